What follows belongs to an exercise in optimizing a design on an open flow for small area, a short achievable clock period and few clock cycles per item; a production flow would make more cautious choices. Where RTL was checked, it was by simulation tests only, not by an equivalence proof against the original. The runs stand in the order in which they began. Some may have run side by side, so a run need not build on the results above it, and the first need not be the original design. Not every run is shown, and edits may drop behaviour that the tests do not exercise. Only the layout flow was run in runs 26, 27, 30, 31 and 36; the RTL was not checked for function there. Power figures rest on the tool's default switching activity, not on a simulated workload.

$ cat flow/config.mk
export PLATFORM = sky130hd
export DESIGN_NAME = upsample_csc
export DESIGN_NICKNAME = upsample_csc
export VERILOG_FILES = /design/flow/design.v
export SDC_FILE = /design/flow/constraint.sdc
export NUM_CORES = 4
export LEC_CHECK = 0
export CAP_MARGIN = 20
export CORE_MARGIN = 2
export CORE_UTILIZATION = 40
export PLACE_DENSITY = 0.6
export SLEW_MARGIN = 20
$ cat flow/constraint.sdc
create_clock -name core_clock -period 11.0 [get_ports {clk}]
set_input_delay 2.2000 -clock core_clock [delete_from_list [all_inputs] [get_ports {clk}]]
set_output_delay 2.2000 -clock core_clock [all_outputs]
set_load 0.01 [all_outputs]
$ cat flow/design.v
typedef enum logic [2:0] {
	S_IDLE,
	S_ENABLE_UART_RX,
	S_WAIT_UART_RX,
	S_M1,
	S_M2,
	S_M3
}top_state_type;
typedef enum logic [5:0] {
	S_M1_IDLE,
	S_M1_Lead_in_0,
	S_M1_Lead_in_1,
	S_M1_Lead_in_2,
	S_M1_Lead_in_3,
	S_M1_Lead_in_4,
	S_M1_Lead_in_5,
	S_M1_Lead_in_6,
	S_M1_Lead_in_7,
	S_M1_Lead_in_8,
	S_M1_Loop_0,
	S_M1_Loop_1,
	S_M1_Loop_2,
	S_M1_Loop_3,
	S_M1_Loop_4,
	S_M1_Loop_5,
	S_M1_Loop_6,
	S_M1_Loop_7,
	S_M1_Loop_8,
	S_M1_Loop_9,
	S_M1_Loop_10,
	S_M1_Loop_11,
	S_M1_Loop_12,
	S_M1_Loop_13,
	S_M1_Loop_14,
	S_M1_Loop_15,
	S_M1_Lead_out_0,
	S_M1_Lead_out_1,
	S_M1_Lead_out_2,
	S_M1_Lead_out_3,
	S_M1_Lead_out_4,
	S_M1_Lead_out_5,
	S_M1_Lead_out_6,
	S_M1_Lead_out_7,
	S_M1_Lead_out_8,
	S_M1_Lead_out_9,
	S_M1_Lead_out_10,
	S_M1_Lead_out_11,
	S_M1_Lead_out_12,
	S_M1_Lead_out_13,
	S_M1_Lead_out_14,
	S_M1_Lead_out_15,
	S_M1_Lead_out_16,
	S_M1_Lead_out_17,
	S_M1_Lead_out_18,
	S_M1_Lead_out_19,
	S_M1_Lead_out_20,
	S_M1_Lead_out_21,
	S_M1_Lead_out_22,
	S_M1_Lead_out_23,
	S_M1_Lead_out_24,
	S_M1_Lead_out_25,
	S_M1_Lead_out_26,
	S_M1_Lead_out_27,
	S_M1_Lead_out_28,
	S_M1_Lead_out_29,
	S_M1_1,
	S_M1_DONE
}M1_state_type;
typedef enum logic [2:0] {
	S_M2_IDLE,
	S_M2_1,
	S_M2_DONE
}M2_state_type;
typedef enum logic [2:0] {
	S_M3_IDLE,
	S_M3_1,
	S_M3_DONE
}M3_state_type;
typedef enum logic [1:0] {
	S_RXC_IDLE,
	S_RXC_SYNC,
	S_RXC_ASSEMBLE_DATA,
	S_RXC_STOP_BIT
} RX_Controller_state_type;
typedef enum logic [2:0] {
	S_US_IDLE,
	S_US_STRIP_FILE_HEADER_1,
	S_US_STRIP_FILE_HEADER_2,
	S_US_START_FIRST_BYTE_RECEIVE,
	S_US_WRITE_FIRST_BYTE,
	S_US_START_SECOND_BYTE_RECEIVE,
	S_US_WRITE_SECOND_BYTE
} UART_SRAM_state_type;
typedef enum logic [3:0] {
	S_VS_WAIT_NEW_PIXEL_ROW,
	S_VS_NEW_PIXEL_ROW_DELAY_1,
	S_VS_NEW_PIXEL_ROW_DELAY_2,
	S_VS_NEW_PIXEL_ROW_DELAY_3,
	S_VS_NEW_PIXEL_ROW_DELAY_4,
	S_VS_NEW_PIXEL_ROW_DELAY_5,
	S_VS_FETCH_PIXEL_DATA_0,
	S_VS_FETCH_PIXEL_DATA_1,
	S_VS_FETCH_PIXEL_DATA_2,
	S_VS_FETCH_PIXEL_DATA_3
} VGA_SRAM_state_type;
`timescale 1ns/100ps
`default_nettype none
module M1 (
    input logic CLOCK_50_I,                    
    input logic resetn,                        
    input logic M1_start,
    output logic M1_done,
    input logic [15:0] M1_SRAM_read_data,
    output logic [15:0] M1_SRAM_write_data,
    output logic [17:0] M1_SRAM_address,
    output logic M1_SRAM_we_n,
    output logic [31:0] M1_mult_1_in1,
    output logic [31:0] M1_mult_1_in2,
    output logic [31:0] M1_mult_2_in1,
    output logic [31:0] M1_mult_2_in2,
    output logic [31:0] M1_mult_3_in1,
    output logic [31:0] M1_mult_3_in2,
    input logic [63:0] M1_mult_res_1,
    input logic [63:0] M1_mult_res_2,
    input logic [63:0] M1_mult_res_3
);
M1_state_type top_state;
parameter Y_base_address = 18'd0,
            U_base_address = 18'd38400,
             V_base_address = 18'd57600,
             RGB_base_address = 18'd146944,
        R_rem = 32'd14608704,
        G_rem = 32'd8879296,
        B_rem = 32'd18148672,
        Y_coe = 18'd76284,
        R_U_coe = 18'd0,
        R_V_coe = 18'd104595,
        G_U_coe = 18'd25624,
        G_V_coe = 18'd53281,
        B_U_coe = 18'd132251,
        B_V_coe = 18'd0,
        UV_5_coe = 18'd21,
        UV_3_coe = 18'd52,
        UV_1_coe = 18'd159,
        UV_rem = 18'd128;
logic [31:0] mult_op_1, mult_op_2, mult_op_3, mult_op_4, mult_op_5, mult_op_6;
logic [63:0] mult_res_1, mult_res_2, mult_res_3;
assign M1_mult_1_in1 = mult_op_1;
assign M1_mult_1_in2 = mult_op_2;
assign M1_mult_2_in1 = mult_op_3;
assign M1_mult_2_in2 = mult_op_4;
assign M1_mult_3_in1 = mult_op_5;
assign M1_mult_3_in2 = mult_op_6;
assign mult_res_1 = M1_mult_res_1;
assign mult_res_2 = M1_mult_res_2;
assign mult_res_3 = M1_mult_res_3;
logic [17:0] Y_counter;
logic [17:0] U_V_counter;
logic [17:0] RGB_counter;
logic [7:0] line_counter;
logic [15:0] Y_data;  
logic [7:0] U_prime_data;  
logic [7:0] U_buffer;  
logic [7:0] U_jplus5_data;
logic [7:0] U_jplus3_data;
logic [7:0] U_jplus1_data;
logic [7:0] U_jminus1_data;
logic [7:0] U_jminus3_data;
logic [7:0] U_jminus5_data;
logic [7:0] V_prime_data;  
logic [7:0] V_buffer;  
logic [7:0] V_jplus5_data;
logic [7:0] V_jplus3_data;
logic [7:0] V_jplus1_data;
logic [7:0] V_jminus1_data;
logic [7:0] V_jminus3_data;
logic [7:0] V_jminus5_data;
logic [63:0] R_data;  
logic [63:0] G_data;  
logic [63:0] B_data;  
logic start_buf;
always @(posedge CLOCK_50_I or negedge resetn) begin
    if (~resetn) begin
        top_state <= S_M1_IDLE;
        start_buf <= 1'b0;
        M1_done <= 1'b0;
        mult_op_1 <= 32'd0;
        mult_op_2 <= 32'd0;
        mult_op_3 <= 32'd0;
        mult_op_4 <= 32'd0;
        mult_op_5 <= 32'd0;
        mult_op_6 <= 32'd0;
        Y_counter <= 18'd0;
        U_V_counter <= 18'd0;
        RGB_counter <= 18'd0;
        Y_data <= 16'd0;
        U_prime_data <= 8'd0;
        U_buffer <= 8'd0;
        U_jplus5_data <= 8'd0;
        U_jplus3_data <= 8'd0;
        U_jplus1_data <= 8'd0;
        U_jminus1_data <= 8'd0;
        U_jminus3_data <= 8'd0;
        U_jminus5_data <= 8'd0;
        V_prime_data <= 8'd0;
        V_buffer <= 8'd0;
        V_jplus5_data <= 8'd0;
        V_jplus3_data <= 8'd0;
        V_jplus1_data <= 8'd0;
        V_jminus1_data <= 8'd0;
        V_jminus3_data <= 8'd0;
        V_jminus5_data <= 8'd0;
        R_data <= 8'd0;
        G_data <= 8'd0;
        B_data <= 8'd0;
        M1_SRAM_address <= 18'd0;
        M1_SRAM_write_data <= 16'd0;
        M1_SRAM_we_n <= 1'b1;
    end else begin
			start_buf <= M1_start;
        case (top_state)
        S_M1_IDLE: begin
            if(M1_start && ~start_buf) begin
              M1_SRAM_address <= Y_base_address + Y_counter;
                top_state <= S_M1_Lead_in_0;
            end
        end
        S_M1_Lead_in_0: begin
            M1_SRAM_address <= U_base_address + U_V_counter;
            M1_SRAM_we_n <= 1'b1;
            top_state <= S_M1_Lead_in_1;
        end
        S_M1_Lead_in_1: begin
            M1_SRAM_address <= V_base_address + U_V_counter;
            U_V_counter <= U_V_counter + 18'd1;
            top_state <= S_M1_Lead_in_2;
        end
        S_M1_Lead_in_2: begin
            M1_SRAM_address <= U_base_address + U_V_counter;
            Y_data <= M1_SRAM_read_data;  
            top_state <= S_M1_Lead_in_3;
        end
        S_M1_Lead_in_3: begin
            M1_SRAM_address <= V_base_address + U_V_counter;
            U_prime_data <= M1_SRAM_read_data[15:8];  
            U_jplus1_data <= M1_SRAM_read_data[7:0];  
            U_jminus1_data <= M1_SRAM_read_data[15:8];  
            U_jminus3_data <= M1_SRAM_read_data[15:8];  
            U_jminus5_data <= M1_SRAM_read_data[15:8];  
            top_state <= S_M1_Lead_in_4;
        end
        S_M1_Lead_in_4: begin
            V_prime_data <= M1_SRAM_read_data[15:8];  
            V_jplus1_data <= M1_SRAM_read_data[7:0];  
            V_jminus1_data <= M1_SRAM_read_data[15:8];  
            V_jminus3_data <= M1_SRAM_read_data[15:8];  
            V_jminus5_data <= M1_SRAM_read_data[15:8];  
            mult_op_1 <= Y_coe;
            mult_op_2 <= Y_data[15:8];
            mult_op_3 <= R_U_coe;
            mult_op_4 <= U_prime_data;
            mult_op_5 <= R_V_coe;
            mult_op_6 <= M1_SRAM_read_data[15:8];
            top_state <= S_M1_Lead_in_5;
        end
        S_M1_Lead_in_5: begin
            U_jplus5_data <= M1_SRAM_read_data[7:0];  
            U_jplus3_data <= M1_SRAM_read_data[15:8];  
            R_data <= (mult_res_1 + mult_res_3 - R_rem);
            mult_op_3 <= G_U_coe;
            mult_op_5 <= G_V_coe;
            top_state <= S_M1_Lead_in_6;
        end
        S_M1_Lead_in_6: begin
            V_jplus5_data <= M1_SRAM_read_data[7:0];  
            V_jplus3_data <= M1_SRAM_read_data[15:8];  
            G_data <= (mult_res_1 - mult_res_2 - mult_res_3 + G_rem);
            mult_op_3 <= B_U_coe;
            mult_op_5 <= B_V_coe;
        if (RGB_counter != 18'd0) RGB_counter <= RGB_counter + 18'd1;
            top_state <= S_M1_Lead_in_7;
        end
        S_M1_Lead_in_7: begin
            M1_SRAM_address <= RGB_base_address + RGB_counter;
            M1_SRAM_we_n <= 1'b0;
            M1_SRAM_write_data[15:8] <= (R_data[31] == 1'b1)?8'b0:((|R_data[30:24])?8'd255:R_data[23:16]);
            M1_SRAM_write_data[7:0] <= (G_data[31] == 1'b1)?8'b0:((|G_data[30:24])?8'd255:G_data[23:16]);;
            B_data <= (mult_res_1 + mult_res_2 - B_rem);
            mult_op_1 <= UV_5_coe;
            mult_op_2 <= U_jplus5_data + U_jminus5_data;
            mult_op_3 <= UV_3_coe;
            mult_op_4 <= U_jplus3_data + U_jminus3_data;
            mult_op_5 <= UV_1_coe;
            mult_op_6 <= U_jplus1_data + U_jminus1_data;
            Y_counter <= Y_counter + 18'd1;
            top_state <= S_M1_Lead_in_8;
        end
        S_M1_Lead_in_8: begin
            M1_SRAM_address <= Y_base_address + Y_counter;
            M1_SRAM_we_n <= 1'b1;
            U_prime_data <= (mult_res_1 - mult_res_2 + mult_res_3 + UV_rem) >> 8;
            mult_op_1 <= UV_5_coe;
            mult_op_2 <= V_jplus5_data + V_jminus5_data;
            mult_op_3 <= UV_3_coe;
            mult_op_4 <= V_jplus3_data + V_jminus3_data;
            mult_op_5 <= UV_1_coe;
            mult_op_6 <= V_jplus1_data + V_jminus1_data;
            U_V_counter <= U_V_counter + 18'd1;
            top_state <= S_M1_Loop_0;
        end
        S_M1_Loop_0: begin
            M1_SRAM_address <= U_base_address + U_V_counter;
            V_prime_data <= (mult_res_1 - mult_res_2 + mult_res_3 + UV_rem) >> 8;
            mult_op_1 <= Y_coe;
            mult_op_2 <= Y_data[7:0];
            mult_op_3 <= R_U_coe;
            mult_op_4 <= U_prime_data;
            mult_op_5 <= R_V_coe;
            mult_op_6 <= (mult_res_1 - mult_res_2 + mult_res_3 + UV_rem) >> 8;
            top_state <= S_M1_Loop_1;
        end
        S_M1_Loop_1: begin
            M1_SRAM_address <= V_base_address + U_V_counter;
            R_data <= (mult_res_1 + mult_res_3 - R_rem);
            mult_op_3 <= G_U_coe;
            mult_op_5 <= G_V_coe;
            RGB_counter <= RGB_counter + 18'd1;
            top_state <= S_M1_Loop_2;
        end
        S_M1_Loop_2: begin
            M1_SRAM_address <= RGB_base_address + RGB_counter;
            Y_data <= M1_SRAM_read_data;  
            M1_SRAM_we_n <= 1'b0;
            M1_SRAM_write_data[15:8] <= (B_data[31] == 1'b1)?8'b0:((|B_data[30:24])?8'd255:B_data[23:16]);;
            M1_SRAM_write_data[7:0] <= (R_data[31] == 1'b1)?8'b0:((|R_data[30:24])?8'd255:R_data[23:16]);;
            U_prime_data <= U_jplus1_data;
            G_data <= (mult_res_1 - mult_res_2 - mult_res_3 + G_rem);
            mult_op_3 <= B_U_coe;
            mult_op_5 <= B_V_coe;
            top_state <= S_M1_Loop_3;
        end
        S_M1_Loop_3: begin
            M1_SRAM_we_n <= 1'b1;
            U_buffer <= M1_SRAM_read_data[7:0];  
            U_jplus5_data <= M1_SRAM_read_data[15:8];  
            U_jplus3_data <= U_jplus5_data;  
            U_jplus1_data <= U_jplus3_data;  
            U_jminus1_data <= U_jplus1_data;  
            U_jminus3_data <= U_jminus1_data;
            U_jminus5_data <= U_jminus3_data;
            V_prime_data <= V_jplus1_data;
            B_data <= (mult_res_1 + mult_res_2 - B_rem);
            mult_op_1 <= Y_coe;
            mult_op_2 <= Y_data[15:8];
            mult_op_3 <= R_U_coe;
            mult_op_4 <= U_prime_data;
            mult_op_5 <= R_V_coe;
            mult_op_6 <= V_jplus1_data;
            RGB_counter <= RGB_counter + 18'd1;
            top_state <= S_M1_Loop_4;
        end
        S_M1_Loop_4: begin
            M1_SRAM_address <= RGB_base_address + RGB_counter;
            M1_SRAM_we_n <= 1'b0;
            M1_SRAM_write_data[15:8] <= (G_data[31] == 1'b1)?8'b0:((|G_data[30:24])?8'd255:G_data[23:16]);;
            M1_SRAM_write_data[7:0] <= (B_data[31] == 1'b1)?8'b0:((|B_data[30:24])?8'd255:B_data[23:16]);;
            V_buffer <= M1_SRAM_read_data[7:0];  
            V_jplus5_data <= M1_SRAM_read_data[15:8];  
            V_jplus3_data <= V_jplus5_data;  
            V_jplus1_data <= V_jplus3_data;  
            V_jminus1_data <= V_jplus1_data;  
            V_jminus3_data <= V_jminus1_data;
            V_jminus5_data <= V_jminus3_data;
            R_data <= (mult_res_1 + mult_res_3 - R_rem);
            mult_op_3 <= G_U_coe;
            mult_op_5 <= G_V_coe;
            top_state <= S_M1_Loop_5;
        end
        S_M1_Loop_5: begin
            M1_SRAM_we_n <= 1'b1;
            G_data <= (mult_res_1 - mult_res_2 - mult_res_3 + G_rem);
            mult_op_3 <= B_U_coe;
            mult_op_5 <= B_V_coe;
            RGB_counter <= RGB_counter + 18'd1;
            top_state <= S_M1_Loop_6;
        end
        S_M1_Loop_6: begin
            M1_SRAM_address <= RGB_base_address + RGB_counter;
            M1_SRAM_we_n <= 1'b0;
            M1_SRAM_write_data[15:8] <= (R_data[31] == 1'b1)?8'b0:((|R_data[30:24])?8'd255:R_data[23:16]);;
            M1_SRAM_write_data[7:0] <= (G_data[31] == 1'b1)?8'b0:((|G_data[30:24])?8'd255:G_data[23:16]);;
            B_data <= (mult_res_1 + mult_res_2 - B_rem);
            mult_op_1 <= UV_5_coe;
            mult_op_2 <= U_jplus5_data + U_jminus5_data;
            mult_op_3 <= UV_3_coe;
            mult_op_4 <= U_jplus3_data + U_jminus3_data;
            mult_op_5 <= UV_1_coe;
            mult_op_6 <= U_jplus1_data + U_jminus1_data;
            Y_counter <= Y_counter + 18'd1;
            top_state <= S_M1_Loop_7;
        end
        S_M1_Loop_7: begin
            M1_SRAM_address <= Y_base_address + Y_counter;
            M1_SRAM_we_n <= 1'b1;
            U_prime_data <= (mult_res_1 - mult_res_2 + mult_res_3 + UV_rem) >> 8;
            mult_op_2 <= V_jplus5_data + V_jminus5_data;
            mult_op_4 <= V_jplus3_data + V_jminus3_data;
            mult_op_6 <= V_jplus1_data + V_jminus1_data;
            top_state <= S_M1_Loop_8;
        end
        S_M1_Loop_8: begin
            V_prime_data <= (mult_res_1 - mult_res_2 + mult_res_3 + UV_rem) >> 8;
            mult_op_1 <= Y_coe;
            mult_op_2 <= Y_data[7:0];
            mult_op_3 <= R_U_coe;
            mult_op_4 <= U_prime_data;
            mult_op_5 <= R_V_coe;
            mult_op_6 <= (mult_res_1 - mult_res_2 + mult_res_3 + UV_rem) >> 8;
            top_state <= S_M1_Loop_9;
        end
        S_M1_Loop_9: begin
            R_data <= (mult_res_1 + mult_res_3 - R_rem);
            mult_op_3 <= G_U_coe;
            mult_op_5 <= G_V_coe;
            RGB_counter <= RGB_counter + 18'd1;
            top_state <= S_M1_Loop_10;
        end
        S_M1_Loop_10: begin
            M1_SRAM_address <= RGB_base_address + RGB_counter;
            Y_data <= M1_SRAM_read_data;  
            M1_SRAM_we_n <= 1'b0;
            M1_SRAM_write_data[15:8] <= (B_data[31] == 1'b1)?8'b0:((|B_data[30:24])?8'd255:B_data[23:16]);;
            M1_SRAM_write_data[7:0] <= (R_data[31] == 1'b1)?8'b0:((|R_data[30:24])?8'd255:R_data[23:16]);;
            U_prime_data <= U_jplus1_data;
            G_data <= (mult_res_1 - mult_res_2 - mult_res_3 + G_rem);
            mult_op_3 <= B_U_coe;
            mult_op_5 <= B_V_coe;
            top_state <= S_M1_Loop_11;
        end
        S_M1_Loop_11: begin
            M1_SRAM_we_n <= 1'b1;
            U_jplus5_data <= U_buffer;
            U_jplus3_data <= U_jplus5_data;  
            U_jplus1_data <= U_jplus3_data;  
            U_jminus1_data <= U_jplus1_data;  
            U_jminus3_data <= U_jminus1_data;
            U_jminus5_data <= U_jminus3_data;
            V_prime_data <= V_jplus1_data;
            B_data <= (mult_res_1 + mult_res_2 - B_rem);
            mult_op_1 <= Y_coe;
            mult_op_2 <= Y_data[15:8];
            mult_op_3 <= R_U_coe;
            mult_op_4 <= U_prime_data;
            mult_op_5 <= R_V_coe;
            mult_op_6 <= V_jplus1_data;
            RGB_counter <= RGB_counter + 18'd1;
            top_state <= S_M1_Loop_12;
        end
        S_M1_Loop_12: begin
            M1_SRAM_address <= RGB_base_address + RGB_counter;
            M1_SRAM_we_n <= 1'b0;
            M1_SRAM_write_data[15:8] <= (G_data[31] == 1'b1)?8'b0:((|G_data[30:24])?8'd255:G_data[23:16]);;
            M1_SRAM_write_data[7:0] <= (B_data[31] == 1'b1)?8'b0:((|B_data[30:24])?8'd255:B_data[23:16]);;
            V_jplus5_data <= V_buffer;
            V_jplus3_data <= V_jplus5_data;
            V_jplus1_data <= V_jplus3_data;
            V_jminus1_data <= V_jplus1_data;
            V_jminus3_data <= V_jminus1_data;
            V_jminus5_data <= V_jminus3_data;
            R_data <= (mult_res_1 + mult_res_3 - R_rem);
            mult_op_3 <= G_U_coe;
            mult_op_5 <= G_V_coe;
            top_state <= S_M1_Loop_13;
        end
        S_M1_Loop_13: begin
            M1_SRAM_we_n <= 1'b1;
            G_data <= (mult_res_1 - mult_res_2 - mult_res_3 + G_rem);
            mult_op_3 <= B_U_coe;
            mult_op_5 <= B_V_coe;
            RGB_counter <= RGB_counter + 18'd1;
            top_state <= S_M1_Loop_14;
        end
        S_M1_Loop_14: begin
            M1_SRAM_address <= RGB_base_address + RGB_counter;
            M1_SRAM_we_n <= 1'b0;
            M1_SRAM_write_data[15:8] <= (R_data[31] == 1'b1)?8'b0:((|R_data[30:24])?8'd255:R_data[23:16]);;
            M1_SRAM_write_data[7:0] <= (G_data[31] == 1'b1)?8'b0:((|G_data[30:24])?8'd255:G_data[23:16]);;
            B_data <= (mult_res_1 + mult_res_2 - B_rem);
            mult_op_1 <= UV_5_coe;
            mult_op_2 <= U_jplus5_data + U_jminus5_data;
            mult_op_3 <= UV_3_coe;
            mult_op_4 <= U_jplus3_data + U_jminus3_data;
            mult_op_5 <= UV_1_coe;
            mult_op_6 <= U_jplus1_data + U_jminus1_data;
            Y_counter <= Y_counter + 18'd1;
            top_state <= S_M1_Loop_15;
        end
        S_M1_Loop_15: begin
            M1_SRAM_address <= Y_base_address + Y_counter;
            M1_SRAM_we_n <= 1'b1;
            U_prime_data <= (mult_res_1 - mult_res_2 + mult_res_3 + UV_rem) >> 8;
            mult_op_2 <= V_jplus5_data + V_jminus5_data;
            mult_op_4 <= V_jplus3_data + V_jminus3_data;
            mult_op_6 <= V_jplus1_data + V_jminus1_data;
            if (U_V_counter % 18'd80 == 18'd79) begin
                top_state <= S_M1_Lead_out_0;
            end else begin
                U_V_counter <= U_V_counter + 18'd1;
                top_state <= S_M1_Loop_0;
        end
        end
        S_M1_Lead_out_0: begin
                        V_prime_data <= (mult_res_1 - mult_res_2 + mult_res_3 + UV_rem) >> 8;
                        mult_op_1 <= Y_coe;
                        mult_op_2 <= Y_data[7:0];
                        mult_op_3 <= R_U_coe;
                        mult_op_4 <= U_prime_data;
                        mult_op_5 <= R_V_coe;
                        mult_op_6 <= ((mult_res_1 - mult_res_2 + mult_res_3 + UV_rem) >> 8);
            top_state <= S_M1_Lead_out_1;
        end
        S_M1_Lead_out_1: begin
                        R_data <= (mult_res_1 + mult_res_3 - R_rem);
                        mult_op_3 <= G_U_coe;
                        mult_op_5 <= G_V_coe;
                        RGB_counter <= RGB_counter + 18'd1;
            top_state <= S_M1_Lead_out_2;
        end
        S_M1_Lead_out_2: begin
                        M1_SRAM_address <= RGB_base_address + RGB_counter;
                        Y_data <= M1_SRAM_read_data;
                        M1_SRAM_we_n <= 1'b0;
                        M1_SRAM_write_data[15:8] <= (B_data[31] == 1'b1)?8'b0:((|B_data[30:24])?8'd255:B_data[23:16]);;
                        M1_SRAM_write_data[7:0] <= (R_data[31] == 1'b1)?8'b0:((|R_data[30:24])?8'd255:R_data[23:16]);;
                        U_prime_data <= U_jplus1_data;
                        G_data <= (mult_res_1 - mult_res_2 - mult_res_3 + G_rem);
                        mult_op_3 <= B_U_coe;
                        mult_op_5 <= B_V_coe;
            top_state <= S_M1_Lead_out_3;
        end
        S_M1_Lead_out_3: begin
                        M1_SRAM_we_n <= 1'b1;
                        U_jplus3_data <= U_jplus5_data;
                        U_jplus1_data <= U_jplus3_data;
                        U_jminus1_data <= U_jplus1_data;
                        U_jminus3_data <= U_jminus1_data;
                        U_jminus5_data <= U_jminus3_data;
                        V_prime_data <= V_jplus1_data;
                        B_data <= (mult_res_1 + mult_res_2 - B_rem);
                        mult_op_1 <= Y_coe;
                        mult_op_2 <= Y_data[15:8];
                        mult_op_3 <= R_U_coe;
                        mult_op_4 <= U_prime_data;
                        mult_op_5 <= R_V_coe;
                        mult_op_6 <= V_jplus1_data;
                        RGB_counter <= RGB_counter + 18'd1;
            top_state <= S_M1_Lead_out_4;
        end
        S_M1_Lead_out_4: begin
                        M1_SRAM_address <= RGB_base_address + RGB_counter;
                        M1_SRAM_we_n <= 1'b0;
                        M1_SRAM_write_data[15:8] <= (G_data[31] == 1'b1)?8'b0:((|G_data[30:24])?8'd255:G_data[23:16]);;
                        M1_SRAM_write_data[7:0] <= (B_data[31] == 1'b1)?8'b0:((|B_data[30:24])?8'd255:B_data[23:16]);;
                        V_jplus3_data <= V_jplus5_data;
                        V_jplus1_data <= V_jplus3_data;
                        V_jminus1_data <= V_jplus1_data;
                        V_jminus3_data <= V_jminus1_data;
                        V_jminus5_data <= V_jminus3_data;
                        R_data <= (mult_res_1 + mult_res_3 - R_rem);
                        mult_op_3 <= G_U_coe;
                        mult_op_5 <= G_V_coe;
            top_state <= S_M1_Lead_out_5;
        end
        S_M1_Lead_out_5: begin
                        M1_SRAM_we_n <= 1'b1;
                        G_data <= (mult_res_1 - mult_res_2 - mult_res_3 + G_rem);
                        mult_op_3 <= B_U_coe;
                        mult_op_5 <= B_V_coe;
                        RGB_counter <= RGB_counter + 18'd1;
            top_state <= S_M1_Lead_out_6;
        end
        S_M1_Lead_out_6: begin
                        M1_SRAM_address <= RGB_base_address + RGB_counter;
                        M1_SRAM_we_n <= 1'b0;
                        M1_SRAM_write_data[15:8] <= (R_data[31] == 1'b1)?8'b0:((|R_data[30:24])?8'd255:R_data[23:16]);;
                        M1_SRAM_write_data[7:0] <= (G_data[31] == 1'b1)?8'b0:((|G_data[30:24])?8'd255:G_data[23:16]);;
                        B_data <= (mult_res_1 + mult_res_2 - B_rem);
                        mult_op_1 <= UV_5_coe;
                        mult_op_2 <= U_jplus5_data + U_jminus5_data;
                        mult_op_3 <= UV_3_coe;
                        mult_op_4 <= U_jplus3_data + U_jminus3_data;
                        mult_op_5 <= UV_1_coe;
                        mult_op_6 <= U_jplus1_data + U_jminus1_data;
                        Y_counter <= Y_counter + 18'd1;
            top_state <= S_M1_Lead_out_7;
        end
        S_M1_Lead_out_7: begin
                        M1_SRAM_address <= Y_base_address + Y_counter;
                        M1_SRAM_we_n <= 1'b1;
                        U_prime_data <= (mult_res_1 - mult_res_2 + mult_res_3 + UV_rem) >> 8;
                        mult_op_2 <= V_jplus5_data + V_jminus5_data;
                        mult_op_4 <= V_jplus3_data + V_jminus3_data;
                        mult_op_6 <= V_jplus1_data + V_jminus1_data;
            top_state <= S_M1_Lead_out_8;
        end
        S_M1_Lead_out_8: begin
                        V_prime_data <= (mult_res_1 - mult_res_2 + mult_res_3 + UV_rem) >> 8;
                        mult_op_1 <= Y_coe;
                        mult_op_2 <= Y_data[7:0];
                        mult_op_3 <= R_U_coe;
                        mult_op_4 <= U_prime_data;
                        mult_op_5 <= R_V_coe;
                        mult_op_6 <= ((mult_res_1 - mult_res_2 + mult_res_3 + UV_rem) >> 8);
            top_state <= S_M1_Lead_out_9;
        end
        S_M1_Lead_out_9: begin
                        R_data <= (mult_res_1 + mult_res_3 - R_rem);
                        mult_op_3 <= G_U_coe;
                        mult_op_5 <= G_V_coe;
                        RGB_counter <= RGB_counter + 18'd1;
            top_state <= S_M1_Lead_out_10;
        end
        S_M1_Lead_out_10: begin
                        M1_SRAM_address <= RGB_base_address + RGB_counter;
                        Y_data <= M1_SRAM_read_data;
                        M1_SRAM_we_n <= 1'b0;
                        M1_SRAM_write_data[15:8] <= (B_data[31] == 1'b1)?8'b0:((|B_data[30:24])?8'd255:B_data[23:16]);;
                        M1_SRAM_write_data[7:0] <= (R_data[31] == 1'b1)?8'b0:((|R_data[30:24])?8'd255:R_data[23:16]);;
                        U_prime_data <= U_jplus1_data;
                        G_data <= (mult_res_1 - mult_res_2 - mult_res_3 + G_rem);
                        mult_op_3 <= B_U_coe;
                        mult_op_5 <= B_V_coe;
            top_state <= S_M1_Lead_out_11;
        end
        S_M1_Lead_out_11: begin
                        M1_SRAM_we_n <= 1'b1;
                        U_jplus1_data <= U_jplus3_data;
                        U_jminus1_data <= U_jplus1_data;
                        U_jminus3_data <= U_jminus1_data;
                        U_jminus5_data <= U_jminus3_data;
                        V_prime_data <= V_jplus1_data;
                        B_data <= (mult_res_1 + mult_res_2 - B_rem);
                        mult_op_1 <= Y_coe;
                        mult_op_2 <= Y_data[15:8];
                        mult_op_3 <= R_U_coe;
                        mult_op_4 <= U_prime_data;
                        mult_op_5 <= R_V_coe;
                        mult_op_6 <= V_jplus1_data;
                        RGB_counter <= RGB_counter + 18'd1;
            top_state <= S_M1_Lead_out_12;
        end
        S_M1_Lead_out_12: begin
                        M1_SRAM_address <= RGB_base_address + RGB_counter;
                        M1_SRAM_we_n <= 1'b0;
                        M1_SRAM_write_data[15:8] <= (G_data[31] == 1'b1)?8'b0:((|G_data[30:24])?8'd255:G_data[23:16]);;
                        M1_SRAM_write_data[7:0] <= (B_data[31] == 1'b1)?8'b0:((|B_data[30:24])?8'd255:B_data[23:16]);;
                        V_jplus1_data <= V_jplus3_data;
                        V_jminus1_data <= V_jplus1_data;
                        V_jminus3_data <= V_jminus1_data;
                        V_jminus5_data <= V_jminus3_data;
                        R_data <= (mult_res_1 + mult_res_3 - R_rem);
                        mult_op_3 <= G_U_coe;
                        mult_op_5 <= G_V_coe;
            top_state <= S_M1_Lead_out_13;
        end
        S_M1_Lead_out_13: begin
                        M1_SRAM_we_n <= 1'b1;
                        G_data <= (mult_res_1 - mult_res_2 - mult_res_3 + G_rem);
                        mult_op_3 <= B_U_coe;
                        mult_op_5 <= B_V_coe;
                        RGB_counter <= RGB_counter + 18'd1;
            top_state <= S_M1_Lead_out_14;
        end
        S_M1_Lead_out_14: begin
                        M1_SRAM_address <= RGB_base_address + RGB_counter;
                        M1_SRAM_we_n <= 1'b0;
                        M1_SRAM_write_data[15:8] <= (R_data[31] == 1'b1)?8'b0:((|R_data[30:24])?8'd255:R_data[23:16]);;
                        M1_SRAM_write_data[7:0] <= (G_data[31] == 1'b1)?8'b0:((|G_data[30:24])?8'd255:G_data[23:16]);;
                        B_data <= (mult_res_1 + mult_res_2 - B_rem);
                        mult_op_1 <= UV_5_coe;
                        mult_op_2 <= U_jplus5_data + U_jminus5_data;
                        mult_op_3 <= UV_3_coe;
                        mult_op_4 <= U_jplus3_data + U_jminus3_data;
                        mult_op_5 <= UV_1_coe;
                        mult_op_6 <= U_jplus1_data + U_jminus1_data;
                        Y_counter <= Y_counter + 18'd1;
            top_state <= S_M1_Lead_out_15;
        end
        S_M1_Lead_out_15: begin
                        M1_SRAM_address <= Y_base_address + Y_counter;
                        M1_SRAM_we_n <= 1'b1;
                        U_prime_data <= (mult_res_1 - mult_res_2 + mult_res_3 + UV_rem) >> 8;
                        mult_op_2 <= V_jplus5_data + V_jminus5_data;
                        mult_op_4 <= V_jplus3_data + V_jminus3_data;
                        mult_op_6 <= V_jplus1_data + V_jminus1_data;
            top_state <= S_M1_Lead_out_16;
        end
        S_M1_Lead_out_16: begin
                        V_prime_data <= (mult_res_1 - mult_res_2 + mult_res_3 + UV_rem) >> 8;
                        mult_op_1 <= Y_coe;
                        mult_op_2 <= Y_data[7:0];
                        mult_op_3 <= R_U_coe;
                        mult_op_4 <= U_prime_data;
                        mult_op_5 <= R_V_coe;
                        mult_op_6 <= ((mult_res_1 - mult_res_2 + mult_res_3 + UV_rem) >> 8);
            top_state <= S_M1_Lead_out_17;
        end
        S_M1_Lead_out_17: begin
                        R_data <= (mult_res_1 + mult_res_3 - R_rem);
                        mult_op_3 <= G_U_coe;
                        mult_op_5 <= G_V_coe;
                        RGB_counter <= RGB_counter + 18'd1;
            top_state <= S_M1_Lead_out_18;
        end
        S_M1_Lead_out_18: begin
                        M1_SRAM_address <= RGB_base_address + RGB_counter;
                        Y_data <= M1_SRAM_read_data;
                        M1_SRAM_we_n <= 1'b0;
                        M1_SRAM_write_data[15:8] <= (B_data[31] == 1'b1)?8'b0:((|B_data[30:24])?8'd255:B_data[23:16]);;
                        M1_SRAM_write_data[7:0] <= (R_data[31] == 1'b1)?8'b0:((|R_data[30:24])?8'd255:R_data[23:16]);;
                        U_prime_data <= U_jplus1_data;
                        G_data <= (mult_res_1 - mult_res_2 - mult_res_3 + G_rem);
                        mult_op_3 <= B_U_coe;
                        mult_op_5 <= B_V_coe;
            top_state <= S_M1_Lead_out_19;
        end
        S_M1_Lead_out_19: begin
                        M1_SRAM_we_n <= 1'b1;
                        U_jminus1_data <= U_jplus1_data;
                        U_jminus3_data <= U_jminus1_data;
                        U_jminus5_data <= U_jminus3_data;
                        V_prime_data <= V_jplus1_data;
                        B_data <= (mult_res_1 + mult_res_2 - B_rem);
                        mult_op_1 <= Y_coe;
                        mult_op_2 <= Y_data[15:8];
                        mult_op_3 <= R_U_coe;
                        mult_op_4 <= U_prime_data;
                        mult_op_5 <= R_V_coe;
                        mult_op_6 <= V_jplus1_data;
                        RGB_counter <= RGB_counter + 18'd1;
            top_state <= S_M1_Lead_out_20;
        end
        S_M1_Lead_out_20: begin
                        M1_SRAM_address <= RGB_base_address + RGB_counter;
                        M1_SRAM_we_n <= 1'b0;
                        M1_SRAM_write_data[15:8] <= (G_data[31] == 1'b1)?8'b0:((|G_data[30:24])?8'd255:G_data[23:16]);;
                        M1_SRAM_write_data[7:0] <= (B_data[31] == 1'b1)?8'b0:((|B_data[30:24])?8'd255:B_data[23:16]);;
                        V_jminus1_data <= V_jplus1_data;
                        V_jminus3_data <= V_jminus1_data;
                        V_jminus5_data <= V_jminus3_data;
                        R_data <= (mult_res_1 + mult_res_3 - R_rem);
                        mult_op_3 <= G_U_coe;
                        mult_op_5 <= G_V_coe;
            top_state <= S_M1_Lead_out_21;
        end
        S_M1_Lead_out_21: begin
                        M1_SRAM_we_n <= 1'b1;
                        G_data <= (mult_res_1 - mult_res_2 - mult_res_3 + G_rem);
                        mult_op_3 <= B_U_coe;
                        mult_op_5 <= B_V_coe;
                        RGB_counter <= RGB_counter + 18'd1;
            top_state <= S_M1_Lead_out_22;
        end
        S_M1_Lead_out_22: begin
                        M1_SRAM_address <= RGB_base_address + RGB_counter;
                        M1_SRAM_we_n <= 1'b0;
                        M1_SRAM_write_data[15:8] <= (R_data[31] == 1'b1)?8'b0:((|R_data[30:24])?8'd255:R_data[23:16]);;
                        M1_SRAM_write_data[7:0] <= (G_data[31] == 1'b1)?8'b0:((|G_data[30:24])?8'd255:G_data[23:16]);;
                        B_data <= (mult_res_1 + mult_res_2 - B_rem);
                        mult_op_1 <= UV_5_coe;
                        mult_op_2 <= U_jplus5_data + U_jminus5_data;
                        mult_op_3 <= UV_3_coe;
                        mult_op_4 <= U_jplus3_data + U_jminus3_data;
                        mult_op_5 <= UV_1_coe;
                        mult_op_6 <= U_jplus1_data + U_jminus1_data;
            top_state <= S_M1_Lead_out_23;
        end
        S_M1_Lead_out_23: begin
                        M1_SRAM_we_n <= 1'b1;
                        U_prime_data <= (mult_res_1 - mult_res_2 + mult_res_3 + UV_rem) >> 8;
                        mult_op_2 <= V_jplus5_data + V_jminus5_data;
                        mult_op_4 <= V_jplus3_data + V_jminus3_data;
                        mult_op_6 <= V_jplus1_data + V_jminus1_data;
            top_state <= S_M1_Lead_out_24;
        end
        S_M1_Lead_out_24: begin
                        V_prime_data <= (mult_res_1 - mult_res_2 + mult_res_3 + UV_rem) >> 8;
                        mult_op_1 <= Y_coe;
                        mult_op_2 <= Y_data[7:0];
                        mult_op_3 <= R_U_coe;
                        mult_op_4 <= U_prime_data;
                        mult_op_5 <= R_V_coe;
                        mult_op_6 <= ((mult_res_1 - mult_res_2 + mult_res_3 + UV_rem) >> 8);
            top_state <= S_M1_Lead_out_25;
        end
        S_M1_Lead_out_25: begin
                        R_data <= (mult_res_1 + mult_res_3 - R_rem);
                        mult_op_3 <= G_U_coe;
                        mult_op_5 <= G_V_coe;
                        RGB_counter <= RGB_counter + 18'd1;
            top_state <= S_M1_Lead_out_26;
        end
        S_M1_Lead_out_26: begin
                        M1_SRAM_address <= RGB_base_address + RGB_counter;
                        M1_SRAM_we_n <= 1'b0;
                        M1_SRAM_write_data[15:8] <= (B_data[31] == 1'b1)?8'b0:((|B_data[30:24])?8'd255:B_data[23:16]);;
                        M1_SRAM_write_data[7:0] <= (R_data[31] == 1'b1)?8'b0:((|R_data[30:24])?8'd255:R_data[23:16]);;
                        G_data <= (mult_res_1 - mult_res_2 - mult_res_3 + G_rem);
                        mult_op_3 <= B_U_coe;
                        mult_op_5 <= B_V_coe;
            top_state <= S_M1_Lead_out_27;
        end
        S_M1_Lead_out_27: begin
                        M1_SRAM_we_n <= 1'b1;
                        B_data <= (mult_res_1 + M1_mult_res_2 - B_rem);
                        RGB_counter <= RGB_counter + 18'd1;
            top_state <= S_M1_Lead_out_28;
        end
        S_M1_Lead_out_28: begin
                        M1_SRAM_address <= RGB_base_address + RGB_counter;
                        M1_SRAM_we_n <= 1'b0;
                        M1_SRAM_write_data[15:8] <= (G_data[31] == 1'b1)?8'b0:((|G_data[30:24])?8'd255:G_data[23:16]);;
                        M1_SRAM_write_data[7:0] <= (B_data[31] == 1'b1)?8'b0:((|B_data[30:24])?8'd255:B_data[23:16]);;
            Y_counter <= Y_counter + 18'd1;
            top_state <= S_M1_Lead_out_29;
        end
        S_M1_Lead_out_29: begin
            M1_SRAM_we_n <= 1'b1;
            M1_SRAM_address <= Y_base_address + Y_counter;
            if (Y_counter >= 18'd38399) begin
                top_state <= S_M1_1;
            end else begin
                U_V_counter <= U_V_counter + 18'd1;
                top_state <= S_M1_Lead_in_0;
            end
        end
        S_M1_1: begin
            top_state <= S_M1_DONE;
        end
        S_M1_DONE: begin
            M1_done <= 1'b1;
        end
        default: top_state <= S_M1_IDLE;
        endcase
    end
end
endmodule
`timescale 1ns/100ps
`default_nettype none
module upsample_csc (
    input  logic        clk,
    input  logic        resetn,
    input  logic        start,
    output logic        done,
    input  logic [15:0] sram_read_data,
    output logic [15:0] sram_write_data,
    output logic [17:0] sram_address,
    output logic        sram_we_n
);
logic [31:0] mult_1_in1, mult_1_in2;
logic [31:0] mult_2_in1, mult_2_in2;
logic [31:0] mult_3_in1, mult_3_in2;
logic [63:0] mult_1_res, mult_2_res, mult_3_res;
assign mult_1_res = mult_1_in1 * mult_1_in2;
assign mult_2_res = mult_2_in1 * mult_2_in2;
assign mult_3_res = mult_3_in1 * mult_3_in2;
M1 M1_unit (
    .CLOCK_50_I(clk),
    .resetn(resetn),
    .M1_start(start),
    .M1_done(done),
    .M1_SRAM_read_data(sram_read_data),
    .M1_SRAM_write_data(sram_write_data),
    .M1_SRAM_address(sram_address),
    .M1_SRAM_we_n(sram_we_n),
    .M1_mult_1_in1(mult_1_in1),
    .M1_mult_1_in2(mult_1_in2),
    .M1_mult_2_in1(mult_2_in1),
    .M1_mult_2_in2(mult_2_in2),
    .M1_mult_3_in1(mult_3_in1),
    .M1_mult_3_in2(mult_3_in2),
    .M1_mult_res_1(mult_1_res),
    .M1_mult_res_2(mult_2_res),
    .M1_mult_res_3(mult_3_res)
);
endmodule
$ cat flow/run.sh
#!/bin/bash
# synth_recipe.tcl (not shown) runs the flow's synth.tcl, then flattens the netlist and writes it again
# the make line also repeats each setting of config.mk as NAME=value (left out here)
make -C /OpenROAD-flow-scripts/flow DESIGN_CONFIG=/design/flow/config.mk WORK_HOME=/design/flow/orfs CLKGATE_MAP_FILE= SYNTH_SCRIPT=/design/flow/synth_recipe.tcl finish
==> results of run 1 <==
layer usage:
metal	wire length (um)	part of all wire [%]	GRT usage (%)
met5	0	0	0
met4	4020	3.2	6.49
met3	5160	4.1	2.01
met2	59100	47	35.3
met1	56500	45	28.6
final cells by class:
class	instances	share of cell area [%]
Clock buffer	62	2.45
Inverter	918	6.70
Timing Repair Buffer	199	3.24
Clock inverter	13	0.377
Multi-Input combinational cell	3761	66.8
Tap cell	1524	3.71
Sequential cell	343	16.7
registers in the layout, summed over array words and instances, names as in the netlist, 9 cells and up:
register and cells:
M1_unit.RGB_counter 18, M1_unit.Y_data 16, M1_unit.M1_SRAM_address 18, M1_unit.R_data 16
M1_unit.mult_op_4 9, M1_unit.B_data 16, M1_unit.mult_op_2 9, M1_unit.M1_SRAM_write_data 16
M1_unit.U_V_counter 18, M1_unit.G_data 16, M1_unit.Y_counter 18, M1_unit.mult_op_6 32
through the flow:
stage / instance area, um^2 / cells
6_report: 51400 / 6820
3_5_place_dp: 49600 / 6732
5_1_grt: 51400 / 6820
4_1_cts: 51000 / 6808
3_3_place_gp: 49600 / 6732
2_1_floorplan: 46700 / 5174
cells in the final DEF (no fill, tap or decap), types with 27 or more instances in the layout:
cell	n
nand4_1	30
clkbuf_16	45
mux2_2	35
nand3_1	66
nand2_1	326
o221a_2	45
ha_1	871
clkdlybuf4s50_1	53
a22oi_1	55
a31oi_1	28
o21ai_0	208
and2_1	210
xor2_1	83
nor2b_1	44
o21a_1	27
nand2b_1	36
dfrtp_1	336
inv_1	910
nor3_1	49
fa_1	371
buf_4	143
o21bai_1	33
nor2_1	267
xnor2_1	193
a221oi_1	27
a21o_1	83
a21oi_1	258
worst max path at each step:
stage	end	startpoint	slack, ns	cells past startpoint
after floorplan	M1_unit.mult_op_6[31]$_DFFE_PN0P_	M1_unit.mult_op_1[13]$_DFFE_PN0P_	0.02	49
after global placement	M1_unit.mult_op_6[31]$_DFFE_PN0P_	M1_unit.mult_op_1[13]$_DFFE_PN0P_	-0.14	48
after detailed placement	M1_unit.mult_op_6[31]$_DFFE_PN0P_	M1_unit.mult_op_1[13]$_DFFE_PN0P_	-0.36	47
after CTS	M1_unit.mult_op_6[31]$_DFFE_PN0P_	M1_unit.mult_op_1[13]$_DFFE_PN0P_	0.003	48
after global routing	M1_unit.mult_op_6[31]$_DFFE_PN0P_	M1_unit.mult_op_1[4]$_DFFE_PN0P_	-0.09	52
final	M1_unit.mult_op_6[31]$_DFFE_PN0P_	M1_unit.mult_op_1[4]$_DFFE_PN0P_	0.53	52
cell families after synthesis:
group           count (synthesis)
fa+ha+maj                    1249
simple gates                 1177
buf+inv                      1070
compound gates               1010
flops                         343
xor+xnor                      281
mux                            44
synthesized netlist by cell type, types with 10 or more instances:
cell type	number	area share, %
inv_1	913	7.3
ha_1	876	23
fa_1	373	16
dfrtp_1	342	18
nand2_1	327	2.6
nor2_1	270	2.2
a21oi_1	265	2.8
o21ai_0	222	2.4
and2_1	211	2.8
xnor2_1	197	3.7
clkbuf_1	130	1.0
a21o_1	83	1.3
xor2_1	83	1.6
nand3_1	66	0.71
a22oi_1	55	0.88
nor3_1	54	0.58
nor2b_1	46	0.62
o221a_2	45	1.1
nand2b_1	36	0.48
mux2_2	35	0.84
o21bai_1	33	0.53
nand4_1	30	0.40
a31oi_1	28	0.38
a221oi_1	27	0.51
o21a_1	27	0.43
a22o_1	26	0.49
and3_1	26	0.35
or3_1	24	0.32
nor4_1	22	0.29
o211ai_1	18	0.29
a222oi_1	16	0.34
o31ai_1	16	0.26
a211oi_1	14	0.23
buf_1	13	0.10
o22ai_1	13	0.17
or2_2	13	0.17
a211o_1	12	0.23
a311oi_1	12	0.23
a21boi_0	10	0.16
critical path: cells and delay by family (launching register included):
family	cells	cell delay [ns]
adder cells (fa/ha/maj)	12	4.14
buffers and inverters	9	0.87
AND/OR/NAND/NOR	6	0.66
AO/OA/AOI/OAI	22	3.65
XOR/XNOR	3	0.60
flip-flops	1	0.42
timing repair:
item | 4_1_cts | 5_1_grt
buffers inserted | 1 | 11
pin swaps | 0 | 31
endpoints found under the setup margin | 2 | 10
gates resized for setup | 10 | 65
hold endpoints to repair | 0 | 0
==> impl_results.md, run 1 <==
* Multi-input gate area at 34400 um^2
* CTS root buf: clkbuf_16
* Synth Area in XOR/XNOR at 5.30%
* Cells after Synth at 5174
* Antenna-violating nets left at 0
* Vias in the first global route at 37200
* Number of flops mapped to enable cells by yosys at 0
* Share of cells above drive strength 1 at 7.46%
* Initial DRC count at 2378
* Worst R2R End: M1_unit.mult_op_6[31]$_DFFE_PN0P_
* Hold_buf cts at 0
* Worst-skew pair later-pin latency at 0.60 ns
* Startpoint Class: flop
* Sum Neg Setup Slack at 0 ns
* Worst Setup End Kind: flop
* Hold crit path type: reg2reg
* Fillers at 11400
* Synth Area in Compound Gates at 14.5%
* Core Footprint at 116000 um^2
* CP max FO at 4
* Final Hold Fails at 0
* Initial antenna violation count at 0
* Synth unique cells at 92
* Combinational family with the most area after synthesis: adder cells
* Final WL at 125000 um
* Worst R2R Start: M1_unit.mult_op_1[4]$_DFFE_PN0P_
* H-tree levels at 2
* Slew Limit Headroom at 26.6%
* Critical Path Most Common Cell: ha_1
* ANT cells at 0
* Post-layout minimum cycle time at 10.47 ns
* Mux contribution to synthesized area at 1.05%
* Crit path DAT at 10.95 ns
* Via count at 36200
* IO buf count at 54
* Cts bufs inserted at 44
* Simple-gate portion of the synthesized area at 12.6%
* First-pass iteration count of the detailed router at 7
* R2R depth at 52
* CTS tree: yes
* TritonCTS sink count at 343
* Final worst clock skew at 0.0198 ns
* R2R Setup Slk at 0.53 ns
* Seq cells post-synth at 343
* Crit path kind: reg2reg
* Hold_ws at 0.471 ns
* Final #Nets at 6535
* Status: no timing/DRC/antenna violations
* Largest net degree at the start of global routing at 134
* Post-synth top flop: dfrtp_1
* CTS max path bufs at 3
* Slew Viols, Final at 0
* Slew at the pin with the worst max-slew slack at 1.09 ns
* Fin crit share at 95.2%
* Width of the die at 346 um
* HP Start: M1_unit.G_data[28]$_DFFE_PN0P_
* Hold Path End: M1_unit.G_data[28]$_DFFE_PN0P_
* Global-route wire length before repair at 203000 um
* Max incr delay on CP at 0.53 ns
* Vias per cell at 5.31
* GR Util All Layers at 21.0%
* Worst Path Required at 11.48 ns
* Gpl congestion at 0.929
* Seq/Total Area, Yosys at 18.4%
* Die area at 119000 um^2
* Ys Warns at 1
* Reg area at 8590 um^2
* Ys async rst share at 100%
* WL/cell at 18.3 um
* Die Span Y at 346 um
* Grt total ovfl at 0
* Residual DRC count at 0
* Syn Std Cell Area at 46700 um^2
* Post-Syn Area per Cell at 9.02 um^2
* Clock transition at path regs at 0.06 ns
* Initial core utilization at 40.3%
* WHS Path Cells at 2
* Crit-path slowest cell: fa_1
* Post-synth net total at 6442
* Final worst slack at 0.529 ns
* Dpl hpwl at 102000 um
* DP Worst Slack at -0.364 ns
* P&R area growth vs syn at 10.2%
* I/O Pins at 55
* Synth Area in Adders at 39.5%
* Setup violators final at 0
* Max Clk Rate at 95.5 MHz
* # Max-Cap Violations at 0
* Post-layout util at 44.4%
* # rows at 125
Testbench counts, summed over its fixed seeds: cycles 1,544,415, pixels 384,000.
Power of run 1 is left out: the tool's default activity adds up to more than one toggle a clock period on the data nets, which glitch-free logic cannot reach.
## Run 2: large edit since run 1, in outline
flow/design.v: 886 -> 1461 lines; modules unchanged: 0
  filt_core: new, 250 lines, not shown
  csc_pix: new, 1076 lines, shown in part
  upsample_csc: edited, 37 -> 129 lines, not shown
  removed: M1
  code outside the modules changed too, not shown
==> module csc_pix as of run 2, first 40 of 1076 lines <==
module csc_pix(input wire [7:0] y, input wire [7:0] u, input wire [9:0] v, output wire [7:0] r, output wire [7:0] gg, output wire [7:0] b);
  wire q_0 = y[4] ^ y[2] ^ y[0];
  wire q_1 = (y[4] & y[2]) | (y[4] & y[0]) | (y[2] & y[0]);
  wire q_2 = y[5] ^ y[3] ^ y[1];
  wire q_3 = (y[5] & y[3]) | (y[5] & y[1]) | (y[3] & y[1]);
  wire q_4 = y[6] ^ y[4] ^ y[2];
  wire q_5 = (y[6] & y[4]) | (y[6] & y[2]) | (y[4] & y[2]);
  wire q_6 = y[7] ^ y[5] ^ y[3];
  wire q_7 = (y[7] & y[5]) | (y[7] & y[3]) | (y[5] & y[3]);
  wire q_8 = y[0] ^ ~v[9];
  wire q_9 = y[0] & ~v[9];
  wire q_10 = y[6] ^ y[4] ^ y[1];
  wire q_11 = (y[6] & y[4]) | (y[6] & y[1]) | (y[4] & y[1]);
  wire q_12 = ~v[6] ^ v[4];
  wire q_13 = ~v[6] & v[4];
  wire q_14 = y[7] ^ y[5] ^ y[2];
  wire q_15 = (y[7] & y[5]) | (y[7] & y[2]) | (y[5] & y[2]);
  wire q_16 = ~v[7] ^ v[5];
  wire q_17 = ~v[7] & v[5];
  wire q_18 = y[6] ^ y[3] ^ ~v[8];
  wire q_19 = (y[6] & y[3]) | (y[6] & ~v[8]) | (y[3] & ~v[8]);
  wire q_20 = y[7] ^ y[4] ^ v[9];
  wire q_21 = (y[7] & y[4]) | (y[7] & v[9]) | (y[4] & v[9]);
  wire q_22 = ~y[4] ^ ~v[6];
  wire q_23 = ~y[4] & ~v[6];
  wire q_24 = ~y[5] ^ ~v[7] ^ v[5];
  wire q_25 = (~y[5] & ~v[7]) | (~y[5] & v[5]) | (~v[7] & v[5]);
  wire q_26 = v[3] ^ v[0];
  wire q_27 = v[3] & v[0];
  wire q_28 = ~y[6] ^ ~v[8] ^ v[6];
  wire q_29 = (~y[6] & ~v[8]) | (~y[6] & v[6]) | (~v[8] & v[6]);
  wire q_30 = v[4] ^ v[1];
  wire q_31 = v[4] & v[1];
  wire q_32 = ~y[7] ^ y[0] ^ v[9];
  wire q_33 = (~y[7] & y[0]) | (~y[7] & v[9]) | (y[0] & v[9]);
  wire q_34 = v[7] ^ v[5] ^ v[2];
  wire q_35 = (v[7] & v[5]) | (v[7] & v[2]) | (v[5] & v[2]);
  wire q_36 = y[1] ^ v[8] ^ v[6];
  wire q_37 = (y[1] & v[8]) | (y[1] & v[6]) | (v[8] & v[6]);
  wire q_38 = y[2] ^ y[0] ^ ~v[9];
==> run 2 against run 1 <==
  * Largest cell class unchanged
  * Cell area shrank 53%
  * Worst setup slack gained 4.6 ns
  * Register-to-register slack gained 4.6 ns
  * Still clean
  * First-iteration DRC count shrank 61%
  * Routed wire length shrank 57%
  * Flip-flop and latch count shrank 37
  * Die area shrank 52%
==> impl_results.md, run 2 <==
* Gpl congestion at 0.933
* Most common cell after layout, fill and taps aside: inv_1
* Worst Path Required at 11.42 ns
* Max incr delay on CP at 0.66 ns
* Fillers at 4979
* Fin cells at 2877
* GR Util All Layers at 19.5%
* Ys Warns at 1
* Final #Nets at 2627
* M1 GR Usage at 26.5%
* Global-route wire length before repair at 86600 um
* Die Span Y at 238 um
* TritonCTS sink count at 306
* Post-layout minimum cycle time at 5.87 ns
* Grt total ovfl at 0
* WHS Path Cells at 0
* Postcts setup bufs at 0
* Initial antenna violation count at 0
* Ys async rst share at 3.27%
* RSZ-0062 raised after global routing: false
* Gr busiest metal: met2
* Number of flops mapped to enable cells by yosys at 120
* Final worst clock skew at 0.0158 ns
* Die area at 56800 um^2
* Width of the die at 238 um
* Core Footprint at 54000 um^2
* Share of cells above drive strength 1 at 4.54%
* Initial DRC count at 936
* Final WL at 53500 um
* ANT cells at 0
* Max FFs per register at 96
* Worst R2R End: sram_write_data[13]$_DFF_P_
* WP buf/inv at 4
* P&R area growth vs syn at 10.9%
* Yosys top cell by area: fa_1
* Antenna-violating nets left at 0
* H-tree levels at 1
* Cts repair resizes at 0
* # rows at 85
* Slew Viols, Final at 0
* Post-synth net total at 2575
* Residual DRC count at 0
* First-pass iteration count of the detailed router at 7
* Crit path DAT at 6.29 ns
* Dpl cells at 2820
* Slew Limit Headroom at 37.3%
* Post-layout util at 45.1%
* Vias per cell at 5.12
* CP max FO at 8
* Final Hold Fails at 0
* Status: no timing/DRC/antenna violations
* HP Start: ch[59]$_DFFE_PP_
* R2R Setup Slk at 5.13 ns
* Worst Setup End Kind: flop
* Post-synth top flop: dfxtp_1
* I/O Pins at 55
* Crit path kind: reg2reg
* Final worst slack at 5.13 ns
* Slew at the pin with the worst max-slew slack at 0.937 ns
* R2R depth at 17
* IO buf count at 54
* Commonest non-fill, non-tap cells in the layout: 378 x inv_1, 236 x fa_1, 215 x ha_1, 184 x nand2_1, 176 x dfxtp_1
* Crit-path slowest cell: dfxtp_1
* Cts bufs inserted at 31
* Largest net degree at the start of global routing at 90
* Syn Std Cell Area at 22000 um^2
* Seq cells post-synth at 306
* Biggest regs: ch: 96 flops, ra: 18 flops, sram_address: 18 flops
* Hold_buf cts at 0
* Setup violators final at 0
* Critical path launch point: py[1]$_DFF_P_
* Vias in the first global route at 15500
* DP Worst Slack at 5.17 ns
* Grt met2 use at 32.8%
* Worst R2R Start: py[1]$_DFF_P_
* Hold Path End: ch[51]$_DFFE_PP_
* GR Util met3 at 2.41%
* Hold crit path type: reg2reg
* Synth unique cells at 68
* Crit path cell chain: inv_1 -> fa_1 -> inv_1 -> fa_1 -> fa_1 -> inv_1 -> fa_1 -> inv_1 -> ha_1 -> nand4_1 -> a211oi_1 -> o211ai_1 -> nand3_1 -> o2111ai_1 -> a31oi_1 -> mux2i_1 -> o21ai_0
* WL/cell at 18.6 um
* Sum Neg Setup Slack at 0 ns
* Most frequent cell after synthesis: inv_1
* CTS tree: yes
* Commonest cells post-synth: 378 x inv_1, 236 x fa_1, 215 x ha_1
* Max Clk Rate at 170 MHz
* Via count at 14700
* Largest reg by FF count: ch
* Seq/Total Area, Yosys at 33.6%
* Post-Syn Area per Cell at 10.4 um^2
* Startpoint Class: flop
* CTS root buf: clkbuf_16
* Initial core utilization at 40.7%
* Worst-skew pair later-pin latency at 0.57 ns
* Crit path max-delay family: adder cells
* Dpl hpwl at 42400 um
* Post-synth top area share at 21.5%
* Clock transition at path regs at 0.07 ns
* Synth area leaders: fa_1 22%, edfxtp_1 16%, dfxtp_1 16%
* CTS max path bufs at 3
* Fin crit share at 53.3%
* # Max-Cap Violations at 0
* Cells after Synth at 2105
## run 2: worst max-delay path by stage
stage | end | cells past startpoint | slack (ns)
final | sram_write_data[13]$_DFF_P_ | 17 | 5.13
after global routing | sram_write_data[13]$_DFF_P_ | 17 | 4.71
after CTS | sram_write_data[13]$_DFF_P_ | 17 | 5.09
after detailed placement | sram_write_data[13]$_DFF_P_ | 17 | 5.17
after global placement | sram_write_data[13]$_DFF_P_ | 17 | 5.42
after floorplan | ch[88]$_DFFE_PP_ | 5 | 2.88
## run 2: area by class of cell
cell class	instances	area, um^2	share of cell area, %
inverter	379	1420	5.84
clock buffer	45	903	3.71
clock inverter	12	155	0.637
multi-input combinational	1375	13000	53.4
timing repair buffer	64	619	2.54
tap	696	871	3.58
sequential	306	7380	30.3
## run 2: worst reg2reg max path, cell delays in order, from the launching register on
cell	delay, ns
dfxtp_1	0.66
inv_1	0.31
fa_1	0.56
inv_1	0.20
fa_1	0.48
fa_1	0.55
inv_1	0.05
fa_1	0.49
inv_1	0.04
ha_1	0.28
nand4_1	0.15
a211oi_1	0.29
o211ai_1	0.18
nand3_1	0.23
o2111ai_1	0.19
a31oi_1	0.31
mux2i_1	0.52
o21ai_0	0.20
## run 2: layer usage
metal,wire [um],up-vias
met5,0,-
met4,1350,0
met3,2240,83
met2,25500,321
met1,24400,7276
li1,-,7049
## run 2: logic make-up after synthesis
kind of cell	count (synthesis)	synth area share (%)
xor+xnor	102	4.07
simple gates	442	9.35
fa+ha+maj	451	33.8
compound gates	334	9.75
mux	46	2.23
flops	306	33.6
buf+inv	424	7.26
## run 2: through the flow
stage,instance area (um^2),hold WS (ns)
floorplan,22000,0.392
global placement,23300,0.399
detailed placement,23300,0.405
CTS,24400,0.414
global route,24400,0.418
finish,24400,0.413
Testbench counts for the RTL of run 2, summed over its fixed seeds: cycles 960,155, pixels 384,000.
Power of run 2 is left out for the same reason.
==> run 3: changes to the inputs <==
--- a/flow/config.mk
+++ b/flow/config.mk
@@ -7,6 +7,6 @@
 export LEC_CHECK = 0
 export CAP_MARGIN = 20
 export CORE_MARGIN = 2
-export CORE_UTILIZATION = 40
-export PLACE_DENSITY = 0.6
+export CORE_UTILIZATION = 60
+export PLACE_DENSITY = 0.75
 export SLEW_MARGIN = 20
==> run 3 against run 2 <==
  * Largest cell class unchanged
  * Utilization rose by 21 points
  * Via count up 1.3%
  * Synthesized cell count unchanged
  * Highest routed layer unchanged
  * Maximum frequency grew 0.43%
  * Final cell count decreased by 8.0%
  * Flip-flop and latch count unchanged
  * Global-route usage is 8.2 points higher
  * Non-clock buffer count fell by 2
  * Sequential share of layout area up 0.51 points
==> impl_results.md, run 3 <==
* Status: no timing/DRC/antenna violations
* Crit path cell chain: inv_1 -> fa_1 -> inv_1 -> fa_1 -> fa_1 -> inv_1 -> fa_1 -> inv_1 -> ha_1 -> nand4_1 -> a211oi_1 -> o211ai_1 -> nand3_1 -> o2111ai_1 -> a31oi_1 -> mux2i_1 -> o21ai_0
* Postcts setup bufs at 0
* Sum Neg Setup Slack at 0 ns
* Most common cell after layout, fill and taps aside: inv_1
* Slew Limit Headroom at 27.8%
* I/O Pins at 55
* Max Clk Rate at 171 MHz
* Critical path launch point: py[1]$_DFF_P_
* R2R depth at 17
* CTS max path bufs at 3
* Seq/Total Area, Yosys at 33.6%
* Post-layout minimum cycle time at 5.84 ns
* RSZ-0062 raised after global routing: false
* Gpl congestion at 0.993
* Multi-input gate area at 13000 um^2
* Width of the die at 195 um
* Cts repair resizes at 0
* WL/cell at 19.0 um
* TritonCTS sink count at 306
* Initial antenna violation count at 1
* # Max-Cap Violations at 0
* Slew at the pin with the worst max-slew slack at 1.08 ns
* H-tree levels at 1
* Final #Nets at 2624
* Seq cells post-synth at 306
* Cts bufs inserted at 30
* Post-synth net total at 2575
* Grt total ovfl at 0
* IO buf count at 54
* Largest reg by FF count: ch
* Hold_buf cts at 0
* Slew Viols, Final at 0
* Post-layout util at 65.9%
* Most frequent cell after synthesis: inv_1
* GR Util All Layers at 27.7%
* Synth area leaders: fa_1 22%, edfxtp_1 16%, dfxtp_1 16%
* CTS root buf: clkbuf_16
* Worst-skew pair later-pin latency at 0.60 ns
* Number of flops mapped to enable cells by yosys at 120
* Final Hold Fails at 0
* Initial core utilization at 60.4%
* Residual DRC count at 0
* CP max FO at 8
* Vias in the first global route at 15900
* Clock transition at path regs at 0.07 ns
* Worst R2R Start: py[1]$_DFF_P_
* Global-route wire length before repair at 83400 um
* Synth unique cells at 68
* Biggest regs: ch: 96 flops, ra: 18 flops, sram_address: 18 flops
* Largest net degree at the start of global routing at 90
* Crit path DAT at 6.24 ns
* Dpl hpwl at 39700 um
* Vias per cell at 5.64
* P&R area growth vs syn at 9.03%
* Final WL at 50300 um
* Core Footprint at 36300 um^2
* Final worst clock skew at 0.0583 ns
* R2R Setup Slk at 5.16 ns
* Share of cells above drive strength 1 at 4.32%
* Commonest cells post-synth: 378 x inv_1, 236 x fa_1, 215 x ha_1
* Post-synth top flop: dfxtp_1
* # rows at 70
* Worst Setup End Kind: flop
* Antenna-violating nets left at 0
* Ys async rst share at 3.27%
* Post-Syn Area per Cell at 10.4 um^2
* Startpoint Class: flop
* First-pass iteration count of the detailed router at 5
* Commonest non-fill, non-tap cells in the layout: 378 x inv_1, 236 x fa_1, 215 x ha_1, 184 x nand2_1, 176 x dfxtp_1
* Die Span Y at 195 um
* Max FFs per register at 96
* Die area at 38200 um^2
* Post-synth top area share at 21.5%
* Fillers at 2686
* Hold crit path type: reg2reg
* Initial DRC count at 933
* Worst R2R End: sram_write_data[13]$_DFF_P_
* Cells after Synth at 2105
* Crit path kind: reg2reg
* Fin crit share at 53.1%
* CTS tree: yes
* Max incr delay on CP at 0.64 ns
* Via count at 14900
* Yosys top cell by area: fa_1
* Worst Path Required at 11.40 ns
* Hold_ws at 0.412 ns
* CP endpoint: sram_write_data[13]$_DFF_P_
* Ys Warns at 1
* Reg area at 7380 um^2
* Setup violators final at 0
* Syn Std Cell Area at 22000 um^2
* Crit-path slowest cell: dfxtp_1
run 3: cell types whose count changed in the layout (fill, tap and decap cells not counted), sizes merged:
cell and delta:
clkinvlp +4, clkinv +7, bufinv -2, diode +1, clkbuf -11, buf -2
run 3: logic make-up (layout without fill, tap and decap cells):
group	Yosys count	after routing	share of synthesized area (%)
adders and majority gates	451	451	33.8
and+or+nand+nor	442	442	9.35
buffers and inverters	424	496	7.26
AOI/OAI and AO/OA	334	334	9.75
DFF	306	306	33.6
xor gates and xnor gates	102	102	4.07
muxes	46	46	2.23
other	0	1	0
run 3: how the worst min path moves through the flow:
stage | from | endpoint | cells past startpoint
2_1_floorplan | fru[0]$_DFF_P_ | pu[0]$_DFF_P_ | 2
3_3_place_gp | ch[11]$_DFFE_PP_ | ch[3]$_DFFE_PP_ | 0
3_5_place_dp | fru[6]$_DFF_P_ | pu[6]$_DFF_P_ | 2
4_1_cts | fru[6]$_DFF_P_ | pu[6]$_DFF_P_ | 2
5_1_grt | ch[15]$_DFFE_PP_ | ch[7]$_DFFE_PP_ | 0
6_report | fru[6]$_DFF_P_ | pu[6]$_DFF_P_ | 2
run 3: metal layers:
metal	GRT usage [%]	vias up	routed length, um
li1	-	7041	-
met1	38.2	7372	22100
met2	46.6	416	24100
met3	2.61	86	2640
met4	8.93	0	1440
met5	0	-	0
run 3: layout make-up:
class	instances	share of cell area (%)
clock inverter	21	0.742
inverter	379	5.94
sequential	306	30.8
multi-input combinational	1375	54.3
clock buffer	34	3.24
timing repair buffer	62	2.52
antenna	1	0.0104
tap	468	2.44
run 3: critical path: cells and delay by family, from the launching register on:
family / cells / cell delay (ns)
simple gates: 2 / 0.38
buf+inv: 4 / 0.62
flops: 1 / 0.64
fa+ha+maj: 5 / 2.38
compound gates: 5 / 1.13
mux: 1 / 0.48
run 3: per-stage QoR:
step / setup WS (ns) / instances / cell area, um^2
2_1_floorplan: 2.88 / 2105 / 22000
3_3_place_gp: 5.44 / 2590 / 23000
3_5_place_dp: 5.25 / 2590 / 23000
4_1_cts: 5.17 / 2645 / 23900
5_1_grt: 4.59 / 2645 / 24000
6_report: 5.16 / 2646 / 24000
Power of run 3 is left out for the same reason.
==> run 4: changes to the inputs <==
--- a/flow/config.mk
+++ b/flow/config.mk
@@ -5,8 +5,9 @@
 export SDC_FILE = /design/flow/constraint.sdc
 export NUM_CORES = 4
 export LEC_CHECK = 0
+export ABC_AREA = 1
 export CAP_MARGIN = 20
 export CORE_MARGIN = 2
-export CORE_UTILIZATION = 60
-export PLACE_DENSITY = 0.75
+export CORE_UTILIZATION = 40
+export PLACE_DENSITY = 0.6
 export SLEW_MARGIN = 20
==> run 4 against run 3 <==
  * Final cell count up 28%
  * Global-route usage down 8.3 points
  * Flip-flop and latch count unchanged
  * Utilization fell by 21 points
  * Highest routed layer unchanged
  * Still clean
  * Clock skew down 0.037 ns
==> impl_results.md, run 4 <==
* HP Start: ch[43]$_DFFE_PP_
* Initial antenna violation count at 1
* Crit path cell chain: inv_1 -> fa_1 -> inv_1 -> fa_1 -> fa_1 -> inv_1 -> fa_1 -> inv_1 -> ha_1 -> nand2_1 -> nor2_1 -> nand2_1 -> nor2_1 -> nand2_1 -> nand2_2 -> nand2_1 -> nand2_1 -> nand2_1 -> nand2_1 -> nand3_1 -> nand3_1 -> nand3_1
* Worst-skew pair later-pin latency at 0.58 ns
* Number of flops mapped to enable cells by yosys at 120
* Width of the die at 243 um
* Syn Std Cell Area at 22800 um^2
* Startpoint Class: flop
* I/O Pins at 55
* Post-Syn Area per Cell at 8.99 um^2
* Initial DRC count at 1022
* Cells after Synth at 2539
* Fin crit share at 47.9%
* Final worst clock skew at 0.0213 ns
* Vias in the first global route at 17400
* Hold crit path type: reg2reg
* Fillers at 5444
* Hold_buf cts at 0
* Grt total ovfl at 0
* Post-synth top area share at 20.7%
* Final #Nets at 3069
* Multi-input gate area at 13200 um^2
* # Max-Cap Violations at 0
* Via count at 16600
* Most common cell after layout, fill and taps aside: inv_1
* ANT cells at 0
* Residual DRC count at 0
* Initial core utilization at 40.5%
* Sum Neg Setup Slack at 0 ns
* Worst Path Required at 11.46 ns
* Seq cells post-synth at 306
* Antenna-violating nets left at 0
* Ys Warns at 1
* CTS max path bufs at 3
* CP max FO at 9
* Max incr delay on CP at 0.67 ns
* Final Hold Fails at 0
* Die Span Y at 243 um
* Crit path DAT at 5.72 ns
* Critical path launch point: py[1]$_DFF_P_
* P&R area growth vs syn at 11.2%
* RSZ-0062 raised after global routing: false
* Slew Viols, Final at 0
* GR Util All Layers at 19.4%
* Die area at 59000 um^2
* Crit path kind: reg2reg
* Share of cells above drive strength 1 at 4.23%
* Max FFs per register at 96
* Yosys top cell by area: fa_1
* Worst Setup End Kind: flop
* Final worst slack at 5.73 ns
* Crit-path slowest cell: dfxtp_1
* IO buf count at 54
* Slew Limit Headroom at 31.9%
* First-pass iteration count of the detailed router at 5
* Seq/Total Area, Yosys at 32.3%
* Global-route wire length before repair at 91200 um
* Core Footprint at 56400 um^2
* Clock transition at path regs at 0.07 ns
* Synth unique cells at 56
* H-tree levels at 1
* Setup violators final at 0
* Cts bufs inserted at 31
* Biggest regs: ch: 96 flops, ra: 18 flops, sram_address: 18 flops
* Ys async rst share at 3.27%
* CTS root buf: clkbuf_16
* Reg area at 7380 um^2
* Critical Path Most Common Cell: nand2_1
* Post-synth net total at 3009
* Status: no timing/DRC/antenna violations
* Largest reg by FF count: ch
* Postcts setup bufs at 0
* Commonest non-fill, non-tap cells in the layout: 548 x inv_1, 495 x nand2_1, 236 x fa_1, 215 x ha_1, 176 x dfxtp_1
* Final WL at 55900 um
* Commonest cells post-synth: 548 x inv_1, 496 x nand2_1, 236 x fa_1
* Most frequent cell after synthesis: inv_1
* Worst R2R Start: py[1]$_DFF_P_
* Gpl congestion at 0.947
* CTS tree: yes
* Cts repair resizes at 0
* Post-synth top flop: dfxtp_1
* DP Worst Slack at 5.75 ns
* TritonCTS sink count at 306
* Slew at the pin with the worst max-slew slack at 1.02 ns
* Dpl hpwl at 44400 um
* Vias per cell at 4.92
* Max Clk Rate at 190 MHz
* WL/cell at 16.6 um
* # rows at 87
* Largest net degree at the start of global routing at 89
* Post-layout minimum cycle time at 5.27 ns
* Synth area leaders: fa_1 21%, edfxtp_1 16%, dfxtp_1 15%
run 4: routing by layer:
metal,up-vias,wire [um],GRT usage [%]
met2,351,27200,33.9
met1,8074,25200,25.4
met3,72,2360,2.40
li1,8115,-,-
met5,-,0,0
met4,0,1200,4.85
run 4: area by class of cell:
class / count / share of cell area [%]
Tap cell: 756 / 3.73
Clock inverter: 20 / 1.19
Timing Repair Buffer: 63 / 2.41
Inverter: 556 / 8.23
Multi-Input combinational cell: 1641 / 52.1
Clock buffer: 37 / 3.26
Sequential cell: 306 / 29.1
run 4: path summary, 6_finish.rpt:
kind                                                to  slack (ns)  cells past startpoint
max                        sram_write_data[10]$_DFF_P_        5.73                     22
min                                   ch[35]$_DFFE_PP_        0.41                      0
max reg2reg                sram_write_data[10]$_DFF_P_        5.73                     22
min reg2reg                           ch[35]$_DFFE_PP_        0.41                      0
max in group asynchronous          sram_we_n$_DFF_PN1_        8.69                      1
min in group asynchronous             k[1]$_DFFE_PN0P_        1.95                      1
run 4: critical path, delay by kind of cell, from the launching register on:
kind                       cells  cell delay [ns]
adders and majority gates      5             2.41
and+or+nand+nor               13             1.51
DFF                            1             0.67
buffers and inverters          4             0.53
run 4: kinds of logic after synthesis:
logic type	synth area share, %
simple gates	16.9
buf+inv	9.81
fa+ha+maj	32.5
flops	32.3
compound gates	6.84
xor+xnor	1.61
mux	0.0439
run 4: metrics by stage:
step	cell area, um^2	cells	hold WS (ns)	util, %
global route	25400	3379	0.422	45.0
detailed placement	24200	3322	0.405	43.0
finish	25400	3379	0.414	45.0
global placement	24200	3322	0.401	43.0
floorplan	22800	2539	0.400	-
CTS	25400	3379	0.418	45.0
Power of run 4 is not shown: the default activity estimate is doubtful for this run.
==> run 5: changes to the inputs <==
==> flow/flow/run.sh (new file) <==
#!/bin/bash
# Own layout flow: the standard synthesis unchanged, then the standard ORFS steps with
# stronger timing repair (a larger setup margin, all endpoints) and faster port buffers.
# Each step's full output goes to a log file in the work folder.
set -euo pipefail
bash standard.sh synth > synth.log 2>&1
bash standard.sh SETUP_SLACK_MARGIN=${MARGIN:-7} TNS_END_PERCENT=100 \
     BUFFER_PORTS_ARGS="-buffer_cell sky130_fd_sc_hd__buf_4" finish > layout.log 2>&1
==> flow/standard.sh (new file) <==
#!/bin/bash
# synth_recipe.tcl (not shown) runs the flow's synth.tcl, then flattens the netlist and writes it again
# the make line also repeats each setting of config.mk as NAME=value (left out here)
make -C /OpenROAD-flow-scripts/flow DESIGN_CONFIG=/design/flow/config.mk WORK_HOME=/design/flow/orfs CLKGATE_MAP_FILE= SYNTH_SCRIPT=/design/flow/synth_recipe.tcl "${@:-finish}"
removed: flow/run.sh
==> run 5 against run 4 <==
  * Sequential share of layout area shrank 1.5 points
  * Synthesized area stayed put
  * Global-route usage increased by 0.62 points
  * Die area did not move
  * Critical path type unchanged
  * Final cell count is 2.4% higher
  * Synthesized cell count did not move
  * Routed wire length up 5.2%
  * Utilization grew 3.0 points
  * First-iteration DRC count down 3.7%
  * Critical endpoint is now sram_write_data[8]$_DFF_P_
==> impl_results.md, run 5 <==
* Slew Limit Headroom at 29.6%
* Synth Area in Adders at 32.5%
* Post-synth net total at 3009
* Synth Area in Compound Gates at 6.84%
* Global-route wire length before repair at 94500 um
* Initial antenna violation count at 1
* ANT cells at 0
* IO buf count at 54
* Grt total ovfl at 0
* Synth area leaders: fa_1 21%, edfxtp_1 16%, dfxtp_1 15%
* Post-Syn Area per Cell at 8.99 um^2
* Most frequent cell after synthesis: inv_1
* CTS root buf: clkbuf_16
* Fin cells at 3460
* Post-layout minimum cycle time at 4.56 ns
* Final #Nets at 3150
* Combinational family with the most area after synthesis: adder cells
* GR Util All Layers at 20.0%
* Ys async rst share at 3.27%
* I/O Pins at 55
* Hold crit path type: reg2reg
* Commonest non-fill, non-tap cells in the layout: 509 x inv_1, 438 x nand2_1, 222 x fa_1, 190 x ha_1, 142 x dfxtp_1
* Slew Viols, Final at 0
* Max FFs per register at 96
* Worst Setup End Kind: flop
* Via count at 17100
* Post-layout util at 48.0%
* WHS Path Cells at 0
* Largest net degree at the start of global routing at 89
* Reg area at 7490 um^2
* Width of the die at 243 um
* WP buf/inv at 3
* Biggest regs: ch: 96 flops, ra: 18 flops, sram_address: 18 flops
* Synth Area in XOR/XNOR at 1.61%
* Crit path DAT at 5.01 ns
* Multi-input gate area at 14400 um^2
* Gpl congestion at 0.917
* Share of cells above drive strength 1 at 18.7%
* Mux contribution to synthesized area at 0.0439%
* Crit path kind: reg2reg
* Worst-skew pair later-pin latency at 0.58 ns
* Commonest cells post-synth: 548 x inv_1, 496 x nand2_1, 236 x fa_1
* Residual DRC count at 0
* Ys Warns at 1
* Clock transition at path regs at 0.07 ns
* Initial DRC count at 984
* TritonCTS sink count at 306
* HP Start: ch[76]$_DFFE_PP_
* Crit path cell chain: fa_2 -> fa_1 -> inv_1 -> fa_1 -> inv_1 -> fa_1 -> ha_4 -> nand2_1 -> nor2_4 -> nand2_1 -> nor2_1 -> nand2_1 -> nand2_4 -> fa_2 -> inv_2 -> nand3_2 -> nand3_2 -> nand3_2
* Cts bufs inserted at 30
* CP max FO at 6
* CTS max path bufs at 3
* Syn Std Cell Area at 22800 um^2
* Post-DP Area at 24200 um^2
* Cells after Synth at 2539
* Simple-gate portion of the synthesized area at 16.9%
* Worst R2R End: sram_write_data[8]$_DFF_P_
* Final worst clock skew at 0.0206 ns
* Max incr delay on CP at 0.58 ns
* P&R area growth vs syn at 18.7%
* Dpl cells at 3319
* WL/cell at 17.0 um
* Vias in the first global route at 17600
* Design area at 27100 um^2
* Worst R2R Start: py[4]$_DFF_P_
* Most common cell after layout, fill and taps aside: inv_1
* RSZ-0062 raised after global routing: true
* R2R depth at 18
* Vias per cell at 4.95
* Final Hold Fails at 0
* CTS tree: yes
* Yosys top cell by area: fa_1
* Initial core utilization at 40.5%
* Seq/Total Area, Yosys at 32.3%
* # rows at 87
* Dpl hpwl at 43900 um
* Post-synth top flop: dfxtp_1
* H-tree levels at 1
* Worst Path Required at 11.45 ns
* Largest reg by FF count: ch
* Status: no timing/DRC/antenna violations
* Synth unique cells at 56
* Die Span Y at 243 um
* R2R Setup Slk at 6.44 ns
* First-pass iteration count of the detailed router at 6
* Hold Path End: ch[68]$_DFFE_PP_
* Sum Neg Setup Slack at 0 ns
* Fillers at 5334
* Max Clk Rate at 219 MHz
* Seq cells post-synth at 306
* Setup violators final at 0
* Crit-path slowest cell: fa_1
* Die area at 59000 um^2
* Startpoint Class: flop
* # Max-Cap Violations at 0
* Slew at the pin with the worst max-slew slack at 1.05 ns
* Number of flops mapped to enable cells by yosys at 120
* Antenna-violating nets left at 0
* Final WL at 58800 um
* Crit path max-delay family: adder cells
* Post-synth top area share at 20.7%
* Core Footprint at 56400 um^2
* Fin crit share at 41.4%
[run 5: cell count changes in the layout (fill, tap and decap cells not counted), moves of 34 or more]
cell / change
buf_4: +115
nand2_1: -57
nand2_2: +37
dfxtp_1: -34
inv_1: -39
nand3_1: -40
clkdlybuf4s50_1: -54
nand3_2: +38
[run 5: per-stage QoR]
step | hold WS [ns] | setup slack (ns)
after floorplan | 0.400 | 6.66
after global placement | 0.400 | 6.00
after detailed placement | 0.405 | 6.01
after CTS | 0.411 | 6.55
after global routing | 0.411 | 6.34
final | 0.410 | 6.44
[run 5: worst max path at each step]
stage,cells past startpoint,start,end
after floorplan,20,py[1]$_DFF_P_,sram_write_data[8]$_DFF_P_
after global placement,18,pu[1]$_DFF_P_,sram_write_data[0]$_DFF_P_
after detailed placement,18,pu[1]$_DFF_P_,sram_write_data[0]$_DFF_P_
after CTS,20,py[1]$_DFF_P_,sram_write_data[0]$_DFF_P_
after global routing,20,pu[5]$_DFF_P_,sram_write_data[0]$_DFF_P_
final,18,py[4]$_DFF_P_,sram_write_data[8]$_DFF_P_
[run 5: final cells by class]
class / count / share of cell area [%]
clock buffers: 43 / 3.26
flip-flops and latches: 306 / 27.6
clock inverters: 13 / 0.342
inverters: 556 / 8.01
multi-input cells: 1643 / 53.0
well taps: 756 / 3.49
repair buffers: 143 / 4.24
[run 5: per-layer routing]
metal  share of wire, %  GRT usage, %  routed length (um)
met1                 44          27.1               26000
met2                 49          34.6               28700
met3                5.2          2.23                3060
met4                1.8          3.93                1050
met5                  0             0                   0
[run 5: cell families after synthesis]
family / count (synthesis)
AO/OA/AOI/OAI: 272
XOR/XNOR: 42
adder cells (fa/ha/maj): 451
buffers and inverters: 592
flip-flops: 306
multiplexers: 1
AND/OR/NAND/NOR: 875
[run 5: worst reg2reg max path, stage by stage (launching register included)]
cell and delay (ns):
dfxtp_4 0.46, fa_2 0.55, fa_1 0.58, inv_1 0.07, fa_1 0.50, inv_1 0.05
fa_1 0.51, ha_4 0.30, nand2_1 0.08, nor2_4 0.12, nand2_1 0.07, nor2_1 0.08
nand2_1 0.09, nand2_4 0.16, fa_2 0.45, inv_2 0.07, nand3_2 0.10, nand3_2 0.09
nand3_2 0.08
[run 5: timing repair]
item	CTS	global route
setup buffers	63	19
hold buffers	0	0
pin swaps	90	92
cloned	2	1
resized for setup	190	117
endpoints found under the setup margin	50	54
Power of run 5 is not shown: the default activity estimate is doubtful for this run.
==> run 6: changes to the inputs <==
--- a/flow/design.v
+++ b/flow/design.v
@@ -1376,7 +1376,7 @@
     end
 end
 always_ff @(posedge clk) begin
-    if (go) begin
+    if (~run) begin                          
         sram_address <= 18'd65530;           
         yc  <= 16'd65531;
         ua  <= 16'd38400;                    
--- a/flow/flow/run.sh
+++ b/flow/flow/run.sh
@@ -4,5 +4,5 @@
 # Each step's full output goes to a log file in the work folder.
 set -euo pipefail
 bash standard.sh synth > synth.log 2>&1
-bash standard.sh SETUP_SLACK_MARGIN=${MARGIN:-7} TNS_END_PERCENT=100 \
+bash standard.sh SETUP_SLACK_MARGIN=9 TNS_END_PERCENT=100 \
      BUFFER_PORTS_ARGS="-buffer_cell sky130_fd_sc_hd__buf_4" finish > layout.log 2>&1
==> run 6 against run 5 <==
  * Cell area rose by 11%
  * Register-to-register slack improved by 0.09 ns
  * Sequential share of layout area fell by 2.6 points
  * Die area fell by 0.42%
  * Synthesized area fell by 0.43%
  * Non-clock buffer count rose by 158
  * Maximum frequency rose by 2.0%
  * Hold slack improved by 0.0050 ns
  * First-iteration DRC count rose by 26%
==> impl_results.md, run 6 <==
* Synth Area in Compound Gates at 7.40%
* Reg area at 7550 um^2
* Seq/Total Area, Yosys at 32.5%
* Initial antenna violation count at 0
* H-tree levels at 1
* Worst R2R End: sram_write_data[9]$_DFF_P_
* Commonest cells post-synth: 552 x inv_1, 452 x nand2_1, 236 x fa_1
* Width of the die at 242 um
* Worst Path Required at 11.46 ns
* Synth area leaders: fa_1 21%, edfxtp_1 16%, dfxtp_1 16%
* Max incr delay on CP at 0.55 ns
* Gpl congestion at 0.911
* Simple-gate portion of the synthesized area at 15.9%
* Antenna-violating nets left at 0
* Mux contribution to synthesized area at 0%
* ANT cells at 0
* Status: no timing/DRC/antenna violations
* Crit-path slowest cell: fa_2
* Int Pwr at 2.36 mW
* Commonest non-fill, non-tap cells in the layout: 495 x inv_1, 362 x nand2_1, 217 x fa_1, 174 x ha_1, 154 x buf_4
* # rows at 87
* Max Clk Rate at 224 MHz
* CTS max path bufs at 3
* Hold crit path type: reg2reg
* Combinational family with the most area after synthesis: adder cells
* Initial DRC count at 1238
* Worst Setup End Kind: flop
* CTS tree: yes
* Design area at 30200 um^2
* Comb pwr share at 34.7%
* Fin crit share at 40.6%
* Cts bufs inserted at 29
* # Max-Cap Violations at 0
* Max FFs per register at 96
* WP buf/inv at 4
* Number of flops mapped to enable cells by yosys at 120
* Switching Share at 33.5%
* I/O Pins at 55
* Vias per cell at 5.05
* Final WL at 64800 um
* Grt total ovfl at 0
* Slew Viols, Final at 0
* Biggest regs: ch: 96 flops, ra: 18 flops, sram_address: 18 flops
* Yosys top cell by area: fa_1
* Critical path launch point: py[4]$_DFF_P_
* Post-DP Area at 24500 um^2
* Fillers at 4746
* Largest reg by FF count: ch
* TritonCTS sink count at 306
* Post-layout minimum cycle time at 4.47 ns
* CP max FO at 6
* P_leak at 13.9 nW
* RSZ-0062 raised after global routing: true
* CP endpoint: sram_write_data[9]$_DFF_P_
* Crit path max-delay family: adder cells
* Worst R2R Start: py[4]$_DFF_P_
* Final Hold Fails at 0
* Final #Nets at 3280
* Crit path kind: reg2reg
* Dpl hpwl at 43700 um
* Most frequent cell after synthesis: inv_1
* Initial core utilization at 40.4%
* Flop pwr share at 35.0%
* Power per cell area at 117 nW/um^2
* Synth Area in Adders at 32.6%
* Crit. path cell count at 18
* Sum Neg Setup Slack at 0 ns
* Syn Std Cell Area at 22700 um^2
* Crit path DAT at 4.93 ns
* Final worst clock skew at 0.0143 ns
* Slew Limit Headroom at 28.0%
* Post-synth top flop: dfxtp_1
* Slew at the pin with the worst max-slew slack at 1.08 ns
* Post-synth top area share at 20.8%
* GR Util All Layers at 21.0%
* First-pass iteration count of the detailed router at 5
* Startpoint Class: flop
* R2R depth at 18
* Hold_buf cts at 0
* Ys Warns at 1
* CTS root buf: clkbuf_16
* R2R Setup Slk at 6.53 ns
* Post-synth net total at 2977
* Synth Area in XOR/XNOR at 1.70%
* Vias in the first global route at 18500
* Crit path cell chain: fa_2 -> buf_6 -> fa_1 -> inv_2 -> fa_1 -> inv_2 -> fa_2 -> ha_4 -> nand2_2 -> nor2_4 -> buf_4 -> a21oi_4 -> nand2_4 -> fa_2 -> xnor2_2 -> nand3_1 -> nand3_1 -> nand3_1
* Most common cell after layout, fill and taps aside: inv_1
* Cells after Synth at 2507
* Clk pwr share at 30.3%
* Setup violators final at 0
* Seq cells post-synth at 306
* Clock transition at path regs at 0.07 ns
* Synth unique cells at 56
* Largest net degree at the start of global routing at 64
* Peak VDD IR at 137 uV
* Multi-input gate area at 15400 um^2
* Die area at 58700 um^2
* Die Span Y at 242 um
* Post-Syn Area per Cell at 9.06 um^2
* Share of cells above drive strength 1 at 30.9%
* Global-route wire length before repair at 98300 um
* P&R area growth vs syn at 32.8%
* Residual DRC count at 0
* Via count at 18100
* Core Footprint at 56300 um^2
* Switch Pwr at 1.19 mW
* Ys async rst share at 3.27%
* Worst-skew pair later-pin latency at 0.58 ns
* IO buf count at 54
* WL/cell at 18.1 um
## run 6: cell types whose count changed after synthesis, moves of 5 or more
cell / previous run / this run
o21ai_0: 84 / 106
nand3b_1: 10 / 15
nand2_1: 496 / 452
o22ai_1: 12 / 20
nor2_1: 135 / 118
## run 6: kinds of logic after synthesis
kind of cell               count (synthesis)
adders and majority gates                451
AOI/OAI and AO/OA                        296
DFF                                      306
buffers and inverters                    595
and+or+nand+nor                          815
xor gates and xnor gates                  44
## run 6: metal layers
layer | vias up | GRT usage, % | part of all wire [%]
met4 | 2 | 6.05 | 2.9
li1 | 8529 | - | -
met3 | 121 | 3.06 | 5.0
met2 | 495 | 37.1 | 50
met5 | - | 0.735 | 0.088
met1 | 8977 | 26.6 | 42
## run 6: repair_timing
item	CTS	global route
endpoints found under the setup margin	285	293
resized for setup	453	215
setup buffers	160	77
cloned	6	5
endpoints found under the hold margin	0	0
pin swaps	180	145
## run 6: worst min-delay path by stage
stage | start | end | cells after the start
floorplan | ylo[1]$_DFF_P_ | py[1]$_DFF_P_ | 2
global placement | ch[44]$_DFFE_PP_ | ch[36]$_DFFE_PP_ | 0
detailed placement | ch[11]$_DFFE_PP_ | ch[3]$_DFFE_PP_ | 0
CTS | ch[42]$_DFFE_PP_ | ch[34]$_DFFE_PP_ | 0
global route | ch[44]$_DFFE_PP_ | ch[36]$_DFFE_PP_ | 0
finish | ch[42]$_DFFE_PP_ | ch[34]$_DFFE_PP_ | 0
## run 6: stage by stage
step	hold slack [ns]	total power [mW]	utilization (%)	instances	setup slack, ns
floorplan	0.395	1.92	-	2507	6.62
global placement	0.401	2.17	43.4	3287	6.03
detailed placement	0.405	2.19	43.4	3287	5.99
CTS	0.417	3.48	50.7	3507	6.59
global route	0.420	3.74	53.6	3589	6.38
finish	0.415	3.54	53.6	3589	6.53
## run 6: power by group through the flow
stage / sequential [mW] / clock, mW / combinational [mW]
6_report: 1.24 / 1.07 / 1.23
5_1_grt: 1.24 / 1.13 / 1.37
4_1_cts: 1.24 / 1.09 / 1.15
3_5_place_dp: 1.27 / 0 / 0.923
3_3_place_gp: 1.27 / 0 / 0.902
2_1_floorplan: 1.27 / 0 / 0.649
## run 6: worst register-to-register path: cells and delay by family, from the launching register on
| family | cells | cell delay, ns |
|---|---|---|
| adder cells (fa/ha/maj) | 6 | 2.71 |
| AND/OR/NAND/NOR | 6 | 0.50 |
| flip-flops | 1 | 0.45 |
| buffers and inverters | 4 | 0.36 |
| XOR/XNOR | 1 | 0.17 |
| AO/OA/AOI/OAI | 1 | 0.16 |
## run 6: final cells by class
cell class                      instances  area share [%]
Sequential cell                       306            25.0
Clock buffer                           40            2.83
Tap cell                              756            3.13
Inverter                              561            7.44
Timing Repair Buffer                  301            9.98
Clock inverter                         14           0.560
Timing Repair inverter                  1          0.0249
Multi-Input combinational cell       1610            51.0
Testbench counts for the RTL of run 6, summed over its fixed seeds: cycles 960,155, pixels 384,000.
==> run 7: changes to the inputs <==
--- a/flow/flow/run.sh
+++ b/flow/flow/run.sh
@@ -4,5 +4,5 @@
 # Each step's full output goes to a log file in the work folder.
 set -euo pipefail
 bash standard.sh synth > synth.log 2>&1
-bash standard.sh SETUP_SLACK_MARGIN=9 TNS_END_PERCENT=100 \
+bash standard.sh SETUP_SLACK_MARGIN=8 TNS_END_PERCENT=100 \
      BUFFER_PORTS_ARGS="-buffer_cell sky130_fd_sc_hd__buf_4" finish > layout.log 2>&1
==> run 7 against run 6 <==
  * Global-route usage down 0.86 points
  * Critical endpoint is now sram_write_data[0]$_DFF_P_
  * Clock-buffer cell count decreased by 2
  * Hold slack better by 0.0014 ns
  * Worst setup slack worse by 0.065 ns
  * Highest routed layer is now met4
  * Combinational power is essentially flat
  * Clock power is essentially flat
  * Critical path type unchanged
  * Flip-flop and latch count unchanged
  * Final cell count fell by 3.5%
  * First-iteration DRC count decreased by 8.1%
==> impl_results.md, run 7 <==
* GR Util All Layers at 20.1%
* Synth area leaders: fa_1 21%, edfxtp_1 16%, dfxtp_1 16%
* Slew Limit Headroom at 27.4%
* Dpl hpwl at 44100 um
* Cells after Synth at 2507
* Final worst clock skew at 0.0349 ns
* Flop pwr share at 34.5%
* Die Span Y at 242 um
* Clk pwr share at 30.5%
* Max Clk Rate at 220 MHz
* Final #Nets at 3154
* Worst-skew pair later-pin latency at 0.59 ns
* Gpl congestion at 0.905
* Setup violators final at 0
* H-tree levels at 1
* Initial core utilization at 40.4%
* IO buf count at 54
* Largest reg by FF count: ch
* Clock transition at path regs at 0.07 ns
* CTS root buf: clkbuf_16
* Syn Std Cell Area at 22700 um^2
* Peak VDD IR at 135 uV
* WL/cell at 17.3 um
* Seq/Total Area, Yosys at 32.5%
* Max FFs per register at 96
* Vias in the first global route at 17500
* I/O Pins at 55
* Most common cell after layout, fill and taps aside: inv_1
* CTS max path bufs at 3
* Most frequent cell after synthesis: inv_1
* Crit path DAT at 5.03 ns
* Design area at 28000 um^2
* Fin crit share at 41.2%
* Width of the die at 242 um
* Slew Viols, Final at 0
* TritonCTS sink count at 306
* CTS tree: yes
* Ys Warns at 1
* Global-route wire length before repair at 94600 um
* Slew at the pin with the worst max-slew slack at 1.09 ns
* Residual DRC count at 0
* Via count at 17200
* Initial antenna violation count at 0
* Hold crit path type: reg2reg
* Worst Setup End Kind: flop
* Commonest non-fill, non-tap cells in the layout: 505 x inv_1, 391 x nand2_1, 217 x fa_1, 181 x ha_1, 121 x buf_4
* Switching Share at 33.6%
* Die area at 58700 um^2
* Final WL at 59900 um
* ANT cells at 0
* Share of cells above drive strength 1 at 23.3%
* Final Hold Fails at 0
* Synth unique cells at 56
* # Max-Cap Violations at 0
* Switch Pwr at 1.21 mW
* Yosys top cell by area: fa_1
* Dpl cells at 3289
* DP Worst Slack at 6.01 ns
* Ys async rst share at 3.27%
* Core Footprint at 56300 um^2
* RSZ-0062 raised after global routing: true
* Worst Path Required at 11.50 ns
* Antenna-violating nets left at 0
* Post-synth top flop: dfxtp_1
* P_leak at 12.9 nW
* P&R area growth vs syn at 23.0%
* Int Pwr at 2.38 mW
* First-pass iteration count of the detailed router at 5
* Final worst slack at 6.46 ns
* Commonest cells post-synth: 552 x inv_1, 452 x nand2_1, 236 x fa_1
* Cts bufs inserted at 30
* Initial DRC count at 1138
* Sum Neg Setup Slack at 0 ns
* Post-layout minimum cycle time at 4.54 ns
* Startpoint Class: flop
* Largest net degree at the start of global routing at 89
* Number of flops mapped to enable cells by yosys at 120
* Power per cell area at 128 nW/um^2
* Crit path kind: reg2reg
* Post-DP Area at 24200 um^2
* Post-synth top area share at 20.8%
* Grt total ovfl at 0
* # rows at 87
* Vias per cell at 4.96
* Post-synth net total at 2977
* Seq cells post-synth at 306
* CP max FO at 8
* Status: no timing/DRC/antenna violations
* Post-Syn Area per Cell at 9.06 um^2
* Fin cells at 3464
* Comb pwr share at 35.0%
* Biggest regs: ch: 96 flops, ra: 18 flops, sram_address: 18 flops
==> run 7: cell counts after synthesis <==
No cell type changed its count.
==> run 7: power groups by stage <==
stage	clock network [mW]	logic, mW	registers (mW)
floorplan	0	0.647	1.26
global placement	0	0.908	1.26
detailed placement	0	0.931	1.26
CTS	1.11	1.15	1.24
global route	1.15	1.40	1.24
finish	1.09	1.26	1.24
==> run 7: cells by family after synthesis <==
| group | Yosys count | synth area share, % |
|---|---|---|
| buffers and inverters | 595 | 9.87 |
| DFF | 306 | 32.5 |
| xor gates and xnor gates | 44 | 1.70 |
| AOI/OAI and AO/OA | 296 | 7.40 |
| and+or+nand+nor | 815 | 15.9 |
| adders and majority gates | 451 | 32.6 |
==> run 7: final timing paths <==
path,start,end,slack [ns],cells past startpoint
worst max-delay path,py[1]$_DFF_P_,sram_write_data[0]$_DFF_P_,6.46,22
worst min-delay path,ch[72]$_DFFE_PP_,ch[64]$_DFFE_PP_,0.42,0
worst max register to register,py[1]$_DFF_P_,sram_write_data[0]$_DFF_P_,6.46,22
worst min register to register,ch[72]$_DFFE_PP_,ch[64]$_DFFE_PP_,0.42,0
max in group asynchronous,resetn,lead[0]$_DFFE_PN1P_,9.36,1
min in group asynchronous,resetn,k[2]$_DFFE_PN0P_,1.42,1
==> run 7: cell type report <==
| class | instances | area, um^2 |
|---|---|---|
| Inverter | 561 | 2180 |
| Sequential cell | 306 | 7540 |
| Clock buffer | 38 | 801 |
| Multi-Input combinational cell | 1608 | 14700 |
| Fill cell | 5120 | 28300 |
| Tap cell | 756 | 946 |
| Clock inverter | 18 | 253 |
| Timing Repair Buffer | 177 | 1560 |
==> run 7: stage by stage <==
step | total power [mW] | hold WS (ns) | utilization, %
2_1_floorplan | 1.91 | 0.400 | -
3_3_place_gp | 2.17 | 0.400 | 42.9
3_5_place_dp | 2.19 | 0.405 | 42.9
4_1_cts | 3.51 | 0.414 | 47.7
5_1_grt | 3.80 | 0.420 | 49.7
6_report | 3.59 | 0.417 | 49.7
==> run 7: what timing repair did <==
action,in CTS,in global routing
setup endpoints to repair,106,95
buffers inserted,78,39
gates cloned,2,0
pin swaps,99,95
resized for setup,291,173
hold buffers,0,0
==> run 7: routing by layer <==
| metal | vias to the layer above | GRT usage [%] | share of wire, % |
|---|---|---|---|
| met1 | 8414 | 27.4 | 45 |
| met4 | 0 | 5.03 | 2.7 |
| met5 | - | 0 | 0 |
| met3 | 94 | 1.91 | 4.5 |
| met2 | 410 | 34.6 | 48 |
| li1 | 8274 | - | - |
==> run 7: worst max-delay path: stages (launching register included) <==
cell        delay (ns)
dfxtp_4           0.39
clkinvlp_4        0.12
fa_2              0.60
inv_2             0.06
fa_1              0.50
fa_1              0.51
inv_2             0.05
fa_1              0.49
inv_2             0.05
ha_4              0.26
nand2_4           0.06
nor2_4            0.12
nand2_1           0.06
nor2_1            0.08
nand2_1           0.09
nand2_4           0.15
buf_6             0.13
nand4_1           0.15
nand2_1           0.11
nand2_2           0.10
nand2_4           0.16
nand3_1           0.10
nand3_1           0.09
==> run 8: changes to the inputs <==
--- a/flow/flow/run.sh
+++ b/flow/flow/run.sh
@@ -4,5 +4,5 @@
 # Each step's full output goes to a log file in the work folder.
 set -euo pipefail
 bash standard.sh synth > synth.log 2>&1
-bash standard.sh SETUP_SLACK_MARGIN=8 TNS_END_PERCENT=100 \
+bash standard.sh SETUP_SLACK_MARGIN=7 TNS_END_PERCENT=100 \
      BUFFER_PORTS_ARGS="-buffer_cell sky130_fd_sc_hd__buf_4" finish > layout.log 2>&1
==> run 8 against run 7 <==
  * Critical endpoint unchanged
  * Still clean on timing, DRC and antenna
  * Synthesized cell count stayed put
  * Largest power group unchanged
  * Die area unchanged
  * Synthesized area unchanged
  * Maximum frequency is 1.2% higher
  * Register-to-register slack better by 0.05 ns
  * Combinational power is essentially flat
  * Clock skew grew 0.018 ns
  * Critical path depth shrank 1
==> impl_results.md, run 8 <==
* CP max FO at 8
* Synth unique cells at 56
* Cells after Synth at 2507
* CTS max path bufs at 3
* Slew Viols, Final at 0
* Most frequent cell after synthesis: inv_1
* Slew Limit Headroom at 18.1%
* Initial DRC count at 1021
* Initial core utilization at 40.4%
* # Max-Cap Violations at 0
* Post-synth net total at 2977
* Clk pwr share at 29.8%
* Post-DP Area at 24100 um^2
* Seq/Total Area, Yosys at 32.5%
* Comb pwr share at 35.2%
* Commonest cells post-synth: 552 x inv_1, 452 x nand2_1, 236 x fa_1
* Final WL at 59100 um
* Biggest regs: ch: 96 flops, ra: 18 flops, sram_address: 18 flops
* Final #Nets at 3155
* Status: no timing/DRC/antenna violations
* Crit path kind: reg2reg
* Dpl hpwl at 43900 um
* CTS root buf: clkbuf_16
* I/O Pins at 55
* RSZ-0062 raised after global routing: true
* Sum Neg Setup Slack at 0 ns
* Seq cells post-synth at 306
* Share of cells above drive strength 1 at 20.0%
* Post-synth top area share at 20.8%
* Vias per cell at 4.94
* TritonCTS sink count at 306
* Die area at 58700 um^2
* Vias in the first global route at 17500
* P&R area growth vs syn at 20.7%
* Cts bufs inserted at 30
* Hold_ws at 0.417 ns
* WL/cell at 17.1 um
* Antenna-violating nets left at 0
* Design area at 27400 um^2
* GR Util All Layers at 20.0%
* Switch Pwr at 1.17 mW
* Gpl congestion at 0.892
* Final worst clock skew at 0.0529 ns
* R2R Setup Slk at 6.52 ns
* Ys async rst share at 3.27%
* Fillers at 5269
* Commonest non-fill, non-tap cells in the layout: 502 x inv_1, 402 x nand2_1, 217 x fa_1, 190 x ha_1, 155 x buf_4
* Slew at the pin with the worst max-slew slack at 1.23 ns
* Syn Std Cell Area at 22700 um^2
* Grt total ovfl at 0
* Hold crit path type: reg2reg
* CP endpoint: sram_write_data[0]$_DFF_P_
* Clock transition at path regs at 0.06 ns
* Global-route wire length before repair at 94000 um
* Yosys top cell by area: fa_1
* Flop pwr share at 35.0%
* Worst Setup End Kind: flop
* Via count at 17100
* Die Span Y at 242 um
* H-tree levels at 1
* Fin crit share at 40.8%
* Largest reg by FF count: ch
* Power per cell area at 128 nW/um^2
* ANT cells at 0
* Number of flops mapped to enable cells by yosys at 120
* Final Hold Fails at 0
* R2R depth at 21
* Most common cell after layout, fill and taps aside: inv_1
* IO buf count at 54
* Core Footprint at 56300 um^2
* Worst R2R End: sram_write_data[0]$_DFF_P_
* P_leak at 12.8 nW
* Switching Share at 33.4%
* # rows at 87
* Peak VDD IR at 116 uV
* Post-layout minimum cycle time at 4.48 ns
* Largest net degree at the start of global routing at 89
* Hold_buf cts at 0
* Width of the die at 242 um
* Startpoint Class: flop
* Post-Syn Area per Cell at 9.06 um^2
* Ys Warns at 1
* Setup violators final at 0
* CTS tree: yes
* Post-synth top flop: dfxtp_1
* Max Clk Rate at 223 MHz
* Residual DRC count at 0
* Critical path launch point: py[4]$_DFF_P_
* Int Pwr at 2.35 mW
* First-pass iteration count of the detailed router at 5
* Max FFs per register at 96
* Crit path DAT at 4.93 ns
* Synth area leaders: fa_1 21%, edfxtp_1 16%, dfxtp_1 16%
* Worst-skew pair later-pin latency at 0.61 ns
* Worst R2R Start: py[4]$_DFF_P_
* Worst Path Required at 11.45 ns
* Initial antenna violation count at 0
-- run 8: cell counts after synthesis --
No cell type changed its count.
-- run 8: metal layers --
| metal | vias up | part of all wire [%] | track usage, % |
|---|---|---|---|
| met2 | 388 | 49 | 34.7 |
| met3 | 69 | 4.5 | 2.12 |
| met4 | 0 | 2.0 | 4.27 |
| met1 | 8404 | 45 | 27.0 |
| met5 | - | 0 | 0 |
| li1 | 8269 | - | - |
-- run 8: worst min path at each step --
stage / startpoint / slack (ns) / cells past startpoint / endpoint
after global routing: ch[73]$_DFFE_PP_ / 0.42 / 0 / ch[65]$_DFFE_PP_
after CTS: ch[56]$_DFFE_PP_ / 0.42 / 0 / ch[48]$_DFFE_PP_
final: ch[56]$_DFFE_PP_ / 0.42 / 0 / ch[48]$_DFFE_PP_
after floorplan: ch[8]$_DFFE_PP_ / 0.40 / 0 / ch[0]$_DFFE_PP_
after detailed placement: ch[56]$_DFFE_PP_ / 0.40 / 0 / ch[48]$_DFFE_PP_
after global placement: ch[44]$_DFFE_PP_ / 0.40 / 0 / ch[36]$_DFFE_PP_
-- run 8: metrics by stage --
step,instances,power (mW),worst slack (ns),utilization [%]
finish,3465,3.52,6.52,48.7
detailed placement,3289,2.16,5.96,42.9
global placement,3289,2.15,6.01,42.9
floorplan,2507,1.91,6.62,-
global route,3465,3.73,6.32,48.7
CTS,3431,3.38,6.52,47.2
-- run 8: worst max-delay path: stages (launching register included) --
cell and delay [ns]:
dfxtp_4 0.38, buf_6 0.13, ha_4 0.22, fa_1 0.46, fa_1 0.57, inv_2 0.04, fa_1 0.52, inv_1 0.05
fa_1 0.48, ha_4 0.28, nand2_2 0.07, nand2_2 0.06, nand2_2 0.09, nand2_4 0.06, nand2_2 0.09, nand2_4 0.07
a21oi_4 0.15, nand3b_1 0.14, nand2_4 0.17, nand3b_1 0.15, nand3_1 0.10, nand3_1 0.07
-- run 8: cell type report --
type / count / area [um^2] / area share [%]
multi-input cells: 1608 / 14300 / 52.3
clock buffers: 45 / 906 / 3.30
repair buffers: 178 / 1450 / 5.30
flip-flops and latches: 306 / 7480 / 27.3
well taps: 756 / 946 / 3.45
inverters: 561 / 2190 / 7.99
clock inverters: 11 / 110 / 0.401
-- run 8: logic make-up (layout without fill, tap and decap cells) --
group                      after synthesis  in the layout  share of synthesized area [%]
AOI/OAI and AO/OA                      296            296                           7.40
buffers and inverters                  595            795                           9.87
adders and majority gates              451            451                           32.6
DFF                                    306            306                           32.5
and+or+nand+nor                        815            817                           15.9
xor gates and xnor gates                44             44                           1.70
-- run 8: repair_timing --
| item | CTS | global route |
|---|---|---|
| hold endpoints to repair | 0 | 0 |
| pin swaps | 91 | 78 |
| resized for setup | 193 | 130 |
| buffers inserted | 85 | 33 |
| setup endpoints to repair | 50 | 51 |
| cloned | 1 | 1 |
-- run 8: power groups by stage --
stage	clock network, mW	registers (mW)	logic (mW)
final	1.05	1.23	1.24
after global routing	1.12	1.24	1.38
after global placement	0	1.26	0.883
after floorplan	0	1.26	0.642
after detailed placement	0	1.26	0.892
after CTS	1.07	1.23	1.08
==> run 9: changes to the inputs <==
--- a/flow/flow/run.sh
+++ b/flow/flow/run.sh
@@ -4,5 +4,5 @@
 # Each step's full output goes to a log file in the work folder.
 set -euo pipefail
 bash standard.sh synth > synth.log 2>&1
-bash standard.sh SETUP_SLACK_MARGIN=7 TNS_END_PERCENT=100 \
+bash standard.sh SETUP_SLACK_MARGIN=6.4 TNS_END_PERCENT=100 \
      BUFFER_PORTS_ARGS="-buffer_cell sky130_fd_sc_hd__buf_4" finish > layout.log 2>&1
==> run 9 against run 8 <==
  * Still clean
  * Die area stayed put
  * Power fell by 5.3%
  * First-iteration DRC count up 9.3%
  * Sequential share of layout area is 1.4 points higher
  * Combinational power decreased by 19%
  * Cell area is 5.1% lower
  * Clock-buffer cell count down 2
  * Sequential power is essentially flat
  * Synthesized cell count unchanged
  * Critical path depth unchanged
  * Critical endpoint is now sram_write_data[10]$_DFF_P_
  * Largest power group is now sequential cells
  * Highest routed layer unchanged
==> impl_results.md, run 9 <==
* Status: no timing/DRC/antenna violations
* Final #Nets at 3087
* ANT cells at 0
* Hold_ws at 0.415 ns
* Yosys top cell by area: fa_1
* CP max FO at 8
* Crit path kind: reg2reg
* Reg area at 7460 um^2
* Dpl hpwl at 44500 um
* Routed wl met2 at 27600 um
* Width of the die at 242 um
* Slew Limit Headroom at 26.5%
* Final Hold Fails at 0
* Crit path cell chain: clkinvlp_4 -> fa_2 -> inv_4 -> fa_1 -> fa_1 -> inv_1 -> fa_1 -> inv_2 -> ha_4 -> nand2_4 -> nor2_4 -> nand2_1 -> nor2_1 -> nand2_1 -> nand2_4 -> buf_4 -> nand4_1 -> nand3_2 -> nand2_4 -> nand3_1 -> nand3_1
* Die Span Y at 242 um
* CTS max path bufs at 3
* Power per cell area at 128 nW/um^2
* Seq cells post-synth at 306
* Largest reg by FF count: ch
* Final worst slack at 6.45 ns
* TritonCTS sink count at 306
* P&R area growth vs syn at 14.5%
* Ys Warns at 1
* Max Clk Rate at 220 MHz
* Dpl cells at 3290
* Grt total ovfl at 0
* Slew at the pin with the worst max-slew slack at 1.10 ns
* Gpl congestion at 0.944
* Critical path launch point: py[5]$_DFF_P_
* Cts bufs inserted at 30
* Max incr delay on CP at 0.62 ns
* Final WL at 57100 um
* Clock transition at path regs at 0.07 ns
* Vias per cell at 4.89
* Post-layout minimum cycle time at 4.55 ns
* # Max-Cap Violations at 0
* RSZ-0062 raised after global routing: true
* Power Total at 3.33 mW
* Setup violators final at 0
* Vias in the first global route at 16500
* Post-synth top area share at 20.8%
* Post-Syn Area per Cell at 9.06 um^2
* Synth area leaders: fa_1 21%, edfxtp_1 16%, dfxtp_1 16%
* Number of flops mapped to enable cells by yosys at 120
* DR WL met3 at 2740 um
* Slew Viols, Final at 0
* Ys async rst share at 3.27%
* DP Worst Slack at 5.52 ns
* CTS root buf: clkbuf_16
* WL/cell at 16.8 um
* Crit-path slowest cell: fa_2
* Most common cell after layout, fill and taps aside: inv_1
* I/O Pins at 55
* Synth unique cells at 56
* Worst R2R Start: py[5]$_DFF_P_
* Core Footprint at 56300 um^2
* Share of cells above drive strength 1 at 12.7%
* Residual DRC count at 0
* Peak VDD IR at 145 uV
* Via count at 16600
* Fin cells at 3396
* Global-route wire length before repair at 90000 um
* Sum Neg Setup Slack at 0 ns
* Crit path DAT at 5.01 ns
* Commonest non-fill, non-tap cells in the layout: 533 x inv_1, 431 x nand2_1, 229 x fa_1, 205 x ha_1, 146 x dfxtp_1
* Fin crit share at 41.3%
* Hold_buf cts at 0
* Design area at 26000 um^2
* Worst-skew pair later-pin latency at 0.59 ns
* Commonest cells post-synth: 552 x inv_1, 452 x nand2_1, 236 x fa_1
* Initial antenna violation count at 0
* Biggest regs: ch: 96 flops, ra: 18 flops, sram_address: 18 flops
* Post-layout util at 46.2%
* Post-DP Area at 24000 um^2
* Worst Path Required at 11.46 ns
* CTS tree: yes
* Initial DRC count at 1116
* H-tree levels at 1
* Seq/Total Area, Yosys at 32.5%
* Syn Std Cell Area at 22700 um^2
* Startpoint Class: flop
* Highest metal used: met4
* Antenna-violating nets left at 0
* Cells after Synth at 2507
* Largest net degree at the start of global routing at 89
* Met1 Wirelength at 25600 um
* Fillers at 5323
* Most frequent cell after synthesis: inv_1
* Die area at 58700 um^2
* Hold crit path type: reg2reg
* Multi-input gate area at 13500 um^2
* P_leak at 12.4 nW
* Worst Setup End Kind: flop
* # rows at 87
* GR Util All Layers at 19.3%
* Post-synth top flop: dfxtp_1
* IO buf count at 54
* Final worst clock skew at 0.0142 ns
* Post-synth net total at 2977
* First-pass iteration count of the detailed router at 5
* Max FFs per register at 96
* Initial core utilization at 40.4%
* HP Start: ch[15]$_DFFE_PP_
==> run 9: routing by layer <==
layer | up-vias | global-route usage [%]
li1 | 8128 | -
met1 | 8010 | 26.5
met2 | 387 | 33.1
met3 | 70 | 2.03
met4 | 0 | 3.81
met5 | - | 0
==> run 9: path summary, 6_finish.rpt <==
path,to,slack (ns),cells after the start
worst max-delay path,sram_write_data[10]$_DFF_P_,6.45,21
worst min-delay path,ch[7]$_DFFE_PP_,0.41,0
worst max register to register,sram_write_data[10]$_DFF_P_,6.45,21
worst min register to register,ch[7]$_DFFE_PP_,0.41,0
max in group asynchronous,lead[1]$_DFFE_PN1P_,9.36,1
min in group asynchronous,start_d$_DFF_PN0_,1.42,1
==> run 9: area by class of cell <==
type                            count  share of cell area, %
Sequential cell                   306                   28.7
Tap cell                          756                   3.64
Timing Repair Buffer              111                   3.23
Multi-Input combinational cell   1607                   52.1
Clock inverter                     12                  0.418
Clock buffer                       43                   3.67
Inverter                          561                   8.31
==> run 9: kinds of logic after synthesis <==
logic type,synth area share (%)
flops,32.5
compound gates,7.40
fa+ha+maj,32.6
buf+inv,9.87
simple gates,15.9
xor+xnor,1.70
==> run 9: worst max-delay path, delay by kind of cell (launching register included) <==
kind	cells	cell delay (ns)
adders and majority gates	5	2.37
and+or+nand+nor	11	1.18
buffers and inverters	5	0.45
DFF	1	0.41
==> run 9: repair_timing <==
action	CTS	global route
pin swaps	6	36
gates cloned	0	1
setup endpoints to repair	42	37
resized for setup	76	80
hold endpoints to repair	0	0
setup buffers	28	22
==> run 9: where the power goes <==
part	switching, mW	internal (mW)
clock network	0.469	0.613
logic	0.608	0.407
registers	0.0230	1.21
total	1.10	2.23
## Run 10: large edit since run 9, in outline
flow/design.v: 1461 -> 1428 lines; modules unchanged: 0
  csa_fa: new, 4 lines
  csa_ha: new, 4 lines
  filt_s1: new, 181 lines, not shown
  filt_s2: new, 64 lines, not shown
  pix_s1: new, 653 lines, shown in part
  pix_s2: new, 368 lines, not shown
  upsample_csc: edited, 129 -> 148 lines, not shown
  removed: filt_core, csc_pix
==> module csa_fa as of run 10 <==
module csa_fa(input wire a, input wire b, input wire c, output wire s, output wire co);
  assign s = a ^ b ^ c;
  assign co = (a & b) | (a & c) | (b & c);
endmodule
==> module csa_ha as of run 10 <==
module csa_ha(input wire a, input wire b, output wire s, output wire co);
  assign s = a ^ b;
  assign co = a & b;
endmodule
==> module pix_s1 as of run 10, first 39 of 653 lines <==
module pix_s1(input wire [7:0] y, input wire [7:0] u, input wire [9:0] v, output wire [34:0] mr, output wire [34:0] mgg, output wire [34:0] mb);
  wire vn9 = ~v[9];
  wire p1_0, p1_1;
  csa_fa p1_i0 (.a(y[4]), .b(y[2]), .c(y[0]), .s(p1_0), .co(p1_1));
  wire p1_2, p1_3;
  csa_fa p1_i2 (.a(y[5]), .b(y[3]), .c(y[1]), .s(p1_2), .co(p1_3));
  wire p1_4, p1_5;
  csa_fa p1_i4 (.a(y[6]), .b(y[4]), .c(y[2]), .s(p1_4), .co(p1_5));
  wire p1_6, p1_7;
  csa_fa p1_i6 (.a(y[7]), .b(y[5]), .c(y[3]), .s(p1_6), .co(p1_7));
  wire p1_8, p1_9;
  csa_ha p1_i8 (.a(y[0]), .b(vn9), .s(p1_8), .co(p1_9));
  wire p1_10, p1_11;
  csa_fa p1_i10 (.a(y[6]), .b(y[4]), .c(y[1]), .s(p1_10), .co(p1_11));
  wire p1_12, p1_13;
  csa_ha p1_i12 (.a(~v[6]), .b(v[4]), .s(p1_12), .co(p1_13));
  wire p1_14, p1_15;
  csa_fa p1_i14 (.a(y[7]), .b(y[5]), .c(y[2]), .s(p1_14), .co(p1_15));
  wire p1_16, p1_17;
  csa_ha p1_i16 (.a(~v[7]), .b(v[5]), .s(p1_16), .co(p1_17));
  wire p1_18, p1_19;
  csa_fa p1_i18 (.a(y[6]), .b(y[3]), .c(~v[8]), .s(p1_18), .co(p1_19));
  wire p1_20, p1_21;
  csa_fa p1_i20 (.a(y[7]), .b(y[4]), .c(~vn9), .s(p1_20), .co(p1_21));
  wire p1_22, p1_23;
  csa_ha p1_i22 (.a(~y[4]), .b(~v[6]), .s(p1_22), .co(p1_23));
  wire p1_24, p1_25;
  csa_fa p1_i24 (.a(~y[5]), .b(~v[7]), .c(v[5]), .s(p1_24), .co(p1_25));
  wire p1_26, p1_27;
  csa_ha p1_i26 (.a(v[3]), .b(v[0]), .s(p1_26), .co(p1_27));
  wire p1_28, p1_29;
  csa_fa p1_i28 (.a(~y[6]), .b(~v[8]), .c(v[6]), .s(p1_28), .co(p1_29));
  wire p1_30, p1_31;
  csa_ha p1_i30 (.a(v[4]), .b(v[1]), .s(p1_30), .co(p1_31));
  wire p1_32, p1_33;
  csa_fa p1_i32 (.a(~y[7]), .b(y[0]), .c(~vn9), .s(p1_32), .co(p1_33));
  wire p1_34, p1_35;
  csa_fa p1_i34 (.a(v[7]), .b(v[5]), .c(v[2]), .s(p1_34), .co(p1_35));
  wire p1_36, p1_37;
--- a/flow/flow/run.sh
+++ b/flow/flow/run.sh
@@ -4,5 +4,5 @@
 # Each step's full output goes to a log file in the work folder.
 set -euo pipefail
 bash standard.sh synth > synth.log 2>&1
-bash standard.sh SETUP_SLACK_MARGIN=6.4 TNS_END_PERCENT=100 \
+bash standard.sh SETUP_SLACK_MARGIN=7.5 TNS_END_PERCENT=100 \
      BUFFER_PORTS_ARGS="-buffer_cell sky130_fd_sc_hd__buf_4" finish > layout.log 2>&1
==> run 10 against run 9 <==
  * Clock skew increased by 0.0012 ns
  * Maximum frequency increased by 32%
  * Worst setup slack improved by 1.1 ns
  * Highest routed layer unchanged
  * Global-route usage decreased by 0.89 points
==> impl_results.md, run 10 <==
* Status: no timing/DRC/antenna violations
* Final worst slack at 7.56 ns
* Reg area at 10400 um^2
* Post-synth top flop: dfxtp_1
* Vias in the first global route at 17200
* Synth area leaders: dfxtp_1 25%, fa_1 19%, edfxtp_1 15%
* Biggest regs: ch: 96 flops, mr: 35 flops, mg: 34 flops
* CTS tree: yes
* Antenna-violating nets left at 0
* Design area at 28500 um^2
* Post-layout minimum cycle time at 3.44 ns
* Largest net degree at the start of global routing at 90
* RSZ-0062 raised after global routing: true
* Cells after Synth at 2495
* Most frequent cell after synthesis: inv_1
* Post-Syn Area per Cell at 10.1 um^2
* Crit path kind: reg2reg
* Core Footprint at 62700 um^2
* GR Util All Layers at 18.4%
* Most common cell after layout, fill and taps aside: inv_1
* R2R Setup Slk at 7.56 ns
* Initial DRC count at 905
* Seq cells post-synth at 451
* R2R depth at 10
* Worst R2R End: fm[20]$_DFF_P_
* Commonest cells post-synth: 500 x inv_1, 385 x nand2_1, 312 x dfxtp_1
* Crit path DAT at 3.95 ns
* Commonest non-fill, non-tap cells in the layout: 499 x inv_1, 384 x nand2_1, 297 x dfxtp_1, 243 x fa_1, 216 x ha_1
* Worst Path Required at 11.51 ns
* IO buf count at 54
* Die Span Y at 255 um
* Final worst clock skew at 0.0153 ns
* Seq/Total Area, Yosys at 41.1%
* Multi-input gate area at 12800 um^2
* Max FFs per register at 96
* WHS Path Cells at 0
* Share of cells above drive strength 1 at 8.87%
* Setup violators final at 0
* Final #Nets at 3053
* CTS max path bufs at 3
* DP Worst Slack at 7.30 ns
* ANT cells at 0
* Vias per cell at 4.76
* TritonCTS sink count at 451
* Dpl hpwl at 44800 um
* Syn Std Cell Area at 25200 um^2
* Post-synth net total at 2974
* Initial antenna violation count at 0
* First-pass iteration count of the detailed router at 5
* Worst-skew pair later-pin latency at 0.60 ns
* H-tree levels at 2
* Final Hold Fails at 0
* WL/cell at 16.7 um
* Width of the die at 255 um
* Max Clk Rate at 290 MHz
* CTS root buf: clkbuf_16
* CP max FO at 3
* Number of flops mapped to enable cells by yosys at 128
* # rows at 92
* Initial core utilization at 40.2%
* # Max-Cap Violations at 0
* Post-synth top area share at 24.7%
* Worst Setup End Kind: flop
* Die area at 65100 um^2
* Hold Path End: yrl[5]$_DFF_P_
* Yosys top cell by area: dfxtp_1
* I/O Pins at 55
* Sum Neg Setup Slack at 0 ns
* Startpoint Class: flop
* P&R area growth vs syn at 12.9%
* Slew Viols, Final at 0
* Largest reg by FF count: ch
* Ys async rst share at 2.44%
* Fillers at 5843
* Cts bufs inserted at 50
* HP Start: yr[5]$_DFF_P_
* Via count at 16500
* Synth unique cells at 63
* Hold crit path type: reg2reg
* Post-DP Area at 26600 um^2
* Final WL at 57800 um
* Ys Warns at 1
* Fin crit share at 31.3%
* Slew Limit Headroom at 25.0%
* Worst R2R Start: fa[5]$_DFF_P_
* Clock transition at path regs at 0.05 ns
* Slew at the pin with the worst max-slew slack at 1.12 ns
* Gpl congestion at 0.943
* Residual DRC count at 0
* Global-route wire length before repair at 92700 um
* Hold_buf cts at 0
* Grt total ovfl at 0
==> run 10: cell count changes in the layout (fill, tap and decap cells not counted), sizes merged, moves of 10 or more <==
cell and change:
o21bai +10, nand3 -30, dfxtp +136, nor2 -20, clkinv +10, clkinvlp -10
inv -28, nand2 -72, o22ai -12, clkbuf +23, buf -46
==> run 10: worst max path at each step <==
stage / endpoint / start / slack, ns / cells after the start
after floorplan: fm[20]$_DFF_P_ / fa[7]$_DFF_P_ / 7.57 / 10
after global placement: mg[34]$_DFF_P_ / py[7]$_DFF_P_ / 7.34 / 10
after detailed placement: fb[8]$_DFF_P_ / jc[4]$_SDFFE_PN1P_ / 7.30 / 16
after CTS: mg[34]$_DFF_P_ / pu[1]$_DFF_P_ / 7.47 / 11
after global routing: fa[7]$_DFF_P_ / jc[5]$_SDFFE_PN0P_ / 7.39 / 15
final: fm[20]$_DFF_P_ / fa[5]$_DFF_P_ / 7.56 / 10
==> run 10: cell families after synthesis <==
family / share of synthesized area [%]
AOI/OAI and AO/OA: 6.83
xor gates and xnor gates: 1.91
adders and majority gates: 30.0
buffers and inverters: 8.51
DFF: 41.1
muxes: 0.0446
and+or+nand+nor: 11.6
==> run 10: area by class of cell <==
class                           count  area share, %
Clock buffer                       66           4.74
Clock inverter                     27           1.39
Inverter                          526           6.94
Multi-Input combinational cell   1480           45.0
Sequential cell                   451           36.4
Tap cell                          846           3.71
Timing Repair Buffer               65           1.72
==> run 10: per-stage QoR <==
stage               instances  utilization [%]  hold WS [ns]
CTS                      3456             45.3         0.325
global placement         3363             42.4         0.315
detailed placement       3363             42.4         0.312
floorplan                2495                -         0.310
finish                   3461             45.4         0.325
global route             3461             45.4         0.335
==> run 10: what timing repair did <==
action	4_1_cts	5_1_grt
gates cloned	0	1
endpoints found under the setup margin	8	19
resized for setup	6	23
pin swaps	4	2
endpoints found under the hold margin	0	0
buffers inserted	0	4
==> run 10: critical path: stages, from the launching register on <==
cell	delay, ns
dfxtp_1	0.34
ha_1	0.33
fa_1	0.54
inv_1	0.05
fa_1	0.47
fa_1	0.55
inv_1	0.05
fa_1	0.47
ha_4	0.30
nand4_1	0.09
o221ai_2	0.18
==> run 10: per-layer routing <==
layer  vias to the layer above  part of all wire [%]  global-route usage [%]
li1                       8041                     -                       -
met1                      7955                    44                    23.5
met2                       353                    47                    31.0
met3                       120                   4.6                    3.22
met4                         0                   4.1                    7.28
met5                         -                     0                       0
Testbench counts for the RTL of run 10, summed over its fixed seeds: cycles 960,175, pixels 384,000.
Power of run 10 is not shown: the default activity estimate is doubtful for this run.
==> run 11: changes to the inputs <==
--- a/flow/config.mk
+++ b/flow/config.mk
@@ -5,7 +5,7 @@
 export SDC_FILE = /design/flow/constraint.sdc
 export NUM_CORES = 4
 export LEC_CHECK = 0
-export ABC_AREA = 1
+export ABC_AREA = 0
 export CAP_MARGIN = 20
 export CORE_MARGIN = 2
 export CORE_UTILIZATION = 40
==> run 11 against run 10 <==
  * Still clean
  * Sequential share of layout area increased by 0.54 points
  * Clock skew up 0.024 ns
  * Final cell count decreased by 9.7%
  * Global-route usage shrank 0.64 points
  * Clock-buffer cell count fell by 1
  * Synthesized cell count decreased by 12%
  * Flip-flop and latch count unchanged
  * Hold slack better by 0.0034 ns
  * Utilization increased by 0.28 points
  * Die area fell by 1.8%
  * Synthesized area is 1.8% lower
  * Largest cell class unchanged
==> impl_results.md, run 11 <==
* Post-layout minimum cycle time at 3.44 ns
* Antenna-violating nets left at 0
* Largest reg by FF count: ch
* Cells after Synth at 2198
* Hold_buf cts at 0
* Worst Setup End Kind: output pin
* WP buf/inv at 1
* Seq cells post-synth at 451
* Final worst slack at 7.56 ns
* Final #Nets at 2776
* Design area at 28100 um^2
* Post-DP Area at 26100 um^2
* Post-synth top flop: dfxtp_1
* Global-route wire length before repair at 87700 um
* Worst R2R Start: pv[4]$_DFF_P_
* H-tree levels at 2
* CTS tree: yes
* Share of cells above drive strength 1 at 10.7%
* Setup violators final at 0
* Fin crit share at 31.3%
* GR Util All Layers at 17.8%
* CP endpoint: sram_we_n
* Fillers at 5631
* TritonCTS sink count at 451
* Initial antenna violation count at 1
* # rows at 91
* Status: no timing/DRC/antenna violations
* Initial core utilization at 40.3%
* Commonest cells post-synth: 364 x inv_1, 312 x dfxtp_1, 245 x nand2_1
* CP max FO at 2
* Vias per cell at 4.89
* Via count at 15300
* CTS max path bufs at 3
* Final Hold Fails at 0
* Final WL at 54600 um
* Ys async rst share at 2.44%
* Largest net degree at the start of global routing at 88
* Crit path DAT at 1.24 ns
* Width of the die at 253 um
* Syn Std Cell Area at 24800 um^2
* Core Footprint at 61500 um^2
* Crit path kind: reg2out
* Ys Warns at 1
* Die area at 64000 um^2
* ANT cells at 0
* Slew at the pin with the worst max-slew slack at 0.933 ns
* Most common cell after layout, fill and taps aside: inv_1
* Clock transition at path regs at 0.06 ns
* Commonest non-fill, non-tap cells in the layout: 357 x inv_1, 294 x dfxtp_1, 243 x nand2_1, 243 x fa_1, 215 x ha_1
* Multi-input gate area at 12900 um^2
* Max FFs per register at 96
* Crit. path cell count at 1
* Vias in the first global route at 16200
* IO buf count at 54
* Post-layout util at 45.7%
* Seq/Total Area, Yosys at 41.8%
* Yosys top cell by area: dfxtp_1
* Slew Limit Headroom at 37.6%
* Final worst clock skew at 0.0388 ns
* Dpl hpwl at 41900 um
* Residual DRC count at 0
* # Max-Cap Violations at 0
* P&R area growth vs syn at 13.5%
* Crit path max-delay family: flip-flops
* CTS root buf: clkbuf_16
* I/O Pins at 55
* Max incr delay on CP at 0.53 ns
* Gpl congestion at 0.904
* Die Span Y at 253 um
* Synth unique cells at 71
* Most frequent cell after synthesis: inv_1
* Synth area leaders: dfxtp_1 25%, fa_1 20%, edfxtp_1 16%
* Sum Neg Setup Slack at 0 ns
* Biggest regs: ch: 96 flops, mr: 35 flops, mg: 34 flops
* Grt total ovfl at 0
* Hold crit path type: reg2reg
* Critical path launch point: sram_we_n$_DFF_PN1_
* Worst R2R End: mr[34]$_DFF_P_
* Crit path cell chain: buf_4
* WL/cell at 17.5 um
* Worst-skew pair later-pin latency at 0.61 ns
* Startpoint Class: flop
* RSZ-0062 raised after global routing: true
* Slew Viols, Final at 0
* DP Worst Slack at 6.90 ns
* Post-Syn Area per Cell at 11.3 um^2
* Crit-path slowest cell: dfstp_2
* R2R depth at 11
* Post-synth top area share at 25.2%
* First-pass iteration count of the detailed router at 5
* Initial DRC count at 737
* Reg area at 10400 um^2
* Max Clk Rate at 291 MHz
* R2R Setup Slk at 7.60 ns
* Post-synth net total at 2677
* Number of flops mapped to enable cells by yosys at 128
* Cts bufs inserted at 48
* Worst Path Required at 8.80 ns
-- run 11: routing by layer --
layer  share of wire (%)  global-route usage (%)  routed length, um  vias up
li1                    -                       -                  -     7352
met1                  44                    22.7              23800     7552
met2                  48                    29.9              26400      293
met3                 5.1                    3.80               2770       85
met4                 2.9                    6.09               1600        0
met5                   0                       0                  0        -
-- run 11: cells by family after synthesis --
family,synth area share (%)
fa+ha+maj,30.6
compound gates,6.91
xor+xnor,3.68
mux,1.70
simple gates,9.03
buf+inv,6.25
flops,41.8
-- run 11: through the flow --
stage	hold WS [ns]	cells
floorplan	0.310	2198
global route	0.330	3127
global placement	0.314	3009
detailed placement	0.312	3009
CTS	0.328	3110
finish	0.328	3127
-- run 11: worst min path at each step --
stage	startpoint	to	slack (ns)	depth (start not counted)
after floorplan	yr[0]$_DFF_P_	yrl[0]$_DFF_P_	0.31	0
after global placement	yr[6]$_DFF_P_	yrl[6]$_DFF_P_	0.31	0
after detailed placement	yr[6]$_DFF_P_	yrl[6]$_DFF_P_	0.31	0
after CTS	yr[2]$_DFF_P_	yrl[2]$_DFF_P_	0.33	0
after global routing	yr[2]$_DFF_P_	yrl[2]$_DFF_P_	0.33	0
final	yr[2]$_DFF_P_	yrl[2]$_DFF_P_	0.33	0
-- run 11: layout make-up --
cell class              instances  share of cell area, %
multi-input cells            1340                   46.0
flip-flops and latches        451                   37.0
clock buffers                  65                   4.97
inverters                     364                   4.95
well taps                     790                   3.52
repair buffers                 92                   2.48
clock inverters                25                   1.05
-- run 11: timing repair --
action                     4_1_cts  5_1_grt
cloned                           0        2
pin swaps                        1        4
setup endpoints to repair       23       15
hold endpoints to repair         0        0
gates resized for setup         18       24
setup buffers                   11       14
Power of run 11 is left out: the tool's default activity adds up to more than one toggle a clock period on the data nets, which glitch-free logic cannot reach.
==> run 12: changes to the inputs <==
--- a/flow/flow/run.sh
+++ b/flow/flow/run.sh
@@ -4,5 +4,5 @@
 # Each step's full output goes to a log file in the work folder.
 set -euo pipefail
 bash standard.sh synth > synth.log 2>&1
-bash standard.sh SETUP_SLACK_MARGIN=7.5 TNS_END_PERCENT=100 \
+bash standard.sh SETUP_SLACK_MARGIN=8.0 TNS_END_PERCENT=100 \
      BUFFER_PORTS_ARGS="-buffer_cell sky130_fd_sc_hd__buf_4" finish > layout.log 2>&1
==> run 12 against run 11 <==
  * Final cell count grew 2.8%
  * Routed wire length is 4.8% higher
  * Non-clock buffer count grew 83
  * Register-to-register slack improved by 0.21 ns
  * Die area did not move
  * Flip-flop and latch count stayed put
  * Utilization is 2.2 points higher
  * Sequential share of layout area decreased by 1.3 points
==> impl_results.md, run 12 <==
* Dpl cells at 3011
* Yosys top cell by area: dfxtp_1
* CTS max path bufs at 3
* Status: no timing/DRC/antenna violations
* Largest reg by FF count: ch
* Number of flops mapped to enable cells by yosys at 128
* Initial antenna violation count at 0
* CTS tree: yes
* Fin crit share at 31.2%
* Slew at the pin with the worst max-slew slack at 1.01 ns
* Residual DRC count at 0
* Width of the die at 253 um
* Crit path kind: reg2out
* Biggest regs: ch: 96 flops, mr: 35 flops, mg: 34 flops
* GR Util All Layers at 18.6%
* Ys Warns at 1
* Seq cells post-synth at 451
* Max Clk Rate at 291 MHz
* Final worst clock skew at 0.0413 ns
* Post-synth top area share at 25.2%
* Largest net degree at the start of global routing at 86
* Initial core utilization at 40.3%
* Hold crit path type: reg2reg
* Worst Path Required at 8.80 ns
* Grt total ovfl at 0
* First-pass iteration count of the detailed router at 4
* Core Footprint at 61500 um^2
* Ys async rst share at 2.44%
* Syn Std Cell Area at 24800 um^2
* # rows at 91
* Setup violators final at 0
* Commonest cells post-synth: 364 x inv_1, 312 x dfxtp_1, 245 x nand2_1
* Max FFs per register at 96
* Post-Syn Area per Cell at 11.3 um^2
* Slew Viols, Final at 0
* Initial DRC count at 983
* CP max FO at 2
* Crit path max-delay family: flip-flops
* Antenna-violating nets left at 0
* Via count at 15700
* Clock transition at path regs at 0.06 ns
* Final #Nets at 2862
* I/O Pins at 55
* Cells after Synth at 2198
* Die area at 64000 um^2
* Max incr delay on CP at 0.54 ns
* # Max-Cap Violations at 0
* Crit path DAT at 1.24 ns
* Seq/Total Area, Yosys at 41.8%
* IO buf count at 54
* Slew Limit Headroom at 32.3%
* Most frequent cell after synthesis: inv_1
* Synth unique cells at 71
* Cts bufs inserted at 51
* Vias in the first global route at 16700
* Fillers at 5436
* Gpl congestion at 0.897
* P&R area growth vs syn at 18.8%
* Synth area leaders: dfxtp_1 25%, fa_1 20%, edfxtp_1 16%
* WL/cell at 17.8 um
* Post-synth net total at 2677
* Die Span Y at 253 um
* Post-layout minimum cycle time at 3.44 ns
* Worst Setup End Kind: output pin
* Design area at 29400 um^2
* TritonCTS sink count at 451
* Share of cells above drive strength 1 at 18.8%
* Startpoint Class: flop
* Crit path cell chain: buf_6
* Final Hold Fails at 0
* Hold_buf cts at 0
* Worst-skew pair later-pin latency at 0.61 ns
* Fin cells at 3215
* WP buf/inv at 1
* Post-synth top flop: dfxtp_1
* CTS root buf: clkbuf_16
* RSZ-0062 raised after global routing: true
* Post-DP Area at 26100 um^2
* Sum Neg Setup Slack at 0 ns
* Global-route wire length before repair at 91400 um
* Final WL at 57200 um
* Most common cell after layout, fill and taps aside: inv_1
* Crit-path slowest cell: dfstp_2
* Post-layout util at 47.9%
* Vias per cell at 4.89
* Commonest non-fill, non-tap cells in the layout: 326 x inv_1, 248 x dfxtp_1, 239 x nand2_1, 231 x fa_1, 204 x ha_1
* Dpl hpwl at 42000 um
* ANT cells at 0
* H-tree levels at 2
run 12: logic make-up after synthesis:
family	count (synthesis)	synth area share (%)
AO/OA/AOI/OAI	249	6.91
buffers and inverters	409	6.25
AND/OR/NAND/NOR	494	9.03
flip-flops	451	41.8
XOR/XNOR	104	3.68
multiplexers	31	1.70
adder cells (fa/ha/maj)	460	30.6
run 12: final cells by class:
cell class	instances	area [um^2]	share of cell area, %
multi-input cells	1340	13200	44.8
flip-flops and latches	451	10500	35.7
repair buffers	175	1570	5.33
inverters	364	1470	4.98
clock buffers	61	1350	4.57
well taps	790	988	3.36
clock inverters	34	367	1.24
run 12: through the flow:
stage               hold slack, ns  worst slack (ns)
finish                       0.323              7.56
global placement             0.314              6.98
CTS                          0.323              7.52
floorplan                    0.310              7.95
global route                 0.325              7.51
detailed placement           0.312              6.92
run 12: worst register-to-register path, delay by kind of cell, from the launching register on:
kind	cells	cell delay, ns
fa+ha+maj	6	2.39
flops	1	0.36
compound gates	2	0.21
buf+inv	2	0.10
run 12: final timing paths:
| path | cells after the start | slack [ns] | end | start |
|---|---|---|---|---|
| max | 1 | 7.56 | sram_we_n | sram_we_n$_DFF_PN1_ |
| min | 0 | 0.32 | yrl[4]$_DFF_P_ | yr[4]$_DFF_P_ |
| max reg2reg | 10 | 7.81 | fm[20]$_DFF_P_ | fa[5]$_DFF_P_ |
| min reg2reg | 0 | 0.32 | yrl[4]$_DFF_P_ | yr[4]$_DFF_P_ |
| max in group asynchronous | 1 | 9.36 | lead[2]$_DFFE_PN1P_ | resetn |
| min in group asynchronous | 1 | 1.41 | k[2]$_DFFE_PN0P_ | resetn |
run 12: layer usage:
layer,up-vias,share of wire [%],track usage (%)
met5,-,0,0
met4,0,2.8,5.66
met3,112,5.3,3.94
met2,343,48,31.7
met1,7736,43,23.6
li1,7523,-,-
run 12: repair_timing:
item,4_1_cts,5_1_grt
gates cloned,1,1
setup endpoints to repair,172,96
resized for setup,149,98
setup buffers,63,44
pin swaps,12,52
Power of run 12 is left out for the same reason.
==> run 13: changes to the inputs <==
--- a/flow/flow/run.sh
+++ b/flow/flow/run.sh
@@ -4,5 +4,5 @@
 # Each step's full output goes to a log file in the work folder.
 set -euo pipefail
 bash standard.sh synth > synth.log 2>&1
-bash standard.sh SETUP_SLACK_MARGIN=8.0 TNS_END_PERCENT=100 \
+bash standard.sh SETUP_SLACK_MARGIN=7.5 TNS_END_PERCENT=100 \
      BUFFER_PORTS_ARGS="-buffer_cell sky130_fd_sc_hd__buf_4" finish > layout.log 2>&1
--- a/flow/config.mk
+++ b/flow/config.mk
@@ -9,5 +9,6 @@
 export CAP_MARGIN = 20
 export CORE_MARGIN = 2
 export CORE_UTILIZATION = 40
+export CTS_BUF_LIST = sky130_fd_sc_hd__clkbuf_4 sky130_fd_sc_hd__clkbuf_8
 export PLACE_DENSITY = 0.6
 export SLEW_MARGIN = 20
==> run 13 against run 12 <==
  * Critical path type unchanged
  * Non-clock buffer count decreased by 82
  * Sequential share of layout area grew 1.2 points
  * Critical path depth stayed put
  * Maximum frequency decreased by 1.0%
  * Global-route usage shrank 0.62 points
  * Worst setup slack got worse by 0.035 ns
==> impl_results.md, run 13 <==
* Initial core utilization at 40.3%
* Simple-gate portion of the synthesized area at 9.03%
* WP buf/inv at 1
* Global-route wire length before repair at 88600 um
* Clock transition at path regs at 0.06 ns
* RSZ-0062 raised after global routing: true
* Final WL at 54900 um
* Worst Setup End Kind: output pin
* Combinational family with the most area after synthesis: adder cells
* Most frequent cell after synthesis: inv_1
* Initial DRC count at 708
* Width of the die at 253 um
* Final #Nets at 2805
* Vias per cell at 4.86
* Residual DRC count at 0
* Yosys top cell by area: dfxtp_1
* Ys Warns at 1
* IO buf count at 54
* CTS max path bufs at 3
* Crit path kind: reg2out
* Crit path max-delay family: flip-flops
* Final Hold Fails at 0
* Post-layout minimum cycle time at 3.47 ns
* R2R Setup Slk at 7.62 ns
* Antenna-violating nets left at 0
* CTS tree: yes
* Share of cells above drive strength 1 at 12.8%
* Ys async rst share at 2.44%
* GR Util All Layers at 17.9%
* Dpl hpwl at 41900 um
* Crit-path slowest cell: dfstp_2
* Post-synth top area share at 25.2%
* Vias in the first global route at 16400
* Number of flops mapped to enable cells by yosys at 128
* Seq cells post-synth at 451
* Max incr delay on CP at 0.54 ns
* First-pass iteration count of the detailed router at 6
* Commonest non-fill, non-tap cells in the layout: 357 x inv_1, 295 x dfxtp_1, 243 x nand2_1, 243 x fa_1, 216 x ha_1
* Worst R2R Start: pv[4]$_DFF_P_
* Post-synth top flop: dfxtp_1
* Startpoint Class: flop
* Largest net degree at the start of global routing at 88
* # Max-Cap Violations at 0
* Fillers at 5658
* CP max FO at 2
* Initial antenna violation count at 2
* Worst Path Required at 8.80 ns
* P&R area growth vs syn at 13.8%
* Sum Neg Setup Slack at 0 ns
* Status: no timing/DRC/antenna violations
* Worst-skew pair later-pin latency at 0.67 ns
* Hold_buf cts at 0
* # rows at 91
* Synth Area in XOR/XNOR at 3.68%
* Final worst clock skew at 0.0630 ns
* Crit path cell chain: buf_6
* Mux contribution to synthesized area at 1.70%
* Synth Area in Compound Gates at 6.91%
* Fin crit share at 31.6%
* Biggest regs: ch: 96 flops, mr: 35 flops, mg: 34 flops
* Critical path launch point: sram_we_n$_DFF_PN1_
* WL/cell at 17.3 um
* Syn Std Cell Area at 24800 um^2
* R2R depth at 8
* Synth area leaders: dfxtp_1 25%, fa_1 20%, edfxtp_1 16%
* Max Clk Rate at 288 MHz
* Post-Syn Area per Cell at 11.3 um^2
* Slew Limit Headroom at 39.8%
* H-tree levels at 3
* Largest reg by FF count: ch
* Grt total ovfl at 0
* Seq/Total Area, Yosys at 41.8%
* Via count at 15500
* Max FFs per register at 96
* Gpl congestion at 0.904
* Crit path DAT at 1.27 ns
* TritonCTS sink count at 451
* Synth unique cells at 71
* I/O Pins at 55
* Die area at 64000 um^2
* Synth Area in Adders at 30.6%
* Core Footprint at 61500 um^2
* Final worst slack at 7.53 ns
* Cts bufs inserted at 77
* Design area at 28200 um^2
* Setup violators final at 0
* CTS root buf: clkbuf_8
* Cells after Synth at 2198
* Post-DP Area at 26100 um^2
* Crit. path cell count at 1
* Slew at the pin with the worst max-slew slack at 0.891 ns
* Die Span Y at 253 um
* CP endpoint: sram_we_n
* DP Worst Slack at 6.90 ns
* Worst R2R End: mg[6]$_DFF_P_
* Hold crit path type: reg2reg
* Most common cell after layout, fill and taps aside: inv_1
* Slew Viols, Final at 0
* Commonest cells post-synth: 364 x inv_1, 312 x dfxtp_1, 245 x nand2_1
* Post-synth net total at 2677
## run 13: per-layer routing
layer	track usage (%)	vias up	wire length (um)
met1	23.0	7639	24300
met3	4.04	100	2710
li1	-	7418	-
met4	5.22	0	1350
met2	30.3	300	26500
met5	0	-	0
## run 13: through the flow
step	hold WS, ns	std cells	utilization [%]
floorplan	0.310	2198	-
global placement	0.314	3009	42.4
detailed placement	0.312	3009	42.4
CTS	0.294	3164	45.5
global route	0.311	3181	45.9
finish	0.304	3181	45.9
## run 13: layout make-up
| type | count | area [um^2] | area share, % |
|---|---|---|---|
| diodes | 1 | 2.50 | 0.00887 |
| well taps | 790 | 988 | 3.50 |
| repair buffers | 93 | 722 | 2.56 |
| clock buffers | 121 | 1480 | 5.26 |
| inverters | 364 | 1390 | 4.94 |
| multi-input cells | 1339 | 12900 | 45.9 |
| flip-flops and latches | 451 | 10400 | 36.9 |
| clock inverters | 22 | 278 | 0.985 |
## run 13: kinds of logic (layout without fill, tap and decap cells)
family                   after synthesis  after routing
AO/OA/AOI/OAI                        249            249
XOR/XNOR                             104            104
adder cells (fa/ha/maj)              460            460
buffers and inverters                409            600
flip-flops                           451            451
multiplexers                          31             31
other                                  0              1
AND/OR/NAND/NOR                      494            495
## run 13: worst min path at each step
stage / from / depth (start not counted) / end
final: yr[6]$_DFF_P_ / 0 / yrl[6]$_DFF_P_
after global routing: yr[6]$_DFF_P_ / 0 / yrl[6]$_DFF_P_
after CTS: yr[6]$_DFF_P_ / 0 / yrl[6]$_DFF_P_
after detailed placement: yr[6]$_DFF_P_ / 0 / yrl[6]$_DFF_P_
after global placement: yr[6]$_DFF_P_ / 0 / yrl[6]$_DFF_P_
after floorplan: yr[0]$_DFF_P_ / 0 / yrl[0]$_DFF_P_
## run 13: timing repair
action	CTS	global route
cloned	0	1
setup endpoints to repair	23	18
setup buffers	12	14
resized for setup	18	24
pin swaps	1	3
Power of run 13 is left out for the same reason.
==> run 14: too many edits to list; what changed since run 13 <==
flow/design.v: 1428 -> 1405 lines; modules unchanged: 1
  upsample_csc: edited, 148 -> 1395 lines, shown in part
  removed: csa_ha, filt_s1, filt_s2, pix_s1, pix_s2
==> module upsample_csc, changes in run 14, first 52 of 1329 lines <==
@@ -14,8 +14,7 @@
 logic        fpar;        
 logic [2:0]  lead;        
 logic [7:0]  jc;          
-logic [15:0] yc;          
-logic [15:0] ua;          
+logic [16:0] yc;          
 logic [17:0] ra;          
 wire go   = ~run & ~done & start & ~start_d;
 wire k4   = (k == 3'd4);
@@ -50,27 +49,21 @@
         sram_we_n <= ~(run & ~last & (lead == 3'd0) & (k <= 3'd2));
     end
 end
+wire [18:0] uv_addr = {{2{yc[16]}}, yc} + (fpar ? 19'd115205 : 19'd76805);
 always_ff @(posedge clk) begin
     if (~run) begin                          
         sram_address <= 18'd65530;           
-        yc  <= 16'd65531;
-        ua  <= 16'd38400;                    
+        yc  <= -17'sd5;                      
         ra  <= 18'd146923;                   
         jc  <= 8'd154;                       
     end else begin
         case (k)
             3'd4: begin                      
-                sram_address <= {2'b00, yc};
-                yc <= yc + 16'd1;
-            end
-            3'd3: begin                      
-                if (fpar) begin
-                    sram_address <= {2'b00, ua} + 18'd19200;
-                    ua <= ua + 16'd1;
-                end else begin
-                    sram_address <= {2'b00, ua};
-                end
+                sram_address <= {2'b00, yc[15:0]};
+                yc <= yc + 17'd1;
             end
+            3'd3:                            
+                sram_address <= uv_addr[18:1];
             default: begin                   
                 sram_address <= ra;
                 ra <= ra + 18'd1;
@@ -109,10 +102,249 @@
 end
 wire [20:0] fm_d;
 logic [20:0] fm;
-filt_s1 u_f1 (.a(fa), .b(fb), .c(fc), .m(fm_d));
+  wire f1_0 = fa[7] ^ fa[5];
+  wire f1_1 = fa[7] & fa[5];
+  wire f1_2 = fa[8] ^ fa[6];
--- a/flow/config.mk
+++ b/flow/config.mk
@@ -9,6 +9,7 @@
 export CAP_MARGIN = 20
 export CORE_MARGIN = 2
 export CORE_UTILIZATION = 40
-export CTS_BUF_LIST = sky130_fd_sc_hd__clkbuf_4 sky130_fd_sc_hd__clkbuf_8
 export PLACE_DENSITY = 0.6
 export SLEW_MARGIN = 20
+export SYNTH_HIERARCHICAL = 1
+export SYNTH_MINIMUM_KEEP_SIZE = 0
==> run 14 against run 13 <==
  * Worst setup slack improved by 0.018 ns
  * Critical path type unchanged
  * Final cell count fell by 9.8%
  * Largest cell class unchanged
  * Cell area fell by 4.5%
  * Still clean on timing, DRC and antenna
  * Non-clock buffer count fell by 14
==> impl_results.md, run 14 <==
* Slew Viols, Final at 0
* Crit path cell chain: buf_6
* Syn Std Cell Area at 23700 um^2
* GR Util All Layers at 17.3%
* Slew Limit Headroom at 39.0%
* Status: no timing/DRC/antenna violations
* GR Util met3 at 2.45%
* Number of flops mapped to enable cells by yosys at 128
* Cts bufs inserted at 47
* Crit path kind: reg2out
* Crit path max-delay family: flip-flops
* Initial core utilization at 40.3%
* I/O Pins at 55
* # Max-Cap Violations at 0
* Worst Path Required at 8.80 ns
* Final WL at 50900 um
* ANT cells at 0
* R2R Setup Slk at 7.60 ns
* Dpl cells at 2769
* Design area at 26900 um^2
* Post-layout minimum cycle time at 3.45 ns
* Setup violators final at 0
* HP Start: yr[4]$_DFF_P_
* Max FFs per register at 96
* P&R area growth vs syn at 13.6%
* Biggest regs: ch: 96 flops, mr: 35 flops, mg: 34 flops
* Largest net degree at the start of global routing at 75
* WHS Path Cells at 0
* Reg area at 10100 um^2
* Final worst slack at 7.55 ns
* CTS max path bufs at 3
* H-tree levels at 2
* Vias in the first global route at 15000
* Global-route wire length before repair at 82000 um
* R2R depth at 10
* Most common cell after layout, fill and taps aside: dfxtp_1
* CTS root buf: clkbuf_16
* Initial DRC count at 858
* Width of the die at 247 um
* Yosys top cell by area: dfxtp_1
* Hold crit path type: reg2reg
* Grt met2 use at 30.0%
* Cells after Synth at 1971
* Worst Setup End Kind: output pin
* CP max FO at 2
* Worst R2R End: mr[34]$_DFF_P_
* Crit path DAT at 1.25 ns
* Fin crit share at 31.4%
* Post-synth top flop: dfxtp_1
* Largest reg by FF count: ch
* Final Hold Fails at 0
* Share of cells above drive strength 1 at 10.4%
* Max incr delay on CP at 0.55 ns
* Hold_buf cts at 0
* Residual DRC count at 0
* Gpl congestion at 0.881
* Post-synth top area share at 25.1%
* WP buf/inv at 1
* Post-synth net total at 2451
* Max Clk Rate at 290 MHz
* Fin cells at 2870
* Dpl hpwl at 38400 um
* TritonCTS sink count at 436
* Most frequent cell after synthesis: dfxtp_1
* Antenna-violating nets left at 0
* Fillers at 5375
* Post-Syn Area per Cell at 12.0 um^2
* DP Worst Slack at 6.76 ns
* Vias per cell at 5.01
* Seq/Total Area, Yosys at 42.5%
* Seq cells post-synth at 436
* Gr busiest metal: met2
* Synth area leaders: dfxtp_1 25%, fa_1 21%, edfxtp_1 16%
* Slew at the pin with the worst max-slew slack at 0.890 ns
* RSZ-0062 raised after global routing: false
* Crit-path slowest cell: dfstp_2
* Core Footprint at 58800 um^2
* Post-DP Area at 25000 um^2
* IO buf count at 54
* Worst R2R Start: pv[4]$_DFF_P_
* M1 GR Usage at 22.8%
* Hold Path End: yrl[4]$_DFF_P_
* First-pass iteration count of the detailed router at 5
* Ys async rst share at 2.52%
* Clock transition at path regs at 0.06 ns
* Die area at 61200 um^2
* Startpoint Class: flop
* Multi-input gate area at 12800 um^2
* Worst-skew pair later-pin latency at 0.60 ns
* Grt total ovfl at 0
* Final #Nets at 2538
* Via count at 14400
* Sum Neg Setup Slack at 0 ns
* Ys Warns at 7
* WL/cell at 17.7 um
* Die Span Y at 247 um
* Final worst clock skew at 0.0232 ns
* Initial antenna violation count at 0
* Commonest non-fill, non-tap cells in the layout: 287 x dfxtp_1, 252 x fa_1, 216 x nand2_1, 208 x ha_1, 186 x inv_1
* Synth unique cells at 77
* # rows at 89
* CTS tree: yes
* Commonest cells post-synth: 297 x dfxtp_1, 252 x fa_1, 219 x nand2_1
-- run 14: worst max path at each step --
stage | from | end | slack [ns] | cells past startpoint
3_5_place_dp | jc[5]$_SDFFE_PN0P_ | fa[8]$_DFF_P_ | 6.76 | 16
6_report | sram_we_n$_DFF_PN1_ | sram_we_n | 7.55 | 1
4_1_cts | jc[5]$_SDFFE_PN0P_ | fa[8]$_DFF_P_ | 7.51 | 16
2_1_floorplan | py[6]$_DFF_P_ | mb[34]$_DFF_P_ | 7.61 | 8
3_3_place_gp | jc[5]$_SDFFE_PN0P_ | fa[8]$_DFF_P_ | 6.95 | 16
5_1_grt | pv[4]$_DFF_P_ | mr[34]$_DFF_P_ | 7.50 | 10
-- run 14: modules after synthesis, one instance, submodules excluded --
module | area [um^2] | copies in the design | flip-flops and latches | cells inside
csa_fa | 20.0 | 242 | 0 | 1
upsample_csc | 18900 | 1 | 436 | 1729
-- run 14: cell type report --
cell class | instances | share of cell area (%)
clock buffer | 60 | 4.87
clock inverter | 28 | 1.46
inverter | 189 | 2.68
multi-input combinational | 1305 | 47.6
sequential | 436 | 37.5
tap | 773 | 3.59
timing repair buffer | 79 | 2.30
-- run 14: what timing repair did --
item,CTS,global route
setup endpoints to repair,25,14
cloned,0,1
pin swaps,0,2
resized for setup,11,22
setup buffers,0,12
-- run 14: cell families (layout without fill, tap and decap cells) --
group,after synthesis,in the layout,share of synthesized area (%)
fa+ha+maj,461,461,32.3
mux,26,26,1.53
flops,436,436,42.5
xor+xnor,89,89,3.29
simple gates,451,452,8.90
buf+inv,231,356,3.70
compound gates,277,277,7.81
-- run 14: metal layers --
layer  part of all wire, %  vias to the layer above
met5                     0                        -
met4                   1.9                        0
met3                   4.1                       64
met2                    50                      276
met1                    44                     7195
li1                      -                     6847
-- run 14: stage by stage --
step                      utilization [%]  hold WS (ns)
after floorplan                         -         0.310
after global placement               42.6         0.314
after detailed placement             42.6         0.315
after CTS                            45.5         0.327
after global routing                 45.8         0.330
final                                45.8         0.326
Testbench counts for the RTL of run 14, summed over its fixed seeds: cycles 960,175, pixels 384,000.
Power of run 14 is left out for the same reason.
==> run 15: changes to the inputs <==
--- a/flow/config.mk
+++ b/flow/config.mk
@@ -8,8 +8,8 @@
 export ABC_AREA = 0
 export CAP_MARGIN = 20
 export CORE_MARGIN = 2
-export CORE_UTILIZATION = 40
-export PLACE_DENSITY = 0.6
+export CORE_UTILIZATION = 55
+export PLACE_DENSITY = 0.7
 export SLEW_MARGIN = 20
 export SYNTH_HIERARCHICAL = 1
 export SYNTH_MINIMUM_KEEP_SIZE = 0
==> run 15 against run 14 <==
  * Routed wire length decreased by 0.89%
  * Non-clock buffer count increased by 2
  * Hold slack improved by 0.0015 ns
  * Critical path depth unchanged
  * Final cell count decreased by 8.0%
  * Still clean on timing, DRC and antenna
  * Cell area decreased by 1.7%
==> impl_results.md, run 15 <==
* Hold_buf cts at 0
* Post-layout minimum cycle time at 3.44 ns
* Slew Limit Headroom at 33.6%
* Initial DRC count at 867
* Initial antenna violation count at 0
* Post-layout util at 61.8%
* CTS tree: yes
* TritonCTS sink count at 436
* Core Footprint at 42800 um^2
* Final worst clock skew at 0.0359 ns
* Fillers at 3350
* Final Hold Fails at 0
* CTS root buf: clkbuf_16
* Slew at the pin with the worst max-slew slack at 0.996 ns
* Vias per cell at 5.52
* Final WL at 50400 um
* Synth unique cells at 77
* Worst Setup End Kind: output pin
* ANT cells at 0
* Post-synth top area share at 25.1%
* WP buf/inv at 1
* Worst R2R End: mg[9]$_DFF_P_
* RSZ-0062 raised after global routing: true
* First-pass iteration count of the detailed router at 5
* WL/cell at 19.1 um
* Sum Neg Setup Slack at 0 ns
* Yosys top cell by area: dfxtp_1
* Largest reg by FF count: ch
* Die Span Y at 212 um
* Setup violators final at 0
* Commonest non-fill, non-tap cells in the layout: 285 x dfxtp_1, 252 x fa_1, 216 x nand2_1, 208 x ha_1, 187 x inv_1
* Status: no timing/DRC/antenna violations
* Biggest regs: ch: 96 flops, mr: 35 flops, mg: 34 flops
* Width of the die at 212 um
* Clock transition at path regs at 0.06 ns
* Die area at 44800 um^2
* Cells after Synth at 1971
* Largest net degree at the start of global routing at 82
* Crit path max-delay family: flip-flops
* Global-route wire length before repair at 82100 um
* Most frequent cell after synthesis: dfxtp_1
* Residual DRC count at 0
* Gpl congestion at 0.903
* Syn Std Cell Area at 23700 um^2
* # Max-Cap Violations at 0
* Commonest cells post-synth: 297 x dfxtp_1, 252 x fa_1, 219 x nand2_1
* Max incr delay on CP at 0.53 ns
* Worst-skew pair later-pin latency at 0.60 ns
* Number of flops mapped to enable cells by yosys at 128
* Ys async rst share at 2.52%
* # rows at 76
* Crit path kind: reg2out
* Seq cells post-synth at 436
* P&R area growth vs syn at 11.6%
* Via count at 14600
* Post-synth net total at 2451
* HP Start: yr[6]$_DFF_P_
* Seq/Total Area, Yosys at 42.5%
* Crit path DAT at 1.24 ns
* Post-Syn Area per Cell at 12.0 um^2
* Max Clk Rate at 290 MHz
* Final #Nets at 2538
* Cts bufs inserted at 45
* Antenna-violating nets left at 0
* Hold crit path type: reg2reg
* R2R Setup Slk at 7.68 ns
* Worst R2R Start: pv[7]$_DFF_P_
* Startpoint Class: flop
* CP max FO at 2
* Vias in the first global route at 15500
* Synth area leaders: dfxtp_1 25%, fa_1 21%, edfxtp_1 16%
* Slew Viols, Final at 0
* CTS max path bufs at 3
* I/O Pins at 55
* Hold Path End: yrl[6]$_DFF_P_
* IO buf count at 54
* Share of cells above drive strength 1 at 10.5%
* Most common cell after layout, fill and taps aside: dfxtp_1
* GR Util All Layers at 23.9%
* Worst Path Required at 8.80 ns
* Post-synth top flop: dfxtp_1
* Max FFs per register at 96
* Dpl hpwl at 37500 um
* Ys Warns at 7
* Crit path cell chain: buf_4
* Grt total ovfl at 0
* H-tree levels at 2
* Crit-path slowest cell: dfstp_2
* WHS Path Cells at 0
* Fin crit share at 31.3%
* Initial core utilization at 55.4%
* R2R depth at 6
## run 15: cell count changes in the layout (fill, tap and decap cells not counted), sizes merged, moves of 2 or more
cell and delta:
bufinv -5, clkinvlp -4, clkbuf +3, inv +3, buf +2
## run 15: worst max-delay path by stage
stage,slack (ns),from,depth (start not counted),to
after floorplan,7.61,py[6]$_DFF_P_,8,mb[34]$_DFF_P_
after global placement,6.91,jc[5]$_SDFFE_PN0P_,16,fa[8]$_DFF_P_
after detailed placement,6.78,jc[5]$_SDFFE_PN0P_,16,fa[8]$_DFF_P_
after CTS,7.50,pu[7]$_DFF_P_,8,mb[34]$_DFF_P_
after global routing,7.49,jc[5]$_SDFFE_PN0P_,16,fb[8]$_DFF_P_
final,7.56,sram_we_n$_DFF_PN1_,1,sram_we_n
## run 15: area by class of cell
cell class                 count  area (um^2)  share of cell area (%)
clock buffer                  63         1290                    4.89
clock inverter                21          245                   0.927
inverter                     189          717                    2.71
multi-input combinational   1305        12800                    48.5
sequential                   436        10100                    38.1
tap                          546          683                    2.58
timing repair buffer          81          612                    2.31
## run 15: routing by layer
layer / global-route usage, % / vias to the layer above / routed length (um)
met2: 40.1 / 342 / 24600
met5: 0 / - / 0
met4: 9.35 / 0 / 1800
li1: - / 6836 / -
met3: 3.06 / 101 / 2340
met1: 31.7 / 7301 / 21700
## run 15: cells by family (layout without fill, tap and decap cells)
family / count (synthesis) / after routing / share of synthesized area, %
fa+ha+maj: 461 / 461 / 32.3
simple gates: 451 / 452 / 8.90
flops: 436 / 436 / 42.5
compound gates: 277 / 277 / 7.81
buf+inv: 231 / 354 / 3.70
xor+xnor: 89 / 89 / 3.29
mux: 26 / 26 / 1.53
## run 15: metrics by stage
step | cell area, um^2 | hold slack [ns] | std cells | setup slack [ns]
floorplan | 23700 | 0.310 | 1971 | 7.61
global placement | 24800 | 0.312 | 2544 | 6.91
detailed placement | 24800 | 0.313 | 2544 | 6.78
CTS | 26300 | 0.328 | 2629 | 7.50
global route | 26500 | 0.332 | 2641 | 7.49
finish | 26500 | 0.327 | 2641 | 7.56
## run 15: what timing repair did
| action | in CTS | in global routing |
|---|---|---|
| endpoints found under the setup margin | 21 | 16 |
| resized for setup | 9 | 21 |
| setup buffers | 1 | 11 |
| pin swaps | 0 | 1 |
| cloned | 0 | 1 |
## run 15: per-module statistics from Yosys, one instance, submodules excluded
module,flip-flops and latches,cells,cell area (um^2),times used
upsample_csc,436,1729,18900,1
csa_fa,0,1,20.0,242
Power of run 15 is left out for the same reason.
==> run 16: changes to the inputs <==
--- a/flow/config.mk
+++ b/flow/config.mk
@@ -9,6 +9,8 @@
 export CAP_MARGIN = 20
 export CORE_MARGIN = 2
 export CORE_UTILIZATION = 55
+export CTS_CLUSTER_DIAMETER = 100
+export CTS_CLUSTER_SIZE = 28
 export PLACE_DENSITY = 0.7
 export SLEW_MARGIN = 20
 export SYNTH_HIERARCHICAL = 1
==> run 16 against run 15 <==
  * Via count fell by 1.5%
  * Cell area down 3.1%
  * Critical path type unchanged
  * Largest cell class unchanged
  * Die area stayed put
  * Critical path depth unchanged
  * Routed wire length decreased by 2.8%
  * Still clean
==> impl_results.md, run 16 <==
* Setup violators final at 0
* CP endpoint: sram_we_n
* CTS tree: yes
* Sum Neg Setup Slack at 0 ns
* Highest metal used: met4
* Worst R2R End: fm[20]$_DFF_P_
* Post-synth top area share at 25.1%
* TritonCTS sink count at 436
* Slew Viols, Final at 0
* R2R Setup Slk at 7.70 ns
* Commonest non-fill, non-tap cells in the layout: 285 x dfxtp_1, 252 x fa_1, 216 x nand2_1, 208 x ha_1, 187 x inv_1
* Fin crit share at 31.2%
* Slew Limit Headroom at 34.1%
* Vias in the first global route at 15200
* Via count at 14400
* Crit path cell chain: buf_4
* Die Span Y at 212 um
* Most frequent cell after synthesis: dfxtp_1
* Commonest cells post-synth: 297 x dfxtp_1, 252 x fa_1, 219 x nand2_1
* Final #Nets at 2515
* Syn Std Cell Area at 23700 um^2
* Initial DRC count at 921
* Yosys top cell by area: dfxtp_1
* Worst Setup End Kind: output pin
* Residual DRC count at 0
* Crit path max-delay family: flip-flops
* Met1 Wirelength at 21500 um
* Max incr delay on CP at 0.55 ns
* Slew at the pin with the worst max-slew slack at 0.989 ns
* ANT cells at 0
* GR Util All Layers at 23.0%
* CP max FO at 2
* Post-synth top flop: dfxtp_1
* Max Clk Rate at 291 MHz
* IO buf count at 54
* # Max-Cap Violations at 0
* Fin cells at 2595
* Worst-skew pair later-pin latency at 0.57 ns
* Share of cells above drive strength 1 at 8.49%
* Number of flops mapped to enable cells by yosys at 128
* WL/cell at 18.9 um
* Clock transition at path regs at 0.11 ns
* Initial core utilization at 55.4%
* Biggest regs: ch: 96 flops, mr: 35 flops, mg: 34 flops
* Largest net degree at the start of global routing at 82
* R2R depth at 8
* Crit path kind: reg2out
* Seq cells post-synth at 436
* Max FFs per register at 96
* Crit. path cell count at 1
* Initial antenna violation count at 0
* DR WL met3 at 2010 um
* Cells after Synth at 1971
* Worst R2R Start: fa[5]$_DFF_P_
* Dpl hpwl at 37500 um
* Startpoint Class: flop
* Largest reg by FF count: ch
* Global-route wire length before repair at 80200 um
* Crit-path slowest cell: dfstp_2
* Post-layout minimum cycle time at 3.43 ns
* Gpl congestion at 0.903
* Grt total ovfl at 0
* Vias per cell at 5.54
* Hold_ws at 0.335 ns
* Ys async rst share at 2.52%
* Status: no timing/DRC/antenna violations
* CTS max path bufs at 3
* Cts bufs inserted at 20
* Antenna-violating nets left at 0
* Final WL at 49000 um
* Hold crit path type: reg2reg
* Worst Path Required at 8.80 ns
* Synth area leaders: dfxtp_1 25%, fa_1 21%, edfxtp_1 16%
* Ys Warns at 7
* Final Hold Fails at 0
* Routed wl met2 at 24300 um
* Final worst clock skew at 0.0356 ns
* RSZ-0062 raised after global routing: true
* Post-Syn Area per Cell at 12.0 um^2
* Post-synth net total at 2451
* Synth unique cells at 77
* # rows at 76
* Width of the die at 212 um
* Most common cell after layout, fill and taps aside: dfxtp_1
* H-tree levels at 1
* Seq/Total Area, Yosys at 42.5%
* Die area at 44800 um^2
* Critical path launch point: sram_we_n$_DFF_PN1_
* WP buf/inv at 1
* I/O Pins at 55
* P&R area growth vs syn at 8.07%
* Core Footprint at 42800 um^2
* First-pass iteration count of the detailed router at 5
* Crit path DAT at 1.23 ns
* CTS root buf: clkbuf_16
* Dpl cells at 2544
run 16: cell counts after synthesis:
No cell type changed its count.
run 16: cell families after synthesis:
| group | share of synthesized area (%) |
|---|---|
| flip-flops | 42.5 |
| multiplexers | 1.53 |
| buffers and inverters | 3.70 |
| AO/OA/AOI/OAI | 7.81 |
| adder cells (fa/ha/maj) | 32.3 |
| AND/OR/NAND/NOR | 8.90 |
| XOR/XNOR | 3.29 |
run 16: cell type report:
class / instances / area (um^2)
Tap cell: 546 / 683
Clock inverter: 6 / 129
Inverter: 189 / 717
Multi-Input combinational cell: 1305 / 12800
Sequential cell: 436 / 10100
Clock buffer: 30 / 548
Timing Repair Buffer: 83 / 627
Fill cell: 3444 / 17200
run 16: Yosys stat by module, one instance, submodules excluded:
module	times used	area, um^2	flip-flops and latches
upsample_csc	1	18900	436
csa_fa	242	20.0	0
run 16: layer usage:
metal / vias to the layer above / GRT usage (%)
met5: - / 0
met4: 0 / 5.51
met3: 69 / 3.14
met2: 293 / 40.1
met1: 7235 / 30.7
li1: 6770 / -
run 16: stage by stage:
stage                     setup WS [ns]  util, %  instance area (um^2)
after CTS                          7.49     59.5                 25500
after global routing               7.48     59.9                 25600
after detailed placement           6.78     57.8                 24800
after floorplan                    7.61        -                 23700
after global placement             6.91     57.8                 24800
final                              7.57     59.9                 25600
run 16: timing repair:
action | CTS | global route
gates resized for setup | 10 | 24
buffers inserted | 1 | 13
pin swaps | 0 | 1
hold buffers | 0 | 0
gates cloned | 0 | 1
endpoints found under the setup margin | 22 | 18
run 16: worst reg2reg max path, stage by stage (launching register included):
cell and delay [ns]:
dfxtp_2 0.37, ha_1 0.33, fa_1 0.52, fa_1 0.52, fa_1 0.52, fa_1 0.56, ha_1 0.22, o21ai_0 0.07
nand2b_1 0.07
run 16: worst min path at each step:
stage | from | to | slack (ns) | depth (start not counted)
final | yr[5]$_DFF_P_ | yrl[5]$_DFF_P_ | 0.34 | 0
after global routing | yr[1]$_DFF_P_ | yrl[1]$_DFF_P_ | 0.34 | 0
after CTS | yr[1]$_DFF_P_ | yrl[1]$_DFF_P_ | 0.34 | 0
after detailed placement | yr[1]$_DFF_P_ | yrl[1]$_DFF_P_ | 0.31 | 0
after global placement | yr[4]$_DFF_P_ | yrl[4]$_DFF_P_ | 0.31 | 0
after floorplan | yr[0]$_DFF_P_ | yrl[0]$_DFF_P_ | 0.31 | 0
Power of run 16 is left out for the same reason.
==> run 17: changes to the inputs <==
--- a/flow/config.mk
+++ b/flow/config.mk
@@ -10,7 +10,7 @@
 export CORE_MARGIN = 2
 export CORE_UTILIZATION = 55
 export CTS_CLUSTER_DIAMETER = 100
-export CTS_CLUSTER_SIZE = 28
+export CTS_CLUSTER_SIZE = 33
 export PLACE_DENSITY = 0.7
 export SLEW_MARGIN = 20
 export SYNTH_HIERARCHICAL = 1
==> run 17 against run 16 <==
  * Synthesized area unchanged
  * Utilization down 0.25 points
  * Synthesized cell count unchanged
  * Clock skew about the same
  * Hold slack better by 0.0045 ns
  * Highest routed layer unchanged
==> impl_results.md, run 17 <==
* Commonest non-fill, non-tap cells in the layout: 285 x dfxtp_1, 252 x fa_1, 217 x nand2_1, 208 x ha_1, 187 x inv_1
* Via count at 14400
* Clock transition at path regs at 0.12 ns
* Synth Area in Adders at 32.3%
* Setup violators final at 0
* Seq/Total Area, Yosys at 42.5%
* Crit path kind: reg2out
* WP buf/inv at 1
* Fin crit share at 31.2%
* Global-route wire length before repair at 80200 um
* CTS root buf: clkbuf_16
* Vias per cell at 5.55
* Final Hold Fails at 0
* Post-layout minimum cycle time at 3.43 ns
* Max FFs per register at 96
* H-tree levels at 1
* # rows at 76
* Yosys top cell by area: dfxtp_1
* Final WL at 49200 um
* WL/cell at 19.0 um
* RSZ-0062 raised after global routing: true
* Combinational family with the most area after synthesis: adder cells
* Status: no timing/DRC/antenna violations
* Biggest regs: ch: 96 flops, mr: 35 flops, mg: 34 flops
* Width of the die at 212 um
* Crit-path slowest cell: dfstp_2
* IO buf count at 54
* Slew Limit Headroom at 33.1%
* Syn Std Cell Area at 23700 um^2
* TritonCTS sink count at 436
* Final worst clock skew at 0.0357 ns
* Sum Neg Setup Slack at 0 ns
* Crit path DAT at 1.23 ns
* Crit path max-delay family: flip-flops
* Hold crit path type: reg2reg
* GR Util All Layers at 23.1%
* P&R area growth vs syn at 7.63%
* Synth area leaders: dfxtp_1 25%, fa_1 21%, edfxtp_1 16%
* Simple-gate portion of the synthesized area at 8.90%
* Dpl hpwl at 37500 um
* Mux contribution to synthesized area at 1.53%
* Worst-skew pair later-pin latency at 0.57 ns
* Hold_buf cts at 0
* Seq cells post-synth at 436
* Max Clk Rate at 292 MHz
* CTS max path bufs at 3
* Largest net degree at the start of global routing at 82
* Worst Path Required at 8.80 ns
* Final #Nets at 2513
* Post-synth net total at 2451
* Ys async rst share at 2.52%
* ANT cells at 0
* # Max-Cap Violations at 0
* Most frequent cell after synthesis: dfxtp_1
* First-pass iteration count of the detailed router at 5
* CTS tree: yes
* Post-synth top area share at 25.1%
* Share of cells above drive strength 1 at 8.36%
* Worst Setup End Kind: output pin
* Cells after Synth at 1971
* Initial DRC count at 908
* Number of flops mapped to enable cells by yosys at 128
* Max incr delay on CP at 0.55 ns
* Synth Area in Compound Gates at 7.81%
* Synth Area in XOR/XNOR at 3.29%
* Slew at the pin with the worst max-slew slack at 1.00 ns
* Ys Warns at 7
* Slew Viols, Final at 0
* Vias in the first global route at 15100
* Initial core utilization at 55.4%
* I/O Pins at 55
* Initial antenna violation count at 0
* Largest reg by FF count: ch
* Antenna-violating nets left at 0
* Commonest cells post-synth: 297 x dfxtp_1, 252 x fa_1, 219 x nand2_1
* Post-Syn Area per Cell at 12.0 um^2
* Gpl congestion at 0.903
* Most common cell after layout, fill and taps aside: dfxtp_1
* Crit path cell chain: buf_4
* Cts bufs inserted at 18
* Die Span Y at 212 um
* Die area at 44800 um^2
* Synth unique cells at 77
* Core Footprint at 42800 um^2
* Grt total ovfl at 0
* Post-synth top flop: dfxtp_1
* Startpoint Class: flop
* Residual DRC count at 0
* CP max FO at 2
-- run 17: cell counts after synthesis --
No cell type changed its count.
-- run 17: path summary, 6_finish.rpt --
check / startpoint / endpoint / slack [ns] / cells after the start
setup / recovery: sram_we_n$_DFF_PN1_ / sram_we_n / 7.57 / 1
hold / removal: yr[1]$_DFF_P_ / yrl[1]$_DFF_P_ / 0.34 / 0
setup reg to reg: jc[5]$_SDFFE_PN0P_ / fa[8]$_DFF_P_ / 7.66 / 18
hold reg to reg: yr[1]$_DFF_P_ / yrl[1]$_DFF_P_ / 0.34 / 0
max in group asynchronous: resetn / lead[2]$_DFFE_PN1P_ / 9.33 / 1
min in group asynchronous: resetn / fpar$_DFFE_PN0P_ / 1.44 / 1
-- run 17: cells by family (layout without fill, tap and decap cells) --
kind of cell	count (synthesis)	count (layout)
XOR/XNOR	89	89
adder cells (fa/ha/maj)	461	461
buffers and inverters	231	304
flip-flops	436	436
AND/OR/NAND/NOR	451	452
multiplexers	26	26
AO/OA/AOI/OAI	277	277
-- run 17: layout make-up --
class / count / area (um^2)
fill: 3453 / 17300
clock buffer: 25 / 477
multi-input combinational: 1305 / 12800
timing repair buffer: 83 / 639
sequential: 436 / 10100
tap: 546 / 683
clock inverter: 7 / 85.1
inverter: 189 / 717
-- run 17: per-module statistics from Yosys (local to each module, per instance) --
| module | copies in the design | area [um^2] |
|---|---|---|
| csa_fa | 242 | 20.0 |
| upsample_csc | 1 | 18900 |
-- run 17: timing repair --
item                                    CTS  global route
setup buffers                             1            13
cloned                                    0             1
pin swaps                                 0             1
endpoints found under the setup margin   23            20
hold endpoints to repair                  0             0
gates resized for setup                  10            22
-- run 17: through the flow --
step,instances,instance area [um^2],setup WS (ns),hold slack [ns],utilization [%]
final,2591,25500,7.57,0.339,59.6
after floorplan,1971,23700,7.61,0.310,-
after detailed placement,2544,24800,6.78,0.313,57.8
after CTS,2577,25300,7.46,0.339,59.2
after global routing,2591,25500,7.44,0.344,59.6
after global placement,2544,24800,6.91,0.312,57.8
-- run 17: routing by layer --
metal  routed length, um  share of wire (%)  GRT usage [%]  up-vias
li1                    -                  -              -     6767
met1               21600                 44           31.1     7233
met2               24300                 49           39.9      302
met3                2030                4.1           2.71       80
met4                1310                2.7           5.83        0
met5                   0                  0              0        -
Power of run 17 is left out for the same reason.
==> run 18: changes to the inputs <==
--- a/flow/config.mk
+++ b/flow/config.mk
@@ -6,11 +6,10 @@
 export NUM_CORES = 4
 export LEC_CHECK = 0
 export ABC_AREA = 0
+export ABC_CLOCK_PERIOD_IN_PS = 3500
 export CAP_MARGIN = 20
 export CORE_MARGIN = 2
 export CORE_UTILIZATION = 55
-export CTS_CLUSTER_DIAMETER = 100
-export CTS_CLUSTER_SIZE = 33
 export PLACE_DENSITY = 0.7
 export SLEW_MARGIN = 20
 export SYNTH_HIERARCHICAL = 1
==> run 18 against run 17 <==
  * Synthesized cell count did not move
  * Die area unchanged
  * Global-route usage increased by 0.79 points
  * Utilization rose by 2.2 points
  * Cell area grew 3.7%
  * Sequential share of layout area fell by 1.4 points
  * Maximum frequency fell by 0.39%
  * Clock skew barely moved
  * Hold slack lost 0.012 ns
  * Flip-flop and latch count did not move
  * Worst setup slack worse by 0.013 ns
  * Non-clock buffer count down 2
==> impl_results.md, run 18 <==
* Commonest cells post-synth: 297 x dfxtp_1, 252 x fa_1, 219 x nand2_1
* Synth unique cells at 77
* Final #Nets at 2538
* CTS max path bufs at 3
* Die Span Y at 212 um
* R2R Setup Slk at 7.68 ns
* Setup violators final at 0
* Fin crit share at 31.3%
* CP max FO at 2
* Reg area at 10100 um^2
* RSZ-0062 raised after global routing: true
* Hold_ws at 0.327 ns
* Cts bufs inserted at 45
* Final Hold Fails at 0
* Initial DRC count at 867
* Slew at the pin with the worst max-slew slack at 0.996 ns
* I/O Pins at 55
* Die area at 44800 um^2
* Number of flops mapped to enable cells by yosys at 128
* Gpl congestion at 0.903
* WHS Path Cells at 0
* Post-synth top flop: dfxtp_1
* Final WL at 50400 um
* Max FFs per register at 96
* Worst R2R End: mg[9]$_DFF_P_
* P&R area growth vs syn at 11.6%
* Yosys top cell by area: dfxtp_1
* Global-route wire length before repair at 82100 um
* Most frequent cell after synthesis: dfxtp_1
* TritonCTS sink count at 436
* Ys async rst share at 2.52%
* Sum Neg Setup Slack at 0 ns
* Post-synth net total at 2451
* Residual DRC count at 0
* Max Clk Rate at 290 MHz
* Worst Path Required at 8.80 ns
* Dpl hpwl at 37500 um
* Core Footprint at 42800 um^2
* Fillers at 3350
* Crit. path cell count at 1
* Commonest non-fill, non-tap cells in the layout: 285 x dfxtp_1, 252 x fa_1, 216 x nand2_1, 208 x ha_1, 187 x inv_1
* WP buf/inv at 1
* Hold_buf cts at 0
* GR Util All Layers at 23.9%
* Slew Viols, Final at 0
* Largest net degree at the start of global routing at 82
* Post-synth top area share at 25.1%
* Final worst clock skew at 0.0359 ns
* Biggest regs: ch: 96 flops, mr: 35 flops, mg: 34 flops
* Worst-skew pair later-pin latency at 0.60 ns
* Crit path max-delay family: flip-flops
* Vias in the first global route at 15500
* HP Start: yr[6]$_DFF_P_
* First-pass iteration count of the detailed router at 5
* IO buf count at 54
* Post-Syn Area per Cell at 12.0 um^2
* Hold Path End: yrl[6]$_DFF_P_
* Status: no timing/DRC/antenna violations
* # rows at 76
* Syn Std Cell Area at 23700 um^2
* Crit path kind: reg2out
* Antenna-violating nets left at 0
* WL/cell at 19.1 um
* # Max-Cap Violations at 0
* Initial antenna violation count at 0
* Crit-path slowest cell: dfstp_2
* Most common cell after layout, fill and taps aside: dfxtp_1
* Crit path cell chain: buf_4
* Via count at 14600
* R2R depth at 6
* H-tree levels at 2
* Cells after Synth at 1971
* Max incr delay on CP at 0.53 ns
* Crit path DAT at 1.24 ns
* Width of the die at 212 um
* Clock transition at path regs at 0.06 ns
* Synth area leaders: dfxtp_1 25%, fa_1 21%, edfxtp_1 16%
* Ys Warns at 7
* Share of cells above drive strength 1 at 10.5%
* Initial core utilization at 55.4%
* Largest reg by FF count: ch
* Seq/Total Area, Yosys at 42.5%
* Slew Limit Headroom at 33.6%
* Vias per cell at 5.52
* Worst R2R Start: pv[7]$_DFF_P_
* Post-layout util at 61.8%
* ANT cells at 0
* Hold crit path type: reg2reg
* Worst Setup End Kind: output pin
* Post-layout minimum cycle time at 3.44 ns
* Seq cells post-synth at 436
* Startpoint Class: flop
* Grt total ovfl at 0
* CTS tree: yes
* Multi-input gate area at 12800 um^2
* CTS root buf: clkbuf_16
## run 18: changes by cell type in the layout (fill, tap and decap cells not counted), sizes merged
| cell | previous run | this run |
|---|---|---|
| clkbuf | 25 | 63 |
| buf | 83 | 81 |
| inv | 192 | 190 |
| bufinv | 0 | 3 |
| clkinvlp | 2 | 3 |
| clkinv | 2 | 14 |
## run 18: timing repair
action	CTS	global route
pin swaps	0	1
cloned	0	1
gates resized for setup	9	21
endpoints found under the setup margin	21	16
buffers inserted	1	11
## run 18: Yosys stat by module (local to each module, per instance)
module | cells inside | area [um^2] | flops+latches | copies in the design
csa_fa | 1 | 20.0 | 0 | 242
upsample_csc | 1729 | 18900 | 436 | 1
## run 18: layout make-up
type	count	share of cell area, %
sequential	436	38.1
timing repair buffer	81	2.31
inverter	189	2.71
clock inverter	21	0.927
multi-input combinational	1305	48.5
tap	546	2.58
clock buffer	63	4.89
## run 18: kinds of logic after synthesis
group                      Yosys count  share of synthesized area (%)
buffers and inverters              231                           3.70
adders and majority gates          461                           32.3
DFF                                436                           42.5
AOI/OAI and AO/OA                  277                           7.81
muxes                               26                           1.53
xor gates and xnor gates            89                           3.29
and+or+nand+nor                    451                           8.90
## run 18: through the flow
stage / instance area, um^2 / setup slack (ns) / std cells
after floorplan: 23700 / 7.61 / 1971
after global placement: 24800 / 6.91 / 2544
after detailed placement: 24800 / 6.78 / 2544
after CTS: 26300 / 7.50 / 2629
after global routing: 26500 / 7.49 / 2641
final: 26500 / 7.56 / 2641
## run 18: metal layers
metal,wire length [um],part of all wire [%],global-route usage (%),up-vias
li1,-,-,-,6836
met1,21700,43,31.7,7301
met2,24600,49,40.1,342
met3,2340,4.6,3.06,101
met4,1800,3.6,9.35,0
met5,0,0,0,-
## run 18: worst max-delay path by stage
stage | slack [ns] | start | endpoint
floorplan | 7.61 | py[6]$_DFF_P_ | mb[34]$_DFF_P_
finish | 7.56 | sram_we_n$_DFF_PN1_ | sram_we_n
global route | 7.49 | jc[5]$_SDFFE_PN0P_ | fb[8]$_DFF_P_
global placement | 6.91 | jc[5]$_SDFFE_PN0P_ | fa[8]$_DFF_P_
CTS | 7.50 | pu[7]$_DFF_P_ | mb[34]$_DFF_P_
detailed placement | 6.78 | jc[5]$_SDFFE_PN0P_ | fa[8]$_DFF_P_
Power of run 18 is left out for the same reason.
==> run 19: changes to the inputs <==
--- a/flow/flow/run.sh
+++ b/flow/flow/run.sh
@@ -4,5 +4,5 @@
 # Each step's full output goes to a log file in the work folder.
 set -euo pipefail
 bash standard.sh synth > synth.log 2>&1
-bash standard.sh SETUP_SLACK_MARGIN=7.5 TNS_END_PERCENT=100 \
+bash standard.sh SETUP_SLACK_MARGIN=7.2 TNS_END_PERCENT=100 \
      BUFFER_PORTS_ARGS="-buffer_cell sky130_fd_sc_hd__buf_4" finish > layout.log 2>&1
--- a/flow/config.mk
+++ b/flow/config.mk
@@ -6,10 +6,11 @@
 export NUM_CORES = 4
 export LEC_CHECK = 0
 export ABC_AREA = 0
-export ABC_CLOCK_PERIOD_IN_PS = 3500
 export CAP_MARGIN = 20
 export CORE_MARGIN = 2
 export CORE_UTILIZATION = 55
+export CTS_CLUSTER_DIAMETER = 100
+export CTS_CLUSTER_SIZE = 28
 export PLACE_DENSITY = 0.7
 export SLEW_MARGIN = 20
 export SYNTH_HIERARCHICAL = 1
==> run 19 against run 18 <==
  * Still clean on timing, DRC and antenna
  * First-iteration DRC count grew 3.3%
  * Critical path depth grew 7
  * Cell area shrank 3.8%
  * Synthesized cell count is the same
  * Flip-flop and latch count is the same
  * Non-clock buffer count shrank 12
  * Global-route usage shrank 0.84 points
  * Die area is the same
  * Hold slack gained 0.0071 ns
  * Critical path type is now reg2reg
==> impl_results.md, run 19 <==
* Postcts setup bufs at 0
* HP Start: yr[5]$_DFF_P_
* Ys async rst share at 2.52%
* Post-synth net total at 2451
* Seq cells post-synth at 436
* Worst-skew pair later-pin latency at 0.57 ns
* Residual DRC count at 0
* Final Hold Fails at 0
* Via count at 14300
* Largest reg by FF count: ch
* Cells after Synth at 1971
* Cts repair resizes at 3
* Slew Viols, Final at 0
* Design area at 25400 um^2
* Clock transition at path regs at 0.11 ns
* Core Footprint at 42800 um^2
* CTS root buf: clkbuf_16
* ANT cells at 0
* Max Clk Rate at 279 MHz
* First-pass iteration count of the detailed router at 5
* Most frequent cell after synthesis: dfxtp_1
* Final #Nets at 2500
* CP max FO at 6
* Startpoint Class: flop
* Cts bufs inserted at 20
* Die Span Y at 212 um
* Share of cells above drive strength 1 at 6.83%
* Hold Path End: yrl[5]$_DFF_P_
* Dpl hpwl at 37500 um
* Seq/Total Area, Yosys at 42.5%
* Final WL at 48700 um
* TritonCTS sink count at 436
* Ys Warns at 7
* Final worst clock skew at 0.0319 ns
* Worst Setup End Kind: flop
* Most common cell after layout, fill and taps aside: dfxtp_1
* Vias per cell at 5.53
* Commonest cells post-synth: 297 x dfxtp_1, 252 x fa_1, 219 x nand2_1
* Post-Syn Area per Cell at 12.0 um^2
* RSZ-0062 raised after global routing: false
* I/O Pins at 55
* Global-route wire length before repair at 80100 um
* Biggest regs: ch: 96 flops, mr: 35 flops, mg: 34 flops
* # Max-Cap Violations at 0
* Die area at 44800 um^2
* Critical Path Most Common Cell: fa_1
* WHS Path Cells at 0
* Sum Neg Setup Slack at 0 ns
* # rows at 76
* Worst R2R End: mb[34]$_DFF_P_
* Critical path launch point: pu[7]$_DFF_P_
* Worst R2R Start: pu[7]$_DFF_P_
* Crit-path slowest cell: dfxtp_1
* Post-layout minimum cycle time at 3.58 ns
* Grt total ovfl at 0
* Initial antenna violation count at 0
* Max FFs per register at 96
* CTS tree: yes
* Gpl congestion at 0.903
* Post-synth top flop: dfxtp_1
* Synth unique cells at 77
* Crit path kind: reg2reg
* P&R area growth vs syn at 7.35%
* Post-synth top area share at 25.1%
* WP buf/inv at 1
* WL/cell at 18.9 um
* Post-DP Area at 24800 um^2
* Yosys top cell by area: dfxtp_1
* Crit path DAT at 4.03 ns
* Commonest non-fill, non-tap cells in the layout: 296 x dfxtp_1, 252 x fa_1, 217 x nand2_1, 209 x ha_1, 189 x inv_1
* Antenna-violating nets left at 0
* Hold crit path type: reg2reg
* Vias in the first global route at 15200
* Fin crit share at 32.5%
* Width of the die at 212 um
* H-tree levels at 1
* Initial core utilization at 55.4%
* Status: no timing/DRC/antenna violations
* Hold_buf cts at 0
* IO buf count at 54
* GR Util All Layers at 23.0%
* R2R depth at 8
* Crit path max-delay family: adder cells
* R2R Setup Slk at 7.42 ns
* Syn Std Cell Area at 23700 um^2
* Setup violators final at 0
* Synth area leaders: dfxtp_1 25%, fa_1 21%, edfxtp_1 16%
* Slew at the pin with the worst max-slew slack at 0.983 ns
* Max incr delay on CP at 0.76 ns
* Crit path cell chain: inv_1 -> fa_1 -> fa_1 -> fa_1 -> ha_1 -> or3_1 -> o21ai_0 -> a21oi_1
* Slew Limit Headroom at 32.6%
* CTS max path bufs at 3
* Initial DRC count at 896
* Worst Path Required at 11.45 ns
* Largest net degree at the start of global routing at 82
* Number of flops mapped to enable cells by yosys at 128
[run 19: how the worst max path moves through the flow]
stage	slack (ns)	depth (start not counted)	endpoint
after floorplan	7.61	8	mb[34]$_DFF_P_
final	7.42	8	mb[34]$_DFF_P_
after global placement	6.91	16	fa[8]$_DFF_P_
after detailed placement	6.78	16	fa[8]$_DFF_P_
after CTS	7.26	15	fa[8]$_DFF_P_
after global routing	7.24	8	mb[34]$_DFF_P_
[run 19: modules after synthesis (local to each module, per instance)]
| module | cell area [um^2] | cells inside |
|---|---|---|
| csa_fa | 20.0 | 1 |
| upsample_csc | 18900 | 1729 |
[run 19: per-stage QoR]
| step | setup slack (ns) | utilization (%) | instances | hold slack (ns) |
|---|---|---|---|---|
| 4_1_cts | 7.26 | 59.4 | 2580 | 0.336 |
| 6_report | 7.42 | 59.5 | 2580 | 0.334 |
| 3_5_place_dp | 6.78 | 57.8 | 2544 | 0.313 |
| 2_1_floorplan | 7.61 | - | 1971 | 0.310 |
| 3_3_place_gp | 6.91 | 57.8 | 2544 | 0.312 |
| 5_1_grt | 7.24 | 59.5 | 2580 | 0.340 |
[run 19: per-layer routing]
layer / track usage, % / vias up / part of all wire (%)
li1: - / 6736 / -
met2: 40.1 / 274 / 50
met1: 30.7 / 7180 / 44
met5: 0 / - / 0
met3: 3.07 / 74 / 3.9
met4: 5.39 / 0 / 2.5
[run 19: kinds of logic (layout without fill, tap and decap cells)]
| family | after synthesis | count (layout) | share of synthesized area (%) |
|---|---|---|---|
| simple gates | 451 | 451 | 8.90 |
| mux | 26 | 26 | 1.53 |
| fa+ha+maj | 461 | 461 | 32.3 |
| compound gates | 277 | 277 | 7.81 |
| xor+xnor | 89 | 89 | 3.29 |
| flops | 436 | 436 | 42.5 |
| buf+inv | 231 | 294 | 3.70 |
[run 19: area by class of cell]
| class | instances | area, um^2 |
|---|---|---|
| flip-flops and latches | 436 | 10100 |
| well taps | 546 | 683 |
| fillers | 3454 | 17300 |
| clock buffers | 30 | 548 |
| repair buffers | 69 | 518 |
| inverters | 189 | 709 |
| clock inverters | 6 | 129 |
| multi-input cells | 1304 | 12800 |
[run 19: worst register-to-register path, cell delays in order (launching register included)]
cell and delay (ns):
dfxtp_1 0.76, inv_1 0.42, fa_1 0.52, fa_1 0.48, fa_1 0.57, ha_1 0.23
or3_1 0.36, o21ai_0 0.08, a21oi_1 0.06
Power of run 19 is left out for the same reason.
==> run 20: changes to the inputs <==
--- a/flow/flow/run.sh
+++ b/flow/flow/run.sh
@@ -4,5 +4,5 @@
 # Each step's full output goes to a log file in the work folder.
 set -euo pipefail
 bash standard.sh synth > synth.log 2>&1
-bash standard.sh SETUP_SLACK_MARGIN=7.2 TNS_END_PERCENT=100 \
+bash standard.sh SETUP_SLACK_MARGIN=7.7 TNS_END_PERCENT=100 \
      BUFFER_PORTS_ARGS="-buffer_cell sky130_fd_sc_hd__buf_4" finish > layout.log 2>&1
==> run 20 against run 19 <==
  * Clock skew grew 0.0056 ns
  * Hold slack lost 0.0067 ns
  * First-iteration DRC count grew 2.1%
  * Synthesized cell count is the same
  * Critical path depth shrank 7
  * Largest cell class unchanged
  * Die area is the same
  * Cell area grew 1.8%
  * Critical path type is now reg2out
  * Synthesized area is the same
  * Global-route usage shrank 0.24 points
  * Still clean
==> impl_results.md, run 20 <==
* Vias in the first global route at 15000
* Hold crit path type: reg2reg
* Yosys top cell by area: dfxtp_1
* I/O Pins at 55
* Design area at 25900 um^2
* Vias per cell at 5.52
* Final Hold Fails at 0
* Slew Limit Headroom at 32.0%
* Setup violators final at 0
* Clock transition at path regs at 0.11 ns
* Cells after Synth at 1971
* Slew at the pin with the worst max-slew slack at 1.02 ns
* WP buf/inv at 1
* Post-synth net total at 2451
* WL/cell at 18.8 um
* Most common cell after layout, fill and taps aside: dfxtp_1
* Final WL at 49200 um
* Biggest regs: ch: 96 flops, mr: 35 flops, mg: 34 flops
* Largest reg by FF count: ch
* RSZ-0062 raised after global routing: true
* Width of the die at 212 um
* CP max FO at 2
* Synth area leaders: dfxtp_1 25%, fa_1 21%, edfxtp_1 16%
* CTS tree: yes
* Crit path DAT at 1.25 ns
* Global-route wire length before repair at 78800 um
* Via count at 14500
* Gpl congestion at 0.912
* Residual DRC count at 0
* Dpl hpwl at 37000 um
* Final #Nets at 2538
* Commonest non-fill, non-tap cells in the layout: 261 x dfxtp_1, 252 x fa_1, 215 x nand2_1, 207 x ha_1, 181 x inv_1
* Seq/Total Area, Yosys at 42.5%
* Final worst clock skew at 0.0374 ns
* Crit path cell chain: buf_6
* Cts bufs inserted at 20
* Worst Path Required at 8.80 ns
* Startpoint Class: flop
* Post-synth top flop: dfxtp_1
* CTS max path bufs at 3
* Fin crit share at 31.3%
* Slew Viols, Final at 0
* Post-Syn Area per Cell at 12.0 um^2
* Max FFs per register at 96
* Hold_buf cts at 0
* Post-layout minimum cycle time at 3.45 ns
* R2R Setup Slk at 7.76 ns
* Synth unique cells at 77
* H-tree levels at 1
* Initial DRC count at 915
* Status: no timing/DRC/antenna violations
* Grt total ovfl at 0
* Core Footprint at 42800 um^2
* Seq cells post-synth at 436
* GR Util All Layers at 22.8%
* Ys Warns at 7
* # Max-Cap Violations at 0
* Syn Std Cell Area at 23700 um^2
* Number of flops mapped to enable cells by yosys at 128
* Initial core utilization at 55.4%
* Initial antenna violation count at 0
* Antenna-violating nets left at 0
* Share of cells above drive strength 1 at 11.2%
* Worst-skew pair later-pin latency at 0.58 ns
* P&R area growth vs syn at 9.31%
* First-pass iteration count of the detailed router at 5
* Crit path max-delay family: flip-flops
* Max Clk Rate at 290 MHz
* Worst Setup End Kind: output pin
* Post-layout util at 60.6%
* Sum Neg Setup Slack at 0 ns
* Die Span Y at 212 um
* # rows at 76
* Die area at 44800 um^2
* Post-DP Area at 24700 um^2
* Most frequent cell after synthesis: dfxtp_1
* ANT cells at 0
* TritonCTS sink count at 436
* Crit-path slowest cell: dfstp_2
* Post-synth top area share at 25.1%
* Crit path kind: reg2out
* CTS root buf: clkbuf_16
* Commonest cells post-synth: 297 x dfxtp_1, 252 x fa_1, 219 x nand2_1
* Max incr delay on CP at 0.56 ns
* Largest net degree at the start of global routing at 83
* Ys async rst share at 2.52%
* IO buf count at 54
[run 20: changes by cell type in the layout (fill, tap and decap cells not counted), moves of 5 or more]
cell,delta
inv_1,-8
buf_6,+5
dfxtp_1,-35
buf_4,+29
dfxtp_2,+30
dfxtp_4,+5
clkinvlp_4,+8
[run 20: kinds of logic (layout without fill, tap and decap cells)]
kind of cell | count (synthesis) | count (layout) | share of synthesized area, %
AOI/OAI and AO/OA | 277 | 277 | 7.81
muxes | 26 | 26 | 1.53
adders and majority gates | 461 | 461 | 32.3
and+or+nand+nor | 451 | 452 | 8.90
xor gates and xnor gates | 89 | 89 | 3.29
DFF | 436 | 436 | 42.5
buffers and inverters | 231 | 330 | 3.70
[run 20: timing repair]
action / CTS / global route
endpoints found under the setup margin: 55 / 33
setup buffers: 10 / 30
cloned: 0 / 1
pin swaps: 3 / 6
resized for setup: 39 / 49
[run 20: per-module statistics from Yosys, one instance, submodules excluded]
module | flip-flops and latches | cell area, um^2
csa_fa | 0 | 20.0
upsample_csc | 436 | 18900
[run 20: worst paths after layout]
check | startpoint | to | cells past startpoint
max in group asynchronous | resetn | lead[1]$_DFFE_PN1P_ | 1
setup / recovery | sram_we_n$_DFF_PN1_ | sram_we_n | 1
hold reg to reg | yr[4]$_DFF_P_ | yrl[4]$_DFF_P_ | 0
setup reg to reg | pv[8]$_SDFF_PN0_ | mr[9]$_DFF_P_ | 6
hold / removal | yr[4]$_DFF_P_ | yrl[4]$_DFF_P_ | 0
min in group asynchronous | resetn | run$_DFFE_PN0P_ | 1
[run 20: per-stage QoR]
stage               worst slack [ns]  instances  hold slack [ns]
floorplan                       7.72       1971            0.310
global placement                6.95       2541            0.315
detailed placement              6.83       2541            0.312
CTS                             7.53       2586            0.333
global route                    7.51       2617            0.342
finish                          7.55       2617            0.328
[run 20: per-layer routing]
metal	routed length [um]	GRT usage, %	vias up	share of wire, %
met2	23800	38.8	326	48
met5	0	0	-	0
met1	21600	31.1	7235	44
met4	1280	5.59	0	2.6
li1	-	-	6818	-
met3	2480	3.12	77	5.0
[run 20: layout make-up]
cell class                 instances  area [um^2]
tap                              546          683
clock buffer                      29          534
fill                            3384        16900
sequential                       436        10100
clock inverter                     6          101
timing repair buffer             106          847
multi-input combinational       1305        12900
inverter                         189          739
Power of run 20 is left out for the same reason.
==> run 21: changes to the inputs <==
--- a/flow/design.v
+++ b/flow/design.v
@@ -19,6 +19,7 @@
 );
 logic        run;
 logic        start_d;
+logic        we;          
 logic [2:0]  k;           
 logic        fpar;        
 logic [2:0]  lead;        
@@ -27,13 +28,14 @@
 logic [17:0] ra;          
 wire go   = ~run & ~done & start & ~start_d;
 wire k4   = (k == 3'd4);
-wire last = ~sram_we_n & (&sram_address);    
+wire last = we & (&sram_address);             
+assign sram_we_n = ~we;
 always_ff @(posedge clk or negedge resetn) begin
     if (~resetn) begin
         run       <= 1'b0;
         start_d   <= 1'b0;
         done      <= 1'b0;
-        sram_we_n <= 1'b1;
+        we        <= 1'b0;
         k         <= 3'd0;
         fpar      <= 1'b0;
         lead      <= 3'd7;
@@ -55,7 +57,7 @@
             done <= 1'b1;
             run  <= 1'b0;
         end
-        sram_we_n <= ~(run & ~last & (lead == 3'd0) & (k <= 3'd2));
+        we <= run & ~last & (lead == 3'd0) & (k <= 3'd2);
     end
 end
 wire [18:0] uv_addr = {{2{yc[16]}}, yc} + (fpar ? 19'd115205 : 19'd76805);
@@ -92,11 +94,14 @@
     if (k == 3'd1 &&  fpar) uw <= sram_read_data;
     if (k == 3'd1 && ~fpar) vw <= sram_read_data;
 end
-wire j0   = (jc == 8'd0);
-wire j1   = (jc == 8'd1);
-wire j157 = (jc == 8'd157);
-wire j158 = (jc == 8'd158);
-wire j159 = (jc == 8'd159);
+logic j0, j1, j157, j158, j159;
+always_ff @(posedge clk) begin
+    j0   <= (jc == 8'd0);
+    j1   <= (jc == 8'd1);
+    j157 <= (jc == 8'd157);
+    j158 <= (jc == 8'd158);
+    j159 <= (jc == 8'd159);
+end
 wire [7:0] t0 = ch[7:0], t1 = ch[23:16], t2 = ch[39:32], t3 = ch[55:48], t4 = ch[71:64], t5 = ch[87:80];
 wire [7:0] la  = j0 ? t2 : j1 ? t1 : t0;
 wire [7:0] lb  = j0 ? t2 : t1;
--- a/flow/flow/run.sh
+++ b/flow/flow/run.sh
@@ -4,5 +4,5 @@
 # Each step's full output goes to a log file in the work folder.
 set -euo pipefail
 bash standard.sh synth > synth.log 2>&1
-bash standard.sh SETUP_SLACK_MARGIN=7.7 TNS_END_PERCENT=100 \
+bash standard.sh SETUP_SLACK_MARGIN=7.5 TNS_END_PERCENT=100 \
      BUFFER_PORTS_ARGS="-buffer_cell sky130_fd_sc_hd__buf_4" finish > layout.log 2>&1
==> run 21 against run 20 <==
  * Still clean on timing, DRC and antenna
  * Worst setup slack better by 0.030 ns
  * Synthesized area is 0.68% higher
  * Synthesized cell count is 0.56% higher
  * Clock skew is 0.010 ns lower
  * Register-to-register slack worse by 0.18 ns
  * Global-route usage is 0.58 points lower
  * First-iteration DRC count is 6.3% lower
  * Die area is 0.67% higher
  * Clock-buffer cell count is 2 lower
  * Non-clock buffer count is 43 lower
  * Highest routed layer unchanged
==> impl_results.md, run 21 <==
* CTS tree: yes
* Share of cells above drive strength 1 at 6.49%
* Most common cell after layout, fill and taps aside: dfxtp_1
* Final WL at 48100 um
* Slew Limit Headroom at 38.0%
* ANT cells at 0
* Post-layout minimum cycle time at 3.42 ns
* Crit path kind: reg2reg
* Combinational family with the most area after synthesis: adder cells
* Final Hold Fails at 0
* Setup violators final at 0
* Hold crit path type: reg2reg
* Cts bufs inserted at 20
* Postcts setup bufs at 0
* Gr busiest metal: met2
* Ys Warns at 7
* CP max FO at 8
* Dpl hpwl at 36500 um
* IO buf count at 54
* Commonest cells post-synth: 302 x dfxtp_1, 252 x fa_1, 216 x inv_1
* Startpoint Class: flop
* Initial antenna violation count at 0
* Vias per cell at 5.40
* Via count at 14100
* Worst Setup End Kind: flop
* Cells after Synth at 1982
* Crit-path slowest cell: dfxtp_1
* Max FFs per register at 96
* Initial DRC count at 857
* Synth Area in XOR/XNOR at 2.97%
* Post-synth top area share at 25.3%
* # rows at 76
* Initial core utilization at 55.5%
* Crit path max-delay family: adder cells
* Hold_ws at 0.336 ns
* Residual DRC count at 0
* Number of flops mapped to enable cells by yosys at 128
* Post-synth net total at 2462
* CTS max path bufs at 3
* Die Span Y at 212 um
* Fillers at 3534
* Max Clk Rate at 293 MHz
* Synth area leaders: dfxtp_1 25%, fa_1 21%, edfxtp_1 16%
* GR Util met3 at 3.09%
* # Max-Cap Violations at 0
* Core Footprint at 43000 um^2
* Post-Syn Area per Cell at 12.0 um^2
* Vias in the first global route at 14600
* Max incr delay on CP at 0.73 ns
* Sum Neg Setup Slack at 0 ns
* CTS root buf: clkbuf_16
* Simple-gate portion of the synthesized area at 7.52%
* Fin cells at 2618
* Synth unique cells at 68
* Biggest regs: ch: 96 flops, mr: 35 flops, mg: 34 flops
* Global-route wire length before repair at 77800 um
* Slew Viols, Final at 0
* Worst Path Required at 11.51 ns
* RSZ-0062 raised after global routing: false
* Largest net degree at the start of global routing at 94
* GR Util All Layers at 22.2%
* Worst-skew pair later-pin latency at 0.57 ns
* Width of the die at 212 um
* Synth Area in Adders at 32.1%
* Status: no timing/DRC/antenna violations
* Die area at 45100 um^2
* Dpl cells at 2586
* Slew at the pin with the worst max-slew slack at 0.928 ns
* Synth Area in Compound Gates at 8.71%
* Syn Std Cell Area at 23900 um^2
* Crit path cell chain: inv_1 -> fa_1 -> fa_1 -> fa_1 -> fa_1
* Seq/Total Area, Yosys at 42.6%
* M1 GR Usage at 31.0%
* Seq cells post-synth at 441
* Grt met2 use at 36.7%
* Final worst slack at 7.58 ns
* P&R area growth vs syn at 7.04%
* Crit path DAT at 3.93 ns
* TritonCTS sink count at 441
* Post-synth top flop: dfxtp_1
* WL/cell at 18.4 um
* Clock transition at path regs at 0.11 ns
* Gpl congestion at 0.863
* DP Worst Slack at 7.14 ns
* Mux contribution to synthesized area at 2.00%
* First-pass iteration count of the detailed router at 5
* Final worst clock skew at 0.0271 ns
* Final #Nets at 2504
* Commonest non-fill, non-tap cells in the layout: 291 x dfxtp_1, 252 x fa_1, 216 x inv_1, 209 x ha_1, 173 x nand2_1
* Grt total ovfl at 0
* Yosys top cell by area: dfxtp_1
* Largest reg by FF count: ch
* Critical Path Most Common Cell: fa_1
* Most frequent cell after synthesis: dfxtp_1
* Ys async rst share at 2.49%
* Fin crit share at 31.1%
* H-tree levels at 1
* Antenna-violating nets left at 0
* WP buf/inv at 1
* I/O Pins at 55
[run 21: layout make-up]
type | instances | area, um^2 | area share, %
multi-input combinational | 1282 | 12800 | 49.9
sequential | 441 | 10200 | 39.9
inverter | 216 | 811 | 3.17
tap | 585 | 732 | 2.86
clock buffer | 27 | 527 | 2.06
timing repair buffer | 63 | 477 | 1.87
clock inverter | 4 | 58.8 | 0.230
[run 21: what timing repair did]
item | in CTS | in global routing
gates cloned | 0 | 1
resized for setup | 7 | 7
pin swaps | 0 | 0
endpoints found under the setup margin | 13 | 6
hold buffers | 0 | 0
[run 21: per-stage QoR]
step | instance area (um^2) | util, %
floorplan | 23900 | -
global placement | 24900 | 58.0
detailed placement | 24900 | 58.0
CTS | 25500 | 59.4
global route | 25500 | 59.4
finish | 25500 | 59.4
[run 21: worst paths after layout]
check                               from  slack [ns]             endpoint  depth (start not counted)
setup / recovery           pv[7]$_DFF_P_        7.58        mg[9]$_DFF_P_                          5
hold / removal             yr[4]$_DFF_P_        0.34       yrl[4]$_DFF_P_                          0
min in group asynchronous         resetn        1.45     done$_DFFE_PN0P_                          1
max in group asynchronous         resetn        9.32  lead[2]$_DFFE_PN1P_                          1
hold reg to reg            yr[4]$_DFF_P_        0.34       yrl[4]$_DFF_P_                          0
setup reg to reg           pv[7]$_DFF_P_        7.58        mg[9]$_DFF_P_                          5
[run 21: cells by family after synthesis]
group / after synthesis
compound gates: 316
buf+inv: 260
mux: 37
xor+xnor: 81
flops: 441
simple gates: 386
fa+ha+maj: 461
[run 21: per-module statistics from Yosys, one instance, submodules excluded]
module | cell area, um^2 | copies in the design
upsample_csc | 19000 | 1
csa_fa | 20.0 | 242
[run 21: routing by layer]
| metal | wire, um | share of wire (%) | vias to the layer above |
|---|---|---|---|
| met3 | 2150 | 4.5 | 67 |
| met4 | 1140 | 2.4 | 0 |
| met5 | 0 | 0 | - |
| met2 | 22900 | 48 | 287 |
| met1 | 21900 | 46 | 7011 |
| li1 | - | - | 6762 |
Testbench counts for the RTL of run 21, summed over its fixed seeds: cycles 960,175, pixels 384,000.
Power of run 21 is left out for the same reason.
==> run 22: changes to the inputs <==
--- a/flow/flow/run.sh
+++ b/flow/flow/run.sh
@@ -4,5 +4,5 @@
 # Each step's full output goes to a log file in the work folder.
 set -euo pipefail
 bash standard.sh synth > synth.log 2>&1
-bash standard.sh SETUP_SLACK_MARGIN=7.5 TNS_END_PERCENT=100 \
+bash standard.sh SETUP_SLACK_MARGIN=7.8 TNS_END_PERCENT=100 \
      BUFFER_PORTS_ARGS="-buffer_cell sky130_fd_sc_hd__buf_4" finish > layout.log 2>&1
==> run 22 against run 21 <==
  * Routed wire length grew 2.3%
  * Utilization rose by 1.1 points
  * Non-clock buffer count increased by 25
  * Global-route usage up 0.23 points
  * Hold slack gained 0.0020 ns
  * Die area unchanged
  * Highest routed layer is now met5
==> impl_results.md, run 22 <==
* Status: no timing/DRC/antenna violations
* Biggest regs: ch: 96 flops, mr: 35 flops, mg: 34 flops
* Seq cells post-synth at 441
* Synth Area in XOR/XNOR at 2.97%
* # rows at 76
* Cells after Synth at 1982
* Die area at 45100 um^2
* CP max FO at 2
* Worst Setup End Kind: output pin
* Setup violators final at 0
* Worst-skew pair later-pin latency at 0.56 ns
* Yosys top cell by area: dfxtp_1
* Most frequent cell after synthesis: dfxtp_1
* Post-layout minimum cycle time at 3.34 ns
* Post-synth top area share at 25.3%
* Vias per cell at 5.40
* Post-synth top flop: dfxtp_1
* Sum Neg Setup Slack at 0 ns
* Slew Limit Headroom at 36.3%
* CTS root buf: clkbuf_16
* Initial antenna violation count at 1
* Hold_buf cts at 0
* Startpoint Class: flop
* I/O Pins at 55
* Residual DRC count at 0
* Final WL at 49200 um
* Max FFs per register at 96
* Syn Std Cell Area at 23900 um^2
* H-tree levels at 1
* Slew at the pin with the worst max-slew slack at 0.955 ns
* WL/cell at 18.6 um
* Vias in the first global route at 14700
* Slew Viols, Final at 0
* Core Footprint at 43000 um^2
* Synth unique cells at 68
* Gpl congestion at 0.899
* Seq/Total Area, Yosys at 42.6%
* R2R Setup Slk at 7.80 ns
* Clock transition at path regs at 0.11 ns
* CTS tree: yes
* Via count at 14300
* Combinational family with the most area after synthesis: adder cells
* Antenna-violating nets left at 0
* Initial core utilization at 55.5%
* # Max-Cap Violations at 0
* Cts bufs inserted at 20
* Largest net degree at the start of global routing at 77
* GR Util All Layers at 22.4%
* Max Clk Rate at 299 MHz
* Commonest cells post-synth: 302 x dfxtp_1, 252 x fa_1, 216 x inv_1
* Fillers at 3443
* Crit path kind: reg2out
* Reg area at 10300 um^2
* ANT cells at 0
* Ys async rst share at 2.49%
* Synth Area in Adders at 32.1%
* Multi-input gate area at 12800 um^2
* Most common cell after layout, fill and taps aside: fa_1
* TritonCTS sink count at 441
* Number of flops mapped to enable cells by yosys at 128
* Fin crit share at 30.4%
* Synth Area in Compound Gates at 8.71%
* First-pass iteration count of the detailed router at 5
* Die Span Y at 212 um
* Largest reg by FF count: ch
* Share of cells above drive strength 1 at 10.5%
* Simple-gate portion of the synthesized area at 7.52%
* P&R area growth vs syn at 9.05%
* Initial DRC count at 1031
* Width of the die at 212 um
* Grt total ovfl at 0
* CTS max path bufs at 3
* Mux contribution to synthesized area at 2.00%
* Final Hold Fails at 0
* Post-Syn Area per Cell at 12.0 um^2
* Final worst clock skew at 0.0250 ns
* IO buf count at 54
* Crit path DAT at 1.14 ns
* Worst Path Required at 8.80 ns
* Synth area leaders: dfxtp_1 25%, fa_1 21%, edfxtp_1 16%
* Final #Nets at 2529
* Global-route wire length before repair at 78300 um
* Hold crit path type: reg2reg
* Ys Warns at 7
* Commonest non-fill, non-tap cells in the layout: 252 x fa_1, 243 x dfxtp_1, 210 x inv_1, 207 x ha_1, 173 x nand2_1
* RSZ-0062 raised after global routing: true
* Post-synth net total at 2462
* Dpl hpwl at 37500 um
## run 22: cell counts after synthesis
Identical to the previous run, type by type.
## run 22: final timing paths
check | start | end | cells past startpoint
setup / recovery | we$_DFF_PN0_ | sram_we_n | 2
hold / removal | yr[6]$_DFF_P_ | yrl[6]$_DFF_P_ | 0
setup reg to reg | fa[5]$_DFF_P_ | fm[20]$_DFF_P_ | 8
hold reg to reg | yr[6]$_DFF_P_ | yrl[6]$_DFF_P_ | 0
max in group asynchronous | resetn | lead[2]$_DFFE_PN1P_ | 1
min in group asynchronous | resetn | k[1]$_DFFE_PN0P_ | 1
## run 22: stage by stage
| step | setup WS (ns) | util (%) | cell area [um^2] | instances | hold slack [ns] |
|---|---|---|---|---|---|
| 4_1_cts | 7.64 | 60.2 | 25900 | 2633 | 0.338 |
| 3_5_place_dp | 7.52 | 58.0 | 24900 | 2586 | 0.314 |
| 3_3_place_gp | 7.58 | 58.0 | 24900 | 2586 | 0.311 |
| 5_1_grt | 7.61 | 60.6 | 26000 | 2646 | 0.341 |
| 6_report | 7.66 | 60.6 | 26000 | 2646 | 0.338 |
| 2_1_floorplan | 7.82 | - | 23900 | 1982 | 0.310 |
## run 22: layout make-up
type | count | area share (%)
Clock buffer | 30 | 2.11
Clock inverter | 4 | 0.288
Inverter | 216 | 3.19
Multi-Input combinational cell | 1282 | 49.1
Sequential cell | 441 | 39.4
Tap cell | 585 | 2.81
Timing Repair Buffer | 88 | 3.06
## run 22: kinds of logic after synthesis
kind of cell	after synthesis
adder cells (fa/ha/maj)	461
flip-flops	441
AND/OR/NAND/NOR	386
AO/OA/AOI/OAI	316
buffers and inverters	260
XOR/XNOR	81
multiplexers	37
## run 22: per-layer routing
layer	up-vias	share of wire (%)	GRT usage (%)
met2	308	47	37.0
met4	2	2.6	5.98
met1	7059	45	31.4
li1	6828	-	-
met3	79	4.9	3.09
met5	-	0.026	0
## run 22: modules after synthesis (local to each module, per instance)
module,area [um^2],cells inside,flip-flops and latches,times used
upsample_csc,19000,1740,441,1
csa_fa,20.0,1,0,242
## run 22: timing repair
item	4_1_cts	5_1_grt
gates resized for setup	86	24
gates cloned	0	1
buffers inserted	13	12
pin swaps	2	6
setup endpoints to repair	65	55
## run 22: worst max-delay path: stages (launching register included)
cell and delay [ns]:
dfrtp_1 0.42, inv_2 0.07, buf_6 0.10
Power of run 22 is left out for the same reason.
--- run 23: outline of the changes from run 22 ---
flow/design.v: 1410 -> 1192 lines; modules unchanged: 1
  upsample_csc: edited, 1400 -> 1182 lines, shown in part
==> module upsample_csc, changes in run 23, first 50 of 1950 lines <==
@@ -23,13 +23,13 @@
 assign sram_we_n = ~we;
 always_ff @(posedge clk or negedge resetn) begin
     if (~resetn) begin
-        run       <= 1'b0;
-        start_d   <= 1'b0;
-        done      <= 1'b0;
-        we        <= 1'b0;
-        k         <= 3'd0;
-        fpar      <= 1'b0;
-        lead      <= 3'd7;
+        run     <= 1'b0;
+        start_d <= 1'b0;
+        done    <= 1'b0;
+        we      <= 1'b0;
+        k       <= 3'd0;
+        fpar    <= 1'b0;
+        lead    <= 3'd7;
     end else begin
         start_d <= start;
         if (go) begin
@@ -48,25 +48,24 @@
             done <= 1'b1;
             run  <= 1'b0;
         end
-        we <= run & ~last & (lead == 3'd0) & (k <= 3'd2);
+        we <= run & ~last & (lead == 3'd0) & (k >= 3'd1) & (k <= 3'd3);
     end
 end
-wire [18:0] uv_addr = {{2{yc[16]}}, yc} + (fpar ? 19'd115205 : 19'd76805);
+wire [18:0] uv_addr = {{2{yc[16]}}, yc} + (yc[0] ? 19'd76804 : 19'd115204);
 always_ff @(posedge clk) begin
     if (~run) begin                          
-        sram_address <= 18'd65530;           
-        yc  <= -17'sd5;                      
+        sram_address <= 18'd0;               
+        yc  <= -17'sd6;                      
         ra  <= 18'd146923;                   
         jc  <= 8'd154;                       
     end else begin
         case (k)
-            3'd4: begin                      
+            3'd4: sram_address <= uv_addr[18:1];    
+            3'd0: begin                             
                 sram_address <= {2'b00, yc[15:0]};
                 yc <= yc + 17'd1;
             end
-            3'd3:                            
-                sram_address <= uv_addr[18:1];
-            default: begin                   
==> run 23 against run 22 <==
  * Still clean on timing, DRC and antenna
  * Non-clock buffer count up 25
  * Routed wire length down 2.8%
  * Sequential share of layout area up 0.42 points
  * Flip-flop and latch count down 43
  * Final cell count down 6.5%
  * Synthesized area down 7.1%
  * Cell area down 6.2%
  * Worst setup slack better by 0.012 ns
  * Critical path type unchanged
==> impl_results.md, run 23 <==
* Status: no timing/DRC/antenna violations
* WP buf/inv at 2
* Seq cells post-synth at 398
* Residual DRC count at 0
* Cts bufs inserted at 19
* # Max-Cap Violations at 0
* Synth unique cells at 64
* Commonest cells post-synth: 235 x fa_1, 222 x dfxtp_1, 211 x inv_1
* Hold crit path type: reg2reg
* Yosys top cell by area: edfxtp_1
* GR Util All Layers at 23.6%
* CTS max path bufs at 3
* Design area at 24400 um^2
* Max Clk Rate at 301 MHz
* Initial DRC count at 970
* Post-synth net total at 2266
* Post-synth top flop: dfxtp_1
* I/O Pins at 55
* Startpoint Class: flop
* ANT cells at 0
* RSZ-0062 raised after global routing: true
* Fin crit share at 30.3%
* Crit-path slowest cell: dfrtp_1
* Share of cells above drive strength 1 at 11.3%
* Seq/Total Area, Yosys at 43.6%
* Largest reg by FF count: ch
* Ys async rst share at 2.76%
* Width of the die at 205 um
* # rows at 73
* Slew at the pin with the worst max-slew slack at 0.834 ns
* Die Span Y at 205 um
* Vias per cell at 5.45
* Slew Viols, Final at 0
* Core Footprint at 39700 um^2
* TritonCTS sink count at 398
* Global-route wire length before repair at 76000 um
* Crit path DAT at 1.13 ns
* Final worst clock skew at 0.0284 ns
* Clock transition at path regs at 0.11 ns
* Worst Path Required at 8.80 ns
* Post-DP Area at 23200 um^2
* Initial antenna violation count at 1
* Crit path kind: reg2out
* IO buf count at 54
* Vias in the first global route at 14000
* Most frequent cell after synthesis: fa_1
* P&R area growth vs syn at 10.1%
* Dpl hpwl at 37300 um
* Crit path cell chain: inv_2 -> buf_6
* Final WL at 47800 um
* Antenna-violating nets left at 0
* Syn Std Cell Area at 22200 um^2
* Initial core utilization at 55.8%
* Worst-skew pair later-pin latency at 0.55 ns
* WL/cell at 19.3 um
* CTS tree: yes
* Grt total ovfl at 0
* Final Hold Fails at 0
* Max incr delay on CP at 0.43 ns
* CP max FO at 2
* Post-layout minimum cycle time at 3.33 ns
* Number of flops mapped to enable cells by yosys at 165
* Via count at 13500
* Max FFs per register at 96
* Commonest non-fill, non-tap cells in the layout: 235 x fa_1, 205 x inv_1, 181 x dfxtp_1, 165 x edfxtp_1, 160 x ha_1
* Setup violators final at 0
* Ys Warns at 7
* CTS root buf: clkbuf_16
* Post-Syn Area per Cell at 12.0 um^2
* Gpl congestion at 0.909
* Die area at 41900 um^2
* Largest net degree at the start of global routing at 89
* H-tree levels at 1
* Crit path max-delay family: flip-flops
* Worst Setup End Kind: output pin
* Most common cell after layout, fill and taps aside: fa_1
* Cells after Synth at 1849
* Slew Limit Headroom at 44.3%
* Sum Neg Setup Slack at 0 ns
* Post-synth top area share at 22.3%
* Synth area leaders: edfxtp_1 22%, fa_1 21%, dfxtp_1 20%
* Biggest regs: ch: 96 flops, mrb: 35 flops, mg: 34 flops
* Final #Nets at 2353
* Fillers at 3107
* First-pass iteration count of the detailed router at 7
-- run 23: layer usage --
layer	vias to the layer above	global-route usage, %	routed length [um]	part of all wire (%)
met4	2	6.21	1240	2.6
met1	6706	33.0	21300	45
li1	6388	-	-	-
met5	-	0	13	0.027
met3	72	2.62	2280	4.8
met2	320	39.5	23000	48
-- run 23: cells by family (layout without fill, tap and decap cells) --
group                      Yosys count  count (layout)  synth area share (%)
AOI/OAI and AO/OA                  284             284                  7.79
buffers and inverters              260             360                  4.40
DFF                                398             398                  43.6
xor gates and xnor gates            71              71                  2.80
and+or+nand+nor                    381             381                  8.33
muxes                               57              57                  2.62
adders and majority gates          398             398                  30.4
-- run 23: area by class of cell --
| cell class | count | area (um^2) | area share [%] |
|---|---|---|---|
| multi-input combinational | 1191 | 11600 | 47.5 |
| clock buffer | 29 | 513 | 2.10 |
| sequential | 398 | 9740 | 39.9 |
| clock inverter | 5 | 73.8 | 0.302 |
| tap | 525 | 657 | 2.69 |
| inverter | 213 | 803 | 3.29 |
| timing repair buffer | 113 | 1040 | 4.27 |
-- run 23: final timing paths --
path                                 startpoint                  end  slack (ns)  depth (start not counted)
min in group asynchronous                resetn         we$_DFF_PN0_        1.47                          1
worst min register to register  ylo1[3]$_DFF_P_      ylo2[3]$_DFF_P_        0.34                          0
worst max register to register  py[7]$_DFFE_PP_      mrb[34]$_DFF_P_        7.83                          9
max in group asynchronous                resetn  lead[0]$_DFFE_PN1P_        9.27                          1
worst max-delay path               we$_DFF_PN0_            sram_we_n        7.67                          2
worst min-delay path            ylo1[3]$_DFF_P_      ylo2[3]$_DFF_P_        0.34                          0
-- run 23: Yosys stat by module, one instance, submodules excluded --
module | flops+latches | times used | area, um^2 | cells inside
upsample_csc | 398 | 1 | 17700 | 1623
csa_fa | 0 | 226 | 20.0 | 1
-- run 23: timing repair --
item / CTS / global route
buffers inserted: 20 / 27
hold endpoints to repair: 0 / 0
pin swaps: 2 / 9
hold buffers: 0 / 0
resized for setup: 62 / 26
setup endpoints to repair: 53 / 65
-- run 23: per-stage QoR --
stage | setup WS, ns | utilization [%] | std cells | hold WS (ns)
2_1_floorplan | 7.77 | - | 1849 | 0.310
3_3_place_gp | 7.62 | 58.4 | 2393 | 0.312
3_5_place_dp | 7.51 | 58.4 | 2393 | 0.312
4_1_cts | 7.65 | 60.8 | 2447 | 0.336
5_1_grt | 7.64 | 61.5 | 2474 | 0.341
6_report | 7.67 | 61.5 | 2474 | 0.335
Testbench counts for the RTL of run 23, summed over its fixed seeds: cycles 960,180, pixels 384,000.
Power of run 23 is left out for the same reason.
==> run 24: changes to the inputs <==
--- a/flow/flow/run.sh
+++ b/flow/flow/run.sh
@@ -4,5 +4,5 @@
 # Each step's full output goes to a log file in the work folder.
 set -euo pipefail
 bash standard.sh synth > synth.log 2>&1
-bash standard.sh SETUP_SLACK_MARGIN=7.8 TNS_END_PERCENT=100 \
+bash standard.sh SETUP_SLACK_MARGIN=7.5 TNS_END_PERCENT=100 \
      BUFFER_PORTS_ARGS="-buffer_cell sky130_fd_sc_hd__buf_4" finish > layout.log 2>&1
==> run 24 against run 23 <==
  * Via count is 1.2% lower
  * Synthesized cell count stayed put
  * Critical path depth is 8 higher
  * Clock-buffer cell count is 1 lower
  * Still clean on timing, DRC and antenna
  * Register-to-register slack worse by 0.17 ns
  * Critical endpoint is now mrb[34]$_DFF_P_
==> impl_results.md, run 24 <==
* Status: no timing/DRC/antenna violations
* Final worst clock skew at 0.0340 ns
* WL/cell at 19.2 um
* Biggest regs: ch: 96 flops, mrb: 35 flops, mg: 34 flops
* Antenna-violating nets left at 0
* Die area at 41900 um^2
* Largest net degree at the start of global routing at 90
* Most frequent cell after synthesis: fa_1
* Commonest non-fill, non-tap cells in the layout: 235 x fa_1, 222 x dfxtp_1, 209 x inv_1, 165 x edfxtp_1, 162 x ha_1
* Clock transition at path regs at 0.11 ns
* H-tree levels at 1
* Final WL at 46900 um
* Cts bufs inserted at 18
* Seq/Total Area, Yosys at 43.6%
* Post-layout minimum cycle time at 3.34 ns
* First-pass iteration count of the detailed router at 5
* Hold crit path type: reg2reg
* Post-synth top flop: dfxtp_1
* Syn Std Cell Area at 22200 um^2
* P&R area growth vs syn at 8.00%
* Cells after Synth at 1849
* TritonCTS sink count at 398
* Share of cells above drive strength 1 at 7.59%
* Slew Limit Headroom at 36.7%
* Initial antenna violation count at 0
* ANT cells at 0
* Slew at the pin with the worst max-slew slack at 0.949 ns
* Worst-skew pair later-pin latency at 0.56 ns
* I/O Pins at 55
* Worst Setup End Kind: flop
* Initial DRC count at 1032
* Seq cells post-synth at 398
* RSZ-0062 raised after global routing: false
* Final #Nets at 2328
* Yosys top cell by area: edfxtp_1
* Width of the die at 205 um
* CTS max path bufs at 3
* Final Hold Fails at 0
* Commonest cells post-synth: 235 x fa_1, 222 x dfxtp_1, 211 x inv_1
* Ys Warns at 7
* Gpl congestion at 0.938
* # Max-Cap Violations at 0
* CTS tree: yes
* Core Footprint at 39700 um^2
* Grt total ovfl at 0
* Worst Path Required at 11.44 ns
* Crit path DAT at 3.78 ns
* Dpl hpwl at 36800 um
* Post-Syn Area per Cell at 12.0 um^2
* Setup violators final at 0
* Post-synth top area share at 22.3%
* # rows at 73
* Number of flops mapped to enable cells by yosys at 165
* Startpoint Class: flop
* Max FFs per register at 96
* Vias in the first global route at 13900
* CP max FO at 8
* Vias per cell at 5.44
* Largest reg by FF count: ch
* Slew Viols, Final at 0
* Hold_buf cts at 0
* Initial core utilization at 55.8%
* Synth unique cells at 64
* GR Util All Layers at 23.3%
* Post-synth net total at 2266
* Most common cell after layout, fill and taps aside: fa_1
* Die Span Y at 205 um
* Sum Neg Setup Slack at 0 ns
* Global-route wire length before repair at 75500 um
* Ys async rst share at 2.76%
* Max Clk Rate at 300 MHz
* Crit path kind: reg2reg
* Residual DRC count at 0
* Via count at 13300
* IO buf count at 54
* Fin crit share at 30.3%
* CTS root buf: clkbuf_16
* Synth area leaders: edfxtp_1 22%, fa_1 21%, dfxtp_1 20%
-- run 24: changes by cell type in the layout (fill, tap and decap cells not counted), moves of 4 or more --
cell | previous run | this run
buf_4 | 70 | 86
buf_6 | 37 | 0
dfxtp_1 | 181 | 222
dfxtp_2 | 39 | 0
inv_1 | 205 | 209
inv_2 | 6 | 1
-- run 24: kinds of logic after synthesis --
family / Yosys count / synth area share [%]
adders and majority gates: 398 / 30.4
DFF: 398 / 43.6
and+or+nand+nor: 381 / 8.33
AOI/OAI and AO/OA: 284 / 7.79
buffers and inverters: 260 / 4.40
xor gates and xnor gates: 71 / 2.80
muxes: 57 / 2.62
-- run 24: path summary, 6_finish.rpt --
check	depth (start not counted)	startpoint	endpoint	slack, ns
setup reg to reg	10	py[5]$_DFFE_PP_	mrb[34]$_DFF_P_	7.66
max in group asynchronous	1	resetn	lead[1]$_DFFE_PN1P_	9.30
hold / removal	0	ylo1[5]$_DFF_P_	ylo2[5]$_DFF_P_	0.34
hold reg to reg	0	ylo1[5]$_DFF_P_	ylo2[5]$_DFF_P_	0.34
setup / recovery	10	py[5]$_DFFE_PP_	mrb[34]$_DFF_P_	7.66
min in group asynchronous	1	resetn	run$_DFFE_PN0P_	1.45
-- run 24: worst max-delay path, stage by stage (launching register included) --
cell and delay (ns):
edfxtp_1 0.38, buf_12 0.16, clkinvlp_4 0.15, ha_4 0.27
fa_1 0.57, fa_1 0.46, fa_1 0.46, ha_1 0.29
or2_2 0.30, a21oi_1 0.14, a21oi_1 0.05
-- run 24: repair_timing --
action,4_1_cts,5_1_grt
pin swaps,0,2
endpoints found under the hold margin,0,0
setup endpoints to repair,10,4
gates resized for setup,2,10
setup buffers,3,19
-- run 24: layout make-up --
cell class,instances,area (um^2)
clock buffer,28,488
clock inverter,4,47.5
fill,3190,15800
inverter,213,807
multi-input combinational,1191,11600
sequential,398,9680
tap,525,657
timing repair buffer,89,713
-- run 24: metal layers --
layer  GRT usage [%]  wire length, um  vias to the layer above
li1                -                -                     6352
met1            32.7            21200                     6636
met2            40.2            22900                      307
met3            2.74             2300                       33
met4            3.26              486                        0
met5               0                0                        -
-- run 24: per-module statistics from Yosys, one instance, submodules excluded --
module	cells	times used	flops+latches
upsample_csc	1623	1	398
csa_fa	1	226	0
-- run 24: metrics by stage --
step | utilization [%] | hold slack [ns] | instances | cell area (um^2) | setup WS, ns
6_report | 60.3 | 0.337 | 2448 | 23900 | 7.66
5_1_grt | 60.3 | 0.344 | 2448 | 23900 | 7.51
4_1_cts | 59.7 | 0.338 | 2428 | 23700 | 7.51
3_5_place_dp | 58.3 | 0.313 | 2393 | 23200 | 7.28
3_3_place_gp | 58.3 | 0.310 | 2393 | 23200 | 7.41
2_1_floorplan | - | 0.310 | 1849 | 22200 | 7.54
Power of run 24 is left out for the same reason.
==> run 25: changes to the inputs <==
--- a/flow/design.v
+++ b/flow/design.v
@@ -368,31 +368,14 @@
 always_ff @(posedge clk) begin
     ylo1 <= sram_read_data[7:0];
     ylo2 <= ylo1;
-    case (k)
-        3'd3: begin
-            py <= sram_read_data[15:8];
-            pw <= {2'b00, ch[47:40]};       
-            sr <= 1'b0;
-        end
-        3'd4: begin
-            pw <= {2'b00, ch[31:24]};       
-            sr <= 1'b1;
-            pu <= ch[39:32];                
-            pv <= {2'b00, ch[31:24]};       
-        end
-        3'd0: begin
-            py <= ylo2;
-            pw <= fq;                       
-            sr <= 1'b1;
-        end
-        3'd1: begin
-            pw <= {2'b00, fq[7:0]};         
-            sr <= 1'b0;
-            pu <= fq[7:0];
-            pv <= fvr;
-        end
-        default: ;
-    endcase
+    if (k == 3'd3) py <= sram_read_data[15:8];
+    if (k == 3'd0) py <= ylo2;
+    sr <= (k == 3'd4) || (k == 3'd0);
+    pw <= (k == 3'd3) ? {2'b00, ch[47:40]} :                   
+          (k == 3'd4) ? {2'b00, ch[31:24]} :                   
+                        {fq[9:8] & {2{k == 3'd0}}, fq[7:0]};   
+    pu <= (k == 3'd4) ? ch[39:32] : fq[7:0];                   
+    pv <= (k == 3'd4) ? {2'b00, ch[31:24]} : fvr;              
 end
 wire [34:0] mrb_d, mg_d;
 logic [34:0] mrb, mg;
--- a/flow/config.mk
+++ b/flow/config.mk
@@ -8,10 +8,10 @@
 export ABC_AREA = 0
 export CAP_MARGIN = 20
 export CORE_MARGIN = 2
-export CORE_UTILIZATION = 55
+export CORE_UTILIZATION = 65
 export CTS_CLUSTER_DIAMETER = 100
 export CTS_CLUSTER_SIZE = 28
-export PLACE_DENSITY = 0.7
+export PLACE_DENSITY = 0.8
 export SLEW_MARGIN = 20
 export SYNTH_HIERARCHICAL = 1
 export SYNTH_MINIMUM_KEEP_SIZE = 0
==> run 25 against run 24 <==
  * Final cell count down 3.2%
  * Worst setup slack worse by 0.063 ns
  * Routed wire length down 2.8%
  * Synthesized area down 1.5%
  * Critical endpoint unchanged
  * First-iteration DRC count down 8.1%
  * Utilization up 10 points
  * Clock-buffer cell count down 1
==> impl_results.md, run 25 <==
* Post-layout minimum cycle time at 3.40 ns
* # Max-Cap Violations at 0
* Post-synth top flop: dfxtp_1
* Worst R2R Start: py[7]$_DFFE_PP_
* Initial core utilization at 65.7%
* Gr busiest metal: met2
* Cells after Synth at 1863
* Reg area at 9390 um^2
* Global-route wire length before repair at 74800 um
* Worst Setup End Kind: flop
* Ys Warns at 7
* Most frequent cell after synthesis: dfxtp_1
* WL/cell at 19.2 um
* Most common cell after layout, fill and taps aside: dfxtp_1
* Vias in the first global route at 14300
* Final worst clock skew at 0.0430 ns
* Multi-input gate area at 11500 um^2
* Max Clk Rate at 294 MHz
* Crit path cell chain: inv_2 -> fa_1 -> fa_1 -> fa_1 -> fa_1 -> ha_1 -> or3_1 -> o21ai_0 -> a21oi_1
* Initial antenna violation count at 1
* Width of the die at 187 um
* Clock transition at path regs at 0.11 ns
* M1 GR Usage at 36.9%
* Hold crit path type: reg2reg
* CP max FO at 3
* WHS Path Cells at 0
* CTS root buf: clkbuf_16
* Startpoint Class: flop
* HP Start: ylo1[2]$_DFF_P_
* CTS max path bufs at 3
* Seq cells post-synth at 398
* Slew Limit Headroom at 31.9%
* Worst R2R End: mrb[34]$_DFF_P_
* Commonest non-fill, non-tap cells in the layout: 248 x dfxtp_1, 235 x fa_1, 198 x inv_1, 174 x nand2_1, 162 x ha_1
* Max incr delay on CP at 0.56 ns
* Slew Viols, Final at 0
* Post-DP Area at 22700 um^2
* CTS tree: yes
* Hold_buf cts at 0
* Max FFs per register at 96
* Grt met2 use at 46.2%
* Initial DRC count at 948
* Worst Path Required at 11.42 ns
* Yosys top cell by area: dfxtp_1
* Vias per cell at 5.74
* Final #Nets at 2326
* R2R depth at 9
* Fin crit share at 30.9%
* Hold_ws at 0.335 ns
* Crit path DAT at 3.82 ns
* IO buf count at 54
* Post-layout util at 70.3%
* Post-synth net total at 2280
* Core Footprint at 33300 um^2
* RSZ-0062 raised after global routing: false
* Final WL at 45600 um
* Synth area leaders: dfxtp_1 23%, fa_1 22%, edfxtp_1 19%
* Ys async rst share at 2.76%
* # rows at 67
* Antenna-violating nets left at 0
* Via count at 13600
* GR Util met3 at 4.02%
* Setup violators final at 0
* Largest reg by FF count: ch
* Syn Std Cell Area at 21900 um^2
* Sum Neg Setup Slack at 0 ns
* Residual DRC count at 0
* Design area at 23400 um^2
* R2R Setup Slk at 7.60 ns
* Gpl congestion at 0.941
* Final Hold Fails at 0
* Dpl hpwl at 35700 um
* H-tree levels at 1
* GR Util All Layers at 27.2%
* Grt total ovfl at 0
* Die Span Y at 187 um
* Share of cells above drive strength 1 at 6.72%
* Crit path kind: reg2reg
* Cts bufs inserted at 18
* Commonest cells post-synth: 251 x dfxtp_1, 235 x fa_1, 201 x inv_1
* Biggest regs: ch: 96 flops, mrb: 35 flops, mg: 34 flops
* ANT cells at 0
* Fillers at 2319
* Post-Syn Area per Cell at 11.7 um^2
* Die area at 35100 um^2
* Critical Path Most Common Cell: fa_1
* Number of flops mapped to enable cells by yosys at 136
* Seq/Total Area, Yosys at 43.0%
* Crit-path slowest cell: fa_1
* Largest net degree at the start of global routing at 51
* First-pass iteration count of the detailed router at 7
* TritonCTS sink count at 398
* Hold Path End: ylo2[2]$_DFF_P_
* P&R area growth vs syn at 7.01%
* Slew at the pin with the worst max-slew slack at 1.02 ns
* I/O Pins at 55
* Status: no timing/DRC/antenna violations
* Post-synth top area share at 23.0%
* Synth unique cells at 65
* Worst-skew pair later-pin latency at 0.56 ns
## run 25: kinds of logic (layout without fill, tap and decap cells)
group / Yosys count / in the layout / share of synthesized area [%]
xor gates and xnor gates: 71 / 71 / 2.88
adders and majority gates: 398 / 398 / 30.9
DFF: 398 / 398 / 43.0
and+or+nand+nor: 409 / 409 / 8.74
muxes: 44 / 44 / 2.02
buffers and inverters: 254 / 312 / 4.43
AOI/OAI and AO/OA: 289 / 289 / 8.11
## run 25: per-module statistics from Yosys, one instance, submodules excluded
module        cell area, um^2  copies in the design  flip-flops and latches
upsample_csc            17300                     1                     398
csa_fa                   20.0                   226                       0
## run 25: stage by stage
stage	cells	setup slack, ns
finish	2369	7.60
global route	2369	7.51
CTS	2357	7.53
detailed placement	2320	7.10
global placement	2320	7.27
floorplan	1863	7.52
## run 25: how the worst max path moves through the flow
stage,slack [ns],to,from
final,7.60,mrb[34]$_DFF_P_,py[7]$_DFFE_PP_
after global routing,7.51,mrb[34]$_DFF_P_,py[7]$_DFFE_PP_
after CTS,7.53,yc[14]$_SDFFE_PN1P_,k[1]$_DFFE_PN0P_
after detailed placement,7.10,yc[14]$_SDFFE_PN1P_,k[0]$_DFFE_PN0P_
after global placement,7.27,mrb[34]$_DFF_P_,py[7]$_DFFE_PP_
after floorplan,7.52,mrb[34]$_DFF_P_,py[7]$_DFFE_PP_
## run 25: per-layer routing
metal / vias to the layer above / wire length, um
met5: - / 9
met3: 81 / 2760
met1: 6757 / 19400
li1: 6307 / -
met2: 452 / 22100
met4: 2 / 1240
## run 25: area by class of cell
type,instances,area share (%)
inverters,201,3.24
multi-input cells,1211,49.2
well taps,448,2.40
repair buffers,79,2.61
clock buffers,27,2.11
flip-flops and latches,398,40.2
clock inverters,5,0.251
## run 25: what timing repair did
item	4_1_cts	5_1_grt
buffers inserted	5	12
resized for setup	2	5
setup endpoints to repair	15	15
pin swaps	0	2
## run 25: critical path, delay by kind of cell, from the launching register on
| family | cells | cell delay (ns) |
|---|---|---|
| flip-flops | 1 | 0.44 |
| AND/OR/NAND/NOR | 1 | 0.36 |
| buffers and inverters | 1 | 0.08 |
| AO/OA/AOI/OAI | 2 | 0.14 |
| adder cells (fa/ha/maj) | 5 | 2.25 |
Testbench counts for the RTL of run 25, summed over its fixed seeds: cycles 960,180, pixels 384,000.
Power of run 25 is left out for the same reason.
==> run 26: changes to the inputs <==
--- a/flow/design.v
+++ b/flow/design.v
@@ -4,6 +4,10 @@
   assign s = a ^ b ^ c;
   assign co = (a & b) | (a & c) | (b & c);
 endmodule
+module csa_ha(input wire a, input wire b, output wire s, output wire co);
+  assign s = a ^ b;
+  assign co = a & b;
+endmodule
 `default_nettype wire
 `timescale 1ns/100ps
 `default_nettype none
@@ -117,12 +121,12 @@
 end
 wire [20:0] fm_d;
 logic [20:0] fm;
-  wire f1_0 = fa[7] ^ fa[5];
-  wire f1_1 = fa[7] & fa[5];
-  wire f1_2 = fa[8] ^ fa[6];
-  wire f1_3 = fa[8] & fa[6];
-  wire f1_4 = fa[5] ^ fa[3];
-  wire f1_5 = fa[5] & fa[3];
+  wire f1_0, f1_1;
+  csa_ha f1_i0 (.a(fa[7]), .b(fa[5]), .s(f1_0), .co(f1_1));
+  wire f1_2, f1_3;
+  csa_ha f1_i2 (.a(fa[8]), .b(fa[6]), .s(f1_2), .co(f1_3));
+  wire f1_4, f1_5;
+  csa_ha f1_i4 (.a(fa[5]), .b(fa[3]), .s(f1_4), .co(f1_5));
   wire f1_6, f1_7;
   csa_fa f1_i6 (.a(fa[6]), .b(fa[4]), .c(fa[2]), .s(f1_6), .co(f1_7));
   wire f1_8, f1_9;
@@ -131,8 +135,8 @@
   csa_fa f1_i10 (.a(f1_0), .b(fa[3]), .c(~fb[5]), .s(f1_10), .co(f1_11));
   wire f1_12, f1_13;
   csa_fa f1_i12 (.a(fb[3]), .b(~fb[1]), .c(~fc[7]), .s(f1_12), .co(f1_13));
-  wire f1_14 = fc[2] ^ fc[0];
-  wire f1_15 = fc[2] & fc[0];
+  wire f1_14, f1_15;
+  csa_ha f1_i14 (.a(fc[2]), .b(fc[0]), .s(f1_14), .co(f1_15));
   wire f1_16, f1_17;
   csa_fa f1_i16 (.a(f1_2), .b(fa[4]), .c(~fb[6]), .s(f1_16), .co(f1_17));
   wire f1_18, f1_19;
@@ -152,16 +156,16 @@
   wire f1_32 = ~fc[3];
   wire f1_33, f1_34;
   csa_fa f1_i33 (.a(fa[7]), .b(fb[7]), .c(~fb[5]), .s(f1_33), .co(f1_34));
-  wire f1_35 = fa[8] ^ fb[8];
-  wire f1_36 = fa[8] & fb[8];
-  wire f1_37 = fa[2] ^ fa[0];
-  wire f1_38 = fa[2] & fa[0];
-  wire f1_39 = fa[3] ^ fa[1];
-  wire f1_40 = fa[3] & fa[1];
+  wire f1_35, f1_36;
+  csa_ha f1_i35 (.a(fa[8]), .b(fb[8]), .s(f1_35), .co(f1_36));
+  wire f1_37, f1_38;
+  csa_ha f1_i37 (.a(fa[2]), .b(fa[0]), .s(f1_37), .co(f1_38));
+  wire f1_39, f1_40;
+  csa_ha f1_i39 (.a(fa[3]), .b(fa[1]), .s(f1_39), .co(f1_40));
   wire f1_41, f1_42;
   csa_fa f1_i41 (.a(fa[4]), .b(fa[2]), .c(fa[0]), .s(f1_41), .co(f1_42));
-  wire f1_43 = ~fb[2] ^ fb[0];
-  wire f1_44 = ~fb[2] & fb[0];
+  wire f1_43, f1_44;
+  csa_ha f1_i43 (.a(~fb[2]), .b(fb[0]), .s(f1_43), .co(f1_44));
   wire f1_45, f1_46;
   csa_fa f1_i45 (.a(f1_4), .b(fa[1]), .c(~fb[3]), .s(f1_45), .co(f1_46));
   wire f1_47, f1_48;
@@ -197,10 +201,10 @@
   wire f1_77, f1_78;
   csa_fa f1_i77 (.a(~fb[7]), .b(fc[8]), .c(fc[6]), .s(f1_77), .co(f1_78));
   wire f1_79 = ~f1_36;
-  wire f1_80 = ~fb[8] ^ fc[7];
-  wire f1_81 = ~fb[8] & fc[7];
-  wire f1_82 = f1_37 ^ ~fb[0];
-  wire f1_83 = f1_37 & ~fb[0];
+  wire f1_80, f1_81;
+  csa_ha f1_i80 (.a(~fb[8]), .b(fc[7]), .s(f1_80), .co(f1_81));
+  wire f1_82, f1_83;
+  csa_ha f1_i82 (.a(f1_37), .b(~fb[0]), .s(f1_82), .co(f1_83));
   wire f1_84, f1_85;
   csa_fa f1_i84 (.a(f1_39), .b(~fb[1]), .c(~fc[3]), .s(f1_84), .co(f1_85));
   wire f1_86, f1_87;
@@ -225,10 +229,10 @@
   csa_fa f1_i104 (.a(f1_77), .b(f1_79), .c(f1_74), .s(f1_104), .co(f1_105));
   wire f1_106 = ~(f1_80 ^ f1_78);
   wire f1_107 = f1_80 | f1_78;
-  wire f1_108 = fa[0] ^ ~fc[0];
-  wire f1_109 = fa[0] & ~fc[0];
-  wire f1_110 = fa[1] ^ ~fc[1];
-  wire f1_111 = fa[1] & ~fc[1];
+  wire f1_108, f1_109;
+  csa_ha f1_i108 (.a(fa[0]), .b(~fc[0]), .s(f1_108), .co(f1_109));
+  wire f1_110, f1_111;
+  csa_ha f1_i110 (.a(fa[1]), .b(~fc[1]), .s(f1_110), .co(f1_111));
   wire f1_112 = ~(f1_82 ^ ~fc[2]);
   wire f1_113 = f1_82 | ~fc[2];
   wire f1_114, f1_115;
@@ -391,22 +395,22 @@
   wire wr7 = pw[7] & sr;
   wire wr8 = pw[8] & sr;
   wire wr9 = wn9 & sr;
-  wire rb1_0 = ~py[5] ^ ~pw[7];
-  wire rb1_1 = ~py[5] & ~pw[7];
-  wire rb1_2 = ~py[6] ^ ~pw[8];
-  wire rb1_3 = ~py[6] & ~pw[8];
+  wire rb1_0, rb1_1;
+  csa_ha rb1_i0 (.a(~py[5]), .b(~pw[7]), .s(rb1_0), .co(rb1_1));
+  wire rb1_2, rb1_3;
+  csa_ha rb1_i2 (.a(~py[6]), .b(~pw[8]), .s(rb1_2), .co(rb1_3));
   wire rb1_4, rb1_5;
   csa_fa rb1_i4 (.a(~py[7]), .b(py[0]), .c(~wn9), .s(rb1_4), .co(rb1_5));
   wire rb1_6, rb1_7;
   csa_fa rb1_i6 (.a(py[1]), .b(~pw[8]), .c(pw[5]), .s(rb1_6), .co(rb1_7));
-  wire rb1_8 = pw[3] ^ pw[0];
-  wire rb1_9 = pw[3] & pw[0];
+  wire rb1_8, rb1_9;
+  csa_ha rb1_i8 (.a(pw[3]), .b(pw[0]), .s(rb1_8), .co(rb1_9));
   wire rb1_10, rb1_11;
   csa_fa rb1_i10 (.a(py[2]), .b(py[0]), .c(~wn9), .s(rb1_10), .co(rb1_11));
   wire rb1_12, rb1_13;
   csa_fa rb1_i12 (.a(pw[6]), .b(pw[4]), .c(pw[1]), .s(rb1_12), .co(rb1_13));
-  wire rb1_14 = ~wr8 ^ wr1;
-  wire rb1_15 = ~wr8 & wr1;
+  wire rb1_14, rb1_15;
+  csa_ha rb1_i14 (.a(~wr8), .b(wr1), .s(rb1_14), .co(rb1_15));
   wire rb1_16, rb1_17;
   csa_fa rb1_i16 (.a(py[3]), .b(py[1]), .c(pw[7]), .s(rb1_16), .co(rb1_17));
   wire rb1_18, rb1_19;
@@ -423,14 +427,14 @@
   csa_fa rb1_i28 (.a(py[5]), .b(py[3]), .c(py[1]), .s(rb1_28), .co(rb1_29));
   wire rb1_30, rb1_31;
   csa_fa rb1_i30 (.a(wn9), .b(pw[7]), .c(pw[4]), .s(rb1_30), .co(rb1_31));
-  wire rb1_32 = wr4 ^ wr2;
-  wire rb1_33 = wr4 & wr2;
+  wire rb1_32, rb1_33;
+  csa_ha rb1_i32 (.a(wr4), .b(wr2), .s(rb1_32), .co(rb1_33));
   wire rb1_34, rb1_35;
   csa_fa rb1_i34 (.a(py[6]), .b(py[4]), .c(py[2]), .s(rb1_34), .co(rb1_35));
   wire rb1_36, rb1_37;
   csa_fa rb1_i36 (.a(pw[8]), .b(pw[5]), .c(wr5), .s(rb1_36), .co(rb1_37));
-  wire rb1_38 = wr3 ^ ~wr0;
-  wire rb1_39 = wr3 & ~wr0;
+  wire rb1_38, rb1_39;
+  csa_ha rb1_i38 (.a(wr3), .b(~wr0), .s(rb1_38), .co(rb1_39));
   wire rb1_40, rb1_41;
   csa_fa rb1_i40 (.a(py[7]), .b(py[5]), .c(py[3]), .s(rb1_40), .co(rb1_41));
   wire rb1_42, rb1_43;
@@ -447,22 +451,22 @@
   csa_fa rb1_i52 (.a(py[7]), .b(py[5]), .c(py[2]), .s(rb1_52), .co(rb1_53));
   wire rb1_54, rb1_55;
   csa_fa rb1_i54 (.a(pw[8]), .b(pw[1]), .c(wr8), .s(rb1_54), .co(rb1_55));
-  wire rb1_56 = wr6 ^ ~wr3;
-  wire rb1_57 = wr6 & ~wr3;
+  wire rb1_56, rb1_57;
+  csa_ha rb1_i56 (.a(wr6), .b(~wr3), .s(rb1_56), .co(rb1_57));
   wire rb1_58, rb1_59;
   csa_fa rb1_i58 (.a(py[6]), .b(py[3]), .c(wn9), .s(rb1_58), .co(rb1_59));
   wire rb1_60, rb1_61;
   csa_fa rb1_i60 (.a(pw[2]), .b(wr9), .c(wr7), .s(rb1_60), .co(rb1_61));
   wire rb1_62, rb1_63;
   csa_fa rb1_i62 (.a(py[7]), .b(py[4]), .c(pw[3]), .s(rb1_62), .co(rb1_63));
-  wire rb1_64 = ~py[2] ^ ~pw[4];
-  wire rb1_65 = ~py[2] & ~pw[4];
+  wire rb1_64, rb1_65;
+  csa_ha rb1_i64 (.a(~py[2]), .b(~pw[4]), .s(rb1_64), .co(rb1_65));
   wire rb1_66, rb1_67;
   csa_fa rb1_i66 (.a(~py[3]), .b(~pw[5]), .c(~pw[3]), .s(rb1_66), .co(rb1_67));
   wire rb1_68, rb1_69;
   csa_fa rb1_i68 (.a(~py[4]), .b(~pw[6]), .c(~pw[4]), .s(rb1_68), .co(rb1_69));
-  wire rb1_70 = pw[1] ^ ~wr3;
-  wire rb1_71 = pw[1] & ~wr3;
+  wire rb1_70, rb1_71;
+  csa_ha rb1_i70 (.a(pw[1]), .b(~wr3), .s(rb1_70), .co(rb1_71));
   wire rb1_72, rb1_73;
   csa_fa rb1_i72 (.a(rb1_0), .b(~pw[5]), .c(pw[2]), .s(rb1_72), .co(rb1_73));
   wire rb1_74 = ~(pw[0] ^ ~wr4);
@@ -525,10 +529,10 @@
   wire rb1_131 = ~wr6 | rb1_63;
   wire rb1_132, rb1_133;
   csa_fa rb1_i132 (.a(py[6]), .b(pw[5]), .c(~wr7), .s(rb1_132), .co(rb1_133));
-  wire rb1_134 = py[7] ^ pw[6];
-  wire rb1_135 = py[7] & pw[6];
-  wire rb1_136 = ~py[1] ^ ~pw[3];
-  wire rb1_137 = ~py[1] & ~pw[3];
+  wire rb1_134, rb1_135;
+  csa_ha rb1_i134 (.a(py[7]), .b(pw[6]), .s(rb1_134), .co(rb1_135));
+  wire rb1_136, rb1_137;
+  csa_ha rb1_i136 (.a(~py[1]), .b(~pw[3]), .s(rb1_136), .co(rb1_137));
   wire rb1_138, rb1_139;
   csa_fa rb1_i138 (.a(rb1_64), .b(~pw[2]), .c(~wr1), .s(rb1_138), .co(rb1_139));
   wire rb1_140, rb1_141;
@@ -571,8 +575,8 @@
   wire rb1_177 = rb1_134 | ~wr8;
   wire rb1_178, rb1_179;
   csa_fa rb1_i178 (.a(pw[7]), .b(~wr9), .c(sr), .s(rb1_178), .co(rb1_179));
-  wire rb1_180 = ~py[0] ^ ~pw[2];
-  wire rb1_181 = ~py[0] & ~pw[2];
+  wire rb1_180, rb1_181;
+  csa_ha rb1_i180 (.a(~py[0]), .b(~pw[2]), .s(rb1_180), .co(rb1_181));
   wire rb1_182, rb1_183;
   csa_fa rb1_i182 (.a(rb1_136), .b(~pw[1]), .c(~wr0), .s(rb1_182), .co(rb1_183));
   wire rb1_184 = ~(rb1_138 ^ rb1_137);
@@ -617,8 +621,8 @@
   csa_fa rb1_i222 (.a(rb1_176), .b(rb1_133), .c(rb1_175), .s(rb1_222), .co(rb1_223));
   wire rb1_224, rb1_225;
   csa_fa rb1_i224 (.a(rb1_178), .b(rb1_135), .c(rb1_177), .s(rb1_224), .co(rb1_225));
-  wire rb1_226 = pw[8] ^ rb1_179;
-  wire rb1_227 = pw[8] & rb1_179;
+  wire rb1_226, rb1_227;
+  csa_ha rb1_i226 (.a(pw[8]), .b(rb1_179), .s(rb1_226), .co(rb1_227));
   wire rb1_228 = rb1_180 ^ ~pw[0];
   wire rb1_229 = rb1_180 & ~pw[0];
   wire rb1_230 = rb1_182 ^ rb1_181;
@@ -666,26 +670,26 @@
   wire rb1_272 = rb1_252 & rb1_268;
   assign mrb_d = {rb1_271, rb1_227, rb1_225, rb1_223, rb1_221, rb1_219, rb1_217, rb1_215, rb1_213, rb1_211, rb1_209, rb1_207, rb1_205, rb1_203, rb1_201, rb1_199, rb1_197, rb1_195, wn9, rb1_226, rb1_224, rb1_222, rb1_220, rb1_218, rb1_216, rb1_214, rb1_212, rb1_210, rb1_208, rb1_206, rb1_204, rb1_202, rb1_200, rb1_198, rb1_196};
   wire vn9 = ~pv[9];
-  wire g1_0 = py[7] ^ py[5];
-  wire g1_1 = py[7] & py[5];
-  wire g1_2 = py[6] ^ py[4];
-  wire g1_3 = py[6] & py[4];
-  wire g1_4 = py[7] ^ py[5];
-  wire g1_5 = py[7] & py[5];
-  wire g1_6 = ~py[7] ^ py[0];
-  wire g1_7 = ~py[7] & py[0];
+  wire g1_0, g1_1;
+  csa_ha g1_i0 (.a(py[7]), .b(py[5]), .s(g1_0), .co(g1_1));
+  wire g1_2, g1_3;
+  csa_ha g1_i2 (.a(py[6]), .b(py[4]), .s(g1_2), .co(g1_3));
+  wire g1_4, g1_5;
+  csa_ha g1_i4 (.a(py[7]), .b(py[5]), .s(g1_4), .co(g1_5));
+  wire g1_6, g1_7;
+  csa_ha g1_i6 (.a(~py[7]), .b(py[0]), .s(g1_6), .co(g1_7));
   wire g1_8, g1_9;
   csa_fa g1_i8 (.a(py[4]), .b(py[2]), .c(py[0]), .s(g1_8), .co(g1_9));
   wire g1_10, g1_11;
   csa_fa g1_i10 (.a(py[5]), .b(py[3]), .c(py[1]), .s(g1_10), .co(g1_11));
-  wire g1_12 = ~pu[4] ^ pu[1];
-  wire g1_13 = ~pu[4] & pu[1];
+  wire g1_12, g1_13;
+  csa_ha g1_i12 (.a(~pu[4]), .b(pu[1]), .s(g1_12), .co(g1_13));
   wire g1_14, g1_15;
   csa_fa g1_i14 (.a(py[6]), .b(py[4]), .c(py[2]), .s(g1_14), .co(g1_15));
   wire g1_16, g1_17;
   csa_fa g1_i16 (.a(~pu[5]), .b(pu[2]), .c(~pu[0]), .s(g1_16), .co(g1_17));
-  wire g1_18 = ~pv[3] ^ pv[1];
-  wire g1_19 = ~pv[3] & pv[1];
+  wire g1_18, g1_19;
+  csa_ha g1_i18 (.a(~pv[3]), .b(pv[1]), .s(g1_18), .co(g1_19));
   wire g1_20, g1_21;
   csa_fa g1_i20 (.a(g1_0), .b(py[3]), .c(py[0]), .s(g1_20), .co(g1_21));
   wire g1_22, g1_23;
@@ -708,24 +712,24 @@
   csa_fa g1_i38 (.a(py[6]), .b(py[3]), .c(pu[6]), .s(g1_38), .co(g1_39));
   wire g1_40, g1_41;
   csa_fa g1_i40 (.a(~pu[4]), .b(~pv[7]), .c(pv[5]), .s(g1_40), .co(g1_41));
-  wire g1_42 = ~pv[3] ^ g1_5;
-  wire g1_43 = ~pv[3] & g1_5;
+  wire g1_42, g1_43;
+  csa_ha g1_i42 (.a(~pv[3]), .b(g1_5), .s(g1_42), .co(g1_43));
   wire g1_44, g1_45;
   csa_fa g1_i44 (.a(py[7]), .b(py[4]), .c(pu[7]), .s(g1_44), .co(g1_45));
   wire g1_46, g1_47;
   csa_fa g1_i46 (.a(~pu[5]), .b(~pv[8]), .c(pv[6]), .s(g1_46), .co(g1_47));
   wire g1_48, g1_49;
   csa_fa g1_i48 (.a(py[5]), .b(~pu[6]), .c(~vn9), .s(g1_48), .co(g1_49));
-  wire g1_50 = ~py[3] ^ pu[2];
-  wire g1_51 = ~py[3] & pu[2];
+  wire g1_50, g1_51;
+  csa_ha g1_i50 (.a(~py[3]), .b(pu[2]), .s(g1_50), .co(g1_51));
   wire g1_52, g1_53;
   csa_fa g1_i52 (.a(~py[4]), .b(pu[3]), .c(~pu[1]), .s(g1_52), .co(g1_53));
   wire g1_54, g1_55;
   csa_fa g1_i54 (.a(~py[5]), .b(pu[4]), .c(~pu[2]), .s(g1_54), .co(g1_55));
   wire g1_56, g1_57;
   csa_fa g1_i56 (.a(~py[6]), .b(pu[5]), .c(~pu[3]), .s(g1_56), .co(g1_57));
-  wire g1_58 = ~pv[8] ^ ~pv[3];
-  wire g1_59 = ~pv[8] & ~pv[3];
+  wire g1_58, g1_59;
+  csa_ha g1_i58 (.a(~pv[8]), .b(~pv[3]), .s(g1_58), .co(g1_59));
   wire g1_60, g1_61;
   csa_fa g1_i60 (.a(g1_6), .b(pu[6]), .c(~pu[4]), .s(g1_60), .co(g1_61));
   wire g1_62 = ~(~vn9 ^ ~pv[4]);
@@ -782,10 +786,10 @@
   csa_fa g1_i112 (.a(py[6]), .b(~pu[7]), .c(pv[8]), .s(g1_112), .co(g1_113));
   wire g1_114 = ~(~pv[6] ^ g1_49);
   wire g1_115 = ~pv[6] | g1_49;
-  wire g1_116 = py[7] ^ vn9;
-  wire g1_117 = py[7] & vn9;
-  wire g1_118 = g1_50 ^ ~pu[0];
-  wire g1_119 = g1_50 & ~pu[0];
+  wire g1_116, g1_117;
+  csa_ha g1_i116 (.a(py[7]), .b(vn9), .s(g1_116), .co(g1_117));
+  wire g1_118, g1_119;
+  csa_ha g1_i118 (.a(g1_50), .b(~pu[0]), .s(g1_118), .co(g1_119));
   wire g1_120, g1_121;
   csa_fa g1_i120 (.a(g1_52), .b(~pv[6]), .c(~pv[1]), .s(g1_120), .co(g1_121));
   wire g1_122, g1_123;
@@ -822,8 +826,8 @@
   csa_fa g1_i152 (.a(g1_112), .b(g1_114), .c(g1_109), .s(g1_152), .co(g1_153));
   wire g1_154, g1_155;
   csa_fa g1_i154 (.a(g1_116), .b(~pv[7]), .c(g1_113), .s(g1_154), .co(g1_155));
-  wire g1_156 = ~py[0] ^ ~pv[2];
-  wire g1_157 = ~py[0] & ~pv[2];
+  wire g1_156, g1_157;
+  csa_ha g1_i156 (.a(~py[0]), .b(~pv[2]), .s(g1_156), .co(g1_157));
   wire g1_158, g1_159;
   csa_fa g1_i158 (.a(~py[1]), .b(pu[0]), .c(~pv[3]), .s(g1_158), .co(g1_159));
   wire g1_160, g1_161;
@@ -868,8 +872,8 @@
   csa_fa g1_i198 (.a(g1_154), .b(g1_115), .c(g1_153), .s(g1_198), .co(g1_199));
   wire g1_200, g1_201;
   csa_fa g1_i200 (.a(pv[8]), .b(g1_117), .c(g1_155), .s(g1_200), .co(g1_201));
-  wire g1_202 = ~vn9 ^ ~pv[8];
-  wire g1_203 = ~vn9 & ~pv[8];
+  wire g1_202, g1_203;
+  csa_ha g1_i202 (.a(~vn9), .b(~pv[8]), .s(g1_202), .co(g1_203));
   wire g1_204 = ~g1_156;
   wire g1_205 = g1_158 ^ g1_157;
   wire g1_206 = g1_158 & g1_157;
--- a/flow/config.mk
+++ b/flow/config.mk
@@ -8,10 +8,10 @@
 export ABC_AREA = 0
 export CAP_MARGIN = 20
 export CORE_MARGIN = 2
-export CORE_UTILIZATION = 65
+export CORE_UTILIZATION = 55
 export CTS_CLUSTER_DIAMETER = 100
 export CTS_CLUSTER_SIZE = 28
-export PLACE_DENSITY = 0.8
+export PLACE_DENSITY = 0.7
 export SLEW_MARGIN = 20
 export SYNTH_HIERARCHICAL = 1
 export SYNTH_MINIMUM_KEEP_SIZE = 0
==> run 26 against run 25 <==
  * Synthesized cell count decreased by 0.97%
  * Cell area increased by 1.0%
  * Clock-buffer cell count unchanged
  * Critical path depth decreased by 2
  * Synthesized area increased by 0.21%
  * Via count decreased by 3.5%
  * First-iteration DRC count decreased by 11%
  * Flip-flop and latch count unchanged
  * Global-route usage decreased by 4.1 points
==> impl_results.md, run 26 <==
* Initial DRC count at 845
* Crit path kind: reg2reg
* Hold_buf cts at 0
* Die area at 41400 um^2
* P&R area growth vs syn at 7.86%
* CTS max path bufs at 3
* Synth unique cells at 68
* Synth Area in Compound Gates at 8.11%
* Setup violators final at 0
* IO buf count at 54
* Final #Nets at 2321
* Max FFs per register at 96
* Syn Std Cell Area at 21900 um^2
* Vias per cell at 5.38
* Largest net degree at the start of global routing at 72
* Number of flops mapped to enable cells by yosys at 136
* WL/cell at 18.6 um
* Post-synth top area share at 22.9%
* Hold crit path type: reg2reg
* Dpl hpwl at 36000 um
* CTS root buf: clkbuf_16
* Most common cell after layout, fill and taps aside: dfxtp_1
* Antenna-violating nets left at 0
* Final worst clock skew at 0.0191 ns
* ANT cells at 0
* Worst Setup End Kind: flop
* Cells after Synth at 1845
* First-pass iteration count of the detailed router at 5
* Post-layout minimum cycle time at 3.44 ns
* Gpl congestion at 0.892
* Crit path DAT at 3.88 ns
* Worst-skew pair later-pin latency at 0.55 ns
* Post-synth net total at 2263
* Global-route wire length before repair at 73700 um
* Initial antenna violation count at 1
* Cts bufs inserted at 19
* Seq cells post-synth at 398
* Die Span Y at 204 um
* Slew Viols, Final at 0
* Post-Syn Area per Cell at 11.9 um^2
* Ys Warns at 7
* Biggest regs: ch: 96 flops, mrb: 35 flops, mg: 34 flops
* Fin crit share at 31.3%
* Max Clk Rate at 291 MHz
* Seq/Total Area, Yosys at 42.9%
* RSZ-0062 raised after global routing: true
* Synth Area in XOR/XNOR at 2.95%
* Commonest cells post-synth: 251 x dfxtp_1, 235 x fa_1, 195 x inv_1
* Largest reg by FF count: ch
* GR Util All Layers at 23.0%
* Final WL at 45400 um
* I/O Pins at 55
* Yosys top cell by area: dfxtp_1
* Share of cells above drive strength 1 at 7.94%
* # rows at 73
* Residual DRC count at 0
* Slew Limit Headroom at 37.6%
* TritonCTS sink count at 398
* Slew at the pin with the worst max-slew slack at 0.935 ns
* Commonest non-fill, non-tap cells in the layout: 248 x dfxtp_1, 235 x fa_1, 195 x inv_1, 178 x nand2_1, 164 x ha_1
* Width of the die at 204 um
* H-tree levels at 1
* Mux contribution to synthesized area at 2.07%
* Synth Area in Adders at 30.9%
* Most frequent cell after synthesis: dfxtp_1
* CTS tree: yes
* Sum Neg Setup Slack at 0 ns
* Worst Path Required at 11.44 ns
* Startpoint Class: flop
* Post-synth top flop: dfxtp_1
* CP max FO at 9
* Core Footprint at 39500 um^2
* Status: no timing/DRC/antenna violations
* Synth area leaders: dfxtp_1 23%, fa_1 21%, edfxtp_1 19%
* # Max-Cap Violations at 0
* Grt total ovfl at 0
* Clock transition at path regs at 0.10 ns
* Simple-gate portion of the synthesized area at 8.92%
* Vias in the first global route at 13800
* Combinational family with the most area after synthesis: adder cells
* Ys async rst share at 2.76%
* Via count at 13100
* Initial core utilization at 55.4%
* Final Hold Fails at 0
## run 26: cell count changes after synthesis, sizes merged, moves of 5 or more
cell	delta
a31oi	+5
and2	+12
and3	+7
inv	-6
nand3b	-6
nor2	-31
nor2b	+8
nor3	-9
o2111ai	-6
o221ai	+7
o22ai	+8
o32ai	-9
or3	-6
## run 26: logic make-up (layout without fill, tap and decap cells)
kind of cell | count (synthesis) | in the layout
and+or+nand+nor | 399 | 399
adders and majority gates | 399 | 399
buffers and inverters | 243 | 313
DFF | 398 | 398
muxes | 45 | 45
xor gates and xnor gates | 73 | 73
AOI/OAI and AO/OA | 288 | 288
## run 26: per-module statistics from Yosys, one instance, submodules excluded
module | times used | cells inside | cell area (um^2)
csa_ha | 38 | 1 | 12.5
upsample_csc | 1 | 1581 | 16900
csa_fa | 226 | 1 | 20.0
## run 26: per-layer routing
metal | vias to the layer above | global-route usage, % | wire length (um)
met1 | 6433 | 32.6 | 20500
met5 | - | 0 | 13
met4 | 2 | 6.52 | 1330
met2 | 322 | 37.2 | 20900
met3 | 79 | 3.52 | 2690
li1 | 6281 | - | -
## run 26: repair_timing
action | CTS | global route
buffers inserted | 2 | 20
endpoints found under the setup margin | 16 | 4
resized for setup | 3 | 4
## run 26: worst paths after layout
path	from	to	slack [ns]	depth (start not counted)
min	ylo1[1]$_DFF_P_	ylo2[1]$_DFF_P_	0.34	0
min reg2reg	ylo1[1]$_DFF_P_	ylo2[1]$_DFF_P_	0.34	0
max	py[0]$_DFFE_PP_	mrb[34]$_DFF_P_	7.56	7
min in group asynchronous	resetn	done$_DFFE_PN0P_	1.47	1
max reg2reg	py[0]$_DFFE_PP_	mrb[34]$_DFF_P_	7.56	7
max in group asynchronous	resetn	lead[2]$_DFFE_PN1P_	9.30	1
## run 26: critical path: stages, from the launching register on
cell      delay [ns]
edfxtp_1        0.76
fa_1            0.56
fa_1            0.52
fa_1            0.52
fa_1            0.56
ha_1            0.23
a21oi_1         0.12
a21oi_1         0.05
## run 26: final cells by class
type	count	area (um^2)
sequential	398	9390
clock buffer	27	505
clock inverter	6	73.8
timing repair buffer	84	647
tap	525	657
multi-input combinational	1204	11600
inverter	196	737
fill	3167	15900
## run 26: through the flow
step / instance area [um^2] / hold WS (ns) / utilization, % / worst slack (ns) / instances
2_1_floorplan: 21900 / 0.310 / - / 7.53 / 1845
3_3_place_gp: 22800 / 0.313 / 57.8 / 7.27 / 2385
3_5_place_dp: 22800 / 0.313 / 57.8 / 7.21 / 2385
4_1_cts: 23400 / 0.339 / 59.3 / 7.40 / 2420
5_1_grt: 23600 / 0.341 / 59.7 / 7.45 / 2440
6_report: 23600 / 0.338 / 59.7 / 7.56 / 2440
Power of run 26 is left out for the same reason.
## Run 27: large edit since run 26, in outline
flow/design.v: 1179 -> 1179 lines; modules unchanged: 1
  upsample_csc: edited, 1165 -> 1169 lines, shown in part
  removed: csa_ha
==> module upsample_csc, changes in run 27, first 49 of 956 lines <==
@@ -108,12 +108,12 @@
 end
 wire [20:0] fm_d;
 logic [20:0] fm;
-  wire f1_0, f1_1;
-  csa_ha f1_i0 (.a(fa[7]), .b(fa[5]), .s(f1_0), .co(f1_1));
-  wire f1_2, f1_3;
-  csa_ha f1_i2 (.a(fa[8]), .b(fa[6]), .s(f1_2), .co(f1_3));
-  wire f1_4, f1_5;
-  csa_ha f1_i4 (.a(fa[5]), .b(fa[3]), .s(f1_4), .co(f1_5));
+  wire f1_0 = fa[7] ^ fa[5];
+  wire f1_1 = fa[7] & fa[5];
+  wire f1_2 = fa[8] ^ fa[6];
+  wire f1_3 = fa[8] & fa[6];
+  wire f1_4 = fa[5] ^ fa[3];
+  wire f1_5 = fa[5] & fa[3];
   wire f1_6, f1_7;
   csa_fa f1_i6 (.a(fa[6]), .b(fa[4]), .c(fa[2]), .s(f1_6), .co(f1_7));
   wire f1_8, f1_9;
@@ -122,8 +122,8 @@
   csa_fa f1_i10 (.a(f1_0), .b(fa[3]), .c(~fb[5]), .s(f1_10), .co(f1_11));
   wire f1_12, f1_13;
   csa_fa f1_i12 (.a(fb[3]), .b(~fb[1]), .c(~fc[7]), .s(f1_12), .co(f1_13));
-  wire f1_14, f1_15;
-  csa_ha f1_i14 (.a(fc[2]), .b(fc[0]), .s(f1_14), .co(f1_15));
+  wire f1_14 = fc[2] ^ fc[0];
+  wire f1_15 = fc[2] & fc[0];
   wire f1_16, f1_17;
   csa_fa f1_i16 (.a(f1_2), .b(fa[4]), .c(~fb[6]), .s(f1_16), .co(f1_17));
   wire f1_18, f1_19;
@@ -143,16 +143,16 @@
   wire f1_32 = ~fc[3];
   wire f1_33, f1_34;
   csa_fa f1_i33 (.a(fa[7]), .b(fb[7]), .c(~fb[5]), .s(f1_33), .co(f1_34));
-  wire f1_35, f1_36;
-  csa_ha f1_i35 (.a(fa[8]), .b(fb[8]), .s(f1_35), .co(f1_36));
-  wire f1_37, f1_38;
-  csa_ha f1_i37 (.a(fa[2]), .b(fa[0]), .s(f1_37), .co(f1_38));
-  wire f1_39, f1_40;
-  csa_ha f1_i39 (.a(fa[3]), .b(fa[1]), .s(f1_39), .co(f1_40));
+  wire f1_35 = fa[8] ^ fb[8];
+  wire f1_36 = fa[8] & fb[8];
+  wire f1_37 = fa[2] ^ fa[0];
+  wire f1_38 = fa[2] & fa[0];
+  wire f1_39 = fa[3] ^ fa[1];
+  wire f1_40 = fa[3] & fa[1];
   wire f1_41, f1_42;
   csa_fa f1_i41 (.a(fa[4]), .b(fa[2]), .c(fa[0]), .s(f1_41), .co(f1_42));
-  wire f1_43, f1_44;
==> run 27 against run 26 <==
  * Utilization is 0.32 points higher
  * Non-clock buffer count is 3 lower
  * Global-route usage is 0.70 points higher
  * Clock skew is 0.0059 ns higher
  * Highest routed layer is now met4
  * First-iteration DRC count is 0.24% higher
  * Clock-buffer cell count is 2 higher
==> impl_results.md, run 27 <==
* Post-synth top flop: dfxtp_1
* Antenna-violating nets left at 0
* GR Util All Layers at 23.7%
* Post-layout util at 60.0%
* GR Util met3 at 3.64%
* Worst R2R Start: py[6]$_DFFE_PP_
* Crit-path slowest cell: edfxtp_1
* Crit path cell chain: ha_1 -> fa_1 -> fa_1 -> fa_1 -> fa_1
* Vias in the first global route at 13900
* Worst-skew pair later-pin latency at 0.56 ns
* Slew Limit Headroom at 32.5%
* Post-synth top area share at 23.4%
* Cts bufs inserted at 19
* Grt total ovfl at 0
* Crit path DAT at 3.87 ns
* Largest reg by FF count: ch
* Crit path kind: reg2reg
* Slew Viols, Final at 0
* Most common cell after layout, fill and taps aside: dfxtp_1
* CP max FO at 9
* Ys async rst share at 2.71%
* Max FFs per register at 96
* Initial DRC count at 847
* Commonest cells post-synth: 259 x dfxtp_1, 237 x fa_1, 199 x inv_1
* Residual DRC count at 0
* R2R Setup Slk at 7.63 ns
* HP Start: ylo1[5]$_DFF_P_
* Share of cells above drive strength 1 at 7.42%
* Critical Path Most Common Cell: fa_1
* Worst Setup End Kind: flop
* Number of flops mapped to enable cells by yosys at 136
* First-pass iteration count of the detailed router at 4
* Sum Neg Setup Slack at 0 ns
* Status: no timing/DRC/antenna violations
* # rows at 73
* Final worst clock skew at 0.0250 ns
* Synth area leaders: dfxtp_1 23%, fa_1 21%, edfxtp_1 18%
* Largest net degree at the start of global routing at 75
* Most frequent cell after synthesis: dfxtp_1
* Gpl congestion at 0.945
* Fin crit share at 30.6%
* Grt met2 use at 39.8%
* Seq cells post-synth at 406
* Post-layout minimum cycle time at 3.37 ns
* Yosys top cell by area: dfxtp_1
* Max incr delay on CP at 0.83 ns
* Die Span Y at 205 um
* Core Footprint at 39700 um^2
* Worst Path Required at 11.50 ns
* R2R depth at 5
* Post-synth net total at 2280
* Post-Syn Area per Cell at 11.9 um^2
* Via count at 13300
* IO buf count at 54
* Seq/Total Area, Yosys at 43.1%
* Max Clk Rate at 297 MHz
* Biggest regs: ch: 96 flops, mrb: 39 flops, mg: 38 flops
* Ys Warns at 7
* Global-route wire length before repair at 75900 um
* RSZ-0062 raised after global routing: false
* Vias per cell at 5.41
* Startpoint Class: flop
* # Max-Cap Violations at 0
* Slew at the pin with the worst max-slew slack at 0.998 ns
* Initial core utilization at 55.7%
* CTS tree: yes
* CP endpoint: mg[9]$_DFF_P_
* WL/cell at 19.4 um
* I/O Pins at 55
* Syn Std Cell Area at 22100 um^2
* Final #Nets at 2332
* Width of the die at 205 um
* P&R area growth vs syn at 7.76%
* Final Hold Fails at 0
* Setup violators final at 0
* Final WL at 47500 um
* CTS max path bufs at 3
* Hold crit path type: reg2reg
* H-tree levels at 1
* Initial antenna violation count at 0
* Dpl hpwl at 37100 um
* CTS root buf: clkbuf_16
* Cells after Synth at 1861
* Critical path launch point: py[6]$_DFFE_PP_
* Clock transition at path regs at 0.10 ns
* Hold_buf cts at 0
* Gr busiest metal: met2
* Synth unique cells at 74
* ANT cells at 0
* Die area at 41900 um^2
* TritonCTS sink count at 406
* M1 GR Usage at 32.8%
* Commonest non-fill, non-tap cells in the layout: 258 x dfxtp_1, 237 x fa_1, 198 x inv_1, 180 x nand2_1, 162 x ha_1
* Worst R2R End: mg[9]$_DFF_P_
[run 27: timing repair]
action | CTS | global route
cloned | 0 | 1
endpoints found under the setup margin | 2 | 16
resized for setup | 1 | 11
buffers inserted | 0 | 20
pin swaps | 0 | 1
[run 27: how the worst min path moves through the flow]
| stage | slack (ns) | depth (start not counted) | to |
|---|---|---|---|
| 6_report | 0.34 | 0 | ylo2[5]$_DFF_P_ |
| 5_1_grt | 0.35 | 0 | ylo2[0]$_DFF_P_ |
| 4_1_cts | 0.34 | 0 | ylo2[0]$_DFF_P_ |
| 3_5_place_dp | 0.31 | 0 | ylo2[0]$_DFF_P_ |
| 3_3_place_gp | 0.31 | 0 | ylo2[2]$_DFF_P_ |
| 2_1_floorplan | 0.31 | 0 | ylo2[0]$_DFF_P_ |
[run 27: metrics by stage]
step	cells	instance area, um^2	setup WS [ns]	hold WS (ns)
2_1_floorplan	1861	22100	7.83	0.310
3_3_place_gp	2396	23100	7.54	0.310
3_5_place_dp	2396	23100	7.47	0.314
4_1_cts	2430	23600	7.53	0.339
5_1_grt	2451	23900	7.51	0.346
6_report	2451	23900	7.63	0.340
[run 27: modules after synthesis (local to each module, per instance)]
module        cells  cell area [um^2]
upsample_csc   1635             17600
csa_fa            1              20.0
[run 27: kinds of logic after synthesis]
kind of cell               synth area share [%]
buffers and inverters                      4.32
muxes                                      2.08
DFF                                        43.1
AOI/OAI and AO/OA                          8.20
and+or+nand+nor                            8.54
adders and majority gates                  30.6
xor gates and xnor gates                   3.07
[run 27: cell type report]
type	count	area, um^2
timing repair inverter	1	5.00
clock buffer	29	513
clock inverter	5	57.6
fill	3272	15900
multi-input combinational	1204	11700
inverter	200	754
tap	525	657
sequential	406	9550
timing repair buffer	81	633
[run 27: layer usage]
| layer | routed length, um | vias to the layer above |
|---|---|---|
| met5 | 0 | - |
| met4 | 932 | 0 |
| met3 | 2270 | 57 |
| met2 | 22800 | 296 |
| met1 | 21500 | 6606 |
| li1 | - | 6309 |
[run 27: critical path: cells and delay by family, from the launching register on]
family                   cells  cell delay [ns]
flip-flops                   1             0.83
adder cells (fa/ha/maj)      5             2.47
Power of run 27 is left out for the same reason.
==> run 28: changes to the inputs <==
==> flow/design.v: back to that of run 25 <==
--- a/flow/config.mk
+++ b/flow/config.mk
@@ -5,7 +5,7 @@
 export SDC_FILE = /design/flow/constraint.sdc
 export NUM_CORES = 4
 export LEC_CHECK = 0
-export ABC_AREA = 0
+export ABC_AREA = 1
 export CAP_MARGIN = 20
 export CORE_MARGIN = 2
 export CORE_UTILIZATION = 55
==> run 28 against run 27 <==
  * Still clean on timing, DRC and antenna
  * Cell area decreased by 0.63%
  * Die area about the same
  * Clock-buffer cell count unchanged
  * Via count rose by 9.4%
  * Highest routed layer unchanged
==> impl_results.md, run 28 <==
* Synth unique cells at 49
* Core Footprint at 39700 um^2
* Synth area leaders: dfxtp_1 23%, fa_1 21%, edfxtp_1 18%
* Final Hold Fails at 0
* Status: no timing/DRC/antenna violations
* Number of flops mapped to enable cells by yosys at 136
* Crit-path slowest cell: dfxtp_1
* Grt met2 use at 39.2%
* Startpoint Class: flop
* Share of cells above drive strength 1 at 5.57%
* Dpl hpwl at 37500 um
* Hold crit path type: reg2reg
* Cts bufs inserted at 18
* Hold_ws at 0.335 ns
* Worst Path Required at 11.44 ns
* Die area at 41800 um^2
* Residual DRC count at 0
* IO buf count at 54
* Max incr delay on CP at 0.58 ns
* Most frequent cell after synthesis: nand2_1
* Commonest cells post-synth: 395 x nand2_1, 306 x inv_1, 251 x dfxtp_1
* Vias per cell at 5.34
* Yosys top cell by area: dfxtp_1
* CTS root buf: clkbuf_16
* CP max FO at 6
* Initial antenna violation count at 0
* I/O Pins at 55
* P&R area growth vs syn at 7.18%
* Post-synth top area share at 22.7%
* Post-synth net total at 2542
* Width of the die at 205 um
* CTS max path bufs at 3
* Syn Std Cell Area at 22100 um^2
* Largest net degree at the start of global routing at 89
* TritonCTS sink count at 398
* # Max-Cap Violations at 0
* Gr busiest metal: met2
* ANT cells at 0
* Crit path cell chain: inv_1 -> ha_1 -> fa_1 -> fa_1 -> fa_1 -> ha_1 -> a21oi_1 -> o21ai_0 -> o211ai_1 -> nand2_1
* Hold_buf cts at 0
* Initial core utilization at 55.7%
* Final worst clock skew at 0.0241 ns
* Setup violators final at 0
* Post-synth top flop: dfxtp_1
* Final #Nets at 2595
* Seq cells post-synth at 398
* Seq/Total Area, Yosys at 42.4%
* GR Util All Layers at 23.4%
* Initial DRC count at 1240
* Post-layout minimum cycle time at 3.48 ns
* Crit path DAT at 3.93 ns
* Ys Warns at 7
* Ys async rst share at 2.76%
* Clock transition at path regs at 0.12 ns
* Grt total ovfl at 0
* Largest reg by FF count: ch
* CTS tree: yes
* Post-Syn Area per Cell at 10.4 um^2
* Commonest non-fill, non-tap cells in the layout: 395 x nand2_1, 305 x inv_1, 248 x dfxtp_1, 235 x fa_1, 162 x ha_1
* Fin crit share at 31.7%
* Critical Path Most Common Cell: fa_1
* RSZ-0062 raised after global routing: true
* First-pass iteration count of the detailed router at 7
* Global-route wire length before repair at 76300 um
* Die Span Y at 205 um
* Via count at 14500
* Gpl congestion at 0.932
* # rows at 73
* Cells after Synth at 2125
* Slew at the pin with the worst max-slew slack at 1.05 ns
* Crit path kind: reg2reg
* M1 GR Usage at 32.3%
* GR Util met3 at 2.80%
* Final WL at 47000 um
* Vias in the first global route at 14700
* Max FFs per register at 96
* Slew Viols, Final at 0
* Biggest regs: ch: 96 flops, mrb: 35 flops, mg: 34 flops
* H-tree levels at 1
* Slew Limit Headroom at 30.1%
* Worst Setup End Kind: flop
* Worst-skew pair later-pin latency at 0.55 ns
* Max Clk Rate at 287 MHz
* WL/cell at 17.3 um
* Antenna-violating nets left at 0
* Sum Neg Setup Slack at 0 ns
* Most common cell after layout, fill and taps aside: nand2_1
-- run 28: changes by cell type after synthesis, moves of 27 or more --
cell     previous run  this run
nand3_1            28       111
inv_1             199       306
nand2_1           183       395
nor2_1             55       121
xnor2_1            40         7
mux2i_1            46         0
a31oi_1             4        31
-- run 28: area by class of cell --
class	instances	area [um^2]
clock buffers	29	492
clock inverters	3	41.3
fillers	3333	16000
inverters	313	1190
multi-input cells	1376	11400
flip-flops and latches	398	9390
well taps	525	657
repair buffers	71	537
-- run 28: per-layer routing --
layer  part of all wire [%]  up-vias  wire (um)
li1                       -     6956          -
met1                     45     7037      21000
met5                      0        -          0
met4                    3.1        0       1440
met3                    5.2       91       2440
met2                     47      425      22100
-- run 28: worst max-delay path: cells and delay by family (launching register included) --
| family | cells | cell delay, ns |
|---|---|---|
| adder cells (fa/ha/maj) | 5 | 2.14 |
| flip-flops | 1 | 0.58 |
| AO/OA/AOI/OAI | 3 | 0.44 |
| buffers and inverters | 1 | 0.15 |
| AND/OR/NAND/NOR | 1 | 0.07 |
-- run 28: through the flow --
stage	std cells	utilization (%)	area [um^2]	worst slack (ns)
finish	2715	59.7	23700	7.52
global route	2715	59.7	23700	7.35
CTS	2705	59.4	23600	7.43
detailed placement	2672	58.1	23100	7.26
global placement	2672	58.1	23100	7.26
floorplan	2125	-	22100	7.62
-- run 28: modules after synthesis, one instance, submodules excluded --
module | flip-flops and latches | copies in the design | cells inside
csa_fa | 0 | 226 | 1
upsample_csc | 398 | 1 | 1899
-- run 28: worst paths after layout --
path,from,to,slack [ns],cells past startpoint
max in group asynchronous,resetn,lead[2]$_DFFE_PN1P_,9.29,1
min reg2reg,ylo1[7]$_DFF_P_,ylo2[7]$_DFF_P_,0.34,0
max reg2reg,pw[7]$_DFF_P_,mrb[34]$_DFF_P_,7.52,10
min in group asynchronous,resetn,done$_DFFE_PN0P_,1.48,1
max,pw[7]$_DFF_P_,mrb[34]$_DFF_P_,7.52,10
min,ylo1[7]$_DFF_P_,ylo2[7]$_DFF_P_,0.34,0
-- run 28: kinds of logic (layout without fill, tap and decap cells) --
kind of cell               Yosys count  count (layout)  share of synthesized area, %
AOI/OAI and AO/OA                  256             256                          6.53
xor gates and xnor gates            30              30                          1.19
adders and majority gates          398             398                          30.5
buffers and inverters              351             416                          6.04
DFF                                398             398                          42.4
and+or+nand+nor                    692             692                          13.3
-- run 28: repair_timing --
item | CTS | global route
gates resized for setup | 3 | 5
pin swaps | 0 | 2
buffers inserted | 1 | 10
endpoints found under the setup margin | 98 | 102
endpoints found under the hold margin | 0 | 0
cloned | 0 | 0
Testbench counts for the RTL of run 28, summed over its fixed seeds: cycles 960,180, pixels 384,000.
Power of run 28 is not shown: the default activity estimate is doubtful for this run.
==> run 29: changes to the inputs <==
--- a/flow/config.mk
+++ b/flow/config.mk
@@ -5,7 +5,7 @@
 export SDC_FILE = /design/flow/constraint.sdc
 export NUM_CORES = 4
 export LEC_CHECK = 0
-export ABC_AREA = 1
+export ABC_AREA = 0
 export CAP_MARGIN = 20
 export CORE_MARGIN = 2
 export CORE_UTILIZATION = 55
==> run 29 against run 28 <==
  * Final cell count shrank 9.8%
  * Cell area shrank 0.84%
  * First-iteration DRC count shrank 29%
  * Hold slack lost 0.0027 ns
  * Via count shrank 8.6%
  * Maximum frequency grew 3.3%
  * Sequential share of layout area grew 0.34 points
  * Clock-buffer cell count is the same
==> impl_results.md, run 29 <==
* Status: no timing/DRC/antenna violations
* Startpoint Class: flop
* Share of cells above drive strength 1 at 6.76%
* Worst Path Required at 11.44 ns
* Slew at the pin with the worst max-slew slack at 0.986 ns
* Post-layout minimum cycle time at 3.37 ns
* Largest net degree at the start of global routing at 49
* Dpl cells at 2396
* Number of flops mapped to enable cells by yosys at 136
* Max incr delay on CP at 0.52 ns
* Initial core utilization at 55.4%
* Reg area at 9390 um^2
* Max FFs per register at 96
* Fillers at 3240
* Most common cell after layout, fill and taps aside: dfxtp_1
* CTS tree: yes
* Post-synth net total at 2280
* CTS max path bufs at 3
* Final WL at 46200 um
* Cells after Synth at 1863
* Post-synth top area share at 23.0%
* Final #Nets at 2328
* Vias in the first global route at 13900
* Crit path max-delay family: adder cells
* Width of the die at 203 um
* Max Clk Rate at 297 MHz
* RSZ-0062 raised after global routing: false
* Cts bufs inserted at 18
* Post-synth top flop: dfxtp_1
* Residual DRC count at 0
* Post-Syn Area per Cell at 11.7 um^2
* Antenna-violating nets left at 0
* WP buf/inv at 1
* Yosys top cell by area: dfxtp_1
* Fin crit share at 30.7%
* Commonest non-fill, non-tap cells in the layout: 248 x dfxtp_1, 235 x fa_1, 199 x inv_1, 174 x nand2_1, 162 x ha_1
* Via count at 13300
* CP max FO at 3
* Final Hold Fails at 0
* ANT cells at 0
* Synth unique cells at 65
* P&R area growth vs syn at 7.57%
* Ys async rst share at 2.76%
* Largest reg by FF count: ch
* Vias per cell at 5.41
* Crit path cell chain: inv_1 -> fa_1 -> fa_1 -> fa_1 -> fa_1 -> ha_1 -> or3_1 -> o21ai_0 -> a21oi_1
* IO buf count at 54
* Seq cells post-synth at 398
* Global-route wire length before repair at 74400 um
* Seq/Total Area, Yosys at 43.0%
* Sum Neg Setup Slack at 0 ns
* Ys Warns at 7
* Setup violators final at 0
* # Max-Cap Violations at 0
* Crit path DAT at 3.81 ns
* Slew Limit Headroom at 33.9%
* H-tree levels at 1
* Crit path kind: reg2reg
* I/O Pins at 55
* TritonCTS sink count at 398
* Slew Viols, Final at 0
* Commonest cells post-synth: 251 x dfxtp_1, 235 x fa_1, 201 x inv_1
* Synth area leaders: dfxtp_1 23%, fa_1 22%, edfxtp_1 19%
* Dpl hpwl at 36200 um
* Final worst clock skew at 0.0215 ns
* Clock transition at path regs at 0.11 ns
* Initial antenna violation count at 0
* Worst Setup End Kind: flop
* Critical Path Most Common Cell: fa_1
* WL/cell at 18.9 um
* Most frequent cell after synthesis: dfxtp_1
* Die Span Y at 203 um
* Worst-skew pair later-pin latency at 0.55 ns
* Grt total ovfl at 0
* Hold crit path type: reg2reg
* Core Footprint at 39500 um^2
* Die area at 41300 um^2
* GR Util All Layers at 23.3%
* CTS root buf: clkbuf_16
* # rows at 73
* Fin cells at 2448
* Crit-path slowest cell: fa_1
* Initial DRC count at 881
* Multi-input gate area at 11500 um^2
* Biggest regs: ch: 96 flops, mrb: 35 flops, mg: 34 flops
* Syn Std Cell Area at 21900 um^2
* Gpl congestion at 0.907
* First-pass iteration count of the detailed router at 5
==> run 29: cell types whose count changed after synthesis, sizes merged, moves of 11 or more <==
cell    change
a21o       +14
a31oi      -29
and3       +12
clkbuf     +11
inv       -107
mux2i      +44
nand2     -222
nand2b     +14
nand3      -88
nor2       -40
nor2b      +15
o21ai      +13
or3        +14
xnor2      +32
==> run 29: through the flow <==
| stage | utilization, % | hold WS [ns] | cell area (um^2) | setup slack (ns) |
|---|---|---|---|---|
| 6_report | 59.6 | 0.332 | 23500 | 7.63 |
| 5_1_grt | 59.6 | 0.339 | 23500 | 7.50 |
| 4_1_cts | 59.2 | 0.336 | 23300 | 7.50 |
| 3_5_place_dp | 57.7 | 0.312 | 22800 | 7.13 |
| 3_3_place_gp | 57.7 | 0.312 | 22800 | 7.23 |
| 2_1_floorplan | - | 0.310 | 21900 | 7.52 |
==> run 29: cells by family after synthesis <==
logic type | share of synthesized area [%]
AOI/OAI and AO/OA | 8.11
xor gates and xnor gates | 2.88
adders and majority gates | 30.9
buffers and inverters | 4.43
DFF | 43.0
muxes | 2.02
and+or+nand+nor | 8.74
==> run 29: routing by layer <==
metal,global-route usage (%),vias up,part of all wire [%]
li1,-,6313,-
met1,32.3,6567,45
met2,39.2,302,48
met3,2.57,72,4.3
met4,6.28,0,2.5
met5,0,-,0
==> run 29: path summary, 6_finish.rpt <==
kind	startpoint	endpoint	slack [ns]	cells after the start
worst max register to register	py[7]$_DFFE_PP_	mrb[34]$_DFF_P_	7.63	9
worst min-delay path	ylo1[5]$_DFF_P_	ylo2[5]$_DFF_P_	0.33	0
max in group asynchronous	resetn	lead[0]$_DFFE_PN1P_	9.31	1
worst max-delay path	py[7]$_DFFE_PP_	mrb[34]$_DFF_P_	7.63	9
worst min register to register	ylo1[5]$_DFF_P_	ylo2[5]$_DFF_P_	0.33	0
min in group asynchronous	resetn	we$_DFF_PN0_	1.46	1
==> run 29: layout make-up <==
class / instances / share of cell area (%)
clock buffer: 29 / 2.13
clock inverter: 3 / 0.170
sequential: 398 / 40.0
tap: 525 / 2.79
multi-input combinational: 1211 / 49.0
inverter: 201 / 3.23
timing repair inverter: 1 / 0.0213
timing repair buffer: 80 / 2.68
==> run 29: repair_timing <==
action,CTS,global route
resized for setup,2,5
hold buffers,0,0
cloned,0,1
endpoints found under the setup margin,58,59
setup buffers,4,15
==> run 29: Yosys stat by module, one instance, submodules excluded <==
| module | flops+latches | area (um^2) | copies in the design |
|---|---|---|---|
| csa_fa | 0 | 20.0 | 226 |
| upsample_csc | 398 | 17300 | 1 |
Power of run 29 is left out: the tool's default activity adds up to more than one toggle a clock period on the data nets, which glitch-free logic cannot reach.
==> run 30: changes to the inputs <==
--- a/flow/design.v
+++ b/flow/design.v
@@ -364,33 +364,27 @@
 always_ff @(posedge clk) fvr <= fq;
 logic [7:0] ylo1, ylo2, py, pu;
 logic [9:0] pw, pv;
-logic       sr;         
+logic       sr, srn_q;  
+logic [9:0] pwr;
+wire        sr_d = (k == 3'd4) || (k == 3'd0);
+wire  [9:0] pw_d = (k == 3'd3) ? {2'b00, ch[47:40]} :                   
+                   (k == 3'd4) ? {2'b00, ch[31:24]} :                   
+                                 {fq[9:8] & {2{k == 3'd0}}, fq[7:0]};   
 always_ff @(posedge clk) begin
     ylo1 <= sram_read_data[7:0];
     ylo2 <= ylo1;
     if (k == 3'd3) py <= sram_read_data[15:8];
     if (k == 3'd0) py <= ylo2;
-    sr <= (k == 3'd4) || (k == 3'd0);
-    pw <= (k == 3'd3) ? {2'b00, ch[47:40]} :                   
-          (k == 3'd4) ? {2'b00, ch[31:24]} :                   
-                        {fq[9:8] & {2{k == 3'd0}}, fq[7:0]};   
+    sr    <= sr_d;
+    srn_q <= ~sr_d;
+    pw    <= pw_d;
+    pwr   <= {~pw_d[9], pw_d[8:0]} & {10{sr_d}};               
     pu <= (k == 3'd4) ? ch[39:32] : fq[7:0];                   
     pv <= (k == 3'd4) ? {2'b00, ch[31:24]} : fvr;              
 end
 wire [34:0] mrb_d, mg_d;
 logic [34:0] mrb, mg;
   wire wn9 = ~pw[9];
-  wire srn = ~sr;
-  wire wr0 = pw[0] & sr;
-  wire wr1 = pw[1] & sr;
-  wire wr2 = pw[2] & sr;
-  wire wr3 = pw[3] & sr;
-  wire wr4 = pw[4] & sr;
-  wire wr5 = pw[5] & sr;
-  wire wr6 = pw[6] & sr;
-  wire wr7 = pw[7] & sr;
-  wire wr8 = pw[8] & sr;
-  wire wr9 = wn9 & sr;
   wire rb1_0 = ~py[5] ^ ~pw[7];
   wire rb1_1 = ~py[5] & ~pw[7];
   wire rb1_2 = ~py[6] ^ ~pw[8];
@@ -405,54 +399,54 @@
   csa_fa rb1_i10 (.a(py[2]), .b(py[0]), .c(~wn9), .s(rb1_10), .co(rb1_11));
   wire rb1_12, rb1_13;
   csa_fa rb1_i12 (.a(pw[6]), .b(pw[4]), .c(pw[1]), .s(rb1_12), .co(rb1_13));
-  wire rb1_14 = ~wr8 ^ wr1;
-  wire rb1_15 = ~wr8 & wr1;
+  wire rb1_14 = ~pwr[8] ^ pwr[1];
+  wire rb1_15 = ~pwr[8] & pwr[1];
   wire rb1_16, rb1_17;
   csa_fa rb1_i16 (.a(py[3]), .b(py[1]), .c(pw[7]), .s(rb1_16), .co(rb1_17));
   wire rb1_18, rb1_19;
-  csa_fa rb1_i18 (.a(pw[5]), .b(pw[2]), .c(~wr9), .s(rb1_18), .co(rb1_19));
+  csa_fa rb1_i18 (.a(pw[5]), .b(pw[2]), .c(~pwr[9]), .s(rb1_18), .co(rb1_19));
   wire rb1_20, rb1_21;
-  csa_fa rb1_i20 (.a(wr2), .b(wr0), .c(sr), .s(rb1_20), .co(rb1_21));
+  csa_fa rb1_i20 (.a(pwr[2]), .b(pwr[0]), .c(sr), .s(rb1_20), .co(rb1_21));
   wire rb1_22, rb1_23;
   csa_fa rb1_i22 (.a(py[4]), .b(py[2]), .c(py[0]), .s(rb1_22), .co(rb1_23));
   wire rb1_24, rb1_25;
   csa_fa rb1_i24 (.a(pw[8]), .b(pw[6]), .c(pw[3]), .s(rb1_24), .co(rb1_25));
-  wire rb1_26 = ~(wr3 ^ wr1);
-  wire rb1_27 = wr3 | wr1;
+  wire rb1_26 = ~(pwr[3] ^ pwr[1]);
+  wire rb1_27 = pwr[3] | pwr[1];
   wire rb1_28, rb1_29;
   csa_fa rb1_i28 (.a(py[5]), .b(py[3]), .c(py[1]), .s(rb1_28), .co(rb1_29));
   wire rb1_30, rb1_31;
   csa_fa rb1_i30 (.a(wn9), .b(pw[7]), .c(pw[4]), .s(rb1_30), .co(rb1_31));
-  wire rb1_32 = wr4 ^ wr2;
-  wire rb1_33 = wr4 & wr2;
+  wire rb1_32 = pwr[4] ^ pwr[2];
+  wire rb1_33 = pwr[4] & pwr[2];
   wire rb1_34, rb1_35;
   csa_fa rb1_i34 (.a(py[6]), .b(py[4]), .c(py[2]), .s(rb1_34), .co(rb1_35));
   wire rb1_36, rb1_37;
-  csa_fa rb1_i36 (.a(pw[8]), .b(pw[5]), .c(wr5), .s(rb1_36), .co(rb1_37));
-  wire rb1_38 = wr3 ^ ~wr0;
-  wire rb1_39 = wr3 & ~wr0;
+  csa_fa rb1_i36 (.a(pw[8]), .b(pw[5]), .c(pwr[5]), .s(rb1_36), .co(rb1_37));
+  wire rb1_38 = pwr[3] ^ ~pwr[0];
+  wire rb1_39 = pwr[3] & ~pwr[0];
   wire rb1_40, rb1_41;
   csa_fa rb1_i40 (.a(py[7]), .b(py[5]), .c(py[3]), .s(rb1_40), .co(rb1_41));
   wire rb1_42, rb1_43;
   csa_fa rb1_i42 (.a(py[0]), .b(wn9), .c(pw[6]), .s(rb1_42), .co(rb1_43));
   wire rb1_44, rb1_45;
-  csa_fa rb1_i44 (.a(wr6), .b(wr4), .c(~wr1), .s(rb1_44), .co(rb1_45));
+  csa_fa rb1_i44 (.a(pwr[6]), .b(pwr[4]), .c(~pwr[1]), .s(rb1_44), .co(rb1_45));
   wire rb1_46, rb1_47;
   csa_fa rb1_i46 (.a(py[6]), .b(py[4]), .c(py[1]), .s(rb1_46), .co(rb1_47));
   wire rb1_48, rb1_49;
-  csa_fa rb1_i48 (.a(pw[7]), .b(pw[0]), .c(wr7), .s(rb1_48), .co(rb1_49));
+  csa_fa rb1_i48 (.a(pw[7]), .b(pw[0]), .c(pwr[7]), .s(rb1_48), .co(rb1_49));
   wire rb1_50, rb1_51;
-  csa_fa rb1_i50 (.a(wr5), .b(~wr2), .c(srn), .s(rb1_50), .co(rb1_51));
+  csa_fa rb1_i50 (.a(pwr[5]), .b(~pwr[2]), .c(srn_q), .s(rb1_50), .co(rb1_51));
   wire rb1_52, rb1_53;
   csa_fa rb1_i52 (.a(py[7]), .b(py[5]), .c(py[2]), .s(rb1_52), .co(rb1_53));
   wire rb1_54, rb1_55;
-  csa_fa rb1_i54 (.a(pw[8]), .b(pw[1]), .c(wr8), .s(rb1_54), .co(rb1_55));
-  wire rb1_56 = wr6 ^ ~wr3;
-  wire rb1_57 = wr6 & ~wr3;
+  csa_fa rb1_i54 (.a(pw[8]), .b(pw[1]), .c(pwr[8]), .s(rb1_54), .co(rb1_55));
+  wire rb1_56 = pwr[6] ^ ~pwr[3];
+  wire rb1_57 = pwr[6] & ~pwr[3];
   wire rb1_58, rb1_59;
   csa_fa rb1_i58 (.a(py[6]), .b(py[3]), .c(wn9), .s(rb1_58), .co(rb1_59));
   wire rb1_60, rb1_61;
-  csa_fa rb1_i60 (.a(pw[2]), .b(wr9), .c(wr7), .s(rb1_60), .co(rb1_61));
+  csa_fa rb1_i60 (.a(pw[2]), .b(pwr[9]), .c(pwr[7]), .s(rb1_60), .co(rb1_61));
   wire rb1_62, rb1_63;
   csa_fa rb1_i62 (.a(py[7]), .b(py[4]), .c(pw[3]), .s(rb1_62), .co(rb1_63));
   wire rb1_64 = ~py[2] ^ ~pw[4];
@@ -461,24 +455,24 @@
   csa_fa rb1_i66 (.a(~py[3]), .b(~pw[5]), .c(~pw[3]), .s(rb1_66), .co(rb1_67));
   wire rb1_68, rb1_69;
   csa_fa rb1_i68 (.a(~py[4]), .b(~pw[6]), .c(~pw[4]), .s(rb1_68), .co(rb1_69));
-  wire rb1_70 = pw[1] ^ ~wr3;
-  wire rb1_71 = pw[1] & ~wr3;
+  wire rb1_70 = pw[1] ^ ~pwr[3];
+  wire rb1_71 = pw[1] & ~pwr[3];
   wire rb1_72, rb1_73;
   csa_fa rb1_i72 (.a(rb1_0), .b(~pw[5]), .c(pw[2]), .s(rb1_72), .co(rb1_73));
-  wire rb1_74 = ~(pw[0] ^ ~wr4);
-  wire rb1_75 = pw[0] | ~wr4;
+  wire rb1_74 = ~(pw[0] ^ ~pwr[4]);
+  wire rb1_75 = pw[0] | ~pwr[4];
   wire rb1_76, rb1_77;
   csa_fa rb1_i76 (.a(rb1_2), .b(~pw[6]), .c(pw[3]), .s(rb1_76), .co(rb1_77));
   wire rb1_78, rb1_79;
-  csa_fa rb1_i78 (.a(pw[1]), .b(~wr5), .c(rb1_1), .s(rb1_78), .co(rb1_79));
+  csa_fa rb1_i78 (.a(pw[1]), .b(~pwr[5]), .c(rb1_1), .s(rb1_78), .co(rb1_79));
   wire rb1_80, rb1_81;
   csa_fa rb1_i80 (.a(rb1_4), .b(~pw[7]), .c(pw[4]), .s(rb1_80), .co(rb1_81));
   wire rb1_82, rb1_83;
-  csa_fa rb1_i82 (.a(pw[2]), .b(~wr6), .c(rb1_3), .s(rb1_82), .co(rb1_83));
+  csa_fa rb1_i82 (.a(pw[2]), .b(~pwr[6]), .c(rb1_3), .s(rb1_82), .co(rb1_83));
   wire rb1_84, rb1_85;
-  csa_fa rb1_i84 (.a(rb1_6), .b(rb1_8), .c(~wr7), .s(rb1_84), .co(rb1_85));
+  csa_fa rb1_i84 (.a(rb1_6), .b(rb1_8), .c(~pwr[7]), .s(rb1_84), .co(rb1_85));
   wire rb1_86, rb1_87;
-  csa_fa rb1_i86 (.a(wr0), .b(srn), .c(rb1_5), .s(rb1_86), .co(rb1_87));
+  csa_fa rb1_i86 (.a(pwr[0]), .b(srn_q), .c(rb1_5), .s(rb1_86), .co(rb1_87));
   wire rb1_88, rb1_89;
   csa_fa rb1_i88 (.a(rb1_10), .b(rb1_12), .c(rb1_14), .s(rb1_88), .co(rb1_89));
   wire rb1_90, rb1_91;
@@ -512,27 +506,27 @@
   wire rb1_118, rb1_119;
   csa_fa rb1_i118 (.a(rb1_47), .b(rb1_49), .c(rb1_51), .s(rb1_118), .co(rb1_119));
   wire rb1_120, rb1_121;
-  csa_fa rb1_i120 (.a(rb1_58), .b(rb1_60), .c(~wr4), .s(rb1_120), .co(rb1_121));
+  csa_fa rb1_i120 (.a(rb1_58), .b(rb1_60), .c(~pwr[4]), .s(rb1_120), .co(rb1_121));
   wire rb1_122, rb1_123;
   csa_fa rb1_i122 (.a(rb1_53), .b(rb1_55), .c(rb1_57), .s(rb1_122), .co(rb1_123));
   wire rb1_124, rb1_125;
-  csa_fa rb1_i124 (.a(rb1_62), .b(wr8), .c(~wr5), .s(rb1_124), .co(rb1_125));
+  csa_fa rb1_i124 (.a(rb1_62), .b(pwr[8]), .c(~pwr[5]), .s(rb1_124), .co(rb1_125));
   wire rb1_126, rb1_127;
   csa_fa rb1_i126 (.a(sr), .b(rb1_59), .c(rb1_61), .s(rb1_126), .co(rb1_127));
   wire rb1_128, rb1_129;
-  csa_fa rb1_i128 (.a(py[5]), .b(pw[4]), .c(wr9), .s(rb1_128), .co(rb1_129));
-  wire rb1_130 = ~(~wr6 ^ rb1_63);
-  wire rb1_131 = ~wr6 | rb1_63;
+  csa_fa rb1_i128 (.a(py[5]), .b(pw[4]), .c(pwr[9]), .s(rb1_128), .co(rb1_129));
+  wire rb1_130 = ~(~pwr[6] ^ rb1_63);
+  wire rb1_131 = ~pwr[6] | rb1_63;
   wire rb1_132, rb1_133;
-  csa_fa rb1_i132 (.a(py[6]), .b(pw[5]), .c(~wr7), .s(rb1_132), .co(rb1_133));
+  csa_fa rb1_i132 (.a(py[6]), .b(pw[5]), .c(~pwr[7]), .s(rb1_132), .co(rb1_133));
   wire rb1_134 = py[7] ^ pw[6];
   wire rb1_135 = py[7] & pw[6];
   wire rb1_136 = ~py[1] ^ ~pw[3];
   wire rb1_137 = ~py[1] & ~pw[3];
   wire rb1_138, rb1_139;
-  csa_fa rb1_i138 (.a(rb1_64), .b(~pw[2]), .c(~wr1), .s(rb1_138), .co(rb1_139));
+  csa_fa rb1_i138 (.a(rb1_64), .b(~pw[2]), .c(~pwr[1]), .s(rb1_138), .co(rb1_139));
   wire rb1_140, rb1_141;
-  csa_fa rb1_i140 (.a(rb1_66), .b(pw[0]), .c(~wr2), .s(rb1_140), .co(rb1_141));
+  csa_fa rb1_i140 (.a(rb1_66), .b(pw[0]), .c(~pwr[2]), .s(rb1_140), .co(rb1_141));
   wire rb1_142 = ~(rb1_68 ^ rb1_70);
   wire rb1_143 = rb1_68 | rb1_70;
   wire rb1_144, rb1_145;
@@ -567,14 +561,14 @@
   csa_fa rb1_i172 (.a(rb1_128), .b(rb1_130), .c(rb1_125), .s(rb1_172), .co(rb1_173));
   wire rb1_174 = ~(rb1_132 ^ rb1_129);
   wire rb1_175 = rb1_132 | rb1_129;
-  wire rb1_176 = ~(rb1_134 ^ ~wr8);
-  wire rb1_177 = rb1_134 | ~wr8;
+  wire rb1_176 = ~(rb1_134 ^ ~pwr[8]);
+  wire rb1_177 = rb1_134 | ~pwr[8];
   wire rb1_178, rb1_179;
-  csa_fa rb1_i178 (.a(pw[7]), .b(~wr9), .c(sr), .s(rb1_178), .co(rb1_179));
+  csa_fa rb1_i178 (.a(pw[7]), .b(~pwr[9]), .c(sr), .s(rb1_178), .co(rb1_179));
   wire rb1_180 = ~py[0] ^ ~pw[2];
   wire rb1_181 = ~py[0] & ~pw[2];
   wire rb1_182, rb1_183;
-  csa_fa rb1_i182 (.a(rb1_136), .b(~pw[1]), .c(~wr0), .s(rb1_182), .co(rb1_183));
+  csa_fa rb1_i182 (.a(rb1_136), .b(~pw[1]), .c(~pwr[0]), .s(rb1_182), .co(rb1_183));
   wire rb1_184 = ~(rb1_138 ^ rb1_137);
   wire rb1_185 = rb1_138 | rb1_137;
   wire rb1_186, rb1_187;
==> run 30 against run 29 <==
  * Still clean on timing, DRC and antenna
  * Routed wire length up 2.5%
  * Clock skew grew 0.0040 ns
  * Worst setup slack better by 0.027 ns
  * Via count rose by 2.1%
  * Register-to-register slack better by 0.04 ns
  * Synthesized area increased by 1.9%
  * Cell area increased by 1.2%
  * Die area grew 1.8%
  * Global-route usage grew 0.30 points
  * Clock-buffer cell count unchanged
==> impl_results.md, run 30 <==
* Max incr delay on CP at 0.43 ns
* Post-synth net total at 2296
* Worst Path Required at 8.80 ns
* Via count at 13500
* Most frequent cell after synthesis: dfxtp_1
* Final WL at 47400 um
* Vias per cell at 5.52
* Worst Setup End Kind: output pin
* IO buf count at 54
* Startpoint Class: flop
* Final worst slack at 7.66 ns
* H-tree levels at 1
* Core Footprint at 39800 um^2
* Cts bufs inserted at 18
* Crit path kind: reg2out
* Global-route wire length before repair at 75600 um
* Initial DRC count at 981
* Ys async rst share at 2.69%
* First-pass iteration count of the detailed router at 5
* Dpl hpwl at 37300 um
* Width of the die at 205 um
* CP max FO at 2
* GR Util All Layers at 23.6%
* TritonCTS sink count at 409
* WL/cell at 19.3 um
* Final worst clock skew at 0.0255 ns
* Dpl cells at 2415
* P&R area growth vs syn at 6.86%
* Max FFs per register at 96
* Most common cell after layout, fill and taps aside: dfxtp_1
* WP buf/inv at 2
* Clock transition at path regs at 0.10 ns
* Yosys top cell by area: dfxtp_1
* Die area at 42100 um^2
* CTS root buf: clkbuf_16
* CTS tree: yes
* Largest net degree at the start of global routing at 90
* Status: no timing/DRC/antenna violations
* Fin crit share at 30.4%
* Max Clk Rate at 299 MHz
* CTS max path bufs at 3
* Largest reg by FF count: ch
* ANT cells at 0
* Crit path cell chain: inv_1 -> buf_4
* DP Worst Slack at 7.28 ns
* Slew Limit Headroom at 26.9%
* Slew at the pin with the worst max-slew slack at 1.10 ns
* Share of cells above drive strength 1 at 7.15%
* Fin cells at 2454
* Seq cells post-synth at 409
* Grt total ovfl at 0
* Final Hold Fails at 0
* Antenna-violating nets left at 0
* Initial core utilization at 55.9%
* # Max-Cap Violations at 0
* I/O Pins at 55
* Commonest non-fill, non-tap cells in the layout: 260 x dfxtp_1, 235 x fa_1, 195 x inv_1, 163 x ha_1, 159 x nand2_1
* RSZ-0062 raised after global routing: false
* Ys Warns at 7
* Cells after Synth at 1879
* Setup violators final at 0
* Residual DRC count at 0
* Crit path DAT at 1.14 ns
* Post-layout minimum cycle time at 3.34 ns
* Initial antenna violation count at 0
* Number of flops mapped to enable cells by yosys at 136
* Post-synth top area share at 23.6%
* Biggest regs: ch: 96 flops, mrb: 35 flops, mg: 34 flops
* Synth area leaders: dfxtp_1 24%, fa_1 21%, edfxtp_1 18%
* Die Span Y at 205 um
* Final #Nets at 2335
* Hold crit path type: reg2reg
* Seq/Total Area, Yosys at 43.2%
* Gpl congestion at 0.928
* Commonest cells post-synth: 262 x dfxtp_1, 235 x fa_1, 196 x inv_1
* Syn Std Cell Area at 22300 um^2
* Crit-path slowest cell: dfrtp_1
* Crit path max-delay family: flip-flops
* Worst-skew pair later-pin latency at 0.56 ns
* Synth unique cells at 81
* Post-synth top flop: dfxtp_1
* Slew Viols, Final at 0
* Post-Syn Area per Cell at 11.8 um^2
* # rows at 73
* Sum Neg Setup Slack at 0 ns
* Vias in the first global route at 13600
==> run 30: cell types whose count changed after synthesis, moves of 6 or more <==
cell      previous run  this run
o21ai_0            105        93
o22ai_1              0         9
nor2_1              88        80
and3_1              13        21
dfxtp_1            251       262
and2_1              10        20
a21oi_1             81        74
a21o_1              23        34
nor2b_1             15         9
nand2_1            175       159
nand2b_1            14         7
o32ai_1              9         0
==> run 30: per-layer routing <==
metal / wire length, um / GRT usage [%] / up-vias
met2: 21600 / 37.4 / 336
li1: - / - / 6385
met1: 22100 / 34.3 / 6740
met5: 0 / 0 / -
met3: 2300 / 3.03 / 77
met4: 1370 / 6.91 / 0
==> run 30: Yosys stat by module (local to each module, per instance) <==
module | area [um^2] | cells inside | copies in the design
csa_fa | 20.0 | 1 | 226
upsample_csc | 17700 | 1653 | 1
==> run 30: worst paths after layout <==
path | from | to | slack [ns] | cells after the start
min in group asynchronous | resetn | k[2]$_DFFE_PN0P_ | 1.46 | 1
max reg2reg | py[7]$_DFFE_PP_ | mrb[34]$_DFF_P_ | 7.67 | 9
min reg2reg | ylo1[7]$_DFF_P_ | ylo2[7]$_DFF_P_ | 0.33 | 0
min | ylo1[7]$_DFF_P_ | ylo2[7]$_DFF_P_ | 0.33 | 0
max | we$_DFF_PN0_ | sram_we_n | 7.66 | 2
max in group asynchronous | resetn | lead[0]$_DFFE_PN1P_ | 9.31 | 1
==> run 30: repair_timing <==
item	4_1_cts	5_1_grt
setup endpoints to repair	1	4
pin swaps	0	1
buffers inserted	5	3
hold buffers	0	0
resized for setup	0	3
==> run 30: layout make-up <==
type | instances | area [um^2]
Clock buffer | 29 | 502
Clock inverter | 2 | 27.5
Fill cell | 3288 | 16000
Inverter | 199 | 747
Multi-Input combinational cell | 1220 | 11700
Sequential cell | 409 | 9610
Tap cell | 525 | 657
Timing Repair Buffer | 70 | 526
==> run 30: metrics by stage <==
stage	util (%)	instance area, um^2	hold WS, ns
after floorplan	-	22300	0.310
after global placement	58.2	23200	0.311
after detailed placement	58.2	23200	0.315
after CTS	59.7	23800	0.337
after global routing	59.7	23800	0.347
final	59.7	23800	0.335
==> run 30: cells by family (layout without fill, tap and decap cells) <==
| family | Yosys count | count (layout) | synth area share [%] |
|---|---|---|---|
| and+or+nand+nor | 409 | 409 | 8.97 |
| xor gates and xnor gates | 72 | 72 | 2.83 |
| muxes | 43 | 43 | 1.94 |
| DFF | 409 | 409 | 43.2 |
| AOI/OAI and AO/OA | 298 | 298 | 8.52 |
| adders and majority gates | 398 | 398 | 30.3 |
| buffers and inverters | 250 | 300 | 4.28 |
Power of run 30 is left out for the same reason.
==> run 31: changes to the inputs <==
--- a/flow/flow/run.sh
+++ b/flow/flow/run.sh
@@ -4,5 +4,5 @@
 # Each step's full output goes to a log file in the work folder.
 set -euo pipefail
 bash standard.sh synth > synth.log 2>&1
-bash standard.sh SETUP_SLACK_MARGIN=7.5 TNS_END_PERCENT=100 \
+bash standard.sh SETUP_SLACK_MARGIN=7.8 TNS_END_PERCENT=100 \
      BUFFER_PORTS_ARGS="-buffer_cell sky130_fd_sc_hd__buf_4" finish > layout.log 2>&1
==> run 31 against run 30 <==
  * Still clean on timing, DRC and antenna
  * Sequential share of layout area is 0.57 points lower
  * First-iteration DRC count fell by 0.61%
  * Worst setup slack better by 0.032 ns
  * Synthesized cell count stayed put
==> impl_results.md, run 31 <==
* Synth area leaders: dfxtp_1 24%, fa_1 21%, edfxtp_1 18%
* Sum Neg Setup Slack at 0 ns
* Seq cells post-synth at 409
* Ys async rst share at 2.69%
* Fillers at 3252
* Setup violators final at 0
* Largest reg by FF count: ch
* Via count at 13500
* Slew Limit Headroom at 32.6%
* Post-DP Area at 23200 um^2
* P&R area growth vs syn at 9.00%
* TritonCTS sink count at 409
* Synth unique cells at 81
* Mux contribution to synthesized area at 1.94%
* Startpoint Class: flop
* Die area at 42100 um^2
* H-tree levels at 1
* CTS tree: yes
* ANT cells at 0
* Max Clk Rate at 302 MHz
* Final #Nets at 2355
* Vias per cell at 5.44
* Status: no timing/DRC/antenna violations
* Most frequent cell after synthesis: dfxtp_1
* Global-route wire length before repair at 75700 um
* Initial core utilization at 55.9%
* Slew Viols, Final at 0
* Initial antenna violation count at 0
* Initial DRC count at 975
* Worst Path Required at 8.80 ns
* Largest net degree at the start of global routing at 73
* Synth Area in Compound Gates at 8.52%
* CP max FO at 2
* Hold crit path type: reg2reg
* First-pass iteration count of the detailed router at 5
* IO buf count at 54
* Gpl congestion at 0.936
* CTS root buf: clkbuf_16
* Combinational family with the most area after synthesis: adder cells
* Grt met2 use at 37.7%
* Fin crit share at 30.1%
* CTS max path bufs at 3
* M1 GR Usage at 33.2%
* Worst-skew pair later-pin latency at 0.55 ns
* Hold_ws at 0.336 ns
* Grt total ovfl at 0
* Worst Setup End Kind: output pin
* Hold_buf cts at 0
* Cells after Synth at 1879
* Commonest non-fill, non-tap cells in the layout: 235 x fa_1, 219 x dfxtp_1, 191 x inv_1, 158 x nand2_1, 158 x ha_1
* Share of cells above drive strength 1 at 11.0%
* Post-synth net total at 2296
* WL/cell at 19.1 um
* Ys Warns at 7
* Die Span Y at 205 um
* Design area at 24300 um^2
* Max FFs per register at 96
* Synth Area in Adders at 30.3%
* Post-synth top flop: dfxtp_1
* Gr busiest metal: met2
* Dpl hpwl at 37400 um
* Most common cell after layout, fill and taps aside: fa_1
* Final worst clock skew at 0.0434 ns
* Vias in the first global route at 13800
* Residual DRC count at 0
* Crit path DAT at 1.11 ns
* Cts bufs inserted at 19
* Post-layout minimum cycle time at 3.31 ns
* # rows at 73
* Slew at the pin with the worst max-slew slack at 1.01 ns
* GR Util met3 at 4.78%
* I/O Pins at 55
* Post-synth top area share at 23.6%
* Biggest regs: ch: 96 flops, mrb: 35 flops, mg: 34 flops
* Seq/Total Area, Yosys at 43.2%
* Final WL at 47200 um
* Syn Std Cell Area at 22300 um^2
* Final Hold Fails at 0
* Number of flops mapped to enable cells by yosys at 136
* Commonest cells post-synth: 262 x dfxtp_1, 235 x fa_1, 196 x inv_1
* Yosys top cell by area: dfxtp_1
* Crit path kind: reg2out
* Synth Area in XOR/XNOR at 2.83%
* Width of the die at 205 um
* GR Util All Layers at 23.5%
* Simple-gate portion of the synthesized area at 8.97%
* # Max-Cap Violations at 0
* Post-Syn Area per Cell at 11.8 um^2
* Clock transition at path regs at 0.10 ns
* Core Footprint at 39800 um^2
* RSZ-0062 raised after global routing: true
* Antenna-violating nets left at 0
[run 31: cell counts after synthesis]
Identical to the previous run, type by type.
[run 31: logic make-up after synthesis]
family | count (synthesis)
and+or+nand+nor | 409
DFF | 409
adders and majority gates | 398
AOI/OAI and AO/OA | 298
buffers and inverters | 250
xor gates and xnor gates | 72
muxes | 43
[run 31: area by class of cell]
type | count | area (um^2) | share of cell area (%)
Multi-Input combinational cell | 1220 | 11800 | 48.6
Sequential cell | 409 | 9660 | 39.8
Timing Repair Buffer | 89 | 823 | 3.39
Inverter | 199 | 754 | 3.11
Tap cell | 525 | 657 | 2.71
Clock buffer | 29 | 523 | 2.16
Clock inverter | 4 | 58.8 | 0.242
[run 31: critical path, cell delays in order (launching register included)]
cell and delay [ns]:
dfrtp_1 0.42, inv_2 0.06, buf_6 0.09
[run 31: path summary, 6_finish.rpt]
check	start	to	slack, ns	depth (start not counted)
max in group asynchronous	resetn	lead[1]$_DFFE_PN1P_	9.31	1
max reg2reg	py[0]$_DFFE_PP_	mrb[34]$_DFF_P_	7.82	8
min reg2reg	ylo1[5]$_DFF_P_	ylo2[5]$_DFF_P_	0.34	0
min	ylo1[5]$_DFF_P_	ylo2[5]$_DFF_P_	0.34	0
max	we$_DFF_PN0_	sram_we_n	7.69	2
min in group asynchronous	resetn	start_d$_DFF_PN0_	1.46	1
[run 31: layer usage]
| layer | part of all wire (%) | vias to the layer above |
|---|---|---|
| met4 | 2.3 | 0 |
| li1 | - | 6431 |
| met3 | 6.3 | 66 |
| met1 | 46 | 6598 |
| met5 | 0 | - |
| met2 | 45 | 364 |
[run 31: stage by stage]
step	utilization [%]	cells	setup slack [ns]
4_1_cts	60.5	2466	7.67
5_1_grt	60.9	2475	7.64
3_3_place_gp	58.3	2416	7.52
6_report	60.9	2475	7.69
3_5_place_dp	58.3	2416	7.51
2_1_floorplan	-	1879	7.76
[run 31: per-module statistics from Yosys (local to each module, per instance)]
module	cells	copies in the design	cell area (um^2)	flip-flops and latches
csa_fa	1	226	20.0	0
upsample_csc	1653	1	17700	409
[run 31: what timing repair did]
action,in CTS,in global routing
gates cloned,0,0
pin swaps,4,13
setup buffers,17,9
endpoints found under the setup margin,42,80
gates resized for setup,54,37
Power of run 31 is left out for the same reason.
==> run 32: changes to the inputs <==
==> flow/design.v: back to that of run 25 <==
==> flow/flow/run.sh (replaced) <==
#!/bin/bash
# Own layout flow: the standard synthesis unchanged, then the standard ORFS steps with
# stronger timing repair (a larger setup margin, all endpoints) and faster port buffers.
# Each step's full output goes to a log file in the work folder.
set -euo pipefail
bash standard.sh synth > synth.log 2>&1
bash standard.sh SETUP_SLACK_MARGIN=7.5 TNS_END_PERCENT=100 \
     BUFFER_PORTS_ARGS="-buffer_cell sky130_fd_sc_hd__buf_4" \
     CTS_ARGS="-sink_clustering_enable -repair_clock_nets -sink_clustering_size 28 -sink_clustering_max_diameter 100 -dont_use_dummy_load -distance_between_buffers 150" finish > layout.log 2>&1
==> run 32 against run 31 <==
  * Critical path depth up 7
  * Clock skew about the same
  * Worst setup slack worse by 0.051 ns
  * Register-to-register slack worse by 0.18 ns
  * First-iteration DRC count down 7.8%
  * Maximum frequency down 1.5%
  * Sequential share of layout area up 0.29 points
  * Clock-buffer cell count down 11
  * Critical endpoint is now mrb[34]$_DFF_P_
  * Highest routed layer unchanged
==> impl_results.md, run 32 <==
* Commonest cells post-synth: 251 x dfxtp_1, 235 x fa_1, 201 x inv_1
* Slew Limit Headroom at 33.8%
* IO buf count at 54
* P&R area growth vs syn at 7.12%
* Global-route wire length before repair at 74200 um
* Dpl hpwl at 36200 um
* Worst Path Required at 11.40 ns
* Post-synth top flop: dfxtp_1
* Initial core utilization at 55.4%
* First-pass iteration count of the detailed router at 8
* Ys Warns at 7
* Max Clk Rate at 297 MHz
* Cells after Synth at 1863
* Biggest regs: ch: 96 flops, mrb: 35 flops, mg: 34 flops
* GR Util All Layers at 23.2%
* Synth Area in XOR/XNOR at 2.88%
* Final WL at 46100 um
* Post-Syn Area per Cell at 11.7 um^2
* CTS root buf: clkbuf_16
* Most common cell after layout, fill and taps aside: dfxtp_1
* Synth area leaders: dfxtp_1 23%, fa_1 22%, edfxtp_1 19%
* Post-synth net total at 2280
* Dpl cells at 2396
* Startpoint Class: flop
* # Max-Cap Violations at 0
* Die Span Y at 203 um
* WL/cell at 18.9 um
* Final worst clock skew at 0.0431 ns
* Status: no timing/DRC/antenna violations
* Share of cells above drive strength 1 at 6.60%
* Post-synth top area share at 23.0%
* Syn Std Cell Area at 21900 um^2
* Synth Area in Compound Gates at 8.11%
* Number of flops mapped to enable cells by yosys at 136
* Largest reg by FF count: ch
* Fin crit share at 30.6%
* Crit path kind: reg2reg
* Commonest non-fill, non-tap cells in the layout: 248 x dfxtp_1, 235 x fa_1, 198 x inv_1, 174 x nand2_1, 162 x ha_1
* Setup violators final at 0
* Simple-gate portion of the synthesized area at 8.74%
* TritonCTS sink count at 398
* Most frequent cell after synthesis: dfxtp_1
* Final #Nets at 2327
* Core Footprint at 39500 um^2
* Via count at 13200
* Vias per cell at 5.43
* Synth unique cells at 65
* Max FFs per register at 96
* Antenna-violating nets left at 0
* Initial DRC count at 899
* Crit path DAT at 3.77 ns
* ANT cells at 0
* Synth Area in Adders at 30.9%
* CTS max path bufs at 3
* Seq/Total Area, Yosys at 43.0%
* Initial antenna violation count at 0
* RSZ-0062 raised after global routing: false
* Slew at the pin with the worst max-slew slack at 0.986 ns
* CTS tree: yes
* Fillers at 3249
* H-tree levels at 1
* Slew Viols, Final at 0
* Gpl congestion at 0.907
* Yosys top cell by area: dfxtp_1
* # rows at 73
* Cts bufs inserted at 18
* Sum Neg Setup Slack at 0 ns
* Fin cells at 2433
* Final Hold Fails at 0
* Residual DRC count at 0
* Die area at 41300 um^2
* Clock transition at path regs at 0.10 ns
* Post-layout minimum cycle time at 3.36 ns
* I/O Pins at 55
* Width of the die at 203 um
* Ys async rst share at 2.76%
* Worst Setup End Kind: flop
* Grt total ovfl at 0
* CP max FO at 3
* Worst-skew pair later-pin latency at 0.55 ns
* Combinational family with the most area after synthesis: adder cells
* Hold_buf cts at 0
* Mux contribution to synthesized area at 2.02%
* Seq cells post-synth at 398
* Largest net degree at the start of global routing at 49
* Hold crit path type: reg2reg
* Vias in the first global route at 13900
[run 32: changes by cell type in the layout (fill, tap and decap cells not counted), sizes merged, moves of 10 or more]
cell / change
o21ai: +15
dfxtp: -11
buf: -10
clkbuf: -11
nand2: +15
and2: -11
a21o: -13
[run 32: layout make-up]
cell class                 count  area (um^2)  share of cell area [%]
clock buffer                  18          450                    1.92
inverter                     201          758                    3.24
multi-input combinational   1211        11500                    49.2
sequential                   398         9390                    40.1
tap                          525          657                    2.81
timing repair buffer          79          622                    2.66
timing repair inverter         1         5.00                  0.0214
[run 32: worst paths after layout]
path / slack [ns] / endpoint / startpoint / cells after the start
worst max-delay path: 7.64 / mrb[34]$_DFF_P_ / py[7]$_DFFE_PP_ / 9
worst min-delay path: 0.33 / ylo2[5]$_DFF_P_ / ylo1[5]$_DFF_P_ / 0
worst max register to register: 7.64 / mrb[34]$_DFF_P_ / py[7]$_DFFE_PP_ / 9
worst min register to register: 0.33 / ylo2[5]$_DFF_P_ / ylo1[5]$_DFF_P_ / 0
max in group asynchronous: 9.31 / lead[0]$_DFFE_PN1P_ / resetn / 1
min in group asynchronous: 1.46 / we$_DFF_PN0_ / resetn / 1
[run 32: modules after synthesis, one instance, submodules excluded]
| module | cells | times used |
|---|---|---|
| csa_fa | 1 | 226 |
| upsample_csc | 1637 | 1 |
[run 32: what timing repair did]
item                       CTS  global route
setup endpoints to repair   58            60
setup buffers                4            14
resized for setup            2             6
cloned                       0             1
[run 32: logic make-up after synthesis]
logic type      count (synthesis)
buf+inv                       254
mux                            44
flops                         398
fa+ha+maj                     398
simple gates                  409
compound gates                289
xor+xnor                       71
[run 32: worst max-delay path: stages (launching register included)]
cell,delay (ns)
edfxtp_1,0.41
inv_2,0.08
fa_1,0.51
fa_1,0.52
fa_1,0.52
fa_1,0.49
ha_1,0.21
or3_1,0.36
o21ai_0,0.09
a21oi_1,0.05
[run 32: metrics by stage]
| stage | worst slack, ns | utilization [%] | cell area [um^2] | hold WS, ns |
|---|---|---|---|---|
| 2_1_floorplan | 7.52 | - | 21900 | 0.310 |
| 3_3_place_gp | 7.23 | 57.7 | 22800 | 0.312 |
| 3_5_place_dp | 7.13 | 57.7 | 22800 | 0.312 |
| 4_1_cts | 7.50 | 58.9 | 23300 | 0.336 |
| 5_1_grt | 7.52 | 59.3 | 23400 | 0.339 |
| 6_report | 7.64 | 59.3 | 23400 | 0.332 |
[run 32: routing by layer]
metal / part of all wire [%] / track usage, % / up-vias
met5: 0 / 0 / -
met2: 48 / 39.2 / 294
met4: 2.3 / 6.26 / 0
met3: 4.1 / 2.60 / 66
met1: 45 / 32.1 / 6543
li1: - / - / 6304
Testbench counts for the RTL of run 32, summed over its fixed seeds: cycles 960,180, pixels 384,000.
Power of run 32 is left out for the same reason.
==> run 33: changes to the inputs <==
--- a/flow/flow/run.sh
+++ b/flow/flow/run.sh
@@ -6,4 +6,4 @@
 bash standard.sh synth > synth.log 2>&1
 bash standard.sh SETUP_SLACK_MARGIN=7.5 TNS_END_PERCENT=100 \
      BUFFER_PORTS_ARGS="-buffer_cell sky130_fd_sc_hd__buf_4" \
-     CTS_ARGS="-sink_clustering_enable -repair_clock_nets -sink_clustering_size 28 -sink_clustering_max_diameter 100 -dont_use_dummy_load -distance_between_buffers 150" finish > layout.log 2>&1
+     CTS_ARGS="-sink_clustering_enable -repair_clock_nets -sink_clustering_size 28 -sink_clustering_max_diameter 100 -dont_use_dummy_load" finish > layout.log 2>&1
==> run 33 against run 32 <==
  * Hold slack unchanged
  * Maximum frequency stayed put
  * Clock-buffer cell count is the same
  * Utilization did not move
  * Global-route usage unchanged
  * Sequential share of layout area stayed put
  * Cell area is the same
==> impl_results.md, run 33 <==
* Final Hold Fails at 0
* Startpoint Class: flop
* Cts bufs inserted at 18
* Seq/Total Area, Yosys at 43.0%
* CP max FO at 3
* H-tree levels at 1
* Ys Warns at 7
* Most common cell after layout, fill and taps aside: dfxtp_1
* # rows at 73
* I/O Pins at 55
* Max Clk Rate at 297 MHz
* Final worst slack at 7.64 ns
* Vias in the first global route at 13900
* Clock transition at path regs at 0.10 ns
* ANT cells at 0
* Fillers at 3249
* Width of the die at 203 um
* Synth area leaders: dfxtp_1 23%, fa_1 22%, edfxtp_1 19%
* WL/cell at 18.9 um
* Crit path DAT at 3.77 ns
* CTS tree: yes
* Slew at the pin with the worst max-slew slack at 0.986 ns
* Dpl hpwl at 36200 um
* CTS root buf: clkbuf_16
* Initial antenna violation count at 0
* Antenna-violating nets left at 0
* Post-DP Area at 22800 um^2
* Vias per cell at 5.43
* Post-layout minimum cycle time at 3.36 ns
* Post-synth top flop: dfxtp_1
* Biggest regs: ch: 96 flops, mrb: 35 flops, mg: 34 flops
* Setup violators final at 0
* Cells after Synth at 1863
* Post-Syn Area per Cell at 11.7 um^2
* Gpl congestion at 0.907
* Die Span Y at 203 um
* Die area at 41300 um^2
* Commonest cells post-synth: 251 x dfxtp_1, 235 x fa_1, 201 x inv_1
* TritonCTS sink count at 398
* DP Worst Slack at 7.13 ns
* Global-route wire length before repair at 74200 um
* # Max-Cap Violations at 0
* Ys async rst share at 2.76%
* IO buf count at 54
* Syn Std Cell Area at 21900 um^2
* Residual DRC count at 0
* Final worst clock skew at 0.0431 ns
* Largest net degree at the start of global routing at 49
* GR Util All Layers at 23.2%
* Sum Neg Setup Slack at 0 ns
* Synth unique cells at 65
* Max FFs per register at 96
* Slew Viols, Final at 0
* Seq cells post-synth at 398
* Worst Setup End Kind: flop
* Most frequent cell after synthesis: dfxtp_1
* Via count at 13200
* Initial DRC count at 899
* Initial core utilization at 55.4%
* Share of cells above drive strength 1 at 6.60%
* Worst-skew pair later-pin latency at 0.55 ns
* Hold crit path type: reg2reg
* Status: no timing/DRC/antenna violations
* First-pass iteration count of the detailed router at 8
* Number of flops mapped to enable cells by yosys at 136
* Hold_buf cts at 0
* Fin crit share at 30.6%
* Commonest non-fill, non-tap cells in the layout: 248 x dfxtp_1, 235 x fa_1, 198 x inv_1, 174 x nand2_1, 162 x ha_1
* Design area at 23400 um^2
* P&R area growth vs syn at 7.12%
* Final #Nets at 2327
* Post-synth net total at 2280
* Final WL at 46100 um
* Fin cells at 2433
* Yosys top cell by area: dfxtp_1
* Crit path kind: reg2reg
* Grt total ovfl at 0
* CTS max path bufs at 3
* Core Footprint at 39500 um^2
* Slew Limit Headroom at 33.8%
* Post-synth top area share at 23.0%
* RSZ-0062 raised after global routing: false
* Largest reg by FF count: ch
* Dpl cells at 2396
* Worst Path Required at 11.40 ns
-- run 33: cell counts after synthesis --
No cell type changed its count.
-- run 33: worst paths after layout --
check | start | end | slack (ns) | cells past startpoint
max in group asynchronous | resetn | lead[0]$_DFFE_PN1P_ | 9.31 | 1
min | ylo1[5]$_DFF_P_ | ylo2[5]$_DFF_P_ | 0.33 | 0
max reg2reg | py[7]$_DFFE_PP_ | mrb[34]$_DFF_P_ | 7.64 | 9
max | py[7]$_DFFE_PP_ | mrb[34]$_DFF_P_ | 7.64 | 9
min in group asynchronous | resetn | we$_DFF_PN0_ | 1.46 | 1
min reg2reg | ylo1[5]$_DFF_P_ | ylo2[5]$_DFF_P_ | 0.33 | 0
-- run 33: per-layer routing --
layer / up-vias / part of all wire (%) / GRT usage (%) / wire length [um]
met4: 0 / 2.3 / 6.26 / 1060
li1: 6304 / - / - / -
met1: 6543 / 45 / 32.1 / 20900
met2: 294 / 48 / 39.2 / 22200
met3: 66 / 4.1 / 2.60 / 1910
met5: - / 0 / 0 / 0
-- run 33: timing repair --
item / CTS / global route
buffers inserted: 4 / 14
endpoints found under the setup margin: 58 / 60
resized for setup: 2 / 6
endpoints found under the hold margin: 0 / 0
gates cloned: 0 / 1
-- run 33: modules after synthesis, one instance, submodules excluded --
module	times used	flops+latches	area, um^2	cells
upsample_csc	1	398	17300	1637
csa_fa	226	0	20.0	1
-- run 33: kinds of logic (layout without fill, tap and decap cells) --
kind of cell | Yosys count | in the layout | synth area share, %
and+or+nand+nor | 409 | 409 | 8.74
adders and majority gates | 398 | 398 | 30.9
DFF | 398 | 398 | 43.0
AOI/OAI and AO/OA | 289 | 289 | 8.11
buffers and inverters | 254 | 299 | 4.43
xor gates and xnor gates | 71 | 71 | 2.88
muxes | 44 | 44 | 2.02
-- run 33: area by class of cell --
type,instances,area [um^2],share of cell area (%)
tap,525,657,2.81
sequential,398,9390,40.1
inverter,201,758,3.24
timing repair inverter,1,5.00,0.0214
timing repair buffer,79,622,2.66
clock buffer,18,450,1.92
multi-input combinational,1211,11500,49.2
-- run 33: worst max-delay path, cell delays in order (launching register included) --
cell and delay [ns]:
edfxtp_1 0.41, inv_2 0.08, fa_1 0.51, fa_1 0.52, fa_1 0.52, fa_1 0.49
ha_1 0.21, or3_1 0.36, o21ai_0 0.09, a21oi_1 0.05
-- run 33: per-stage QoR --
| step | hold WS (ns) | utilization, % |
|---|---|---|
| floorplan | 0.310 | - |
| global placement | 0.312 | 57.7 |
| detailed placement | 0.312 | 57.7 |
| CTS | 0.336 | 58.9 |
| global route | 0.339 | 59.3 |
| finish | 0.332 | 59.3 |
Power of run 33 is left out for the same reason.
==> run 34: changes to the inputs <==
--- a/flow/flow/run.sh
+++ b/flow/flow/run.sh
@@ -1,6 +1,7 @@
 #!/bin/bash
 # Own layout flow: the standard synthesis unchanged, then the standard ORFS steps with
-# stronger timing repair (a larger setup margin, all endpoints) and faster port buffers.
+# stronger timing repair (a larger setup margin, all endpoints), faster port buffers and
+# clock tree synthesis without dummy balancing loads.
 # Each step's full output goes to a log file in the work folder.
 set -euo pipefail
 bash standard.sh synth > synth.log 2>&1
==> run 34 against run 33 <==
  * Still clean on timing, DRC and antenna
  * Clock-buffer cell count unchanged
  * Highest routed layer unchanged
  * Utilization unchanged
  * Die area unchanged
==> impl_results.md, run 34 <==
* Final #Nets at 2327
* R2R depth at 9
* Cts bufs inserted at 18
* Yosys top cell by area: dfxtp_1
* Initial core utilization at 55.4%
* Max FFs per register at 96
* Residual DRC count at 0
* Crit-path slowest cell: fa_1
* Core Footprint at 39500 um^2
* Critical path launch point: py[7]$_DFFE_PP_
* Final worst clock skew at 0.0431 ns
* Crit. path cell count at 9
* Setup violators final at 0
* Hold crit path type: reg2reg
* Initial DRC count at 899
* Grt total ovfl at 0
* Via count at 13200
* Ys Warns at 7
* Ys async rst share at 2.76%
* Hold_buf cts at 0
* H-tree levels at 1
* # Max-Cap Violations at 0
* Seq/Total Area, Yosys at 43.0%
* Seq cells post-synth at 398
* Commonest non-fill, non-tap cells in the layout: 248 x dfxtp_1, 235 x fa_1, 198 x inv_1, 174 x nand2_1, 162 x ha_1
* Sum Neg Setup Slack at 0 ns
* Vias in the first global route at 13900
* Fillers at 3249
* GR Util All Layers at 23.2%
* Critical Path Most Common Cell: fa_1
* Commonest cells post-synth: 251 x dfxtp_1, 235 x fa_1, 201 x inv_1
* Die Span Y at 203 um
* P&R area growth vs syn at 7.12%
* Fin crit share at 30.6%
* CP endpoint: mrb[34]$_DFF_P_
* ANT cells at 0
* Post-layout minimum cycle time at 3.36 ns
* Most frequent cell after synthesis: dfxtp_1
* Final worst slack at 7.64 ns
* I/O Pins at 55
* First-pass iteration count of the detailed router at 8
* RSZ-0062 raised after global routing: false
* CTS max path bufs at 3
* Multi-input gate area at 11500 um^2
* CP max FO at 3
* Post-synth net total at 2280
* HP Start: ylo1[5]$_DFF_P_
* DP Worst Slack at 7.13 ns
* Dpl hpwl at 36200 um
* Initial antenna violation count at 0
* Crit path cell chain: inv_2 -> fa_1 -> fa_1 -> fa_1 -> fa_1 -> ha_1 -> or3_1 -> o21ai_0 -> a21oi_1
* Crit path max-delay family: adder cells
* Design area at 23400 um^2
* Worst Setup End Kind: flop
* Worst-skew pair later-pin latency at 0.55 ns
* # rows at 73
* Worst R2R Start: py[7]$_DFFE_PP_
* Startpoint Class: flop
* Post-Syn Area per Cell at 11.7 um^2
* CTS root buf: clkbuf_16
* Synth unique cells at 65
* Die area at 41300 um^2
* Clock transition at path regs at 0.10 ns
* Post-synth top area share at 23.0%
* WL/cell at 18.9 um
* Slew Viols, Final at 0
* Gpl congestion at 0.907
* IO buf count at 54
* Worst R2R End: mrb[34]$_DFF_P_
* Slew Limit Headroom at 33.8%
* Vias per cell at 5.43
* Share of cells above drive strength 1 at 6.60%
* Max incr delay on CP at 0.52 ns
* Post-synth top flop: dfxtp_1
* Antenna-violating nets left at 0
* Most common cell after layout, fill and taps aside: dfxtp_1
* Largest net degree at the start of global routing at 49
* Width of the die at 203 um
* Reg area at 9390 um^2
* CTS tree: yes
* Worst Path Required at 11.40 ns
* WP buf/inv at 1
* Max Clk Rate at 297 MHz
* R2R Setup Slk at 7.64 ns
* Number of flops mapped to enable cells by yosys at 136
* Slew at the pin with the worst max-slew slack at 0.986 ns
* Post-DP Area at 22800 um^2
* Cells after Synth at 1863
* Final Hold Fails at 0
* Status: no timing/DRC/antenna violations
* Crit path kind: reg2reg
* Largest reg by FF count: ch
* Syn Std Cell Area at 21900 um^2
* Synth area leaders: dfxtp_1 23%, fa_1 22%, edfxtp_1 19%
* Biggest regs: ch: 96 flops, mrb: 35 flops, mg: 34 flops
* Final WL at 46100 um
* Crit path DAT at 3.77 ns
* TritonCTS sink count at 398
* Global-route wire length before repair at 74200 um
[run 34: cells by family after synthesis]
kind of cell | after synthesis | synth area share [%]
multiplexers | 44 | 2.02
adder cells (fa/ha/maj) | 398 | 30.9
XOR/XNOR | 71 | 2.88
AO/OA/AOI/OAI | 289 | 8.11
AND/OR/NAND/NOR | 409 | 8.74
buffers and inverters | 254 | 4.43
flip-flops | 398 | 43.0
[run 34: per-module statistics from Yosys (local to each module, per instance)]
module | flip-flops and latches | times used | cell area (um^2) | cells
csa_fa | 0 | 226 | 20.0 | 1
upsample_csc | 398 | 1 | 17300 | 1637
[run 34: timing repair]
item / 4_1_cts / 5_1_grt
resized for setup: 2 / 6
gates cloned: 0 / 1
buffers inserted: 4 / 14
endpoints found under the setup margin: 58 / 60
[run 34: layout make-up]
type	instances	share of cell area (%)
multi-input combinational	1211	49.2
sequential	398	40.1
timing repair buffer	79	2.66
timing repair inverter	1	0.0214
inverter	201	3.24
clock buffer	18	1.92
tap	525	2.81
[run 34: worst min-delay path by stage]
stage                 endpoint  slack (ns)  cells after the start
2_1_floorplan  ylo2[0]$_DFF_P_        0.31                      0
3_3_place_gp   ylo2[7]$_DFF_P_        0.31                      0
3_5_place_dp   ylo2[7]$_DFF_P_        0.31                      0
4_1_cts        ylo2[5]$_DFF_P_        0.34                      0
5_1_grt        ylo2[5]$_DFF_P_        0.34                      0
6_report       ylo2[5]$_DFF_P_        0.33                      0
[run 34: through the flow]
stage	hold WS (ns)	std cells	util [%]
floorplan	0.310	1863	-
global placement	0.312	2396	57.7
detailed placement	0.312	2396	57.7
CTS	0.336	2418	58.9
global route	0.339	2433	59.3
finish	0.332	2433	59.3
[run 34: routing by layer]
metal,GRT usage (%),up-vias,wire (um)
met5,0,-,0
met4,6.26,0,1060
met1,32.1,6543,20900
met2,39.2,294,22200
li1,-,6304,-
met3,2.60,66,1910
[run 34: worst register-to-register path, cell delays in order, from the launching register on]
cell and delay [ns]:
edfxtp_1 0.41, inv_2 0.08, fa_1 0.51, fa_1 0.52
fa_1 0.52, fa_1 0.49, ha_1 0.21, or3_1 0.36
o21ai_0 0.09, a21oi_1 0.05
Power of run 34 is left out for the same reason.
==> run 35: changes to the inputs <==
--- a/flow/design.v
+++ b/flow/design.v
@@ -83,16 +83,18 @@
     end
 end
 logic [95:0] ch;      
-logic [15:0] vw;      
+logic [7:0]  vhi;     
+logic [7:0]  vlo;     
 logic [7:0]  ulo;     
 wire shift  = (k == 3'd3) || k4;
 wire c11_ld = shift || (k == 3'd2 && fpar);
 wire [7:0] c11_in = (k == 3'd2) ? sram_read_data[15:8] :
-                    (k == 3'd3) ? (fpar ? vw[7:0] : vw[15:8]) : ulo;
+                    (k == 3'd3) ? (fpar ? vlo : vhi) : ulo;
 always_ff @(posedge clk) begin
     if (shift)  ch[87:0] <= ch[95:8];
     if (c11_ld) ch[95:88] <= c11_in;
-    if (k == 3'd2 && ~fpar) vw <= sram_read_data;
+    vhi <= sram_read_data[15:8];
+    if (k == 3'd2 && ~fpar) vlo <= sram_read_data[7:0];
     if (k == 3'd2 &&  fpar) ulo <= sram_read_data[7:0];
 end
 logic j0, j1, j157, j158, j159;
@@ -360,22 +362,21 @@
   wire f2_59 = f2_16 ^ f2_45;
   wire f2_60 = f2_18 ^ f2_47;
   assign fq = {f2_60, f2_59, f2_58, f2_57, f2_56, f2_55, f2_54, f2_53, f2_52, f2_51};
-logic [9:0] fvr;    
-always_ff @(posedge clk) fvr <= fq;
-logic [7:0] ylo1, ylo2, py, pu;
+logic [7:0] ylo, py, pu;
 logic [9:0] pw, pv;
 logic       sr;         
 always_ff @(posedge clk) begin
-    ylo1 <= sram_read_data[7:0];
-    ylo2 <= ylo1;
-    if (k == 3'd3) py <= sram_read_data[15:8];
-    if (k == 3'd0) py <= ylo2;
-    sr <= (k == 3'd4) || (k == 3'd0);
-    pw <= (k == 3'd3) ? {2'b00, ch[47:40]} :                   
-          (k == 3'd4) ? {2'b00, ch[31:24]} :                   
+    if (k == 3'd3) begin
+        py  <= sram_read_data[15:8];
+        ylo <= sram_read_data[7:0];
+    end
+    if (k == 3'd0) py <= ylo;
+    if (k == 3'd4) pv <= {2'b00, ch[31:24]};               
+    if (k == 3'd0) pv <= fq;                               
+    sr <= (k == 3'd3) || (k == 3'd0);
+    pw <= (k == 3'd3 || k == 3'd4) ? {2'b00, ch[39:32]} :   
                         {fq[9:8] & {2{k == 3'd0}}, fq[7:0]};   
-    pu <= (k == 3'd4) ? ch[39:32] : fq[7:0];                   
-    pv <= (k == 3'd4) ? {2'b00, ch[31:24]} : fvr;              
+    pu <= (k == 3'd4) ? ch[39:32] : fq[7:0];               
 end
 wire [34:0] mrb_d, mg_d;
 logic [34:0] mrb, mg;
@@ -1162,12 +1163,12 @@
   wire g2_119 = ~g2_111 & (g2_112 | g2_107);
   wire g2_120 = ~g2_111 & (g2_112 | g2_108);
   assign qg = {g2_120, g2_119, g2_118, g2_117, g2_116, g2_115, g2_114, g2_113};
-logic [7:0] bh;         
+logic [7:0] rbd;        
 always_ff @(posedge clk) begin
-    if (k == 3'd0) bh <= qrb;
+    rbd <= qrb;
     case (k)
-        3'd1:    sram_write_data <= {qrb, qg};     
-        3'd2:    sram_write_data <= {bh, qrb};     
+        3'd1:    sram_write_data <= {rbd, qg};     
+        3'd2:    sram_write_data <= {rbd, qrb};    
         default: sram_write_data <= {qg, qrb};     
     endcase
 end
==> run 35 against run 34 <==
  * Routed wire length decreased by 4.0%
  * Synthesized cell count decreased by 1.4%
  * Worst setup slack improved by 0.0096 ns
  * Flip-flop and latch count decreased by 18
  * Via count decreased by 1.8%
  * Sequential share of layout area decreased by 0.85 points
  * Utilization increased by 0.31 points
  * Clock-buffer cell count decreased by 1
  * Hold slack improved by 0.088 ns
  * First-iteration DRC count decreased by 16%
  * Non-clock buffer count decreased by 5
  * Largest cell class unchanged
  * Highest routed layer is now met5
==> impl_results.md, run 35 <==
* Sum Neg Setup Slack at 0 ns
* Max Clk Rate at 298 MHz
* Post-layout minimum cycle time at 3.35 ns
* Ys Warns at 7
* Seq/Total Area, Yosys at 42.0%
* Synth area leaders: fa_1 22%, dfxtp_1 21%, edfxtp_1 19%
* Vias per cell at 5.40
* IO buf count at 54
* First-pass iteration count of the detailed router at 5
* Number of flops mapped to enable cells by yosys at 138
* Seq cells post-synth at 380
* Initial core utilization at 55.8%
* Initial antenna violation count at 1
* Worst Path Required at 11.41 ns
* # rows at 72
* Post-synth top flop: dfxtp_1
* # Max-Cap Violations at 0
* Die area at 40800 um^2
* Die Span Y at 202 um
* GR Util All Layers at 22.3%
* Flop pwr share at 51.5%
* RSZ-0062 raised after global routing: false
* Synth unique cells at 78
* Peak VDD IR at 122 uV
* Dpl hpwl at 35400 um
* Worst-skew pair later-pin latency at 0.54 ns
* Core Footprint at 38600 um^2
* Hold_buf cts at 0
* Power per cell area at 135 nW/um^2
* Biggest regs: ch: 96 flops, mrb: 35 flops, mg: 34 flops
* Final worst slack at 7.65 ns
* Setup violators final at 0
* Final worst clock skew at 0.0396 ns
* Fillers at 3115
* Gpl congestion at 0.916
* Cells after Synth at 1837
* Post-synth top area share at 21.8%
* Comb pwr share at 26.3%
* Final WL at 44200 um
* Slew Viols, Final at 0
* Width of the die at 202 um
* P&R area growth vs syn at 6.87%
* Max FFs per register at 96
* Post-DP Area at 22500 um^2
* Hold crit path type: reg2reg
* H-tree levels at 1
* Status: no timing/DRC/antenna violations
* Switch Pwr at 942 uW
* ANT cells at 0
* Commonest non-fill, non-tap cells in the layout: 235 x fa_1, 228 x dfxtp_1, 205 x inv_1, 175 x nand2_1, 162 x ha_1
* Vias in the first global route at 13300
* Most common cell after layout, fill and taps aside: fa_1
* Crit path DAT at 3.76 ns
* Most frequent cell after synthesis: fa_1
* Switching Share at 30.2%
* CTS max path bufs at 3
* CTS tree: yes
* Yosys top cell by area: fa_1
* Multi-input gate area at 11600 um^2
* Reg area at 9050 um^2
* Fin crit share at 30.5%
* Final #Nets at 2303
* Crit path kind: reg2reg
* Slew Limit Headroom at 30.5%
* I/O Pins at 55
* Post-synth net total at 2254
* Post-layout util at 59.6%
* Ys async rst share at 2.89%
* Syn Std Cell Area at 21600 um^2
* Worst Setup End Kind: flop
* Clock transition at path regs at 0.11 ns
* Grt total ovfl at 0
* Cts bufs inserted at 17
* Design area at 23000 um^2
* DP Worst Slack at 7.15 ns
* Largest reg by FF count: ch
* Largest net degree at the start of global routing at 88
* Initial DRC count at 756
* CP max FO at 3
* Share of cells above drive strength 1 at 7.22%
* Global-route wire length before repair at 71100 um
* Slew at the pin with the worst max-slew slack at 1.04 ns
* Post-Syn Area per Cell at 11.7 um^2
* Residual DRC count at 0
* Antenna-violating nets left at 0
* Int Pwr at 2.18 mW
* CTS root buf: clkbuf_16
* Clk pwr share at 22.2%
* Startpoint Class: flop
* TritonCTS sink count at 380
* Via count at 13000
* WL/cell at 18.4 um
* Commonest cells post-synth: 235 x fa_1, 231 x dfxtp_1, 206 x inv_1
* Final Hold Fails at 0
* P_leak at 9.90 nW
## run 35: kinds of logic after synthesis
group / count (synthesis) / share of synthesized area, %
AOI/OAI and AO/OA: 300 / 8.96
xor gates and xnor gates: 66 / 2.68
adders and majority gates: 398 / 31.3
buffers and inverters: 251 / 4.40
DFF: 380 / 42.0
muxes: 48 / 2.24
and+or+nand+nor: 394 / 8.48
## run 35: cell type report
cell class                      count  area share (%)
Clock buffer                       17            1.85
Inverter                          207            3.38
Multi-Input combinational cell   1206            50.2
Sequential cell                   380            39.3
Tap cell                          518            2.81
Timing Repair Buffer               74            2.46
## run 35: power groups by stage
stage	clock network (mW)	logic (mW)	registers, mW
floorplan	0	0.626	1.63
global route	0.760	0.911	1.62
global placement	0	0.796	1.64
finish	0.692	0.821	1.61
CTS	0.717	0.819	1.61
detailed placement	0	0.812	1.64
## run 35: repair_timing
| action | in CTS | in global routing |
|---|---|---|
| setup buffers | 3 | 11 |
| resized for setup | 2 | 6 |
| setup endpoints to repair | 88 | 90 |
| cloned | 0 | 0 |
## run 35: worst max-delay path: stages, from the launching register on
cell and delay (ns):
dfxtp_1 0.44, ha_1 0.29, fa_1 0.51, fa_1 0.52
fa_1 0.52, fa_1 0.57, ha_1 0.23, a21o_1 0.16
## run 35: final timing paths
path	start	to	slack, ns	cells past startpoint
max	fa[7]$_DFF_P_	fm[20]$_DFF_P_	7.65	7
min	ch[45]$_DFFE_PP_	ch[37]$_DFFE_PP_	0.42	0
max reg2reg	fa[7]$_DFF_P_	fm[20]$_DFF_P_	7.65	7
min reg2reg	ch[45]$_DFFE_PP_	ch[37]$_DFFE_PP_	0.42	0
max in group asynchronous	resetn	lead[2]$_DFFE_PN1P_	9.29	1
min in group asynchronous	resetn	we$_DFF_PN0_	1.47	1
## run 35: routing by layer
layer / wire, um / vias up / GRT usage (%)
met4: 945 / 2 / 4.75
met5: 13 / - / 0
met2: 20700 / 266 / 35.7
li1: - / 6220 / -
met3: 2150 / 57 / 3.40
met1: 20400 / 6422 / 32.3
## run 35: Yosys stat by module, one instance, submodules excluded
module,flip-flops and latches,cell area (um^2),cells inside
upsample_csc,380,17000,1611
csa_fa,0,20.0,1
## run 35: per-stage QoR
step	power (mW)	hold slack, ns	instances
after global placement	2.44	0.400	2371
final	3.12	0.420	2402
after global routing	3.29	0.421	2402
after floorplan	2.25	0.400	1837
after CTS	3.15	0.420	2391
after detailed placement	2.46	0.405	2371
Testbench counts for the RTL of run 35, summed over its fixed seeds: cycles 960,180, pixels 384,000.
==> run 36: changes to the inputs <==
--- a/flow/design.v
+++ b/flow/design.v
@@ -260,37 +260,37 @@
   wire f1_138, f1_139;
   csa_fa f1_i138 (.a(fc[8]), .b(f1_81), .c(f1_107), .s(f1_138), .co(f1_139));
   wire f1_140 = ~f1_108;
-  wire f1_141 = f1_110 ^ f1_109;
-  wire f1_142 = f1_110 & f1_109;
-  wire f1_143 = f1_112 ^ f1_111;
-  wire f1_144 = f1_112 & f1_111;
-  wire f1_145 = f1_114 ^ f1_113;
-  wire f1_146 = f1_114 & f1_113;
-  wire f1_147 = f1_116 ^ f1_115;
-  wire f1_148 = f1_116 & f1_115;
-  wire f1_149 = f1_118 ^ f1_117;
-  wire f1_150 = f1_118 & f1_117;
-  wire f1_151 = f1_120 ^ f1_119;
-  wire f1_152 = f1_120 & f1_119;
-  wire f1_153 = f1_122 ^ f1_121;
-  wire f1_154 = f1_122 & f1_121;
-  wire f1_155 = f1_142 | (f1_141 & f1_108);
-  wire f1_156 = f1_146 | (f1_145 & f1_144);
-  wire f1_157 = f1_145 & f1_143;
-  wire f1_158 = f1_150 | (f1_149 & f1_148);
-  wire f1_159 = f1_149 & f1_147;
-  wire f1_160 = f1_154 | (f1_153 & f1_152);
-  wire f1_161 = f1_153 & f1_151;
-  wire f1_162 = f1_144 | (f1_143 & f1_155);
-  wire f1_163 = f1_143 & f1_141;
+  wire f1_141 = f1_110 & f1_109;
+  wire f1_142 = f1_112 & f1_111;
+  wire f1_143 = f1_114 & f1_113;
+  wire f1_144 = f1_116 & f1_115;
+  wire f1_145 = f1_118 & f1_117;
+  wire f1_146 = f1_120 & f1_119;
+  wire f1_147 = f1_122 & f1_121;
+  wire f1_148 = f1_110 | f1_109;
+  wire f1_149 = f1_112 | f1_111;
+  wire f1_150 = f1_114 | f1_113;
+  wire f1_151 = f1_116 | f1_115;
+  wire f1_152 = f1_118 | f1_117;
+  wire f1_153 = f1_120 | f1_119;
+  wire f1_154 = f1_122 | f1_121;
+  wire f1_155 = f1_141 | (f1_148 & f1_108);
+  wire f1_156 = f1_143 | (f1_150 & f1_142);
+  wire f1_157 = f1_150 & f1_149;
+  wire f1_158 = f1_145 | (f1_152 & f1_144);
+  wire f1_159 = f1_152 & f1_151;
+  wire f1_160 = f1_147 | (f1_154 & f1_146);
+  wire f1_161 = f1_154 & f1_153;
+  wire f1_162 = f1_142 | (f1_149 & f1_155);
+  wire f1_163 = f1_149 & f1_148;
   wire f1_164 = f1_156 | (f1_157 & f1_155);
-  wire f1_165 = f1_157 & f1_141;
-  wire f1_166 = f1_152 | (f1_151 & f1_158);
-  wire f1_167 = f1_151 & f1_159;
+  wire f1_165 = f1_157 & f1_148;
+  wire f1_166 = f1_146 | (f1_153 & f1_158);
+  wire f1_167 = f1_153 & f1_159;
   wire f1_168 = f1_160 | (f1_161 & f1_158);
   wire f1_169 = f1_161 & f1_159;
-  wire f1_170 = f1_148 | (f1_147 & f1_164);
-  wire f1_171 = f1_147 & f1_165;
+  wire f1_170 = f1_144 | (f1_151 & f1_164);
+  wire f1_171 = f1_151 & f1_165;
   wire f1_172 = f1_158 | (f1_159 & f1_164);
   wire f1_173 = f1_159 & f1_165;
   wire f1_174 = f1_166 | (f1_167 & f1_164);
@@ -620,49 +620,49 @@
   csa_fa rb1_i224 (.a(rb1_178), .b(rb1_135), .c(rb1_177), .s(rb1_224), .co(rb1_225));
   wire rb1_226 = pw[8] ^ rb1_179;
   wire rb1_227 = pw[8] & rb1_179;
-  wire rb1_228 = rb1_180 ^ ~pw[0];
-  wire rb1_229 = rb1_180 & ~pw[0];
-  wire rb1_230 = rb1_182 ^ rb1_181;
-  wire rb1_231 = rb1_182 & rb1_181;
-  wire rb1_232 = rb1_184 ^ rb1_183;
-  wire rb1_233 = rb1_184 & rb1_183;
-  wire rb1_234 = rb1_186 ^ rb1_185;
-  wire rb1_235 = rb1_186 & rb1_185;
-  wire rb1_236 = rb1_188 ^ rb1_187;
-  wire rb1_237 = rb1_188 & rb1_187;
-  wire rb1_238 = rb1_190 ^ rb1_189;
-  wire rb1_239 = rb1_190 & rb1_189;
-  wire rb1_240 = rb1_192 ^ rb1_191;
-  wire rb1_241 = rb1_192 & rb1_191;
-  wire rb1_242 = rb1_194 ^ rb1_193;
-  wire rb1_243 = rb1_194 & rb1_193;
+  wire rb1_228 = rb1_180 & ~pw[0];
+  wire rb1_229 = rb1_182 & rb1_181;
+  wire rb1_230 = rb1_184 & rb1_183;
+  wire rb1_231 = rb1_186 & rb1_185;
+  wire rb1_232 = rb1_188 & rb1_187;
+  wire rb1_233 = rb1_190 & rb1_189;
+  wire rb1_234 = rb1_192 & rb1_191;
+  wire rb1_235 = rb1_194 & rb1_193;
+  wire rb1_236 = rb1_180 | ~pw[0];
+  wire rb1_237 = rb1_182 | rb1_181;
+  wire rb1_238 = rb1_184 | rb1_183;
+  wire rb1_239 = rb1_186 | rb1_185;
+  wire rb1_240 = rb1_188 | rb1_187;
+  wire rb1_241 = rb1_190 | rb1_189;
+  wire rb1_242 = rb1_192 | rb1_191;
+  wire rb1_243 = rb1_194 | rb1_193;
   wire rb1_244 = ~pw[1] & ~pw[0];
-  wire rb1_245 = rb1_231 | (rb1_230 & rb1_229);
-  wire rb1_246 = rb1_230 & rb1_228;
-  wire rb1_247 = rb1_235 | (rb1_234 & rb1_233);
-  wire rb1_248 = rb1_234 & rb1_232;
-  wire rb1_249 = rb1_239 | (rb1_238 & rb1_237);
-  wire rb1_250 = rb1_238 & rb1_236;
-  wire rb1_251 = rb1_243 | (rb1_242 & rb1_241);
-  wire rb1_252 = rb1_242 & rb1_240;
-  wire rb1_253 = rb1_229 | (rb1_228 & rb1_244);
-  wire rb1_254 = rb1_228 & ~pw[1];
+  wire rb1_245 = rb1_229 | (rb1_237 & rb1_228);
+  wire rb1_246 = rb1_237 & rb1_236;
+  wire rb1_247 = rb1_231 | (rb1_239 & rb1_230);
+  wire rb1_248 = rb1_239 & rb1_238;
+  wire rb1_249 = rb1_233 | (rb1_241 & rb1_232);
+  wire rb1_250 = rb1_241 & rb1_240;
+  wire rb1_251 = rb1_235 | (rb1_243 & rb1_234);
+  wire rb1_252 = rb1_243 & rb1_242;
+  wire rb1_253 = rb1_228 | (rb1_236 & rb1_244);
+  wire rb1_254 = rb1_236 & ~pw[1];
   wire rb1_255 = rb1_245 | (rb1_246 & rb1_244);
   wire rb1_256 = rb1_246 & ~pw[1];
-  wire rb1_257 = rb1_237 | (rb1_236 & rb1_247);
-  wire rb1_258 = rb1_236 & rb1_248;
+  wire rb1_257 = rb1_232 | (rb1_240 & rb1_247);
+  wire rb1_258 = rb1_240 & rb1_248;
   wire rb1_259 = rb1_249 | (rb1_250 & rb1_247);
   wire rb1_260 = rb1_250 & rb1_248;
-  wire rb1_261 = rb1_233 | (rb1_232 & rb1_255);
-  wire rb1_262 = rb1_232 & rb1_256;
+  wire rb1_261 = rb1_230 | (rb1_238 & rb1_255);
+  wire rb1_262 = rb1_238 & rb1_256;
   wire rb1_263 = rb1_247 | (rb1_248 & rb1_255);
   wire rb1_264 = rb1_248 & rb1_256;
   wire rb1_265 = rb1_257 | (rb1_258 & rb1_255);
   wire rb1_266 = rb1_258 & rb1_256;
   wire rb1_267 = rb1_259 | (rb1_260 & rb1_255);
   wire rb1_268 = rb1_260 & rb1_256;
-  wire rb1_269 = rb1_241 | (rb1_240 & rb1_267);
-  wire rb1_270 = rb1_240 & rb1_268;
+  wire rb1_269 = rb1_234 | (rb1_242 & rb1_267);
+  wire rb1_270 = rb1_242 & rb1_268;
   wire rb1_271 = rb1_251 | (rb1_252 & rb1_267);
   wire rb1_272 = rb1_252 & rb1_268;
   assign mrb_d = {rb1_271, rb1_227, rb1_225, rb1_223, rb1_221, rb1_219, rb1_217, rb1_215, rb1_213, rb1_211, rb1_209, rb1_207, rb1_205, rb1_203, rb1_201, rb1_199, rb1_197, rb1_195, wn9, rb1_226, rb1_224, rb1_222, rb1_220, rb1_218, rb1_216, rb1_214, rb1_212, rb1_210, rb1_208, rb1_206, rb1_204, rb1_202, rb1_200, rb1_198, rb1_196};
@@ -872,45 +872,45 @@
   wire g1_202 = ~vn9 ^ ~pv[8];
   wire g1_203 = ~vn9 & ~pv[8];
   wire g1_204 = ~g1_156;
-  wire g1_205 = g1_158 ^ g1_157;
-  wire g1_206 = g1_158 & g1_157;
-  wire g1_207 = g1_160 ^ g1_159;
-  wire g1_208 = g1_160 & g1_159;
-  wire g1_209 = g1_162 ^ g1_161;
-  wire g1_210 = g1_162 & g1_161;
-  wire g1_211 = g1_164 ^ g1_163;
-  wire g1_212 = g1_164 & g1_163;
-  wire g1_213 = g1_166 ^ g1_165;
-  wire g1_214 = g1_166 & g1_165;
-  wire g1_215 = g1_168 ^ g1_167;
-  wire g1_216 = g1_168 & g1_167;
-  wire g1_217 = g1_170 ^ g1_169;
-  wire g1_218 = g1_170 & g1_169;
+  wire g1_205 = g1_158 & g1_157;
+  wire g1_206 = g1_160 & g1_159;
+  wire g1_207 = g1_162 & g1_161;
+  wire g1_208 = g1_164 & g1_163;
+  wire g1_209 = g1_166 & g1_165;
+  wire g1_210 = g1_168 & g1_167;
+  wire g1_211 = g1_170 & g1_169;
+  wire g1_212 = g1_158 | g1_157;
+  wire g1_213 = g1_160 | g1_159;
+  wire g1_214 = g1_162 | g1_161;
+  wire g1_215 = g1_164 | g1_163;
+  wire g1_216 = g1_166 | g1_165;
+  wire g1_217 = g1_168 | g1_167;
+  wire g1_218 = g1_170 | g1_169;
   wire g1_219 = ~pv[1] & ~pv[0];
-  wire g1_220 = g1_206 | (g1_205 & g1_156);
-  wire g1_221 = g1_210 | (g1_209 & g1_208);
-  wire g1_222 = g1_209 & g1_207;
-  wire g1_223 = g1_214 | (g1_213 & g1_212);
-  wire g1_224 = g1_213 & g1_211;
-  wire g1_225 = g1_218 | (g1_217 & g1_216);
-  wire g1_226 = g1_217 & g1_215;
+  wire g1_220 = g1_205 | (g1_212 & g1_156);
+  wire g1_221 = g1_207 | (g1_214 & g1_206);
+  wire g1_222 = g1_214 & g1_213;
+  wire g1_223 = g1_209 | (g1_216 & g1_208);
+  wire g1_224 = g1_216 & g1_215;
+  wire g1_225 = g1_211 | (g1_218 & g1_210);
+  wire g1_226 = g1_218 & g1_217;
   wire g1_227 = g1_156 | (1'b1 & g1_219);
-  wire g1_228 = g1_220 | (g1_205 & g1_219);
-  wire g1_229 = g1_205 & ~pv[1];
-  wire g1_230 = g1_212 | (g1_211 & g1_221);
-  wire g1_231 = g1_211 & g1_222;
+  wire g1_228 = g1_220 | (g1_212 & g1_219);
+  wire g1_229 = g1_212 & ~pv[1];
+  wire g1_230 = g1_208 | (g1_215 & g1_221);
+  wire g1_231 = g1_215 & g1_222;
   wire g1_232 = g1_223 | (g1_224 & g1_221);
   wire g1_233 = g1_224 & g1_222;
-  wire g1_234 = g1_208 | (g1_207 & g1_228);
-  wire g1_235 = g1_207 & g1_229;
+  wire g1_234 = g1_206 | (g1_213 & g1_228);
+  wire g1_235 = g1_213 & g1_229;
   wire g1_236 = g1_221 | (g1_222 & g1_228);
   wire g1_237 = g1_222 & g1_229;
   wire g1_238 = g1_230 | (g1_231 & g1_228);
   wire g1_239 = g1_231 & g1_229;
   wire g1_240 = g1_232 | (g1_233 & g1_228);
   wire g1_241 = g1_233 & g1_229;
-  wire g1_242 = g1_216 | (g1_215 & g1_240);
-  wire g1_243 = g1_215 & g1_241;
+  wire g1_242 = g1_210 | (g1_217 & g1_240);
+  wire g1_243 = g1_217 & g1_241;
   wire g1_244 = g1_225 | (g1_226 & g1_240);
   wire g1_245 = g1_226 & g1_241;
   assign mg_d = {g1_244, g1_203, g1_201, g1_199, g1_197, g1_195, g1_193, g1_191, g1_189, g1_187, g1_185, g1_183, g1_181, g1_179, g1_177, g1_175, g1_173, g1_171, 1'b1, g1_202, g1_200, g1_198, g1_196, g1_194, g1_192, g1_190, g1_188, g1_186, g1_184, g1_182, g1_180, g1_178, g1_176, g1_174, g1_172};
@@ -919,91 +919,91 @@
     mg  <= mg_d;
 end
 wire [7:0] qrb, qg;
-  wire rb2_0 = mrb[0] ^ mrb[17];
-  wire rb2_1 = mrb[0] & mrb[17];
-  wire rb2_2 = mrb[1] ^ mrb[18];
-  wire rb2_3 = mrb[1] & mrb[18];
-  wire rb2_4 = mrb[2] ^ mrb[19];
-  wire rb2_5 = mrb[2] & mrb[19];
-  wire rb2_6 = mrb[3] ^ mrb[20];
-  wire rb2_7 = mrb[3] & mrb[20];
-  wire rb2_8 = mrb[4] ^ mrb[21];
-  wire rb2_9 = mrb[4] & mrb[21];
-  wire rb2_10 = mrb[5] ^ mrb[22];
-  wire rb2_11 = mrb[5] & mrb[22];
-  wire rb2_12 = mrb[6] ^ mrb[23];
-  wire rb2_13 = mrb[6] & mrb[23];
-  wire rb2_14 = mrb[7] ^ mrb[24];
-  wire rb2_15 = mrb[7] & mrb[24];
-  wire rb2_16 = mrb[8] ^ mrb[25];
-  wire rb2_17 = mrb[8] & mrb[25];
-  wire rb2_18 = mrb[9] ^ mrb[26];
-  wire rb2_19 = mrb[9] & mrb[26];
-  wire rb2_20 = mrb[10] ^ mrb[27];
-  wire rb2_21 = mrb[10] & mrb[27];
-  wire rb2_22 = mrb[11] ^ mrb[28];
-  wire rb2_23 = mrb[11] & mrb[28];
-  wire rb2_24 = mrb[12] ^ mrb[29];
-  wire rb2_25 = mrb[12] & mrb[29];
-  wire rb2_26 = mrb[13] ^ mrb[30];
-  wire rb2_27 = mrb[13] & mrb[30];
-  wire rb2_28 = mrb[14] ^ mrb[31];
-  wire rb2_29 = mrb[14] & mrb[31];
-  wire rb2_30 = mrb[15] ^ mrb[32];
-  wire rb2_31 = mrb[15] & mrb[32];
-  wire rb2_32 = mrb[16] ^ mrb[33];
-  wire rb2_33 = mrb[16] & mrb[33];
-  wire rb2_34 = rb2_1 | (rb2_0 & mrb[34]);
-  wire rb2_35 = rb2_3 | (rb2_2 & rb2_34);
-  wire rb2_36 = rb2_2 & rb2_0;
-  wire rb2_37 = rb2_7 | (rb2_6 & rb2_5);
-  wire rb2_38 = rb2_6 & rb2_4;
-  wire rb2_39 = rb2_11 | (rb2_10 & rb2_9);
-  wire rb2_40 = rb2_10 & rb2_8;
-  wire rb2_41 = rb2_15 | (rb2_14 & rb2_13);
-  wire rb2_42 = rb2_14 & rb2_12;
-  wire rb2_43 = rb2_19 | (rb2_18 & rb2_17);
-  wire rb2_44 = rb2_18 & rb2_16;
-  wire rb2_45 = rb2_23 | (rb2_22 & rb2_21);
-  wire rb2_46 = rb2_22 & rb2_20;
-  wire rb2_47 = rb2_27 | (rb2_26 & rb2_25);
-  wire rb2_48 = rb2_26 & rb2_24;
-  wire rb2_49 = rb2_31 | (rb2_30 & rb2_29);
-  wire rb2_50 = rb2_30 & rb2_28;
-  wire rb2_51 = rb2_5 | (rb2_4 & rb2_35);
-  wire rb2_52 = rb2_4 & rb2_36;
+  wire rb2_0 = mrb[0] & mrb[17];
+  wire rb2_1 = mrb[1] & mrb[18];
+  wire rb2_2 = mrb[2] & mrb[19];
+  wire rb2_3 = mrb[3] & mrb[20];
+  wire rb2_4 = mrb[4] & mrb[21];
+  wire rb2_5 = mrb[5] & mrb[22];
+  wire rb2_6 = mrb[6] ^ mrb[23];
+  wire rb2_7 = mrb[6] & mrb[23];
+  wire rb2_8 = mrb[7] ^ mrb[24];
+  wire rb2_9 = mrb[7] & mrb[24];
+  wire rb2_10 = mrb[8] ^ mrb[25];
+  wire rb2_11 = mrb[8] & mrb[25];
+  wire rb2_12 = mrb[9] ^ mrb[26];
+  wire rb2_13 = mrb[9] & mrb[26];
+  wire rb2_14 = mrb[10] ^ mrb[27];
+  wire rb2_15 = mrb[10] & mrb[27];
+  wire rb2_16 = mrb[11] ^ mrb[28];
+  wire rb2_17 = mrb[11] & mrb[28];
+  wire rb2_18 = mrb[12] ^ mrb[29];
+  wire rb2_19 = mrb[12] & mrb[29];
+  wire rb2_20 = mrb[13] ^ mrb[30];
+  wire rb2_21 = mrb[13] & mrb[30];
+  wire rb2_22 = mrb[14] ^ mrb[31];
+  wire rb2_23 = mrb[14] & mrb[31];
+  wire rb2_24 = mrb[15] ^ mrb[32];
+  wire rb2_25 = mrb[15] & mrb[32];
+  wire rb2_26 = mrb[16] ^ mrb[33];
+  wire rb2_27 = mrb[16] & mrb[33];
+  wire rb2_28 = mrb[0] | mrb[17];
+  wire rb2_29 = mrb[1] | mrb[18];
+  wire rb2_30 = mrb[2] | mrb[19];
+  wire rb2_31 = mrb[3] | mrb[20];
+  wire rb2_32 = mrb[4] | mrb[21];
+  wire rb2_33 = mrb[5] | mrb[22];
+  wire rb2_34 = rb2_0 | (rb2_28 & mrb[34]);
+  wire rb2_35 = rb2_1 | (rb2_29 & rb2_34);
+  wire rb2_36 = rb2_29 & rb2_28;
+  wire rb2_37 = rb2_3 | (rb2_31 & rb2_2);
+  wire rb2_38 = rb2_31 & rb2_30;
+  wire rb2_39 = rb2_5 | (rb2_33 & rb2_4);
+  wire rb2_40 = rb2_33 & rb2_32;
+  wire rb2_41 = rb2_9 | (rb2_8 & rb2_7);
+  wire rb2_42 = rb2_8 & rb2_6;
+  wire rb2_43 = rb2_13 | (rb2_12 & rb2_11);
+  wire rb2_44 = rb2_12 & rb2_10;
+  wire rb2_45 = rb2_17 | (rb2_16 & rb2_15);
+  wire rb2_46 = rb2_16 & rb2_14;
+  wire rb2_47 = rb2_21 | (rb2_20 & rb2_19);
+  wire rb2_48 = rb2_20 & rb2_18;
+  wire rb2_49 = rb2_25 | (rb2_24 & rb2_23);
+  wire rb2_50 = rb2_24 & rb2_22;
+  wire rb2_51 = rb2_2 | (rb2_30 & rb2_35);
+  wire rb2_52 = rb2_30 & rb2_36;
   wire rb2_53 = rb2_37 | (rb2_38 & rb2_35);
   wire rb2_54 = rb2_38 & rb2_36;
-  wire rb2_55 = rb2_13 | (rb2_12 & rb2_39);
-  wire rb2_56 = rb2_12 & rb2_40;
+  wire rb2_55 = rb2_7 | (rb2_6 & rb2_39);
+  wire rb2_56 = rb2_6 & rb2_40;
   wire rb2_57 = rb2_41 | (rb2_42 & rb2_39);
   wire rb2_58 = rb2_42 & rb2_40;
-  wire rb2_59 = rb2_21 | (rb2_20 & rb2_43);
-  wire rb2_60 = rb2_20 & rb2_44;
+  wire rb2_59 = rb2_15 | (rb2_14 & rb2_43);
+  wire rb2_60 = rb2_14 & rb2_44;
   wire rb2_61 = rb2_45 | (rb2_46 & rb2_43);
   wire rb2_62 = rb2_46 & rb2_44;
-  wire rb2_63 = rb2_29 | (rb2_28 & rb2_47);
-  wire rb2_64 = rb2_28 & rb2_48;
+  wire rb2_63 = rb2_23 | (rb2_22 & rb2_47);
+  wire rb2_64 = rb2_22 & rb2_48;
   wire rb2_65 = rb2_49 | (rb2_50 & rb2_47);
   wire rb2_66 = rb2_50 & rb2_48;
-  wire rb2_67 = rb2_9 | (rb2_8 & rb2_53);
-  wire rb2_68 = rb2_8 & rb2_54;
+  wire rb2_67 = rb2_4 | (rb2_32 & rb2_53);
+  wire rb2_68 = rb2_32 & rb2_54;
   wire rb2_69 = rb2_39 | (rb2_40 & rb2_53);
   wire rb2_70 = rb2_40 & rb2_54;
   wire rb2_71 = rb2_55 | (rb2_56 & rb2_53);
   wire rb2_72 = rb2_56 & rb2_54;
   wire rb2_73 = rb2_57 | (rb2_58 & rb2_53);
   wire rb2_74 = rb2_58 & rb2_54;
-  wire rb2_75 = rb2_25 | (rb2_24 & rb2_61);
-  wire rb2_76 = rb2_24 & rb2_62;
+  wire rb2_75 = rb2_19 | (rb2_18 & rb2_61);
+  wire rb2_76 = rb2_18 & rb2_62;
   wire rb2_77 = rb2_47 | (rb2_48 & rb2_61);
   wire rb2_78 = rb2_48 & rb2_62;
   wire rb2_79 = rb2_63 | (rb2_64 & rb2_61);
   wire rb2_80 = rb2_64 & rb2_62;
   wire rb2_81 = rb2_65 | (rb2_66 & rb2_61);
   wire rb2_82 = rb2_66 & rb2_62;
-  wire rb2_83 = rb2_17 | (rb2_16 & rb2_73);
-  wire rb2_84 = rb2_16 & rb2_74;
+  wire rb2_83 = rb2_11 | (rb2_10 & rb2_73);
+  wire rb2_84 = rb2_10 & rb2_74;
   wire rb2_85 = rb2_43 | (rb2_44 & rb2_73);
   wire rb2_86 = rb2_44 & rb2_74;
   wire rb2_87 = rb2_59 | (rb2_60 & rb2_73);
@@ -1018,19 +1018,19 @@
   wire rb2_96 = rb2_80 & rb2_74;
   wire rb2_97 = rb2_81 | (rb2_82 & rb2_73);
   wire rb2_98 = rb2_82 & rb2_74;
-  wire rb2_99 = rb2_33 | (rb2_32 & rb2_97);
-  wire rb2_100 = rb2_32 & rb2_98;
-  wire rb2_101 = rb2_12 ^ rb2_69;
-  wire rb2_102 = rb2_14 ^ rb2_71;
-  wire rb2_103 = rb2_16 ^ rb2_73;
-  wire rb2_104 = rb2_18 ^ rb2_83;
-  wire rb2_105 = rb2_20 ^ rb2_85;
-  wire rb2_106 = rb2_22 ^ rb2_87;
-  wire rb2_107 = rb2_24 ^ rb2_89;
-  wire rb2_108 = rb2_26 ^ rb2_91;
-  wire rb2_109 = rb2_28 ^ rb2_93;
-  wire rb2_110 = rb2_30 ^ rb2_95;
-  wire rb2_111 = rb2_32 ^ rb2_97;
+  wire rb2_99 = rb2_27 | (rb2_26 & rb2_97);
+  wire rb2_100 = rb2_26 & rb2_98;
+  wire rb2_101 = rb2_6 ^ rb2_69;
+  wire rb2_102 = rb2_8 ^ rb2_71;
+  wire rb2_103 = rb2_10 ^ rb2_73;
+  wire rb2_104 = rb2_12 ^ rb2_83;
+  wire rb2_105 = rb2_14 ^ rb2_85;
+  wire rb2_106 = rb2_16 ^ rb2_87;
+  wire rb2_107 = rb2_18 ^ rb2_89;
+  wire rb2_108 = rb2_20 ^ rb2_91;
+  wire rb2_109 = rb2_22 ^ rb2_93;
+  wire rb2_110 = rb2_24 ^ rb2_95;
+  wire rb2_111 = rb2_26 ^ rb2_97;
   wire rb2_112 = rb2_109 | rb2_110;
   wire rb2_113 = ~rb2_111 & (rb2_112 | rb2_101);
   wire rb2_114 = ~rb2_111 & (rb2_112 | rb2_102);
@@ -1041,91 +1041,91 @@
   wire rb2_119 = ~rb2_111 & (rb2_112 | rb2_107);
   wire rb2_120 = ~rb2_111 & (rb2_112 | rb2_108);
   assign qrb = {rb2_120, rb2_119, rb2_118, rb2_117, rb2_116, rb2_115, rb2_114, rb2_113};
-  wire g2_0 = mg[0] ^ mg[17];
-  wire g2_1 = mg[0] & mg[17];
-  wire g2_2 = mg[1] ^ mg[18];
-  wire g2_3 = mg[1] & mg[18];
-  wire g2_4 = mg[2] ^ mg[19];
-  wire g2_5 = mg[2] & mg[19];
-  wire g2_6 = mg[3] ^ mg[20];
-  wire g2_7 = mg[3] & mg[20];
-  wire g2_8 = mg[4] ^ mg[21];
-  wire g2_9 = mg[4] & mg[21];
-  wire g2_10 = mg[5] ^ mg[22];
-  wire g2_11 = mg[5] & mg[22];
-  wire g2_12 = mg[6] ^ mg[23];
-  wire g2_13 = mg[6] & mg[23];
-  wire g2_14 = mg[7] ^ mg[24];
-  wire g2_15 = mg[7] & mg[24];
-  wire g2_16 = mg[8] ^ mg[25];
-  wire g2_17 = mg[8] & mg[25];
-  wire g2_18 = mg[9] ^ mg[26];
-  wire g2_19 = mg[9] & mg[26];
-  wire g2_20 = mg[10] ^ mg[27];
-  wire g2_21 = mg[10] & mg[27];
-  wire g2_22 = mg[11] ^ mg[28];
-  wire g2_23 = mg[11] & mg[28];
-  wire g2_24 = mg[12] ^ mg[29];
-  wire g2_25 = mg[12] & mg[29];
-  wire g2_26 = mg[13] ^ mg[30];
-  wire g2_27 = mg[13] & mg[30];
-  wire g2_28 = mg[14] ^ mg[31];
-  wire g2_29 = mg[14] & mg[31];
-  wire g2_30 = mg[15] ^ mg[32];
-  wire g2_31 = mg[15] & mg[32];
-  wire g2_32 = mg[16] ^ mg[33];
-  wire g2_33 = mg[16] & mg[33];
-  wire g2_34 = g2_1 | (g2_0 & mg[34]);
-  wire g2_35 = g2_3 | (g2_2 & g2_34);
-  wire g2_36 = g2_2 & g2_0;
-  wire g2_37 = g2_7 | (g2_6 & g2_5);
-  wire g2_38 = g2_6 & g2_4;
-  wire g2_39 = g2_11 | (g2_10 & g2_9);
-  wire g2_40 = g2_10 & g2_8;
-  wire g2_41 = g2_15 | (g2_14 & g2_13);
-  wire g2_42 = g2_14 & g2_12;
-  wire g2_43 = g2_19 | (g2_18 & g2_17);
-  wire g2_44 = g2_18 & g2_16;
-  wire g2_45 = g2_23 | (g2_22 & g2_21);
-  wire g2_46 = g2_22 & g2_20;
-  wire g2_47 = g2_27 | (g2_26 & g2_25);
-  wire g2_48 = g2_26 & g2_24;
-  wire g2_49 = g2_31 | (g2_30 & g2_29);
-  wire g2_50 = g2_30 & g2_28;
-  wire g2_51 = g2_5 | (g2_4 & g2_35);
-  wire g2_52 = g2_4 & g2_36;
+  wire g2_0 = mg[0] & mg[17];
+  wire g2_1 = mg[1] & mg[18];
+  wire g2_2 = mg[2] & mg[19];
+  wire g2_3 = mg[3] & mg[20];
+  wire g2_4 = mg[4] & mg[21];
+  wire g2_5 = mg[5] & mg[22];
+  wire g2_6 = mg[6] ^ mg[23];
+  wire g2_7 = mg[6] & mg[23];
+  wire g2_8 = mg[7] ^ mg[24];
+  wire g2_9 = mg[7] & mg[24];
+  wire g2_10 = mg[8] ^ mg[25];
+  wire g2_11 = mg[8] & mg[25];
+  wire g2_12 = mg[9] ^ mg[26];
+  wire g2_13 = mg[9] & mg[26];
+  wire g2_14 = mg[10] ^ mg[27];
+  wire g2_15 = mg[10] & mg[27];
+  wire g2_16 = mg[11] ^ mg[28];
+  wire g2_17 = mg[11] & mg[28];
+  wire g2_18 = mg[12] ^ mg[29];
+  wire g2_19 = mg[12] & mg[29];
+  wire g2_20 = mg[13] ^ mg[30];
+  wire g2_21 = mg[13] & mg[30];
+  wire g2_22 = mg[14] ^ mg[31];
+  wire g2_23 = mg[14] & mg[31];
+  wire g2_24 = mg[15] ^ mg[32];
+  wire g2_25 = mg[15] & mg[32];
+  wire g2_26 = mg[16] ^ mg[33];
+  wire g2_27 = mg[16] & mg[33];
+  wire g2_28 = mg[0] | mg[17];
+  wire g2_29 = mg[1] | mg[18];
+  wire g2_30 = mg[2] | mg[19];
+  wire g2_31 = mg[3] | mg[20];
+  wire g2_32 = mg[4] | mg[21];
+  wire g2_33 = mg[5] | mg[22];
+  wire g2_34 = g2_0 | (g2_28 & mg[34]);
+  wire g2_35 = g2_1 | (g2_29 & g2_34);
+  wire g2_36 = g2_29 & g2_28;
+  wire g2_37 = g2_3 | (g2_31 & g2_2);
+  wire g2_38 = g2_31 & g2_30;
+  wire g2_39 = g2_5 | (g2_33 & g2_4);
+  wire g2_40 = g2_33 & g2_32;
+  wire g2_41 = g2_9 | (g2_8 & g2_7);
+  wire g2_42 = g2_8 & g2_6;
+  wire g2_43 = g2_13 | (g2_12 & g2_11);
+  wire g2_44 = g2_12 & g2_10;
+  wire g2_45 = g2_17 | (g2_16 & g2_15);
+  wire g2_46 = g2_16 & g2_14;
+  wire g2_47 = g2_21 | (g2_20 & g2_19);
+  wire g2_48 = g2_20 & g2_18;
+  wire g2_49 = g2_25 | (g2_24 & g2_23);
+  wire g2_50 = g2_24 & g2_22;
+  wire g2_51 = g2_2 | (g2_30 & g2_35);
+  wire g2_52 = g2_30 & g2_36;
   wire g2_53 = g2_37 | (g2_38 & g2_35);
   wire g2_54 = g2_38 & g2_36;
-  wire g2_55 = g2_13 | (g2_12 & g2_39);
-  wire g2_56 = g2_12 & g2_40;
+  wire g2_55 = g2_7 | (g2_6 & g2_39);
+  wire g2_56 = g2_6 & g2_40;
   wire g2_57 = g2_41 | (g2_42 & g2_39);
   wire g2_58 = g2_42 & g2_40;
-  wire g2_59 = g2_21 | (g2_20 & g2_43);
-  wire g2_60 = g2_20 & g2_44;
+  wire g2_59 = g2_15 | (g2_14 & g2_43);
+  wire g2_60 = g2_14 & g2_44;
   wire g2_61 = g2_45 | (g2_46 & g2_43);
   wire g2_62 = g2_46 & g2_44;
-  wire g2_63 = g2_29 | (g2_28 & g2_47);
-  wire g2_64 = g2_28 & g2_48;
+  wire g2_63 = g2_23 | (g2_22 & g2_47);
+  wire g2_64 = g2_22 & g2_48;
   wire g2_65 = g2_49 | (g2_50 & g2_47);
   wire g2_66 = g2_50 & g2_48;
-  wire g2_67 = g2_9 | (g2_8 & g2_53);
-  wire g2_68 = g2_8 & g2_54;
+  wire g2_67 = g2_4 | (g2_32 & g2_53);
+  wire g2_68 = g2_32 & g2_54;
   wire g2_69 = g2_39 | (g2_40 & g2_53);
   wire g2_70 = g2_40 & g2_54;
   wire g2_71 = g2_55 | (g2_56 & g2_53);
   wire g2_72 = g2_56 & g2_54;
   wire g2_73 = g2_57 | (g2_58 & g2_53);
   wire g2_74 = g2_58 & g2_54;
-  wire g2_75 = g2_25 | (g2_24 & g2_61);
-  wire g2_76 = g2_24 & g2_62;
+  wire g2_75 = g2_19 | (g2_18 & g2_61);
+  wire g2_76 = g2_18 & g2_62;
   wire g2_77 = g2_47 | (g2_48 & g2_61);
   wire g2_78 = g2_48 & g2_62;
   wire g2_79 = g2_63 | (g2_64 & g2_61);
   wire g2_80 = g2_64 & g2_62;
   wire g2_81 = g2_65 | (g2_66 & g2_61);
   wire g2_82 = g2_66 & g2_62;
-  wire g2_83 = g2_17 | (g2_16 & g2_73);
-  wire g2_84 = g2_16 & g2_74;
+  wire g2_83 = g2_11 | (g2_10 & g2_73);
+  wire g2_84 = g2_10 & g2_74;
   wire g2_85 = g2_43 | (g2_44 & g2_73);
   wire g2_86 = g2_44 & g2_74;
   wire g2_87 = g2_59 | (g2_60 & g2_73);
@@ -1140,19 +1140,19 @@
   wire g2_96 = g2_80 & g2_74;
   wire g2_97 = g2_81 | (g2_82 & g2_73);
   wire g2_98 = g2_82 & g2_74;
-  wire g2_99 = g2_33 | (g2_32 & g2_97);
-  wire g2_100 = g2_32 & g2_98;
-  wire g2_101 = g2_12 ^ g2_69;
-  wire g2_102 = g2_14 ^ g2_71;
-  wire g2_103 = g2_16 ^ g2_73;
-  wire g2_104 = g2_18 ^ g2_83;
-  wire g2_105 = g2_20 ^ g2_85;
-  wire g2_106 = g2_22 ^ g2_87;
-  wire g2_107 = g2_24 ^ g2_89;
-  wire g2_108 = g2_26 ^ g2_91;
-  wire g2_109 = g2_28 ^ g2_93;
-  wire g2_110 = g2_30 ^ g2_95;
-  wire g2_111 = g2_32 ^ g2_97;
+  wire g2_99 = g2_27 | (g2_26 & g2_97);
+  wire g2_100 = g2_26 & g2_98;
+  wire g2_101 = g2_6 ^ g2_69;
+  wire g2_102 = g2_8 ^ g2_71;
+  wire g2_103 = g2_10 ^ g2_73;
+  wire g2_104 = g2_12 ^ g2_83;
+  wire g2_105 = g2_14 ^ g2_85;
+  wire g2_106 = g2_16 ^ g2_87;
+  wire g2_107 = g2_18 ^ g2_89;
+  wire g2_108 = g2_20 ^ g2_91;
+  wire g2_109 = g2_22 ^ g2_93;
+  wire g2_110 = g2_24 ^ g2_95;
+  wire g2_111 = g2_26 ^ g2_97;
   wire g2_112 = g2_109 | g2_110;
   wire g2_113 = ~g2_111 & (g2_112 | g2_101);
   wire g2_114 = ~g2_111 & (g2_112 | g2_102);
==> run 36 against run 35 <==
  * Still clean on timing, DRC and antenna
  * Utilization increased by 0.50 points
  * Hold slack better by 0.0012 ns
  * Combinational power is 2% lower
  * Worst setup slack got worse by 0.18 ns
  * Flip-flop and latch count unchanged
  * Register-to-register slack lost 0.18 ns
  * Clock power down 0.9%
  * Largest power group unchanged
==> impl_results.md, run 36 <==
* Status: no timing/DRC/antenna violations
* CTS root buf: clkbuf_16
* Antenna-violating nets left at 0
* Vias in the first global route at 13400
* Number of flops mapped to enable cells by yosys at 138
* Commonest cells post-synth: 235 x fa_1, 231 x dfxtp_1, 208 x inv_1
* Grt total ovfl at 0
* DR WL met3 at 2690 um
* Vias per cell at 5.54
* Slew at the pin with the worst max-slew slack at 0.913 ns
* Syn Std Cell Area at 21200 um^2
* P&R area growth vs syn at 7.13%
* CP max FO at 2
* Initial DRC count at 732
* Final Hold Fails at 0
* Global-route wire length before repair at 71200 um
* Startpoint Class: flop
* Final worst clock skew at 0.0422 ns
* Largest reg by FF count: ch
* Synth Area in Adders at 30.3%
* Clock transition at path regs at 0.10 ns
* Seq cells post-synth at 380
* Synth Area in XOR/XNOR at 2.56%
* First-pass iteration count of the detailed router at 5
* Post-Syn Area per Cell at 11.6 um^2
* IO buf count at 54
* Hold Path End: ch[32]$_DFFE_PP_
* Biggest regs: ch: 96 flops, mrb: 35 flops, mg: 34 flops
* Combinational family with the most area after synthesis: adder cells
* WHS Path Cells at 0
* Share of cells above drive strength 1 at 7.05%
* Commonest non-fill, non-tap cells in the layout: 235 x fa_1, 224 x dfxtp_1, 204 x inv_1, 174 x nand2_1, 138 x edfxtp_1
* P_leak at 9.66 nW
* Largest net degree at the start of global routing at 57
* Routed wl met2 at 20900 um
* HP Start: ch[40]$_DFFE_PP_
* Slew Viols, Final at 0
* Worst Path Required at 11.43 ns
* Worst-skew pair later-pin latency at 0.53 ns
* Power per cell area at 137 nW/um^2
* RSZ-0062 raised after global routing: true
* GR Util All Layers at 22.4%
* Post-synth net total at 2222
* Worst R2R End: mrb[34]$_DFF_P_
* Most common cell after layout, fill and taps aside: fa_1
* Core Footprint at 37800 um^2
* Final WL at 44200 um
* I/O Pins at 55
* Yosys top cell by area: fa_1
* Worst R2R Start: py[3]$_DFFE_PP_
* Die Span Y at 201 um
* Post-synth top area share at 22.1%
* TritonCTS sink count at 380
* Setup violators final at 0
* H-tree levels at 1
* Cells after Synth at 1839
* Post-layout util at 60.1%
* Hold crit path type: reg2reg
* R2R Setup Slk at 7.46 ns
* Max FFs per register at 96
* Synth area leaders: fa_1 22%, dfxtp_1 22%, edfxtp_1 20%
* Gpl congestion at 0.898
* Fillers at 3113
* Sum Neg Setup Slack at 0 ns
* Worst Setup End Kind: flop
* Seq/Total Area, Yosys at 42.6%
* Synth Area in Compound Gates at 9.50%
* Ys Warns at 7
* Peak VDD IR at 127 uV
* Via count at 13300
* Width of the die at 201 um
* Most frequent cell after synthesis: fa_1
* WL/cell at 18.4 um
* Final #Nets at 2271
* # Max-Cap Violations at 0
* Mux contribution to synthesized area at 1.93%
* Initial antenna violation count at 3
* Slew Limit Headroom at 39.0%
* Die area at 40200 um^2
* Synth unique cells at 74
* Post-layout minimum cycle time at 3.54 ns
* Cts bufs inserted at 17
* Residual DRC count at 0
* Post-synth top flop: dfxtp_1
* Ys async rst share at 2.89%
* Max Clk Rate at 283 MHz
* Fin crit share at 32.2%
* Met1 Wirelength at 19800 um
* Crit path kind: reg2reg
* CTS max path bufs at 3
* # rows at 71
* Initial core utilization at 56.1%
* Dpl hpwl at 35000 um
* Crit path DAT at 3.97 ns
* Simple-gate portion of the synthesized area at 8.64%
* CTS tree: yes
* R2R depth at 10
* Highest metal used: met5
* Hold_buf cts at 0
## run 36: critical path: stages, from the launching register on
cell and delay (ns):
edfxtp_1 0.46, inv_2 0.11, fa_1 0.43, fa_1 0.51, fa_1 0.46, o22ai_2 0.21, o2bb2ai_2 0.08, maj3_2 0.30
maj3_2 0.29, maj3_2 0.29, maj3_2 0.28
## run 36: layout make-up
| type | instances | area [um^2] | share of cell area [%] |
|---|---|---|---|
| Multi-Input combinational cell | 1207 | 11300 | 49.5 |
| Sequential cell | 380 | 9070 | 39.8 |
| Inverter | 209 | 790 | 3.47 |
| Tap cell | 511 | 639 | 2.81 |
| Timing Repair Buffer | 73 | 556 | 2.44 |
| Clock buffer | 17 | 425 | 1.87 |
| Antenna cell | 2 | 5.00 | 0.0220 |
## run 36: stage by stage
stage               hold slack, ns  std cells  area (um^2)  setup slack, ns  power (mW)
finish                       0.421       2399        22800             7.46        3.11
global route                 0.435       2397        22800             7.36        3.29
CTS                          0.426       2395        22700             7.50        3.13
detailed placement           0.405       2369        22200             6.86        2.44
global placement             0.401       2369        22200             7.03        2.42
floorplan                    0.400       1839        21200             7.42        2.24
## run 36: routing by layer
metal | global-route usage [%] | up-vias
li1 | - | 6270
met5 | 0 | -
met2 | 36.4 | 351
met4 | 4.50 | 2
met3 | 4.09 | 40
met1 | 31.7 | 6617
## run 36: power breakdown
part | leakage, nW | internal (mW) | total, mW | switching, mW
Clock | 0.210 | 0.280 | 0.686 | 0.406
Combinational | 5.99 | 0.329 | 0.804 | 0.475
Sequential | 3.47 | 1.57 | 1.62 | 0.0523
## run 36: worst max-delay path by stage
stage,startpoint,endpoint,slack (ns)
2_1_floorplan,py[3]$_DFFE_PP_,mrb[34]$_DFF_P_,7.42
3_3_place_gp,k[0]$_DFFE_PN0P_,ch[0]$_DFFE_PP_,7.03
3_5_place_dp,k[0]$_DFFE_PN0P_,ch[8]$_DFFE_PP_,6.86
4_1_cts,pw[4]$_DFF_P_,mrb[34]$_DFF_P_,7.50
5_1_grt,py[3]$_DFFE_PP_,mrb[34]$_DFF_P_,7.36
6_report,py[3]$_DFFE_PP_,mrb[34]$_DFF_P_,7.46
## run 36: logic make-up after synthesis
family	Yosys count
mux	41
flops	380
fa+ha+maj	376
xor+xnor	62
simple gates	408
buf+inv	252
compound gates	320
## run 36: what timing repair did
action                     CTS  global route
buffers inserted             9             2
setup endpoints to repair   66            66
resized for setup           12             7
## run 36: modules after synthesis, one instance, submodules excluded
module | flops+latches | copies in the design
upsample_csc | 380 | 1
csa_fa | 0 | 226
## Run 37: large edit since run 36, in outline
flow/design.v: 1176 -> 1175 lines; modules unchanged: 1
  upsample_csc: edited, 1166 -> 1165 lines, shown in part
==> module upsample_csc, changes in run 37, first 49 of 749 lines <==
@@ -251,37 +251,37 @@
   wire f1_138, f1_139;
   csa_fa f1_i138 (.a(fc[8]), .b(f1_81), .c(f1_107), .s(f1_138), .co(f1_139));
   wire f1_140 = ~f1_108;
-  wire f1_141 = f1_110 & f1_109;
-  wire f1_142 = f1_112 & f1_111;
-  wire f1_143 = f1_114 & f1_113;
-  wire f1_144 = f1_116 & f1_115;
-  wire f1_145 = f1_118 & f1_117;
-  wire f1_146 = f1_120 & f1_119;
-  wire f1_147 = f1_122 & f1_121;
-  wire f1_148 = f1_110 | f1_109;
-  wire f1_149 = f1_112 | f1_111;
-  wire f1_150 = f1_114 | f1_113;
-  wire f1_151 = f1_116 | f1_115;
-  wire f1_152 = f1_118 | f1_117;
-  wire f1_153 = f1_120 | f1_119;
-  wire f1_154 = f1_122 | f1_121;
-  wire f1_155 = f1_141 | (f1_148 & f1_108);
-  wire f1_156 = f1_143 | (f1_150 & f1_142);
-  wire f1_157 = f1_150 & f1_149;
-  wire f1_158 = f1_145 | (f1_152 & f1_144);
-  wire f1_159 = f1_152 & f1_151;
-  wire f1_160 = f1_147 | (f1_154 & f1_146);
-  wire f1_161 = f1_154 & f1_153;
-  wire f1_162 = f1_142 | (f1_149 & f1_155);
-  wire f1_163 = f1_149 & f1_148;
+  wire f1_141 = f1_110 ^ f1_109;
+  wire f1_142 = f1_110 & f1_109;
+  wire f1_143 = f1_112 ^ f1_111;
+  wire f1_144 = f1_112 & f1_111;
+  wire f1_145 = f1_114 ^ f1_113;
+  wire f1_146 = f1_114 & f1_113;
+  wire f1_147 = f1_116 ^ f1_115;
+  wire f1_148 = f1_116 & f1_115;
+  wire f1_149 = f1_118 ^ f1_117;
+  wire f1_150 = f1_118 & f1_117;
+  wire f1_151 = f1_120 ^ f1_119;
+  wire f1_152 = f1_120 & f1_119;
+  wire f1_153 = f1_122 ^ f1_121;
+  wire f1_154 = f1_122 & f1_121;
+  wire f1_155 = f1_142 | (f1_141 & f1_108);
+  wire f1_156 = f1_146 | (f1_145 & f1_144);
+  wire f1_157 = f1_145 & f1_143;
+  wire f1_158 = f1_150 | (f1_149 & f1_148);
+  wire f1_159 = f1_149 & f1_147;
+  wire f1_160 = f1_154 | (f1_153 & f1_152);
+  wire f1_161 = f1_153 & f1_151;
+  wire f1_162 = f1_144 | (f1_143 & f1_155);
==> run 37 against run 36 <==
  * Clock power barely moved
  * Utilization fell by 0.54 points
  * Combinational power fell by 6.8%
  * Clock skew fell by 0.0022 ns
  * Clock-buffer cell count did not move
  * Critical path type unchanged
  * Synthesized cell count fell by 4.2%
  * Non-clock buffer count fell by 2
  * Critical endpoint unchanged
  * Flip-flop and latch count fell by 8
  * Routed wire length fell by 2.1%
  * Power fell by 3.0%
==> impl_results.md, run 37 <==
* Status: no timing/DRC/antenna violations
* Startpoint Class: flop
* Multi-input gate area at 11200 um^2
* Vias per cell at 5.49
* Commonest cells post-synth: 235 x fa_1, 223 x dfxtp_1, 192 x inv_1
* Cells after Synth at 1762
* Global-route wire length before repair at 69700 um
* Slew at the pin with the worst max-slew slack at 0.975 ns
* Yosys top cell by area: fa_1
* Core Footprint at 37600 um^2
* Vias in the first global route at 13000
* Synth unique cells at 68
* Final WL at 43200 um
* Ys Warns at 7
* Slew Viols, Final at 0
* IO buf count at 54
* CTS max path bufs at 3
* Die Span Y at 199 um
* Worst Path Required at 11.42 ns
* Cts bufs inserted at 17
* Width of the die at 199 um
* Residual DRC count at 0
* Syn Std Cell Area at 21000 um^2
* Most common cell after layout, fill and taps aside: fa_1
* Crit path DAT at 3.85 ns
* Reg area at 8890 um^2
* Max FFs per register at 96
* Seq/Total Area, Yosys at 42.4%
* Largest net degree at the start of global routing at 78
* Final #Nets at 2224
* Hold crit path type: reg2reg
* Max Clk Rate at 292 MHz
* Final worst clock skew at 0.0401 ns
* CTS tree: yes
* DP Worst Slack at 7.43 ns
* Initial antenna violation count at 0
* CP max FO at 9
* Share of cells above drive strength 1 at 6.37%
* P&R area growth vs syn at 6.89%
* Worst-skew pair later-pin latency at 0.53 ns
* Biggest regs: ch: 96 flops, mrb: 35 flops, mg: 34 flops
* Commonest non-fill, non-tap cells in the layout: 235 x fa_1, 217 x dfxtp_1, 191 x inv_1, 162 x ha_1, 155 x nand2_1
* WL/cell at 18.7 um
* Synth area leaders: fa_1 22%, dfxtp_1 21%, edfxtp_1 20%
* Crit path kind: reg2reg
* Initial DRC count at 815
* Ys async rst share at 2.96%
* Via count at 12700
* Post-synth net total at 2179
* TritonCTS sink count at 372
* Setup violators final at 0
* Most frequent cell after synthesis: fa_1
* Fin crit share at 31.1%
* Initial core utilization at 55.8%
* Post-Syn Area per Cell at 11.9 um^2
* Post-synth top flop: dfxtp_1
* Sum Neg Setup Slack at 0 ns
* Antenna-violating nets left at 0
* Post-layout minimum cycle time at 3.42 ns
* Post-synth top area share at 22.5%
* Fillers at 3050
* Largest reg by FF count: ch
* Die area at 39700 um^2
* RSZ-0062 raised after global routing: true
* # rows at 71
* Final worst slack at 7.58 ns
* Hold_buf cts at 0
* # Max-Cap Violations at 0
* Number of flops mapped to enable cells by yosys at 138
* P_leak at 9.56 nW
* H-tree levels at 1
* Seq cells post-synth at 372
* Clock transition at path regs at 0.11 ns
* Gpl congestion at 0.933
* Final Hold Fails at 0
* CTS root buf: clkbuf_16
* I/O Pins at 55
* ANT cells at 0
* Slew Limit Headroom at 34.3%
* GR Util All Layers at 22.8%
* Power per cell area at 135 nW/um^2
* First-pass iteration count of the detailed router at 5
* Post-layout util at 59.6%
* Worst Setup End Kind: flop
* Dpl hpwl at 34400 um
* Power Total at 3.02 mW
* Peak VDD IR at 131 uV
* Grt total ovfl at 0
## run 37: Yosys stat by module, one instance, submodules excluded
module / flip-flops and latches / cells inside
upsample_csc: 372 / 1536
csa_fa: 0 / 1
## run 37: area by class of cell
type,count,share of cell area (%)
sequential,372,39.7
tap,511,2.86
multi-input combinational,1153,49.9
inverter,192,3.22
clock buffer,17,1.90
timing repair buffer,71,2.40
## run 37: cells by family after synthesis
logic type               share of synthesized area, %
multiplexers                                     2.35
flip-flops                                       42.4
XOR/XNOR                                         2.92
adder cells (fa/ha/maj)                          32.2
AO/OA/AOI/OAI                                    8.11
buffers and inverters                            4.29
AND/OR/NAND/NOR                                  7.72
## run 37: where the power goes
group          internal, mW  total [mW]  switching (mW)
logic                 0.312       0.749           0.437
registers              1.54        1.58          0.0430
clock network         0.280       0.686           0.406
## run 37: repair_timing
item                       CTS  global route
resized for setup            1             7
setup buffers                1             9
setup endpoints to repair   77            80
## run 37: final timing paths
check                           cells past startpoint  slack, ns             endpoint             start
worst max register to register                      7       7.58      mrb[34]$_DFF_P_   py[0]$_DFFE_PP_
min in group asynchronous                           1       1.48     fpar$_DFFE_PN0P_            resetn
worst min-delay path                                0       0.42     ch[53]$_DFFE_PP_  ch[61]$_DFFE_PP_
worst max-delay path                                7       7.58      mrb[34]$_DFF_P_   py[0]$_DFFE_PP_
max in group asynchronous                           1       9.28  lead[2]$_DFFE_PN1P_            resetn
worst min register to register                      0       0.42     ch[53]$_DFFE_PP_  ch[61]$_DFFE_PP_
## run 37: layer usage
| layer | GRT usage, % | routed length, um |
|---|---|---|
| met2 | 37.0 | 20300 |
| met5 | 0 | 0 |
| met1 | 32.5 | 19700 |
| met4 | 6.44 | 1100 |
| met3 | 2.77 | 2110 |
## run 37: metrics by stage
stage / std cells / cell area (um^2) / hold WS [ns]
2_1_floorplan: 1762 / 21000 / 0.400
3_3_place_gp: 2289 / 21900 / 0.401
3_5_place_dp: 2289 / 21900 / 0.405
4_1_cts: 2307 / 22300 / 0.424
5_1_grt: 2316 / 22400 / 0.430
6_report: 2316 / 22400 / 0.421
## run 37: worst max-delay path, stage by stage, from the launching register on
cell and delay [ns]:
edfxtp_1 0.73, fa_1 0.55, fa_1 0.52, fa_1 0.51
fa_1 0.49, ha_1 0.31, a21oi_1 0.15, o21ai_1 0.08
Testbench counts for the RTL of run 37, summed over its fixed seeds: cycles 960,180, pixels 384,000.
==> run 38: changes to the inputs <==
--- a/flow/flow/run.sh
+++ b/flow/flow/run.sh
@@ -5,6 +5,6 @@
 # Each step's full output goes to a log file in the work folder.
 set -euo pipefail
 bash standard.sh synth > synth.log 2>&1
-bash standard.sh SETUP_SLACK_MARGIN=7.5 TNS_END_PERCENT=100 \
+bash standard.sh SETUP_SLACK_MARGIN=7.6 TNS_END_PERCENT=100 \
      BUFFER_PORTS_ARGS="-buffer_cell sky130_fd_sc_hd__buf_4" \
      CTS_ARGS="-sink_clustering_enable -repair_clock_nets -sink_clustering_size 28 -sink_clustering_max_diameter 100 -dont_use_dummy_load" finish > layout.log 2>&1
==> run 38 against run 37 <==
  * Global-route usage stayed put
  * Synthesized cell count did not move
  * Synthesized area did not move
  * Combinational power about the same
  * Hold slack about the same
  * Register-to-register slack got worse by 0.02 ns
  * Clock skew increased by 0.0039 ns
  * Via count up 0.27%
  * Cell area increased by 0.22%
  * Sequential power about the same
  * Non-clock buffer count increased by 6
  * Highest routed layer unchanged
==> impl_results.md, run 38 <==
* Global-route wire length before repair at 69700 um
* WL/cell at 18.6 um
* Slew Limit Headroom at 34.6%
* Hold_ws at 0.421 ns
* Initial antenna violation count at 0
* Clock transition at path regs at 0.11 ns
* Crit-path slowest cell: edfxtp_1
* Syn Std Cell Area at 21000 um^2
* IO buf count at 54
* Number of flops mapped to enable cells by yosys at 138
* Grt total ovfl at 0
* I/O Pins at 55
* Max FFs per register at 96
* Crit path cell chain: fa_1 -> fa_1 -> fa_1 -> fa_1 -> ha_1 -> a21oi_1 -> o21ai_1
* Seq cells post-synth at 372
* Fillers at 3047
* Sum Neg Setup Slack at 0 ns
* Share of cells above drive strength 1 at 6.90%
* Peak VDD IR at 131 uV
* Final #Nets at 2230
* Biggest regs: ch: 96 flops, mrb: 35 flops, mg: 34 flops
* Die area at 39700 um^2
* Dpl hpwl at 34400 um
* Largest net degree at the start of global routing at 78
* Synth area leaders: fa_1 22%, dfxtp_1 21%, edfxtp_1 20%
* Worst Setup End Kind: flop
* CTS root buf: clkbuf_16
* Max incr delay on CP at 0.74 ns
* Width of the die at 199 um
* P&R area growth vs syn at 7.13%
* CP max FO at 9
* Gpl congestion at 0.933
* Design area at 22400 um^2
* Fin cells at 2322
* CTS tree: yes
* WP buf/inv at 0
* Final WL at 43300 um
* Max Clk Rate at 290 MHz
* Initial DRC count at 776
* Fin crit share at 31.3%
* R2R Setup Slk at 7.55 ns
* Vias per cell at 5.49
* Vias in the first global route at 13000
* Post-layout minimum cycle time at 3.45 ns
* Post-synth net total at 2179
* Setup violators final at 0
* Worst-skew pair later-pin latency at 0.53 ns
* Residual DRC count at 0
* P_leak at 9.58 nW
* Die Span Y at 199 um
* Post-DP Area at 21900 um^2
* GR Util All Layers at 22.8%
* Crit path DAT at 3.87 ns
* RSZ-0062 raised after global routing: true
* Via count at 12700
* Yosys top cell by area: fa_1
* Post-layout util at 59.7%
* Antenna-violating nets left at 0
* Final Hold Fails at 0
* Post-synth top area share at 22.5%
* Slew at the pin with the worst max-slew slack at 0.971 ns
* Synth unique cells at 68
* Initial core utilization at 55.8%
* Dpl cells at 2289
* Ys Warns at 7
* Core Footprint at 37600 um^2
* Status: no timing/DRC/antenna violations
* Seq/Total Area, Yosys at 42.4%
* TritonCTS sink count at 372
* Commonest cells post-synth: 235 x fa_1, 223 x dfxtp_1, 192 x inv_1
* # Max-Cap Violations at 0
* Crit path max-delay family: adder cells
* H-tree levels at 1
* Commonest non-fill, non-tap cells in the layout: 235 x fa_1, 213 x dfxtp_1, 191 x inv_1, 162 x ha_1, 155 x nand2_1
* Cells after Synth at 1762
* Most common cell after layout, fill and taps aside: fa_1
* Cts bufs inserted at 17
* Power per cell area at 134 nW/um^2
* Crit path kind: reg2reg
* Critical Path Most Common Cell: fa_1
* First-pass iteration count of the detailed router at 5
* Most frequent cell after synthesis: fa_1
* Worst Path Required at 11.42 ns
* Startpoint Class: flop
* Ys async rst share at 2.96%
* ANT cells at 0
* Post-Syn Area per Cell at 11.9 um^2
* Hold crit path type: reg2reg
* Slew Viols, Final at 0
* Largest reg by FF count: ch
* Final worst clock skew at 0.0440 ns
* CTS max path bufs at 3
* # rows at 71
* Post-synth top flop: dfxtp_1
==> run 38: final cells by class <==
type | count | area, um^2 | area share, %
clock buffer | 17 | 425 | 1.90
inverter | 192 | 722 | 3.22
multi-input combinational | 1153 | 11200 | 49.8
sequential | 372 | 8900 | 39.7
tap | 511 | 639 | 2.85
timing repair buffer | 77 | 582 | 2.59
==> run 38: timing repair <==
item,4_1_cts,5_1_grt
endpoints found under the setup margin,77,94
gates resized for setup,1,11
setup buffers,1,15
hold buffers,0,0
hold endpoints to repair,0,0
pin swaps,0,3
==> run 38: logic make-up after synthesis <==
family,Yosys count,synth area share (%)
compound gates,284,8.11
fa+ha+maj,398,32.2
simple gates,353,7.72
xor+xnor,69,2.92
mux,49,2.35
buf+inv,237,4.29
flops,372,42.4
==> run 38: per-layer routing <==
layer  routed length [um]  vias to the layer above  global-route usage, %
met3                 2340                       65                   2.77
met5                    0                        -                      0
met1                19500                     6359                   32.5
met4                 1120                        0                   6.44
li1                     -                     5977                      -
met2                20300                      344                   37.0
==> run 38: power by group <==
| group | total (mW) | leakage (nW) | internal, mW | switching, mW |
|---|---|---|---|---|
| Combinational | 0.747 | 5.98 | 0.312 | 0.435 |
| Sequential | 1.58 | 3.40 | 1.54 | 0.0431 |
| Clock | 0.686 | 0.209 | 0.280 | 0.406 |
==> run 38: per-stage QoR <==
stage	worst slack (ns)	total power, mW
2_1_floorplan	7.66	2.17
3_3_place_gp	7.50	2.34
3_5_place_dp	7.43	2.36
4_1_cts	7.45	3.04
5_1_grt	7.43	3.17
6_report	7.55	3.02
==> run 38: path summary, 6_finish.rpt <==
path | depth (start not counted) | from | to
setup / recovery | 7 | py[0]$_DFFE_PP_ | mrb[34]$_DFF_P_
min in group asynchronous | 1 | resetn | fpar$_DFFE_PN0P_
max in group asynchronous | 1 | resetn | lead[2]$_DFFE_PN1P_
setup reg to reg | 7 | py[0]$_DFFE_PP_ | mrb[34]$_DFF_P_
hold reg to reg | 0 | ch[61]$_DFFE_PP_ | ch[53]$_DFFE_PP_
hold / removal | 0 | ch[61]$_DFFE_PP_ | ch[53]$_DFFE_PP_
==> run 38: modules after synthesis (local to each module, per instance) <==
module / area, um^2 / flops+latches / cells
upsample_csc: 16400 / 372 / 1536
csa_fa: 20.0 / 0 / 1
==> run 39: changes to the inputs <==
--- a/flow/flow/run.sh
+++ b/flow/flow/run.sh
@@ -5,6 +5,6 @@
 # Each step's full output goes to a log file in the work folder.
 set -euo pipefail
 bash standard.sh synth > synth.log 2>&1
-bash standard.sh SETUP_SLACK_MARGIN=7.6 TNS_END_PERCENT=100 \
+bash standard.sh SETUP_SLACK_MARGIN=7.75 TNS_END_PERCENT=100 \
      BUFFER_PORTS_ARGS="-buffer_cell sky130_fd_sc_hd__buf_4" \
      CTS_ARGS="-sink_clustering_enable -repair_clock_nets -sink_clustering_size 28 -sink_clustering_max_diameter 100 -dont_use_dummy_load" finish > layout.log 2>&1
==> run 39 against run 38 <==
  * Synthesized cell count unchanged
  * Via count shrank 0.97%
  * Worst setup slack better by 0.19 ns
  * Cell area is 0.64% higher
  * Die area unchanged
  * Clock skew increased by 0.0054 ns
  * Power down 0.69%
  * Utilization grew 0.38 points
  * Critical endpoint is now sram_we_n
  * Largest power group unchanged
==> impl_results.md, run 39 <==
* Status: no timing/DRC/antenna violations
* Core Footprint at 37600 um^2
* Max FFs per register at 96
* ANT cells at 0
* Syn Std Cell Area at 21000 um^2
* Number of flops mapped to enable cells by yosys at 138
* Biggest regs: ch: 96 flops, mrb: 35 flops, mg: 34 flops
* CTS tree: yes
* Yosys top cell by area: fa_1
* Post-synth net total at 2179
* P&R area growth vs syn at 7.81%
* Die Span Y at 199 um
* Post-synth top flop: dfxtp_1
* Crit path kind: reg2out
* Fin cells at 2336
* H-tree levels at 1
* Share of cells above drive strength 1 at 8.33%
* Largest reg by FF count: ch
* Startpoint Class: flop
* Initial core utilization at 55.8%
* TritonCTS sink count at 372
* Switching Share at 28.8%
* Dpl hpwl at 33500 um
* Final worst slack at 7.74 ns
* Grt total ovfl at 0
* CP max FO at 2
* Slew Viols, Final at 0
* Clk pwr share at 22.8%
* First-pass iteration count of the detailed router at 5
* GR Util All Layers at 22.7%
* Final worst clock skew at 0.0494 ns
* Synth unique cells at 68
* Commonest non-fill, non-tap cells in the layout: 235 x fa_1, 205 x dfxtp_1, 187 x inv_1, 162 x ha_1, 154 x nand2_1
* CTS max path bufs at 3
* Initial DRC count at 963
* Sum Neg Setup Slack at 0 ns
* Post-synth top area share at 22.5%
* Hold_buf cts at 0
* Clock transition at path regs at 0.10 ns
* Max incr delay on CP at 0.39 ns
* RSZ-0062 raised after global routing: true
* Power Total at 2.99 mW
* Crit-path slowest cell: dfrtp_1
* Post-layout minimum cycle time at 3.26 ns
* P_leak at 9.65 nW
* Int Pwr at 2.13 mW
* Post-layout util at 60.1%
* Antenna-violating nets left at 0
* # Max-Cap Violations at 0
* Cells after Synth at 1762
* Seq/Total Area, Yosys at 42.4%
* Commonest cells post-synth: 235 x fa_1, 223 x dfxtp_1, 192 x inv_1
* Ys Warns at 7
* Die area at 39700 um^2
* Ys async rst share at 2.96%
* Peak VDD IR at 118 uV
* IO buf count at 54
* Dpl cells at 2290
* Crit path max-delay family: flip-flops
* Global-route wire length before repair at 69500 um
* Max Clk Rate at 307 MHz
* # rows at 71
* Hold crit path type: reg2reg
* Largest net degree at the start of global routing at 101
* DP Worst Slack at 7.38 ns
* Fin crit share at 29.6%
* Worst Path Required at 8.80 ns
* Setup violators final at 0
* Switch Pwr at 862 uW
* Comb pwr share at 24.5%
* Crit path DAT at 1.06 ns
* Most common cell after layout, fill and taps aside: fa_1
* Synth area leaders: fa_1 22%, dfxtp_1 21%, edfxtp_1 20%
* WL/cell at 18.4 um
* Post-Syn Area per Cell at 11.9 um^2
* Most frequent cell after synthesis: fa_1
* Seq cells post-synth at 372
* Cts bufs inserted at 17
* Final WL at 42900 um
* Slew at the pin with the worst max-slew slack at 0.936 ns
* Flop pwr share at 52.7%
* WP buf/inv at 2
* Design area at 22600 um^2
* Initial antenna violation count at 1
* Worst-skew pair later-pin latency at 0.53 ns
* Final Hold Fails at 0
* Width of the die at 199 um
* I/O Pins at 55
* Hold_ws at 0.426 ns
* Vias in the first global route at 13200
* Post-DP Area at 21900 um^2
* Vias per cell at 5.40
* Final #Nets at 2244
* Worst Setup End Kind: output pin
* CTS root buf: clkbuf_16
* Slew Limit Headroom at 37.6%
* Crit path cell chain: inv_1 -> buf_4
* Via count at 12600
* Residual DRC count at 0
* Gpl congestion at 0.909
* Power per cell area at 133 nW/um^2
## run 39: cell counts after synthesis
Identical to the previous run, type by type.
## run 39: worst min-delay path: stages, from the launching register on
cell	delay, ns
dfxtp_1	0.32
nand2_1	0.06
nor2_1	0.03
## run 39: area by class of cell
cell class | instances | area, um^2
Timing Repair Buffer | 91 | 691
Clock buffer | 17 | 425
Inverter | 192 | 729
Sequential cell | 372 | 8920
Tap cell | 511 | 639
Multi-Input combinational cell | 1153 | 11200
Fill cell | 3026 | 15000
## run 39: kinds of logic after synthesis
logic type,share of synthesized area (%)
adders and majority gates,32.2
DFF,42.4
and+or+nand+nor,7.72
AOI/OAI and AO/OA,8.11
buffers and inverters,4.29
xor gates and xnor gates,2.92
muxes,2.35
## run 39: what timing repair did
item	4_1_cts	5_1_grt
setup endpoints to repair	115	26
pin swaps	2	9
setup buffers	14	15
gates resized for setup	12	18
## run 39: Yosys stat by module (local to each module, per instance)
module        cell area (um^2)  times used  cells  flip-flops and latches
csa_fa                    20.0         226      1                       0
upsample_csc             16400           1   1536                     372
## run 39: worst paths after layout
| path | startpoint | endpoint | slack [ns] | cells after the start |
|---|---|---|---|---|
| max in group asynchronous | resetn | lead[2]$_DFFE_PN1P_ | 9.27 | 1 |
| worst min-delay path | ra[17]$_SDFFE_PN1P_ | sram_address[17]$_SDFF_PN0_ | 0.43 | 2 |
| worst min register to register | ra[17]$_SDFFE_PN1P_ | sram_address[17]$_SDFF_PN0_ | 0.43 | 2 |
| min in group asynchronous | resetn | k[2]$_DFFE_PN0P_ | 1.49 | 1 |
| worst max register to register | py[5]$_DFFE_PP_ | mrb[34]$_DFF_P_ | 7.80 | 8 |
| worst max-delay path | we$_DFF_PN0_ | sram_we_n | 7.74 | 2 |
## run 39: per-layer routing
metal / vias to the layer above / GRT usage (%) / routed length (um)
li1: 5996 / - / -
met1: 6241 / 31.1 / 19300
met2: 317 / 37.3 / 20000
met3: 66 / 4.30 / 2510
met4: 2 / 5.83 / 1030
met5: - / 0 / 13
## run 39: power groups by stage
stage / Clock [mW] / Sequential [mW] / Combinational (mW)
after global routing: 0.743 / 1.59 / 0.828
after detailed placement: 0 / 1.61 / 0.730
after CTS: 0.702 / 1.58 / 0.738
after floorplan: 0 / 1.60 / 0.569
after global placement: 0 / 1.61 / 0.708
final: 0.682 / 1.58 / 0.733
==> run 40: changes to the inputs <==
--- a/flow/flow/run.sh
+++ b/flow/flow/run.sh
@@ -5,6 +5,6 @@
 # Each step's full output goes to a log file in the work folder.
 set -euo pipefail
 bash standard.sh synth > synth.log 2>&1
-bash standard.sh SETUP_SLACK_MARGIN=7.75 TNS_END_PERCENT=100 \
+bash standard.sh SETUP_SLACK_MARGIN=7.9 TNS_END_PERCENT=100 \
      BUFFER_PORTS_ARGS="-buffer_cell sky130_fd_sc_hd__buf_4" \
      CTS_ARGS="-sink_clustering_enable -repair_clock_nets -sink_clustering_size 28 -sink_clustering_max_diameter 100 -dont_use_dummy_load" finish > layout.log 2>&1
==> run 40 against run 39 <==
  * Synthesized area unchanged
  * Routed wire length up 1.7%
  * Die area unchanged
  * Critical endpoint unchanged
  * Critical path depth unchanged
  * Critical path type unchanged
  * Worst setup slack worse by 0.0081 ns
  * Still clean on timing, DRC and antenna
  * Non-clock buffer count up 8
  * Cell area up 1.9%
==> impl_results.md, run 40 <==
* Die Span Y at 199 um
* Largest reg by FF count: ch
* Antenna-violating nets left at 0
* Fin crit share at 29.7%
* IO buf count at 54
* WL/cell at 18.6 um
* Status: no timing/DRC/antenna violations
* Post-synth top area share at 22.5%
* CTS root buf: clkbuf_16
* Max Clk Rate at 306 MHz
* Grt total ovfl at 0
* Fin cells at 2344
* TritonCTS sink count at 372
* CP max FO at 2
* Core Footprint at 37600 um^2
* Max FFs per register at 96
* Clock transition at path regs at 0.11 ns
* Crit path cell chain: inv_2 -> buf_6
* Final #Nets at 2252
* Worst-skew pair later-pin latency at 0.53 ns
* Number of flops mapped to enable cells by yosys at 138
* Post-Syn Area per Cell at 11.9 um^2
* Power per cell area at 131 nW/um^2
* Final Hold Fails at 0
* Hold crit path type: reg2reg
* Seq cells post-synth at 372
* Slew at the pin with the worst max-slew slack at 0.964 ns
* Combinational family with the most area after synthesis: adder cells
* Synth Area in Adders at 32.2%
* First-pass iteration count of the detailed router at 5
* CTS max path bufs at 3
* Gpl congestion at 0.944
* Worst Path Required at 8.80 ns
* Fillers at 2986
* Yosys top cell by area: fa_1
* Vias in the first global route at 12900
* Multi-input gate area at 11300 um^2
* Initial antenna violation count at 0
* Syn Std Cell Area at 21000 um^2
* RSZ-0062 raised after global routing: true
* Most frequent cell after synthesis: fa_1
* Largest net degree at the start of global routing at 92
* Dpl cells at 2289
* Vias per cell at 5.40
* Dpl hpwl at 34300 um
* Slew Viols, Final at 0
* Max incr delay on CP at 0.40 ns
* Final WL at 43600 um
* Seq/Total Area, Yosys at 42.4%
* Post-synth net total at 2179
* Reg area at 8980 um^2
* H-tree levels at 1
* Share of cells above drive strength 1 at 12.1%
* Initial DRC count at 857
* Commonest non-fill, non-tap cells in the layout: 235 x fa_1, 181 x inv_1, 170 x dfxtp_1, 157 x ha_1, 155 x nand2_1
* Via count at 12600
* Hold_buf cts at 0
* Commonest cells post-synth: 235 x fa_1, 223 x dfxtp_1, 192 x inv_1
* Global-route wire length before repair at 69200 um
* Post-layout minimum cycle time at 3.27 ns
* Cells after Synth at 1762
* Synth area leaders: fa_1 22%, dfxtp_1 21%, edfxtp_1 20%
* Die area at 39700 um^2
* Residual DRC count at 0
* Slew Limit Headroom at 35.7%
* Mux contribution to synthesized area at 2.35%
* Initial core utilization at 55.8%
* Peak VDD IR at 114 uV
* Post-layout util at 61.2%
* Sum Neg Setup Slack at 0 ns
* Setup violators final at 0
* Biggest regs: ch: 96 flops, mrb: 35 flops, mg: 34 flops
* Crit path kind: reg2out
* Most common cell after layout, fill and taps aside: fa_1
* Power Total at 3.02 mW
* Simple-gate portion of the synthesized area at 7.72%
* Cts bufs inserted at 17
* P_leak at 9.75 nW
* I/O Pins at 55
* Final worst clock skew at 0.0493 ns
* Crit path DAT at 1.07 ns
* Crit-path slowest cell: dfrtp_1
* Worst Setup End Kind: output pin
* CTS tree: yes
* Ys async rst share at 2.96%
* GR Util All Layers at 22.8%
* Post-synth top flop: dfxtp_1
* Ys Warns at 7
* Synth Area in XOR/XNOR at 2.92%
* P&R area growth vs syn at 9.82%
* ANT cells at 0
* Synth unique cells at 68
* Startpoint Class: flop
* Synth Area in Compound Gates at 8.11%
* Width of the die at 199 um
* # Max-Cap Violations at 0
* # rows at 71
[run 40: cell counts after synthesis]
Identical to the previous run, type by type.
[run 40: per-module statistics from Yosys, one instance, submodules excluded]
module	times used	cell area (um^2)
csa_fa	226	20.0
upsample_csc	1	16400
[run 40: routing by layer]
layer	up-vias	part of all wire, %	GRT usage (%)
met5	-	0	0
met4	0	2.0	4.56
met3	47	5.9	3.95
met2	338	47	37.5
met1	6252	45	32.2
li1	6009	-	-
[run 40: critical path, delay by kind of cell, from the launching register on]
| kind | cells | cell delay (ns) |
|---|---|---|
| DFF | 1 | 0.40 |
| buffers and inverters | 2 | 0.15 |
[run 40: cells by family (layout without fill, tap and decap cells)]
kind of cell / count (synthesis) / after routing
fa+ha+maj: 398 / 398
xor+xnor: 69 / 69
buf+inv: 237 / 308
simple gates: 353 / 353
flops: 372 / 372
compound gates: 284 / 284
mux: 49 / 49
[run 40: path summary, 6_finish.rpt]
check,to,slack (ns),from,depth (start not counted)
min,ch[48]$_DFFE_PP_,0.43,ch[56]$_DFFE_PP_,0
min in group asynchronous,fpar$_DFFE_PN0P_,1.48,resetn,1
max reg2reg,fm[20]$_DFF_P_,7.93,fa[5]$_DFF_P_,8
max,sram_we_n,7.73,we$_DFF_PN0_,2
min reg2reg,ch[48]$_DFFE_PP_,0.43,ch[56]$_DFFE_PP_,0
max in group asynchronous,lead[2]$_DFFE_PN1P_,9.28,resetn,1
[run 40: per-stage QoR]
step	instance area, um^2	hold WS (ns)	setup slack, ns
finish	23000	0.427	7.73
CTS	22700	0.429	7.71
global route	23000	0.432	7.68
global placement	21900	0.401	7.64
floorplan	21000	0.400	7.82
detailed placement	21900	0.405	7.50
[run 40: repair_timing]
item,CTS,global route
setup buffers,22,16
hold endpoints to repair,0,0
gates resized for setup,97,33
endpoints found under the setup margin,180,170
pin swaps,7,17
[run 40: where the power goes]
group | switching, mW | leakage [nW] | internal (mW)
clock network | 0.404 | 0.209 | 0.280
logic | 0.441 | 6.13 | 0.323
registers | 0.0398 | 3.41 | 1.54
[run 40: area by class of cell]
| type | count | share of cell area [%] |
|---|---|---|
| multi-input cells | 1153 | 49.2 |
| flip-flops and latches | 372 | 39.0 |
| repair buffers | 99 | 3.95 |
| well taps | 511 | 2.78 |
| clock buffers | 17 | 1.85 |
| inverters | 192 | 3.20 |

==> separate check: timing with driven ports <==
Ports are ideal in the flow. The routed layouts listed here were re-timed in OpenROAD.
Step 1 assumes that a clkbuf_16 drives the clock port and a buf_2 every other input.
Step 2 adds t to the input delays and takes it off the output delays; t is the mean of the earliest and latest rising clock arrival at the registers after step 1. Input paths then give back, and output paths get back, about the clock's delay inside the block.
Three values: no drivers, after step 1, after step 2; two values: the first two.
| run | shift t [ns] | setup WS [ns] | worst setup path after step 2 | slew at the worst register clock pin (ns) | worst slew at a driven data input, ns |
|---|---|---|---|---|---|
| run 1 | 0.662 | 0.529 / 0.529 / 0.529 | register to register | 0.06 / 0.06 | 0.05 |
| run 2 | 0.617 | 5.135 / 5.135 / 5.135 | register to register | 0.07 / 0.07 | 0.04 |
| run 3 | 0.620 | 5.159 / 5.159 / 5.159 | register to register | 0.07 / 0.07 | 0.06 |
| run 4 | 0.619 | 5.733 / 5.733 / 5.733 | register to register | 0.07 / 0.07 | 0.05 |
| run 5 | 0.619 | 6.441 / 6.441 / 6.441 | register to register | 0.07 / 0.07 | 0.04 |
| run 6 | 0.629 | 6.530 / 6.530 / 6.530 | register to register | 0.07 / 0.07 | 0.09 |
| run 7 | 0.625 | 6.465 / 6.465 / 6.465 | register to register | 0.07 / 0.07 | 0.04 |
| run 8 | 0.636 | 6.517 / 6.517 / 6.517 | register to register | 0.07 / 0.07 | 0.05 |
| run 9 | 0.636 | 6.453 / 6.453 / 6.453 | register to register | 0.07 / 0.07 | 0.04 |
| run 10 | 0.655 | 7.557 / 7.499 / 7.557 | register to register | 0.07 / 0.07 | 0.06 |
| run 11 | 0.647 | 7.560 / 7.502 / 7.601 | register to register | 0.07 / 0.07 | 0.04 |
| run 12 | 0.647 | 7.564 / 7.505 / 7.710 | input to register | 0.07 / 0.07 | 0.04 |
| run 13 | 0.698 | 7.529 / 7.474 / 7.620 | register to register | 0.07 / 0.07 | 0.04 |
| run 14 | 0.645 | 7.547 / 7.490 / 7.604 | register to register | 0.06 / 0.06 | 0.03 |
| run 15 | 0.639 | 7.558 / 7.502 / 7.627 | input to register | 0.07 / 0.07 | 0.03 |
| run 16 | 0.611 | 7.568 / 7.514 / 7.632 | input to register | 0.11 / 0.11 | 0.03 |
| run 17 | 0.607 | 7.571 / 7.515 / 7.635 | input to register | 0.12 / 0.12 | 0.03 |
| run 18 | 0.639 | 7.558 / 7.502 / 7.627 | input to register | 0.07 / 0.07 | 0.03 |
| run 19 | 0.611 | 7.421 / 7.421 / 7.421 | register to register | 0.11 / 0.11 | 0.03 |
| run 20 | 0.623 | 7.552 / 7.493 / 7.644 | input to register | 0.11 / 0.11 | 0.03 |
| run 21 | 0.615 | 7.582 / 7.582 / 7.582 | register to register | 0.11 / 0.11 | 0.03 |
| run 22 | 0.608 | 7.661 / 7.606 / 7.658 | input to register | 0.11 / 0.11 | 0.03 |
| run 23 | 0.591 | 7.672 / 7.617 / 7.706 | input to register | 0.11 / 0.11 | 0.03 |
| run 24 | 0.599 | 7.663 / 7.616 / 7.490 | input to register | 0.12 / 0.12 | 0.05 |
| run 25 | 0.595 | 7.600 / 7.600 / 7.600 | register to register | 0.11 / 0.11 | 0.04 |
| run 26 | 0.595 | 7.560 / 7.560 / 7.560 | register to register | 0.11 / 0.11 | 0.04 |
| run 27 | 0.599 | 7.629 / 7.577 / 7.629 | register to register | 0.11 / 0.11 | 0.03 |
| run 28 | 0.589 | 7.516 / 7.516 / 7.516 | register to register | 0.12 / 0.12 | 0.03 |
| run 29 | 0.599 | 7.628 / 7.582 / 7.628 | register to register | 0.11 / 0.11 | 0.04 |
| run 30 | 0.607 | 7.655 / 7.600 / 7.672 | register to register | 0.12 / 0.12 | 0.04 |
| run 31 | 0.585 | 7.687 / 7.632 / 7.691 | input to register | 0.11 / 0.11 | 0.03 |
| run 32 | 0.585 | 7.636 / 7.593 / 7.636 | register to register | 0.11 / 0.11 | 0.04 |
| run 33 | 0.585 | 7.636 / 7.593 / 7.636 | register to register | 0.11 / 0.11 | 0.04 |
| run 34 | 0.585 | 7.636 / 7.593 / 7.636 | register to register | 0.11 / 0.11 | 0.04 |
| run 35 | 0.581 | 7.646 / 7.608 / 7.621 | input to register | 0.11 / 0.11 | 0.04 |
| run 36 | 0.570 | 7.461 / 7.461 / 7.461 | register to register | 0.12 / 0.12 | 0.04 |
| run 37 | 0.568 | 7.575 / 7.575 / 7.516 | input to register | 0.11 / 0.11 | 0.04 |
| run 38 | 0.569 | 7.552 / 7.552 / 7.514 | input to register | 0.11 / 0.11 | 0.04 |
| run 39 | 0.561 | 7.741 / 7.686 / 7.729 | input to register | 0.12 / 0.12 | 0.04 |
| run 40 | 0.557 | 7.733 / 7.679 / 7.737 | input to register | 0.11 / 0.11 | 0.03 |
After both steps every run listed still meets setup and hold. The setup slack of run 24, which loses most, moves by -0.047 ns with the drivers and by -0.173 ns with both steps.
